From an optimization exercise on the open Yosys and OpenROAD flow, aimed at small area; shortcuts taken in it are not production practice.
Only simulation tests tie the RTL to the original design; equivalence was not proved.
The runs stand in the order in which they began. Some may have run side by side, so a run need not build on the results above it, and the first need not be the original design.
Some runs may be left out. An edit can pass the tests and still lose a function that they never use.

## design/flow/design.v

```verilog
module fma_mul (
  input  logic [53:0] x,
  input  logic [53:0] y,
  output logic [54:0] p
);
  wire one0 = y[0] ^ 1'b0;
  wire two0 = (y[1] & ~y[0] & ~1'b0) | (~y[1] & y[0] & 1'b0);
  wire neg0 = y[1];
  wire v0_0 = (one0 & x[0]) ^ neg0;
  wire v0_1 = ((one0 & x[1]) | (two0 & x[0])) ^ neg0;
  wire v0_2 = ((one0 & x[2]) | (two0 & x[1])) ^ neg0;
  wire v0_3 = ((one0 & x[3]) | (two0 & x[2])) ^ neg0;
  wire v0_4 = ((one0 & x[4]) | (two0 & x[3])) ^ neg0;
  wire v0_5 = ((one0 & x[5]) | (two0 & x[4])) ^ neg0;
  wire v0_6 = ((one0 & x[6]) | (two0 & x[5])) ^ neg0;
  wire v0_7 = ((one0 & x[7]) | (two0 & x[6])) ^ neg0;
  wire v0_8 = ((one0 & x[8]) | (two0 & x[7])) ^ neg0;
  wire v0_9 = ((one0 & x[9]) | (two0 & x[8])) ^ neg0;
  wire v0_10 = ((one0 & x[10]) | (two0 & x[9])) ^ neg0;
  wire v0_11 = ((one0 & x[11]) | (two0 & x[10])) ^ neg0;
  wire v0_12 = ((one0 & x[12]) | (two0 & x[11])) ^ neg0;
  wire v0_13 = ((one0 & x[13]) | (two0 & x[12])) ^ neg0;
  wire v0_14 = ((one0 & x[14]) | (two0 & x[13])) ^ neg0;
  wire v0_15 = ((one0 & x[15]) | (two0 & x[14])) ^ neg0;
  wire v0_16 = ((one0 & x[16]) | (two0 & x[15])) ^ neg0;
  wire v0_17 = ((one0 & x[17]) | (two0 & x[16])) ^ neg0;
  wire v0_18 = ((one0 & x[18]) | (two0 & x[17])) ^ neg0;
  wire v0_19 = ((one0 & x[19]) | (two0 & x[18])) ^ neg0;
  wire v0_20 = ((one0 & x[20]) | (two0 & x[19])) ^ neg0;
  wire v0_21 = ((one0 & x[21]) | (two0 & x[20])) ^ neg0;
  wire v0_22 = ((one0 & x[22]) | (two0 & x[21])) ^ neg0;
  wire v0_23 = ((one0 & x[23]) | (two0 & x[22])) ^ neg0;
  wire v0_24 = ((one0 & x[24]) | (two0 & x[23])) ^ neg0;
  wire v0_25 = ((one0 & x[25]) | (two0 & x[24])) ^ neg0;
  wire v0_26 = ((one0 & x[26]) | (two0 & x[25])) ^ neg0;
  wire v0_27 = ((one0 & x[27]) | (two0 & x[26])) ^ neg0;
  wire v0_28 = ((one0 & x[28]) | (two0 & x[27])) ^ neg0;
  wire v0_29 = ((one0 & x[29]) | (two0 & x[28])) ^ neg0;
  wire v0_30 = ((one0 & x[30]) | (two0 & x[29])) ^ neg0;
  wire v0_31 = ((one0 & x[31]) | (two0 & x[30])) ^ neg0;
  wire v0_32 = ((one0 & x[32]) | (two0 & x[31])) ^ neg0;
  wire v0_33 = ((one0 & x[33]) | (two0 & x[32])) ^ neg0;
  wire v0_34 = ((one0 & x[34]) | (two0 & x[33])) ^ neg0;
  wire v0_35 = ((one0 & x[35]) | (two0 & x[34])) ^ neg0;
  wire v0_36 = ((one0 & x[36]) | (two0 & x[35])) ^ neg0;
  wire v0_37 = ((one0 & x[37]) | (two0 & x[36])) ^ neg0;
  wire v0_38 = ((one0 & x[38]) | (two0 & x[37])) ^ neg0;
  wire v0_39 = ((one0 & x[39]) | (two0 & x[38])) ^ neg0;
  wire v0_40 = ((one0 & x[40]) | (two0 & x[39])) ^ neg0;
  wire v0_41 = ((one0 & x[41]) | (two0 & x[40])) ^ neg0;
  wire v0_42 = ((one0 & x[42]) | (two0 & x[41])) ^ neg0;
  wire v0_43 = ((one0 & x[43]) | (two0 & x[42])) ^ neg0;
  wire v0_44 = ((one0 & x[44]) | (two0 & x[43])) ^ neg0;
  wire v0_45 = ((one0 & x[45]) | (two0 & x[44])) ^ neg0;
  wire v0_46 = ((one0 & x[46]) | (two0 & x[45])) ^ neg0;
  wire v0_47 = ((one0 & x[47]) | (two0 & x[46])) ^ neg0;
  wire v0_48 = ((one0 & x[48]) | (two0 & x[47])) ^ neg0;
  wire v0_49 = ((one0 & x[49]) | (two0 & x[48])) ^ neg0;
  wire v0_50 = ((one0 & x[50]) | (two0 & x[49])) ^ neg0;
  wire v0_51 = ((one0 & x[51]) | (two0 & x[50])) ^ neg0;
  wire v0_52 = ((one0 & x[52]) | (two0 & x[51])) ^ neg0;
  wire v0_53 = ((one0 & x[53]) | (two0 & x[52])) ^ neg0;
  wire v0_54 = ((one0 & x[53]) | (two0 & x[53])) ^ neg0;
  wire sx1 = v0_54;
  wire sx2 = v0_54;
  wire sx3 = ~v0_54;
  wire one1 = y[2] ^ y[1];
  wire two1 = (y[3] & ~y[2] & ~y[1]) | (~y[3] & y[2] & y[1]);
  wire neg1 = y[3];
  wire v1_0 = (one1 & x[0]) ^ neg1;
  wire v1_1 = ((one1 & x[1]) | (two1 & x[0])) ^ neg1;
  wire v1_2 = ((one1 & x[2]) | (two1 & x[1])) ^ neg1;
  wire v1_3 = ((one1 & x[3]) | (two1 & x[2])) ^ neg1;
  wire v1_4 = ((one1 & x[4]) | (two1 & x[3])) ^ neg1;
  wire v1_5 = ((one1 & x[5]) | (two1 & x[4])) ^ neg1;
  wire v1_6 = ((one1 & x[6]) | (two1 & x[5])) ^ neg1;
  wire v1_7 = ((one1 & x[7]) | (two1 & x[6])) ^ neg1;
  wire v1_8 = ((one1 & x[8]) | (two1 & x[7])) ^ neg1;
  wire v1_9 = ((one1 & x[9]) | (two1 & x[8])) ^ neg1;
  wire v1_10 = ((one1 & x[10]) | (two1 & x[9])) ^ neg1;
  wire v1_11 = ((one1 & x[11]) | (two1 & x[10])) ^ neg1;
  wire v1_12 = ((one1 & x[12]) | (two1 & x[11])) ^ neg1;
  wire v1_13 = ((one1 & x[13]) | (two1 & x[12])) ^ neg1;
  wire v1_14 = ((one1 & x[14]) | (two1 & x[13])) ^ neg1;
  wire v1_15 = ((one1 & x[15]) | (two1 & x[14])) ^ neg1;
  wire v1_16 = ((one1 & x[16]) | (two1 & x[15])) ^ neg1;
  wire v1_17 = ((one1 & x[17]) | (two1 & x[16])) ^ neg1;
  wire v1_18 = ((one1 & x[18]) | (two1 & x[17])) ^ neg1;
  wire v1_19 = ((one1 & x[19]) | (two1 & x[18])) ^ neg1;
  wire v1_20 = ((one1 & x[20]) | (two1 & x[19])) ^ neg1;
  wire v1_21 = ((one1 & x[21]) | (two1 & x[20])) ^ neg1;
  wire v1_22 = ((one1 & x[22]) | (two1 & x[21])) ^ neg1;
  wire v1_23 = ((one1 & x[23]) | (two1 & x[22])) ^ neg1;
  wire v1_24 = ((one1 & x[24]) | (two1 & x[23])) ^ neg1;
  wire v1_25 = ((one1 & x[25]) | (two1 & x[24])) ^ neg1;
  wire v1_26 = ((one1 & x[26]) | (two1 & x[25])) ^ neg1;
  wire v1_27 = ((one1 & x[27]) | (two1 & x[26])) ^ neg1;
  wire v1_28 = ((one1 & x[28]) | (two1 & x[27])) ^ neg1;
  wire v1_29 = ((one1 & x[29]) | (two1 & x[28])) ^ neg1;
  wire v1_30 = ((one1 & x[30]) | (two1 & x[29])) ^ neg1;
  wire v1_31 = ((one1 & x[31]) | (two1 & x[30])) ^ neg1;
  wire v1_32 = ((one1 & x[32]) | (two1 & x[31])) ^ neg1;
  wire v1_33 = ((one1 & x[33]) | (two1 & x[32])) ^ neg1;
  wire v1_34 = ((one1 & x[34]) | (two1 & x[33])) ^ neg1;
  wire v1_35 = ((one1 & x[35]) | (two1 & x[34])) ^ neg1;
  wire v1_36 = ((one1 & x[36]) | (two1 & x[35])) ^ neg1;
  wire v1_37 = ((one1 & x[37]) | (two1 & x[36])) ^ neg1;
  wire v1_38 = ((one1 & x[38]) | (two1 & x[37])) ^ neg1;
  wire v1_39 = ((one1 & x[39]) | (two1 & x[38])) ^ neg1;
  wire v1_40 = ((one1 & x[40]) | (two1 & x[39])) ^ neg1;
  wire v1_41 = ((one1 & x[41]) | (two1 & x[40])) ^ neg1;
  wire v1_42 = ((one1 & x[42]) | (two1 & x[41])) ^ neg1;
  wire v1_43 = ((one1 & x[43]) | (two1 & x[42])) ^ neg1;
  wire v1_44 = ((one1 & x[44]) | (two1 & x[43])) ^ neg1;
  wire v1_45 = ((one1 & x[45]) | (two1 & x[44])) ^ neg1;
  wire v1_46 = ((one1 & x[46]) | (two1 & x[45])) ^ neg1;
  wire v1_47 = ((one1 & x[47]) | (two1 & x[46])) ^ neg1;
  wire v1_48 = ((one1 & x[48]) | (two1 & x[47])) ^ neg1;
  wire v1_49 = ((one1 & x[49]) | (two1 & x[48])) ^ neg1;
  wire v1_50 = ((one1 & x[50]) | (two1 & x[49])) ^ neg1;
  wire v1_51 = ((one1 & x[51]) | (two1 & x[50])) ^ neg1;
  wire v1_52 = ((one1 & x[52]) | (two1 & x[51])) ^ neg1;
  wire v1_53 = ((one1 & x[53]) | (two1 & x[52])) ^ neg1;
  wire v1_54 = ((one1 & x[53]) | (two1 & x[53])) ^ neg1;
  wire sx4 = ~v1_54;
  wire one2 = y[4] ^ y[3];
  wire two2 = (y[5] & ~y[4] & ~y[3]) | (~y[5] & y[4] & y[3]);
  wire neg2 = y[5];
  wire v2_0 = (one2 & x[0]) ^ neg2;
  wire v2_1 = ((one2 & x[1]) | (two2 & x[0])) ^ neg2;
  wire v2_2 = ((one2 & x[2]) | (two2 & x[1])) ^ neg2;
  wire v2_3 = ((one2 & x[3]) | (two2 & x[2])) ^ neg2;
  wire v2_4 = ((one2 & x[4]) | (two2 & x[3])) ^ neg2;
  wire v2_5 = ((one2 & x[5]) | (two2 & x[4])) ^ neg2;
  wire v2_6 = ((one2 & x[6]) | (two2 & x[5])) ^ neg2;
  wire v2_7 = ((one2 & x[7]) | (two2 & x[6])) ^ neg2;
  wire v2_8 = ((one2 & x[8]) | (two2 & x[7])) ^ neg2;
  wire v2_9 = ((one2 & x[9]) | (two2 & x[8])) ^ neg2;
  wire v2_10 = ((one2 & x[10]) | (two2 & x[9])) ^ neg2;
  wire v2_11 = ((one2 & x[11]) | (two2 & x[10])) ^ neg2;
  wire v2_12 = ((one2 & x[12]) | (two2 & x[11])) ^ neg2;
  wire v2_13 = ((one2 & x[13]) | (two2 & x[12])) ^ neg2;
  wire v2_14 = ((one2 & x[14]) | (two2 & x[13])) ^ neg2;
  wire v2_15 = ((one2 & x[15]) | (two2 & x[14])) ^ neg2;
  wire v2_16 = ((one2 & x[16]) | (two2 & x[15])) ^ neg2;
  wire v2_17 = ((one2 & x[17]) | (two2 & x[16])) ^ neg2;
  wire v2_18 = ((one2 & x[18]) | (two2 & x[17])) ^ neg2;
  wire v2_19 = ((one2 & x[19]) | (two2 & x[18])) ^ neg2;
  wire v2_20 = ((one2 & x[20]) | (two2 & x[19])) ^ neg2;
  wire v2_21 = ((one2 & x[21]) | (two2 & x[20])) ^ neg2;
  wire v2_22 = ((one2 & x[22]) | (two2 & x[21])) ^ neg2;
  wire v2_23 = ((one2 & x[23]) | (two2 & x[22])) ^ neg2;
  wire v2_24 = ((one2 & x[24]) | (two2 & x[23])) ^ neg2;
  wire v2_25 = ((one2 & x[25]) | (two2 & x[24])) ^ neg2;
  wire v2_26 = ((one2 & x[26]) | (two2 & x[25])) ^ neg2;
  wire v2_27 = ((one2 & x[27]) | (two2 & x[26])) ^ neg2;
  wire v2_28 = ((one2 & x[28]) | (two2 & x[27])) ^ neg2;
  wire v2_29 = ((one2 & x[29]) | (two2 & x[28])) ^ neg2;
  wire v2_30 = ((one2 & x[30]) | (two2 & x[29])) ^ neg2;
  wire v2_31 = ((one2 & x[31]) | (two2 & x[30])) ^ neg2;
  wire v2_32 = ((one2 & x[32]) | (two2 & x[31])) ^ neg2;
  wire v2_33 = ((one2 & x[33]) | (two2 & x[32])) ^ neg2;
  wire v2_34 = ((one2 & x[34]) | (two2 & x[33])) ^ neg2;
  wire v2_35 = ((one2 & x[35]) | (two2 & x[34])) ^ neg2;
  wire v2_36 = ((one2 & x[36]) | (two2 & x[35])) ^ neg2;
  wire v2_37 = ((one2 & x[37]) | (two2 & x[36])) ^ neg2;
  wire v2_38 = ((one2 & x[38]) | (two2 & x[37])) ^ neg2;
  wire v2_39 = ((one2 & x[39]) | (two2 & x[38])) ^ neg2;
  wire v2_40 = ((one2 & x[40]) | (two2 & x[39])) ^ neg2;
  wire v2_41 = ((one2 & x[41]) | (two2 & x[40])) ^ neg2;
  wire v2_42 = ((one2 & x[42]) | (two2 & x[41])) ^ neg2;
  wire v2_43 = ((one2 & x[43]) | (two2 & x[42])) ^ neg2;
  wire v2_44 = ((one2 & x[44]) | (two2 & x[43])) ^ neg2;
  wire v2_45 = ((one2 & x[45]) | (two2 & x[44])) ^ neg2;
  wire v2_46 = ((one2 & x[46]) | (two2 & x[45])) ^ neg2;
  wire v2_47 = ((one2 & x[47]) | (two2 & x[46])) ^ neg2;
  wire v2_48 = ((one2 & x[48]) | (two2 & x[47])) ^ neg2;
  wire v2_49 = ((one2 & x[49]) | (two2 & x[48])) ^ neg2;
  wire v2_50 = ((one2 & x[50]) | (two2 & x[49])) ^ neg2;
  wire v2_51 = ((one2 & x[51]) | (two2 & x[50])) ^ neg2;
  wire v2_52 = ((one2 & x[52]) | (two2 & x[51])) ^ neg2;
  wire v2_53 = ((one2 & x[53]) | (two2 & x[52])) ^ neg2;
  wire v2_54 = ((one2 & x[53]) | (two2 & x[53])) ^ neg2;
  wire sx5 = ~v2_54;
  wire one3 = y[6] ^ y[5];
  wire two3 = (y[7] & ~y[6] & ~y[5]) | (~y[7] & y[6] & y[5]);
  wire neg3 = y[7];
  wire v3_0 = (one3 & x[0]) ^ neg3;
  wire v3_1 = ((one3 & x[1]) | (two3 & x[0])) ^ neg3;
  wire v3_2 = ((one3 & x[2]) | (two3 & x[1])) ^ neg3;
  wire v3_3 = ((one3 & x[3]) | (two3 & x[2])) ^ neg3;
  wire v3_4 = ((one3 & x[4]) | (two3 & x[3])) ^ neg3;
  wire v3_5 = ((one3 & x[5]) | (two3 & x[4])) ^ neg3;
  wire v3_6 = ((one3 & x[6]) | (two3 & x[5])) ^ neg3;
  wire v3_7 = ((one3 & x[7]) | (two3 & x[6])) ^ neg3;
  wire v3_8 = ((one3 & x[8]) | (two3 & x[7])) ^ neg3;
  wire v3_9 = ((one3 & x[9]) | (two3 & x[8])) ^ neg3;
  wire v3_10 = ((one3 & x[10]) | (two3 & x[9])) ^ neg3;
  wire v3_11 = ((one3 & x[11]) | (two3 & x[10])) ^ neg3;
  wire v3_12 = ((one3 & x[12]) | (two3 & x[11])) ^ neg3;
  wire v3_13 = ((one3 & x[13]) | (two3 & x[12])) ^ neg3;
  wire v3_14 = ((one3 & x[14]) | (two3 & x[13])) ^ neg3;
  wire v3_15 = ((one3 & x[15]) | (two3 & x[14])) ^ neg3;
  wire v3_16 = ((one3 & x[16]) | (two3 & x[15])) ^ neg3;
  wire v3_17 = ((one3 & x[17]) | (two3 & x[16])) ^ neg3;
  wire v3_18 = ((one3 & x[18]) | (two3 & x[17])) ^ neg3;
  wire v3_19 = ((one3 & x[19]) | (two3 & x[18])) ^ neg3;
  wire v3_20 = ((one3 & x[20]) | (two3 & x[19])) ^ neg3;
  wire v3_21 = ((one3 & x[21]) | (two3 & x[20])) ^ neg3;
  wire v3_22 = ((one3 & x[22]) | (two3 & x[21])) ^ neg3;
  wire v3_23 = ((one3 & x[23]) | (two3 & x[22])) ^ neg3;
  wire v3_24 = ((one3 & x[24]) | (two3 & x[23])) ^ neg3;
  wire v3_25 = ((one3 & x[25]) | (two3 & x[24])) ^ neg3;
  wire v3_26 = ((one3 & x[26]) | (two3 & x[25])) ^ neg3;
  wire v3_27 = ((one3 & x[27]) | (two3 & x[26])) ^ neg3;
  wire v3_28 = ((one3 & x[28]) | (two3 & x[27])) ^ neg3;
  wire v3_29 = ((one3 & x[29]) | (two3 & x[28])) ^ neg3;
  wire v3_30 = ((one3 & x[30]) | (two3 & x[29])) ^ neg3;
  wire v3_31 = ((one3 & x[31]) | (two3 & x[30])) ^ neg3;
  wire v3_32 = ((one3 & x[32]) | (two3 & x[31])) ^ neg3;
  wire v3_33 = ((one3 & x[33]) | (two3 & x[32])) ^ neg3;
  wire v3_34 = ((one3 & x[34]) | (two3 & x[33])) ^ neg3;
  wire v3_35 = ((one3 & x[35]) | (two3 & x[34])) ^ neg3;
  wire v3_36 = ((one3 & x[36]) | (two3 & x[35])) ^ neg3;
  wire v3_37 = ((one3 & x[37]) | (two3 & x[36])) ^ neg3;
  wire v3_38 = ((one3 & x[38]) | (two3 & x[37])) ^ neg3;
  wire v3_39 = ((one3 & x[39]) | (two3 & x[38])) ^ neg3;
  wire v3_40 = ((one3 & x[40]) | (two3 & x[39])) ^ neg3;
  wire v3_41 = ((one3 & x[41]) | (two3 & x[40])) ^ neg3;
  wire v3_42 = ((one3 & x[42]) | (two3 & x[41])) ^ neg3;
  wire v3_43 = ((one3 & x[43]) | (two3 & x[42])) ^ neg3;
  wire v3_44 = ((one3 & x[44]) | (two3 & x[43])) ^ neg3;
  wire v3_45 = ((one3 & x[45]) | (two3 & x[44])) ^ neg3;
  wire v3_46 = ((one3 & x[46]) | (two3 & x[45])) ^ neg3;
  wire v3_47 = ((one3 & x[47]) | (two3 & x[46])) ^ neg3;
  wire v3_48 = ((one3 & x[48]) | (two3 & x[47])) ^ neg3;
  wire v3_49 = ((one3 & x[49]) | (two3 & x[48])) ^ neg3;
  wire v3_50 = ((one3 & x[50]) | (two3 & x[49])) ^ neg3;
  wire v3_51 = ((one3 & x[51]) | (two3 & x[50])) ^ neg3;
  wire v3_52 = ((one3 & x[52]) | (two3 & x[51])) ^ neg3;
  wire v3_53 = ((one3 & x[53]) | (two3 & x[52])) ^ neg3;
  wire v3_54 = ((one3 & x[53]) | (two3 & x[53])) ^ neg3;
  wire sx6 = ~v3_54;
  wire one4 = y[8] ^ y[7];
  wire two4 = (y[9] & ~y[8] & ~y[7]) | (~y[9] & y[8] & y[7]);
  wire neg4 = y[9];
  wire v4_0 = (one4 & x[0]) ^ neg4;
  wire v4_1 = ((one4 & x[1]) | (two4 & x[0])) ^ neg4;
  wire v4_2 = ((one4 & x[2]) | (two4 & x[1])) ^ neg4;
  wire v4_3 = ((one4 & x[3]) | (two4 & x[2])) ^ neg4;
  wire v4_4 = ((one4 & x[4]) | (two4 & x[3])) ^ neg4;
  wire v4_5 = ((one4 & x[5]) | (two4 & x[4])) ^ neg4;
  wire v4_6 = ((one4 & x[6]) | (two4 & x[5])) ^ neg4;
  wire v4_7 = ((one4 & x[7]) | (two4 & x[6])) ^ neg4;
  wire v4_8 = ((one4 & x[8]) | (two4 & x[7])) ^ neg4;
  wire v4_9 = ((one4 & x[9]) | (two4 & x[8])) ^ neg4;
  wire v4_10 = ((one4 & x[10]) | (two4 & x[9])) ^ neg4;
  wire v4_11 = ((one4 & x[11]) | (two4 & x[10])) ^ neg4;
  wire v4_12 = ((one4 & x[12]) | (two4 & x[11])) ^ neg4;
  wire v4_13 = ((one4 & x[13]) | (two4 & x[12])) ^ neg4;
  wire v4_14 = ((one4 & x[14]) | (two4 & x[13])) ^ neg4;
  wire v4_15 = ((one4 & x[15]) | (two4 & x[14])) ^ neg4;
  wire v4_16 = ((one4 & x[16]) | (two4 & x[15])) ^ neg4;
  wire v4_17 = ((one4 & x[17]) | (two4 & x[16])) ^ neg4;
  wire v4_18 = ((one4 & x[18]) | (two4 & x[17])) ^ neg4;
  wire v4_19 = ((one4 & x[19]) | (two4 & x[18])) ^ neg4;
  wire v4_20 = ((one4 & x[20]) | (two4 & x[19])) ^ neg4;
  wire v4_21 = ((one4 & x[21]) | (two4 & x[20])) ^ neg4;
  wire v4_22 = ((one4 & x[22]) | (two4 & x[21])) ^ neg4;
  wire v4_23 = ((one4 & x[23]) | (two4 & x[22])) ^ neg4;
  wire v4_24 = ((one4 & x[24]) | (two4 & x[23])) ^ neg4;
  wire v4_25 = ((one4 & x[25]) | (two4 & x[24])) ^ neg4;
  wire v4_26 = ((one4 & x[26]) | (two4 & x[25])) ^ neg4;
  wire v4_27 = ((one4 & x[27]) | (two4 & x[26])) ^ neg4;
  wire v4_28 = ((one4 & x[28]) | (two4 & x[27])) ^ neg4;
  wire v4_29 = ((one4 & x[29]) | (two4 & x[28])) ^ neg4;
  wire v4_30 = ((one4 & x[30]) | (two4 & x[29])) ^ neg4;
  wire v4_31 = ((one4 & x[31]) | (two4 & x[30])) ^ neg4;
  wire v4_32 = ((one4 & x[32]) | (two4 & x[31])) ^ neg4;
  wire v4_33 = ((one4 & x[33]) | (two4 & x[32])) ^ neg4;
  wire v4_34 = ((one4 & x[34]) | (two4 & x[33])) ^ neg4;
  wire v4_35 = ((one4 & x[35]) | (two4 & x[34])) ^ neg4;
  wire v4_36 = ((one4 & x[36]) | (two4 & x[35])) ^ neg4;
  wire v4_37 = ((one4 & x[37]) | (two4 & x[36])) ^ neg4;
  wire v4_38 = ((one4 & x[38]) | (two4 & x[37])) ^ neg4;
  wire v4_39 = ((one4 & x[39]) | (two4 & x[38])) ^ neg4;
  wire v4_40 = ((one4 & x[40]) | (two4 & x[39])) ^ neg4;
  wire v4_41 = ((one4 & x[41]) | (two4 & x[40])) ^ neg4;
  wire v4_42 = ((one4 & x[42]) | (two4 & x[41])) ^ neg4;
  wire v4_43 = ((one4 & x[43]) | (two4 & x[42])) ^ neg4;
  wire v4_44 = ((one4 & x[44]) | (two4 & x[43])) ^ neg4;
  wire v4_45 = ((one4 & x[45]) | (two4 & x[44])) ^ neg4;
  wire v4_46 = ((one4 & x[46]) | (two4 & x[45])) ^ neg4;
  wire v4_47 = ((one4 & x[47]) | (two4 & x[46])) ^ neg4;
  wire v4_48 = ((one4 & x[48]) | (two4 & x[47])) ^ neg4;
  wire v4_49 = ((one4 & x[49]) | (two4 & x[48])) ^ neg4;
  wire v4_50 = ((one4 & x[50]) | (two4 & x[49])) ^ neg4;
  wire v4_51 = ((one4 & x[51]) | (two4 & x[50])) ^ neg4;
  wire v4_52 = ((one4 & x[52]) | (two4 & x[51])) ^ neg4;
  wire v4_53 = ((one4 & x[53]) | (two4 & x[52])) ^ neg4;
  wire v4_54 = ((one4 & x[53]) | (two4 & x[53])) ^ neg4;
  wire sx7 = ~v4_54;
  wire one5 = y[10] ^ y[9];
  wire two5 = (y[11] & ~y[10] & ~y[9]) | (~y[11] & y[10] & y[9]);
  wire neg5 = y[11];
  wire v5_0 = (one5 & x[0]) ^ neg5;
  wire v5_1 = ((one5 & x[1]) | (two5 & x[0])) ^ neg5;
  wire v5_2 = ((one5 & x[2]) | (two5 & x[1])) ^ neg5;
  wire v5_3 = ((one5 & x[3]) | (two5 & x[2])) ^ neg5;
  wire v5_4 = ((one5 & x[4]) | (two5 & x[3])) ^ neg5;
  wire v5_5 = ((one5 & x[5]) | (two5 & x[4])) ^ neg5;
  wire v5_6 = ((one5 & x[6]) | (two5 & x[5])) ^ neg5;
  wire v5_7 = ((one5 & x[7]) | (two5 & x[6])) ^ neg5;
  wire v5_8 = ((one5 & x[8]) | (two5 & x[7])) ^ neg5;
  wire v5_9 = ((one5 & x[9]) | (two5 & x[8])) ^ neg5;
  wire v5_10 = ((one5 & x[10]) | (two5 & x[9])) ^ neg5;
  wire v5_11 = ((one5 & x[11]) | (two5 & x[10])) ^ neg5;
  wire v5_12 = ((one5 & x[12]) | (two5 & x[11])) ^ neg5;
  wire v5_13 = ((one5 & x[13]) | (two5 & x[12])) ^ neg5;
  wire v5_14 = ((one5 & x[14]) | (two5 & x[13])) ^ neg5;
  wire v5_15 = ((one5 & x[15]) | (two5 & x[14])) ^ neg5;
  wire v5_16 = ((one5 & x[16]) | (two5 & x[15])) ^ neg5;
  wire v5_17 = ((one5 & x[17]) | (two5 & x[16])) ^ neg5;
  wire v5_18 = ((one5 & x[18]) | (two5 & x[17])) ^ neg5;
  wire v5_19 = ((one5 & x[19]) | (two5 & x[18])) ^ neg5;
  wire v5_20 = ((one5 & x[20]) | (two5 & x[19])) ^ neg5;
  wire v5_21 = ((one5 & x[21]) | (two5 & x[20])) ^ neg5;
  wire v5_22 = ((one5 & x[22]) | (two5 & x[21])) ^ neg5;
  wire v5_23 = ((one5 & x[23]) | (two5 & x[22])) ^ neg5;
  wire v5_24 = ((one5 & x[24]) | (two5 & x[23])) ^ neg5;
  wire v5_25 = ((one5 & x[25]) | (two5 & x[24])) ^ neg5;
  wire v5_26 = ((one5 & x[26]) | (two5 & x[25])) ^ neg5;
  wire v5_27 = ((one5 & x[27]) | (two5 & x[26])) ^ neg5;
  wire v5_28 = ((one5 & x[28]) | (two5 & x[27])) ^ neg5;
  wire v5_29 = ((one5 & x[29]) | (two5 & x[28])) ^ neg5;
  wire v5_30 = ((one5 & x[30]) | (two5 & x[29])) ^ neg5;
  wire v5_31 = ((one5 & x[31]) | (two5 & x[30])) ^ neg5;
  wire v5_32 = ((one5 & x[32]) | (two5 & x[31])) ^ neg5;
  wire v5_33 = ((one5 & x[33]) | (two5 & x[32])) ^ neg5;
  wire v5_34 = ((one5 & x[34]) | (two5 & x[33])) ^ neg5;
  wire v5_35 = ((one5 & x[35]) | (two5 & x[34])) ^ neg5;
  wire v5_36 = ((one5 & x[36]) | (two5 & x[35])) ^ neg5;
  wire v5_37 = ((one5 & x[37]) | (two5 & x[36])) ^ neg5;
  wire v5_38 = ((one5 & x[38]) | (two5 & x[37])) ^ neg5;
  wire v5_39 = ((one5 & x[39]) | (two5 & x[38])) ^ neg5;
  wire v5_40 = ((one5 & x[40]) | (two5 & x[39])) ^ neg5;
  wire v5_41 = ((one5 & x[41]) | (two5 & x[40])) ^ neg5;
  wire v5_42 = ((one5 & x[42]) | (two5 & x[41])) ^ neg5;
  wire v5_43 = ((one5 & x[43]) | (two5 & x[42])) ^ neg5;
  wire v5_44 = ((one5 & x[44]) | (two5 & x[43])) ^ neg5;
  wire v5_45 = ((one5 & x[45]) | (two5 & x[44])) ^ neg5;
  wire v5_46 = ((one5 & x[46]) | (two5 & x[45])) ^ neg5;
  wire v5_47 = ((one5 & x[47]) | (two5 & x[46])) ^ neg5;
  wire v5_48 = ((one5 & x[48]) | (two5 & x[47])) ^ neg5;
  wire v5_49 = ((one5 & x[49]) | (two5 & x[48])) ^ neg5;
  wire v5_50 = ((one5 & x[50]) | (two5 & x[49])) ^ neg5;
  wire v5_51 = ((one5 & x[51]) | (two5 & x[50])) ^ neg5;
  wire v5_52 = ((one5 & x[52]) | (two5 & x[51])) ^ neg5;
  wire v5_53 = ((one5 & x[53]) | (two5 & x[52])) ^ neg5;
  wire v5_54 = ((one5 & x[53]) | (two5 & x[53])) ^ neg5;
  wire sx8 = ~v5_54;
  wire one6 = y[12] ^ y[11];
  wire two6 = (y[13] & ~y[12] & ~y[11]) | (~y[13] & y[12] & y[11]);
  wire neg6 = y[13];
  wire v6_0 = (one6 & x[0]) ^ neg6;
  wire v6_1 = ((one6 & x[1]) | (two6 & x[0])) ^ neg6;
  wire v6_2 = ((one6 & x[2]) | (two6 & x[1])) ^ neg6;
  wire v6_3 = ((one6 & x[3]) | (two6 & x[2])) ^ neg6;
  wire v6_4 = ((one6 & x[4]) | (two6 & x[3])) ^ neg6;
  wire v6_5 = ((one6 & x[5]) | (two6 & x[4])) ^ neg6;
  wire v6_6 = ((one6 & x[6]) | (two6 & x[5])) ^ neg6;
  wire v6_7 = ((one6 & x[7]) | (two6 & x[6])) ^ neg6;
  wire v6_8 = ((one6 & x[8]) | (two6 & x[7])) ^ neg6;
  wire v6_9 = ((one6 & x[9]) | (two6 & x[8])) ^ neg6;
  wire v6_10 = ((one6 & x[10]) | (two6 & x[9])) ^ neg6;
  wire v6_11 = ((one6 & x[11]) | (two6 & x[10])) ^ neg6;
  wire v6_12 = ((one6 & x[12]) | (two6 & x[11])) ^ neg6;
  wire v6_13 = ((one6 & x[13]) | (two6 & x[12])) ^ neg6;
  wire v6_14 = ((one6 & x[14]) | (two6 & x[13])) ^ neg6;
  wire v6_15 = ((one6 & x[15]) | (two6 & x[14])) ^ neg6;
  wire v6_16 = ((one6 & x[16]) | (two6 & x[15])) ^ neg6;
  wire v6_17 = ((one6 & x[17]) | (two6 & x[16])) ^ neg6;
  wire v6_18 = ((one6 & x[18]) | (two6 & x[17])) ^ neg6;
  wire v6_19 = ((one6 & x[19]) | (two6 & x[18])) ^ neg6;
  wire v6_20 = ((one6 & x[20]) | (two6 & x[19])) ^ neg6;
  wire v6_21 = ((one6 & x[21]) | (two6 & x[20])) ^ neg6;
  wire v6_22 = ((one6 & x[22]) | (two6 & x[21])) ^ neg6;
  wire v6_23 = ((one6 & x[23]) | (two6 & x[22])) ^ neg6;
  wire v6_24 = ((one6 & x[24]) | (two6 & x[23])) ^ neg6;
  wire v6_25 = ((one6 & x[25]) | (two6 & x[24])) ^ neg6;
  wire v6_26 = ((one6 & x[26]) | (two6 & x[25])) ^ neg6;
  wire v6_27 = ((one6 & x[27]) | (two6 & x[26])) ^ neg6;
  wire v6_28 = ((one6 & x[28]) | (two6 & x[27])) ^ neg6;
  wire v6_29 = ((one6 & x[29]) | (two6 & x[28])) ^ neg6;
  wire v6_30 = ((one6 & x[30]) | (two6 & x[29])) ^ neg6;
  wire v6_31 = ((one6 & x[31]) | (two6 & x[30])) ^ neg6;
  wire v6_32 = ((one6 & x[32]) | (two6 & x[31])) ^ neg6;
  wire v6_33 = ((one6 & x[33]) | (two6 & x[32])) ^ neg6;
  wire v6_34 = ((one6 & x[34]) | (two6 & x[33])) ^ neg6;
  wire v6_35 = ((one6 & x[35]) | (two6 & x[34])) ^ neg6;
  wire v6_36 = ((one6 & x[36]) | (two6 & x[35])) ^ neg6;
  wire v6_37 = ((one6 & x[37]) | (two6 & x[36])) ^ neg6;
  wire v6_38 = ((one6 & x[38]) | (two6 & x[37])) ^ neg6;
  wire v6_39 = ((one6 & x[39]) | (two6 & x[38])) ^ neg6;
  wire v6_40 = ((one6 & x[40]) | (two6 & x[39])) ^ neg6;
  wire v6_41 = ((one6 & x[41]) | (two6 & x[40])) ^ neg6;
  wire v6_42 = ((one6 & x[42]) | (two6 & x[41])) ^ neg6;
  wire v6_43 = ((one6 & x[43]) | (two6 & x[42])) ^ neg6;
  wire v6_44 = ((one6 & x[44]) | (two6 & x[43])) ^ neg6;
  wire v6_45 = ((one6 & x[45]) | (two6 & x[44])) ^ neg6;
  wire v6_46 = ((one6 & x[46]) | (two6 & x[45])) ^ neg6;
  wire v6_47 = ((one6 & x[47]) | (two6 & x[46])) ^ neg6;
  wire v6_48 = ((one6 & x[48]) | (two6 & x[47])) ^ neg6;
  wire v6_49 = ((one6 & x[49]) | (two6 & x[48])) ^ neg6;
  wire v6_50 = ((one6 & x[50]) | (two6 & x[49])) ^ neg6;
  wire v6_51 = ((one6 & x[51]) | (two6 & x[50])) ^ neg6;
  wire v6_52 = ((one6 & x[52]) | (two6 & x[51])) ^ neg6;
  wire v6_53 = ((one6 & x[53]) | (two6 & x[52])) ^ neg6;
  wire v6_54 = ((one6 & x[53]) | (two6 & x[53])) ^ neg6;
  wire sx9 = ~v6_54;
  wire one7 = y[14] ^ y[13];
  wire two7 = (y[15] & ~y[14] & ~y[13]) | (~y[15] & y[14] & y[13]);
  wire neg7 = y[15];
  wire v7_0 = (one7 & x[0]) ^ neg7;
  wire v7_1 = ((one7 & x[1]) | (two7 & x[0])) ^ neg7;
  wire v7_2 = ((one7 & x[2]) | (two7 & x[1])) ^ neg7;
  wire v7_3 = ((one7 & x[3]) | (two7 & x[2])) ^ neg7;
  wire v7_4 = ((one7 & x[4]) | (two7 & x[3])) ^ neg7;
  wire v7_5 = ((one7 & x[5]) | (two7 & x[4])) ^ neg7;
  wire v7_6 = ((one7 & x[6]) | (two7 & x[5])) ^ neg7;
  wire v7_7 = ((one7 & x[7]) | (two7 & x[6])) ^ neg7;
  wire v7_8 = ((one7 & x[8]) | (two7 & x[7])) ^ neg7;
  wire v7_9 = ((one7 & x[9]) | (two7 & x[8])) ^ neg7;
  wire v7_10 = ((one7 & x[10]) | (two7 & x[9])) ^ neg7;
  wire v7_11 = ((one7 & x[11]) | (two7 & x[10])) ^ neg7;
  wire v7_12 = ((one7 & x[12]) | (two7 & x[11])) ^ neg7;
  wire v7_13 = ((one7 & x[13]) | (two7 & x[12])) ^ neg7;
  wire v7_14 = ((one7 & x[14]) | (two7 & x[13])) ^ neg7;
  wire v7_15 = ((one7 & x[15]) | (two7 & x[14])) ^ neg7;
  wire v7_16 = ((one7 & x[16]) | (two7 & x[15])) ^ neg7;
  wire v7_17 = ((one7 & x[17]) | (two7 & x[16])) ^ neg7;
  wire v7_18 = ((one7 & x[18]) | (two7 & x[17])) ^ neg7;
  wire v7_19 = ((one7 & x[19]) | (two7 & x[18])) ^ neg7;
  wire v7_20 = ((one7 & x[20]) | (two7 & x[19])) ^ neg7;
  wire v7_21 = ((one7 & x[21]) | (two7 & x[20])) ^ neg7;
  wire v7_22 = ((one7 & x[22]) | (two7 & x[21])) ^ neg7;
  wire v7_23 = ((one7 & x[23]) | (two7 & x[22])) ^ neg7;
  wire v7_24 = ((one7 & x[24]) | (two7 & x[23])) ^ neg7;
  wire v7_25 = ((one7 & x[25]) | (two7 & x[24])) ^ neg7;
  wire v7_26 = ((one7 & x[26]) | (two7 & x[25])) ^ neg7;
  wire v7_27 = ((one7 & x[27]) | (two7 & x[26])) ^ neg7;
  wire v7_28 = ((one7 & x[28]) | (two7 & x[27])) ^ neg7;
  wire v7_29 = ((one7 & x[29]) | (two7 & x[28])) ^ neg7;
  wire v7_30 = ((one7 & x[30]) | (two7 & x[29])) ^ neg7;
  wire v7_31 = ((one7 & x[31]) | (two7 & x[30])) ^ neg7;
  wire v7_32 = ((one7 & x[32]) | (two7 & x[31])) ^ neg7;
  wire v7_33 = ((one7 & x[33]) | (two7 & x[32])) ^ neg7;
  wire v7_34 = ((one7 & x[34]) | (two7 & x[33])) ^ neg7;
  wire v7_35 = ((one7 & x[35]) | (two7 & x[34])) ^ neg7;
  wire v7_36 = ((one7 & x[36]) | (two7 & x[35])) ^ neg7;
  wire v7_37 = ((one7 & x[37]) | (two7 & x[36])) ^ neg7;
  wire v7_38 = ((one7 & x[38]) | (two7 & x[37])) ^ neg7;
  wire v7_39 = ((one7 & x[39]) | (two7 & x[38])) ^ neg7;
  wire v7_40 = ((one7 & x[40]) | (two7 & x[39])) ^ neg7;
  wire v7_41 = ((one7 & x[41]) | (two7 & x[40])) ^ neg7;
  wire v7_42 = ((one7 & x[42]) | (two7 & x[41])) ^ neg7;
  wire v7_43 = ((one7 & x[43]) | (two7 & x[42])) ^ neg7;
  wire v7_44 = ((one7 & x[44]) | (two7 & x[43])) ^ neg7;
  wire v7_45 = ((one7 & x[45]) | (two7 & x[44])) ^ neg7;
  wire v7_46 = ((one7 & x[46]) | (two7 & x[45])) ^ neg7;
  wire v7_47 = ((one7 & x[47]) | (two7 & x[46])) ^ neg7;
  wire v7_48 = ((one7 & x[48]) | (two7 & x[47])) ^ neg7;
  wire v7_49 = ((one7 & x[49]) | (two7 & x[48])) ^ neg7;
  wire v7_50 = ((one7 & x[50]) | (two7 & x[49])) ^ neg7;
  wire v7_51 = ((one7 & x[51]) | (two7 & x[50])) ^ neg7;
  wire v7_52 = ((one7 & x[52]) | (two7 & x[51])) ^ neg7;
  wire v7_53 = ((one7 & x[53]) | (two7 & x[52])) ^ neg7;
  wire v7_54 = ((one7 & x[53]) | (two7 & x[53])) ^ neg7;
  wire sx10 = ~v7_54;
  wire one8 = y[16] ^ y[15];
  wire two8 = (y[17] & ~y[16] & ~y[15]) | (~y[17] & y[16] & y[15]);
  wire neg8 = y[17];
  wire v8_0 = (one8 & x[0]) ^ neg8;
  wire v8_1 = ((one8 & x[1]) | (two8 & x[0])) ^ neg8;
  wire v8_2 = ((one8 & x[2]) | (two8 & x[1])) ^ neg8;
  wire v8_3 = ((one8 & x[3]) | (two8 & x[2])) ^ neg8;
  wire v8_4 = ((one8 & x[4]) | (two8 & x[3])) ^ neg8;
  wire v8_5 = ((one8 & x[5]) | (two8 & x[4])) ^ neg8;
  wire v8_6 = ((one8 & x[6]) | (two8 & x[5])) ^ neg8;
  wire v8_7 = ((one8 & x[7]) | (two8 & x[6])) ^ neg8;
  wire v8_8 = ((one8 & x[8]) | (two8 & x[7])) ^ neg8;
  wire v8_9 = ((one8 & x[9]) | (two8 & x[8])) ^ neg8;
  wire v8_10 = ((one8 & x[10]) | (two8 & x[9])) ^ neg8;
  wire v8_11 = ((one8 & x[11]) | (two8 & x[10])) ^ neg8;
  wire v8_12 = ((one8 & x[12]) | (two8 & x[11])) ^ neg8;
  wire v8_13 = ((one8 & x[13]) | (two8 & x[12])) ^ neg8;
  wire v8_14 = ((one8 & x[14]) | (two8 & x[13])) ^ neg8;
  wire v8_15 = ((one8 & x[15]) | (two8 & x[14])) ^ neg8;
  wire v8_16 = ((one8 & x[16]) | (two8 & x[15])) ^ neg8;
  wire v8_17 = ((one8 & x[17]) | (two8 & x[16])) ^ neg8;
  wire v8_18 = ((one8 & x[18]) | (two8 & x[17])) ^ neg8;
  wire v8_19 = ((one8 & x[19]) | (two8 & x[18])) ^ neg8;
  wire v8_20 = ((one8 & x[20]) | (two8 & x[19])) ^ neg8;
  wire v8_21 = ((one8 & x[21]) | (two8 & x[20])) ^ neg8;
  wire v8_22 = ((one8 & x[22]) | (two8 & x[21])) ^ neg8;
  wire v8_23 = ((one8 & x[23]) | (two8 & x[22])) ^ neg8;
  wire v8_24 = ((one8 & x[24]) | (two8 & x[23])) ^ neg8;
  wire v8_25 = ((one8 & x[25]) | (two8 & x[24])) ^ neg8;
  wire v8_26 = ((one8 & x[26]) | (two8 & x[25])) ^ neg8;
  wire v8_27 = ((one8 & x[27]) | (two8 & x[26])) ^ neg8;
  wire v8_28 = ((one8 & x[28]) | (two8 & x[27])) ^ neg8;
  wire v8_29 = ((one8 & x[29]) | (two8 & x[28])) ^ neg8;
  wire v8_30 = ((one8 & x[30]) | (two8 & x[29])) ^ neg8;
  wire v8_31 = ((one8 & x[31]) | (two8 & x[30])) ^ neg8;
  wire v8_32 = ((one8 & x[32]) | (two8 & x[31])) ^ neg8;
  wire v8_33 = ((one8 & x[33]) | (two8 & x[32])) ^ neg8;
  wire v8_34 = ((one8 & x[34]) | (two8 & x[33])) ^ neg8;
  wire v8_35 = ((one8 & x[35]) | (two8 & x[34])) ^ neg8;
  wire v8_36 = ((one8 & x[36]) | (two8 & x[35])) ^ neg8;
  wire v8_37 = ((one8 & x[37]) | (two8 & x[36])) ^ neg8;
  wire v8_38 = ((one8 & x[38]) | (two8 & x[37])) ^ neg8;
  wire v8_39 = ((one8 & x[39]) | (two8 & x[38])) ^ neg8;
  wire v8_40 = ((one8 & x[40]) | (two8 & x[39])) ^ neg8;
  wire v8_41 = ((one8 & x[41]) | (two8 & x[40])) ^ neg8;
  wire v8_42 = ((one8 & x[42]) | (two8 & x[41])) ^ neg8;
  wire v8_43 = ((one8 & x[43]) | (two8 & x[42])) ^ neg8;
  wire v8_44 = ((one8 & x[44]) | (two8 & x[43])) ^ neg8;
  wire v8_45 = ((one8 & x[45]) | (two8 & x[44])) ^ neg8;
  wire v8_46 = ((one8 & x[46]) | (two8 & x[45])) ^ neg8;
  wire v8_47 = ((one8 & x[47]) | (two8 & x[46])) ^ neg8;
  wire v8_48 = ((one8 & x[48]) | (two8 & x[47])) ^ neg8;
  wire v8_49 = ((one8 & x[49]) | (two8 & x[48])) ^ neg8;
  wire v8_50 = ((one8 & x[50]) | (two8 & x[49])) ^ neg8;
  wire v8_51 = ((one8 & x[51]) | (two8 & x[50])) ^ neg8;
  wire v8_52 = ((one8 & x[52]) | (two8 & x[51])) ^ neg8;
  wire v8_53 = ((one8 & x[53]) | (two8 & x[52])) ^ neg8;
  wire v8_54 = ((one8 & x[53]) | (two8 & x[53])) ^ neg8;
  wire sx11 = ~v8_54;
  wire one9 = y[18] ^ y[17];
  wire two9 = (y[19] & ~y[18] & ~y[17]) | (~y[19] & y[18] & y[17]);
  wire neg9 = y[19];
  wire v9_0 = (one9 & x[0]) ^ neg9;
  wire v9_1 = ((one9 & x[1]) | (two9 & x[0])) ^ neg9;
  wire v9_2 = ((one9 & x[2]) | (two9 & x[1])) ^ neg9;
  wire v9_3 = ((one9 & x[3]) | (two9 & x[2])) ^ neg9;
  wire v9_4 = ((one9 & x[4]) | (two9 & x[3])) ^ neg9;
  wire v9_5 = ((one9 & x[5]) | (two9 & x[4])) ^ neg9;
  wire v9_6 = ((one9 & x[6]) | (two9 & x[5])) ^ neg9;
  wire v9_7 = ((one9 & x[7]) | (two9 & x[6])) ^ neg9;
  wire v9_8 = ((one9 & x[8]) | (two9 & x[7])) ^ neg9;
  wire v9_9 = ((one9 & x[9]) | (two9 & x[8])) ^ neg9;
  wire v9_10 = ((one9 & x[10]) | (two9 & x[9])) ^ neg9;
  wire v9_11 = ((one9 & x[11]) | (two9 & x[10])) ^ neg9;
  wire v9_12 = ((one9 & x[12]) | (two9 & x[11])) ^ neg9;
  wire v9_13 = ((one9 & x[13]) | (two9 & x[12])) ^ neg9;
  wire v9_14 = ((one9 & x[14]) | (two9 & x[13])) ^ neg9;
  wire v9_15 = ((one9 & x[15]) | (two9 & x[14])) ^ neg9;
  wire v9_16 = ((one9 & x[16]) | (two9 & x[15])) ^ neg9;
  wire v9_17 = ((one9 & x[17]) | (two9 & x[16])) ^ neg9;
  wire v9_18 = ((one9 & x[18]) | (two9 & x[17])) ^ neg9;
  wire v9_19 = ((one9 & x[19]) | (two9 & x[18])) ^ neg9;
  wire v9_20 = ((one9 & x[20]) | (two9 & x[19])) ^ neg9;
  wire v9_21 = ((one9 & x[21]) | (two9 & x[20])) ^ neg9;
  wire v9_22 = ((one9 & x[22]) | (two9 & x[21])) ^ neg9;
  wire v9_23 = ((one9 & x[23]) | (two9 & x[22])) ^ neg9;
  wire v9_24 = ((one9 & x[24]) | (two9 & x[23])) ^ neg9;
  wire v9_25 = ((one9 & x[25]) | (two9 & x[24])) ^ neg9;
  wire v9_26 = ((one9 & x[26]) | (two9 & x[25])) ^ neg9;
  wire v9_27 = ((one9 & x[27]) | (two9 & x[26])) ^ neg9;
  wire v9_28 = ((one9 & x[28]) | (two9 & x[27])) ^ neg9;
  wire v9_29 = ((one9 & x[29]) | (two9 & x[28])) ^ neg9;
  wire v9_30 = ((one9 & x[30]) | (two9 & x[29])) ^ neg9;
  wire v9_31 = ((one9 & x[31]) | (two9 & x[30])) ^ neg9;
  wire v9_32 = ((one9 & x[32]) | (two9 & x[31])) ^ neg9;
  wire v9_33 = ((one9 & x[33]) | (two9 & x[32])) ^ neg9;
  wire v9_34 = ((one9 & x[34]) | (two9 & x[33])) ^ neg9;
  wire v9_35 = ((one9 & x[35]) | (two9 & x[34])) ^ neg9;
  wire v9_36 = ((one9 & x[36]) | (two9 & x[35])) ^ neg9;
  wire v9_37 = ((one9 & x[37]) | (two9 & x[36])) ^ neg9;
  wire v9_38 = ((one9 & x[38]) | (two9 & x[37])) ^ neg9;
  wire v9_39 = ((one9 & x[39]) | (two9 & x[38])) ^ neg9;
  wire v9_40 = ((one9 & x[40]) | (two9 & x[39])) ^ neg9;
  wire v9_41 = ((one9 & x[41]) | (two9 & x[40])) ^ neg9;
  wire v9_42 = ((one9 & x[42]) | (two9 & x[41])) ^ neg9;
  wire v9_43 = ((one9 & x[43]) | (two9 & x[42])) ^ neg9;
  wire v9_44 = ((one9 & x[44]) | (two9 & x[43])) ^ neg9;
  wire v9_45 = ((one9 & x[45]) | (two9 & x[44])) ^ neg9;
  wire v9_46 = ((one9 & x[46]) | (two9 & x[45])) ^ neg9;
  wire v9_47 = ((one9 & x[47]) | (two9 & x[46])) ^ neg9;
  wire v9_48 = ((one9 & x[48]) | (two9 & x[47])) ^ neg9;
  wire v9_49 = ((one9 & x[49]) | (two9 & x[48])) ^ neg9;
  wire v9_50 = ((one9 & x[50]) | (two9 & x[49])) ^ neg9;
  wire v9_51 = ((one9 & x[51]) | (two9 & x[50])) ^ neg9;
  wire v9_52 = ((one9 & x[52]) | (two9 & x[51])) ^ neg9;
  wire v9_53 = ((one9 & x[53]) | (two9 & x[52])) ^ neg9;
  wire v9_54 = ((one9 & x[53]) | (two9 & x[53])) ^ neg9;
  wire sx12 = ~v9_54;
  wire one10 = y[20] ^ y[19];
  wire two10 = (y[21] & ~y[20] & ~y[19]) | (~y[21] & y[20] & y[19]);
  wire neg10 = y[21];
  wire v10_0 = (one10 & x[0]) ^ neg10;
  wire v10_1 = ((one10 & x[1]) | (two10 & x[0])) ^ neg10;
  wire v10_2 = ((one10 & x[2]) | (two10 & x[1])) ^ neg10;
  wire v10_3 = ((one10 & x[3]) | (two10 & x[2])) ^ neg10;
  wire v10_4 = ((one10 & x[4]) | (two10 & x[3])) ^ neg10;
  wire v10_5 = ((one10 & x[5]) | (two10 & x[4])) ^ neg10;
  wire v10_6 = ((one10 & x[6]) | (two10 & x[5])) ^ neg10;
  wire v10_7 = ((one10 & x[7]) | (two10 & x[6])) ^ neg10;
  wire v10_8 = ((one10 & x[8]) | (two10 & x[7])) ^ neg10;
  wire v10_9 = ((one10 & x[9]) | (two10 & x[8])) ^ neg10;
  wire v10_10 = ((one10 & x[10]) | (two10 & x[9])) ^ neg10;
  wire v10_11 = ((one10 & x[11]) | (two10 & x[10])) ^ neg10;
  wire v10_12 = ((one10 & x[12]) | (two10 & x[11])) ^ neg10;
  wire v10_13 = ((one10 & x[13]) | (two10 & x[12])) ^ neg10;
  wire v10_14 = ((one10 & x[14]) | (two10 & x[13])) ^ neg10;
  wire v10_15 = ((one10 & x[15]) | (two10 & x[14])) ^ neg10;
  wire v10_16 = ((one10 & x[16]) | (two10 & x[15])) ^ neg10;
  wire v10_17 = ((one10 & x[17]) | (two10 & x[16])) ^ neg10;
  wire v10_18 = ((one10 & x[18]) | (two10 & x[17])) ^ neg10;
  wire v10_19 = ((one10 & x[19]) | (two10 & x[18])) ^ neg10;
  wire v10_20 = ((one10 & x[20]) | (two10 & x[19])) ^ neg10;
  wire v10_21 = ((one10 & x[21]) | (two10 & x[20])) ^ neg10;
  wire v10_22 = ((one10 & x[22]) | (two10 & x[21])) ^ neg10;
  wire v10_23 = ((one10 & x[23]) | (two10 & x[22])) ^ neg10;
  wire v10_24 = ((one10 & x[24]) | (two10 & x[23])) ^ neg10;
  wire v10_25 = ((one10 & x[25]) | (two10 & x[24])) ^ neg10;
  wire v10_26 = ((one10 & x[26]) | (two10 & x[25])) ^ neg10;
  wire v10_27 = ((one10 & x[27]) | (two10 & x[26])) ^ neg10;
  wire v10_28 = ((one10 & x[28]) | (two10 & x[27])) ^ neg10;
  wire v10_29 = ((one10 & x[29]) | (two10 & x[28])) ^ neg10;
  wire v10_30 = ((one10 & x[30]) | (two10 & x[29])) ^ neg10;
  wire v10_31 = ((one10 & x[31]) | (two10 & x[30])) ^ neg10;
  wire v10_32 = ((one10 & x[32]) | (two10 & x[31])) ^ neg10;
  wire v10_33 = ((one10 & x[33]) | (two10 & x[32])) ^ neg10;
  wire v10_34 = ((one10 & x[34]) | (two10 & x[33])) ^ neg10;
  wire v10_35 = ((one10 & x[35]) | (two10 & x[34])) ^ neg10;
  wire v10_36 = ((one10 & x[36]) | (two10 & x[35])) ^ neg10;
  wire v10_37 = ((one10 & x[37]) | (two10 & x[36])) ^ neg10;
  wire v10_38 = ((one10 & x[38]) | (two10 & x[37])) ^ neg10;
  wire v10_39 = ((one10 & x[39]) | (two10 & x[38])) ^ neg10;
  wire v10_40 = ((one10 & x[40]) | (two10 & x[39])) ^ neg10;
  wire v10_41 = ((one10 & x[41]) | (two10 & x[40])) ^ neg10;
  wire v10_42 = ((one10 & x[42]) | (two10 & x[41])) ^ neg10;
  wire v10_43 = ((one10 & x[43]) | (two10 & x[42])) ^ neg10;
  wire v10_44 = ((one10 & x[44]) | (two10 & x[43])) ^ neg10;
  wire v10_45 = ((one10 & x[45]) | (two10 & x[44])) ^ neg10;
  wire v10_46 = ((one10 & x[46]) | (two10 & x[45])) ^ neg10;
  wire v10_47 = ((one10 & x[47]) | (two10 & x[46])) ^ neg10;
  wire v10_48 = ((one10 & x[48]) | (two10 & x[47])) ^ neg10;
  wire v10_49 = ((one10 & x[49]) | (two10 & x[48])) ^ neg10;
  wire v10_50 = ((one10 & x[50]) | (two10 & x[49])) ^ neg10;
  wire v10_51 = ((one10 & x[51]) | (two10 & x[50])) ^ neg10;
  wire v10_52 = ((one10 & x[52]) | (two10 & x[51])) ^ neg10;
  wire v10_53 = ((one10 & x[53]) | (two10 & x[52])) ^ neg10;
  wire v10_54 = ((one10 & x[53]) | (two10 & x[53])) ^ neg10;
  wire sx13 = ~v10_54;
  wire one11 = y[22] ^ y[21];
  wire two11 = (y[23] & ~y[22] & ~y[21]) | (~y[23] & y[22] & y[21]);
  wire neg11 = y[23];
  wire v11_0 = (one11 & x[0]) ^ neg11;
  wire v11_1 = ((one11 & x[1]) | (two11 & x[0])) ^ neg11;
  wire v11_2 = ((one11 & x[2]) | (two11 & x[1])) ^ neg11;
  wire v11_3 = ((one11 & x[3]) | (two11 & x[2])) ^ neg11;
  wire v11_4 = ((one11 & x[4]) | (two11 & x[3])) ^ neg11;
  wire v11_5 = ((one11 & x[5]) | (two11 & x[4])) ^ neg11;
  wire v11_6 = ((one11 & x[6]) | (two11 & x[5])) ^ neg11;
  wire v11_7 = ((one11 & x[7]) | (two11 & x[6])) ^ neg11;
  wire v11_8 = ((one11 & x[8]) | (two11 & x[7])) ^ neg11;
  wire v11_9 = ((one11 & x[9]) | (two11 & x[8])) ^ neg11;
  wire v11_10 = ((one11 & x[10]) | (two11 & x[9])) ^ neg11;
  wire v11_11 = ((one11 & x[11]) | (two11 & x[10])) ^ neg11;
  wire v11_12 = ((one11 & x[12]) | (two11 & x[11])) ^ neg11;
  wire v11_13 = ((one11 & x[13]) | (two11 & x[12])) ^ neg11;
  wire v11_14 = ((one11 & x[14]) | (two11 & x[13])) ^ neg11;
  wire v11_15 = ((one11 & x[15]) | (two11 & x[14])) ^ neg11;
  wire v11_16 = ((one11 & x[16]) | (two11 & x[15])) ^ neg11;
  wire v11_17 = ((one11 & x[17]) | (two11 & x[16])) ^ neg11;
  wire v11_18 = ((one11 & x[18]) | (two11 & x[17])) ^ neg11;
  wire v11_19 = ((one11 & x[19]) | (two11 & x[18])) ^ neg11;
  wire v11_20 = ((one11 & x[20]) | (two11 & x[19])) ^ neg11;
  wire v11_21 = ((one11 & x[21]) | (two11 & x[20])) ^ neg11;
  wire v11_22 = ((one11 & x[22]) | (two11 & x[21])) ^ neg11;
  wire v11_23 = ((one11 & x[23]) | (two11 & x[22])) ^ neg11;
  wire v11_24 = ((one11 & x[24]) | (two11 & x[23])) ^ neg11;
  wire v11_25 = ((one11 & x[25]) | (two11 & x[24])) ^ neg11;
  wire v11_26 = ((one11 & x[26]) | (two11 & x[25])) ^ neg11;
  wire v11_27 = ((one11 & x[27]) | (two11 & x[26])) ^ neg11;
  wire v11_28 = ((one11 & x[28]) | (two11 & x[27])) ^ neg11;
  wire v11_29 = ((one11 & x[29]) | (two11 & x[28])) ^ neg11;
  wire v11_30 = ((one11 & x[30]) | (two11 & x[29])) ^ neg11;
  wire v11_31 = ((one11 & x[31]) | (two11 & x[30])) ^ neg11;
  wire v11_32 = ((one11 & x[32]) | (two11 & x[31])) ^ neg11;
  wire v11_33 = ((one11 & x[33]) | (two11 & x[32])) ^ neg11;
  wire v11_34 = ((one11 & x[34]) | (two11 & x[33])) ^ neg11;
  wire v11_35 = ((one11 & x[35]) | (two11 & x[34])) ^ neg11;
  wire v11_36 = ((one11 & x[36]) | (two11 & x[35])) ^ neg11;
  wire v11_37 = ((one11 & x[37]) | (two11 & x[36])) ^ neg11;
  wire v11_38 = ((one11 & x[38]) | (two11 & x[37])) ^ neg11;
  wire v11_39 = ((one11 & x[39]) | (two11 & x[38])) ^ neg11;
  wire v11_40 = ((one11 & x[40]) | (two11 & x[39])) ^ neg11;
  wire v11_41 = ((one11 & x[41]) | (two11 & x[40])) ^ neg11;
  wire v11_42 = ((one11 & x[42]) | (two11 & x[41])) ^ neg11;
  wire v11_43 = ((one11 & x[43]) | (two11 & x[42])) ^ neg11;
  wire v11_44 = ((one11 & x[44]) | (two11 & x[43])) ^ neg11;
  wire v11_45 = ((one11 & x[45]) | (two11 & x[44])) ^ neg11;
  wire v11_46 = ((one11 & x[46]) | (two11 & x[45])) ^ neg11;
  wire v11_47 = ((one11 & x[47]) | (two11 & x[46])) ^ neg11;
  wire v11_48 = ((one11 & x[48]) | (two11 & x[47])) ^ neg11;
  wire v11_49 = ((one11 & x[49]) | (two11 & x[48])) ^ neg11;
  wire v11_50 = ((one11 & x[50]) | (two11 & x[49])) ^ neg11;
  wire v11_51 = ((one11 & x[51]) | (two11 & x[50])) ^ neg11;
  wire v11_52 = ((one11 & x[52]) | (two11 & x[51])) ^ neg11;
  wire v11_53 = ((one11 & x[53]) | (two11 & x[52])) ^ neg11;
  wire v11_54 = ((one11 & x[53]) | (two11 & x[53])) ^ neg11;
  wire sx14 = ~v11_54;
  wire one12 = y[24] ^ y[23];
  wire two12 = (y[25] & ~y[24] & ~y[23]) | (~y[25] & y[24] & y[23]);
  wire neg12 = y[25];
  wire v12_0 = (one12 & x[0]) ^ neg12;
  wire v12_1 = ((one12 & x[1]) | (two12 & x[0])) ^ neg12;
  wire v12_2 = ((one12 & x[2]) | (two12 & x[1])) ^ neg12;
  wire v12_3 = ((one12 & x[3]) | (two12 & x[2])) ^ neg12;
  wire v12_4 = ((one12 & x[4]) | (two12 & x[3])) ^ neg12;
  wire v12_5 = ((one12 & x[5]) | (two12 & x[4])) ^ neg12;
  wire v12_6 = ((one12 & x[6]) | (two12 & x[5])) ^ neg12;
  wire v12_7 = ((one12 & x[7]) | (two12 & x[6])) ^ neg12;
  wire v12_8 = ((one12 & x[8]) | (two12 & x[7])) ^ neg12;
  wire v12_9 = ((one12 & x[9]) | (two12 & x[8])) ^ neg12;
  wire v12_10 = ((one12 & x[10]) | (two12 & x[9])) ^ neg12;
  wire v12_11 = ((one12 & x[11]) | (two12 & x[10])) ^ neg12;
  wire v12_12 = ((one12 & x[12]) | (two12 & x[11])) ^ neg12;
  wire v12_13 = ((one12 & x[13]) | (two12 & x[12])) ^ neg12;
  wire v12_14 = ((one12 & x[14]) | (two12 & x[13])) ^ neg12;
  wire v12_15 = ((one12 & x[15]) | (two12 & x[14])) ^ neg12;
  wire v12_16 = ((one12 & x[16]) | (two12 & x[15])) ^ neg12;
  wire v12_17 = ((one12 & x[17]) | (two12 & x[16])) ^ neg12;
  wire v12_18 = ((one12 & x[18]) | (two12 & x[17])) ^ neg12;
  wire v12_19 = ((one12 & x[19]) | (two12 & x[18])) ^ neg12;
  wire v12_20 = ((one12 & x[20]) | (two12 & x[19])) ^ neg12;
  wire v12_21 = ((one12 & x[21]) | (two12 & x[20])) ^ neg12;
  wire v12_22 = ((one12 & x[22]) | (two12 & x[21])) ^ neg12;
  wire v12_23 = ((one12 & x[23]) | (two12 & x[22])) ^ neg12;
  wire v12_24 = ((one12 & x[24]) | (two12 & x[23])) ^ neg12;
  wire v12_25 = ((one12 & x[25]) | (two12 & x[24])) ^ neg12;
  wire v12_26 = ((one12 & x[26]) | (two12 & x[25])) ^ neg12;
  wire v12_27 = ((one12 & x[27]) | (two12 & x[26])) ^ neg12;
  wire v12_28 = ((one12 & x[28]) | (two12 & x[27])) ^ neg12;
  wire v12_29 = ((one12 & x[29]) | (two12 & x[28])) ^ neg12;
  wire v12_30 = ((one12 & x[30]) | (two12 & x[29])) ^ neg12;
  wire v12_31 = ((one12 & x[31]) | (two12 & x[30])) ^ neg12;
  wire v12_32 = ((one12 & x[32]) | (two12 & x[31])) ^ neg12;
  wire v12_33 = ((one12 & x[33]) | (two12 & x[32])) ^ neg12;
  wire v12_34 = ((one12 & x[34]) | (two12 & x[33])) ^ neg12;
  wire v12_35 = ((one12 & x[35]) | (two12 & x[34])) ^ neg12;
  wire v12_36 = ((one12 & x[36]) | (two12 & x[35])) ^ neg12;
  wire v12_37 = ((one12 & x[37]) | (two12 & x[36])) ^ neg12;
  wire v12_38 = ((one12 & x[38]) | (two12 & x[37])) ^ neg12;
  wire v12_39 = ((one12 & x[39]) | (two12 & x[38])) ^ neg12;
  wire v12_40 = ((one12 & x[40]) | (two12 & x[39])) ^ neg12;
  wire v12_41 = ((one12 & x[41]) | (two12 & x[40])) ^ neg12;
  wire v12_42 = ((one12 & x[42]) | (two12 & x[41])) ^ neg12;
  wire v12_43 = ((one12 & x[43]) | (two12 & x[42])) ^ neg12;
  wire v12_44 = ((one12 & x[44]) | (two12 & x[43])) ^ neg12;
  wire v12_45 = ((one12 & x[45]) | (two12 & x[44])) ^ neg12;
  wire v12_46 = ((one12 & x[46]) | (two12 & x[45])) ^ neg12;
  wire v12_47 = ((one12 & x[47]) | (two12 & x[46])) ^ neg12;
  wire v12_48 = ((one12 & x[48]) | (two12 & x[47])) ^ neg12;
  wire v12_49 = ((one12 & x[49]) | (two12 & x[48])) ^ neg12;
  wire v12_50 = ((one12 & x[50]) | (two12 & x[49])) ^ neg12;
  wire v12_51 = ((one12 & x[51]) | (two12 & x[50])) ^ neg12;
  wire v12_52 = ((one12 & x[52]) | (two12 & x[51])) ^ neg12;
  wire v12_53 = ((one12 & x[53]) | (two12 & x[52])) ^ neg12;
  wire v12_54 = ((one12 & x[53]) | (two12 & x[53])) ^ neg12;
  wire sx15 = ~v12_54;
  wire one13 = y[26] ^ y[25];
  wire two13 = (y[27] & ~y[26] & ~y[25]) | (~y[27] & y[26] & y[25]);
  wire neg13 = y[27];
  wire v13_0 = (one13 & x[0]) ^ neg13;
  wire v13_1 = ((one13 & x[1]) | (two13 & x[0])) ^ neg13;
  wire v13_2 = ((one13 & x[2]) | (two13 & x[1])) ^ neg13;
  wire v13_3 = ((one13 & x[3]) | (two13 & x[2])) ^ neg13;
  wire v13_4 = ((one13 & x[4]) | (two13 & x[3])) ^ neg13;
  wire v13_5 = ((one13 & x[5]) | (two13 & x[4])) ^ neg13;
  wire v13_6 = ((one13 & x[6]) | (two13 & x[5])) ^ neg13;
  wire v13_7 = ((one13 & x[7]) | (two13 & x[6])) ^ neg13;
  wire v13_8 = ((one13 & x[8]) | (two13 & x[7])) ^ neg13;
  wire v13_9 = ((one13 & x[9]) | (two13 & x[8])) ^ neg13;
  wire v13_10 = ((one13 & x[10]) | (two13 & x[9])) ^ neg13;
  wire v13_11 = ((one13 & x[11]) | (two13 & x[10])) ^ neg13;
  wire v13_12 = ((one13 & x[12]) | (two13 & x[11])) ^ neg13;
  wire v13_13 = ((one13 & x[13]) | (two13 & x[12])) ^ neg13;
  wire v13_14 = ((one13 & x[14]) | (two13 & x[13])) ^ neg13;
  wire v13_15 = ((one13 & x[15]) | (two13 & x[14])) ^ neg13;
  wire v13_16 = ((one13 & x[16]) | (two13 & x[15])) ^ neg13;
  wire v13_17 = ((one13 & x[17]) | (two13 & x[16])) ^ neg13;
  wire v13_18 = ((one13 & x[18]) | (two13 & x[17])) ^ neg13;
  wire v13_19 = ((one13 & x[19]) | (two13 & x[18])) ^ neg13;
  wire v13_20 = ((one13 & x[20]) | (two13 & x[19])) ^ neg13;
  wire v13_21 = ((one13 & x[21]) | (two13 & x[20])) ^ neg13;
  wire v13_22 = ((one13 & x[22]) | (two13 & x[21])) ^ neg13;
  wire v13_23 = ((one13 & x[23]) | (two13 & x[22])) ^ neg13;
  wire v13_24 = ((one13 & x[24]) | (two13 & x[23])) ^ neg13;
  wire v13_25 = ((one13 & x[25]) | (two13 & x[24])) ^ neg13;
  wire v13_26 = ((one13 & x[26]) | (two13 & x[25])) ^ neg13;
  wire v13_27 = ((one13 & x[27]) | (two13 & x[26])) ^ neg13;
  wire v13_28 = ((one13 & x[28]) | (two13 & x[27])) ^ neg13;
  wire v13_29 = ((one13 & x[29]) | (two13 & x[28])) ^ neg13;
  wire v13_30 = ((one13 & x[30]) | (two13 & x[29])) ^ neg13;
  wire v13_31 = ((one13 & x[31]) | (two13 & x[30])) ^ neg13;
  wire v13_32 = ((one13 & x[32]) | (two13 & x[31])) ^ neg13;
  wire v13_33 = ((one13 & x[33]) | (two13 & x[32])) ^ neg13;
  wire v13_34 = ((one13 & x[34]) | (two13 & x[33])) ^ neg13;
  wire v13_35 = ((one13 & x[35]) | (two13 & x[34])) ^ neg13;
  wire v13_36 = ((one13 & x[36]) | (two13 & x[35])) ^ neg13;
  wire v13_37 = ((one13 & x[37]) | (two13 & x[36])) ^ neg13;
  wire v13_38 = ((one13 & x[38]) | (two13 & x[37])) ^ neg13;
  wire v13_39 = ((one13 & x[39]) | (two13 & x[38])) ^ neg13;
  wire v13_40 = ((one13 & x[40]) | (two13 & x[39])) ^ neg13;
  wire v13_41 = ((one13 & x[41]) | (two13 & x[40])) ^ neg13;
  wire v13_42 = ((one13 & x[42]) | (two13 & x[41])) ^ neg13;
  wire v13_43 = ((one13 & x[43]) | (two13 & x[42])) ^ neg13;
  wire v13_44 = ((one13 & x[44]) | (two13 & x[43])) ^ neg13;
  wire v13_45 = ((one13 & x[45]) | (two13 & x[44])) ^ neg13;
  wire v13_46 = ((one13 & x[46]) | (two13 & x[45])) ^ neg13;
  wire v13_47 = ((one13 & x[47]) | (two13 & x[46])) ^ neg13;
  wire v13_48 = ((one13 & x[48]) | (two13 & x[47])) ^ neg13;
  wire v13_49 = ((one13 & x[49]) | (two13 & x[48])) ^ neg13;
  wire v13_50 = ((one13 & x[50]) | (two13 & x[49])) ^ neg13;
  wire v13_51 = ((one13 & x[51]) | (two13 & x[50])) ^ neg13;
  wire v13_52 = ((one13 & x[52]) | (two13 & x[51])) ^ neg13;
  wire v13_53 = ((one13 & x[53]) | (two13 & x[52])) ^ neg13;
  wire v13_54 = ((one13 & x[53]) | (two13 & x[53])) ^ neg13;
  wire sx16 = ~v13_54;
  wire one14 = y[28] ^ y[27];
  wire two14 = (y[29] & ~y[28] & ~y[27]) | (~y[29] & y[28] & y[27]);
  wire neg14 = y[29];
  wire v14_0 = (one14 & x[0]) ^ neg14;
  wire v14_1 = ((one14 & x[1]) | (two14 & x[0])) ^ neg14;
  wire v14_2 = ((one14 & x[2]) | (two14 & x[1])) ^ neg14;
  wire v14_3 = ((one14 & x[3]) | (two14 & x[2])) ^ neg14;
  wire v14_4 = ((one14 & x[4]) | (two14 & x[3])) ^ neg14;
  wire v14_5 = ((one14 & x[5]) | (two14 & x[4])) ^ neg14;
  wire v14_6 = ((one14 & x[6]) | (two14 & x[5])) ^ neg14;
  wire v14_7 = ((one14 & x[7]) | (two14 & x[6])) ^ neg14;
  wire v14_8 = ((one14 & x[8]) | (two14 & x[7])) ^ neg14;
  wire v14_9 = ((one14 & x[9]) | (two14 & x[8])) ^ neg14;
  wire v14_10 = ((one14 & x[10]) | (two14 & x[9])) ^ neg14;
  wire v14_11 = ((one14 & x[11]) | (two14 & x[10])) ^ neg14;
  wire v14_12 = ((one14 & x[12]) | (two14 & x[11])) ^ neg14;
  wire v14_13 = ((one14 & x[13]) | (two14 & x[12])) ^ neg14;
  wire v14_14 = ((one14 & x[14]) | (two14 & x[13])) ^ neg14;
  wire v14_15 = ((one14 & x[15]) | (two14 & x[14])) ^ neg14;
  wire v14_16 = ((one14 & x[16]) | (two14 & x[15])) ^ neg14;
  wire v14_17 = ((one14 & x[17]) | (two14 & x[16])) ^ neg14;
  wire v14_18 = ((one14 & x[18]) | (two14 & x[17])) ^ neg14;
  wire v14_19 = ((one14 & x[19]) | (two14 & x[18])) ^ neg14;
  wire v14_20 = ((one14 & x[20]) | (two14 & x[19])) ^ neg14;
  wire v14_21 = ((one14 & x[21]) | (two14 & x[20])) ^ neg14;
  wire v14_22 = ((one14 & x[22]) | (two14 & x[21])) ^ neg14;
  wire v14_23 = ((one14 & x[23]) | (two14 & x[22])) ^ neg14;
  wire v14_24 = ((one14 & x[24]) | (two14 & x[23])) ^ neg14;
  wire v14_25 = ((one14 & x[25]) | (two14 & x[24])) ^ neg14;
  wire v14_26 = ((one14 & x[26]) | (two14 & x[25])) ^ neg14;
  wire v14_27 = ((one14 & x[27]) | (two14 & x[26])) ^ neg14;
  wire v14_28 = ((one14 & x[28]) | (two14 & x[27])) ^ neg14;
  wire v14_29 = ((one14 & x[29]) | (two14 & x[28])) ^ neg14;
  wire v14_30 = ((one14 & x[30]) | (two14 & x[29])) ^ neg14;
  wire v14_31 = ((one14 & x[31]) | (two14 & x[30])) ^ neg14;
  wire v14_32 = ((one14 & x[32]) | (two14 & x[31])) ^ neg14;
  wire v14_33 = ((one14 & x[33]) | (two14 & x[32])) ^ neg14;
  wire v14_34 = ((one14 & x[34]) | (two14 & x[33])) ^ neg14;
  wire v14_35 = ((one14 & x[35]) | (two14 & x[34])) ^ neg14;
  wire v14_36 = ((one14 & x[36]) | (two14 & x[35])) ^ neg14;
  wire v14_37 = ((one14 & x[37]) | (two14 & x[36])) ^ neg14;
  wire v14_38 = ((one14 & x[38]) | (two14 & x[37])) ^ neg14;
  wire v14_39 = ((one14 & x[39]) | (two14 & x[38])) ^ neg14;
  wire v14_40 = ((one14 & x[40]) | (two14 & x[39])) ^ neg14;
  wire v14_41 = ((one14 & x[41]) | (two14 & x[40])) ^ neg14;
  wire v14_42 = ((one14 & x[42]) | (two14 & x[41])) ^ neg14;
  wire v14_43 = ((one14 & x[43]) | (two14 & x[42])) ^ neg14;
  wire v14_44 = ((one14 & x[44]) | (two14 & x[43])) ^ neg14;
  wire v14_45 = ((one14 & x[45]) | (two14 & x[44])) ^ neg14;
  wire v14_46 = ((one14 & x[46]) | (two14 & x[45])) ^ neg14;
  wire v14_47 = ((one14 & x[47]) | (two14 & x[46])) ^ neg14;
  wire v14_48 = ((one14 & x[48]) | (two14 & x[47])) ^ neg14;
  wire v14_49 = ((one14 & x[49]) | (two14 & x[48])) ^ neg14;
  wire v14_50 = ((one14 & x[50]) | (two14 & x[49])) ^ neg14;
  wire v14_51 = ((one14 & x[51]) | (two14 & x[50])) ^ neg14;
  wire v14_52 = ((one14 & x[52]) | (two14 & x[51])) ^ neg14;
  wire v14_53 = ((one14 & x[53]) | (two14 & x[52])) ^ neg14;
  wire v14_54 = ((one14 & x[53]) | (two14 & x[53])) ^ neg14;
  wire sx17 = ~v14_54;
  wire one15 = y[30] ^ y[29];
  wire two15 = (y[31] & ~y[30] & ~y[29]) | (~y[31] & y[30] & y[29]);
  wire neg15 = y[31];
  wire v15_0 = (one15 & x[0]) ^ neg15;
  wire v15_1 = ((one15 & x[1]) | (two15 & x[0])) ^ neg15;
  wire v15_2 = ((one15 & x[2]) | (two15 & x[1])) ^ neg15;
  wire v15_3 = ((one15 & x[3]) | (two15 & x[2])) ^ neg15;
  wire v15_4 = ((one15 & x[4]) | (two15 & x[3])) ^ neg15;
  wire v15_5 = ((one15 & x[5]) | (two15 & x[4])) ^ neg15;
  wire v15_6 = ((one15 & x[6]) | (two15 & x[5])) ^ neg15;
  wire v15_7 = ((one15 & x[7]) | (two15 & x[6])) ^ neg15;
  wire v15_8 = ((one15 & x[8]) | (two15 & x[7])) ^ neg15;
  wire v15_9 = ((one15 & x[9]) | (two15 & x[8])) ^ neg15;
  wire v15_10 = ((one15 & x[10]) | (two15 & x[9])) ^ neg15;
  wire v15_11 = ((one15 & x[11]) | (two15 & x[10])) ^ neg15;
  wire v15_12 = ((one15 & x[12]) | (two15 & x[11])) ^ neg15;
  wire v15_13 = ((one15 & x[13]) | (two15 & x[12])) ^ neg15;
  wire v15_14 = ((one15 & x[14]) | (two15 & x[13])) ^ neg15;
  wire v15_15 = ((one15 & x[15]) | (two15 & x[14])) ^ neg15;
  wire v15_16 = ((one15 & x[16]) | (two15 & x[15])) ^ neg15;
  wire v15_17 = ((one15 & x[17]) | (two15 & x[16])) ^ neg15;
  wire v15_18 = ((one15 & x[18]) | (two15 & x[17])) ^ neg15;
  wire v15_19 = ((one15 & x[19]) | (two15 & x[18])) ^ neg15;
  wire v15_20 = ((one15 & x[20]) | (two15 & x[19])) ^ neg15;
  wire v15_21 = ((one15 & x[21]) | (two15 & x[20])) ^ neg15;
  wire v15_22 = ((one15 & x[22]) | (two15 & x[21])) ^ neg15;
  wire v15_23 = ((one15 & x[23]) | (two15 & x[22])) ^ neg15;
  wire v15_24 = ((one15 & x[24]) | (two15 & x[23])) ^ neg15;
  wire v15_25 = ((one15 & x[25]) | (two15 & x[24])) ^ neg15;
  wire v15_26 = ((one15 & x[26]) | (two15 & x[25])) ^ neg15;
  wire v15_27 = ((one15 & x[27]) | (two15 & x[26])) ^ neg15;
  wire v15_28 = ((one15 & x[28]) | (two15 & x[27])) ^ neg15;
  wire v15_29 = ((one15 & x[29]) | (two15 & x[28])) ^ neg15;
  wire v15_30 = ((one15 & x[30]) | (two15 & x[29])) ^ neg15;
  wire v15_31 = ((one15 & x[31]) | (two15 & x[30])) ^ neg15;
  wire v15_32 = ((one15 & x[32]) | (two15 & x[31])) ^ neg15;
  wire v15_33 = ((one15 & x[33]) | (two15 & x[32])) ^ neg15;
  wire v15_34 = ((one15 & x[34]) | (two15 & x[33])) ^ neg15;
  wire v15_35 = ((one15 & x[35]) | (two15 & x[34])) ^ neg15;
  wire v15_36 = ((one15 & x[36]) | (two15 & x[35])) ^ neg15;
  wire v15_37 = ((one15 & x[37]) | (two15 & x[36])) ^ neg15;
  wire v15_38 = ((one15 & x[38]) | (two15 & x[37])) ^ neg15;
  wire v15_39 = ((one15 & x[39]) | (two15 & x[38])) ^ neg15;
  wire v15_40 = ((one15 & x[40]) | (two15 & x[39])) ^ neg15;
  wire v15_41 = ((one15 & x[41]) | (two15 & x[40])) ^ neg15;
  wire v15_42 = ((one15 & x[42]) | (two15 & x[41])) ^ neg15;
  wire v15_43 = ((one15 & x[43]) | (two15 & x[42])) ^ neg15;
  wire v15_44 = ((one15 & x[44]) | (two15 & x[43])) ^ neg15;
  wire v15_45 = ((one15 & x[45]) | (two15 & x[44])) ^ neg15;
  wire v15_46 = ((one15 & x[46]) | (two15 & x[45])) ^ neg15;
  wire v15_47 = ((one15 & x[47]) | (two15 & x[46])) ^ neg15;
  wire v15_48 = ((one15 & x[48]) | (two15 & x[47])) ^ neg15;
  wire v15_49 = ((one15 & x[49]) | (two15 & x[48])) ^ neg15;
  wire v15_50 = ((one15 & x[50]) | (two15 & x[49])) ^ neg15;
  wire v15_51 = ((one15 & x[51]) | (two15 & x[50])) ^ neg15;
  wire v15_52 = ((one15 & x[52]) | (two15 & x[51])) ^ neg15;
  wire v15_53 = ((one15 & x[53]) | (two15 & x[52])) ^ neg15;
  wire v15_54 = ((one15 & x[53]) | (two15 & x[53])) ^ neg15;
  wire sx18 = ~v15_54;
  wire one16 = y[32] ^ y[31];
  wire two16 = (y[33] & ~y[32] & ~y[31]) | (~y[33] & y[32] & y[31]);
  wire neg16 = y[33];
  wire v16_0 = (one16 & x[0]) ^ neg16;
  wire v16_1 = ((one16 & x[1]) | (two16 & x[0])) ^ neg16;
  wire v16_2 = ((one16 & x[2]) | (two16 & x[1])) ^ neg16;
  wire v16_3 = ((one16 & x[3]) | (two16 & x[2])) ^ neg16;
  wire v16_4 = ((one16 & x[4]) | (two16 & x[3])) ^ neg16;
  wire v16_5 = ((one16 & x[5]) | (two16 & x[4])) ^ neg16;
  wire v16_6 = ((one16 & x[6]) | (two16 & x[5])) ^ neg16;
  wire v16_7 = ((one16 & x[7]) | (two16 & x[6])) ^ neg16;
  wire v16_8 = ((one16 & x[8]) | (two16 & x[7])) ^ neg16;
  wire v16_9 = ((one16 & x[9]) | (two16 & x[8])) ^ neg16;
  wire v16_10 = ((one16 & x[10]) | (two16 & x[9])) ^ neg16;
  wire v16_11 = ((one16 & x[11]) | (two16 & x[10])) ^ neg16;
  wire v16_12 = ((one16 & x[12]) | (two16 & x[11])) ^ neg16;
  wire v16_13 = ((one16 & x[13]) | (two16 & x[12])) ^ neg16;
  wire v16_14 = ((one16 & x[14]) | (two16 & x[13])) ^ neg16;
  wire v16_15 = ((one16 & x[15]) | (two16 & x[14])) ^ neg16;
  wire v16_16 = ((one16 & x[16]) | (two16 & x[15])) ^ neg16;
  wire v16_17 = ((one16 & x[17]) | (two16 & x[16])) ^ neg16;
  wire v16_18 = ((one16 & x[18]) | (two16 & x[17])) ^ neg16;
  wire v16_19 = ((one16 & x[19]) | (two16 & x[18])) ^ neg16;
  wire v16_20 = ((one16 & x[20]) | (two16 & x[19])) ^ neg16;
  wire v16_21 = ((one16 & x[21]) | (two16 & x[20])) ^ neg16;
  wire v16_22 = ((one16 & x[22]) | (two16 & x[21])) ^ neg16;
  wire v16_23 = ((one16 & x[23]) | (two16 & x[22])) ^ neg16;
  wire v16_24 = ((one16 & x[24]) | (two16 & x[23])) ^ neg16;
  wire v16_25 = ((one16 & x[25]) | (two16 & x[24])) ^ neg16;
  wire v16_26 = ((one16 & x[26]) | (two16 & x[25])) ^ neg16;
  wire v16_27 = ((one16 & x[27]) | (two16 & x[26])) ^ neg16;
  wire v16_28 = ((one16 & x[28]) | (two16 & x[27])) ^ neg16;
  wire v16_29 = ((one16 & x[29]) | (two16 & x[28])) ^ neg16;
  wire v16_30 = ((one16 & x[30]) | (two16 & x[29])) ^ neg16;
  wire v16_31 = ((one16 & x[31]) | (two16 & x[30])) ^ neg16;
  wire v16_32 = ((one16 & x[32]) | (two16 & x[31])) ^ neg16;
  wire v16_33 = ((one16 & x[33]) | (two16 & x[32])) ^ neg16;
  wire v16_34 = ((one16 & x[34]) | (two16 & x[33])) ^ neg16;
  wire v16_35 = ((one16 & x[35]) | (two16 & x[34])) ^ neg16;
  wire v16_36 = ((one16 & x[36]) | (two16 & x[35])) ^ neg16;
  wire v16_37 = ((one16 & x[37]) | (two16 & x[36])) ^ neg16;
  wire v16_38 = ((one16 & x[38]) | (two16 & x[37])) ^ neg16;
  wire v16_39 = ((one16 & x[39]) | (two16 & x[38])) ^ neg16;
  wire v16_40 = ((one16 & x[40]) | (two16 & x[39])) ^ neg16;
  wire v16_41 = ((one16 & x[41]) | (two16 & x[40])) ^ neg16;
  wire v16_42 = ((one16 & x[42]) | (two16 & x[41])) ^ neg16;
  wire v16_43 = ((one16 & x[43]) | (two16 & x[42])) ^ neg16;
  wire v16_44 = ((one16 & x[44]) | (two16 & x[43])) ^ neg16;
  wire v16_45 = ((one16 & x[45]) | (two16 & x[44])) ^ neg16;
  wire v16_46 = ((one16 & x[46]) | (two16 & x[45])) ^ neg16;
  wire v16_47 = ((one16 & x[47]) | (two16 & x[46])) ^ neg16;
  wire v16_48 = ((one16 & x[48]) | (two16 & x[47])) ^ neg16;
  wire v16_49 = ((one16 & x[49]) | (two16 & x[48])) ^ neg16;
  wire v16_50 = ((one16 & x[50]) | (two16 & x[49])) ^ neg16;
  wire v16_51 = ((one16 & x[51]) | (two16 & x[50])) ^ neg16;
  wire v16_52 = ((one16 & x[52]) | (two16 & x[51])) ^ neg16;
  wire v16_53 = ((one16 & x[53]) | (two16 & x[52])) ^ neg16;
  wire v16_54 = ((one16 & x[53]) | (two16 & x[53])) ^ neg16;
  wire sx19 = ~v16_54;
  wire one17 = y[34] ^ y[33];
  wire two17 = (y[35] & ~y[34] & ~y[33]) | (~y[35] & y[34] & y[33]);
  wire neg17 = y[35];
  wire v17_0 = (one17 & x[0]) ^ neg17;
  wire v17_1 = ((one17 & x[1]) | (two17 & x[0])) ^ neg17;
  wire v17_2 = ((one17 & x[2]) | (two17 & x[1])) ^ neg17;
  wire v17_3 = ((one17 & x[3]) | (two17 & x[2])) ^ neg17;
  wire v17_4 = ((one17 & x[4]) | (two17 & x[3])) ^ neg17;
  wire v17_5 = ((one17 & x[5]) | (two17 & x[4])) ^ neg17;
  wire v17_6 = ((one17 & x[6]) | (two17 & x[5])) ^ neg17;
  wire v17_7 = ((one17 & x[7]) | (two17 & x[6])) ^ neg17;
  wire v17_8 = ((one17 & x[8]) | (two17 & x[7])) ^ neg17;
  wire v17_9 = ((one17 & x[9]) | (two17 & x[8])) ^ neg17;
  wire v17_10 = ((one17 & x[10]) | (two17 & x[9])) ^ neg17;
  wire v17_11 = ((one17 & x[11]) | (two17 & x[10])) ^ neg17;
  wire v17_12 = ((one17 & x[12]) | (two17 & x[11])) ^ neg17;
  wire v17_13 = ((one17 & x[13]) | (two17 & x[12])) ^ neg17;
  wire v17_14 = ((one17 & x[14]) | (two17 & x[13])) ^ neg17;
  wire v17_15 = ((one17 & x[15]) | (two17 & x[14])) ^ neg17;
  wire v17_16 = ((one17 & x[16]) | (two17 & x[15])) ^ neg17;
  wire v17_17 = ((one17 & x[17]) | (two17 & x[16])) ^ neg17;
  wire v17_18 = ((one17 & x[18]) | (two17 & x[17])) ^ neg17;
  wire v17_19 = ((one17 & x[19]) | (two17 & x[18])) ^ neg17;
  wire v17_20 = ((one17 & x[20]) | (two17 & x[19])) ^ neg17;
  wire v17_21 = ((one17 & x[21]) | (two17 & x[20])) ^ neg17;
  wire v17_22 = ((one17 & x[22]) | (two17 & x[21])) ^ neg17;
  wire v17_23 = ((one17 & x[23]) | (two17 & x[22])) ^ neg17;
  wire v17_24 = ((one17 & x[24]) | (two17 & x[23])) ^ neg17;
  wire v17_25 = ((one17 & x[25]) | (two17 & x[24])) ^ neg17;
  wire v17_26 = ((one17 & x[26]) | (two17 & x[25])) ^ neg17;
  wire v17_27 = ((one17 & x[27]) | (two17 & x[26])) ^ neg17;
  wire v17_28 = ((one17 & x[28]) | (two17 & x[27])) ^ neg17;
  wire v17_29 = ((one17 & x[29]) | (two17 & x[28])) ^ neg17;
  wire v17_30 = ((one17 & x[30]) | (two17 & x[29])) ^ neg17;
  wire v17_31 = ((one17 & x[31]) | (two17 & x[30])) ^ neg17;
  wire v17_32 = ((one17 & x[32]) | (two17 & x[31])) ^ neg17;
  wire v17_33 = ((one17 & x[33]) | (two17 & x[32])) ^ neg17;
  wire v17_34 = ((one17 & x[34]) | (two17 & x[33])) ^ neg17;
  wire v17_35 = ((one17 & x[35]) | (two17 & x[34])) ^ neg17;
  wire v17_36 = ((one17 & x[36]) | (two17 & x[35])) ^ neg17;
  wire v17_37 = ((one17 & x[37]) | (two17 & x[36])) ^ neg17;
  wire v17_38 = ((one17 & x[38]) | (two17 & x[37])) ^ neg17;
  wire v17_39 = ((one17 & x[39]) | (two17 & x[38])) ^ neg17;
  wire v17_40 = ((one17 & x[40]) | (two17 & x[39])) ^ neg17;
  wire v17_41 = ((one17 & x[41]) | (two17 & x[40])) ^ neg17;
  wire v17_42 = ((one17 & x[42]) | (two17 & x[41])) ^ neg17;
  wire v17_43 = ((one17 & x[43]) | (two17 & x[42])) ^ neg17;
  wire v17_44 = ((one17 & x[44]) | (two17 & x[43])) ^ neg17;
  wire v17_45 = ((one17 & x[45]) | (two17 & x[44])) ^ neg17;
  wire v17_46 = ((one17 & x[46]) | (two17 & x[45])) ^ neg17;
  wire v17_47 = ((one17 & x[47]) | (two17 & x[46])) ^ neg17;
  wire v17_48 = ((one17 & x[48]) | (two17 & x[47])) ^ neg17;
  wire v17_49 = ((one17 & x[49]) | (two17 & x[48])) ^ neg17;
  wire v17_50 = ((one17 & x[50]) | (two17 & x[49])) ^ neg17;
  wire v17_51 = ((one17 & x[51]) | (two17 & x[50])) ^ neg17;
  wire v17_52 = ((one17 & x[52]) | (two17 & x[51])) ^ neg17;
  wire v17_53 = ((one17 & x[53]) | (two17 & x[52])) ^ neg17;
  wire v17_54 = ((one17 & x[53]) | (two17 & x[53])) ^ neg17;
  wire sx20 = ~v17_54;
  wire one18 = y[36] ^ y[35];
  wire two18 = (y[37] & ~y[36] & ~y[35]) | (~y[37] & y[36] & y[35]);
  wire neg18 = y[37];
  wire v18_0 = (one18 & x[0]) ^ neg18;
  wire v18_1 = ((one18 & x[1]) | (two18 & x[0])) ^ neg18;
  wire v18_2 = ((one18 & x[2]) | (two18 & x[1])) ^ neg18;
  wire v18_3 = ((one18 & x[3]) | (two18 & x[2])) ^ neg18;
  wire v18_4 = ((one18 & x[4]) | (two18 & x[3])) ^ neg18;
  wire v18_5 = ((one18 & x[5]) | (two18 & x[4])) ^ neg18;
  wire v18_6 = ((one18 & x[6]) | (two18 & x[5])) ^ neg18;
  wire v18_7 = ((one18 & x[7]) | (two18 & x[6])) ^ neg18;
  wire v18_8 = ((one18 & x[8]) | (two18 & x[7])) ^ neg18;
  wire v18_9 = ((one18 & x[9]) | (two18 & x[8])) ^ neg18;
  wire v18_10 = ((one18 & x[10]) | (two18 & x[9])) ^ neg18;
  wire v18_11 = ((one18 & x[11]) | (two18 & x[10])) ^ neg18;
  wire v18_12 = ((one18 & x[12]) | (two18 & x[11])) ^ neg18;
  wire v18_13 = ((one18 & x[13]) | (two18 & x[12])) ^ neg18;
  wire v18_14 = ((one18 & x[14]) | (two18 & x[13])) ^ neg18;
  wire v18_15 = ((one18 & x[15]) | (two18 & x[14])) ^ neg18;
  wire v18_16 = ((one18 & x[16]) | (two18 & x[15])) ^ neg18;
  wire v18_17 = ((one18 & x[17]) | (two18 & x[16])) ^ neg18;
  wire v18_18 = ((one18 & x[18]) | (two18 & x[17])) ^ neg18;
  wire v18_19 = ((one18 & x[19]) | (two18 & x[18])) ^ neg18;
  wire v18_20 = ((one18 & x[20]) | (two18 & x[19])) ^ neg18;
  wire v18_21 = ((one18 & x[21]) | (two18 & x[20])) ^ neg18;
  wire v18_22 = ((one18 & x[22]) | (two18 & x[21])) ^ neg18;
  wire v18_23 = ((one18 & x[23]) | (two18 & x[22])) ^ neg18;
  wire v18_24 = ((one18 & x[24]) | (two18 & x[23])) ^ neg18;
  wire v18_25 = ((one18 & x[25]) | (two18 & x[24])) ^ neg18;
  wire v18_26 = ((one18 & x[26]) | (two18 & x[25])) ^ neg18;
  wire v18_27 = ((one18 & x[27]) | (two18 & x[26])) ^ neg18;
  wire v18_28 = ((one18 & x[28]) | (two18 & x[27])) ^ neg18;
  wire v18_29 = ((one18 & x[29]) | (two18 & x[28])) ^ neg18;
  wire v18_30 = ((one18 & x[30]) | (two18 & x[29])) ^ neg18;
  wire v18_31 = ((one18 & x[31]) | (two18 & x[30])) ^ neg18;
  wire v18_32 = ((one18 & x[32]) | (two18 & x[31])) ^ neg18;
  wire v18_33 = ((one18 & x[33]) | (two18 & x[32])) ^ neg18;
  wire v18_34 = ((one18 & x[34]) | (two18 & x[33])) ^ neg18;
  wire v18_35 = ((one18 & x[35]) | (two18 & x[34])) ^ neg18;
  wire v18_36 = ((one18 & x[36]) | (two18 & x[35])) ^ neg18;
  wire v18_37 = ((one18 & x[37]) | (two18 & x[36])) ^ neg18;
  wire v18_38 = ((one18 & x[38]) | (two18 & x[37])) ^ neg18;
  wire v18_39 = ((one18 & x[39]) | (two18 & x[38])) ^ neg18;
  wire v18_40 = ((one18 & x[40]) | (two18 & x[39])) ^ neg18;
  wire v18_41 = ((one18 & x[41]) | (two18 & x[40])) ^ neg18;
  wire v18_42 = ((one18 & x[42]) | (two18 & x[41])) ^ neg18;
  wire v18_43 = ((one18 & x[43]) | (two18 & x[42])) ^ neg18;
  wire v18_44 = ((one18 & x[44]) | (two18 & x[43])) ^ neg18;
  wire v18_45 = ((one18 & x[45]) | (two18 & x[44])) ^ neg18;
  wire v18_46 = ((one18 & x[46]) | (two18 & x[45])) ^ neg18;
  wire v18_47 = ((one18 & x[47]) | (two18 & x[46])) ^ neg18;
  wire v18_48 = ((one18 & x[48]) | (two18 & x[47])) ^ neg18;
  wire v18_49 = ((one18 & x[49]) | (two18 & x[48])) ^ neg18;
  wire v18_50 = ((one18 & x[50]) | (two18 & x[49])) ^ neg18;
  wire v18_51 = ((one18 & x[51]) | (two18 & x[50])) ^ neg18;
  wire v18_52 = ((one18 & x[52]) | (two18 & x[51])) ^ neg18;
  wire v18_53 = ((one18 & x[53]) | (two18 & x[52])) ^ neg18;
  wire v18_54 = ((one18 & x[53]) | (two18 & x[53])) ^ neg18;
  wire sx21 = ~v18_54;
  wire one19 = y[38] ^ y[37];
  wire two19 = (y[39] & ~y[38] & ~y[37]) | (~y[39] & y[38] & y[37]);
  wire neg19 = y[39];
  wire v19_0 = (one19 & x[0]) ^ neg19;
  wire v19_1 = ((one19 & x[1]) | (two19 & x[0])) ^ neg19;
  wire v19_2 = ((one19 & x[2]) | (two19 & x[1])) ^ neg19;
  wire v19_3 = ((one19 & x[3]) | (two19 & x[2])) ^ neg19;
  wire v19_4 = ((one19 & x[4]) | (two19 & x[3])) ^ neg19;
  wire v19_5 = ((one19 & x[5]) | (two19 & x[4])) ^ neg19;
  wire v19_6 = ((one19 & x[6]) | (two19 & x[5])) ^ neg19;
  wire v19_7 = ((one19 & x[7]) | (two19 & x[6])) ^ neg19;
  wire v19_8 = ((one19 & x[8]) | (two19 & x[7])) ^ neg19;
  wire v19_9 = ((one19 & x[9]) | (two19 & x[8])) ^ neg19;
  wire v19_10 = ((one19 & x[10]) | (two19 & x[9])) ^ neg19;
  wire v19_11 = ((one19 & x[11]) | (two19 & x[10])) ^ neg19;
  wire v19_12 = ((one19 & x[12]) | (two19 & x[11])) ^ neg19;
  wire v19_13 = ((one19 & x[13]) | (two19 & x[12])) ^ neg19;
  wire v19_14 = ((one19 & x[14]) | (two19 & x[13])) ^ neg19;
  wire v19_15 = ((one19 & x[15]) | (two19 & x[14])) ^ neg19;
  wire v19_16 = ((one19 & x[16]) | (two19 & x[15])) ^ neg19;
  wire v19_17 = ((one19 & x[17]) | (two19 & x[16])) ^ neg19;
  wire v19_18 = ((one19 & x[18]) | (two19 & x[17])) ^ neg19;
  wire v19_19 = ((one19 & x[19]) | (two19 & x[18])) ^ neg19;
  wire v19_20 = ((one19 & x[20]) | (two19 & x[19])) ^ neg19;
  wire v19_21 = ((one19 & x[21]) | (two19 & x[20])) ^ neg19;
  wire v19_22 = ((one19 & x[22]) | (two19 & x[21])) ^ neg19;
  wire v19_23 = ((one19 & x[23]) | (two19 & x[22])) ^ neg19;
  wire v19_24 = ((one19 & x[24]) | (two19 & x[23])) ^ neg19;
  wire v19_25 = ((one19 & x[25]) | (two19 & x[24])) ^ neg19;
  wire v19_26 = ((one19 & x[26]) | (two19 & x[25])) ^ neg19;
  wire v19_27 = ((one19 & x[27]) | (two19 & x[26])) ^ neg19;
  wire v19_28 = ((one19 & x[28]) | (two19 & x[27])) ^ neg19;
  wire v19_29 = ((one19 & x[29]) | (two19 & x[28])) ^ neg19;
  wire v19_30 = ((one19 & x[30]) | (two19 & x[29])) ^ neg19;
  wire v19_31 = ((one19 & x[31]) | (two19 & x[30])) ^ neg19;
  wire v19_32 = ((one19 & x[32]) | (two19 & x[31])) ^ neg19;
  wire v19_33 = ((one19 & x[33]) | (two19 & x[32])) ^ neg19;
  wire v19_34 = ((one19 & x[34]) | (two19 & x[33])) ^ neg19;
  wire v19_35 = ((one19 & x[35]) | (two19 & x[34])) ^ neg19;
  wire v19_36 = ((one19 & x[36]) | (two19 & x[35])) ^ neg19;
  wire v19_37 = ((one19 & x[37]) | (two19 & x[36])) ^ neg19;
  wire v19_38 = ((one19 & x[38]) | (two19 & x[37])) ^ neg19;
  wire v19_39 = ((one19 & x[39]) | (two19 & x[38])) ^ neg19;
  wire v19_40 = ((one19 & x[40]) | (two19 & x[39])) ^ neg19;
  wire v19_41 = ((one19 & x[41]) | (two19 & x[40])) ^ neg19;
  wire v19_42 = ((one19 & x[42]) | (two19 & x[41])) ^ neg19;
  wire v19_43 = ((one19 & x[43]) | (two19 & x[42])) ^ neg19;
  wire v19_44 = ((one19 & x[44]) | (two19 & x[43])) ^ neg19;
  wire v19_45 = ((one19 & x[45]) | (two19 & x[44])) ^ neg19;
  wire v19_46 = ((one19 & x[46]) | (two19 & x[45])) ^ neg19;
  wire v19_47 = ((one19 & x[47]) | (two19 & x[46])) ^ neg19;
  wire v19_48 = ((one19 & x[48]) | (two19 & x[47])) ^ neg19;
  wire v19_49 = ((one19 & x[49]) | (two19 & x[48])) ^ neg19;
  wire v19_50 = ((one19 & x[50]) | (two19 & x[49])) ^ neg19;
  wire v19_51 = ((one19 & x[51]) | (two19 & x[50])) ^ neg19;
  wire v19_52 = ((one19 & x[52]) | (two19 & x[51])) ^ neg19;
  wire v19_53 = ((one19 & x[53]) | (two19 & x[52])) ^ neg19;
  wire v19_54 = ((one19 & x[53]) | (two19 & x[53])) ^ neg19;
  wire sx22 = ~v19_54;
  wire one20 = y[40] ^ y[39];
  wire two20 = (y[41] & ~y[40] & ~y[39]) | (~y[41] & y[40] & y[39]);
  wire neg20 = y[41];
  wire v20_0 = (one20 & x[0]) ^ neg20;
  wire v20_1 = ((one20 & x[1]) | (two20 & x[0])) ^ neg20;
  wire v20_2 = ((one20 & x[2]) | (two20 & x[1])) ^ neg20;
  wire v20_3 = ((one20 & x[3]) | (two20 & x[2])) ^ neg20;
  wire v20_4 = ((one20 & x[4]) | (two20 & x[3])) ^ neg20;
  wire v20_5 = ((one20 & x[5]) | (two20 & x[4])) ^ neg20;
  wire v20_6 = ((one20 & x[6]) | (two20 & x[5])) ^ neg20;
  wire v20_7 = ((one20 & x[7]) | (two20 & x[6])) ^ neg20;
  wire v20_8 = ((one20 & x[8]) | (two20 & x[7])) ^ neg20;
  wire v20_9 = ((one20 & x[9]) | (two20 & x[8])) ^ neg20;
  wire v20_10 = ((one20 & x[10]) | (two20 & x[9])) ^ neg20;
  wire v20_11 = ((one20 & x[11]) | (two20 & x[10])) ^ neg20;
  wire v20_12 = ((one20 & x[12]) | (two20 & x[11])) ^ neg20;
  wire v20_13 = ((one20 & x[13]) | (two20 & x[12])) ^ neg20;
  wire v20_14 = ((one20 & x[14]) | (two20 & x[13])) ^ neg20;
  wire v20_15 = ((one20 & x[15]) | (two20 & x[14])) ^ neg20;
  wire v20_16 = ((one20 & x[16]) | (two20 & x[15])) ^ neg20;
  wire v20_17 = ((one20 & x[17]) | (two20 & x[16])) ^ neg20;
  wire v20_18 = ((one20 & x[18]) | (two20 & x[17])) ^ neg20;
  wire v20_19 = ((one20 & x[19]) | (two20 & x[18])) ^ neg20;
  wire v20_20 = ((one20 & x[20]) | (two20 & x[19])) ^ neg20;
  wire v20_21 = ((one20 & x[21]) | (two20 & x[20])) ^ neg20;
  wire v20_22 = ((one20 & x[22]) | (two20 & x[21])) ^ neg20;
  wire v20_23 = ((one20 & x[23]) | (two20 & x[22])) ^ neg20;
  wire v20_24 = ((one20 & x[24]) | (two20 & x[23])) ^ neg20;
  wire v20_25 = ((one20 & x[25]) | (two20 & x[24])) ^ neg20;
  wire v20_26 = ((one20 & x[26]) | (two20 & x[25])) ^ neg20;
  wire v20_27 = ((one20 & x[27]) | (two20 & x[26])) ^ neg20;
  wire v20_28 = ((one20 & x[28]) | (two20 & x[27])) ^ neg20;
  wire v20_29 = ((one20 & x[29]) | (two20 & x[28])) ^ neg20;
  wire v20_30 = ((one20 & x[30]) | (two20 & x[29])) ^ neg20;
  wire v20_31 = ((one20 & x[31]) | (two20 & x[30])) ^ neg20;
  wire v20_32 = ((one20 & x[32]) | (two20 & x[31])) ^ neg20;
  wire v20_33 = ((one20 & x[33]) | (two20 & x[32])) ^ neg20;
  wire v20_34 = ((one20 & x[34]) | (two20 & x[33])) ^ neg20;
  wire v20_35 = ((one20 & x[35]) | (two20 & x[34])) ^ neg20;
  wire v20_36 = ((one20 & x[36]) | (two20 & x[35])) ^ neg20;
  wire v20_37 = ((one20 & x[37]) | (two20 & x[36])) ^ neg20;
  wire v20_38 = ((one20 & x[38]) | (two20 & x[37])) ^ neg20;
  wire v20_39 = ((one20 & x[39]) | (two20 & x[38])) ^ neg20;
  wire v20_40 = ((one20 & x[40]) | (two20 & x[39])) ^ neg20;
  wire v20_41 = ((one20 & x[41]) | (two20 & x[40])) ^ neg20;
  wire v20_42 = ((one20 & x[42]) | (two20 & x[41])) ^ neg20;
  wire v20_43 = ((one20 & x[43]) | (two20 & x[42])) ^ neg20;
  wire v20_44 = ((one20 & x[44]) | (two20 & x[43])) ^ neg20;
  wire v20_45 = ((one20 & x[45]) | (two20 & x[44])) ^ neg20;
  wire v20_46 = ((one20 & x[46]) | (two20 & x[45])) ^ neg20;
  wire v20_47 = ((one20 & x[47]) | (two20 & x[46])) ^ neg20;
  wire v20_48 = ((one20 & x[48]) | (two20 & x[47])) ^ neg20;
  wire v20_49 = ((one20 & x[49]) | (two20 & x[48])) ^ neg20;
  wire v20_50 = ((one20 & x[50]) | (two20 & x[49])) ^ neg20;
  wire v20_51 = ((one20 & x[51]) | (two20 & x[50])) ^ neg20;
  wire v20_52 = ((one20 & x[52]) | (two20 & x[51])) ^ neg20;
  wire v20_53 = ((one20 & x[53]) | (two20 & x[52])) ^ neg20;
  wire v20_54 = ((one20 & x[53]) | (two20 & x[53])) ^ neg20;
  wire sx23 = ~v20_54;
  wire one21 = y[42] ^ y[41];
  wire two21 = (y[43] & ~y[42] & ~y[41]) | (~y[43] & y[42] & y[41]);
  wire neg21 = y[43];
  wire v21_0 = (one21 & x[0]) ^ neg21;
  wire v21_1 = ((one21 & x[1]) | (two21 & x[0])) ^ neg21;
  wire v21_2 = ((one21 & x[2]) | (two21 & x[1])) ^ neg21;
  wire v21_3 = ((one21 & x[3]) | (two21 & x[2])) ^ neg21;
  wire v21_4 = ((one21 & x[4]) | (two21 & x[3])) ^ neg21;
  wire v21_5 = ((one21 & x[5]) | (two21 & x[4])) ^ neg21;
  wire v21_6 = ((one21 & x[6]) | (two21 & x[5])) ^ neg21;
  wire v21_7 = ((one21 & x[7]) | (two21 & x[6])) ^ neg21;
  wire v21_8 = ((one21 & x[8]) | (two21 & x[7])) ^ neg21;
  wire v21_9 = ((one21 & x[9]) | (two21 & x[8])) ^ neg21;
  wire v21_10 = ((one21 & x[10]) | (two21 & x[9])) ^ neg21;
  wire v21_11 = ((one21 & x[11]) | (two21 & x[10])) ^ neg21;
  wire v21_12 = ((one21 & x[12]) | (two21 & x[11])) ^ neg21;
  wire v21_13 = ((one21 & x[13]) | (two21 & x[12])) ^ neg21;
  wire v21_14 = ((one21 & x[14]) | (two21 & x[13])) ^ neg21;
  wire v21_15 = ((one21 & x[15]) | (two21 & x[14])) ^ neg21;
  wire v21_16 = ((one21 & x[16]) | (two21 & x[15])) ^ neg21;
  wire v21_17 = ((one21 & x[17]) | (two21 & x[16])) ^ neg21;
  wire v21_18 = ((one21 & x[18]) | (two21 & x[17])) ^ neg21;
  wire v21_19 = ((one21 & x[19]) | (two21 & x[18])) ^ neg21;
  wire v21_20 = ((one21 & x[20]) | (two21 & x[19])) ^ neg21;
  wire v21_21 = ((one21 & x[21]) | (two21 & x[20])) ^ neg21;
  wire v21_22 = ((one21 & x[22]) | (two21 & x[21])) ^ neg21;
  wire v21_23 = ((one21 & x[23]) | (two21 & x[22])) ^ neg21;
  wire v21_24 = ((one21 & x[24]) | (two21 & x[23])) ^ neg21;
  wire v21_25 = ((one21 & x[25]) | (two21 & x[24])) ^ neg21;
  wire v21_26 = ((one21 & x[26]) | (two21 & x[25])) ^ neg21;
  wire v21_27 = ((one21 & x[27]) | (two21 & x[26])) ^ neg21;
  wire v21_28 = ((one21 & x[28]) | (two21 & x[27])) ^ neg21;
  wire v21_29 = ((one21 & x[29]) | (two21 & x[28])) ^ neg21;
  wire v21_30 = ((one21 & x[30]) | (two21 & x[29])) ^ neg21;
  wire v21_31 = ((one21 & x[31]) | (two21 & x[30])) ^ neg21;
  wire v21_32 = ((one21 & x[32]) | (two21 & x[31])) ^ neg21;
  wire v21_33 = ((one21 & x[33]) | (two21 & x[32])) ^ neg21;
  wire v21_34 = ((one21 & x[34]) | (two21 & x[33])) ^ neg21;
  wire v21_35 = ((one21 & x[35]) | (two21 & x[34])) ^ neg21;
  wire v21_36 = ((one21 & x[36]) | (two21 & x[35])) ^ neg21;
  wire v21_37 = ((one21 & x[37]) | (two21 & x[36])) ^ neg21;
  wire v21_38 = ((one21 & x[38]) | (two21 & x[37])) ^ neg21;
  wire v21_39 = ((one21 & x[39]) | (two21 & x[38])) ^ neg21;
  wire v21_40 = ((one21 & x[40]) | (two21 & x[39])) ^ neg21;
  wire v21_41 = ((one21 & x[41]) | (two21 & x[40])) ^ neg21;
  wire v21_42 = ((one21 & x[42]) | (two21 & x[41])) ^ neg21;
  wire v21_43 = ((one21 & x[43]) | (two21 & x[42])) ^ neg21;
  wire v21_44 = ((one21 & x[44]) | (two21 & x[43])) ^ neg21;
  wire v21_45 = ((one21 & x[45]) | (two21 & x[44])) ^ neg21;
  wire v21_46 = ((one21 & x[46]) | (two21 & x[45])) ^ neg21;
  wire v21_47 = ((one21 & x[47]) | (two21 & x[46])) ^ neg21;
  wire v21_48 = ((one21 & x[48]) | (two21 & x[47])) ^ neg21;
  wire v21_49 = ((one21 & x[49]) | (two21 & x[48])) ^ neg21;
  wire v21_50 = ((one21 & x[50]) | (two21 & x[49])) ^ neg21;
  wire v21_51 = ((one21 & x[51]) | (two21 & x[50])) ^ neg21;
  wire v21_52 = ((one21 & x[52]) | (two21 & x[51])) ^ neg21;
  wire v21_53 = ((one21 & x[53]) | (two21 & x[52])) ^ neg21;
  wire v21_54 = ((one21 & x[53]) | (two21 & x[53])) ^ neg21;
  wire sx24 = ~v21_54;
  wire one22 = y[44] ^ y[43];
  wire two22 = (y[45] & ~y[44] & ~y[43]) | (~y[45] & y[44] & y[43]);
  wire neg22 = y[45];
  wire v22_0 = (one22 & x[0]) ^ neg22;
  wire v22_1 = ((one22 & x[1]) | (two22 & x[0])) ^ neg22;
  wire v22_2 = ((one22 & x[2]) | (two22 & x[1])) ^ neg22;
  wire v22_3 = ((one22 & x[3]) | (two22 & x[2])) ^ neg22;
  wire v22_4 = ((one22 & x[4]) | (two22 & x[3])) ^ neg22;
  wire v22_5 = ((one22 & x[5]) | (two22 & x[4])) ^ neg22;
  wire v22_6 = ((one22 & x[6]) | (two22 & x[5])) ^ neg22;
  wire v22_7 = ((one22 & x[7]) | (two22 & x[6])) ^ neg22;
  wire v22_8 = ((one22 & x[8]) | (two22 & x[7])) ^ neg22;
  wire v22_9 = ((one22 & x[9]) | (two22 & x[8])) ^ neg22;
  wire v22_10 = ((one22 & x[10]) | (two22 & x[9])) ^ neg22;
  wire v22_11 = ((one22 & x[11]) | (two22 & x[10])) ^ neg22;
  wire v22_12 = ((one22 & x[12]) | (two22 & x[11])) ^ neg22;
  wire v22_13 = ((one22 & x[13]) | (two22 & x[12])) ^ neg22;
  wire v22_14 = ((one22 & x[14]) | (two22 & x[13])) ^ neg22;
  wire v22_15 = ((one22 & x[15]) | (two22 & x[14])) ^ neg22;
  wire v22_16 = ((one22 & x[16]) | (two22 & x[15])) ^ neg22;
  wire v22_17 = ((one22 & x[17]) | (two22 & x[16])) ^ neg22;
  wire v22_18 = ((one22 & x[18]) | (two22 & x[17])) ^ neg22;
  wire v22_19 = ((one22 & x[19]) | (two22 & x[18])) ^ neg22;
  wire v22_20 = ((one22 & x[20]) | (two22 & x[19])) ^ neg22;
  wire v22_21 = ((one22 & x[21]) | (two22 & x[20])) ^ neg22;
  wire v22_22 = ((one22 & x[22]) | (two22 & x[21])) ^ neg22;
  wire v22_23 = ((one22 & x[23]) | (two22 & x[22])) ^ neg22;
  wire v22_24 = ((one22 & x[24]) | (two22 & x[23])) ^ neg22;
  wire v22_25 = ((one22 & x[25]) | (two22 & x[24])) ^ neg22;
  wire v22_26 = ((one22 & x[26]) | (two22 & x[25])) ^ neg22;
  wire v22_27 = ((one22 & x[27]) | (two22 & x[26])) ^ neg22;
  wire v22_28 = ((one22 & x[28]) | (two22 & x[27])) ^ neg22;
  wire v22_29 = ((one22 & x[29]) | (two22 & x[28])) ^ neg22;
  wire v22_30 = ((one22 & x[30]) | (two22 & x[29])) ^ neg22;
  wire v22_31 = ((one22 & x[31]) | (two22 & x[30])) ^ neg22;
  wire v22_32 = ((one22 & x[32]) | (two22 & x[31])) ^ neg22;
  wire v22_33 = ((one22 & x[33]) | (two22 & x[32])) ^ neg22;
  wire v22_34 = ((one22 & x[34]) | (two22 & x[33])) ^ neg22;
  wire v22_35 = ((one22 & x[35]) | (two22 & x[34])) ^ neg22;
  wire v22_36 = ((one22 & x[36]) | (two22 & x[35])) ^ neg22;
  wire v22_37 = ((one22 & x[37]) | (two22 & x[36])) ^ neg22;
  wire v22_38 = ((one22 & x[38]) | (two22 & x[37])) ^ neg22;
  wire v22_39 = ((one22 & x[39]) | (two22 & x[38])) ^ neg22;
  wire v22_40 = ((one22 & x[40]) | (two22 & x[39])) ^ neg22;
  wire v22_41 = ((one22 & x[41]) | (two22 & x[40])) ^ neg22;
  wire v22_42 = ((one22 & x[42]) | (two22 & x[41])) ^ neg22;
  wire v22_43 = ((one22 & x[43]) | (two22 & x[42])) ^ neg22;
  wire v22_44 = ((one22 & x[44]) | (two22 & x[43])) ^ neg22;
  wire v22_45 = ((one22 & x[45]) | (two22 & x[44])) ^ neg22;
  wire v22_46 = ((one22 & x[46]) | (two22 & x[45])) ^ neg22;
  wire v22_47 = ((one22 & x[47]) | (two22 & x[46])) ^ neg22;
  wire v22_48 = ((one22 & x[48]) | (two22 & x[47])) ^ neg22;
  wire v22_49 = ((one22 & x[49]) | (two22 & x[48])) ^ neg22;
  wire v22_50 = ((one22 & x[50]) | (two22 & x[49])) ^ neg22;
  wire v22_51 = ((one22 & x[51]) | (two22 & x[50])) ^ neg22;
  wire v22_52 = ((one22 & x[52]) | (two22 & x[51])) ^ neg22;
  wire v22_53 = ((one22 & x[53]) | (two22 & x[52])) ^ neg22;
  wire v22_54 = ((one22 & x[53]) | (two22 & x[53])) ^ neg22;
  wire sx25 = ~v22_54;
  wire one23 = y[46] ^ y[45];
  wire two23 = (y[47] & ~y[46] & ~y[45]) | (~y[47] & y[46] & y[45]);
  wire neg23 = y[47];
  wire v23_0 = (one23 & x[0]) ^ neg23;
  wire v23_1 = ((one23 & x[1]) | (two23 & x[0])) ^ neg23;
  wire v23_2 = ((one23 & x[2]) | (two23 & x[1])) ^ neg23;
  wire v23_3 = ((one23 & x[3]) | (two23 & x[2])) ^ neg23;
  wire v23_4 = ((one23 & x[4]) | (two23 & x[3])) ^ neg23;
  wire v23_5 = ((one23 & x[5]) | (two23 & x[4])) ^ neg23;
  wire v23_6 = ((one23 & x[6]) | (two23 & x[5])) ^ neg23;
  wire v23_7 = ((one23 & x[7]) | (two23 & x[6])) ^ neg23;
  wire v23_8 = ((one23 & x[8]) | (two23 & x[7])) ^ neg23;
  wire v23_9 = ((one23 & x[9]) | (two23 & x[8])) ^ neg23;
  wire v23_10 = ((one23 & x[10]) | (two23 & x[9])) ^ neg23;
  wire v23_11 = ((one23 & x[11]) | (two23 & x[10])) ^ neg23;
  wire v23_12 = ((one23 & x[12]) | (two23 & x[11])) ^ neg23;
  wire v23_13 = ((one23 & x[13]) | (two23 & x[12])) ^ neg23;
  wire v23_14 = ((one23 & x[14]) | (two23 & x[13])) ^ neg23;
  wire v23_15 = ((one23 & x[15]) | (two23 & x[14])) ^ neg23;
  wire v23_16 = ((one23 & x[16]) | (two23 & x[15])) ^ neg23;
  wire v23_17 = ((one23 & x[17]) | (two23 & x[16])) ^ neg23;
  wire v23_18 = ((one23 & x[18]) | (two23 & x[17])) ^ neg23;
  wire v23_19 = ((one23 & x[19]) | (two23 & x[18])) ^ neg23;
  wire v23_20 = ((one23 & x[20]) | (two23 & x[19])) ^ neg23;
  wire v23_21 = ((one23 & x[21]) | (two23 & x[20])) ^ neg23;
  wire v23_22 = ((one23 & x[22]) | (two23 & x[21])) ^ neg23;
  wire v23_23 = ((one23 & x[23]) | (two23 & x[22])) ^ neg23;
  wire v23_24 = ((one23 & x[24]) | (two23 & x[23])) ^ neg23;
  wire v23_25 = ((one23 & x[25]) | (two23 & x[24])) ^ neg23;
  wire v23_26 = ((one23 & x[26]) | (two23 & x[25])) ^ neg23;
  wire v23_27 = ((one23 & x[27]) | (two23 & x[26])) ^ neg23;
  wire v23_28 = ((one23 & x[28]) | (two23 & x[27])) ^ neg23;
  wire v23_29 = ((one23 & x[29]) | (two23 & x[28])) ^ neg23;
  wire v23_30 = ((one23 & x[30]) | (two23 & x[29])) ^ neg23;
  wire v23_31 = ((one23 & x[31]) | (two23 & x[30])) ^ neg23;
  wire v23_32 = ((one23 & x[32]) | (two23 & x[31])) ^ neg23;
  wire v23_33 = ((one23 & x[33]) | (two23 & x[32])) ^ neg23;
  wire v23_34 = ((one23 & x[34]) | (two23 & x[33])) ^ neg23;
  wire v23_35 = ((one23 & x[35]) | (two23 & x[34])) ^ neg23;
  wire v23_36 = ((one23 & x[36]) | (two23 & x[35])) ^ neg23;
  wire v23_37 = ((one23 & x[37]) | (two23 & x[36])) ^ neg23;
  wire v23_38 = ((one23 & x[38]) | (two23 & x[37])) ^ neg23;
  wire v23_39 = ((one23 & x[39]) | (two23 & x[38])) ^ neg23;
  wire v23_40 = ((one23 & x[40]) | (two23 & x[39])) ^ neg23;
  wire v23_41 = ((one23 & x[41]) | (two23 & x[40])) ^ neg23;
  wire v23_42 = ((one23 & x[42]) | (two23 & x[41])) ^ neg23;
  wire v23_43 = ((one23 & x[43]) | (two23 & x[42])) ^ neg23;
  wire v23_44 = ((one23 & x[44]) | (two23 & x[43])) ^ neg23;
  wire v23_45 = ((one23 & x[45]) | (two23 & x[44])) ^ neg23;
  wire v23_46 = ((one23 & x[46]) | (two23 & x[45])) ^ neg23;
  wire v23_47 = ((one23 & x[47]) | (two23 & x[46])) ^ neg23;
  wire v23_48 = ((one23 & x[48]) | (two23 & x[47])) ^ neg23;
  wire v23_49 = ((one23 & x[49]) | (two23 & x[48])) ^ neg23;
  wire v23_50 = ((one23 & x[50]) | (two23 & x[49])) ^ neg23;
  wire v23_51 = ((one23 & x[51]) | (two23 & x[50])) ^ neg23;
  wire v23_52 = ((one23 & x[52]) | (two23 & x[51])) ^ neg23;
  wire v23_53 = ((one23 & x[53]) | (two23 & x[52])) ^ neg23;
  wire v23_54 = ((one23 & x[53]) | (two23 & x[53])) ^ neg23;
  wire sx26 = ~v23_54;
  wire one24 = y[48] ^ y[47];
  wire two24 = (y[49] & ~y[48] & ~y[47]) | (~y[49] & y[48] & y[47]);
  wire neg24 = y[49];
  wire v24_0 = (one24 & x[0]) ^ neg24;
  wire v24_1 = ((one24 & x[1]) | (two24 & x[0])) ^ neg24;
  wire v24_2 = ((one24 & x[2]) | (two24 & x[1])) ^ neg24;
  wire v24_3 = ((one24 & x[3]) | (two24 & x[2])) ^ neg24;
  wire v24_4 = ((one24 & x[4]) | (two24 & x[3])) ^ neg24;
  wire v24_5 = ((one24 & x[5]) | (two24 & x[4])) ^ neg24;
  wire v24_6 = ((one24 & x[6]) | (two24 & x[5])) ^ neg24;
  wire v24_7 = ((one24 & x[7]) | (two24 & x[6])) ^ neg24;
  wire v24_8 = ((one24 & x[8]) | (two24 & x[7])) ^ neg24;
  wire v24_9 = ((one24 & x[9]) | (two24 & x[8])) ^ neg24;
  wire v24_10 = ((one24 & x[10]) | (two24 & x[9])) ^ neg24;
  wire v24_11 = ((one24 & x[11]) | (two24 & x[10])) ^ neg24;
  wire v24_12 = ((one24 & x[12]) | (two24 & x[11])) ^ neg24;
  wire v24_13 = ((one24 & x[13]) | (two24 & x[12])) ^ neg24;
  wire v24_14 = ((one24 & x[14]) | (two24 & x[13])) ^ neg24;
  wire v24_15 = ((one24 & x[15]) | (two24 & x[14])) ^ neg24;
  wire v24_16 = ((one24 & x[16]) | (two24 & x[15])) ^ neg24;
  wire v24_17 = ((one24 & x[17]) | (two24 & x[16])) ^ neg24;
  wire v24_18 = ((one24 & x[18]) | (two24 & x[17])) ^ neg24;
  wire v24_19 = ((one24 & x[19]) | (two24 & x[18])) ^ neg24;
  wire v24_20 = ((one24 & x[20]) | (two24 & x[19])) ^ neg24;
  wire v24_21 = ((one24 & x[21]) | (two24 & x[20])) ^ neg24;
  wire v24_22 = ((one24 & x[22]) | (two24 & x[21])) ^ neg24;
  wire v24_23 = ((one24 & x[23]) | (two24 & x[22])) ^ neg24;
  wire v24_24 = ((one24 & x[24]) | (two24 & x[23])) ^ neg24;
  wire v24_25 = ((one24 & x[25]) | (two24 & x[24])) ^ neg24;
  wire v24_26 = ((one24 & x[26]) | (two24 & x[25])) ^ neg24;
  wire v24_27 = ((one24 & x[27]) | (two24 & x[26])) ^ neg24;
  wire v24_28 = ((one24 & x[28]) | (two24 & x[27])) ^ neg24;
  wire v24_29 = ((one24 & x[29]) | (two24 & x[28])) ^ neg24;
  wire v24_30 = ((one24 & x[30]) | (two24 & x[29])) ^ neg24;
  wire v24_31 = ((one24 & x[31]) | (two24 & x[30])) ^ neg24;
  wire v24_32 = ((one24 & x[32]) | (two24 & x[31])) ^ neg24;
  wire v24_33 = ((one24 & x[33]) | (two24 & x[32])) ^ neg24;
  wire v24_34 = ((one24 & x[34]) | (two24 & x[33])) ^ neg24;
  wire v24_35 = ((one24 & x[35]) | (two24 & x[34])) ^ neg24;
  wire v24_36 = ((one24 & x[36]) | (two24 & x[35])) ^ neg24;
  wire v24_37 = ((one24 & x[37]) | (two24 & x[36])) ^ neg24;
  wire v24_38 = ((one24 & x[38]) | (two24 & x[37])) ^ neg24;
  wire v24_39 = ((one24 & x[39]) | (two24 & x[38])) ^ neg24;
  wire v24_40 = ((one24 & x[40]) | (two24 & x[39])) ^ neg24;
  wire v24_41 = ((one24 & x[41]) | (two24 & x[40])) ^ neg24;
  wire v24_42 = ((one24 & x[42]) | (two24 & x[41])) ^ neg24;
  wire v24_43 = ((one24 & x[43]) | (two24 & x[42])) ^ neg24;
  wire v24_44 = ((one24 & x[44]) | (two24 & x[43])) ^ neg24;
  wire v24_45 = ((one24 & x[45]) | (two24 & x[44])) ^ neg24;
  wire v24_46 = ((one24 & x[46]) | (two24 & x[45])) ^ neg24;
  wire v24_47 = ((one24 & x[47]) | (two24 & x[46])) ^ neg24;
  wire v24_48 = ((one24 & x[48]) | (two24 & x[47])) ^ neg24;
  wire v24_49 = ((one24 & x[49]) | (two24 & x[48])) ^ neg24;
  wire v24_50 = ((one24 & x[50]) | (two24 & x[49])) ^ neg24;
  wire v24_51 = ((one24 & x[51]) | (two24 & x[50])) ^ neg24;
  wire v24_52 = ((one24 & x[52]) | (two24 & x[51])) ^ neg24;
  wire v24_53 = ((one24 & x[53]) | (two24 & x[52])) ^ neg24;
  wire v24_54 = ((one24 & x[53]) | (two24 & x[53])) ^ neg24;
  wire sx27 = ~v24_54;
  wire one25 = y[50] ^ y[49];
  wire two25 = (y[51] & ~y[50] & ~y[49]) | (~y[51] & y[50] & y[49]);
  wire neg25 = y[51];
  wire v25_0 = (one25 & x[0]) ^ neg25;
  wire v25_1 = ((one25 & x[1]) | (two25 & x[0])) ^ neg25;
  wire v25_2 = ((one25 & x[2]) | (two25 & x[1])) ^ neg25;
  wire v25_3 = ((one25 & x[3]) | (two25 & x[2])) ^ neg25;
  wire v25_4 = ((one25 & x[4]) | (two25 & x[3])) ^ neg25;
  wire v25_5 = ((one25 & x[5]) | (two25 & x[4])) ^ neg25;
  wire v25_6 = ((one25 & x[6]) | (two25 & x[5])) ^ neg25;
  wire v25_7 = ((one25 & x[7]) | (two25 & x[6])) ^ neg25;
  wire v25_8 = ((one25 & x[8]) | (two25 & x[7])) ^ neg25;
  wire v25_9 = ((one25 & x[9]) | (two25 & x[8])) ^ neg25;
  wire v25_10 = ((one25 & x[10]) | (two25 & x[9])) ^ neg25;
  wire v25_11 = ((one25 & x[11]) | (two25 & x[10])) ^ neg25;
  wire v25_12 = ((one25 & x[12]) | (two25 & x[11])) ^ neg25;
  wire v25_13 = ((one25 & x[13]) | (two25 & x[12])) ^ neg25;
  wire v25_14 = ((one25 & x[14]) | (two25 & x[13])) ^ neg25;
  wire v25_15 = ((one25 & x[15]) | (two25 & x[14])) ^ neg25;
  wire v25_16 = ((one25 & x[16]) | (two25 & x[15])) ^ neg25;
  wire v25_17 = ((one25 & x[17]) | (two25 & x[16])) ^ neg25;
  wire v25_18 = ((one25 & x[18]) | (two25 & x[17])) ^ neg25;
  wire v25_19 = ((one25 & x[19]) | (two25 & x[18])) ^ neg25;
  wire v25_20 = ((one25 & x[20]) | (two25 & x[19])) ^ neg25;
  wire v25_21 = ((one25 & x[21]) | (two25 & x[20])) ^ neg25;
  wire v25_22 = ((one25 & x[22]) | (two25 & x[21])) ^ neg25;
  wire v25_23 = ((one25 & x[23]) | (two25 & x[22])) ^ neg25;
  wire v25_24 = ((one25 & x[24]) | (two25 & x[23])) ^ neg25;
  wire v25_25 = ((one25 & x[25]) | (two25 & x[24])) ^ neg25;
  wire v25_26 = ((one25 & x[26]) | (two25 & x[25])) ^ neg25;
  wire v25_27 = ((one25 & x[27]) | (two25 & x[26])) ^ neg25;
  wire v25_28 = ((one25 & x[28]) | (two25 & x[27])) ^ neg25;
  wire v25_29 = ((one25 & x[29]) | (two25 & x[28])) ^ neg25;
  wire v25_30 = ((one25 & x[30]) | (two25 & x[29])) ^ neg25;
  wire v25_31 = ((one25 & x[31]) | (two25 & x[30])) ^ neg25;
  wire v25_32 = ((one25 & x[32]) | (two25 & x[31])) ^ neg25;
  wire v25_33 = ((one25 & x[33]) | (two25 & x[32])) ^ neg25;
  wire v25_34 = ((one25 & x[34]) | (two25 & x[33])) ^ neg25;
  wire v25_35 = ((one25 & x[35]) | (two25 & x[34])) ^ neg25;
  wire v25_36 = ((one25 & x[36]) | (two25 & x[35])) ^ neg25;
  wire v25_37 = ((one25 & x[37]) | (two25 & x[36])) ^ neg25;
  wire v25_38 = ((one25 & x[38]) | (two25 & x[37])) ^ neg25;
  wire v25_39 = ((one25 & x[39]) | (two25 & x[38])) ^ neg25;
  wire v25_40 = ((one25 & x[40]) | (two25 & x[39])) ^ neg25;
  wire v25_41 = ((one25 & x[41]) | (two25 & x[40])) ^ neg25;
  wire v25_42 = ((one25 & x[42]) | (two25 & x[41])) ^ neg25;
  wire v25_43 = ((one25 & x[43]) | (two25 & x[42])) ^ neg25;
  wire v25_44 = ((one25 & x[44]) | (two25 & x[43])) ^ neg25;
  wire v25_45 = ((one25 & x[45]) | (two25 & x[44])) ^ neg25;
  wire v25_46 = ((one25 & x[46]) | (two25 & x[45])) ^ neg25;
  wire v25_47 = ((one25 & x[47]) | (two25 & x[46])) ^ neg25;
  wire v25_48 = ((one25 & x[48]) | (two25 & x[47])) ^ neg25;
  wire v25_49 = ((one25 & x[49]) | (two25 & x[48])) ^ neg25;
  wire v25_50 = ((one25 & x[50]) | (two25 & x[49])) ^ neg25;
  wire v25_51 = ((one25 & x[51]) | (two25 & x[50])) ^ neg25;
  wire v25_52 = ((one25 & x[52]) | (two25 & x[51])) ^ neg25;
  wire v25_53 = ((one25 & x[53]) | (two25 & x[52])) ^ neg25;
  wire v25_54 = ((one25 & x[53]) | (two25 & x[53])) ^ neg25;
  wire sx28 = ~v25_54;
  wire one26 = y[52] ^ y[51];
  wire two26 = (y[53] & ~y[52] & ~y[51]) | (~y[53] & y[52] & y[51]);
  wire neg26 = y[53];
  wire v26_0 = (one26 & x[0]) ^ neg26;
  wire v26_1 = ((one26 & x[1]) | (two26 & x[0])) ^ neg26;
  wire v26_2 = ((one26 & x[2]) | (two26 & x[1])) ^ neg26;
  wire v26_3 = ((one26 & x[3]) | (two26 & x[2])) ^ neg26;
  wire v26_4 = ((one26 & x[4]) | (two26 & x[3])) ^ neg26;
  wire v26_5 = ((one26 & x[5]) | (two26 & x[4])) ^ neg26;
  wire v26_6 = ((one26 & x[6]) | (two26 & x[5])) ^ neg26;
  wire v26_7 = ((one26 & x[7]) | (two26 & x[6])) ^ neg26;
  wire v26_8 = ((one26 & x[8]) | (two26 & x[7])) ^ neg26;
  wire v26_9 = ((one26 & x[9]) | (two26 & x[8])) ^ neg26;
  wire v26_10 = ((one26 & x[10]) | (two26 & x[9])) ^ neg26;
  wire v26_11 = ((one26 & x[11]) | (two26 & x[10])) ^ neg26;
  wire v26_12 = ((one26 & x[12]) | (two26 & x[11])) ^ neg26;
  wire v26_13 = ((one26 & x[13]) | (two26 & x[12])) ^ neg26;
  wire v26_14 = ((one26 & x[14]) | (two26 & x[13])) ^ neg26;
  wire v26_15 = ((one26 & x[15]) | (two26 & x[14])) ^ neg26;
  wire v26_16 = ((one26 & x[16]) | (two26 & x[15])) ^ neg26;
  wire v26_17 = ((one26 & x[17]) | (two26 & x[16])) ^ neg26;
  wire v26_18 = ((one26 & x[18]) | (two26 & x[17])) ^ neg26;
  wire v26_19 = ((one26 & x[19]) | (two26 & x[18])) ^ neg26;
  wire v26_20 = ((one26 & x[20]) | (two26 & x[19])) ^ neg26;
  wire v26_21 = ((one26 & x[21]) | (two26 & x[20])) ^ neg26;
  wire v26_22 = ((one26 & x[22]) | (two26 & x[21])) ^ neg26;
  wire v26_23 = ((one26 & x[23]) | (two26 & x[22])) ^ neg26;
  wire v26_24 = ((one26 & x[24]) | (two26 & x[23])) ^ neg26;
  wire v26_25 = ((one26 & x[25]) | (two26 & x[24])) ^ neg26;
  wire v26_26 = ((one26 & x[26]) | (two26 & x[25])) ^ neg26;
  wire v26_27 = ((one26 & x[27]) | (two26 & x[26])) ^ neg26;
  wire v26_28 = ((one26 & x[28]) | (two26 & x[27])) ^ neg26;
  wire v26_29 = ((one26 & x[29]) | (two26 & x[28])) ^ neg26;
  wire v26_30 = ((one26 & x[30]) | (two26 & x[29])) ^ neg26;
  wire v26_31 = ((one26 & x[31]) | (two26 & x[30])) ^ neg26;
  wire v26_32 = ((one26 & x[32]) | (two26 & x[31])) ^ neg26;
  wire v26_33 = ((one26 & x[33]) | (two26 & x[32])) ^ neg26;
  wire v26_34 = ((one26 & x[34]) | (two26 & x[33])) ^ neg26;
  wire v26_35 = ((one26 & x[35]) | (two26 & x[34])) ^ neg26;
  wire v26_36 = ((one26 & x[36]) | (two26 & x[35])) ^ neg26;
  wire v26_37 = ((one26 & x[37]) | (two26 & x[36])) ^ neg26;
  wire v26_38 = ((one26 & x[38]) | (two26 & x[37])) ^ neg26;
  wire v26_39 = ((one26 & x[39]) | (two26 & x[38])) ^ neg26;
  wire v26_40 = ((one26 & x[40]) | (two26 & x[39])) ^ neg26;
  wire v26_41 = ((one26 & x[41]) | (two26 & x[40])) ^ neg26;
  wire v26_42 = ((one26 & x[42]) | (two26 & x[41])) ^ neg26;
  wire v26_43 = ((one26 & x[43]) | (two26 & x[42])) ^ neg26;
  wire v26_44 = ((one26 & x[44]) | (two26 & x[43])) ^ neg26;
  wire v26_45 = ((one26 & x[45]) | (two26 & x[44])) ^ neg26;
  wire v26_46 = ((one26 & x[46]) | (two26 & x[45])) ^ neg26;
  wire v26_47 = ((one26 & x[47]) | (two26 & x[46])) ^ neg26;
  wire v26_48 = ((one26 & x[48]) | (two26 & x[47])) ^ neg26;
  wire v26_49 = ((one26 & x[49]) | (two26 & x[48])) ^ neg26;
  wire v26_50 = ((one26 & x[50]) | (two26 & x[49])) ^ neg26;
  wire v26_51 = ((one26 & x[51]) | (two26 & x[50])) ^ neg26;
  wire v26_52 = ((one26 & x[52]) | (two26 & x[51])) ^ neg26;
  wire v26_53 = ((one26 & x[53]) | (two26 & x[52])) ^ neg26;
  wire v26_54 = ((one26 & x[53]) | (two26 & x[53])) ^ neg26;
  wire sx29 = ~v26_54;
  wire hs30, hc31;
  fma_ha u_hs30 (.a(v0_36), .b(v1_34), .s(hs30), .co(hc31));
  wire hs32, hc33;
  fma_ha u_hs32 (.a(v0_37), .b(v1_35), .s(hs32), .co(hc33));
  wire fs34, fc35;
  fma_fa u_fs34 (.a(v0_38), .b(v1_36), .c(v2_34), .s(fs34), .co(fc35));
  wire hs36, hc37;
  fma_ha u_hs36 (.a(v3_32), .b(v4_30), .s(hs36), .co(hc37));
  wire fs38, fc39;
  fma_fa u_fs38 (.a(v0_39), .b(v1_37), .c(v2_35), .s(fs38), .co(fc39));
  wire hs40, hc41;
  fma_ha u_hs40 (.a(v3_33), .b(v4_31), .s(hs40), .co(hc41));
  wire fs42, fc43;
  fma_fa u_fs42 (.a(v0_40), .b(v1_38), .c(v2_36), .s(fs42), .co(fc43));
  wire fs44, fc45;
  fma_fa u_fs44 (.a(v3_34), .b(v4_32), .c(v5_30), .s(fs44), .co(fc45));
  wire hs46, hc47;
  fma_ha u_hs46 (.a(v6_28), .b(v7_26), .s(hs46), .co(hc47));
  wire fs48, fc49;
  fma_fa u_fs48 (.a(v0_41), .b(v1_39), .c(v2_37), .s(fs48), .co(fc49));
  wire fs50, fc51;
  fma_fa u_fs50 (.a(v3_35), .b(v4_33), .c(v5_31), .s(fs50), .co(fc51));
  wire hs52, hc53;
  fma_ha u_hs52 (.a(v6_29), .b(v7_27), .s(hs52), .co(hc53));
  wire fs54, fc55;
  fma_fa u_fs54 (.a(v0_42), .b(v1_40), .c(v2_38), .s(fs54), .co(fc55));
  wire fs56, fc57;
  fma_fa u_fs56 (.a(v3_36), .b(v4_34), .c(v5_32), .s(fs56), .co(fc57));
  wire fs58, fc59;
  fma_fa u_fs58 (.a(v6_30), .b(v7_28), .c(v8_26), .s(fs58), .co(fc59));
  wire hs60, hc61;
  fma_ha u_hs60 (.a(v9_24), .b(v10_22), .s(hs60), .co(hc61));
  wire fs62, fc63;
  fma_fa u_fs62 (.a(v0_43), .b(v1_41), .c(v2_39), .s(fs62), .co(fc63));
  wire fs64, fc65;
  fma_fa u_fs64 (.a(v3_37), .b(v4_35), .c(v5_33), .s(fs64), .co(fc65));
  wire fs66, fc67;
  fma_fa u_fs66 (.a(v6_31), .b(v7_29), .c(v8_27), .s(fs66), .co(fc67));
  wire hs68, hc69;
  fma_ha u_hs68 (.a(v9_25), .b(v10_23), .s(hs68), .co(hc69));
  wire fs70, fc71;
  fma_fa u_fs70 (.a(v0_44), .b(v1_42), .c(v2_40), .s(fs70), .co(fc71));
  wire fs72, fc73;
  fma_fa u_fs72 (.a(v3_38), .b(v4_36), .c(v5_34), .s(fs72), .co(fc73));
  wire fs74, fc75;
  fma_fa u_fs74 (.a(v6_32), .b(v7_30), .c(v8_28), .s(fs74), .co(fc75));
  wire fs76, fc77;
  fma_fa u_fs76 (.a(v9_26), .b(v10_24), .c(v11_22), .s(fs76), .co(fc77));
  wire hs78, hc79;
  fma_ha u_hs78 (.a(v12_20), .b(v13_18), .s(hs78), .co(hc79));
  wire fs80, fc81;
  fma_fa u_fs80 (.a(v0_45), .b(v1_43), .c(v2_41), .s(fs80), .co(fc81));
  wire fs82, fc83;
  fma_fa u_fs82 (.a(v3_39), .b(v4_37), .c(v5_35), .s(fs82), .co(fc83));
  wire fs84, fc85;
  fma_fa u_fs84 (.a(v6_33), .b(v7_31), .c(v8_29), .s(fs84), .co(fc85));
  wire fs86, fc87;
  fma_fa u_fs86 (.a(v9_27), .b(v10_25), .c(v11_23), .s(fs86), .co(fc87));
  wire hs88, hc89;
  fma_ha u_hs88 (.a(v12_21), .b(v13_19), .s(hs88), .co(hc89));
  wire fs90, fc91;
  fma_fa u_fs90 (.a(v0_46), .b(v1_44), .c(v2_42), .s(fs90), .co(fc91));
  wire fs92, fc93;
  fma_fa u_fs92 (.a(v3_40), .b(v4_38), .c(v5_36), .s(fs92), .co(fc93));
  wire fs94, fc95;
  fma_fa u_fs94 (.a(v6_34), .b(v7_32), .c(v8_30), .s(fs94), .co(fc95));
  wire fs96, fc97;
  fma_fa u_fs96 (.a(v9_28), .b(v10_26), .c(v11_24), .s(fs96), .co(fc97));
  wire fs98, fc99;
  fma_fa u_fs98 (.a(v12_22), .b(v13_20), .c(v14_18), .s(fs98), .co(fc99));
  wire hs100, hc101;
  fma_ha u_hs100 (.a(v15_16), .b(v16_14), .s(hs100), .co(hc101));
  wire fs102, fc103;
  fma_fa u_fs102 (.a(v0_47), .b(v1_45), .c(v2_43), .s(fs102), .co(fc103));
  wire fs104, fc105;
  fma_fa u_fs104 (.a(v3_41), .b(v4_39), .c(v5_37), .s(fs104), .co(fc105));
  wire fs106, fc107;
  fma_fa u_fs106 (.a(v6_35), .b(v7_33), .c(v8_31), .s(fs106), .co(fc107));
  wire fs108, fc109;
  fma_fa u_fs108 (.a(v9_29), .b(v10_27), .c(v11_25), .s(fs108), .co(fc109));
  wire fs110, fc111;
  fma_fa u_fs110 (.a(v12_23), .b(v13_21), .c(v14_19), .s(fs110), .co(fc111));
  wire hs112, hc113;
  fma_ha u_hs112 (.a(v15_17), .b(v16_15), .s(hs112), .co(hc113));
  wire fs114, fc115;
  fma_fa u_fs114 (.a(v0_48), .b(v1_46), .c(v2_44), .s(fs114), .co(fc115));
  wire fs116, fc117;
  fma_fa u_fs116 (.a(v3_42), .b(v4_40), .c(v5_38), .s(fs116), .co(fc117));
  wire fs118, fc119;
  fma_fa u_fs118 (.a(v6_36), .b(v7_34), .c(v8_32), .s(fs118), .co(fc119));
  wire fs120, fc121;
  fma_fa u_fs120 (.a(v9_30), .b(v10_28), .c(v11_26), .s(fs120), .co(fc121));
  wire fs122, fc123;
  fma_fa u_fs122 (.a(v12_24), .b(v13_22), .c(v14_20), .s(fs122), .co(fc123));
  wire fs124, fc125;
  fma_fa u_fs124 (.a(v15_18), .b(v16_16), .c(v17_14), .s(fs124), .co(fc125));
  wire hs126, hc127;
  fma_ha u_hs126 (.a(v18_12), .b(v19_10), .s(hs126), .co(hc127));
  wire fs128, fc129;
  fma_fa u_fs128 (.a(v0_49), .b(v1_47), .c(v2_45), .s(fs128), .co(fc129));
  wire fs130, fc131;
  fma_fa u_fs130 (.a(v3_43), .b(v4_41), .c(v5_39), .s(fs130), .co(fc131));
  wire fs132, fc133;
  fma_fa u_fs132 (.a(v6_37), .b(v7_35), .c(v8_33), .s(fs132), .co(fc133));
  wire fs134, fc135;
  fma_fa u_fs134 (.a(v9_31), .b(v10_29), .c(v11_27), .s(fs134), .co(fc135));
  wire fs136, fc137;
  fma_fa u_fs136 (.a(v12_25), .b(v13_23), .c(v14_21), .s(fs136), .co(fc137));
  wire fs138, fc139;
  fma_fa u_fs138 (.a(v15_19), .b(v16_17), .c(v17_15), .s(fs138), .co(fc139));
  wire hs140, hc141;
  fma_ha u_hs140 (.a(v18_13), .b(v19_11), .s(hs140), .co(hc141));
  wire fs142, fc143;
  fma_fa u_fs142 (.a(v0_50), .b(v1_48), .c(v2_46), .s(fs142), .co(fc143));
  wire fs144, fc145;
  fma_fa u_fs144 (.a(v3_44), .b(v4_42), .c(v5_40), .s(fs144), .co(fc145));
  wire fs146, fc147;
  fma_fa u_fs146 (.a(v6_38), .b(v7_36), .c(v8_34), .s(fs146), .co(fc147));
  wire fs148, fc149;
  fma_fa u_fs148 (.a(v9_32), .b(v10_30), .c(v11_28), .s(fs148), .co(fc149));
  wire fs150, fc151;
  fma_fa u_fs150 (.a(v12_26), .b(v13_24), .c(v14_22), .s(fs150), .co(fc151));
  wire fs152, fc153;
  fma_fa u_fs152 (.a(v15_20), .b(v16_18), .c(v17_16), .s(fs152), .co(fc153));
  wire fs154, fc155;
  fma_fa u_fs154 (.a(v18_14), .b(v19_12), .c(v20_10), .s(fs154), .co(fc155));
  wire hs156, hc157;
  fma_ha u_hs156 (.a(v21_8), .b(v22_6), .s(hs156), .co(hc157));
  wire fs158, fc159;
  fma_fa u_fs158 (.a(v0_51), .b(v1_49), .c(v2_47), .s(fs158), .co(fc159));
  wire fs160, fc161;
  fma_fa u_fs160 (.a(v3_45), .b(v4_43), .c(v5_41), .s(fs160), .co(fc161));
  wire fs162, fc163;
  fma_fa u_fs162 (.a(v6_39), .b(v7_37), .c(v8_35), .s(fs162), .co(fc163));
  wire fs164, fc165;
  fma_fa u_fs164 (.a(v9_33), .b(v10_31), .c(v11_29), .s(fs164), .co(fc165));
  wire fs166, fc167;
  fma_fa u_fs166 (.a(v12_27), .b(v13_25), .c(v14_23), .s(fs166), .co(fc167));
  wire fs168, fc169;
  fma_fa u_fs168 (.a(v15_21), .b(v16_19), .c(v17_17), .s(fs168), .co(fc169));
  wire fs170, fc171;
  fma_fa u_fs170 (.a(v18_15), .b(v19_13), .c(v20_11), .s(fs170), .co(fc171));
  wire hs172, hc173;
  fma_ha u_hs172 (.a(v21_9), .b(v22_7), .s(hs172), .co(hc173));
  wire fs174, fc175;
  fma_fa u_fs174 (.a(v0_52), .b(v1_50), .c(v2_48), .s(fs174), .co(fc175));
  wire fs176, fc177;
  fma_fa u_fs176 (.a(v3_46), .b(v4_44), .c(v5_42), .s(fs176), .co(fc177));
  wire fs178, fc179;
  fma_fa u_fs178 (.a(v6_40), .b(v7_38), .c(v8_36), .s(fs178), .co(fc179));
  wire fs180, fc181;
  fma_fa u_fs180 (.a(v9_34), .b(v10_32), .c(v11_30), .s(fs180), .co(fc181));
  wire fs182, fc183;
  fma_fa u_fs182 (.a(v12_28), .b(v13_26), .c(v14_24), .s(fs182), .co(fc183));
  wire fs184, fc185;
  fma_fa u_fs184 (.a(v15_22), .b(v16_20), .c(v17_18), .s(fs184), .co(fc185));
  wire fs186, fc187;
  fma_fa u_fs186 (.a(v18_16), .b(v19_14), .c(v20_12), .s(fs186), .co(fc187));
  wire fs188, fc189;
  fma_fa u_fs188 (.a(v21_10), .b(v22_8), .c(v23_6), .s(fs188), .co(fc189));
  wire hs190, hc191;
  fma_ha u_hs190 (.a(v24_4), .b(v25_2), .s(hs190), .co(hc191));
  wire fs192, fc193;
  fma_fa u_fs192 (.a(v0_53), .b(v1_51), .c(v2_49), .s(fs192), .co(fc193));
  wire fs194, fc195;
  fma_fa u_fs194 (.a(v3_47), .b(v4_45), .c(v5_43), .s(fs194), .co(fc195));
  wire fs196, fc197;
  fma_fa u_fs196 (.a(v6_41), .b(v7_39), .c(v8_37), .s(fs196), .co(fc197));
  wire fs198, fc199;
  fma_fa u_fs198 (.a(v9_35), .b(v10_33), .c(v11_31), .s(fs198), .co(fc199));
  wire fs200, fc201;
  fma_fa u_fs200 (.a(v12_29), .b(v13_27), .c(v14_25), .s(fs200), .co(fc201));
  wire fs202, fc203;
  fma_fa u_fs202 (.a(v15_23), .b(v16_21), .c(v17_19), .s(fs202), .co(fc203));
  wire fs204, fc205;
  fma_fa u_fs204 (.a(v18_17), .b(v19_15), .c(v20_13), .s(fs204), .co(fc205));
  wire fs206, fc207;
  fma_fa u_fs206 (.a(v21_11), .b(v22_9), .c(v23_7), .s(fs206), .co(fc207));
  wire hs208, hc209;
  fma_ha u_hs208 (.a(v24_5), .b(v25_3), .s(hs208), .co(hc209));
  wire fs210, fc211;
  fma_fa u_fs210 (.a(sx1), .b(v1_52), .c(v2_50), .s(fs210), .co(fc211));
  wire fs212, fc213;
  fma_fa u_fs212 (.a(v3_48), .b(v4_46), .c(v5_44), .s(fs212), .co(fc213));
  wire fs214, fc215;
  fma_fa u_fs214 (.a(v6_42), .b(v7_40), .c(v8_38), .s(fs214), .co(fc215));
  wire fs216, fc217;
  fma_fa u_fs216 (.a(v9_36), .b(v10_34), .c(v11_32), .s(fs216), .co(fc217));
  wire fs218, fc219;
  fma_fa u_fs218 (.a(v12_30), .b(v13_28), .c(v14_26), .s(fs218), .co(fc219));
  wire fs220, fc221;
  fma_fa u_fs220 (.a(v15_24), .b(v16_22), .c(v17_20), .s(fs220), .co(fc221));
  wire fs222, fc223;
  fma_fa u_fs222 (.a(v18_18), .b(v19_16), .c(v20_14), .s(fs222), .co(fc223));
  wire fs224, fc225;
  fma_fa u_fs224 (.a(v21_12), .b(v22_10), .c(v23_8), .s(fs224), .co(fc225));
  wire hs226, hc227;
  fma_ha u_hs226 (.a(v24_6), .b(v25_4), .s(hs226), .co(hc227));
  wire fs228, fc229;
  fma_fa u_fs228 (.a(sx2), .b(v1_53), .c(v2_51), .s(fs228), .co(fc229));
  wire fs230, fc231;
  fma_fa u_fs230 (.a(v3_49), .b(v4_47), .c(v5_45), .s(fs230), .co(fc231));
  wire fs232, fc233;
  fma_fa u_fs232 (.a(v6_43), .b(v7_41), .c(v8_39), .s(fs232), .co(fc233));
  wire fs234, fc235;
  fma_fa u_fs234 (.a(v9_37), .b(v10_35), .c(v11_33), .s(fs234), .co(fc235));
  wire fs236, fc237;
  fma_fa u_fs236 (.a(v12_31), .b(v13_29), .c(v14_27), .s(fs236), .co(fc237));
  wire fs238, fc239;
  fma_fa u_fs238 (.a(v15_25), .b(v16_23), .c(v17_21), .s(fs238), .co(fc239));
  wire fs240, fc241;
  fma_fa u_fs240 (.a(v18_19), .b(v19_17), .c(v20_15), .s(fs240), .co(fc241));
  wire fs242, fc243;
  fma_fa u_fs242 (.a(v21_13), .b(v22_11), .c(v23_9), .s(fs242), .co(fc243));
  wire hs244, hc245;
  fma_ha u_hs244 (.a(v24_7), .b(v25_5), .s(hs244), .co(hc245));
  wire fs246, fc247;
  fma_fa u_fs246 (.a(sx3), .b(sx4), .c(v2_52), .s(fs246), .co(fc247));
  wire fs248, fc249;
  fma_fa u_fs248 (.a(v3_50), .b(v4_48), .c(v5_46), .s(fs248), .co(fc249));
  wire fs250, fc251;
  fma_fa u_fs250 (.a(v6_44), .b(v7_42), .c(v8_40), .s(fs250), .co(fc251));
  wire fs252, fc253;
  fma_fa u_fs252 (.a(v9_38), .b(v10_36), .c(v11_34), .s(fs252), .co(fc253));
  wire fs254, fc255;
  fma_fa u_fs254 (.a(v12_32), .b(v13_30), .c(v14_28), .s(fs254), .co(fc255));
  wire fs256, fc257;
  fma_fa u_fs256 (.a(v15_26), .b(v16_24), .c(v17_22), .s(fs256), .co(fc257));
  wire fs258, fc259;
  fma_fa u_fs258 (.a(v18_20), .b(v19_18), .c(v20_16), .s(fs258), .co(fc259));
  wire fs260, fc261;
  fma_fa u_fs260 (.a(v21_14), .b(v22_12), .c(v23_10), .s(fs260), .co(fc261));
  wire hs262, hc263;
  fma_ha u_hs262 (.a(v24_8), .b(v25_6), .s(hs262), .co(hc263));
  wire fs264, fc265;
  fma_fa u_fs264 (.a(1'b1), .b(v2_53), .c(v3_51), .s(fs264), .co(fc265));
  wire fs266, fc267;
  fma_fa u_fs266 (.a(v4_49), .b(v5_47), .c(v6_45), .s(fs266), .co(fc267));
  wire fs268, fc269;
  fma_fa u_fs268 (.a(v7_43), .b(v8_41), .c(v9_39), .s(fs268), .co(fc269));
  wire fs270, fc271;
  fma_fa u_fs270 (.a(v10_37), .b(v11_35), .c(v12_33), .s(fs270), .co(fc271));
  wire fs272, fc273;
  fma_fa u_fs272 (.a(v13_31), .b(v14_29), .c(v15_27), .s(fs272), .co(fc273));
  wire fs274, fc275;
  fma_fa u_fs274 (.a(v16_25), .b(v17_23), .c(v18_21), .s(fs274), .co(fc275));
  wire fs276, fc277;
  fma_fa u_fs276 (.a(v19_19), .b(v20_17), .c(v21_15), .s(fs276), .co(fc277));
  wire fs278, fc279;
  fma_fa u_fs278 (.a(v22_13), .b(v23_11), .c(v24_9), .s(fs278), .co(fc279));
  wire fs280, fc281;
  fma_fa u_fs280 (.a(sx5), .b(v3_52), .c(v4_50), .s(fs280), .co(fc281));
  wire fs282, fc283;
  fma_fa u_fs282 (.a(v5_48), .b(v6_46), .c(v7_44), .s(fs282), .co(fc283));
  wire fs284, fc285;
  fma_fa u_fs284 (.a(v8_42), .b(v9_40), .c(v10_38), .s(fs284), .co(fc285));
  wire fs286, fc287;
  fma_fa u_fs286 (.a(v11_36), .b(v12_34), .c(v13_32), .s(fs286), .co(fc287));
  wire fs288, fc289;
  fma_fa u_fs288 (.a(v14_30), .b(v15_28), .c(v16_26), .s(fs288), .co(fc289));
  wire fs290, fc291;
  fma_fa u_fs290 (.a(v17_24), .b(v18_22), .c(v19_20), .s(fs290), .co(fc291));
  wire fs292, fc293;
  fma_fa u_fs292 (.a(v20_18), .b(v21_16), .c(v22_14), .s(fs292), .co(fc293));
  wire fs294, fc295;
  fma_fa u_fs294 (.a(1'b1), .b(v3_53), .c(v4_51), .s(fs294), .co(fc295));
  wire fs296, fc297;
  fma_fa u_fs296 (.a(v5_49), .b(v6_47), .c(v7_45), .s(fs296), .co(fc297));
  wire fs298, fc299;
  fma_fa u_fs298 (.a(v8_43), .b(v9_41), .c(v10_39), .s(fs298), .co(fc299));
  wire fs300, fc301;
  fma_fa u_fs300 (.a(v11_37), .b(v12_35), .c(v13_33), .s(fs300), .co(fc301));
  wire fs302, fc303;
  fma_fa u_fs302 (.a(v14_31), .b(v15_29), .c(v16_27), .s(fs302), .co(fc303));
  wire fs304, fc305;
  fma_fa u_fs304 (.a(v17_25), .b(v18_23), .c(v19_21), .s(fs304), .co(fc305));
  wire hs306, hc307;
  fma_ha u_hs306 (.a(v20_19), .b(v21_17), .s(hs306), .co(hc307));
  wire fs308, fc309;
  fma_fa u_fs308 (.a(sx6), .b(v4_52), .c(v5_50), .s(fs308), .co(fc309));
  wire fs310, fc311;
  fma_fa u_fs310 (.a(v6_48), .b(v7_46), .c(v8_44), .s(fs310), .co(fc311));
  wire fs312, fc313;
  fma_fa u_fs312 (.a(v9_42), .b(v10_40), .c(v11_38), .s(fs312), .co(fc313));
  wire fs314, fc315;
  fma_fa u_fs314 (.a(v12_36), .b(v13_34), .c(v14_32), .s(fs314), .co(fc315));
  wire fs316, fc317;
  fma_fa u_fs316 (.a(v15_30), .b(v16_28), .c(v17_26), .s(fs316), .co(fc317));
  wire fs318, fc319;
  fma_fa u_fs318 (.a(v18_24), .b(v19_22), .c(v20_20), .s(fs318), .co(fc319));
  wire fs320, fc321;
  fma_fa u_fs320 (.a(1'b1), .b(v4_53), .c(v5_51), .s(fs320), .co(fc321));
  wire fs322, fc323;
  fma_fa u_fs322 (.a(v6_49), .b(v7_47), .c(v8_45), .s(fs322), .co(fc323));
  wire fs324, fc325;
  fma_fa u_fs324 (.a(v9_43), .b(v10_41), .c(v11_39), .s(fs324), .co(fc325));
  wire fs326, fc327;
  fma_fa u_fs326 (.a(v12_37), .b(v13_35), .c(v14_33), .s(fs326), .co(fc327));
  wire fs328, fc329;
  fma_fa u_fs328 (.a(v15_31), .b(v16_29), .c(v17_27), .s(fs328), .co(fc329));
  wire hs330, hc331;
  fma_ha u_hs330 (.a(v18_25), .b(v19_23), .s(hs330), .co(hc331));
  wire fs332, fc333;
  fma_fa u_fs332 (.a(sx7), .b(v5_52), .c(v6_50), .s(fs332), .co(fc333));
  wire fs334, fc335;
  fma_fa u_fs334 (.a(v7_48), .b(v8_46), .c(v9_44), .s(fs334), .co(fc335));
  wire fs336, fc337;
  fma_fa u_fs336 (.a(v10_42), .b(v11_40), .c(v12_38), .s(fs336), .co(fc337));
  wire fs338, fc339;
  fma_fa u_fs338 (.a(v13_36), .b(v14_34), .c(v15_32), .s(fs338), .co(fc339));
  wire fs340, fc341;
  fma_fa u_fs340 (.a(v16_30), .b(v17_28), .c(v18_26), .s(fs340), .co(fc341));
  wire fs342, fc343;
  fma_fa u_fs342 (.a(1'b1), .b(v5_53), .c(v6_51), .s(fs342), .co(fc343));
  wire fs344, fc345;
  fma_fa u_fs344 (.a(v7_49), .b(v8_47), .c(v9_45), .s(fs344), .co(fc345));
  wire fs346, fc347;
  fma_fa u_fs346 (.a(v10_43), .b(v11_41), .c(v12_39), .s(fs346), .co(fc347));
  wire fs348, fc349;
  fma_fa u_fs348 (.a(v13_37), .b(v14_35), .c(v15_33), .s(fs348), .co(fc349));
  wire hs350, hc351;
  fma_ha u_hs350 (.a(v16_31), .b(v17_29), .s(hs350), .co(hc351));
  wire fs352, fc353;
  fma_fa u_fs352 (.a(sx8), .b(v6_52), .c(v7_50), .s(fs352), .co(fc353));
  wire fs354, fc355;
  fma_fa u_fs354 (.a(v8_48), .b(v9_46), .c(v10_44), .s(fs354), .co(fc355));
  wire fs356, fc357;
  fma_fa u_fs356 (.a(v11_42), .b(v12_40), .c(v13_38), .s(fs356), .co(fc357));
  wire fs358, fc359;
  fma_fa u_fs358 (.a(v14_36), .b(v15_34), .c(v16_32), .s(fs358), .co(fc359));
  wire fs360, fc361;
  fma_fa u_fs360 (.a(1'b1), .b(v6_53), .c(v7_51), .s(fs360), .co(fc361));
  wire fs362, fc363;
  fma_fa u_fs362 (.a(v8_49), .b(v9_47), .c(v10_45), .s(fs362), .co(fc363));
  wire fs364, fc365;
  fma_fa u_fs364 (.a(v11_43), .b(v12_41), .c(v13_39), .s(fs364), .co(fc365));
  wire hs366, hc367;
  fma_ha u_hs366 (.a(v14_37), .b(v15_35), .s(hs366), .co(hc367));
  wire fs368, fc369;
  fma_fa u_fs368 (.a(sx9), .b(v7_52), .c(v8_50), .s(fs368), .co(fc369));
  wire fs370, fc371;
  fma_fa u_fs370 (.a(v9_48), .b(v10_46), .c(v11_44), .s(fs370), .co(fc371));
  wire fs372, fc373;
  fma_fa u_fs372 (.a(v12_42), .b(v13_40), .c(v14_38), .s(fs372), .co(fc373));
  wire fs374, fc375;
  fma_fa u_fs374 (.a(1'b1), .b(v7_53), .c(v8_51), .s(fs374), .co(fc375));
  wire fs376, fc377;
  fma_fa u_fs376 (.a(v9_49), .b(v10_47), .c(v11_45), .s(fs376), .co(fc377));
  wire hs378, hc379;
  fma_ha u_hs378 (.a(v12_43), .b(v13_41), .s(hs378), .co(hc379));
  wire fs380, fc381;
  fma_fa u_fs380 (.a(sx10), .b(v8_52), .c(v9_50), .s(fs380), .co(fc381));
  wire fs382, fc383;
  fma_fa u_fs382 (.a(v10_48), .b(v11_46), .c(v12_44), .s(fs382), .co(fc383));
  wire fs384, fc385;
  fma_fa u_fs384 (.a(1'b1), .b(v8_53), .c(v9_51), .s(fs384), .co(fc385));
  wire hs386, hc387;
  fma_ha u_hs386 (.a(v10_49), .b(v11_47), .s(hs386), .co(hc387));
  wire fs388, fc389;
  fma_fa u_fs388 (.a(sx11), .b(v9_52), .c(v10_50), .s(fs388), .co(fc389));
  wire hs390, hc391;
  fma_ha u_hs390 (.a(1'b1), .b(v9_53), .s(hs390), .co(hc391));
  wire hs392, hc393;
  fma_ha u_hs392 (.a(v0_24), .b(v1_22), .s(hs392), .co(hc393));
  wire hs394, hc395;
  fma_ha u_hs394 (.a(v0_25), .b(v1_23), .s(hs394), .co(hc395));
  wire fs396, fc397;
  fma_fa u_fs396 (.a(v0_26), .b(v1_24), .c(v2_22), .s(fs396), .co(fc397));
  wire hs398, hc399;
  fma_ha u_hs398 (.a(v3_20), .b(v4_18), .s(hs398), .co(hc399));
  wire fs400, fc401;
  fma_fa u_fs400 (.a(v0_27), .b(v1_25), .c(v2_23), .s(fs400), .co(fc401));
  wire hs402, hc403;
  fma_ha u_hs402 (.a(v3_21), .b(v4_19), .s(hs402), .co(hc403));
  wire fs404, fc405;
  fma_fa u_fs404 (.a(v0_28), .b(v1_26), .c(v2_24), .s(fs404), .co(fc405));
  wire fs406, fc407;
  fma_fa u_fs406 (.a(v3_22), .b(v4_20), .c(v5_18), .s(fs406), .co(fc407));
  wire hs408, hc409;
  fma_ha u_hs408 (.a(v6_16), .b(v7_14), .s(hs408), .co(hc409));
  wire fs410, fc411;
  fma_fa u_fs410 (.a(v0_29), .b(v1_27), .c(v2_25), .s(fs410), .co(fc411));
  wire fs412, fc413;
  fma_fa u_fs412 (.a(v3_23), .b(v4_21), .c(v5_19), .s(fs412), .co(fc413));
  wire hs414, hc415;
  fma_ha u_hs414 (.a(v6_17), .b(v7_15), .s(hs414), .co(hc415));
  wire fs416, fc417;
  fma_fa u_fs416 (.a(v0_30), .b(v1_28), .c(v2_26), .s(fs416), .co(fc417));
  wire fs418, fc419;
  fma_fa u_fs418 (.a(v3_24), .b(v4_22), .c(v5_20), .s(fs418), .co(fc419));
  wire fs420, fc421;
  fma_fa u_fs420 (.a(v6_18), .b(v7_16), .c(v8_14), .s(fs420), .co(fc421));
  wire hs422, hc423;
  fma_ha u_hs422 (.a(v9_12), .b(v10_10), .s(hs422), .co(hc423));
  wire fs424, fc425;
  fma_fa u_fs424 (.a(v0_31), .b(v1_29), .c(v2_27), .s(fs424), .co(fc425));
  wire fs426, fc427;
  fma_fa u_fs426 (.a(v3_25), .b(v4_23), .c(v5_21), .s(fs426), .co(fc427));
  wire fs428, fc429;
  fma_fa u_fs428 (.a(v6_19), .b(v7_17), .c(v8_15), .s(fs428), .co(fc429));
  wire hs430, hc431;
  fma_ha u_hs430 (.a(v9_13), .b(v10_11), .s(hs430), .co(hc431));
  wire fs432, fc433;
  fma_fa u_fs432 (.a(v0_32), .b(v1_30), .c(v2_28), .s(fs432), .co(fc433));
  wire fs434, fc435;
  fma_fa u_fs434 (.a(v3_26), .b(v4_24), .c(v5_22), .s(fs434), .co(fc435));
  wire fs436, fc437;
  fma_fa u_fs436 (.a(v6_20), .b(v7_18), .c(v8_16), .s(fs436), .co(fc437));
  wire fs438, fc439;
  fma_fa u_fs438 (.a(v9_14), .b(v10_12), .c(v11_10), .s(fs438), .co(fc439));
  wire hs440, hc441;
  fma_ha u_hs440 (.a(v12_8), .b(v13_6), .s(hs440), .co(hc441));
  wire fs442, fc443;
  fma_fa u_fs442 (.a(v0_33), .b(v1_31), .c(v2_29), .s(fs442), .co(fc443));
  wire fs444, fc445;
  fma_fa u_fs444 (.a(v3_27), .b(v4_25), .c(v5_23), .s(fs444), .co(fc445));
  wire fs446, fc447;
  fma_fa u_fs446 (.a(v6_21), .b(v7_19), .c(v8_17), .s(fs446), .co(fc447));
  wire fs448, fc449;
  fma_fa u_fs448 (.a(v9_15), .b(v10_13), .c(v11_11), .s(fs448), .co(fc449));
  wire hs450, hc451;
  fma_ha u_hs450 (.a(v12_9), .b(v13_7), .s(hs450), .co(hc451));
  wire fs452, fc453;
  fma_fa u_fs452 (.a(v0_34), .b(v1_32), .c(v2_30), .s(fs452), .co(fc453));
  wire fs454, fc455;
  fma_fa u_fs454 (.a(v3_28), .b(v4_26), .c(v5_24), .s(fs454), .co(fc455));
  wire fs456, fc457;
  fma_fa u_fs456 (.a(v6_22), .b(v7_20), .c(v8_18), .s(fs456), .co(fc457));
  wire fs458, fc459;
  fma_fa u_fs458 (.a(v9_16), .b(v10_14), .c(v11_12), .s(fs458), .co(fc459));
  wire fs460, fc461;
  fma_fa u_fs460 (.a(v12_10), .b(v13_8), .c(v14_6), .s(fs460), .co(fc461));
  wire hs462, hc463;
  fma_ha u_hs462 (.a(v15_4), .b(v16_2), .s(hs462), .co(hc463));
  wire fs464, fc465;
  fma_fa u_fs464 (.a(v0_35), .b(v1_33), .c(v2_31), .s(fs464), .co(fc465));
  wire fs466, fc467;
  fma_fa u_fs466 (.a(v3_29), .b(v4_27), .c(v5_25), .s(fs466), .co(fc467));
  wire fs468, fc469;
  fma_fa u_fs468 (.a(v6_23), .b(v7_21), .c(v8_19), .s(fs468), .co(fc469));
  wire fs470, fc471;
  fma_fa u_fs470 (.a(v9_17), .b(v10_15), .c(v11_13), .s(fs470), .co(fc471));
  wire fs472, fc473;
  fma_fa u_fs472 (.a(v12_11), .b(v13_9), .c(v14_7), .s(fs472), .co(fc473));
  wire hs474, hc475;
  fma_ha u_hs474 (.a(v15_5), .b(v16_3), .s(hs474), .co(hc475));
  wire fs476, fc477;
  fma_fa u_fs476 (.a(hs30), .b(v2_32), .c(v3_30), .s(fs476), .co(fc477));
  wire fs478, fc479;
  fma_fa u_fs478 (.a(v4_28), .b(v5_26), .c(v6_24), .s(fs478), .co(fc479));
  wire fs480, fc481;
  fma_fa u_fs480 (.a(v7_22), .b(v8_20), .c(v9_18), .s(fs480), .co(fc481));
  wire fs482, fc483;
  fma_fa u_fs482 (.a(v10_16), .b(v11_14), .c(v12_12), .s(fs482), .co(fc483));
  wire fs484, fc485;
  fma_fa u_fs484 (.a(v13_10), .b(v14_8), .c(v15_6), .s(fs484), .co(fc485));
  wire fs486, fc487;
  fma_fa u_fs486 (.a(v16_4), .b(v17_2), .c(v18_0), .s(fs486), .co(fc487));
  wire fs488, fc489;
  fma_fa u_fs488 (.a(hc31), .b(hs32), .c(v2_33), .s(fs488), .co(fc489));
  wire fs490, fc491;
  fma_fa u_fs490 (.a(v3_31), .b(v4_29), .c(v5_27), .s(fs490), .co(fc491));
  wire fs492, fc493;
  fma_fa u_fs492 (.a(v6_25), .b(v7_23), .c(v8_21), .s(fs492), .co(fc493));
  wire fs494, fc495;
  fma_fa u_fs494 (.a(v9_19), .b(v10_17), .c(v11_15), .s(fs494), .co(fc495));
  wire fs496, fc497;
  fma_fa u_fs496 (.a(v12_13), .b(v13_11), .c(v14_9), .s(fs496), .co(fc497));
  wire fs498, fc499;
  fma_fa u_fs498 (.a(v15_7), .b(v16_5), .c(v17_3), .s(fs498), .co(fc499));
  wire fs500, fc501;
  fma_fa u_fs500 (.a(hc33), .b(fs34), .c(hs36), .s(fs500), .co(fc501));
  wire fs502, fc503;
  fma_fa u_fs502 (.a(v5_28), .b(v6_26), .c(v7_24), .s(fs502), .co(fc503));
  wire fs504, fc505;
  fma_fa u_fs504 (.a(v8_22), .b(v9_20), .c(v10_18), .s(fs504), .co(fc505));
  wire fs506, fc507;
  fma_fa u_fs506 (.a(v11_16), .b(v12_14), .c(v13_12), .s(fs506), .co(fc507));
  wire fs508, fc509;
  fma_fa u_fs508 (.a(v14_10), .b(v15_8), .c(v16_6), .s(fs508), .co(fc509));
  wire fs510, fc511;
  fma_fa u_fs510 (.a(v17_4), .b(v18_2), .c(v19_0), .s(fs510), .co(fc511));
  wire fs512, fc513;
  fma_fa u_fs512 (.a(fc35), .b(hc37), .c(fs38), .s(fs512), .co(fc513));
  wire fs514, fc515;
  fma_fa u_fs514 (.a(hs40), .b(v5_29), .c(v6_27), .s(fs514), .co(fc515));
  wire fs516, fc517;
  fma_fa u_fs516 (.a(v7_25), .b(v8_23), .c(v9_21), .s(fs516), .co(fc517));
  wire fs518, fc519;
  fma_fa u_fs518 (.a(v10_19), .b(v11_17), .c(v12_15), .s(fs518), .co(fc519));
  wire fs520, fc521;
  fma_fa u_fs520 (.a(v13_13), .b(v14_11), .c(v15_9), .s(fs520), .co(fc521));
  wire fs522, fc523;
  fma_fa u_fs522 (.a(v16_7), .b(v17_5), .c(v18_3), .s(fs522), .co(fc523));
  wire fs524, fc525;
  fma_fa u_fs524 (.a(fc39), .b(hc41), .c(fs42), .s(fs524), .co(fc525));
  wire fs526, fc527;
  fma_fa u_fs526 (.a(fs44), .b(hs46), .c(v8_24), .s(fs526), .co(fc527));
  wire fs528, fc529;
  fma_fa u_fs528 (.a(v9_22), .b(v10_20), .c(v11_18), .s(fs528), .co(fc529));
  wire fs530, fc531;
  fma_fa u_fs530 (.a(v12_16), .b(v13_14), .c(v14_12), .s(fs530), .co(fc531));
  wire fs532, fc533;
  fma_fa u_fs532 (.a(v15_10), .b(v16_8), .c(v17_6), .s(fs532), .co(fc533));
  wire fs534, fc535;
  fma_fa u_fs534 (.a(v18_4), .b(v19_2), .c(v20_0), .s(fs534), .co(fc535));
  wire fs536, fc537;
  fma_fa u_fs536 (.a(fc43), .b(fc45), .c(hc47), .s(fs536), .co(fc537));
  wire fs538, fc539;
  fma_fa u_fs538 (.a(fs48), .b(fs50), .c(hs52), .s(fs538), .co(fc539));
  wire fs540, fc541;
  fma_fa u_fs540 (.a(v8_25), .b(v9_23), .c(v10_21), .s(fs540), .co(fc541));
  wire fs542, fc543;
  fma_fa u_fs542 (.a(v11_19), .b(v12_17), .c(v13_15), .s(fs542), .co(fc543));
  wire fs544, fc545;
  fma_fa u_fs544 (.a(v14_13), .b(v15_11), .c(v16_9), .s(fs544), .co(fc545));
  wire fs546, fc547;
  fma_fa u_fs546 (.a(v17_7), .b(v18_5), .c(v19_3), .s(fs546), .co(fc547));
  wire fs548, fc549;
  fma_fa u_fs548 (.a(fc49), .b(fc51), .c(hc53), .s(fs548), .co(fc549));
  wire fs550, fc551;
  fma_fa u_fs550 (.a(fs54), .b(fs56), .c(fs58), .s(fs550), .co(fc551));
  wire fs552, fc553;
  fma_fa u_fs552 (.a(hs60), .b(v11_20), .c(v12_18), .s(fs552), .co(fc553));
  wire fs554, fc555;
  fma_fa u_fs554 (.a(v13_16), .b(v14_14), .c(v15_12), .s(fs554), .co(fc555));
  wire fs556, fc557;
  fma_fa u_fs556 (.a(v16_10), .b(v17_8), .c(v18_6), .s(fs556), .co(fc557));
  wire fs558, fc559;
  fma_fa u_fs558 (.a(v19_4), .b(v20_2), .c(v21_0), .s(fs558), .co(fc559));
  wire fs560, fc561;
  fma_fa u_fs560 (.a(fc55), .b(fc57), .c(fc59), .s(fs560), .co(fc561));
  wire fs562, fc563;
  fma_fa u_fs562 (.a(hc61), .b(fs62), .c(fs64), .s(fs562), .co(fc563));
  wire fs564, fc565;
  fma_fa u_fs564 (.a(fs66), .b(hs68), .c(v11_21), .s(fs564), .co(fc565));
  wire fs566, fc567;
  fma_fa u_fs566 (.a(v12_19), .b(v13_17), .c(v14_15), .s(fs566), .co(fc567));
  wire fs568, fc569;
  fma_fa u_fs568 (.a(v15_13), .b(v16_11), .c(v17_9), .s(fs568), .co(fc569));
  wire fs570, fc571;
  fma_fa u_fs570 (.a(v18_7), .b(v19_5), .c(v20_3), .s(fs570), .co(fc571));
  wire fs572, fc573;
  fma_fa u_fs572 (.a(fc63), .b(fc65), .c(fc67), .s(fs572), .co(fc573));
  wire fs574, fc575;
  fma_fa u_fs574 (.a(hc69), .b(fs70), .c(fs72), .s(fs574), .co(fc575));
  wire fs576, fc577;
  fma_fa u_fs576 (.a(fs74), .b(fs76), .c(hs78), .s(fs576), .co(fc577));
  wire fs578, fc579;
  fma_fa u_fs578 (.a(v14_16), .b(v15_14), .c(v16_12), .s(fs578), .co(fc579));
  wire fs580, fc581;
  fma_fa u_fs580 (.a(v17_10), .b(v18_8), .c(v19_6), .s(fs580), .co(fc581));
  wire fs582, fc583;
  fma_fa u_fs582 (.a(v20_4), .b(v21_2), .c(v22_0), .s(fs582), .co(fc583));
  wire fs584, fc585;
  fma_fa u_fs584 (.a(fc71), .b(fc73), .c(fc75), .s(fs584), .co(fc585));
  wire fs586, fc587;
  fma_fa u_fs586 (.a(fc77), .b(hc79), .c(fs80), .s(fs586), .co(fc587));
  wire fs588, fc589;
  fma_fa u_fs588 (.a(fs82), .b(fs84), .c(fs86), .s(fs588), .co(fc589));
  wire fs590, fc591;
  fma_fa u_fs590 (.a(hs88), .b(v14_17), .c(v15_15), .s(fs590), .co(fc591));
  wire fs592, fc593;
  fma_fa u_fs592 (.a(v16_13), .b(v17_11), .c(v18_9), .s(fs592), .co(fc593));
  wire fs594, fc595;
  fma_fa u_fs594 (.a(v19_7), .b(v20_5), .c(v21_3), .s(fs594), .co(fc595));
  wire fs596, fc597;
  fma_fa u_fs596 (.a(fc81), .b(fc83), .c(fc85), .s(fs596), .co(fc597));
  wire fs598, fc599;
  fma_fa u_fs598 (.a(fc87), .b(hc89), .c(fs90), .s(fs598), .co(fc599));
  wire fs600, fc601;
  fma_fa u_fs600 (.a(fs92), .b(fs94), .c(fs96), .s(fs600), .co(fc601));
  wire fs602, fc603;
  fma_fa u_fs602 (.a(fs98), .b(hs100), .c(v17_12), .s(fs602), .co(fc603));
  wire fs604, fc605;
  fma_fa u_fs604 (.a(v18_10), .b(v19_8), .c(v20_6), .s(fs604), .co(fc605));
  wire fs606, fc607;
  fma_fa u_fs606 (.a(v21_4), .b(v22_2), .c(v23_0), .s(fs606), .co(fc607));
  wire fs608, fc609;
  fma_fa u_fs608 (.a(fc91), .b(fc93), .c(fc95), .s(fs608), .co(fc609));
  wire fs610, fc611;
  fma_fa u_fs610 (.a(fc97), .b(fc99), .c(hc101), .s(fs610), .co(fc611));
  wire fs612, fc613;
  fma_fa u_fs612 (.a(fs102), .b(fs104), .c(fs106), .s(fs612), .co(fc613));
  wire fs614, fc615;
  fma_fa u_fs614 (.a(fs108), .b(fs110), .c(hs112), .s(fs614), .co(fc615));
  wire fs616, fc617;
  fma_fa u_fs616 (.a(v17_13), .b(v18_11), .c(v19_9), .s(fs616), .co(fc617));
  wire fs618, fc619;
  fma_fa u_fs618 (.a(v20_7), .b(v21_5), .c(v22_3), .s(fs618), .co(fc619));
  wire fs620, fc621;
  fma_fa u_fs620 (.a(fc103), .b(fc105), .c(fc107), .s(fs620), .co(fc621));
  wire fs622, fc623;
  fma_fa u_fs622 (.a(fc109), .b(fc111), .c(hc113), .s(fs622), .co(fc623));
  wire fs624, fc625;
  fma_fa u_fs624 (.a(fs114), .b(fs116), .c(fs118), .s(fs624), .co(fc625));
  wire fs626, fc627;
  fma_fa u_fs626 (.a(fs120), .b(fs122), .c(fs124), .s(fs626), .co(fc627));
  wire fs628, fc629;
  fma_fa u_fs628 (.a(hs126), .b(v20_8), .c(v21_6), .s(fs628), .co(fc629));
  wire fs630, fc631;
  fma_fa u_fs630 (.a(v22_4), .b(v23_2), .c(v24_0), .s(fs630), .co(fc631));
  wire fs632, fc633;
  fma_fa u_fs632 (.a(fc115), .b(fc117), .c(fc119), .s(fs632), .co(fc633));
  wire fs634, fc635;
  fma_fa u_fs634 (.a(fc121), .b(fc123), .c(fc125), .s(fs634), .co(fc635));
  wire fs636, fc637;
  fma_fa u_fs636 (.a(hc127), .b(fs128), .c(fs130), .s(fs636), .co(fc637));
  wire fs638, fc639;
  fma_fa u_fs638 (.a(fs132), .b(fs134), .c(fs136), .s(fs638), .co(fc639));
  wire fs640, fc641;
  fma_fa u_fs640 (.a(fs138), .b(hs140), .c(v20_9), .s(fs640), .co(fc641));
  wire fs642, fc643;
  fma_fa u_fs642 (.a(v21_7), .b(v22_5), .c(v23_3), .s(fs642), .co(fc643));
  wire fs644, fc645;
  fma_fa u_fs644 (.a(fc129), .b(fc131), .c(fc133), .s(fs644), .co(fc645));
  wire fs646, fc647;
  fma_fa u_fs646 (.a(fc135), .b(fc137), .c(fc139), .s(fs646), .co(fc647));
  wire fs648, fc649;
  fma_fa u_fs648 (.a(hc141), .b(fs142), .c(fs144), .s(fs648), .co(fc649));
  wire fs650, fc651;
  fma_fa u_fs650 (.a(fs146), .b(fs148), .c(fs150), .s(fs650), .co(fc651));
  wire fs652, fc653;
  fma_fa u_fs652 (.a(fs152), .b(fs154), .c(hs156), .s(fs652), .co(fc653));
  wire fs654, fc655;
  fma_fa u_fs654 (.a(v23_4), .b(v24_2), .c(v25_0), .s(fs654), .co(fc655));
  wire fs656, fc657;
  fma_fa u_fs656 (.a(fc143), .b(fc145), .c(fc147), .s(fs656), .co(fc657));
  wire fs658, fc659;
  fma_fa u_fs658 (.a(fc149), .b(fc151), .c(fc153), .s(fs658), .co(fc659));
  wire fs660, fc661;
  fma_fa u_fs660 (.a(fc155), .b(hc157), .c(fs158), .s(fs660), .co(fc661));
  wire fs662, fc663;
  fma_fa u_fs662 (.a(fs160), .b(fs162), .c(fs164), .s(fs662), .co(fc663));
  wire fs664, fc665;
  fma_fa u_fs664 (.a(fs166), .b(fs168), .c(fs170), .s(fs664), .co(fc665));
  wire fs666, fc667;
  fma_fa u_fs666 (.a(hs172), .b(v23_5), .c(v24_3), .s(fs666), .co(fc667));
  wire fs668, fc669;
  fma_fa u_fs668 (.a(fc159), .b(fc161), .c(fc163), .s(fs668), .co(fc669));
  wire fs670, fc671;
  fma_fa u_fs670 (.a(fc165), .b(fc167), .c(fc169), .s(fs670), .co(fc671));
  wire fs672, fc673;
  fma_fa u_fs672 (.a(fc171), .b(hc173), .c(fs174), .s(fs672), .co(fc673));
  wire fs674, fc675;
  fma_fa u_fs674 (.a(fs176), .b(fs178), .c(fs180), .s(fs674), .co(fc675));
  wire fs676, fc677;
  fma_fa u_fs676 (.a(fs182), .b(fs184), .c(fs186), .s(fs676), .co(fc677));
  wire fs678, fc679;
  fma_fa u_fs678 (.a(fs188), .b(hs190), .c(v26_0), .s(fs678), .co(fc679));
  wire fs680, fc681;
  fma_fa u_fs680 (.a(fc175), .b(fc177), .c(fc179), .s(fs680), .co(fc681));
  wire fs682, fc683;
  fma_fa u_fs682 (.a(fc181), .b(fc183), .c(fc185), .s(fs682), .co(fc683));
  wire fs684, fc685;
  fma_fa u_fs684 (.a(fc187), .b(fc189), .c(hc191), .s(fs684), .co(fc685));
  wire fs686, fc687;
  fma_fa u_fs686 (.a(fs192), .b(fs194), .c(fs196), .s(fs686), .co(fc687));
  wire fs688, fc689;
  fma_fa u_fs688 (.a(fs198), .b(fs200), .c(fs202), .s(fs688), .co(fc689));
  wire fs690, fc691;
  fma_fa u_fs690 (.a(fs204), .b(fs206), .c(hs208), .s(fs690), .co(fc691));
  wire fs692, fc693;
  fma_fa u_fs692 (.a(fc193), .b(fc195), .c(fc197), .s(fs692), .co(fc693));
  wire fs694, fc695;
  fma_fa u_fs694 (.a(fc199), .b(fc201), .c(fc203), .s(fs694), .co(fc695));
  wire fs696, fc697;
  fma_fa u_fs696 (.a(fc205), .b(fc207), .c(hc209), .s(fs696), .co(fc697));
  wire fs698, fc699;
  fma_fa u_fs698 (.a(fs210), .b(fs212), .c(fs214), .s(fs698), .co(fc699));
  wire fs700, fc701;
  fma_fa u_fs700 (.a(fs216), .b(fs218), .c(fs220), .s(fs700), .co(fc701));
  wire fs702, fc703;
  fma_fa u_fs702 (.a(fs222), .b(fs224), .c(hs226), .s(fs702), .co(fc703));
  wire fs704, fc705;
  fma_fa u_fs704 (.a(fc211), .b(fc213), .c(fc215), .s(fs704), .co(fc705));
  wire fs706, fc707;
  fma_fa u_fs706 (.a(fc217), .b(fc219), .c(fc221), .s(fs706), .co(fc707));
  wire fs708, fc709;
  fma_fa u_fs708 (.a(fc223), .b(fc225), .c(hc227), .s(fs708), .co(fc709));
  wire fs710, fc711;
  fma_fa u_fs710 (.a(fs228), .b(fs230), .c(fs232), .s(fs710), .co(fc711));
  wire fs712, fc713;
  fma_fa u_fs712 (.a(fs234), .b(fs236), .c(fs238), .s(fs712), .co(fc713));
  wire fs714, fc715;
  fma_fa u_fs714 (.a(fs240), .b(fs242), .c(hs244), .s(fs714), .co(fc715));
  wire fs716, fc717;
  fma_fa u_fs716 (.a(fc229), .b(fc231), .c(fc233), .s(fs716), .co(fc717));
  wire fs718, fc719;
  fma_fa u_fs718 (.a(fc235), .b(fc237), .c(fc239), .s(fs718), .co(fc719));
  wire fs720, fc721;
  fma_fa u_fs720 (.a(fc241), .b(fc243), .c(hc245), .s(fs720), .co(fc721));
  wire fs722, fc723;
  fma_fa u_fs722 (.a(fs246), .b(fs248), .c(fs250), .s(fs722), .co(fc723));
  wire fs724, fc725;
  fma_fa u_fs724 (.a(fs252), .b(fs254), .c(fs256), .s(fs724), .co(fc725));
  wire fs726, fc727;
  fma_fa u_fs726 (.a(fs258), .b(fs260), .c(hs262), .s(fs726), .co(fc727));
  wire fs728, fc729;
  fma_fa u_fs728 (.a(fc247), .b(fc249), .c(fc251), .s(fs728), .co(fc729));
  wire fs730, fc731;
  fma_fa u_fs730 (.a(fc253), .b(fc255), .c(fc257), .s(fs730), .co(fc731));
  wire fs732, fc733;
  fma_fa u_fs732 (.a(fc259), .b(fc261), .c(hc263), .s(fs732), .co(fc733));
  wire fs734, fc735;
  fma_fa u_fs734 (.a(fs264), .b(fs266), .c(fs268), .s(fs734), .co(fc735));
  wire fs736, fc737;
  fma_fa u_fs736 (.a(fs270), .b(fs272), .c(fs274), .s(fs736), .co(fc737));
  wire fs738, fc739;
  fma_fa u_fs738 (.a(fs276), .b(fs278), .c(v25_7), .s(fs738), .co(fc739));
  wire fs740, fc741;
  fma_fa u_fs740 (.a(fc265), .b(fc267), .c(fc269), .s(fs740), .co(fc741));
  wire fs742, fc743;
  fma_fa u_fs742 (.a(fc271), .b(fc273), .c(fc275), .s(fs742), .co(fc743));
  wire fs744, fc745;
  fma_fa u_fs744 (.a(fc277), .b(fc279), .c(fs280), .s(fs744), .co(fc745));
  wire fs746, fc747;
  fma_fa u_fs746 (.a(fs282), .b(fs284), .c(fs286), .s(fs746), .co(fc747));
  wire fs748, fc749;
  fma_fa u_fs748 (.a(fs288), .b(fs290), .c(fs292), .s(fs748), .co(fc749));
  wire fs750, fc751;
  fma_fa u_fs750 (.a(v23_12), .b(v24_10), .c(v25_8), .s(fs750), .co(fc751));
  wire fs752, fc753;
  fma_fa u_fs752 (.a(fc281), .b(fc283), .c(fc285), .s(fs752), .co(fc753));
  wire fs754, fc755;
  fma_fa u_fs754 (.a(fc287), .b(fc289), .c(fc291), .s(fs754), .co(fc755));
  wire fs756, fc757;
  fma_fa u_fs756 (.a(fc293), .b(fs294), .c(fs296), .s(fs756), .co(fc757));
  wire fs758, fc759;
  fma_fa u_fs758 (.a(fs298), .b(fs300), .c(fs302), .s(fs758), .co(fc759));
  wire fs760, fc761;
  fma_fa u_fs760 (.a(fs304), .b(hs306), .c(v22_15), .s(fs760), .co(fc761));
  wire fs762, fc763;
  fma_fa u_fs762 (.a(v23_13), .b(v24_11), .c(v25_9), .s(fs762), .co(fc763));
  wire fs764, fc765;
  fma_fa u_fs764 (.a(fc295), .b(fc297), .c(fc299), .s(fs764), .co(fc765));
  wire fs766, fc767;
  fma_fa u_fs766 (.a(fc301), .b(fc303), .c(fc305), .s(fs766), .co(fc767));
  wire fs768, fc769;
  fma_fa u_fs768 (.a(hc307), .b(fs308), .c(fs310), .s(fs768), .co(fc769));
  wire fs770, fc771;
  fma_fa u_fs770 (.a(fs312), .b(fs314), .c(fs316), .s(fs770), .co(fc771));
  wire fs772, fc773;
  fma_fa u_fs772 (.a(fs318), .b(v21_18), .c(v22_16), .s(fs772), .co(fc773));
  wire fs774, fc775;
  fma_fa u_fs774 (.a(v23_14), .b(v24_12), .c(v25_10), .s(fs774), .co(fc775));
  wire fs776, fc777;
  fma_fa u_fs776 (.a(fc309), .b(fc311), .c(fc313), .s(fs776), .co(fc777));
  wire fs778, fc779;
  fma_fa u_fs778 (.a(fc315), .b(fc317), .c(fc319), .s(fs778), .co(fc779));
  wire fs780, fc781;
  fma_fa u_fs780 (.a(fs320), .b(fs322), .c(fs324), .s(fs780), .co(fc781));
  wire fs782, fc783;
  fma_fa u_fs782 (.a(fs326), .b(fs328), .c(hs330), .s(fs782), .co(fc783));
  wire fs784, fc785;
  fma_fa u_fs784 (.a(v20_21), .b(v21_19), .c(v22_17), .s(fs784), .co(fc785));
  wire fs786, fc787;
  fma_fa u_fs786 (.a(v23_15), .b(v24_13), .c(v25_11), .s(fs786), .co(fc787));
  wire fs788, fc789;
  fma_fa u_fs788 (.a(fc321), .b(fc323), .c(fc325), .s(fs788), .co(fc789));
  wire fs790, fc791;
  fma_fa u_fs790 (.a(fc327), .b(fc329), .c(hc331), .s(fs790), .co(fc791));
  wire fs792, fc793;
  fma_fa u_fs792 (.a(fs332), .b(fs334), .c(fs336), .s(fs792), .co(fc793));
  wire fs794, fc795;
  fma_fa u_fs794 (.a(fs338), .b(fs340), .c(v19_24), .s(fs794), .co(fc795));
  wire fs796, fc797;
  fma_fa u_fs796 (.a(v20_22), .b(v21_20), .c(v22_18), .s(fs796), .co(fc797));
  wire fs798, fc799;
  fma_fa u_fs798 (.a(v23_16), .b(v24_14), .c(v25_12), .s(fs798), .co(fc799));
  wire fs800, fc801;
  fma_fa u_fs800 (.a(fc333), .b(fc335), .c(fc337), .s(fs800), .co(fc801));
  wire fs802, fc803;
  fma_fa u_fs802 (.a(fc339), .b(fc341), .c(fs342), .s(fs802), .co(fc803));
  wire fs804, fc805;
  fma_fa u_fs804 (.a(fs344), .b(fs346), .c(fs348), .s(fs804), .co(fc805));
  wire fs806, fc807;
  fma_fa u_fs806 (.a(hs350), .b(v18_27), .c(v19_25), .s(fs806), .co(fc807));
  wire fs808, fc809;
  fma_fa u_fs808 (.a(v20_23), .b(v21_21), .c(v22_19), .s(fs808), .co(fc809));
  wire fs810, fc811;
  fma_fa u_fs810 (.a(v23_17), .b(v24_15), .c(v25_13), .s(fs810), .co(fc811));
  wire fs812, fc813;
  fma_fa u_fs812 (.a(fc343), .b(fc345), .c(fc347), .s(fs812), .co(fc813));
  wire fs814, fc815;
  fma_fa u_fs814 (.a(fc349), .b(hc351), .c(fs352), .s(fs814), .co(fc815));
  wire fs816, fc817;
  fma_fa u_fs816 (.a(fs354), .b(fs356), .c(fs358), .s(fs816), .co(fc817));
  wire fs818, fc819;
  fma_fa u_fs818 (.a(v17_30), .b(v18_28), .c(v19_26), .s(fs818), .co(fc819));
  wire fs820, fc821;
  fma_fa u_fs820 (.a(v20_24), .b(v21_22), .c(v22_20), .s(fs820), .co(fc821));
  wire fs822, fc823;
  fma_fa u_fs822 (.a(v23_18), .b(v24_16), .c(v25_14), .s(fs822), .co(fc823));
  wire fs824, fc825;
  fma_fa u_fs824 (.a(fc353), .b(fc355), .c(fc357), .s(fs824), .co(fc825));
  wire fs826, fc827;
  fma_fa u_fs826 (.a(fc359), .b(fs360), .c(fs362), .s(fs826), .co(fc827));
  wire fs828, fc829;
  fma_fa u_fs828 (.a(fs364), .b(hs366), .c(v16_33), .s(fs828), .co(fc829));
  wire fs830, fc831;
  fma_fa u_fs830 (.a(v17_31), .b(v18_29), .c(v19_27), .s(fs830), .co(fc831));
  wire fs832, fc833;
  fma_fa u_fs832 (.a(v20_25), .b(v21_23), .c(v22_21), .s(fs832), .co(fc833));
  wire fs834, fc835;
  fma_fa u_fs834 (.a(v23_19), .b(v24_17), .c(v25_15), .s(fs834), .co(fc835));
  wire fs836, fc837;
  fma_fa u_fs836 (.a(fc361), .b(fc363), .c(fc365), .s(fs836), .co(fc837));
  wire fs838, fc839;
  fma_fa u_fs838 (.a(hc367), .b(fs368), .c(fs370), .s(fs838), .co(fc839));
  wire fs840, fc841;
  fma_fa u_fs840 (.a(fs372), .b(v15_36), .c(v16_34), .s(fs840), .co(fc841));
  wire fs842, fc843;
  fma_fa u_fs842 (.a(v17_32), .b(v18_30), .c(v19_28), .s(fs842), .co(fc843));
  wire fs844, fc845;
  fma_fa u_fs844 (.a(v20_26), .b(v21_24), .c(v22_22), .s(fs844), .co(fc845));
  wire fs846, fc847;
  fma_fa u_fs846 (.a(v23_20), .b(v24_18), .c(v25_16), .s(fs846), .co(fc847));
  wire fs848, fc849;
  fma_fa u_fs848 (.a(fc369), .b(fc371), .c(fc373), .s(fs848), .co(fc849));
  wire fs850, fc851;
  fma_fa u_fs850 (.a(fs374), .b(fs376), .c(hs378), .s(fs850), .co(fc851));
  wire fs852, fc853;
  fma_fa u_fs852 (.a(v14_39), .b(v15_37), .c(v16_35), .s(fs852), .co(fc853));
  wire fs854, fc855;
  fma_fa u_fs854 (.a(v17_33), .b(v18_31), .c(v19_29), .s(fs854), .co(fc855));
  wire fs856, fc857;
  fma_fa u_fs856 (.a(v20_27), .b(v21_25), .c(v22_23), .s(fs856), .co(fc857));
  wire fs858, fc859;
  fma_fa u_fs858 (.a(v23_21), .b(v24_19), .c(v25_17), .s(fs858), .co(fc859));
  wire fs860, fc861;
  fma_fa u_fs860 (.a(fc375), .b(fc377), .c(hc379), .s(fs860), .co(fc861));
  wire fs862, fc863;
  fma_fa u_fs862 (.a(fs380), .b(fs382), .c(v13_42), .s(fs862), .co(fc863));
  wire fs864, fc865;
  fma_fa u_fs864 (.a(v14_40), .b(v15_38), .c(v16_36), .s(fs864), .co(fc865));
  wire fs866, fc867;
  fma_fa u_fs866 (.a(v17_34), .b(v18_32), .c(v19_30), .s(fs866), .co(fc867));
  wire fs868, fc869;
  fma_fa u_fs868 (.a(v20_28), .b(v21_26), .c(v22_24), .s(fs868), .co(fc869));
  wire fs870, fc871;
  fma_fa u_fs870 (.a(v23_22), .b(v24_20), .c(v25_18), .s(fs870), .co(fc871));
  wire fs872, fc873;
  fma_fa u_fs872 (.a(fc381), .b(fc383), .c(fs384), .s(fs872), .co(fc873));
  wire fs874, fc875;
  fma_fa u_fs874 (.a(hs386), .b(v12_45), .c(v13_43), .s(fs874), .co(fc875));
  wire fs876, fc877;
  fma_fa u_fs876 (.a(v14_41), .b(v15_39), .c(v16_37), .s(fs876), .co(fc877));
  wire fs878, fc879;
  fma_fa u_fs878 (.a(v17_35), .b(v18_33), .c(v19_31), .s(fs878), .co(fc879));
  wire fs880, fc881;
  fma_fa u_fs880 (.a(v20_29), .b(v21_27), .c(v22_25), .s(fs880), .co(fc881));
  wire fs882, fc883;
  fma_fa u_fs882 (.a(v23_23), .b(v24_21), .c(v25_19), .s(fs882), .co(fc883));
  wire fs884, fc885;
  fma_fa u_fs884 (.a(fc385), .b(hc387), .c(fs388), .s(fs884), .co(fc885));
  wire fs886, fc887;
  fma_fa u_fs886 (.a(v11_48), .b(v12_46), .c(v13_44), .s(fs886), .co(fc887));
  wire fs888, fc889;
  fma_fa u_fs888 (.a(v14_42), .b(v15_40), .c(v16_38), .s(fs888), .co(fc889));
  wire fs890, fc891;
  fma_fa u_fs890 (.a(v17_36), .b(v18_34), .c(v19_32), .s(fs890), .co(fc891));
  wire fs892, fc893;
  fma_fa u_fs892 (.a(v20_30), .b(v21_28), .c(v22_26), .s(fs892), .co(fc893));
  wire fs894, fc895;
  fma_fa u_fs894 (.a(v23_24), .b(v24_22), .c(v25_20), .s(fs894), .co(fc895));
  wire fs896, fc897;
  fma_fa u_fs896 (.a(fc389), .b(hs390), .c(v10_51), .s(fs896), .co(fc897));
  wire fs898, fc899;
  fma_fa u_fs898 (.a(v11_49), .b(v12_47), .c(v13_45), .s(fs898), .co(fc899));
  wire fs900, fc901;
  fma_fa u_fs900 (.a(v14_43), .b(v15_41), .c(v16_39), .s(fs900), .co(fc901));
  wire fs902, fc903;
  fma_fa u_fs902 (.a(v17_37), .b(v18_35), .c(v19_33), .s(fs902), .co(fc903));
  wire fs904, fc905;
  fma_fa u_fs904 (.a(v20_31), .b(v21_29), .c(v22_27), .s(fs904), .co(fc905));
  wire fs906, fc907;
  fma_fa u_fs906 (.a(v23_25), .b(v24_23), .c(v25_21), .s(fs906), .co(fc907));
  wire fs908, fc909;
  fma_fa u_fs908 (.a(hc391), .b(sx12), .c(v10_52), .s(fs908), .co(fc909));
  wire fs910, fc911;
  fma_fa u_fs910 (.a(v11_50), .b(v12_48), .c(v13_46), .s(fs910), .co(fc911));
  wire fs912, fc913;
  fma_fa u_fs912 (.a(v14_44), .b(v15_42), .c(v16_40), .s(fs912), .co(fc913));
  wire fs914, fc915;
  fma_fa u_fs914 (.a(v17_38), .b(v18_36), .c(v19_34), .s(fs914), .co(fc915));
  wire fs916, fc917;
  fma_fa u_fs916 (.a(v20_32), .b(v21_30), .c(v22_28), .s(fs916), .co(fc917));
  wire fs918, fc919;
  fma_fa u_fs918 (.a(v23_26), .b(v24_24), .c(v25_22), .s(fs918), .co(fc919));
  wire fs920, fc921;
  fma_fa u_fs920 (.a(1'b1), .b(v10_53), .c(v11_51), .s(fs920), .co(fc921));
  wire fs922, fc923;
  fma_fa u_fs922 (.a(v12_49), .b(v13_47), .c(v14_45), .s(fs922), .co(fc923));
  wire fs924, fc925;
  fma_fa u_fs924 (.a(v15_43), .b(v16_41), .c(v17_39), .s(fs924), .co(fc925));
  wire fs926, fc927;
  fma_fa u_fs926 (.a(v18_37), .b(v19_35), .c(v20_33), .s(fs926), .co(fc927));
  wire fs928, fc929;
  fma_fa u_fs928 (.a(v21_31), .b(v22_29), .c(v23_27), .s(fs928), .co(fc929));
  wire hs930, hc931;
  fma_ha u_hs930 (.a(v24_25), .b(v25_23), .s(hs930), .co(hc931));
  wire fs932, fc933;
  fma_fa u_fs932 (.a(sx13), .b(v11_52), .c(v12_50), .s(fs932), .co(fc933));
  wire fs934, fc935;
  fma_fa u_fs934 (.a(v13_48), .b(v14_46), .c(v15_44), .s(fs934), .co(fc935));
  wire fs936, fc937;
  fma_fa u_fs936 (.a(v16_42), .b(v17_40), .c(v18_38), .s(fs936), .co(fc937));
  wire fs938, fc939;
  fma_fa u_fs938 (.a(v19_36), .b(v20_34), .c(v21_32), .s(fs938), .co(fc939));
  wire fs940, fc941;
  fma_fa u_fs940 (.a(v22_30), .b(v23_28), .c(v24_26), .s(fs940), .co(fc941));
  wire fs942, fc943;
  fma_fa u_fs942 (.a(1'b1), .b(v11_53), .c(v12_51), .s(fs942), .co(fc943));
  wire fs944, fc945;
  fma_fa u_fs944 (.a(v13_49), .b(v14_47), .c(v15_45), .s(fs944), .co(fc945));
  wire fs946, fc947;
  fma_fa u_fs946 (.a(v16_43), .b(v17_41), .c(v18_39), .s(fs946), .co(fc947));
  wire fs948, fc949;
  fma_fa u_fs948 (.a(v19_37), .b(v20_35), .c(v21_33), .s(fs948), .co(fc949));
  wire hs950, hc951;
  fma_ha u_hs950 (.a(v22_31), .b(v23_29), .s(hs950), .co(hc951));
  wire fs952, fc953;
  fma_fa u_fs952 (.a(sx14), .b(v12_52), .c(v13_50), .s(fs952), .co(fc953));
  wire fs954, fc955;
  fma_fa u_fs954 (.a(v14_48), .b(v15_46), .c(v16_44), .s(fs954), .co(fc955));
  wire fs956, fc957;
  fma_fa u_fs956 (.a(v17_42), .b(v18_40), .c(v19_38), .s(fs956), .co(fc957));
  wire fs958, fc959;
  fma_fa u_fs958 (.a(v20_36), .b(v21_34), .c(v22_32), .s(fs958), .co(fc959));
  wire fs960, fc961;
  fma_fa u_fs960 (.a(1'b1), .b(v12_53), .c(v13_51), .s(fs960), .co(fc961));
  wire fs962, fc963;
  fma_fa u_fs962 (.a(v14_49), .b(v15_47), .c(v16_45), .s(fs962), .co(fc963));
  wire fs964, fc965;
  fma_fa u_fs964 (.a(v17_43), .b(v18_41), .c(v19_39), .s(fs964), .co(fc965));
  wire hs966, hc967;
  fma_ha u_hs966 (.a(v20_37), .b(v21_35), .s(hs966), .co(hc967));
  wire fs968, fc969;
  fma_fa u_fs968 (.a(sx15), .b(v13_52), .c(v14_50), .s(fs968), .co(fc969));
  wire fs970, fc971;
  fma_fa u_fs970 (.a(v15_48), .b(v16_46), .c(v17_44), .s(fs970), .co(fc971));
  wire fs972, fc973;
  fma_fa u_fs972 (.a(v18_42), .b(v19_40), .c(v20_38), .s(fs972), .co(fc973));
  wire fs974, fc975;
  fma_fa u_fs974 (.a(1'b1), .b(v13_53), .c(v14_51), .s(fs974), .co(fc975));
  wire fs976, fc977;
  fma_fa u_fs976 (.a(v15_49), .b(v16_47), .c(v17_45), .s(fs976), .co(fc977));
  wire hs978, hc979;
  fma_ha u_hs978 (.a(v18_43), .b(v19_41), .s(hs978), .co(hc979));
  wire fs980, fc981;
  fma_fa u_fs980 (.a(sx16), .b(v14_52), .c(v15_50), .s(fs980), .co(fc981));
  wire fs982, fc983;
  fma_fa u_fs982 (.a(v16_48), .b(v17_46), .c(v18_44), .s(fs982), .co(fc983));
  wire fs984, fc985;
  fma_fa u_fs984 (.a(1'b1), .b(v14_53), .c(v15_51), .s(fs984), .co(fc985));
  wire hs986, hc987;
  fma_ha u_hs986 (.a(v16_49), .b(v17_47), .s(hs986), .co(hc987));
  wire fs988, fc989;
  fma_fa u_fs988 (.a(sx17), .b(v15_52), .c(v16_50), .s(fs988), .co(fc989));
  wire hs990, hc991;
  fma_ha u_hs990 (.a(1'b1), .b(v15_53), .s(hs990), .co(hc991));
  wire hs992, hc993;
  fma_ha u_hs992 (.a(v0_16), .b(v1_14), .s(hs992), .co(hc993));
  wire hs994, hc995;
  fma_ha u_hs994 (.a(v0_17), .b(v1_15), .s(hs994), .co(hc995));
  wire fs996, fc997;
  fma_fa u_fs996 (.a(v0_18), .b(v1_16), .c(v2_14), .s(fs996), .co(fc997));
  wire hs998, hc999;
  fma_ha u_hs998 (.a(v3_12), .b(v4_10), .s(hs998), .co(hc999));
  wire fs1000, fc1001;
  fma_fa u_fs1000 (.a(v0_19), .b(v1_17), .c(v2_15), .s(fs1000), .co(fc1001));
  wire hs1002, hc1003;
  fma_ha u_hs1002 (.a(v3_13), .b(v4_11), .s(hs1002), .co(hc1003));
  wire fs1004, fc1005;
  fma_fa u_fs1004 (.a(v0_20), .b(v1_18), .c(v2_16), .s(fs1004), .co(fc1005));
  wire fs1006, fc1007;
  fma_fa u_fs1006 (.a(v3_14), .b(v4_12), .c(v5_10), .s(fs1006), .co(fc1007));
  wire hs1008, hc1009;
  fma_ha u_hs1008 (.a(v6_8), .b(v7_6), .s(hs1008), .co(hc1009));
  wire fs1010, fc1011;
  fma_fa u_fs1010 (.a(v0_21), .b(v1_19), .c(v2_17), .s(fs1010), .co(fc1011));
  wire fs1012, fc1013;
  fma_fa u_fs1012 (.a(v3_15), .b(v4_13), .c(v5_11), .s(fs1012), .co(fc1013));
  wire hs1014, hc1015;
  fma_ha u_hs1014 (.a(v6_9), .b(v7_7), .s(hs1014), .co(hc1015));
  wire fs1016, fc1017;
  fma_fa u_fs1016 (.a(v0_22), .b(v1_20), .c(v2_18), .s(fs1016), .co(fc1017));
  wire fs1018, fc1019;
  fma_fa u_fs1018 (.a(v3_16), .b(v4_14), .c(v5_12), .s(fs1018), .co(fc1019));
  wire fs1020, fc1021;
  fma_fa u_fs1020 (.a(v6_10), .b(v7_8), .c(v8_6), .s(fs1020), .co(fc1021));
  wire hs1022, hc1023;
  fma_ha u_hs1022 (.a(v9_4), .b(v10_2), .s(hs1022), .co(hc1023));
  wire fs1024, fc1025;
  fma_fa u_fs1024 (.a(v0_23), .b(v1_21), .c(v2_19), .s(fs1024), .co(fc1025));
  wire fs1026, fc1027;
  fma_fa u_fs1026 (.a(v3_17), .b(v4_15), .c(v5_13), .s(fs1026), .co(fc1027));
  wire fs1028, fc1029;
  fma_fa u_fs1028 (.a(v6_11), .b(v7_9), .c(v8_7), .s(fs1028), .co(fc1029));
  wire hs1030, hc1031;
  fma_ha u_hs1030 (.a(v9_5), .b(v10_3), .s(hs1030), .co(hc1031));
  wire fs1032, fc1033;
  fma_fa u_fs1032 (.a(hs392), .b(v2_20), .c(v3_18), .s(fs1032), .co(fc1033));
  wire fs1034, fc1035;
  fma_fa u_fs1034 (.a(v4_16), .b(v5_14), .c(v6_12), .s(fs1034), .co(fc1035));
  wire fs1036, fc1037;
  fma_fa u_fs1036 (.a(v7_10), .b(v8_8), .c(v9_6), .s(fs1036), .co(fc1037));
  wire fs1038, fc1039;
  fma_fa u_fs1038 (.a(v10_4), .b(v11_2), .c(v12_0), .s(fs1038), .co(fc1039));
  wire fs1040, fc1041;
  fma_fa u_fs1040 (.a(hc393), .b(hs394), .c(v2_21), .s(fs1040), .co(fc1041));
  wire fs1042, fc1043;
  fma_fa u_fs1042 (.a(v3_19), .b(v4_17), .c(v5_15), .s(fs1042), .co(fc1043));
  wire fs1044, fc1045;
  fma_fa u_fs1044 (.a(v6_13), .b(v7_11), .c(v8_9), .s(fs1044), .co(fc1045));
  wire fs1046, fc1047;
  fma_fa u_fs1046 (.a(v9_7), .b(v10_5), .c(v11_3), .s(fs1046), .co(fc1047));
  wire fs1048, fc1049;
  fma_fa u_fs1048 (.a(hc395), .b(fs396), .c(hs398), .s(fs1048), .co(fc1049));
  wire fs1050, fc1051;
  fma_fa u_fs1050 (.a(v5_16), .b(v6_14), .c(v7_12), .s(fs1050), .co(fc1051));
  wire fs1052, fc1053;
  fma_fa u_fs1052 (.a(v8_10), .b(v9_8), .c(v10_6), .s(fs1052), .co(fc1053));
  wire fs1054, fc1055;
  fma_fa u_fs1054 (.a(v11_4), .b(v12_2), .c(v13_0), .s(fs1054), .co(fc1055));
  wire fs1056, fc1057;
  fma_fa u_fs1056 (.a(fc397), .b(hc399), .c(fs400), .s(fs1056), .co(fc1057));
  wire fs1058, fc1059;
  fma_fa u_fs1058 (.a(hs402), .b(v5_17), .c(v6_15), .s(fs1058), .co(fc1059));
  wire fs1060, fc1061;
  fma_fa u_fs1060 (.a(v7_13), .b(v8_11), .c(v9_9), .s(fs1060), .co(fc1061));
  wire fs1062, fc1063;
  fma_fa u_fs1062 (.a(v10_7), .b(v11_5), .c(v12_3), .s(fs1062), .co(fc1063));
  wire fs1064, fc1065;
  fma_fa u_fs1064 (.a(fc401), .b(hc403), .c(fs404), .s(fs1064), .co(fc1065));
  wire fs1066, fc1067;
  fma_fa u_fs1066 (.a(fs406), .b(hs408), .c(v8_12), .s(fs1066), .co(fc1067));
  wire fs1068, fc1069;
  fma_fa u_fs1068 (.a(v9_10), .b(v10_8), .c(v11_6), .s(fs1068), .co(fc1069));
  wire fs1070, fc1071;
  fma_fa u_fs1070 (.a(v12_4), .b(v13_2), .c(v14_0), .s(fs1070), .co(fc1071));
  wire fs1072, fc1073;
  fma_fa u_fs1072 (.a(fc405), .b(fc407), .c(hc409), .s(fs1072), .co(fc1073));
  wire fs1074, fc1075;
  fma_fa u_fs1074 (.a(fs410), .b(fs412), .c(hs414), .s(fs1074), .co(fc1075));
  wire fs1076, fc1077;
  fma_fa u_fs1076 (.a(v8_13), .b(v9_11), .c(v10_9), .s(fs1076), .co(fc1077));
  wire fs1078, fc1079;
  fma_fa u_fs1078 (.a(v11_7), .b(v12_5), .c(v13_3), .s(fs1078), .co(fc1079));
  wire fs1080, fc1081;
  fma_fa u_fs1080 (.a(fc411), .b(fc413), .c(hc415), .s(fs1080), .co(fc1081));
  wire fs1082, fc1083;
  fma_fa u_fs1082 (.a(fs416), .b(fs418), .c(fs420), .s(fs1082), .co(fc1083));
  wire fs1084, fc1085;
  fma_fa u_fs1084 (.a(hs422), .b(v11_8), .c(v12_6), .s(fs1084), .co(fc1085));
  wire fs1086, fc1087;
  fma_fa u_fs1086 (.a(v13_4), .b(v14_2), .c(v15_0), .s(fs1086), .co(fc1087));
  wire fs1088, fc1089;
  fma_fa u_fs1088 (.a(fc417), .b(fc419), .c(fc421), .s(fs1088), .co(fc1089));
  wire fs1090, fc1091;
  fma_fa u_fs1090 (.a(hc423), .b(fs424), .c(fs426), .s(fs1090), .co(fc1091));
  wire fs1092, fc1093;
  fma_fa u_fs1092 (.a(fs428), .b(hs430), .c(v11_9), .s(fs1092), .co(fc1093));
  wire fs1094, fc1095;
  fma_fa u_fs1094 (.a(v12_7), .b(v13_5), .c(v14_3), .s(fs1094), .co(fc1095));
  wire fs1096, fc1097;
  fma_fa u_fs1096 (.a(fc425), .b(fc427), .c(fc429), .s(fs1096), .co(fc1097));
  wire fs1098, fc1099;
  fma_fa u_fs1098 (.a(hc431), .b(fs432), .c(fs434), .s(fs1098), .co(fc1099));
  wire fs1100, fc1101;
  fma_fa u_fs1100 (.a(fs436), .b(fs438), .c(hs440), .s(fs1100), .co(fc1101));
  wire fs1102, fc1103;
  fma_fa u_fs1102 (.a(v14_4), .b(v15_2), .c(v16_0), .s(fs1102), .co(fc1103));
  wire fs1104, fc1105;
  fma_fa u_fs1104 (.a(fc433), .b(fc435), .c(fc437), .s(fs1104), .co(fc1105));
  wire fs1106, fc1107;
  fma_fa u_fs1106 (.a(fc439), .b(hc441), .c(fs442), .s(fs1106), .co(fc1107));
  wire fs1108, fc1109;
  fma_fa u_fs1108 (.a(fs444), .b(fs446), .c(fs448), .s(fs1108), .co(fc1109));
  wire fs1110, fc1111;
  fma_fa u_fs1110 (.a(hs450), .b(v14_5), .c(v15_3), .s(fs1110), .co(fc1111));
  wire fs1112, fc1113;
  fma_fa u_fs1112 (.a(fc443), .b(fc445), .c(fc447), .s(fs1112), .co(fc1113));
  wire fs1114, fc1115;
  fma_fa u_fs1114 (.a(fc449), .b(hc451), .c(fs452), .s(fs1114), .co(fc1115));
  wire fs1116, fc1117;
  fma_fa u_fs1116 (.a(fs454), .b(fs456), .c(fs458), .s(fs1116), .co(fc1117));
  wire fs1118, fc1119;
  fma_fa u_fs1118 (.a(fs460), .b(hs462), .c(v17_0), .s(fs1118), .co(fc1119));
  wire fs1120, fc1121;
  fma_fa u_fs1120 (.a(fc453), .b(fc455), .c(fc457), .s(fs1120), .co(fc1121));
  wire fs1122, fc1123;
  fma_fa u_fs1122 (.a(fc459), .b(fc461), .c(hc463), .s(fs1122), .co(fc1123));
  wire fs1124, fc1125;
  fma_fa u_fs1124 (.a(fs464), .b(fs466), .c(fs468), .s(fs1124), .co(fc1125));
  wire fs1126, fc1127;
  fma_fa u_fs1126 (.a(fs470), .b(fs472), .c(hs474), .s(fs1126), .co(fc1127));
  wire fs1128, fc1129;
  fma_fa u_fs1128 (.a(fc465), .b(fc467), .c(fc469), .s(fs1128), .co(fc1129));
  wire fs1130, fc1131;
  fma_fa u_fs1130 (.a(fc471), .b(fc473), .c(hc475), .s(fs1130), .co(fc1131));
  wire fs1132, fc1133;
  fma_fa u_fs1132 (.a(fs476), .b(fs478), .c(fs480), .s(fs1132), .co(fc1133));
  wire fs1134, fc1135;
  fma_fa u_fs1134 (.a(fs482), .b(fs484), .c(fs486), .s(fs1134), .co(fc1135));
  wire fs1136, fc1137;
  fma_fa u_fs1136 (.a(fc477), .b(fc479), .c(fc481), .s(fs1136), .co(fc1137));
  wire fs1138, fc1139;
  fma_fa u_fs1138 (.a(fc483), .b(fc485), .c(fc487), .s(fs1138), .co(fc1139));
  wire fs1140, fc1141;
  fma_fa u_fs1140 (.a(fs488), .b(fs490), .c(fs492), .s(fs1140), .co(fc1141));
  wire fs1142, fc1143;
  fma_fa u_fs1142 (.a(fs494), .b(fs496), .c(fs498), .s(fs1142), .co(fc1143));
  wire fs1144, fc1145;
  fma_fa u_fs1144 (.a(fc489), .b(fc491), .c(fc493), .s(fs1144), .co(fc1145));
  wire fs1146, fc1147;
  fma_fa u_fs1146 (.a(fc495), .b(fc497), .c(fc499), .s(fs1146), .co(fc1147));
  wire fs1148, fc1149;
  fma_fa u_fs1148 (.a(fs500), .b(fs502), .c(fs504), .s(fs1148), .co(fc1149));
  wire fs1150, fc1151;
  fma_fa u_fs1150 (.a(fs506), .b(fs508), .c(fs510), .s(fs1150), .co(fc1151));
  wire fs1152, fc1153;
  fma_fa u_fs1152 (.a(fc501), .b(fc503), .c(fc505), .s(fs1152), .co(fc1153));
  wire fs1154, fc1155;
  fma_fa u_fs1154 (.a(fc507), .b(fc509), .c(fc511), .s(fs1154), .co(fc1155));
  wire fs1156, fc1157;
  fma_fa u_fs1156 (.a(fs512), .b(fs514), .c(fs516), .s(fs1156), .co(fc1157));
  wire fs1158, fc1159;
  fma_fa u_fs1158 (.a(fs518), .b(fs520), .c(fs522), .s(fs1158), .co(fc1159));
  wire fs1160, fc1161;
  fma_fa u_fs1160 (.a(fc513), .b(fc515), .c(fc517), .s(fs1160), .co(fc1161));
  wire fs1162, fc1163;
  fma_fa u_fs1162 (.a(fc519), .b(fc521), .c(fc523), .s(fs1162), .co(fc1163));
  wire fs1164, fc1165;
  fma_fa u_fs1164 (.a(fs524), .b(fs526), .c(fs528), .s(fs1164), .co(fc1165));
  wire fs1166, fc1167;
  fma_fa u_fs1166 (.a(fs530), .b(fs532), .c(fs534), .s(fs1166), .co(fc1167));
  wire fs1168, fc1169;
  fma_fa u_fs1168 (.a(fc525), .b(fc527), .c(fc529), .s(fs1168), .co(fc1169));
  wire fs1170, fc1171;
  fma_fa u_fs1170 (.a(fc531), .b(fc533), .c(fc535), .s(fs1170), .co(fc1171));
  wire fs1172, fc1173;
  fma_fa u_fs1172 (.a(fs536), .b(fs538), .c(fs540), .s(fs1172), .co(fc1173));
  wire fs1174, fc1175;
  fma_fa u_fs1174 (.a(fs542), .b(fs544), .c(fs546), .s(fs1174), .co(fc1175));
  wire fs1176, fc1177;
  fma_fa u_fs1176 (.a(fc537), .b(fc539), .c(fc541), .s(fs1176), .co(fc1177));
  wire fs1178, fc1179;
  fma_fa u_fs1178 (.a(fc543), .b(fc545), .c(fc547), .s(fs1178), .co(fc1179));
  wire fs1180, fc1181;
  fma_fa u_fs1180 (.a(fs548), .b(fs550), .c(fs552), .s(fs1180), .co(fc1181));
  wire fs1182, fc1183;
  fma_fa u_fs1182 (.a(fs554), .b(fs556), .c(fs558), .s(fs1182), .co(fc1183));
  wire fs1184, fc1185;
  fma_fa u_fs1184 (.a(fc549), .b(fc551), .c(fc553), .s(fs1184), .co(fc1185));
  wire fs1186, fc1187;
  fma_fa u_fs1186 (.a(fc555), .b(fc557), .c(fc559), .s(fs1186), .co(fc1187));
  wire fs1188, fc1189;
  fma_fa u_fs1188 (.a(fs560), .b(fs562), .c(fs564), .s(fs1188), .co(fc1189));
  wire fs1190, fc1191;
  fma_fa u_fs1190 (.a(fs566), .b(fs568), .c(fs570), .s(fs1190), .co(fc1191));
  wire fs1192, fc1193;
  fma_fa u_fs1192 (.a(fc561), .b(fc563), .c(fc565), .s(fs1192), .co(fc1193));
  wire fs1194, fc1195;
  fma_fa u_fs1194 (.a(fc567), .b(fc569), .c(fc571), .s(fs1194), .co(fc1195));
  wire fs1196, fc1197;
  fma_fa u_fs1196 (.a(fs572), .b(fs574), .c(fs576), .s(fs1196), .co(fc1197));
  wire fs1198, fc1199;
  fma_fa u_fs1198 (.a(fs578), .b(fs580), .c(fs582), .s(fs1198), .co(fc1199));
  wire fs1200, fc1201;
  fma_fa u_fs1200 (.a(fc573), .b(fc575), .c(fc577), .s(fs1200), .co(fc1201));
  wire fs1202, fc1203;
  fma_fa u_fs1202 (.a(fc579), .b(fc581), .c(fc583), .s(fs1202), .co(fc1203));
  wire fs1204, fc1205;
  fma_fa u_fs1204 (.a(fs584), .b(fs586), .c(fs588), .s(fs1204), .co(fc1205));
  wire fs1206, fc1207;
  fma_fa u_fs1206 (.a(fs590), .b(fs592), .c(fs594), .s(fs1206), .co(fc1207));
  wire fs1208, fc1209;
  fma_fa u_fs1208 (.a(fc585), .b(fc587), .c(fc589), .s(fs1208), .co(fc1209));
  wire fs1210, fc1211;
  fma_fa u_fs1210 (.a(fc591), .b(fc593), .c(fc595), .s(fs1210), .co(fc1211));
  wire fs1212, fc1213;
  fma_fa u_fs1212 (.a(fs596), .b(fs598), .c(fs600), .s(fs1212), .co(fc1213));
  wire fs1214, fc1215;
  fma_fa u_fs1214 (.a(fs602), .b(fs604), .c(fs606), .s(fs1214), .co(fc1215));
  wire fs1216, fc1217;
  fma_fa u_fs1216 (.a(fc597), .b(fc599), .c(fc601), .s(fs1216), .co(fc1217));
  wire fs1218, fc1219;
  fma_fa u_fs1218 (.a(fc603), .b(fc605), .c(fc607), .s(fs1218), .co(fc1219));
  wire fs1220, fc1221;
  fma_fa u_fs1220 (.a(fs608), .b(fs610), .c(fs612), .s(fs1220), .co(fc1221));
  wire fs1222, fc1223;
  fma_fa u_fs1222 (.a(fs614), .b(fs616), .c(fs618), .s(fs1222), .co(fc1223));
  wire fs1224, fc1225;
  fma_fa u_fs1224 (.a(fc609), .b(fc611), .c(fc613), .s(fs1224), .co(fc1225));
  wire fs1226, fc1227;
  fma_fa u_fs1226 (.a(fc615), .b(fc617), .c(fc619), .s(fs1226), .co(fc1227));
  wire fs1228, fc1229;
  fma_fa u_fs1228 (.a(fs620), .b(fs622), .c(fs624), .s(fs1228), .co(fc1229));
  wire fs1230, fc1231;
  fma_fa u_fs1230 (.a(fs626), .b(fs628), .c(fs630), .s(fs1230), .co(fc1231));
  wire fs1232, fc1233;
  fma_fa u_fs1232 (.a(fc621), .b(fc623), .c(fc625), .s(fs1232), .co(fc1233));
  wire fs1234, fc1235;
  fma_fa u_fs1234 (.a(fc627), .b(fc629), .c(fc631), .s(fs1234), .co(fc1235));
  wire fs1236, fc1237;
  fma_fa u_fs1236 (.a(fs632), .b(fs634), .c(fs636), .s(fs1236), .co(fc1237));
  wire fs1238, fc1239;
  fma_fa u_fs1238 (.a(fs638), .b(fs640), .c(fs642), .s(fs1238), .co(fc1239));
  wire fs1240, fc1241;
  fma_fa u_fs1240 (.a(fc633), .b(fc635), .c(fc637), .s(fs1240), .co(fc1241));
  wire fs1242, fc1243;
  fma_fa u_fs1242 (.a(fc639), .b(fc641), .c(fc643), .s(fs1242), .co(fc1243));
  wire fs1244, fc1245;
  fma_fa u_fs1244 (.a(fs644), .b(fs646), .c(fs648), .s(fs1244), .co(fc1245));
  wire fs1246, fc1247;
  fma_fa u_fs1246 (.a(fs650), .b(fs652), .c(fs654), .s(fs1246), .co(fc1247));
  wire fs1248, fc1249;
  fma_fa u_fs1248 (.a(fc645), .b(fc647), .c(fc649), .s(fs1248), .co(fc1249));
  wire fs1250, fc1251;
  fma_fa u_fs1250 (.a(fc651), .b(fc653), .c(fc655), .s(fs1250), .co(fc1251));
  wire fs1252, fc1253;
  fma_fa u_fs1252 (.a(fs656), .b(fs658), .c(fs660), .s(fs1252), .co(fc1253));
  wire fs1254, fc1255;
  fma_fa u_fs1254 (.a(fs662), .b(fs664), .c(fs666), .s(fs1254), .co(fc1255));
  wire fs1256, fc1257;
  fma_fa u_fs1256 (.a(fc657), .b(fc659), .c(fc661), .s(fs1256), .co(fc1257));
  wire fs1258, fc1259;
  fma_fa u_fs1258 (.a(fc663), .b(fc665), .c(fc667), .s(fs1258), .co(fc1259));
  wire fs1260, fc1261;
  fma_fa u_fs1260 (.a(fs668), .b(fs670), .c(fs672), .s(fs1260), .co(fc1261));
  wire fs1262, fc1263;
  fma_fa u_fs1262 (.a(fs674), .b(fs676), .c(fs678), .s(fs1262), .co(fc1263));
  wire fs1264, fc1265;
  fma_fa u_fs1264 (.a(fc669), .b(fc671), .c(fc673), .s(fs1264), .co(fc1265));
  wire fs1266, fc1267;
  fma_fa u_fs1266 (.a(fc675), .b(fc677), .c(fc679), .s(fs1266), .co(fc1267));
  wire fs1268, fc1269;
  fma_fa u_fs1268 (.a(fs680), .b(fs682), .c(fs684), .s(fs1268), .co(fc1269));
  wire fs1270, fc1271;
  fma_fa u_fs1270 (.a(fs686), .b(fs688), .c(fs690), .s(fs1270), .co(fc1271));
  wire fs1272, fc1273;
  fma_fa u_fs1272 (.a(fc681), .b(fc683), .c(fc685), .s(fs1272), .co(fc1273));
  wire fs1274, fc1275;
  fma_fa u_fs1274 (.a(fc687), .b(fc689), .c(fc691), .s(fs1274), .co(fc1275));
  wire fs1276, fc1277;
  fma_fa u_fs1276 (.a(fs692), .b(fs694), .c(fs696), .s(fs1276), .co(fc1277));
  wire fs1278, fc1279;
  fma_fa u_fs1278 (.a(fs698), .b(fs700), .c(fs702), .s(fs1278), .co(fc1279));
  wire fs1280, fc1281;
  fma_fa u_fs1280 (.a(fc693), .b(fc695), .c(fc697), .s(fs1280), .co(fc1281));
  wire fs1282, fc1283;
  fma_fa u_fs1282 (.a(fc699), .b(fc701), .c(fc703), .s(fs1282), .co(fc1283));
  wire fs1284, fc1285;
  fma_fa u_fs1284 (.a(fs704), .b(fs706), .c(fs708), .s(fs1284), .co(fc1285));
  wire fs1286, fc1287;
  fma_fa u_fs1286 (.a(fs710), .b(fs712), .c(fs714), .s(fs1286), .co(fc1287));
  wire fs1288, fc1289;
  fma_fa u_fs1288 (.a(fc705), .b(fc707), .c(fc709), .s(fs1288), .co(fc1289));
  wire fs1290, fc1291;
  fma_fa u_fs1290 (.a(fc711), .b(fc713), .c(fc715), .s(fs1290), .co(fc1291));
  wire fs1292, fc1293;
  fma_fa u_fs1292 (.a(fs716), .b(fs718), .c(fs720), .s(fs1292), .co(fc1293));
  wire fs1294, fc1295;
  fma_fa u_fs1294 (.a(fs722), .b(fs724), .c(fs726), .s(fs1294), .co(fc1295));
  wire fs1296, fc1297;
  fma_fa u_fs1296 (.a(fc717), .b(fc719), .c(fc721), .s(fs1296), .co(fc1297));
  wire fs1298, fc1299;
  fma_fa u_fs1298 (.a(fc723), .b(fc725), .c(fc727), .s(fs1298), .co(fc1299));
  wire fs1300, fc1301;
  fma_fa u_fs1300 (.a(fs728), .b(fs730), .c(fs732), .s(fs1300), .co(fc1301));
  wire fs1302, fc1303;
  fma_fa u_fs1302 (.a(fs734), .b(fs736), .c(fs738), .s(fs1302), .co(fc1303));
  wire fs1304, fc1305;
  fma_fa u_fs1304 (.a(fc729), .b(fc731), .c(fc733), .s(fs1304), .co(fc1305));
  wire fs1306, fc1307;
  fma_fa u_fs1306 (.a(fc735), .b(fc737), .c(fc739), .s(fs1306), .co(fc1307));
  wire fs1308, fc1309;
  fma_fa u_fs1308 (.a(fs740), .b(fs742), .c(fs744), .s(fs1308), .co(fc1309));
  wire fs1310, fc1311;
  fma_fa u_fs1310 (.a(fs746), .b(fs748), .c(fs750), .s(fs1310), .co(fc1311));
  wire fs1312, fc1313;
  fma_fa u_fs1312 (.a(fc741), .b(fc743), .c(fc745), .s(fs1312), .co(fc1313));
  wire fs1314, fc1315;
  fma_fa u_fs1314 (.a(fc747), .b(fc749), .c(fc751), .s(fs1314), .co(fc1315));
  wire fs1316, fc1317;
  fma_fa u_fs1316 (.a(fs752), .b(fs754), .c(fs756), .s(fs1316), .co(fc1317));
  wire fs1318, fc1319;
  fma_fa u_fs1318 (.a(fs758), .b(fs760), .c(fs762), .s(fs1318), .co(fc1319));
  wire fs1320, fc1321;
  fma_fa u_fs1320 (.a(fc753), .b(fc755), .c(fc757), .s(fs1320), .co(fc1321));
  wire fs1322, fc1323;
  fma_fa u_fs1322 (.a(fc759), .b(fc761), .c(fc763), .s(fs1322), .co(fc1323));
  wire fs1324, fc1325;
  fma_fa u_fs1324 (.a(fs764), .b(fs766), .c(fs768), .s(fs1324), .co(fc1325));
  wire fs1326, fc1327;
  fma_fa u_fs1326 (.a(fs770), .b(fs772), .c(fs774), .s(fs1326), .co(fc1327));
  wire fs1328, fc1329;
  fma_fa u_fs1328 (.a(fc765), .b(fc767), .c(fc769), .s(fs1328), .co(fc1329));
  wire fs1330, fc1331;
  fma_fa u_fs1330 (.a(fc771), .b(fc773), .c(fc775), .s(fs1330), .co(fc1331));
  wire fs1332, fc1333;
  fma_fa u_fs1332 (.a(fs776), .b(fs778), .c(fs780), .s(fs1332), .co(fc1333));
  wire fs1334, fc1335;
  fma_fa u_fs1334 (.a(fs782), .b(fs784), .c(fs786), .s(fs1334), .co(fc1335));
  wire fs1336, fc1337;
  fma_fa u_fs1336 (.a(fc777), .b(fc779), .c(fc781), .s(fs1336), .co(fc1337));
  wire fs1338, fc1339;
  fma_fa u_fs1338 (.a(fc783), .b(fc785), .c(fc787), .s(fs1338), .co(fc1339));
  wire fs1340, fc1341;
  fma_fa u_fs1340 (.a(fs788), .b(fs790), .c(fs792), .s(fs1340), .co(fc1341));
  wire fs1342, fc1343;
  fma_fa u_fs1342 (.a(fs794), .b(fs796), .c(fs798), .s(fs1342), .co(fc1343));
  wire fs1344, fc1345;
  fma_fa u_fs1344 (.a(fc789), .b(fc791), .c(fc793), .s(fs1344), .co(fc1345));
  wire fs1346, fc1347;
  fma_fa u_fs1346 (.a(fc795), .b(fc797), .c(fc799), .s(fs1346), .co(fc1347));
  wire fs1348, fc1349;
  fma_fa u_fs1348 (.a(fs800), .b(fs802), .c(fs804), .s(fs1348), .co(fc1349));
  wire fs1350, fc1351;
  fma_fa u_fs1350 (.a(fs806), .b(fs808), .c(fs810), .s(fs1350), .co(fc1351));
  wire fs1352, fc1353;
  fma_fa u_fs1352 (.a(fc801), .b(fc803), .c(fc805), .s(fs1352), .co(fc1353));
  wire fs1354, fc1355;
  fma_fa u_fs1354 (.a(fc807), .b(fc809), .c(fc811), .s(fs1354), .co(fc1355));
  wire fs1356, fc1357;
  fma_fa u_fs1356 (.a(fs812), .b(fs814), .c(fs816), .s(fs1356), .co(fc1357));
  wire fs1358, fc1359;
  fma_fa u_fs1358 (.a(fs818), .b(fs820), .c(fs822), .s(fs1358), .co(fc1359));
  wire fs1360, fc1361;
  fma_fa u_fs1360 (.a(fc813), .b(fc815), .c(fc817), .s(fs1360), .co(fc1361));
  wire fs1362, fc1363;
  fma_fa u_fs1362 (.a(fc819), .b(fc821), .c(fc823), .s(fs1362), .co(fc1363));
  wire fs1364, fc1365;
  fma_fa u_fs1364 (.a(fs824), .b(fs826), .c(fs828), .s(fs1364), .co(fc1365));
  wire fs1366, fc1367;
  fma_fa u_fs1366 (.a(fs830), .b(fs832), .c(fs834), .s(fs1366), .co(fc1367));
  wire fs1368, fc1369;
  fma_fa u_fs1368 (.a(fc825), .b(fc827), .c(fc829), .s(fs1368), .co(fc1369));
  wire fs1370, fc1371;
  fma_fa u_fs1370 (.a(fc831), .b(fc833), .c(fc835), .s(fs1370), .co(fc1371));
  wire fs1372, fc1373;
  fma_fa u_fs1372 (.a(fs836), .b(fs838), .c(fs840), .s(fs1372), .co(fc1373));
  wire fs1374, fc1375;
  fma_fa u_fs1374 (.a(fs842), .b(fs844), .c(fs846), .s(fs1374), .co(fc1375));
  wire fs1376, fc1377;
  fma_fa u_fs1376 (.a(fc837), .b(fc839), .c(fc841), .s(fs1376), .co(fc1377));
  wire fs1378, fc1379;
  fma_fa u_fs1378 (.a(fc843), .b(fc845), .c(fc847), .s(fs1378), .co(fc1379));
  wire fs1380, fc1381;
  fma_fa u_fs1380 (.a(fs848), .b(fs850), .c(fs852), .s(fs1380), .co(fc1381));
  wire fs1382, fc1383;
  fma_fa u_fs1382 (.a(fs854), .b(fs856), .c(fs858), .s(fs1382), .co(fc1383));
  wire fs1384, fc1385;
  fma_fa u_fs1384 (.a(fc849), .b(fc851), .c(fc853), .s(fs1384), .co(fc1385));
  wire fs1386, fc1387;
  fma_fa u_fs1386 (.a(fc855), .b(fc857), .c(fc859), .s(fs1386), .co(fc1387));
  wire fs1388, fc1389;
  fma_fa u_fs1388 (.a(fs860), .b(fs862), .c(fs864), .s(fs1388), .co(fc1389));
  wire fs1390, fc1391;
  fma_fa u_fs1390 (.a(fs866), .b(fs868), .c(fs870), .s(fs1390), .co(fc1391));
  wire fs1392, fc1393;
  fma_fa u_fs1392 (.a(fc861), .b(fc863), .c(fc865), .s(fs1392), .co(fc1393));
  wire fs1394, fc1395;
  fma_fa u_fs1394 (.a(fc867), .b(fc869), .c(fc871), .s(fs1394), .co(fc1395));
  wire fs1396, fc1397;
  fma_fa u_fs1396 (.a(fs872), .b(fs874), .c(fs876), .s(fs1396), .co(fc1397));
  wire fs1398, fc1399;
  fma_fa u_fs1398 (.a(fs878), .b(fs880), .c(fs882), .s(fs1398), .co(fc1399));
  wire fs1400, fc1401;
  fma_fa u_fs1400 (.a(fc873), .b(fc875), .c(fc877), .s(fs1400), .co(fc1401));
  wire fs1402, fc1403;
  fma_fa u_fs1402 (.a(fc879), .b(fc881), .c(fc883), .s(fs1402), .co(fc1403));
  wire fs1404, fc1405;
  fma_fa u_fs1404 (.a(fs884), .b(fs886), .c(fs888), .s(fs1404), .co(fc1405));
  wire fs1406, fc1407;
  fma_fa u_fs1406 (.a(fs890), .b(fs892), .c(fs894), .s(fs1406), .co(fc1407));
  wire fs1408, fc1409;
  fma_fa u_fs1408 (.a(fc885), .b(fc887), .c(fc889), .s(fs1408), .co(fc1409));
  wire fs1410, fc1411;
  fma_fa u_fs1410 (.a(fc891), .b(fc893), .c(fc895), .s(fs1410), .co(fc1411));
  wire fs1412, fc1413;
  fma_fa u_fs1412 (.a(fs896), .b(fs898), .c(fs900), .s(fs1412), .co(fc1413));
  wire fs1414, fc1415;
  fma_fa u_fs1414 (.a(fs902), .b(fs904), .c(fs906), .s(fs1414), .co(fc1415));
  wire fs1416, fc1417;
  fma_fa u_fs1416 (.a(fc897), .b(fc899), .c(fc901), .s(fs1416), .co(fc1417));
  wire fs1418, fc1419;
  fma_fa u_fs1418 (.a(fc903), .b(fc905), .c(fc907), .s(fs1418), .co(fc1419));
  wire fs1420, fc1421;
  fma_fa u_fs1420 (.a(fs908), .b(fs910), .c(fs912), .s(fs1420), .co(fc1421));
  wire fs1422, fc1423;
  fma_fa u_fs1422 (.a(fs914), .b(fs916), .c(fs918), .s(fs1422), .co(fc1423));
  wire fs1424, fc1425;
  fma_fa u_fs1424 (.a(fc909), .b(fc911), .c(fc913), .s(fs1424), .co(fc1425));
  wire fs1426, fc1427;
  fma_fa u_fs1426 (.a(fc915), .b(fc917), .c(fc919), .s(fs1426), .co(fc1427));
  wire fs1428, fc1429;
  fma_fa u_fs1428 (.a(fs920), .b(fs922), .c(fs924), .s(fs1428), .co(fc1429));
  wire fs1430, fc1431;
  fma_fa u_fs1430 (.a(fs926), .b(fs928), .c(hs930), .s(fs1430), .co(fc1431));
  wire fs1432, fc1433;
  fma_fa u_fs1432 (.a(fc921), .b(fc923), .c(fc925), .s(fs1432), .co(fc1433));
  wire fs1434, fc1435;
  fma_fa u_fs1434 (.a(fc927), .b(fc929), .c(hc931), .s(fs1434), .co(fc1435));
  wire fs1436, fc1437;
  fma_fa u_fs1436 (.a(fs932), .b(fs934), .c(fs936), .s(fs1436), .co(fc1437));
  wire fs1438, fc1439;
  fma_fa u_fs1438 (.a(fs938), .b(fs940), .c(v25_24), .s(fs1438), .co(fc1439));
  wire fs1440, fc1441;
  fma_fa u_fs1440 (.a(fc933), .b(fc935), .c(fc937), .s(fs1440), .co(fc1441));
  wire fs1442, fc1443;
  fma_fa u_fs1442 (.a(fc939), .b(fc941), .c(fs942), .s(fs1442), .co(fc1443));
  wire fs1444, fc1445;
  fma_fa u_fs1444 (.a(fs944), .b(fs946), .c(fs948), .s(fs1444), .co(fc1445));
  wire fs1446, fc1447;
  fma_fa u_fs1446 (.a(hs950), .b(v24_27), .c(v25_25), .s(fs1446), .co(fc1447));
  wire fs1448, fc1449;
  fma_fa u_fs1448 (.a(fc943), .b(fc945), .c(fc947), .s(fs1448), .co(fc1449));
  wire fs1450, fc1451;
  fma_fa u_fs1450 (.a(fc949), .b(hc951), .c(fs952), .s(fs1450), .co(fc1451));
  wire fs1452, fc1453;
  fma_fa u_fs1452 (.a(fs954), .b(fs956), .c(fs958), .s(fs1452), .co(fc1453));
  wire fs1454, fc1455;
  fma_fa u_fs1454 (.a(v23_30), .b(v24_28), .c(v25_26), .s(fs1454), .co(fc1455));
  wire fs1456, fc1457;
  fma_fa u_fs1456 (.a(fc953), .b(fc955), .c(fc957), .s(fs1456), .co(fc1457));
  wire fs1458, fc1459;
  fma_fa u_fs1458 (.a(fc959), .b(fs960), .c(fs962), .s(fs1458), .co(fc1459));
  wire fs1460, fc1461;
  fma_fa u_fs1460 (.a(fs964), .b(hs966), .c(v22_33), .s(fs1460), .co(fc1461));
  wire fs1462, fc1463;
  fma_fa u_fs1462 (.a(v23_31), .b(v24_29), .c(v25_27), .s(fs1462), .co(fc1463));
  wire fs1464, fc1465;
  fma_fa u_fs1464 (.a(fc961), .b(fc963), .c(fc965), .s(fs1464), .co(fc1465));
  wire fs1466, fc1467;
  fma_fa u_fs1466 (.a(hc967), .b(fs968), .c(fs970), .s(fs1466), .co(fc1467));
  wire fs1468, fc1469;
  fma_fa u_fs1468 (.a(fs972), .b(v21_36), .c(v22_34), .s(fs1468), .co(fc1469));
  wire fs1470, fc1471;
  fma_fa u_fs1470 (.a(v23_32), .b(v24_30), .c(v25_28), .s(fs1470), .co(fc1471));
  wire fs1472, fc1473;
  fma_fa u_fs1472 (.a(fc969), .b(fc971), .c(fc973), .s(fs1472), .co(fc1473));
  wire fs1474, fc1475;
  fma_fa u_fs1474 (.a(fs974), .b(fs976), .c(hs978), .s(fs1474), .co(fc1475));
  wire fs1476, fc1477;
  fma_fa u_fs1476 (.a(v20_39), .b(v21_37), .c(v22_35), .s(fs1476), .co(fc1477));
  wire fs1478, fc1479;
  fma_fa u_fs1478 (.a(v23_33), .b(v24_31), .c(v25_29), .s(fs1478), .co(fc1479));
  wire fs1480, fc1481;
  fma_fa u_fs1480 (.a(fc975), .b(fc977), .c(hc979), .s(fs1480), .co(fc1481));
  wire fs1482, fc1483;
  fma_fa u_fs1482 (.a(fs980), .b(fs982), .c(v19_42), .s(fs1482), .co(fc1483));
  wire fs1484, fc1485;
  fma_fa u_fs1484 (.a(v20_40), .b(v21_38), .c(v22_36), .s(fs1484), .co(fc1485));
  wire fs1486, fc1487;
  fma_fa u_fs1486 (.a(v23_34), .b(v24_32), .c(v25_30), .s(fs1486), .co(fc1487));
  wire fs1488, fc1489;
  fma_fa u_fs1488 (.a(fc981), .b(fc983), .c(fs984), .s(fs1488), .co(fc1489));
  wire fs1490, fc1491;
  fma_fa u_fs1490 (.a(hs986), .b(v18_45), .c(v19_43), .s(fs1490), .co(fc1491));
  wire fs1492, fc1493;
  fma_fa u_fs1492 (.a(v20_41), .b(v21_39), .c(v22_37), .s(fs1492), .co(fc1493));
  wire fs1494, fc1495;
  fma_fa u_fs1494 (.a(v23_35), .b(v24_33), .c(v25_31), .s(fs1494), .co(fc1495));
  wire fs1496, fc1497;
  fma_fa u_fs1496 (.a(fc985), .b(hc987), .c(fs988), .s(fs1496), .co(fc1497));
  wire fs1498, fc1499;
  fma_fa u_fs1498 (.a(v17_48), .b(v18_46), .c(v19_44), .s(fs1498), .co(fc1499));
  wire fs1500, fc1501;
  fma_fa u_fs1500 (.a(v20_42), .b(v21_40), .c(v22_38), .s(fs1500), .co(fc1501));
  wire fs1502, fc1503;
  fma_fa u_fs1502 (.a(v23_36), .b(v24_34), .c(v25_32), .s(fs1502), .co(fc1503));
  wire fs1504, fc1505;
  fma_fa u_fs1504 (.a(fc989), .b(hs990), .c(v16_51), .s(fs1504), .co(fc1505));
  wire fs1506, fc1507;
  fma_fa u_fs1506 (.a(v17_49), .b(v18_47), .c(v19_45), .s(fs1506), .co(fc1507));
  wire fs1508, fc1509;
  fma_fa u_fs1508 (.a(v20_43), .b(v21_41), .c(v22_39), .s(fs1508), .co(fc1509));
  wire fs1510, fc1511;
  fma_fa u_fs1510 (.a(v23_37), .b(v24_35), .c(v25_33), .s(fs1510), .co(fc1511));
  wire fs1512, fc1513;
  fma_fa u_fs1512 (.a(hc991), .b(sx18), .c(v16_52), .s(fs1512), .co(fc1513));
  wire fs1514, fc1515;
  fma_fa u_fs1514 (.a(v17_50), .b(v18_48), .c(v19_46), .s(fs1514), .co(fc1515));
  wire fs1516, fc1517;
  fma_fa u_fs1516 (.a(v20_44), .b(v21_42), .c(v22_40), .s(fs1516), .co(fc1517));
  wire fs1518, fc1519;
  fma_fa u_fs1518 (.a(v23_38), .b(v24_36), .c(v25_34), .s(fs1518), .co(fc1519));
  wire fs1520, fc1521;
  fma_fa u_fs1520 (.a(1'b1), .b(v16_53), .c(v17_51), .s(fs1520), .co(fc1521));
  wire fs1522, fc1523;
  fma_fa u_fs1522 (.a(v18_49), .b(v19_47), .c(v20_45), .s(fs1522), .co(fc1523));
  wire fs1524, fc1525;
  fma_fa u_fs1524 (.a(v21_43), .b(v22_41), .c(v23_39), .s(fs1524), .co(fc1525));
  wire hs1526, hc1527;
  fma_ha u_hs1526 (.a(v24_37), .b(v25_35), .s(hs1526), .co(hc1527));
  wire fs1528, fc1529;
  fma_fa u_fs1528 (.a(sx19), .b(v17_52), .c(v18_50), .s(fs1528), .co(fc1529));
  wire fs1530, fc1531;
  fma_fa u_fs1530 (.a(v19_48), .b(v20_46), .c(v21_44), .s(fs1530), .co(fc1531));
  wire fs1532, fc1533;
  fma_fa u_fs1532 (.a(v22_42), .b(v23_40), .c(v24_38), .s(fs1532), .co(fc1533));
  wire fs1534, fc1535;
  fma_fa u_fs1534 (.a(1'b1), .b(v17_53), .c(v18_51), .s(fs1534), .co(fc1535));
  wire fs1536, fc1537;
  fma_fa u_fs1536 (.a(v19_49), .b(v20_47), .c(v21_45), .s(fs1536), .co(fc1537));
  wire hs1538, hc1539;
  fma_ha u_hs1538 (.a(v22_43), .b(v23_41), .s(hs1538), .co(hc1539));
  wire fs1540, fc1541;
  fma_fa u_fs1540 (.a(sx20), .b(v18_52), .c(v19_50), .s(fs1540), .co(fc1541));
  wire fs1542, fc1543;
  fma_fa u_fs1542 (.a(v20_48), .b(v21_46), .c(v22_44), .s(fs1542), .co(fc1543));
  wire fs1544, fc1545;
  fma_fa u_fs1544 (.a(1'b1), .b(v18_53), .c(v19_51), .s(fs1544), .co(fc1545));
  wire hs1546, hc1547;
  fma_ha u_hs1546 (.a(v20_49), .b(v21_47), .s(hs1546), .co(hc1547));
  wire fs1548, fc1549;
  fma_fa u_fs1548 (.a(sx21), .b(v19_52), .c(v20_50), .s(fs1548), .co(fc1549));
  wire hs1550, hc1551;
  fma_ha u_hs1550 (.a(1'b1), .b(v19_53), .s(hs1550), .co(hc1551));
  wire hs1552, hc1553;
  fma_ha u_hs1552 (.a(v0_10), .b(v1_8), .s(hs1552), .co(hc1553));
  wire hs1554, hc1555;
  fma_ha u_hs1554 (.a(v0_11), .b(v1_9), .s(hs1554), .co(hc1555));
  wire fs1556, fc1557;
  fma_fa u_fs1556 (.a(v0_12), .b(v1_10), .c(v2_8), .s(fs1556), .co(fc1557));
  wire hs1558, hc1559;
  fma_ha u_hs1558 (.a(v3_6), .b(v4_4), .s(hs1558), .co(hc1559));
  wire fs1560, fc1561;
  fma_fa u_fs1560 (.a(v0_13), .b(v1_11), .c(v2_9), .s(fs1560), .co(fc1561));
  wire hs1562, hc1563;
  fma_ha u_hs1562 (.a(v3_7), .b(v4_5), .s(hs1562), .co(hc1563));
  wire fs1564, fc1565;
  fma_fa u_fs1564 (.a(v0_14), .b(v1_12), .c(v2_10), .s(fs1564), .co(fc1565));
  wire fs1566, fc1567;
  fma_fa u_fs1566 (.a(v3_8), .b(v4_6), .c(v5_4), .s(fs1566), .co(fc1567));
  wire hs1568, hc1569;
  fma_ha u_hs1568 (.a(v6_2), .b(v7_0), .s(hs1568), .co(hc1569));
  wire fs1570, fc1571;
  fma_fa u_fs1570 (.a(v0_15), .b(v1_13), .c(v2_11), .s(fs1570), .co(fc1571));
  wire fs1572, fc1573;
  fma_fa u_fs1572 (.a(v3_9), .b(v4_7), .c(v5_5), .s(fs1572), .co(fc1573));
  wire hs1574, hc1575;
  fma_ha u_hs1574 (.a(v6_3), .b(v7_1), .s(hs1574), .co(hc1575));
  wire fs1576, fc1577;
  fma_fa u_fs1576 (.a(hs992), .b(v2_12), .c(v3_10), .s(fs1576), .co(fc1577));
  wire fs1578, fc1579;
  fma_fa u_fs1578 (.a(v4_8), .b(v5_6), .c(v6_4), .s(fs1578), .co(fc1579));
  wire fs1580, fc1581;
  fma_fa u_fs1580 (.a(v7_2), .b(v8_0), .c(neg8), .s(fs1580), .co(fc1581));
  wire fs1582, fc1583;
  fma_fa u_fs1582 (.a(hc993), .b(hs994), .c(v2_13), .s(fs1582), .co(fc1583));
  wire fs1584, fc1585;
  fma_fa u_fs1584 (.a(v3_11), .b(v4_9), .c(v5_7), .s(fs1584), .co(fc1585));
  wire fs1586, fc1587;
  fma_fa u_fs1586 (.a(v6_5), .b(v7_3), .c(v8_1), .s(fs1586), .co(fc1587));
  wire fs1588, fc1589;
  fma_fa u_fs1588 (.a(hc995), .b(fs996), .c(hs998), .s(fs1588), .co(fc1589));
  wire fs1590, fc1591;
  fma_fa u_fs1590 (.a(v5_8), .b(v6_6), .c(v7_4), .s(fs1590), .co(fc1591));
  wire fs1592, fc1593;
  fma_fa u_fs1592 (.a(v8_2), .b(v9_0), .c(neg9), .s(fs1592), .co(fc1593));
  wire fs1594, fc1595;
  fma_fa u_fs1594 (.a(fc997), .b(hc999), .c(fs1000), .s(fs1594), .co(fc1595));
  wire fs1596, fc1597;
  fma_fa u_fs1596 (.a(hs1002), .b(v5_9), .c(v6_7), .s(fs1596), .co(fc1597));
  wire fs1598, fc1599;
  fma_fa u_fs1598 (.a(v7_5), .b(v8_3), .c(v9_1), .s(fs1598), .co(fc1599));
  wire fs1600, fc1601;
  fma_fa u_fs1600 (.a(fc1001), .b(hc1003), .c(fs1004), .s(fs1600), .co(fc1601));
  wire fs1602, fc1603;
  fma_fa u_fs1602 (.a(fs1006), .b(hs1008), .c(v8_4), .s(fs1602), .co(fc1603));
  wire fs1604, fc1605;
  fma_fa u_fs1604 (.a(v9_2), .b(v10_0), .c(neg10), .s(fs1604), .co(fc1605));
  wire fs1606, fc1607;
  fma_fa u_fs1606 (.a(fc1005), .b(fc1007), .c(hc1009), .s(fs1606), .co(fc1607));
  wire fs1608, fc1609;
  fma_fa u_fs1608 (.a(fs1010), .b(fs1012), .c(hs1014), .s(fs1608), .co(fc1609));
  wire fs1610, fc1611;
  fma_fa u_fs1610 (.a(v8_5), .b(v9_3), .c(v10_1), .s(fs1610), .co(fc1611));
  wire fs1612, fc1613;
  fma_fa u_fs1612 (.a(fc1011), .b(fc1013), .c(hc1015), .s(fs1612), .co(fc1613));
  wire fs1614, fc1615;
  fma_fa u_fs1614 (.a(fs1016), .b(fs1018), .c(fs1020), .s(fs1614), .co(fc1615));
  wire fs1616, fc1617;
  fma_fa u_fs1616 (.a(hs1022), .b(v11_0), .c(neg11), .s(fs1616), .co(fc1617));
  wire fs1618, fc1619;
  fma_fa u_fs1618 (.a(fc1017), .b(fc1019), .c(fc1021), .s(fs1618), .co(fc1619));
  wire fs1620, fc1621;
  fma_fa u_fs1620 (.a(hc1023), .b(fs1024), .c(fs1026), .s(fs1620), .co(fc1621));
  wire fs1622, fc1623;
  fma_fa u_fs1622 (.a(fs1028), .b(hs1030), .c(v11_1), .s(fs1622), .co(fc1623));
  wire fs1624, fc1625;
  fma_fa u_fs1624 (.a(fc1025), .b(fc1027), .c(fc1029), .s(fs1624), .co(fc1625));
  wire fs1626, fc1627;
  fma_fa u_fs1626 (.a(hc1031), .b(fs1032), .c(fs1034), .s(fs1626), .co(fc1627));
  wire fs1628, fc1629;
  fma_fa u_fs1628 (.a(fs1036), .b(fs1038), .c(neg12), .s(fs1628), .co(fc1629));
  wire fs1630, fc1631;
  fma_fa u_fs1630 (.a(fc1033), .b(fc1035), .c(fc1037), .s(fs1630), .co(fc1631));
  wire fs1632, fc1633;
  fma_fa u_fs1632 (.a(fc1039), .b(fs1040), .c(fs1042), .s(fs1632), .co(fc1633));
  wire fs1634, fc1635;
  fma_fa u_fs1634 (.a(fs1044), .b(fs1046), .c(v12_1), .s(fs1634), .co(fc1635));
  wire fs1636, fc1637;
  fma_fa u_fs1636 (.a(fc1041), .b(fc1043), .c(fc1045), .s(fs1636), .co(fc1637));
  wire fs1638, fc1639;
  fma_fa u_fs1638 (.a(fc1047), .b(fs1048), .c(fs1050), .s(fs1638), .co(fc1639));
  wire fs1640, fc1641;
  fma_fa u_fs1640 (.a(fs1052), .b(fs1054), .c(neg13), .s(fs1640), .co(fc1641));
  wire fs1642, fc1643;
  fma_fa u_fs1642 (.a(fc1049), .b(fc1051), .c(fc1053), .s(fs1642), .co(fc1643));
  wire fs1644, fc1645;
  fma_fa u_fs1644 (.a(fc1055), .b(fs1056), .c(fs1058), .s(fs1644), .co(fc1645));
  wire fs1646, fc1647;
  fma_fa u_fs1646 (.a(fs1060), .b(fs1062), .c(v13_1), .s(fs1646), .co(fc1647));
  wire fs1648, fc1649;
  fma_fa u_fs1648 (.a(fc1057), .b(fc1059), .c(fc1061), .s(fs1648), .co(fc1649));
  wire fs1650, fc1651;
  fma_fa u_fs1650 (.a(fc1063), .b(fs1064), .c(fs1066), .s(fs1650), .co(fc1651));
  wire fs1652, fc1653;
  fma_fa u_fs1652 (.a(fs1068), .b(fs1070), .c(neg14), .s(fs1652), .co(fc1653));
  wire fs1654, fc1655;
  fma_fa u_fs1654 (.a(fc1065), .b(fc1067), .c(fc1069), .s(fs1654), .co(fc1655));
  wire fs1656, fc1657;
  fma_fa u_fs1656 (.a(fc1071), .b(fs1072), .c(fs1074), .s(fs1656), .co(fc1657));
  wire fs1658, fc1659;
  fma_fa u_fs1658 (.a(fs1076), .b(fs1078), .c(v14_1), .s(fs1658), .co(fc1659));
  wire fs1660, fc1661;
  fma_fa u_fs1660 (.a(fc1073), .b(fc1075), .c(fc1077), .s(fs1660), .co(fc1661));
  wire fs1662, fc1663;
  fma_fa u_fs1662 (.a(fc1079), .b(fs1080), .c(fs1082), .s(fs1662), .co(fc1663));
  wire fs1664, fc1665;
  fma_fa u_fs1664 (.a(fs1084), .b(fs1086), .c(neg15), .s(fs1664), .co(fc1665));
  wire fs1666, fc1667;
  fma_fa u_fs1666 (.a(fc1081), .b(fc1083), .c(fc1085), .s(fs1666), .co(fc1667));
  wire fs1668, fc1669;
  fma_fa u_fs1668 (.a(fc1087), .b(fs1088), .c(fs1090), .s(fs1668), .co(fc1669));
  wire fs1670, fc1671;
  fma_fa u_fs1670 (.a(fs1092), .b(fs1094), .c(v15_1), .s(fs1670), .co(fc1671));
  wire fs1672, fc1673;
  fma_fa u_fs1672 (.a(fc1089), .b(fc1091), .c(fc1093), .s(fs1672), .co(fc1673));
  wire fs1674, fc1675;
  fma_fa u_fs1674 (.a(fc1095), .b(fs1096), .c(fs1098), .s(fs1674), .co(fc1675));
  wire fs1676, fc1677;
  fma_fa u_fs1676 (.a(fs1100), .b(fs1102), .c(neg16), .s(fs1676), .co(fc1677));
  wire fs1678, fc1679;
  fma_fa u_fs1678 (.a(fc1097), .b(fc1099), .c(fc1101), .s(fs1678), .co(fc1679));
  wire fs1680, fc1681;
  fma_fa u_fs1680 (.a(fc1103), .b(fs1104), .c(fs1106), .s(fs1680), .co(fc1681));
  wire fs1682, fc1683;
  fma_fa u_fs1682 (.a(fs1108), .b(fs1110), .c(v16_1), .s(fs1682), .co(fc1683));
  wire fs1684, fc1685;
  fma_fa u_fs1684 (.a(fc1105), .b(fc1107), .c(fc1109), .s(fs1684), .co(fc1685));
  wire fs1686, fc1687;
  fma_fa u_fs1686 (.a(fc1111), .b(fs1112), .c(fs1114), .s(fs1686), .co(fc1687));
  wire fs1688, fc1689;
  fma_fa u_fs1688 (.a(fs1116), .b(fs1118), .c(neg17), .s(fs1688), .co(fc1689));
  wire fs1690, fc1691;
  fma_fa u_fs1690 (.a(fc1113), .b(fc1115), .c(fc1117), .s(fs1690), .co(fc1691));
  wire fs1692, fc1693;
  fma_fa u_fs1692 (.a(fc1119), .b(fs1120), .c(fs1122), .s(fs1692), .co(fc1693));
  wire fs1694, fc1695;
  fma_fa u_fs1694 (.a(fs1124), .b(fs1126), .c(v17_1), .s(fs1694), .co(fc1695));
  wire fs1696, fc1697;
  fma_fa u_fs1696 (.a(fc1121), .b(fc1123), .c(fc1125), .s(fs1696), .co(fc1697));
  wire fs1698, fc1699;
  fma_fa u_fs1698 (.a(fc1127), .b(fs1128), .c(fs1130), .s(fs1698), .co(fc1699));
  wire fs1700, fc1701;
  fma_fa u_fs1700 (.a(fs1132), .b(fs1134), .c(neg18), .s(fs1700), .co(fc1701));
  wire fs1702, fc1703;
  fma_fa u_fs1702 (.a(fc1129), .b(fc1131), .c(fc1133), .s(fs1702), .co(fc1703));
  wire fs1704, fc1705;
  fma_fa u_fs1704 (.a(fc1135), .b(fs1136), .c(fs1138), .s(fs1704), .co(fc1705));
  wire fs1706, fc1707;
  fma_fa u_fs1706 (.a(fs1140), .b(fs1142), .c(v18_1), .s(fs1706), .co(fc1707));
  wire fs1708, fc1709;
  fma_fa u_fs1708 (.a(fc1137), .b(fc1139), .c(fc1141), .s(fs1708), .co(fc1709));
  wire fs1710, fc1711;
  fma_fa u_fs1710 (.a(fc1143), .b(fs1144), .c(fs1146), .s(fs1710), .co(fc1711));
  wire fs1712, fc1713;
  fma_fa u_fs1712 (.a(fs1148), .b(fs1150), .c(neg19), .s(fs1712), .co(fc1713));
  wire fs1714, fc1715;
  fma_fa u_fs1714 (.a(fc1145), .b(fc1147), .c(fc1149), .s(fs1714), .co(fc1715));
  wire fs1716, fc1717;
  fma_fa u_fs1716 (.a(fc1151), .b(fs1152), .c(fs1154), .s(fs1716), .co(fc1717));
  wire fs1718, fc1719;
  fma_fa u_fs1718 (.a(fs1156), .b(fs1158), .c(v19_1), .s(fs1718), .co(fc1719));
  wire fs1720, fc1721;
  fma_fa u_fs1720 (.a(fc1153), .b(fc1155), .c(fc1157), .s(fs1720), .co(fc1721));
  wire fs1722, fc1723;
  fma_fa u_fs1722 (.a(fc1159), .b(fs1160), .c(fs1162), .s(fs1722), .co(fc1723));
  wire fs1724, fc1725;
  fma_fa u_fs1724 (.a(fs1164), .b(fs1166), .c(neg20), .s(fs1724), .co(fc1725));
  wire fs1726, fc1727;
  fma_fa u_fs1726 (.a(fc1161), .b(fc1163), .c(fc1165), .s(fs1726), .co(fc1727));
  wire fs1728, fc1729;
  fma_fa u_fs1728 (.a(fc1167), .b(fs1168), .c(fs1170), .s(fs1728), .co(fc1729));
  wire fs1730, fc1731;
  fma_fa u_fs1730 (.a(fs1172), .b(fs1174), .c(v20_1), .s(fs1730), .co(fc1731));
  wire fs1732, fc1733;
  fma_fa u_fs1732 (.a(fc1169), .b(fc1171), .c(fc1173), .s(fs1732), .co(fc1733));
  wire fs1734, fc1735;
  fma_fa u_fs1734 (.a(fc1175), .b(fs1176), .c(fs1178), .s(fs1734), .co(fc1735));
  wire fs1736, fc1737;
  fma_fa u_fs1736 (.a(fs1180), .b(fs1182), .c(neg21), .s(fs1736), .co(fc1737));
  wire fs1738, fc1739;
  fma_fa u_fs1738 (.a(fc1177), .b(fc1179), .c(fc1181), .s(fs1738), .co(fc1739));
  wire fs1740, fc1741;
  fma_fa u_fs1740 (.a(fc1183), .b(fs1184), .c(fs1186), .s(fs1740), .co(fc1741));
  wire fs1742, fc1743;
  fma_fa u_fs1742 (.a(fs1188), .b(fs1190), .c(v21_1), .s(fs1742), .co(fc1743));
  wire fs1744, fc1745;
  fma_fa u_fs1744 (.a(fc1185), .b(fc1187), .c(fc1189), .s(fs1744), .co(fc1745));
  wire fs1746, fc1747;
  fma_fa u_fs1746 (.a(fc1191), .b(fs1192), .c(fs1194), .s(fs1746), .co(fc1747));
  wire fs1748, fc1749;
  fma_fa u_fs1748 (.a(fs1196), .b(fs1198), .c(neg22), .s(fs1748), .co(fc1749));
  wire fs1750, fc1751;
  fma_fa u_fs1750 (.a(fc1193), .b(fc1195), .c(fc1197), .s(fs1750), .co(fc1751));
  wire fs1752, fc1753;
  fma_fa u_fs1752 (.a(fc1199), .b(fs1200), .c(fs1202), .s(fs1752), .co(fc1753));
  wire fs1754, fc1755;
  fma_fa u_fs1754 (.a(fs1204), .b(fs1206), .c(v22_1), .s(fs1754), .co(fc1755));
  wire fs1756, fc1757;
  fma_fa u_fs1756 (.a(fc1201), .b(fc1203), .c(fc1205), .s(fs1756), .co(fc1757));
  wire fs1758, fc1759;
  fma_fa u_fs1758 (.a(fc1207), .b(fs1208), .c(fs1210), .s(fs1758), .co(fc1759));
  wire fs1760, fc1761;
  fma_fa u_fs1760 (.a(fs1212), .b(fs1214), .c(neg23), .s(fs1760), .co(fc1761));
  wire fs1762, fc1763;
  fma_fa u_fs1762 (.a(fc1209), .b(fc1211), .c(fc1213), .s(fs1762), .co(fc1763));
  wire fs1764, fc1765;
  fma_fa u_fs1764 (.a(fc1215), .b(fs1216), .c(fs1218), .s(fs1764), .co(fc1765));
  wire fs1766, fc1767;
  fma_fa u_fs1766 (.a(fs1220), .b(fs1222), .c(v23_1), .s(fs1766), .co(fc1767));
  wire fs1768, fc1769;
  fma_fa u_fs1768 (.a(fc1217), .b(fc1219), .c(fc1221), .s(fs1768), .co(fc1769));
  wire fs1770, fc1771;
  fma_fa u_fs1770 (.a(fc1223), .b(fs1224), .c(fs1226), .s(fs1770), .co(fc1771));
  wire fs1772, fc1773;
  fma_fa u_fs1772 (.a(fs1228), .b(fs1230), .c(neg24), .s(fs1772), .co(fc1773));
  wire fs1774, fc1775;
  fma_fa u_fs1774 (.a(fc1225), .b(fc1227), .c(fc1229), .s(fs1774), .co(fc1775));
  wire fs1776, fc1777;
  fma_fa u_fs1776 (.a(fc1231), .b(fs1232), .c(fs1234), .s(fs1776), .co(fc1777));
  wire fs1778, fc1779;
  fma_fa u_fs1778 (.a(fs1236), .b(fs1238), .c(v24_1), .s(fs1778), .co(fc1779));
  wire fs1780, fc1781;
  fma_fa u_fs1780 (.a(fc1233), .b(fc1235), .c(fc1237), .s(fs1780), .co(fc1781));
  wire fs1782, fc1783;
  fma_fa u_fs1782 (.a(fc1239), .b(fs1240), .c(fs1242), .s(fs1782), .co(fc1783));
  wire fs1784, fc1785;
  fma_fa u_fs1784 (.a(fs1244), .b(fs1246), .c(neg25), .s(fs1784), .co(fc1785));
  wire fs1786, fc1787;
  fma_fa u_fs1786 (.a(fc1241), .b(fc1243), .c(fc1245), .s(fs1786), .co(fc1787));
  wire fs1788, fc1789;
  fma_fa u_fs1788 (.a(fc1247), .b(fs1248), .c(fs1250), .s(fs1788), .co(fc1789));
  wire fs1790, fc1791;
  fma_fa u_fs1790 (.a(fs1252), .b(fs1254), .c(v25_1), .s(fs1790), .co(fc1791));
  wire fs1792, fc1793;
  fma_fa u_fs1792 (.a(fc1249), .b(fc1251), .c(fc1253), .s(fs1792), .co(fc1793));
  wire fs1794, fc1795;
  fma_fa u_fs1794 (.a(fc1255), .b(fs1256), .c(fs1258), .s(fs1794), .co(fc1795));
  wire fs1796, fc1797;
  fma_fa u_fs1796 (.a(fs1260), .b(fs1262), .c(neg26), .s(fs1796), .co(fc1797));
  wire fs1798, fc1799;
  fma_fa u_fs1798 (.a(fc1257), .b(fc1259), .c(fc1261), .s(fs1798), .co(fc1799));
  wire fs1800, fc1801;
  fma_fa u_fs1800 (.a(fc1263), .b(fs1264), .c(fs1266), .s(fs1800), .co(fc1801));
  wire fs1802, fc1803;
  fma_fa u_fs1802 (.a(fs1268), .b(fs1270), .c(v26_1), .s(fs1802), .co(fc1803));
  wire fs1804, fc1805;
  fma_fa u_fs1804 (.a(fc1265), .b(fc1267), .c(fc1269), .s(fs1804), .co(fc1805));
  wire fs1806, fc1807;
  fma_fa u_fs1806 (.a(fc1271), .b(fs1272), .c(fs1274), .s(fs1806), .co(fc1807));
  wire fs1808, fc1809;
  fma_fa u_fs1808 (.a(fs1276), .b(fs1278), .c(v26_2), .s(fs1808), .co(fc1809));
  wire fs1810, fc1811;
  fma_fa u_fs1810 (.a(fc1273), .b(fc1275), .c(fc1277), .s(fs1810), .co(fc1811));
  wire fs1812, fc1813;
  fma_fa u_fs1812 (.a(fc1279), .b(fs1280), .c(fs1282), .s(fs1812), .co(fc1813));
  wire fs1814, fc1815;
  fma_fa u_fs1814 (.a(fs1284), .b(fs1286), .c(v26_3), .s(fs1814), .co(fc1815));
  wire fs1816, fc1817;
  fma_fa u_fs1816 (.a(fc1281), .b(fc1283), .c(fc1285), .s(fs1816), .co(fc1817));
  wire fs1818, fc1819;
  fma_fa u_fs1818 (.a(fc1287), .b(fs1288), .c(fs1290), .s(fs1818), .co(fc1819));
  wire fs1820, fc1821;
  fma_fa u_fs1820 (.a(fs1292), .b(fs1294), .c(v26_4), .s(fs1820), .co(fc1821));
  wire fs1822, fc1823;
  fma_fa u_fs1822 (.a(fc1289), .b(fc1291), .c(fc1293), .s(fs1822), .co(fc1823));
  wire fs1824, fc1825;
  fma_fa u_fs1824 (.a(fc1295), .b(fs1296), .c(fs1298), .s(fs1824), .co(fc1825));
  wire fs1826, fc1827;
  fma_fa u_fs1826 (.a(fs1300), .b(fs1302), .c(v26_5), .s(fs1826), .co(fc1827));
  wire fs1828, fc1829;
  fma_fa u_fs1828 (.a(fc1297), .b(fc1299), .c(fc1301), .s(fs1828), .co(fc1829));
  wire fs1830, fc1831;
  fma_fa u_fs1830 (.a(fc1303), .b(fs1304), .c(fs1306), .s(fs1830), .co(fc1831));
  wire fs1832, fc1833;
  fma_fa u_fs1832 (.a(fs1308), .b(fs1310), .c(v26_6), .s(fs1832), .co(fc1833));
  wire fs1834, fc1835;
  fma_fa u_fs1834 (.a(fc1305), .b(fc1307), .c(fc1309), .s(fs1834), .co(fc1835));
  wire fs1836, fc1837;
  fma_fa u_fs1836 (.a(fc1311), .b(fs1312), .c(fs1314), .s(fs1836), .co(fc1837));
  wire fs1838, fc1839;
  fma_fa u_fs1838 (.a(fs1316), .b(fs1318), .c(v26_7), .s(fs1838), .co(fc1839));
  wire fs1840, fc1841;
  fma_fa u_fs1840 (.a(fc1313), .b(fc1315), .c(fc1317), .s(fs1840), .co(fc1841));
  wire fs1842, fc1843;
  fma_fa u_fs1842 (.a(fc1319), .b(fs1320), .c(fs1322), .s(fs1842), .co(fc1843));
  wire fs1844, fc1845;
  fma_fa u_fs1844 (.a(fs1324), .b(fs1326), .c(v26_8), .s(fs1844), .co(fc1845));
  wire fs1846, fc1847;
  fma_fa u_fs1846 (.a(fc1321), .b(fc1323), .c(fc1325), .s(fs1846), .co(fc1847));
  wire fs1848, fc1849;
  fma_fa u_fs1848 (.a(fc1327), .b(fs1328), .c(fs1330), .s(fs1848), .co(fc1849));
  wire fs1850, fc1851;
  fma_fa u_fs1850 (.a(fs1332), .b(fs1334), .c(v26_9), .s(fs1850), .co(fc1851));
  wire fs1852, fc1853;
  fma_fa u_fs1852 (.a(fc1329), .b(fc1331), .c(fc1333), .s(fs1852), .co(fc1853));
  wire fs1854, fc1855;
  fma_fa u_fs1854 (.a(fc1335), .b(fs1336), .c(fs1338), .s(fs1854), .co(fc1855));
  wire fs1856, fc1857;
  fma_fa u_fs1856 (.a(fs1340), .b(fs1342), .c(v26_10), .s(fs1856), .co(fc1857));
  wire fs1858, fc1859;
  fma_fa u_fs1858 (.a(fc1337), .b(fc1339), .c(fc1341), .s(fs1858), .co(fc1859));
  wire fs1860, fc1861;
  fma_fa u_fs1860 (.a(fc1343), .b(fs1344), .c(fs1346), .s(fs1860), .co(fc1861));
  wire fs1862, fc1863;
  fma_fa u_fs1862 (.a(fs1348), .b(fs1350), .c(v26_11), .s(fs1862), .co(fc1863));
  wire fs1864, fc1865;
  fma_fa u_fs1864 (.a(fc1345), .b(fc1347), .c(fc1349), .s(fs1864), .co(fc1865));
  wire fs1866, fc1867;
  fma_fa u_fs1866 (.a(fc1351), .b(fs1352), .c(fs1354), .s(fs1866), .co(fc1867));
  wire fs1868, fc1869;
  fma_fa u_fs1868 (.a(fs1356), .b(fs1358), .c(v26_12), .s(fs1868), .co(fc1869));
  wire fs1870, fc1871;
  fma_fa u_fs1870 (.a(fc1353), .b(fc1355), .c(fc1357), .s(fs1870), .co(fc1871));
  wire fs1872, fc1873;
  fma_fa u_fs1872 (.a(fc1359), .b(fs1360), .c(fs1362), .s(fs1872), .co(fc1873));
  wire fs1874, fc1875;
  fma_fa u_fs1874 (.a(fs1364), .b(fs1366), .c(v26_13), .s(fs1874), .co(fc1875));
  wire fs1876, fc1877;
  fma_fa u_fs1876 (.a(fc1361), .b(fc1363), .c(fc1365), .s(fs1876), .co(fc1877));
  wire fs1878, fc1879;
  fma_fa u_fs1878 (.a(fc1367), .b(fs1368), .c(fs1370), .s(fs1878), .co(fc1879));
  wire fs1880, fc1881;
  fma_fa u_fs1880 (.a(fs1372), .b(fs1374), .c(v26_14), .s(fs1880), .co(fc1881));
  wire fs1882, fc1883;
  fma_fa u_fs1882 (.a(fc1369), .b(fc1371), .c(fc1373), .s(fs1882), .co(fc1883));
  wire fs1884, fc1885;
  fma_fa u_fs1884 (.a(fc1375), .b(fs1376), .c(fs1378), .s(fs1884), .co(fc1885));
  wire fs1886, fc1887;
  fma_fa u_fs1886 (.a(fs1380), .b(fs1382), .c(v26_15), .s(fs1886), .co(fc1887));
  wire fs1888, fc1889;
  fma_fa u_fs1888 (.a(fc1377), .b(fc1379), .c(fc1381), .s(fs1888), .co(fc1889));
  wire fs1890, fc1891;
  fma_fa u_fs1890 (.a(fc1383), .b(fs1384), .c(fs1386), .s(fs1890), .co(fc1891));
  wire fs1892, fc1893;
  fma_fa u_fs1892 (.a(fs1388), .b(fs1390), .c(v26_16), .s(fs1892), .co(fc1893));
  wire fs1894, fc1895;
  fma_fa u_fs1894 (.a(fc1385), .b(fc1387), .c(fc1389), .s(fs1894), .co(fc1895));
  wire fs1896, fc1897;
  fma_fa u_fs1896 (.a(fc1391), .b(fs1392), .c(fs1394), .s(fs1896), .co(fc1897));
  wire fs1898, fc1899;
  fma_fa u_fs1898 (.a(fs1396), .b(fs1398), .c(v26_17), .s(fs1898), .co(fc1899));
  wire fs1900, fc1901;
  fma_fa u_fs1900 (.a(fc1393), .b(fc1395), .c(fc1397), .s(fs1900), .co(fc1901));
  wire fs1902, fc1903;
  fma_fa u_fs1902 (.a(fc1399), .b(fs1400), .c(fs1402), .s(fs1902), .co(fc1903));
  wire fs1904, fc1905;
  fma_fa u_fs1904 (.a(fs1404), .b(fs1406), .c(v26_18), .s(fs1904), .co(fc1905));
  wire fs1906, fc1907;
  fma_fa u_fs1906 (.a(fc1401), .b(fc1403), .c(fc1405), .s(fs1906), .co(fc1907));
  wire fs1908, fc1909;
  fma_fa u_fs1908 (.a(fc1407), .b(fs1408), .c(fs1410), .s(fs1908), .co(fc1909));
  wire fs1910, fc1911;
  fma_fa u_fs1910 (.a(fs1412), .b(fs1414), .c(v26_19), .s(fs1910), .co(fc1911));
  wire fs1912, fc1913;
  fma_fa u_fs1912 (.a(fc1409), .b(fc1411), .c(fc1413), .s(fs1912), .co(fc1913));
  wire fs1914, fc1915;
  fma_fa u_fs1914 (.a(fc1415), .b(fs1416), .c(fs1418), .s(fs1914), .co(fc1915));
  wire fs1916, fc1917;
  fma_fa u_fs1916 (.a(fs1420), .b(fs1422), .c(v26_20), .s(fs1916), .co(fc1917));
  wire fs1918, fc1919;
  fma_fa u_fs1918 (.a(fc1417), .b(fc1419), .c(fc1421), .s(fs1918), .co(fc1919));
  wire fs1920, fc1921;
  fma_fa u_fs1920 (.a(fc1423), .b(fs1424), .c(fs1426), .s(fs1920), .co(fc1921));
  wire fs1922, fc1923;
  fma_fa u_fs1922 (.a(fs1428), .b(fs1430), .c(v26_21), .s(fs1922), .co(fc1923));
  wire fs1924, fc1925;
  fma_fa u_fs1924 (.a(fc1425), .b(fc1427), .c(fc1429), .s(fs1924), .co(fc1925));
  wire fs1926, fc1927;
  fma_fa u_fs1926 (.a(fc1431), .b(fs1432), .c(fs1434), .s(fs1926), .co(fc1927));
  wire fs1928, fc1929;
  fma_fa u_fs1928 (.a(fs1436), .b(fs1438), .c(v26_22), .s(fs1928), .co(fc1929));
  wire fs1930, fc1931;
  fma_fa u_fs1930 (.a(fc1433), .b(fc1435), .c(fc1437), .s(fs1930), .co(fc1931));
  wire fs1932, fc1933;
  fma_fa u_fs1932 (.a(fc1439), .b(fs1440), .c(fs1442), .s(fs1932), .co(fc1933));
  wire fs1934, fc1935;
  fma_fa u_fs1934 (.a(fs1444), .b(fs1446), .c(v26_23), .s(fs1934), .co(fc1935));
  wire fs1936, fc1937;
  fma_fa u_fs1936 (.a(fc1441), .b(fc1443), .c(fc1445), .s(fs1936), .co(fc1937));
  wire fs1938, fc1939;
  fma_fa u_fs1938 (.a(fc1447), .b(fs1448), .c(fs1450), .s(fs1938), .co(fc1939));
  wire fs1940, fc1941;
  fma_fa u_fs1940 (.a(fs1452), .b(fs1454), .c(v26_24), .s(fs1940), .co(fc1941));
  wire fs1942, fc1943;
  fma_fa u_fs1942 (.a(fc1449), .b(fc1451), .c(fc1453), .s(fs1942), .co(fc1943));
  wire fs1944, fc1945;
  fma_fa u_fs1944 (.a(fc1455), .b(fs1456), .c(fs1458), .s(fs1944), .co(fc1945));
  wire fs1946, fc1947;
  fma_fa u_fs1946 (.a(fs1460), .b(fs1462), .c(v26_25), .s(fs1946), .co(fc1947));
  wire fs1948, fc1949;
  fma_fa u_fs1948 (.a(fc1457), .b(fc1459), .c(fc1461), .s(fs1948), .co(fc1949));
  wire fs1950, fc1951;
  fma_fa u_fs1950 (.a(fc1463), .b(fs1464), .c(fs1466), .s(fs1950), .co(fc1951));
  wire fs1952, fc1953;
  fma_fa u_fs1952 (.a(fs1468), .b(fs1470), .c(v26_26), .s(fs1952), .co(fc1953));
  wire fs1954, fc1955;
  fma_fa u_fs1954 (.a(fc1465), .b(fc1467), .c(fc1469), .s(fs1954), .co(fc1955));
  wire fs1956, fc1957;
  fma_fa u_fs1956 (.a(fc1471), .b(fs1472), .c(fs1474), .s(fs1956), .co(fc1957));
  wire fs1958, fc1959;
  fma_fa u_fs1958 (.a(fs1476), .b(fs1478), .c(v26_27), .s(fs1958), .co(fc1959));
  wire fs1960, fc1961;
  fma_fa u_fs1960 (.a(fc1473), .b(fc1475), .c(fc1477), .s(fs1960), .co(fc1961));
  wire fs1962, fc1963;
  fma_fa u_fs1962 (.a(fc1479), .b(fs1480), .c(fs1482), .s(fs1962), .co(fc1963));
  wire fs1964, fc1965;
  fma_fa u_fs1964 (.a(fs1484), .b(fs1486), .c(v26_28), .s(fs1964), .co(fc1965));
  wire fs1966, fc1967;
  fma_fa u_fs1966 (.a(fc1481), .b(fc1483), .c(fc1485), .s(fs1966), .co(fc1967));
  wire fs1968, fc1969;
  fma_fa u_fs1968 (.a(fc1487), .b(fs1488), .c(fs1490), .s(fs1968), .co(fc1969));
  wire fs1970, fc1971;
  fma_fa u_fs1970 (.a(fs1492), .b(fs1494), .c(v26_29), .s(fs1970), .co(fc1971));
  wire fs1972, fc1973;
  fma_fa u_fs1972 (.a(fc1489), .b(fc1491), .c(fc1493), .s(fs1972), .co(fc1973));
  wire fs1974, fc1975;
  fma_fa u_fs1974 (.a(fc1495), .b(fs1496), .c(fs1498), .s(fs1974), .co(fc1975));
  wire fs1976, fc1977;
  fma_fa u_fs1976 (.a(fs1500), .b(fs1502), .c(v26_30), .s(fs1976), .co(fc1977));
  wire fs1978, fc1979;
  fma_fa u_fs1978 (.a(fc1497), .b(fc1499), .c(fc1501), .s(fs1978), .co(fc1979));
  wire fs1980, fc1981;
  fma_fa u_fs1980 (.a(fc1503), .b(fs1504), .c(fs1506), .s(fs1980), .co(fc1981));
  wire fs1982, fc1983;
  fma_fa u_fs1982 (.a(fs1508), .b(fs1510), .c(v26_31), .s(fs1982), .co(fc1983));
  wire fs1984, fc1985;
  fma_fa u_fs1984 (.a(fc1505), .b(fc1507), .c(fc1509), .s(fs1984), .co(fc1985));
  wire fs1986, fc1987;
  fma_fa u_fs1986 (.a(fc1511), .b(fs1512), .c(fs1514), .s(fs1986), .co(fc1987));
  wire fs1988, fc1989;
  fma_fa u_fs1988 (.a(fs1516), .b(fs1518), .c(v26_32), .s(fs1988), .co(fc1989));
  wire fs1990, fc1991;
  fma_fa u_fs1990 (.a(fc1513), .b(fc1515), .c(fc1517), .s(fs1990), .co(fc1991));
  wire fs1992, fc1993;
  fma_fa u_fs1992 (.a(fc1519), .b(fs1520), .c(fs1522), .s(fs1992), .co(fc1993));
  wire fs1994, fc1995;
  fma_fa u_fs1994 (.a(fs1524), .b(hs1526), .c(v26_33), .s(fs1994), .co(fc1995));
  wire fs1996, fc1997;
  fma_fa u_fs1996 (.a(fc1521), .b(fc1523), .c(fc1525), .s(fs1996), .co(fc1997));
  wire fs1998, fc1999;
  fma_fa u_fs1998 (.a(hc1527), .b(fs1528), .c(fs1530), .s(fs1998), .co(fc1999));
  wire fs2000, fc2001;
  fma_fa u_fs2000 (.a(fs1532), .b(v25_36), .c(v26_34), .s(fs2000), .co(fc2001));
  wire fs2002, fc2003;
  fma_fa u_fs2002 (.a(fc1529), .b(fc1531), .c(fc1533), .s(fs2002), .co(fc2003));
  wire fs2004, fc2005;
  fma_fa u_fs2004 (.a(fs1534), .b(fs1536), .c(hs1538), .s(fs2004), .co(fc2005));
  wire fs2006, fc2007;
  fma_fa u_fs2006 (.a(v24_39), .b(v25_37), .c(v26_35), .s(fs2006), .co(fc2007));
  wire fs2008, fc2009;
  fma_fa u_fs2008 (.a(fc1535), .b(fc1537), .c(hc1539), .s(fs2008), .co(fc2009));
  wire fs2010, fc2011;
  fma_fa u_fs2010 (.a(fs1540), .b(fs1542), .c(v23_42), .s(fs2010), .co(fc2011));
  wire fs2012, fc2013;
  fma_fa u_fs2012 (.a(v24_40), .b(v25_38), .c(v26_36), .s(fs2012), .co(fc2013));
  wire fs2014, fc2015;
  fma_fa u_fs2014 (.a(fc1541), .b(fc1543), .c(fs1544), .s(fs2014), .co(fc2015));
  wire fs2016, fc2017;
  fma_fa u_fs2016 (.a(hs1546), .b(v22_45), .c(v23_43), .s(fs2016), .co(fc2017));
  wire fs2018, fc2019;
  fma_fa u_fs2018 (.a(v24_41), .b(v25_39), .c(v26_37), .s(fs2018), .co(fc2019));
  wire fs2020, fc2021;
  fma_fa u_fs2020 (.a(fc1545), .b(hc1547), .c(fs1548), .s(fs2020), .co(fc2021));
  wire fs2022, fc2023;
  fma_fa u_fs2022 (.a(v21_48), .b(v22_46), .c(v23_44), .s(fs2022), .co(fc2023));
  wire fs2024, fc2025;
  fma_fa u_fs2024 (.a(v24_42), .b(v25_40), .c(v26_38), .s(fs2024), .co(fc2025));
  wire fs2026, fc2027;
  fma_fa u_fs2026 (.a(fc1549), .b(hs1550), .c(v20_51), .s(fs2026), .co(fc2027));
  wire fs2028, fc2029;
  fma_fa u_fs2028 (.a(v21_49), .b(v22_47), .c(v23_45), .s(fs2028), .co(fc2029));
  wire fs2030, fc2031;
  fma_fa u_fs2030 (.a(v24_43), .b(v25_41), .c(v26_39), .s(fs2030), .co(fc2031));
  wire fs2032, fc2033;
  fma_fa u_fs2032 (.a(hc1551), .b(sx22), .c(v20_52), .s(fs2032), .co(fc2033));
  wire fs2034, fc2035;
  fma_fa u_fs2034 (.a(v21_50), .b(v22_48), .c(v23_46), .s(fs2034), .co(fc2035));
  wire fs2036, fc2037;
  fma_fa u_fs2036 (.a(v24_44), .b(v25_42), .c(v26_40), .s(fs2036), .co(fc2037));
  wire fs2038, fc2039;
  fma_fa u_fs2038 (.a(1'b1), .b(v20_53), .c(v21_51), .s(fs2038), .co(fc2039));
  wire fs2040, fc2041;
  fma_fa u_fs2040 (.a(v22_49), .b(v23_47), .c(v24_45), .s(fs2040), .co(fc2041));
  wire hs2042, hc2043;
  fma_ha u_hs2042 (.a(v25_43), .b(v26_41), .s(hs2042), .co(hc2043));
  wire fs2044, fc2045;
  fma_fa u_fs2044 (.a(sx23), .b(v21_52), .c(v22_50), .s(fs2044), .co(fc2045));
  wire fs2046, fc2047;
  fma_fa u_fs2046 (.a(v23_48), .b(v24_46), .c(v25_44), .s(fs2046), .co(fc2047));
  wire fs2048, fc2049;
  fma_fa u_fs2048 (.a(1'b1), .b(v21_53), .c(v22_51), .s(fs2048), .co(fc2049));
  wire hs2050, hc2051;
  fma_ha u_hs2050 (.a(v23_49), .b(v24_47), .s(hs2050), .co(hc2051));
  wire fs2052, fc2053;
  fma_fa u_fs2052 (.a(sx24), .b(v22_52), .c(v23_50), .s(fs2052), .co(fc2053));
  wire hs2054, hc2055;
  fma_ha u_hs2054 (.a(1'b1), .b(v22_53), .s(hs2054), .co(hc2055));
  wire hs2056, hc2057;
  fma_ha u_hs2056 (.a(v0_6), .b(v1_4), .s(hs2056), .co(hc2057));
  wire hs2058, hc2059;
  fma_ha u_hs2058 (.a(v0_7), .b(v1_5), .s(hs2058), .co(hc2059));
  wire fs2060, fc2061;
  fma_fa u_fs2060 (.a(v0_8), .b(v1_6), .c(v2_4), .s(fs2060), .co(fc2061));
  wire hs2062, hc2063;
  fma_ha u_hs2062 (.a(v3_2), .b(v4_0), .s(hs2062), .co(hc2063));
  wire fs2064, fc2065;
  fma_fa u_fs2064 (.a(v0_9), .b(v1_7), .c(v2_5), .s(fs2064), .co(fc2065));
  wire hs2066, hc2067;
  fma_ha u_hs2066 (.a(v3_3), .b(v4_1), .s(hs2066), .co(hc2067));
  wire fs2068, fc2069;
  fma_fa u_fs2068 (.a(hs1552), .b(v2_6), .c(v3_4), .s(fs2068), .co(fc2069));
  wire fs2070, fc2071;
  fma_fa u_fs2070 (.a(v4_2), .b(v5_0), .c(neg5), .s(fs2070), .co(fc2071));
  wire fs2072, fc2073;
  fma_fa u_fs2072 (.a(hc1553), .b(hs1554), .c(v2_7), .s(fs2072), .co(fc2073));
  wire fs2074, fc2075;
  fma_fa u_fs2074 (.a(v3_5), .b(v4_3), .c(v5_1), .s(fs2074), .co(fc2075));
  wire fs2076, fc2077;
  fma_fa u_fs2076 (.a(hc1555), .b(fs1556), .c(hs1558), .s(fs2076), .co(fc2077));
  wire fs2078, fc2079;
  fma_fa u_fs2078 (.a(v5_2), .b(v6_0), .c(neg6), .s(fs2078), .co(fc2079));
  wire fs2080, fc2081;
  fma_fa u_fs2080 (.a(fc1557), .b(hc1559), .c(fs1560), .s(fs2080), .co(fc2081));
  wire fs2082, fc2083;
  fma_fa u_fs2082 (.a(hs1562), .b(v5_3), .c(v6_1), .s(fs2082), .co(fc2083));
  wire fs2084, fc2085;
  fma_fa u_fs2084 (.a(fc1561), .b(hc1563), .c(fs1564), .s(fs2084), .co(fc2085));
  wire fs2086, fc2087;
  fma_fa u_fs2086 (.a(fs1566), .b(hs1568), .c(neg7), .s(fs2086), .co(fc2087));
  wire fs2088, fc2089;
  fma_fa u_fs2088 (.a(fc1565), .b(fc1567), .c(hc1569), .s(fs2088), .co(fc2089));
  wire fs2090, fc2091;
  fma_fa u_fs2090 (.a(fs1570), .b(fs1572), .c(hs1574), .s(fs2090), .co(fc2091));
  wire fs2092, fc2093;
  fma_fa u_fs2092 (.a(fc1571), .b(fc1573), .c(hc1575), .s(fs2092), .co(fc2093));
  wire fs2094, fc2095;
  fma_fa u_fs2094 (.a(fs1576), .b(fs1578), .c(fs1580), .s(fs2094), .co(fc2095));
  wire fs2096, fc2097;
  fma_fa u_fs2096 (.a(fc1577), .b(fc1579), .c(fc1581), .s(fs2096), .co(fc2097));
  wire fs2098, fc2099;
  fma_fa u_fs2098 (.a(fs1582), .b(fs1584), .c(fs1586), .s(fs2098), .co(fc2099));
  wire fs2100, fc2101;
  fma_fa u_fs2100 (.a(fc1583), .b(fc1585), .c(fc1587), .s(fs2100), .co(fc2101));
  wire fs2102, fc2103;
  fma_fa u_fs2102 (.a(fs1588), .b(fs1590), .c(fs1592), .s(fs2102), .co(fc2103));
  wire fs2104, fc2105;
  fma_fa u_fs2104 (.a(fc1589), .b(fc1591), .c(fc1593), .s(fs2104), .co(fc2105));
  wire fs2106, fc2107;
  fma_fa u_fs2106 (.a(fs1594), .b(fs1596), .c(fs1598), .s(fs2106), .co(fc2107));
  wire fs2108, fc2109;
  fma_fa u_fs2108 (.a(fc1595), .b(fc1597), .c(fc1599), .s(fs2108), .co(fc2109));
  wire fs2110, fc2111;
  fma_fa u_fs2110 (.a(fs1600), .b(fs1602), .c(fs1604), .s(fs2110), .co(fc2111));
  wire fs2112, fc2113;
  fma_fa u_fs2112 (.a(fc1601), .b(fc1603), .c(fc1605), .s(fs2112), .co(fc2113));
  wire fs2114, fc2115;
  fma_fa u_fs2114 (.a(fs1606), .b(fs1608), .c(fs1610), .s(fs2114), .co(fc2115));
  wire fs2116, fc2117;
  fma_fa u_fs2116 (.a(fc1607), .b(fc1609), .c(fc1611), .s(fs2116), .co(fc2117));
  wire fs2118, fc2119;
  fma_fa u_fs2118 (.a(fs1612), .b(fs1614), .c(fs1616), .s(fs2118), .co(fc2119));
  wire fs2120, fc2121;
  fma_fa u_fs2120 (.a(fc1613), .b(fc1615), .c(fc1617), .s(fs2120), .co(fc2121));
  wire fs2122, fc2123;
  fma_fa u_fs2122 (.a(fs1618), .b(fs1620), .c(fs1622), .s(fs2122), .co(fc2123));
  wire fs2124, fc2125;
  fma_fa u_fs2124 (.a(fc1619), .b(fc1621), .c(fc1623), .s(fs2124), .co(fc2125));
  wire fs2126, fc2127;
  fma_fa u_fs2126 (.a(fs1624), .b(fs1626), .c(fs1628), .s(fs2126), .co(fc2127));
  wire fs2128, fc2129;
  fma_fa u_fs2128 (.a(fc1625), .b(fc1627), .c(fc1629), .s(fs2128), .co(fc2129));
  wire fs2130, fc2131;
  fma_fa u_fs2130 (.a(fs1630), .b(fs1632), .c(fs1634), .s(fs2130), .co(fc2131));
  wire fs2132, fc2133;
  fma_fa u_fs2132 (.a(fc1631), .b(fc1633), .c(fc1635), .s(fs2132), .co(fc2133));
  wire fs2134, fc2135;
  fma_fa u_fs2134 (.a(fs1636), .b(fs1638), .c(fs1640), .s(fs2134), .co(fc2135));
  wire fs2136, fc2137;
  fma_fa u_fs2136 (.a(fc1637), .b(fc1639), .c(fc1641), .s(fs2136), .co(fc2137));
  wire fs2138, fc2139;
  fma_fa u_fs2138 (.a(fs1642), .b(fs1644), .c(fs1646), .s(fs2138), .co(fc2139));
  wire fs2140, fc2141;
  fma_fa u_fs2140 (.a(fc1643), .b(fc1645), .c(fc1647), .s(fs2140), .co(fc2141));
  wire fs2142, fc2143;
  fma_fa u_fs2142 (.a(fs1648), .b(fs1650), .c(fs1652), .s(fs2142), .co(fc2143));
  wire fs2144, fc2145;
  fma_fa u_fs2144 (.a(fc1649), .b(fc1651), .c(fc1653), .s(fs2144), .co(fc2145));
  wire fs2146, fc2147;
  fma_fa u_fs2146 (.a(fs1654), .b(fs1656), .c(fs1658), .s(fs2146), .co(fc2147));
  wire fs2148, fc2149;
  fma_fa u_fs2148 (.a(fc1655), .b(fc1657), .c(fc1659), .s(fs2148), .co(fc2149));
  wire fs2150, fc2151;
  fma_fa u_fs2150 (.a(fs1660), .b(fs1662), .c(fs1664), .s(fs2150), .co(fc2151));
  wire fs2152, fc2153;
  fma_fa u_fs2152 (.a(fc1661), .b(fc1663), .c(fc1665), .s(fs2152), .co(fc2153));
  wire fs2154, fc2155;
  fma_fa u_fs2154 (.a(fs1666), .b(fs1668), .c(fs1670), .s(fs2154), .co(fc2155));
  wire fs2156, fc2157;
  fma_fa u_fs2156 (.a(fc1667), .b(fc1669), .c(fc1671), .s(fs2156), .co(fc2157));
  wire fs2158, fc2159;
  fma_fa u_fs2158 (.a(fs1672), .b(fs1674), .c(fs1676), .s(fs2158), .co(fc2159));
  wire fs2160, fc2161;
  fma_fa u_fs2160 (.a(fc1673), .b(fc1675), .c(fc1677), .s(fs2160), .co(fc2161));
  wire fs2162, fc2163;
  fma_fa u_fs2162 (.a(fs1678), .b(fs1680), .c(fs1682), .s(fs2162), .co(fc2163));
  wire fs2164, fc2165;
  fma_fa u_fs2164 (.a(fc1679), .b(fc1681), .c(fc1683), .s(fs2164), .co(fc2165));
  wire fs2166, fc2167;
  fma_fa u_fs2166 (.a(fs1684), .b(fs1686), .c(fs1688), .s(fs2166), .co(fc2167));
  wire fs2168, fc2169;
  fma_fa u_fs2168 (.a(fc1685), .b(fc1687), .c(fc1689), .s(fs2168), .co(fc2169));
  wire fs2170, fc2171;
  fma_fa u_fs2170 (.a(fs1690), .b(fs1692), .c(fs1694), .s(fs2170), .co(fc2171));
  wire fs2172, fc2173;
  fma_fa u_fs2172 (.a(fc1691), .b(fc1693), .c(fc1695), .s(fs2172), .co(fc2173));
  wire fs2174, fc2175;
  fma_fa u_fs2174 (.a(fs1696), .b(fs1698), .c(fs1700), .s(fs2174), .co(fc2175));
  wire fs2176, fc2177;
  fma_fa u_fs2176 (.a(fc1697), .b(fc1699), .c(fc1701), .s(fs2176), .co(fc2177));
  wire fs2178, fc2179;
  fma_fa u_fs2178 (.a(fs1702), .b(fs1704), .c(fs1706), .s(fs2178), .co(fc2179));
  wire fs2180, fc2181;
  fma_fa u_fs2180 (.a(fc1703), .b(fc1705), .c(fc1707), .s(fs2180), .co(fc2181));
  wire fs2182, fc2183;
  fma_fa u_fs2182 (.a(fs1708), .b(fs1710), .c(fs1712), .s(fs2182), .co(fc2183));
  wire fs2184, fc2185;
  fma_fa u_fs2184 (.a(fc1709), .b(fc1711), .c(fc1713), .s(fs2184), .co(fc2185));
  wire fs2186, fc2187;
  fma_fa u_fs2186 (.a(fs1714), .b(fs1716), .c(fs1718), .s(fs2186), .co(fc2187));
  wire fs2188, fc2189;
  fma_fa u_fs2188 (.a(fc1715), .b(fc1717), .c(fc1719), .s(fs2188), .co(fc2189));
  wire fs2190, fc2191;
  fma_fa u_fs2190 (.a(fs1720), .b(fs1722), .c(fs1724), .s(fs2190), .co(fc2191));
  wire fs2192, fc2193;
  fma_fa u_fs2192 (.a(fc1721), .b(fc1723), .c(fc1725), .s(fs2192), .co(fc2193));
  wire fs2194, fc2195;
  fma_fa u_fs2194 (.a(fs1726), .b(fs1728), .c(fs1730), .s(fs2194), .co(fc2195));
  wire fs2196, fc2197;
  fma_fa u_fs2196 (.a(fc1727), .b(fc1729), .c(fc1731), .s(fs2196), .co(fc2197));
  wire fs2198, fc2199;
  fma_fa u_fs2198 (.a(fs1732), .b(fs1734), .c(fs1736), .s(fs2198), .co(fc2199));
  wire fs2200, fc2201;
  fma_fa u_fs2200 (.a(fc1733), .b(fc1735), .c(fc1737), .s(fs2200), .co(fc2201));
  wire fs2202, fc2203;
  fma_fa u_fs2202 (.a(fs1738), .b(fs1740), .c(fs1742), .s(fs2202), .co(fc2203));
  wire fs2204, fc2205;
  fma_fa u_fs2204 (.a(fc1739), .b(fc1741), .c(fc1743), .s(fs2204), .co(fc2205));
  wire fs2206, fc2207;
  fma_fa u_fs2206 (.a(fs1744), .b(fs1746), .c(fs1748), .s(fs2206), .co(fc2207));
  wire fs2208, fc2209;
  fma_fa u_fs2208 (.a(fc1745), .b(fc1747), .c(fc1749), .s(fs2208), .co(fc2209));
  wire fs2210, fc2211;
  fma_fa u_fs2210 (.a(fs1750), .b(fs1752), .c(fs1754), .s(fs2210), .co(fc2211));
  wire fs2212, fc2213;
  fma_fa u_fs2212 (.a(fc1751), .b(fc1753), .c(fc1755), .s(fs2212), .co(fc2213));
  wire fs2214, fc2215;
  fma_fa u_fs2214 (.a(fs1756), .b(fs1758), .c(fs1760), .s(fs2214), .co(fc2215));
  wire fs2216, fc2217;
  fma_fa u_fs2216 (.a(fc1757), .b(fc1759), .c(fc1761), .s(fs2216), .co(fc2217));
  wire fs2218, fc2219;
  fma_fa u_fs2218 (.a(fs1762), .b(fs1764), .c(fs1766), .s(fs2218), .co(fc2219));
  wire fs2220, fc2221;
  fma_fa u_fs2220 (.a(fc1763), .b(fc1765), .c(fc1767), .s(fs2220), .co(fc2221));
  wire fs2222, fc2223;
  fma_fa u_fs2222 (.a(fs1768), .b(fs1770), .c(fs1772), .s(fs2222), .co(fc2223));
  wire fs2224, fc2225;
  fma_fa u_fs2224 (.a(fc1769), .b(fc1771), .c(fc1773), .s(fs2224), .co(fc2225));
  wire fs2226, fc2227;
  fma_fa u_fs2226 (.a(fs1774), .b(fs1776), .c(fs1778), .s(fs2226), .co(fc2227));
  wire fs2228, fc2229;
  fma_fa u_fs2228 (.a(fc1775), .b(fc1777), .c(fc1779), .s(fs2228), .co(fc2229));
  wire fs2230, fc2231;
  fma_fa u_fs2230 (.a(fs1780), .b(fs1782), .c(fs1784), .s(fs2230), .co(fc2231));
  wire fs2232, fc2233;
  fma_fa u_fs2232 (.a(fc1781), .b(fc1783), .c(fc1785), .s(fs2232), .co(fc2233));
  wire fs2234, fc2235;
  fma_fa u_fs2234 (.a(fs1786), .b(fs1788), .c(fs1790), .s(fs2234), .co(fc2235));
  wire fs2236, fc2237;
  fma_fa u_fs2236 (.a(fc1787), .b(fc1789), .c(fc1791), .s(fs2236), .co(fc2237));
  wire fs2238, fc2239;
  fma_fa u_fs2238 (.a(fs1792), .b(fs1794), .c(fs1796), .s(fs2238), .co(fc2239));
  wire fs2240, fc2241;
  fma_fa u_fs2240 (.a(fc1793), .b(fc1795), .c(fc1797), .s(fs2240), .co(fc2241));
  wire fs2242, fc2243;
  fma_fa u_fs2242 (.a(fs1798), .b(fs1800), .c(fs1802), .s(fs2242), .co(fc2243));
  wire fs2244, fc2245;
  fma_fa u_fs2244 (.a(fc1799), .b(fc1801), .c(fc1803), .s(fs2244), .co(fc2245));
  wire fs2246, fc2247;
  fma_fa u_fs2246 (.a(fs1804), .b(fs1806), .c(fs1808), .s(fs2246), .co(fc2247));
  wire fs2248, fc2249;
  fma_fa u_fs2248 (.a(fc1805), .b(fc1807), .c(fc1809), .s(fs2248), .co(fc2249));
  wire fs2250, fc2251;
  fma_fa u_fs2250 (.a(fs1810), .b(fs1812), .c(fs1814), .s(fs2250), .co(fc2251));
  wire fs2252, fc2253;
  fma_fa u_fs2252 (.a(fc1811), .b(fc1813), .c(fc1815), .s(fs2252), .co(fc2253));
  wire fs2254, fc2255;
  fma_fa u_fs2254 (.a(fs1816), .b(fs1818), .c(fs1820), .s(fs2254), .co(fc2255));
  wire fs2256, fc2257;
  fma_fa u_fs2256 (.a(fc1817), .b(fc1819), .c(fc1821), .s(fs2256), .co(fc2257));
  wire fs2258, fc2259;
  fma_fa u_fs2258 (.a(fs1822), .b(fs1824), .c(fs1826), .s(fs2258), .co(fc2259));
  wire fs2260, fc2261;
  fma_fa u_fs2260 (.a(fc1823), .b(fc1825), .c(fc1827), .s(fs2260), .co(fc2261));
  wire fs2262, fc2263;
  fma_fa u_fs2262 (.a(fs1828), .b(fs1830), .c(fs1832), .s(fs2262), .co(fc2263));
  wire fs2264, fc2265;
  fma_fa u_fs2264 (.a(fc1829), .b(fc1831), .c(fc1833), .s(fs2264), .co(fc2265));
  wire fs2266, fc2267;
  fma_fa u_fs2266 (.a(fs1834), .b(fs1836), .c(fs1838), .s(fs2266), .co(fc2267));
  wire fs2268, fc2269;
  fma_fa u_fs2268 (.a(fc1835), .b(fc1837), .c(fc1839), .s(fs2268), .co(fc2269));
  wire fs2270, fc2271;
  fma_fa u_fs2270 (.a(fs1840), .b(fs1842), .c(fs1844), .s(fs2270), .co(fc2271));
  wire fs2272, fc2273;
  fma_fa u_fs2272 (.a(fc1841), .b(fc1843), .c(fc1845), .s(fs2272), .co(fc2273));
  wire fs2274, fc2275;
  fma_fa u_fs2274 (.a(fs1846), .b(fs1848), .c(fs1850), .s(fs2274), .co(fc2275));
  wire fs2276, fc2277;
  fma_fa u_fs2276 (.a(fc1847), .b(fc1849), .c(fc1851), .s(fs2276), .co(fc2277));
  wire fs2278, fc2279;
  fma_fa u_fs2278 (.a(fs1852), .b(fs1854), .c(fs1856), .s(fs2278), .co(fc2279));
  wire fs2280, fc2281;
  fma_fa u_fs2280 (.a(fc1853), .b(fc1855), .c(fc1857), .s(fs2280), .co(fc2281));
  wire fs2282, fc2283;
  fma_fa u_fs2282 (.a(fs1858), .b(fs1860), .c(fs1862), .s(fs2282), .co(fc2283));
  wire fs2284, fc2285;
  fma_fa u_fs2284 (.a(fc1859), .b(fc1861), .c(fc1863), .s(fs2284), .co(fc2285));
  wire fs2286, fc2287;
  fma_fa u_fs2286 (.a(fs1864), .b(fs1866), .c(fs1868), .s(fs2286), .co(fc2287));
  wire fs2288, fc2289;
  fma_fa u_fs2288 (.a(fc1865), .b(fc1867), .c(fc1869), .s(fs2288), .co(fc2289));
  wire fs2290, fc2291;
  fma_fa u_fs2290 (.a(fs1870), .b(fs1872), .c(fs1874), .s(fs2290), .co(fc2291));
  wire fs2292, fc2293;
  fma_fa u_fs2292 (.a(fc1871), .b(fc1873), .c(fc1875), .s(fs2292), .co(fc2293));
  wire fs2294, fc2295;
  fma_fa u_fs2294 (.a(fs1876), .b(fs1878), .c(fs1880), .s(fs2294), .co(fc2295));
  wire fs2296, fc2297;
  fma_fa u_fs2296 (.a(fc1877), .b(fc1879), .c(fc1881), .s(fs2296), .co(fc2297));
  wire fs2298, fc2299;
  fma_fa u_fs2298 (.a(fs1882), .b(fs1884), .c(fs1886), .s(fs2298), .co(fc2299));
  wire fs2300, fc2301;
  fma_fa u_fs2300 (.a(fc1883), .b(fc1885), .c(fc1887), .s(fs2300), .co(fc2301));
  wire fs2302, fc2303;
  fma_fa u_fs2302 (.a(fs1888), .b(fs1890), .c(fs1892), .s(fs2302), .co(fc2303));
  wire fs2304, fc2305;
  fma_fa u_fs2304 (.a(fc1889), .b(fc1891), .c(fc1893), .s(fs2304), .co(fc2305));
  wire fs2306, fc2307;
  fma_fa u_fs2306 (.a(fs1894), .b(fs1896), .c(fs1898), .s(fs2306), .co(fc2307));
  wire fs2308, fc2309;
  fma_fa u_fs2308 (.a(fc1895), .b(fc1897), .c(fc1899), .s(fs2308), .co(fc2309));
  wire fs2310, fc2311;
  fma_fa u_fs2310 (.a(fs1900), .b(fs1902), .c(fs1904), .s(fs2310), .co(fc2311));
  wire fs2312, fc2313;
  fma_fa u_fs2312 (.a(fc1901), .b(fc1903), .c(fc1905), .s(fs2312), .co(fc2313));
  wire fs2314, fc2315;
  fma_fa u_fs2314 (.a(fs1906), .b(fs1908), .c(fs1910), .s(fs2314), .co(fc2315));
  wire fs2316, fc2317;
  fma_fa u_fs2316 (.a(fc1907), .b(fc1909), .c(fc1911), .s(fs2316), .co(fc2317));
  wire fs2318, fc2319;
  fma_fa u_fs2318 (.a(fs1912), .b(fs1914), .c(fs1916), .s(fs2318), .co(fc2319));
  wire fs2320, fc2321;
  fma_fa u_fs2320 (.a(fc1913), .b(fc1915), .c(fc1917), .s(fs2320), .co(fc2321));
  wire fs2322, fc2323;
  fma_fa u_fs2322 (.a(fs1918), .b(fs1920), .c(fs1922), .s(fs2322), .co(fc2323));
  wire fs2324, fc2325;
  fma_fa u_fs2324 (.a(fc1919), .b(fc1921), .c(fc1923), .s(fs2324), .co(fc2325));
  wire fs2326, fc2327;
  fma_fa u_fs2326 (.a(fs1924), .b(fs1926), .c(fs1928), .s(fs2326), .co(fc2327));
  wire fs2328, fc2329;
  fma_fa u_fs2328 (.a(fc1925), .b(fc1927), .c(fc1929), .s(fs2328), .co(fc2329));
  wire fs2330, fc2331;
  fma_fa u_fs2330 (.a(fs1930), .b(fs1932), .c(fs1934), .s(fs2330), .co(fc2331));
  wire fs2332, fc2333;
  fma_fa u_fs2332 (.a(fc1931), .b(fc1933), .c(fc1935), .s(fs2332), .co(fc2333));
  wire fs2334, fc2335;
  fma_fa u_fs2334 (.a(fs1936), .b(fs1938), .c(fs1940), .s(fs2334), .co(fc2335));
  wire fs2336, fc2337;
  fma_fa u_fs2336 (.a(fc1937), .b(fc1939), .c(fc1941), .s(fs2336), .co(fc2337));
  wire fs2338, fc2339;
  fma_fa u_fs2338 (.a(fs1942), .b(fs1944), .c(fs1946), .s(fs2338), .co(fc2339));
  wire fs2340, fc2341;
  fma_fa u_fs2340 (.a(fc1943), .b(fc1945), .c(fc1947), .s(fs2340), .co(fc2341));
  wire fs2342, fc2343;
  fma_fa u_fs2342 (.a(fs1948), .b(fs1950), .c(fs1952), .s(fs2342), .co(fc2343));
  wire fs2344, fc2345;
  fma_fa u_fs2344 (.a(fc1949), .b(fc1951), .c(fc1953), .s(fs2344), .co(fc2345));
  wire fs2346, fc2347;
  fma_fa u_fs2346 (.a(fs1954), .b(fs1956), .c(fs1958), .s(fs2346), .co(fc2347));
  wire fs2348, fc2349;
  fma_fa u_fs2348 (.a(fc1955), .b(fc1957), .c(fc1959), .s(fs2348), .co(fc2349));
  wire fs2350, fc2351;
  fma_fa u_fs2350 (.a(fs1960), .b(fs1962), .c(fs1964), .s(fs2350), .co(fc2351));
  wire fs2352, fc2353;
  fma_fa u_fs2352 (.a(fc1961), .b(fc1963), .c(fc1965), .s(fs2352), .co(fc2353));
  wire fs2354, fc2355;
  fma_fa u_fs2354 (.a(fs1966), .b(fs1968), .c(fs1970), .s(fs2354), .co(fc2355));
  wire fs2356, fc2357;
  fma_fa u_fs2356 (.a(fc1967), .b(fc1969), .c(fc1971), .s(fs2356), .co(fc2357));
  wire fs2358, fc2359;
  fma_fa u_fs2358 (.a(fs1972), .b(fs1974), .c(fs1976), .s(fs2358), .co(fc2359));
  wire fs2360, fc2361;
  fma_fa u_fs2360 (.a(fc1973), .b(fc1975), .c(fc1977), .s(fs2360), .co(fc2361));
  wire fs2362, fc2363;
  fma_fa u_fs2362 (.a(fs1978), .b(fs1980), .c(fs1982), .s(fs2362), .co(fc2363));
  wire fs2364, fc2365;
  fma_fa u_fs2364 (.a(fc1979), .b(fc1981), .c(fc1983), .s(fs2364), .co(fc2365));
  wire fs2366, fc2367;
  fma_fa u_fs2366 (.a(fs1984), .b(fs1986), .c(fs1988), .s(fs2366), .co(fc2367));
  wire fs2368, fc2369;
  fma_fa u_fs2368 (.a(fc1985), .b(fc1987), .c(fc1989), .s(fs2368), .co(fc2369));
  wire fs2370, fc2371;
  fma_fa u_fs2370 (.a(fs1990), .b(fs1992), .c(fs1994), .s(fs2370), .co(fc2371));
  wire fs2372, fc2373;
  fma_fa u_fs2372 (.a(fc1991), .b(fc1993), .c(fc1995), .s(fs2372), .co(fc2373));
  wire fs2374, fc2375;
  fma_fa u_fs2374 (.a(fs1996), .b(fs1998), .c(fs2000), .s(fs2374), .co(fc2375));
  wire fs2376, fc2377;
  fma_fa u_fs2376 (.a(fc1997), .b(fc1999), .c(fc2001), .s(fs2376), .co(fc2377));
  wire fs2378, fc2379;
  fma_fa u_fs2378 (.a(fs2002), .b(fs2004), .c(fs2006), .s(fs2378), .co(fc2379));
  wire fs2380, fc2381;
  fma_fa u_fs2380 (.a(fc2003), .b(fc2005), .c(fc2007), .s(fs2380), .co(fc2381));
  wire fs2382, fc2383;
  fma_fa u_fs2382 (.a(fs2008), .b(fs2010), .c(fs2012), .s(fs2382), .co(fc2383));
  wire fs2384, fc2385;
  fma_fa u_fs2384 (.a(fc2009), .b(fc2011), .c(fc2013), .s(fs2384), .co(fc2385));
  wire fs2386, fc2387;
  fma_fa u_fs2386 (.a(fs2014), .b(fs2016), .c(fs2018), .s(fs2386), .co(fc2387));
  wire fs2388, fc2389;
  fma_fa u_fs2388 (.a(fc2015), .b(fc2017), .c(fc2019), .s(fs2388), .co(fc2389));
  wire fs2390, fc2391;
  fma_fa u_fs2390 (.a(fs2020), .b(fs2022), .c(fs2024), .s(fs2390), .co(fc2391));
  wire fs2392, fc2393;
  fma_fa u_fs2392 (.a(fc2021), .b(fc2023), .c(fc2025), .s(fs2392), .co(fc2393));
  wire fs2394, fc2395;
  fma_fa u_fs2394 (.a(fs2026), .b(fs2028), .c(fs2030), .s(fs2394), .co(fc2395));
  wire fs2396, fc2397;
  fma_fa u_fs2396 (.a(fc2027), .b(fc2029), .c(fc2031), .s(fs2396), .co(fc2397));
  wire fs2398, fc2399;
  fma_fa u_fs2398 (.a(fs2032), .b(fs2034), .c(fs2036), .s(fs2398), .co(fc2399));
  wire fs2400, fc2401;
  fma_fa u_fs2400 (.a(fc2033), .b(fc2035), .c(fc2037), .s(fs2400), .co(fc2401));
  wire fs2402, fc2403;
  fma_fa u_fs2402 (.a(fs2038), .b(fs2040), .c(hs2042), .s(fs2402), .co(fc2403));
  wire fs2404, fc2405;
  fma_fa u_fs2404 (.a(fc2039), .b(fc2041), .c(hc2043), .s(fs2404), .co(fc2405));
  wire fs2406, fc2407;
  fma_fa u_fs2406 (.a(fs2044), .b(fs2046), .c(v26_42), .s(fs2406), .co(fc2407));
  wire fs2408, fc2409;
  fma_fa u_fs2408 (.a(fc2045), .b(fc2047), .c(fs2048), .s(fs2408), .co(fc2409));
  wire fs2410, fc2411;
  fma_fa u_fs2410 (.a(hs2050), .b(v25_45), .c(v26_43), .s(fs2410), .co(fc2411));
  wire fs2412, fc2413;
  fma_fa u_fs2412 (.a(fc2049), .b(hc2051), .c(fs2052), .s(fs2412), .co(fc2413));
  wire fs2414, fc2415;
  fma_fa u_fs2414 (.a(v24_48), .b(v25_46), .c(v26_44), .s(fs2414), .co(fc2415));
  wire fs2416, fc2417;
  fma_fa u_fs2416 (.a(fc2053), .b(hs2054), .c(v23_51), .s(fs2416), .co(fc2417));
  wire fs2418, fc2419;
  fma_fa u_fs2418 (.a(v24_49), .b(v25_47), .c(v26_45), .s(fs2418), .co(fc2419));
  wire fs2420, fc2421;
  fma_fa u_fs2420 (.a(hc2055), .b(sx25), .c(v23_52), .s(fs2420), .co(fc2421));
  wire fs2422, fc2423;
  fma_fa u_fs2422 (.a(v24_50), .b(v25_48), .c(v26_46), .s(fs2422), .co(fc2423));
  wire fs2424, fc2425;
  fma_fa u_fs2424 (.a(1'b1), .b(v23_53), .c(v24_51), .s(fs2424), .co(fc2425));
  wire hs2426, hc2427;
  fma_ha u_hs2426 (.a(v25_49), .b(v26_47), .s(hs2426), .co(hc2427));
  wire fs2428, fc2429;
  fma_fa u_fs2428 (.a(sx26), .b(v24_52), .c(v25_50), .s(fs2428), .co(fc2429));
  wire hs2430, hc2431;
  fma_ha u_hs2430 (.a(1'b1), .b(v24_53), .s(hs2430), .co(hc2431));
  wire hs2432, hc2433;
  fma_ha u_hs2432 (.a(v0_4), .b(v1_2), .s(hs2432), .co(hc2433));
  wire hs2434, hc2435;
  fma_ha u_hs2434 (.a(v0_5), .b(v1_3), .s(hs2434), .co(hc2435));
  wire fs2436, fc2437;
  fma_fa u_fs2436 (.a(hs2056), .b(v2_2), .c(v3_0), .s(fs2436), .co(fc2437));
  wire fs2438, fc2439;
  fma_fa u_fs2438 (.a(hc2057), .b(hs2058), .c(v2_3), .s(fs2438), .co(fc2439));
  wire fs2440, fc2441;
  fma_fa u_fs2440 (.a(hc2059), .b(fs2060), .c(hs2062), .s(fs2440), .co(fc2441));
  wire fs2442, fc2443;
  fma_fa u_fs2442 (.a(fc2061), .b(hc2063), .c(fs2064), .s(fs2442), .co(fc2443));
  wire fs2444, fc2445;
  fma_fa u_fs2444 (.a(fc2065), .b(hc2067), .c(fs2068), .s(fs2444), .co(fc2445));
  wire fs2446, fc2447;
  fma_fa u_fs2446 (.a(fc2069), .b(fc2071), .c(fs2072), .s(fs2446), .co(fc2447));
  wire fs2448, fc2449;
  fma_fa u_fs2448 (.a(fc2073), .b(fc2075), .c(fs2076), .s(fs2448), .co(fc2449));
  wire fs2450, fc2451;
  fma_fa u_fs2450 (.a(fc2077), .b(fc2079), .c(fs2080), .s(fs2450), .co(fc2451));
  wire fs2452, fc2453;
  fma_fa u_fs2452 (.a(fc2081), .b(fc2083), .c(fs2084), .s(fs2452), .co(fc2453));
  wire fs2454, fc2455;
  fma_fa u_fs2454 (.a(fc2085), .b(fc2087), .c(fs2088), .s(fs2454), .co(fc2455));
  wire fs2456, fc2457;
  fma_fa u_fs2456 (.a(fc2089), .b(fc2091), .c(fs2092), .s(fs2456), .co(fc2457));
  wire fs2458, fc2459;
  fma_fa u_fs2458 (.a(fc2093), .b(fc2095), .c(fs2096), .s(fs2458), .co(fc2459));
  wire fs2460, fc2461;
  fma_fa u_fs2460 (.a(fc2097), .b(fc2099), .c(fs2100), .s(fs2460), .co(fc2461));
  wire fs2462, fc2463;
  fma_fa u_fs2462 (.a(fc2101), .b(fc2103), .c(fs2104), .s(fs2462), .co(fc2463));
  wire fs2464, fc2465;
  fma_fa u_fs2464 (.a(fc2105), .b(fc2107), .c(fs2108), .s(fs2464), .co(fc2465));
  wire fs2466, fc2467;
  fma_fa u_fs2466 (.a(fc2109), .b(fc2111), .c(fs2112), .s(fs2466), .co(fc2467));
  wire fs2468, fc2469;
  fma_fa u_fs2468 (.a(fc2113), .b(fc2115), .c(fs2116), .s(fs2468), .co(fc2469));
  wire fs2470, fc2471;
  fma_fa u_fs2470 (.a(fc2117), .b(fc2119), .c(fs2120), .s(fs2470), .co(fc2471));
  wire fs2472, fc2473;
  fma_fa u_fs2472 (.a(fc2121), .b(fc2123), .c(fs2124), .s(fs2472), .co(fc2473));
  wire fs2474, fc2475;
  fma_fa u_fs2474 (.a(fc2125), .b(fc2127), .c(fs2128), .s(fs2474), .co(fc2475));
  wire fs2476, fc2477;
  fma_fa u_fs2476 (.a(fc2129), .b(fc2131), .c(fs2132), .s(fs2476), .co(fc2477));
  wire fs2478, fc2479;
  fma_fa u_fs2478 (.a(fc2133), .b(fc2135), .c(fs2136), .s(fs2478), .co(fc2479));
  wire fs2480, fc2481;
  fma_fa u_fs2480 (.a(fc2137), .b(fc2139), .c(fs2140), .s(fs2480), .co(fc2481));
  wire fs2482, fc2483;
  fma_fa u_fs2482 (.a(fc2141), .b(fc2143), .c(fs2144), .s(fs2482), .co(fc2483));
  wire fs2484, fc2485;
  fma_fa u_fs2484 (.a(fc2145), .b(fc2147), .c(fs2148), .s(fs2484), .co(fc2485));
  wire fs2486, fc2487;
  fma_fa u_fs2486 (.a(fc2149), .b(fc2151), .c(fs2152), .s(fs2486), .co(fc2487));
  wire fs2488, fc2489;
  fma_fa u_fs2488 (.a(fc2153), .b(fc2155), .c(fs2156), .s(fs2488), .co(fc2489));
  wire fs2490, fc2491;
  fma_fa u_fs2490 (.a(fc2157), .b(fc2159), .c(fs2160), .s(fs2490), .co(fc2491));
  wire fs2492, fc2493;
  fma_fa u_fs2492 (.a(fc2161), .b(fc2163), .c(fs2164), .s(fs2492), .co(fc2493));
  wire fs2494, fc2495;
  fma_fa u_fs2494 (.a(fc2165), .b(fc2167), .c(fs2168), .s(fs2494), .co(fc2495));
  wire fs2496, fc2497;
  fma_fa u_fs2496 (.a(fc2169), .b(fc2171), .c(fs2172), .s(fs2496), .co(fc2497));
  wire fs2498, fc2499;
  fma_fa u_fs2498 (.a(fc2173), .b(fc2175), .c(fs2176), .s(fs2498), .co(fc2499));
  wire fs2500, fc2501;
  fma_fa u_fs2500 (.a(fc2177), .b(fc2179), .c(fs2180), .s(fs2500), .co(fc2501));
  wire fs2502, fc2503;
  fma_fa u_fs2502 (.a(fc2181), .b(fc2183), .c(fs2184), .s(fs2502), .co(fc2503));
  wire fs2504, fc2505;
  fma_fa u_fs2504 (.a(fc2185), .b(fc2187), .c(fs2188), .s(fs2504), .co(fc2505));
  wire fs2506, fc2507;
  fma_fa u_fs2506 (.a(fc2189), .b(fc2191), .c(fs2192), .s(fs2506), .co(fc2507));
  wire fs2508, fc2509;
  fma_fa u_fs2508 (.a(fc2193), .b(fc2195), .c(fs2196), .s(fs2508), .co(fc2509));
  wire fs2510, fc2511;
  fma_fa u_fs2510 (.a(fc2197), .b(fc2199), .c(fs2200), .s(fs2510), .co(fc2511));
  wire fs2512, fc2513;
  fma_fa u_fs2512 (.a(fc2201), .b(fc2203), .c(fs2204), .s(fs2512), .co(fc2513));
  wire fs2514, fc2515;
  fma_fa u_fs2514 (.a(fc2205), .b(fc2207), .c(fs2208), .s(fs2514), .co(fc2515));
  wire fs2516, fc2517;
  fma_fa u_fs2516 (.a(fc2209), .b(fc2211), .c(fs2212), .s(fs2516), .co(fc2517));
  wire fs2518, fc2519;
  fma_fa u_fs2518 (.a(fc2213), .b(fc2215), .c(fs2216), .s(fs2518), .co(fc2519));
  wire fs2520, fc2521;
  fma_fa u_fs2520 (.a(fc2217), .b(fc2219), .c(fs2220), .s(fs2520), .co(fc2521));
  wire fs2522, fc2523;
  fma_fa u_fs2522 (.a(fc2221), .b(fc2223), .c(fs2224), .s(fs2522), .co(fc2523));
  wire fs2524, fc2525;
  fma_fa u_fs2524 (.a(fc2225), .b(fc2227), .c(fs2228), .s(fs2524), .co(fc2525));
  wire fs2526, fc2527;
  fma_fa u_fs2526 (.a(fc2229), .b(fc2231), .c(fs2232), .s(fs2526), .co(fc2527));
  wire fs2528, fc2529;
  fma_fa u_fs2528 (.a(fc2233), .b(fc2235), .c(fs2236), .s(fs2528), .co(fc2529));
  wire fs2530, fc2531;
  fma_fa u_fs2530 (.a(fc2237), .b(fc2239), .c(fs2240), .s(fs2530), .co(fc2531));
  wire fs2532, fc2533;
  fma_fa u_fs2532 (.a(fc2241), .b(fc2243), .c(fs2244), .s(fs2532), .co(fc2533));
  wire fs2534, fc2535;
  fma_fa u_fs2534 (.a(fc2245), .b(fc2247), .c(fs2248), .s(fs2534), .co(fc2535));
  wire fs2536, fc2537;
  fma_fa u_fs2536 (.a(fc2249), .b(fc2251), .c(fs2252), .s(fs2536), .co(fc2537));
  wire fs2538, fc2539;
  fma_fa u_fs2538 (.a(fc2253), .b(fc2255), .c(fs2256), .s(fs2538), .co(fc2539));
  wire fs2540, fc2541;
  fma_fa u_fs2540 (.a(fc2257), .b(fc2259), .c(fs2260), .s(fs2540), .co(fc2541));
  wire fs2542, fc2543;
  fma_fa u_fs2542 (.a(fc2261), .b(fc2263), .c(fs2264), .s(fs2542), .co(fc2543));
  wire fs2544, fc2545;
  fma_fa u_fs2544 (.a(fc2265), .b(fc2267), .c(fs2268), .s(fs2544), .co(fc2545));
  wire fs2546, fc2547;
  fma_fa u_fs2546 (.a(fc2269), .b(fc2271), .c(fs2272), .s(fs2546), .co(fc2547));
  wire fs2548, fc2549;
  fma_fa u_fs2548 (.a(fc2273), .b(fc2275), .c(fs2276), .s(fs2548), .co(fc2549));
  wire fs2550, fc2551;
  fma_fa u_fs2550 (.a(fc2277), .b(fc2279), .c(fs2280), .s(fs2550), .co(fc2551));
  wire fs2552, fc2553;
  fma_fa u_fs2552 (.a(fc2281), .b(fc2283), .c(fs2284), .s(fs2552), .co(fc2553));
  wire fs2554, fc2555;
  fma_fa u_fs2554 (.a(fc2285), .b(fc2287), .c(fs2288), .s(fs2554), .co(fc2555));
  wire fs2556, fc2557;
  fma_fa u_fs2556 (.a(fc2289), .b(fc2291), .c(fs2292), .s(fs2556), .co(fc2557));
  wire fs2558, fc2559;
  fma_fa u_fs2558 (.a(fc2293), .b(fc2295), .c(fs2296), .s(fs2558), .co(fc2559));
  wire fs2560, fc2561;
  fma_fa u_fs2560 (.a(fc2297), .b(fc2299), .c(fs2300), .s(fs2560), .co(fc2561));
  wire fs2562, fc2563;
  fma_fa u_fs2562 (.a(fc2301), .b(fc2303), .c(fs2304), .s(fs2562), .co(fc2563));
  wire fs2564, fc2565;
  fma_fa u_fs2564 (.a(fc2305), .b(fc2307), .c(fs2308), .s(fs2564), .co(fc2565));
  wire fs2566, fc2567;
  fma_fa u_fs2566 (.a(fc2309), .b(fc2311), .c(fs2312), .s(fs2566), .co(fc2567));
  wire fs2568, fc2569;
  fma_fa u_fs2568 (.a(fc2313), .b(fc2315), .c(fs2316), .s(fs2568), .co(fc2569));
  wire fs2570, fc2571;
  fma_fa u_fs2570 (.a(fc2317), .b(fc2319), .c(fs2320), .s(fs2570), .co(fc2571));
  wire fs2572, fc2573;
  fma_fa u_fs2572 (.a(fc2321), .b(fc2323), .c(fs2324), .s(fs2572), .co(fc2573));
  wire fs2574, fc2575;
  fma_fa u_fs2574 (.a(fc2325), .b(fc2327), .c(fs2328), .s(fs2574), .co(fc2575));
  wire fs2576, fc2577;
  fma_fa u_fs2576 (.a(fc2329), .b(fc2331), .c(fs2332), .s(fs2576), .co(fc2577));
  wire fs2578, fc2579;
  fma_fa u_fs2578 (.a(fc2333), .b(fc2335), .c(fs2336), .s(fs2578), .co(fc2579));
  wire fs2580, fc2581;
  fma_fa u_fs2580 (.a(fc2337), .b(fc2339), .c(fs2340), .s(fs2580), .co(fc2581));
  wire fs2582, fc2583;
  fma_fa u_fs2582 (.a(fc2341), .b(fc2343), .c(fs2344), .s(fs2582), .co(fc2583));
  wire fs2584, fc2585;
  fma_fa u_fs2584 (.a(fc2345), .b(fc2347), .c(fs2348), .s(fs2584), .co(fc2585));
  wire fs2586, fc2587;
  fma_fa u_fs2586 (.a(fc2349), .b(fc2351), .c(fs2352), .s(fs2586), .co(fc2587));
  wire fs2588, fc2589;
  fma_fa u_fs2588 (.a(fc2353), .b(fc2355), .c(fs2356), .s(fs2588), .co(fc2589));
  wire fs2590, fc2591;
  fma_fa u_fs2590 (.a(fc2357), .b(fc2359), .c(fs2360), .s(fs2590), .co(fc2591));
  wire fs2592, fc2593;
  fma_fa u_fs2592 (.a(fc2361), .b(fc2363), .c(fs2364), .s(fs2592), .co(fc2593));
  wire fs2594, fc2595;
  fma_fa u_fs2594 (.a(fc2365), .b(fc2367), .c(fs2368), .s(fs2594), .co(fc2595));
  wire fs2596, fc2597;
  fma_fa u_fs2596 (.a(fc2369), .b(fc2371), .c(fs2372), .s(fs2596), .co(fc2597));
  wire fs2598, fc2599;
  fma_fa u_fs2598 (.a(fc2373), .b(fc2375), .c(fs2376), .s(fs2598), .co(fc2599));
  wire fs2600, fc2601;
  fma_fa u_fs2600 (.a(fc2377), .b(fc2379), .c(fs2380), .s(fs2600), .co(fc2601));
  wire fs2602, fc2603;
  fma_fa u_fs2602 (.a(fc2381), .b(fc2383), .c(fs2384), .s(fs2602), .co(fc2603));
  wire fs2604, fc2605;
  fma_fa u_fs2604 (.a(fc2385), .b(fc2387), .c(fs2388), .s(fs2604), .co(fc2605));
  wire fs2606, fc2607;
  fma_fa u_fs2606 (.a(fc2389), .b(fc2391), .c(fs2392), .s(fs2606), .co(fc2607));
  wire fs2608, fc2609;
  fma_fa u_fs2608 (.a(fc2393), .b(fc2395), .c(fs2396), .s(fs2608), .co(fc2609));
  wire fs2610, fc2611;
  fma_fa u_fs2610 (.a(fc2397), .b(fc2399), .c(fs2400), .s(fs2610), .co(fc2611));
  wire fs2612, fc2613;
  fma_fa u_fs2612 (.a(fc2401), .b(fc2403), .c(fs2404), .s(fs2612), .co(fc2613));
  wire fs2614, fc2615;
  fma_fa u_fs2614 (.a(fc2405), .b(fc2407), .c(fs2408), .s(fs2614), .co(fc2615));
  wire fs2616, fc2617;
  fma_fa u_fs2616 (.a(fc2409), .b(fc2411), .c(fs2412), .s(fs2616), .co(fc2617));
  wire fs2618, fc2619;
  fma_fa u_fs2618 (.a(fc2413), .b(fc2415), .c(fs2416), .s(fs2618), .co(fc2619));
  wire fs2620, fc2621;
  fma_fa u_fs2620 (.a(fc2417), .b(fc2419), .c(fs2420), .s(fs2620), .co(fc2621));
  wire fs2622, fc2623;
  fma_fa u_fs2622 (.a(fc2421), .b(fc2423), .c(fs2424), .s(fs2622), .co(fc2623));
  wire fs2624, fc2625;
  fma_fa u_fs2624 (.a(fc2425), .b(hc2427), .c(fs2428), .s(fs2624), .co(fc2625));
  wire fs2626, fc2627;
  fma_fa u_fs2626 (.a(fc2429), .b(hs2430), .c(v25_51), .s(fs2626), .co(fc2627));
  wire fs2628, fc2629;
  fma_fa u_fs2628 (.a(hc2431), .b(sx27), .c(v25_52), .s(fs2628), .co(fc2629));
  wire hs2630, hc2631;
  fma_ha u_hs2630 (.a(1'b1), .b(v25_53), .s(hs2630), .co(hc2631));
  wire hs2632, hc2633;
  fma_ha u_hs2632 (.a(v0_2), .b(v1_0), .s(hs2632), .co(hc2633));
  wire hs2634, hc2635;
  fma_ha u_hs2634 (.a(v0_3), .b(v1_1), .s(hs2634), .co(hc2635));
  wire fs2636, fc2637;
  fma_fa u_fs2636 (.a(hs2432), .b(v2_0), .c(neg2), .s(fs2636), .co(fc2637));
  wire fs2638, fc2639;
  fma_fa u_fs2638 (.a(hc2433), .b(hs2434), .c(v2_1), .s(fs2638), .co(fc2639));
  wire fs2640, fc2641;
  fma_fa u_fs2640 (.a(hc2435), .b(fs2436), .c(neg3), .s(fs2640), .co(fc2641));
  wire fs2642, fc2643;
  fma_fa u_fs2642 (.a(fc2437), .b(fs2438), .c(v3_1), .s(fs2642), .co(fc2643));
  wire fs2644, fc2645;
  fma_fa u_fs2644 (.a(fc2439), .b(fs2440), .c(neg4), .s(fs2644), .co(fc2645));
  wire fs2646, fc2647;
  fma_fa u_fs2646 (.a(fc2441), .b(fs2442), .c(hs2066), .s(fs2646), .co(fc2647));
  wire fs2648, fc2649;
  fma_fa u_fs2648 (.a(fc2443), .b(fs2444), .c(fs2070), .s(fs2648), .co(fc2649));
  wire fs2650, fc2651;
  fma_fa u_fs2650 (.a(fc2445), .b(fs2446), .c(fs2074), .s(fs2650), .co(fc2651));
  wire fs2652, fc2653;
  fma_fa u_fs2652 (.a(fc2447), .b(fs2448), .c(fs2078), .s(fs2652), .co(fc2653));
  wire fs2654, fc2655;
  fma_fa u_fs2654 (.a(fc2449), .b(fs2450), .c(fs2082), .s(fs2654), .co(fc2655));
  wire fs2656, fc2657;
  fma_fa u_fs2656 (.a(fc2451), .b(fs2452), .c(fs2086), .s(fs2656), .co(fc2657));
  wire fs2658, fc2659;
  fma_fa u_fs2658 (.a(fc2453), .b(fs2454), .c(fs2090), .s(fs2658), .co(fc2659));
  wire fs2660, fc2661;
  fma_fa u_fs2660 (.a(fc2455), .b(fs2456), .c(fs2094), .s(fs2660), .co(fc2661));
  wire fs2662, fc2663;
  fma_fa u_fs2662 (.a(fc2457), .b(fs2458), .c(fs2098), .s(fs2662), .co(fc2663));
  wire fs2664, fc2665;
  fma_fa u_fs2664 (.a(fc2459), .b(fs2460), .c(fs2102), .s(fs2664), .co(fc2665));
  wire fs2666, fc2667;
  fma_fa u_fs2666 (.a(fc2461), .b(fs2462), .c(fs2106), .s(fs2666), .co(fc2667));
  wire fs2668, fc2669;
  fma_fa u_fs2668 (.a(fc2463), .b(fs2464), .c(fs2110), .s(fs2668), .co(fc2669));
  wire fs2670, fc2671;
  fma_fa u_fs2670 (.a(fc2465), .b(fs2466), .c(fs2114), .s(fs2670), .co(fc2671));
  wire fs2672, fc2673;
  fma_fa u_fs2672 (.a(fc2467), .b(fs2468), .c(fs2118), .s(fs2672), .co(fc2673));
  wire fs2674, fc2675;
  fma_fa u_fs2674 (.a(fc2469), .b(fs2470), .c(fs2122), .s(fs2674), .co(fc2675));
  wire fs2676, fc2677;
  fma_fa u_fs2676 (.a(fc2471), .b(fs2472), .c(fs2126), .s(fs2676), .co(fc2677));
  wire fs2678, fc2679;
  fma_fa u_fs2678 (.a(fc2473), .b(fs2474), .c(fs2130), .s(fs2678), .co(fc2679));
  wire fs2680, fc2681;
  fma_fa u_fs2680 (.a(fc2475), .b(fs2476), .c(fs2134), .s(fs2680), .co(fc2681));
  wire fs2682, fc2683;
  fma_fa u_fs2682 (.a(fc2477), .b(fs2478), .c(fs2138), .s(fs2682), .co(fc2683));
  wire fs2684, fc2685;
  fma_fa u_fs2684 (.a(fc2479), .b(fs2480), .c(fs2142), .s(fs2684), .co(fc2685));
  wire fs2686, fc2687;
  fma_fa u_fs2686 (.a(fc2481), .b(fs2482), .c(fs2146), .s(fs2686), .co(fc2687));
  wire fs2688, fc2689;
  fma_fa u_fs2688 (.a(fc2483), .b(fs2484), .c(fs2150), .s(fs2688), .co(fc2689));
  wire fs2690, fc2691;
  fma_fa u_fs2690 (.a(fc2485), .b(fs2486), .c(fs2154), .s(fs2690), .co(fc2691));
  wire fs2692, fc2693;
  fma_fa u_fs2692 (.a(fc2487), .b(fs2488), .c(fs2158), .s(fs2692), .co(fc2693));
  wire fs2694, fc2695;
  fma_fa u_fs2694 (.a(fc2489), .b(fs2490), .c(fs2162), .s(fs2694), .co(fc2695));
  wire fs2696, fc2697;
  fma_fa u_fs2696 (.a(fc2491), .b(fs2492), .c(fs2166), .s(fs2696), .co(fc2697));
  wire fs2698, fc2699;
  fma_fa u_fs2698 (.a(fc2493), .b(fs2494), .c(fs2170), .s(fs2698), .co(fc2699));
  wire fs2700, fc2701;
  fma_fa u_fs2700 (.a(fc2495), .b(fs2496), .c(fs2174), .s(fs2700), .co(fc2701));
  wire fs2702, fc2703;
  fma_fa u_fs2702 (.a(fc2497), .b(fs2498), .c(fs2178), .s(fs2702), .co(fc2703));
  wire fs2704, fc2705;
  fma_fa u_fs2704 (.a(fc2499), .b(fs2500), .c(fs2182), .s(fs2704), .co(fc2705));
  wire fs2706, fc2707;
  fma_fa u_fs2706 (.a(fc2501), .b(fs2502), .c(fs2186), .s(fs2706), .co(fc2707));
  wire fs2708, fc2709;
  fma_fa u_fs2708 (.a(fc2503), .b(fs2504), .c(fs2190), .s(fs2708), .co(fc2709));
  wire fs2710, fc2711;
  fma_fa u_fs2710 (.a(fc2505), .b(fs2506), .c(fs2194), .s(fs2710), .co(fc2711));
  wire fs2712, fc2713;
  fma_fa u_fs2712 (.a(fc2507), .b(fs2508), .c(fs2198), .s(fs2712), .co(fc2713));
  wire fs2714, fc2715;
  fma_fa u_fs2714 (.a(fc2509), .b(fs2510), .c(fs2202), .s(fs2714), .co(fc2715));
  wire fs2716, fc2717;
  fma_fa u_fs2716 (.a(fc2511), .b(fs2512), .c(fs2206), .s(fs2716), .co(fc2717));
  wire fs2718, fc2719;
  fma_fa u_fs2718 (.a(fc2513), .b(fs2514), .c(fs2210), .s(fs2718), .co(fc2719));
  wire fs2720, fc2721;
  fma_fa u_fs2720 (.a(fc2515), .b(fs2516), .c(fs2214), .s(fs2720), .co(fc2721));
  wire fs2722, fc2723;
  fma_fa u_fs2722 (.a(fc2517), .b(fs2518), .c(fs2218), .s(fs2722), .co(fc2723));
  wire fs2724, fc2725;
  fma_fa u_fs2724 (.a(fc2519), .b(fs2520), .c(fs2222), .s(fs2724), .co(fc2725));
  wire fs2726, fc2727;
  fma_fa u_fs2726 (.a(fc2521), .b(fs2522), .c(fs2226), .s(fs2726), .co(fc2727));
  wire fs2728, fc2729;
  fma_fa u_fs2728 (.a(fc2523), .b(fs2524), .c(fs2230), .s(fs2728), .co(fc2729));
  wire fs2730, fc2731;
  fma_fa u_fs2730 (.a(fc2525), .b(fs2526), .c(fs2234), .s(fs2730), .co(fc2731));
  wire fs2732, fc2733;
  fma_fa u_fs2732 (.a(fc2527), .b(fs2528), .c(fs2238), .s(fs2732), .co(fc2733));
  wire fs2734, fc2735;
  fma_fa u_fs2734 (.a(fc2529), .b(fs2530), .c(fs2242), .s(fs2734), .co(fc2735));
  wire fs2736, fc2737;
  fma_fa u_fs2736 (.a(fc2531), .b(fs2532), .c(fs2246), .s(fs2736), .co(fc2737));
  wire fs2738, fc2739;
  fma_fa u_fs2738 (.a(fc2533), .b(fs2534), .c(fs2250), .s(fs2738), .co(fc2739));
  wire fs2740, fc2741;
  fma_fa u_fs2740 (.a(fc2535), .b(fs2536), .c(fs2254), .s(fs2740), .co(fc2741));
  wire fs2742, fc2743;
  fma_fa u_fs2742 (.a(fc2537), .b(fs2538), .c(fs2258), .s(fs2742), .co(fc2743));
  wire fs2744, fc2745;
  fma_fa u_fs2744 (.a(fc2539), .b(fs2540), .c(fs2262), .s(fs2744), .co(fc2745));
  wire fs2746, fc2747;
  fma_fa u_fs2746 (.a(fc2541), .b(fs2542), .c(fs2266), .s(fs2746), .co(fc2747));
  wire fs2748, fc2749;
  fma_fa u_fs2748 (.a(fc2543), .b(fs2544), .c(fs2270), .s(fs2748), .co(fc2749));
  wire fs2750, fc2751;
  fma_fa u_fs2750 (.a(fc2545), .b(fs2546), .c(fs2274), .s(fs2750), .co(fc2751));
  wire fs2752, fc2753;
  fma_fa u_fs2752 (.a(fc2547), .b(fs2548), .c(fs2278), .s(fs2752), .co(fc2753));
  wire fs2754, fc2755;
  fma_fa u_fs2754 (.a(fc2549), .b(fs2550), .c(fs2282), .s(fs2754), .co(fc2755));
  wire fs2756, fc2757;
  fma_fa u_fs2756 (.a(fc2551), .b(fs2552), .c(fs2286), .s(fs2756), .co(fc2757));
  wire fs2758, fc2759;
  fma_fa u_fs2758 (.a(fc2553), .b(fs2554), .c(fs2290), .s(fs2758), .co(fc2759));
  wire fs2760, fc2761;
  fma_fa u_fs2760 (.a(fc2555), .b(fs2556), .c(fs2294), .s(fs2760), .co(fc2761));
  wire fs2762, fc2763;
  fma_fa u_fs2762 (.a(fc2557), .b(fs2558), .c(fs2298), .s(fs2762), .co(fc2763));
  wire fs2764, fc2765;
  fma_fa u_fs2764 (.a(fc2559), .b(fs2560), .c(fs2302), .s(fs2764), .co(fc2765));
  wire fs2766, fc2767;
  fma_fa u_fs2766 (.a(fc2561), .b(fs2562), .c(fs2306), .s(fs2766), .co(fc2767));
  wire fs2768, fc2769;
  fma_fa u_fs2768 (.a(fc2563), .b(fs2564), .c(fs2310), .s(fs2768), .co(fc2769));
  wire fs2770, fc2771;
  fma_fa u_fs2770 (.a(fc2565), .b(fs2566), .c(fs2314), .s(fs2770), .co(fc2771));
  wire fs2772, fc2773;
  fma_fa u_fs2772 (.a(fc2567), .b(fs2568), .c(fs2318), .s(fs2772), .co(fc2773));
  wire fs2774, fc2775;
  fma_fa u_fs2774 (.a(fc2569), .b(fs2570), .c(fs2322), .s(fs2774), .co(fc2775));
  wire fs2776, fc2777;
  fma_fa u_fs2776 (.a(fc2571), .b(fs2572), .c(fs2326), .s(fs2776), .co(fc2777));
  wire fs2778, fc2779;
  fma_fa u_fs2778 (.a(fc2573), .b(fs2574), .c(fs2330), .s(fs2778), .co(fc2779));
  wire fs2780, fc2781;
  fma_fa u_fs2780 (.a(fc2575), .b(fs2576), .c(fs2334), .s(fs2780), .co(fc2781));
  wire fs2782, fc2783;
  fma_fa u_fs2782 (.a(fc2577), .b(fs2578), .c(fs2338), .s(fs2782), .co(fc2783));
  wire fs2784, fc2785;
  fma_fa u_fs2784 (.a(fc2579), .b(fs2580), .c(fs2342), .s(fs2784), .co(fc2785));
  wire fs2786, fc2787;
  fma_fa u_fs2786 (.a(fc2581), .b(fs2582), .c(fs2346), .s(fs2786), .co(fc2787));
  wire fs2788, fc2789;
  fma_fa u_fs2788 (.a(fc2583), .b(fs2584), .c(fs2350), .s(fs2788), .co(fc2789));
  wire fs2790, fc2791;
  fma_fa u_fs2790 (.a(fc2585), .b(fs2586), .c(fs2354), .s(fs2790), .co(fc2791));
  wire fs2792, fc2793;
  fma_fa u_fs2792 (.a(fc2587), .b(fs2588), .c(fs2358), .s(fs2792), .co(fc2793));
  wire fs2794, fc2795;
  fma_fa u_fs2794 (.a(fc2589), .b(fs2590), .c(fs2362), .s(fs2794), .co(fc2795));
  wire fs2796, fc2797;
  fma_fa u_fs2796 (.a(fc2591), .b(fs2592), .c(fs2366), .s(fs2796), .co(fc2797));
  wire fs2798, fc2799;
  fma_fa u_fs2798 (.a(fc2593), .b(fs2594), .c(fs2370), .s(fs2798), .co(fc2799));
  wire fs2800, fc2801;
  fma_fa u_fs2800 (.a(fc2595), .b(fs2596), .c(fs2374), .s(fs2800), .co(fc2801));
  wire fs2802, fc2803;
  fma_fa u_fs2802 (.a(fc2597), .b(fs2598), .c(fs2378), .s(fs2802), .co(fc2803));
  wire fs2804, fc2805;
  fma_fa u_fs2804 (.a(fc2599), .b(fs2600), .c(fs2382), .s(fs2804), .co(fc2805));
  wire fs2806, fc2807;
  fma_fa u_fs2806 (.a(fc2601), .b(fs2602), .c(fs2386), .s(fs2806), .co(fc2807));
  wire fs2808, fc2809;
  fma_fa u_fs2808 (.a(fc2603), .b(fs2604), .c(fs2390), .s(fs2808), .co(fc2809));
  wire fs2810, fc2811;
  fma_fa u_fs2810 (.a(fc2605), .b(fs2606), .c(fs2394), .s(fs2810), .co(fc2811));
  wire fs2812, fc2813;
  fma_fa u_fs2812 (.a(fc2607), .b(fs2608), .c(fs2398), .s(fs2812), .co(fc2813));
  wire fs2814, fc2815;
  fma_fa u_fs2814 (.a(fc2609), .b(fs2610), .c(fs2402), .s(fs2814), .co(fc2815));
  wire fs2816, fc2817;
  fma_fa u_fs2816 (.a(fc2611), .b(fs2612), .c(fs2406), .s(fs2816), .co(fc2817));
  wire fs2818, fc2819;
  fma_fa u_fs2818 (.a(fc2613), .b(fs2614), .c(fs2410), .s(fs2818), .co(fc2819));
  wire fs2820, fc2821;
  fma_fa u_fs2820 (.a(fc2615), .b(fs2616), .c(fs2414), .s(fs2820), .co(fc2821));
  wire fs2822, fc2823;
  fma_fa u_fs2822 (.a(fc2617), .b(fs2618), .c(fs2418), .s(fs2822), .co(fc2823));
  wire fs2824, fc2825;
  fma_fa u_fs2824 (.a(fc2619), .b(fs2620), .c(fs2422), .s(fs2824), .co(fc2825));
  wire fs2826, fc2827;
  fma_fa u_fs2826 (.a(fc2621), .b(fs2622), .c(hs2426), .s(fs2826), .co(fc2827));
  wire fs2828, fc2829;
  fma_fa u_fs2828 (.a(fc2623), .b(fs2624), .c(v26_48), .s(fs2828), .co(fc2829));
  wire fs2830, fc2831;
  fma_fa u_fs2830 (.a(fc2625), .b(fs2626), .c(v26_49), .s(fs2830), .co(fc2831));
  wire fs2832, fc2833;
  fma_fa u_fs2832 (.a(fc2627), .b(fs2628), .c(v26_50), .s(fs2832), .co(fc2833));
  wire fs2834, fc2835;
  fma_fa u_fs2834 (.a(fc2629), .b(hs2630), .c(v26_51), .s(fs2834), .co(fc2835));
  wire fs2836, fc2837;
  fma_fa u_fs2836 (.a(hc2631), .b(sx28), .c(v26_52), .s(fs2836), .co(fc2837));
  wire hs2838, hc2839;
  fma_ha u_hs2838 (.a(1'b1), .b(v26_53), .s(hs2838), .co(hc2839));
  wire ax2840 = v0_0 ^ neg0;
  wire ag2841 = v0_0 & neg0;
  wire ax2842 = v0_1 ^ 1'b0;
  wire ag2843 = v0_1 & 1'b0;
  wire ax2844 = hs2632 ^ neg1;
  wire ag2845 = hs2632 & neg1;
  wire ax2846 = hc2633 ^ hs2634;
  wire ag2847 = hc2633 & hs2634;
  wire ax2848 = hc2635 ^ fs2636;
  wire ag2849 = hc2635 & fs2636;
  wire ax2850 = fc2637 ^ fs2638;
  wire ag2851 = fc2637 & fs2638;
  wire ax2852 = fc2639 ^ fs2640;
  wire ag2853 = fc2639 & fs2640;
  wire ax2854 = fc2641 ^ fs2642;
  wire ag2855 = fc2641 & fs2642;
  wire ax2856 = fc2643 ^ fs2644;
  wire ag2857 = fc2643 & fs2644;
  wire ax2858 = fc2645 ^ fs2646;
  wire ag2859 = fc2645 & fs2646;
  wire ax2860 = fc2647 ^ fs2648;
  wire ag2861 = fc2647 & fs2648;
  wire ax2862 = fc2649 ^ fs2650;
  wire ag2863 = fc2649 & fs2650;
  wire ax2864 = fc2651 ^ fs2652;
  wire ag2865 = fc2651 & fs2652;
  wire ax2866 = fc2653 ^ fs2654;
  wire ag2867 = fc2653 & fs2654;
  wire ax2868 = fc2655 ^ fs2656;
  wire ag2869 = fc2655 & fs2656;
  wire ax2870 = fc2657 ^ fs2658;
  wire ag2871 = fc2657 & fs2658;
  wire ax2872 = fc2659 ^ fs2660;
  wire ag2873 = fc2659 & fs2660;
  wire ax2874 = fc2661 ^ fs2662;
  wire ag2875 = fc2661 & fs2662;
  wire ax2876 = fc2663 ^ fs2664;
  wire ag2877 = fc2663 & fs2664;
  wire ax2878 = fc2665 ^ fs2666;
  wire ag2879 = fc2665 & fs2666;
  wire ax2880 = fc2667 ^ fs2668;
  wire ag2881 = fc2667 & fs2668;
  wire ax2882 = fc2669 ^ fs2670;
  wire ag2883 = fc2669 & fs2670;
  wire ax2884 = fc2671 ^ fs2672;
  wire ag2885 = fc2671 & fs2672;
  wire ax2886 = fc2673 ^ fs2674;
  wire ag2887 = fc2673 & fs2674;
  wire ax2888 = fc2675 ^ fs2676;
  wire ag2889 = fc2675 & fs2676;
  wire ax2890 = fc2677 ^ fs2678;
  wire ag2891 = fc2677 & fs2678;
  wire ax2892 = fc2679 ^ fs2680;
  wire ag2893 = fc2679 & fs2680;
  wire ax2894 = fc2681 ^ fs2682;
  wire ag2895 = fc2681 & fs2682;
  wire ax2896 = fc2683 ^ fs2684;
  wire ag2897 = fc2683 & fs2684;
  wire ax2898 = fc2685 ^ fs2686;
  wire ag2899 = fc2685 & fs2686;
  wire ax2900 = fc2687 ^ fs2688;
  wire ag2901 = fc2687 & fs2688;
  wire ax2902 = fc2689 ^ fs2690;
  wire ag2903 = fc2689 & fs2690;
  wire ax2904 = fc2691 ^ fs2692;
  wire ag2905 = fc2691 & fs2692;
  wire ax2906 = fc2693 ^ fs2694;
  wire ag2907 = fc2693 & fs2694;
  wire ax2908 = fc2695 ^ fs2696;
  wire ag2909 = fc2695 & fs2696;
  wire ax2910 = fc2697 ^ fs2698;
  wire ag2911 = fc2697 & fs2698;
  wire ax2912 = fc2699 ^ fs2700;
  wire ag2913 = fc2699 & fs2700;
  wire ax2914 = fc2701 ^ fs2702;
  wire ag2915 = fc2701 & fs2702;
  wire ax2916 = fc2703 ^ fs2704;
  wire ag2917 = fc2703 & fs2704;
  wire ax2918 = fc2705 ^ fs2706;
  wire ag2919 = fc2705 & fs2706;
  wire ax2920 = fc2707 ^ fs2708;
  wire ag2921 = fc2707 & fs2708;
  wire ax2922 = fc2709 ^ fs2710;
  wire ag2923 = fc2709 & fs2710;
  wire ax2924 = fc2711 ^ fs2712;
  wire ag2925 = fc2711 & fs2712;
  wire ax2926 = fc2713 ^ fs2714;
  wire ag2927 = fc2713 & fs2714;
  wire ax2928 = fc2715 ^ fs2716;
  wire ag2929 = fc2715 & fs2716;
  wire ax2930 = fc2717 ^ fs2718;
  wire ag2931 = fc2717 & fs2718;
  wire ax2932 = fc2719 ^ fs2720;
  wire ag2933 = fc2719 & fs2720;
  wire ax2934 = fc2721 ^ fs2722;
  wire ag2935 = fc2721 & fs2722;
  wire ax2936 = fc2723 ^ fs2724;
  wire ag2937 = fc2723 & fs2724;
  wire ax2938 = fc2725 ^ fs2726;
  wire ag2939 = fc2725 & fs2726;
  wire ax2940 = fc2727 ^ fs2728;
  wire ag2941 = fc2727 & fs2728;
  wire ax2942 = fc2729 ^ fs2730;
  wire ag2943 = fc2729 & fs2730;
  wire ax2944 = fc2731 ^ fs2732;
  wire ag2945 = fc2731 & fs2732;
  wire pg2946 = ag2843 | (ax2842 & ag2841);
  wire pg2947 = ag2847 | (ax2846 & ag2845);
  wire pp2948 = ax2846 & ax2844;
  wire pg2949 = ag2851 | (ax2850 & ag2849);
  wire pp2950 = ax2850 & ax2848;
  wire pg2951 = ag2855 | (ax2854 & ag2853);
  wire pp2952 = ax2854 & ax2852;
  wire pg2953 = ag2859 | (ax2858 & ag2857);
  wire pp2954 = ax2858 & ax2856;
  wire pg2955 = ag2863 | (ax2862 & ag2861);
  wire pp2956 = ax2862 & ax2860;
  wire pg2957 = ag2867 | (ax2866 & ag2865);
  wire pp2958 = ax2866 & ax2864;
  wire pg2959 = ag2871 | (ax2870 & ag2869);
  wire pp2960 = ax2870 & ax2868;
  wire pg2961 = ag2875 | (ax2874 & ag2873);
  wire pp2962 = ax2874 & ax2872;
  wire pg2963 = ag2879 | (ax2878 & ag2877);
  wire pp2964 = ax2878 & ax2876;
  wire pg2965 = ag2883 | (ax2882 & ag2881);
  wire pp2966 = ax2882 & ax2880;
  wire pg2967 = ag2887 | (ax2886 & ag2885);
  wire pp2968 = ax2886 & ax2884;
  wire pg2969 = ag2891 | (ax2890 & ag2889);
  wire pp2970 = ax2890 & ax2888;
  wire pg2971 = ag2895 | (ax2894 & ag2893);
  wire pp2972 = ax2894 & ax2892;
  wire pg2973 = ag2899 | (ax2898 & ag2897);
  wire pp2974 = ax2898 & ax2896;
  wire pg2975 = ag2903 | (ax2902 & ag2901);
  wire pp2976 = ax2902 & ax2900;
  wire pg2977 = ag2907 | (ax2906 & ag2905);
  wire pp2978 = ax2906 & ax2904;
  wire pg2979 = ag2911 | (ax2910 & ag2909);
  wire pp2980 = ax2910 & ax2908;
  wire pg2981 = ag2915 | (ax2914 & ag2913);
  wire pp2982 = ax2914 & ax2912;
  wire pg2983 = ag2919 | (ax2918 & ag2917);
  wire pp2984 = ax2918 & ax2916;
  wire pg2985 = ag2923 | (ax2922 & ag2921);
  wire pp2986 = ax2922 & ax2920;
  wire pg2987 = ag2927 | (ax2926 & ag2925);
  wire pp2988 = ax2926 & ax2924;
  wire pg2989 = ag2931 | (ax2930 & ag2929);
  wire pp2990 = ax2930 & ax2928;
  wire pg2991 = ag2935 | (ax2934 & ag2933);
  wire pp2992 = ax2934 & ax2932;
  wire pg2993 = ag2939 | (ax2938 & ag2937);
  wire pp2994 = ax2938 & ax2936;
  wire pg2995 = ag2943 | (ax2942 & ag2941);
  wire pp2996 = ax2942 & ax2940;
  wire pg2997 = pg2947 | (pp2948 & pg2946);
  wire pg2998 = pg2951 | (pp2952 & pg2949);
  wire pp2999 = pp2952 & pp2950;
  wire pg3000 = pg2955 | (pp2956 & pg2953);
  wire pp3001 = pp2956 & pp2954;
  wire pg3002 = pg2959 | (pp2960 & pg2957);
  wire pp3003 = pp2960 & pp2958;
  wire pg3004 = pg2963 | (pp2964 & pg2961);
  wire pp3005 = pp2964 & pp2962;
  wire pg3006 = pg2967 | (pp2968 & pg2965);
  wire pp3007 = pp2968 & pp2966;
  wire pg3008 = pg2971 | (pp2972 & pg2969);
  wire pp3009 = pp2972 & pp2970;
  wire pg3010 = pg2975 | (pp2976 & pg2973);
  wire pp3011 = pp2976 & pp2974;
  wire pg3012 = pg2979 | (pp2980 & pg2977);
  wire pp3013 = pp2980 & pp2978;
  wire pg3014 = pg2983 | (pp2984 & pg2981);
  wire pp3015 = pp2984 & pp2982;
  wire pg3016 = pg2987 | (pp2988 & pg2985);
  wire pp3017 = pp2988 & pp2986;
  wire pg3018 = pg2991 | (pp2992 & pg2989);
  wire pp3019 = pp2992 & pp2990;
  wire pg3020 = pg2995 | (pp2996 & pg2993);
  wire pp3021 = pp2996 & pp2994;
  wire pg3022 = pg2998 | (pp2999 & pg2997);
  wire pg3023 = pg3002 | (pp3003 & pg3000);
  wire pp3024 = pp3003 & pp3001;
  wire pg3025 = pg3006 | (pp3007 & pg3004);
  wire pp3026 = pp3007 & pp3005;
  wire pg3027 = pg3010 | (pp3011 & pg3008);
  wire pp3028 = pp3011 & pp3009;
  wire pg3029 = pg3014 | (pp3015 & pg3012);
  wire pp3030 = pp3015 & pp3013;
  wire pg3031 = pg3018 | (pp3019 & pg3016);
  wire pp3032 = pp3019 & pp3017;
  wire pg3033 = pg3023 | (pp3024 & pg3022);
  wire pg3034 = pg3027 | (pp3028 & pg3025);
  wire pp3035 = pp3028 & pp3026;
  wire pg3036 = pg3031 | (pp3032 & pg3029);
  wire pp3037 = pp3032 & pp3030;
  wire pg3038 = pg3034 | (pp3035 & pg3033);
  wire pg3039 = pg3036 | (pp3037 & pg3038);
  wire pg3040 = pg3025 | (pp3026 & pg3033);
  wire pg3041 = pg3029 | (pp3030 & pg3038);
  wire pg3042 = pg3000 | (pp3001 & pg3022);
  wire pg3043 = pg3004 | (pp3005 & pg3033);
  wire pg3044 = pg3008 | (pp3009 & pg3040);
  wire pg3045 = pg3012 | (pp3013 & pg3038);
  wire pg3046 = pg3016 | (pp3017 & pg3041);
  wire pg3047 = pg3020 | (pp3021 & pg3039);
  wire pg3048 = pg2949 | (pp2950 & pg2997);
  wire pg3049 = pg2953 | (pp2954 & pg3022);
  wire pg3050 = pg2957 | (pp2958 & pg3042);
  wire pg3051 = pg2961 | (pp2962 & pg3033);
  wire pg3052 = pg2965 | (pp2966 & pg3043);
  wire pg3053 = pg2969 | (pp2970 & pg3040);
  wire pg3054 = pg2973 | (pp2974 & pg3044);
  wire pg3055 = pg2977 | (pp2978 & pg3038);
  wire pg3056 = pg2981 | (pp2982 & pg3045);
  wire pg3057 = pg2985 | (pp2986 & pg3041);
  wire pg3058 = pg2989 | (pp2990 & pg3046);
  wire pg3059 = pg2993 | (pp2994 & pg3039);
  wire pg3060 = ag2845 | (ax2844 & pg2946);
  wire pg3061 = ag2849 | (ax2848 & pg2997);
  wire pg3062 = ag2853 | (ax2852 & pg3048);
  wire pg3063 = ag2857 | (ax2856 & pg3022);
  wire pg3064 = ag2861 | (ax2860 & pg3049);
  wire pg3065 = ag2865 | (ax2864 & pg3042);
  wire pg3066 = ag2869 | (ax2868 & pg3050);
  wire pg3067 = ag2873 | (ax2872 & pg3033);
  wire pg3068 = ag2877 | (ax2876 & pg3051);
  wire pg3069 = ag2881 | (ax2880 & pg3043);
  wire pg3070 = ag2885 | (ax2884 & pg3052);
  wire pg3071 = ag2889 | (ax2888 & pg3040);
  wire pg3072 = ag2893 | (ax2892 & pg3053);
  wire pg3073 = ag2897 | (ax2896 & pg3044);
  wire pg3074 = ag2901 | (ax2900 & pg3054);
  wire pg3075 = ag2905 | (ax2904 & pg3038);
  wire pg3076 = ag2909 | (ax2908 & pg3055);
  wire pg3077 = ag2913 | (ax2912 & pg3045);
  wire pg3078 = ag2917 | (ax2916 & pg3056);
  wire pg3079 = ag2921 | (ax2920 & pg3041);
  wire pg3080 = ag2925 | (ax2924 & pg3057);
  wire pg3081 = ag2929 | (ax2928 & pg3046);
  wire pg3082 = ag2933 | (ax2932 & pg3058);
  wire pg3083 = ag2937 | (ax2936 & pg3039);
  wire pg3084 = ag2941 | (ax2940 & pg3059);
  wire pg3085 = ag2945 | (ax2944 & pg3047);
  wire ax3086 = fc2733 ^ fs2734;
  wire ag3087 = fc2733 & fs2734;
  wire ax3088 = fc2735 ^ fs2736;
  wire ag3089 = fc2735 & fs2736;
  wire ax3090 = fc2737 ^ fs2738;
  wire ag3091 = fc2737 & fs2738;
  wire ax3092 = fc2739 ^ fs2740;
  wire ag3093 = fc2739 & fs2740;
  wire ax3094 = fc2741 ^ fs2742;
  wire ag3095 = fc2741 & fs2742;
  wire ax3096 = fc2743 ^ fs2744;
  wire ag3097 = fc2743 & fs2744;
  wire ax3098 = fc2745 ^ fs2746;
  wire ag3099 = fc2745 & fs2746;
  wire ax3100 = fc2747 ^ fs2748;
  wire ag3101 = fc2747 & fs2748;
  wire ax3102 = fc2749 ^ fs2750;
  wire ag3103 = fc2749 & fs2750;
  wire ax3104 = fc2751 ^ fs2752;
  wire ag3105 = fc2751 & fs2752;
  wire ax3106 = fc2753 ^ fs2754;
  wire ag3107 = fc2753 & fs2754;
  wire ax3108 = fc2755 ^ fs2756;
  wire ag3109 = fc2755 & fs2756;
  wire ax3110 = fc2757 ^ fs2758;
  wire ag3111 = fc2757 & fs2758;
  wire ax3112 = fc2759 ^ fs2760;
  wire ag3113 = fc2759 & fs2760;
  wire ax3114 = fc2761 ^ fs2762;
  wire ag3115 = fc2761 & fs2762;
  wire ax3116 = fc2763 ^ fs2764;
  wire ag3117 = fc2763 & fs2764;
  wire ax3118 = fc2765 ^ fs2766;
  wire ag3119 = fc2765 & fs2766;
  wire ax3120 = fc2767 ^ fs2768;
  wire ag3121 = fc2767 & fs2768;
  wire ax3122 = fc2769 ^ fs2770;
  wire ag3123 = fc2769 & fs2770;
  wire ax3124 = fc2771 ^ fs2772;
  wire ag3125 = fc2771 & fs2772;
  wire ax3126 = fc2773 ^ fs2774;
  wire ag3127 = fc2773 & fs2774;
  wire ax3128 = fc2775 ^ fs2776;
  wire ag3129 = fc2775 & fs2776;
  wire ax3130 = fc2777 ^ fs2778;
  wire ag3131 = fc2777 & fs2778;
  wire ax3132 = fc2779 ^ fs2780;
  wire ag3133 = fc2779 & fs2780;
  wire ax3134 = fc2781 ^ fs2782;
  wire ag3135 = fc2781 & fs2782;
  wire ax3136 = fc2783 ^ fs2784;
  wire ag3137 = fc2783 & fs2784;
  wire ax3138 = fc2785 ^ fs2786;
  wire ag3139 = fc2785 & fs2786;
  wire ax3140 = fc2787 ^ fs2788;
  wire ag3141 = fc2787 & fs2788;
  wire ax3142 = fc2789 ^ fs2790;
  wire ag3143 = fc2789 & fs2790;
  wire ax3144 = fc2791 ^ fs2792;
  wire ag3145 = fc2791 & fs2792;
  wire ax3146 = fc2793 ^ fs2794;
  wire ag3147 = fc2793 & fs2794;
  wire ax3148 = fc2795 ^ fs2796;
  wire ag3149 = fc2795 & fs2796;
  wire ax3150 = fc2797 ^ fs2798;
  wire ag3151 = fc2797 & fs2798;
  wire ax3152 = fc2799 ^ fs2800;
  wire ag3153 = fc2799 & fs2800;
  wire ax3154 = fc2801 ^ fs2802;
  wire ag3155 = fc2801 & fs2802;
  wire ax3156 = fc2803 ^ fs2804;
  wire ag3157 = fc2803 & fs2804;
  wire ax3158 = fc2805 ^ fs2806;
  wire ag3159 = fc2805 & fs2806;
  wire ax3160 = fc2807 ^ fs2808;
  wire ag3161 = fc2807 & fs2808;
  wire ax3162 = fc2809 ^ fs2810;
  wire ag3163 = fc2809 & fs2810;
  wire ax3164 = fc2811 ^ fs2812;
  wire ag3165 = fc2811 & fs2812;
  wire ax3166 = fc2813 ^ fs2814;
  wire ag3167 = fc2813 & fs2814;
  wire ax3168 = fc2815 ^ fs2816;
  wire ag3169 = fc2815 & fs2816;
  wire ax3170 = fc2817 ^ fs2818;
  wire ag3171 = fc2817 & fs2818;
  wire ax3172 = fc2819 ^ fs2820;
  wire ag3173 = fc2819 & fs2820;
  wire ax3174 = fc2821 ^ fs2822;
  wire ag3175 = fc2821 & fs2822;
  wire ax3176 = fc2823 ^ fs2824;
  wire ag3177 = fc2823 & fs2824;
  wire ax3178 = fc2825 ^ fs2826;
  wire ag3179 = fc2825 & fs2826;
  wire ax3180 = fc2827 ^ fs2828;
  wire ag3181 = fc2827 & fs2828;
  wire ax3182 = fc2829 ^ fs2830;
  wire ag3183 = fc2829 & fs2830;
  wire ax3184 = fc2831 ^ fs2832;
  wire ag3185 = fc2831 & fs2832;
  wire ax3186 = fc2833 ^ fs2834;
  wire ag3187 = fc2833 & fs2834;
  wire ax3188 = fc2835 ^ fs2836;
  wire ag3189 = fc2835 & fs2836;
  wire ax3190 = fc2837 ^ hs2838;
  wire ag3191 = fc2837 & hs2838;
  wire ax3192 = hc2839 ^ sx29;
  wire ag3193 = hc2839 & sx29;
  wire ax3194 = 1'b1 ^ 1'b0;
  wire ag3195 = 1'b1 & 1'b0;
  wire pg3196 = ag3089 | (ax3088 & ag3087);
  wire pp3197 = ax3088 & ax3086;
  wire pg3198 = ag3093 | (ax3092 & ag3091);
  wire pp3199 = ax3092 & ax3090;
  wire pg3200 = ag3097 | (ax3096 & ag3095);
  wire pp3201 = ax3096 & ax3094;
  wire pg3202 = ag3101 | (ax3100 & ag3099);
  wire pp3203 = ax3100 & ax3098;
  wire pg3204 = ag3105 | (ax3104 & ag3103);
  wire pp3205 = ax3104 & ax3102;
  wire pg3206 = ag3109 | (ax3108 & ag3107);
  wire pp3207 = ax3108 & ax3106;
  wire pg3208 = ag3113 | (ax3112 & ag3111);
  wire pp3209 = ax3112 & ax3110;
  wire pg3210 = ag3117 | (ax3116 & ag3115);
  wire pp3211 = ax3116 & ax3114;
  wire pg3212 = ag3121 | (ax3120 & ag3119);
  wire pp3213 = ax3120 & ax3118;
  wire pg3214 = ag3125 | (ax3124 & ag3123);
  wire pp3215 = ax3124 & ax3122;
  wire pg3216 = ag3129 | (ax3128 & ag3127);
  wire pp3217 = ax3128 & ax3126;
  wire pg3218 = ag3133 | (ax3132 & ag3131);
  wire pp3219 = ax3132 & ax3130;
  wire pg3220 = ag3137 | (ax3136 & ag3135);
  wire pp3221 = ax3136 & ax3134;
  wire pg3222 = ag3141 | (ax3140 & ag3139);
  wire pp3223 = ax3140 & ax3138;
  wire pg3224 = ag3145 | (ax3144 & ag3143);
  wire pp3225 = ax3144 & ax3142;
  wire pg3226 = ag3149 | (ax3148 & ag3147);
  wire pp3227 = ax3148 & ax3146;
  wire pg3228 = ag3153 | (ax3152 & ag3151);
  wire pp3229 = ax3152 & ax3150;
  wire pg3230 = ag3157 | (ax3156 & ag3155);
  wire pp3231 = ax3156 & ax3154;
  wire pg3232 = ag3161 | (ax3160 & ag3159);
  wire pp3233 = ax3160 & ax3158;
  wire pg3234 = ag3165 | (ax3164 & ag3163);
  wire pp3235 = ax3164 & ax3162;
  wire pg3236 = ag3169 | (ax3168 & ag3167);
  wire pp3237 = ax3168 & ax3166;
  wire pg3238 = ag3173 | (ax3172 & ag3171);
  wire pp3239 = ax3172 & ax3170;
  wire pg3240 = ag3177 | (ax3176 & ag3175);
  wire pp3241 = ax3176 & ax3174;
  wire pg3242 = ag3181 | (ax3180 & ag3179);
  wire pp3243 = ax3180 & ax3178;
  wire pg3244 = ag3185 | (ax3184 & ag3183);
  wire pp3245 = ax3184 & ax3182;
  wire pg3246 = ag3189 | (ax3188 & ag3187);
  wire pp3247 = ax3188 & ax3186;
  wire pg3248 = ag3193 | (ax3192 & ag3191);
  wire pp3249 = ax3192 & ax3190;
  wire pg3250 = pg3198 | (pp3199 & pg3196);
  wire pp3251 = pp3199 & pp3197;
  wire pg3252 = pg3202 | (pp3203 & pg3200);
  wire pp3253 = pp3203 & pp3201;
  wire pg3254 = pg3206 | (pp3207 & pg3204);
  wire pp3255 = pp3207 & pp3205;
  wire pg3256 = pg3210 | (pp3211 & pg3208);
  wire pp3257 = pp3211 & pp3209;
  wire pg3258 = pg3214 | (pp3215 & pg3212);
  wire pp3259 = pp3215 & pp3213;
  wire pg3260 = pg3218 | (pp3219 & pg3216);
  wire pp3261 = pp3219 & pp3217;
  wire pg3262 = pg3222 | (pp3223 & pg3220);
  wire pp3263 = pp3223 & pp3221;
  wire pg3264 = pg3226 | (pp3227 & pg3224);
  wire pp3265 = pp3227 & pp3225;
  wire pg3266 = pg3230 | (pp3231 & pg3228);
  wire pp3267 = pp3231 & pp3229;
  wire pg3268 = pg3234 | (pp3235 & pg3232);
  wire pp3269 = pp3235 & pp3233;
  wire pg3270 = pg3238 | (pp3239 & pg3236);
  wire pp3271 = pp3239 & pp3237;
  wire pg3272 = pg3242 | (pp3243 & pg3240);
  wire pp3273 = pp3243 & pp3241;
  wire pg3274 = pg3246 | (pp3247 & pg3244);
  wire pp3275 = pp3247 & pp3245;
  wire pg3276 = pg3252 | (pp3253 & pg3250);
  wire pp3277 = pp3253 & pp3251;
  wire pg3278 = pg3256 | (pp3257 & pg3254);
  wire pp3279 = pp3257 & pp3255;
  wire pg3280 = pg3260 | (pp3261 & pg3258);
  wire pp3281 = pp3261 & pp3259;
  wire pg3282 = pg3264 | (pp3265 & pg3262);
  wire pp3283 = pp3265 & pp3263;
  wire pg3284 = pg3268 | (pp3269 & pg3266);
  wire pp3285 = pp3269 & pp3267;
  wire pg3286 = pg3272 | (pp3273 & pg3270);
  wire pp3287 = pp3273 & pp3271;
  wire pg3288 = pg3278 | (pp3279 & pg3276);
  wire pp3289 = pp3279 & pp3277;
  wire pg3290 = pg3282 | (pp3283 & pg3280);
  wire pp3291 = pp3283 & pp3281;
  wire pg3292 = pg3286 | (pp3287 & pg3284);
  wire pp3293 = pp3287 & pp3285;
  wire pg3294 = pg3290 | (pp3291 & pg3288);
  wire pp3295 = pp3291 & pp3289;
  wire pg3296 = pg3292 | (pp3293 & pg3294);
  wire pp3297 = pp3293 & pp3295;
  wire pg3298 = pg3280 | (pp3281 & pg3288);
  wire pp3299 = pp3281 & pp3289;
  wire pg3300 = pg3284 | (pp3285 & pg3294);
  wire pp3301 = pp3285 & pp3295;
  wire pg3302 = pg3254 | (pp3255 & pg3276);
  wire pp3303 = pp3255 & pp3277;
  wire pg3304 = pg3258 | (pp3259 & pg3288);
  wire pp3305 = pp3259 & pp3289;
  wire pg3306 = pg3262 | (pp3263 & pg3298);
  wire pp3307 = pp3263 & pp3299;
  wire pg3308 = pg3266 | (pp3267 & pg3294);
  wire pp3309 = pp3267 & pp3295;
  wire pg3310 = pg3270 | (pp3271 & pg3300);
  wire pp3311 = pp3271 & pp3301;
  wire pg3312 = pg3274 | (pp3275 & pg3296);
  wire pp3313 = pp3275 & pp3297;
  wire pg3314 = pg3200 | (pp3201 & pg3250);
  wire pp3315 = pp3201 & pp3251;
  wire pg3316 = pg3204 | (pp3205 & pg3276);
  wire pp3317 = pp3205 & pp3277;
  wire pg3318 = pg3208 | (pp3209 & pg3302);
  wire pp3319 = pp3209 & pp3303;
  wire pg3320 = pg3212 | (pp3213 & pg3288);
  wire pp3321 = pp3213 & pp3289;
  wire pg3322 = pg3216 | (pp3217 & pg3304);
  wire pp3323 = pp3217 & pp3305;
  wire pg3324 = pg3220 | (pp3221 & pg3298);
  wire pp3325 = pp3221 & pp3299;
  wire pg3326 = pg3224 | (pp3225 & pg3306);
  wire pp3327 = pp3225 & pp3307;
  wire pg3328 = pg3228 | (pp3229 & pg3294);
  wire pp3329 = pp3229 & pp3295;
  wire pg3330 = pg3232 | (pp3233 & pg3308);
  wire pp3331 = pp3233 & pp3309;
  wire pg3332 = pg3236 | (pp3237 & pg3300);
  wire pp3333 = pp3237 & pp3301;
  wire pg3334 = pg3240 | (pp3241 & pg3310);
  wire pp3335 = pp3241 & pp3311;
  wire pg3336 = pg3244 | (pp3245 & pg3296);
  wire pp3337 = pp3245 & pp3297;
  wire pg3338 = pg3248 | (pp3249 & pg3312);
  wire pp3339 = pp3249 & pp3313;
  wire pg3340 = ag3091 | (ax3090 & pg3196);
  wire pp3341 = ax3090 & pp3197;
  wire pg3342 = ag3095 | (ax3094 & pg3250);
  wire pp3343 = ax3094 & pp3251;
  wire pg3344 = ag3099 | (ax3098 & pg3314);
  wire pp3345 = ax3098 & pp3315;
  wire pg3346 = ag3103 | (ax3102 & pg3276);
  wire pp3347 = ax3102 & pp3277;
  wire pg3348 = ag3107 | (ax3106 & pg3316);
  wire pp3349 = ax3106 & pp3317;
  wire pg3350 = ag3111 | (ax3110 & pg3302);
  wire pp3351 = ax3110 & pp3303;
  wire pg3352 = ag3115 | (ax3114 & pg3318);
  wire pp3353 = ax3114 & pp3319;
  wire pg3354 = ag3119 | (ax3118 & pg3288);
  wire pp3355 = ax3118 & pp3289;
  wire pg3356 = ag3123 | (ax3122 & pg3320);
  wire pp3357 = ax3122 & pp3321;
  wire pg3358 = ag3127 | (ax3126 & pg3304);
  wire pp3359 = ax3126 & pp3305;
  wire pg3360 = ag3131 | (ax3130 & pg3322);
  wire pp3361 = ax3130 & pp3323;
  wire pg3362 = ag3135 | (ax3134 & pg3298);
  wire pp3363 = ax3134 & pp3299;
  wire pg3364 = ag3139 | (ax3138 & pg3324);
  wire pp3365 = ax3138 & pp3325;
  wire pg3366 = ag3143 | (ax3142 & pg3306);
  wire pp3367 = ax3142 & pp3307;
  wire pg3368 = ag3147 | (ax3146 & pg3326);
  wire pp3369 = ax3146 & pp3327;
  wire pg3370 = ag3151 | (ax3150 & pg3294);
  wire pp3371 = ax3150 & pp3295;
  wire pg3372 = ag3155 | (ax3154 & pg3328);
  wire pp3373 = ax3154 & pp3329;
  wire pg3374 = ag3159 | (ax3158 & pg3308);
  wire pp3375 = ax3158 & pp3309;
  wire pg3376 = ag3163 | (ax3162 & pg3330);
  wire pp3377 = ax3162 & pp3331;
  wire pg3378 = ag3167 | (ax3166 & pg3300);
  wire pp3379 = ax3166 & pp3301;
  wire pg3380 = ag3171 | (ax3170 & pg3332);
  wire pp3381 = ax3170 & pp3333;
  wire pg3382 = ag3175 | (ax3174 & pg3310);
  wire pp3383 = ax3174 & pp3311;
  wire pg3384 = ag3179 | (ax3178 & pg3334);
  wire pp3385 = ax3178 & pp3335;
  wire pg3386 = ag3183 | (ax3182 & pg3296);
  wire pp3387 = ax3182 & pp3297;
  wire pg3388 = ag3187 | (ax3186 & pg3336);
  wire pp3389 = ax3186 & pp3337;
  wire pg3390 = ag3191 | (ax3190 & pg3312);
  wire pp3391 = ax3190 & pp3313;
  wire pg3392 = ag3195 | (ax3194 & pg3338);
  wire pp3393 = ax3194 & pp3339;
  wire lc3394 = ag3087 | (ax3086 & pg3085);
  wire lc3395 = pg3196 | (pp3197 & pg3085);
  wire lc3396 = pg3340 | (pp3341 & pg3085);
  wire lc3397 = pg3250 | (pp3251 & pg3085);
  wire lc3398 = pg3342 | (pp3343 & pg3085);
  wire lc3399 = pg3314 | (pp3315 & pg3085);
  wire lc3400 = pg3344 | (pp3345 & pg3085);
  wire lc3401 = pg3276 | (pp3277 & pg3085);
  wire lc3402 = pg3346 | (pp3347 & pg3085);
  wire lc3403 = pg3316 | (pp3317 & pg3085);
  wire lc3404 = pg3348 | (pp3349 & pg3085);
  wire lc3405 = pg3302 | (pp3303 & pg3085);
  wire lc3406 = pg3350 | (pp3351 & pg3085);
  wire lc3407 = pg3318 | (pp3319 & pg3085);
  wire lc3408 = pg3352 | (pp3353 & pg3085);
  wire lc3409 = pg3288 | (pp3289 & pg3085);
  wire lc3410 = pg3354 | (pp3355 & pg3085);
  wire lc3411 = pg3320 | (pp3321 & pg3085);
  wire lc3412 = pg3356 | (pp3357 & pg3085);
  wire lc3413 = pg3304 | (pp3305 & pg3085);
  wire lc3414 = pg3358 | (pp3359 & pg3085);
  wire lc3415 = pg3322 | (pp3323 & pg3085);
  wire lc3416 = pg3360 | (pp3361 & pg3085);
  wire lc3417 = pg3298 | (pp3299 & pg3085);
  wire lc3418 = pg3362 | (pp3363 & pg3085);
  wire lc3419 = pg3324 | (pp3325 & pg3085);
  wire lc3420 = pg3364 | (pp3365 & pg3085);
  wire lc3421 = pg3306 | (pp3307 & pg3085);
  wire lc3422 = pg3366 | (pp3367 & pg3085);
  wire lc3423 = pg3326 | (pp3327 & pg3085);
  wire lc3424 = pg3368 | (pp3369 & pg3085);
  wire lc3425 = pg3294 | (pp3295 & pg3085);
  wire lc3426 = pg3370 | (pp3371 & pg3085);
  wire lc3427 = pg3328 | (pp3329 & pg3085);
  wire lc3428 = pg3372 | (pp3373 & pg3085);
  wire lc3429 = pg3308 | (pp3309 & pg3085);
  wire lc3430 = pg3374 | (pp3375 & pg3085);
  wire lc3431 = pg3330 | (pp3331 & pg3085);
  wire lc3432 = pg3376 | (pp3377 & pg3085);
  wire lc3433 = pg3300 | (pp3301 & pg3085);
  wire lc3434 = pg3378 | (pp3379 & pg3085);
  wire lc3435 = pg3332 | (pp3333 & pg3085);
  wire lc3436 = pg3380 | (pp3381 & pg3085);
  wire lc3437 = pg3310 | (pp3311 & pg3085);
  wire lc3438 = pg3382 | (pp3383 & pg3085);
  wire lc3439 = pg3334 | (pp3335 & pg3085);
  wire lc3440 = pg3384 | (pp3385 & pg3085);
  wire lc3441 = pg3296 | (pp3297 & pg3085);
  wire lc3442 = pg3386 | (pp3387 & pg3085);
  wire lc3443 = pg3336 | (pp3337 & pg3085);
  wire lc3444 = pg3388 | (pp3389 & pg3085);
  wire lc3445 = pg3312 | (pp3313 & pg3085);
  wire lc3446 = pg3390 | (pp3391 & pg3085);
  wire lc3447 = pg3338 | (pp3339 & pg3085);
  wire lc3448 = pg3392 | (pp3393 & pg3085);
  wire as3449 = ax3086 ^ pg3085;
  wire as3450 = ax3088 ^ lc3394;
  wire as3451 = ax3090 ^ lc3395;
  wire as3452 = ax3092 ^ lc3396;
  wire as3453 = ax3094 ^ lc3397;
  wire as3454 = ax3096 ^ lc3398;
  wire as3455 = ax3098 ^ lc3399;
  wire as3456 = ax3100 ^ lc3400;
  wire as3457 = ax3102 ^ lc3401;
  wire as3458 = ax3104 ^ lc3402;
  wire as3459 = ax3106 ^ lc3403;
  wire as3460 = ax3108 ^ lc3404;
  wire as3461 = ax3110 ^ lc3405;
  wire as3462 = ax3112 ^ lc3406;
  wire as3463 = ax3114 ^ lc3407;
  wire as3464 = ax3116 ^ lc3408;
  wire as3465 = ax3118 ^ lc3409;
  wire as3466 = ax3120 ^ lc3410;
  wire as3467 = ax3122 ^ lc3411;
  wire as3468 = ax3124 ^ lc3412;
  wire as3469 = ax3126 ^ lc3413;
  wire as3470 = ax3128 ^ lc3414;
  wire as3471 = ax3130 ^ lc3415;
  wire as3472 = ax3132 ^ lc3416;
  wire as3473 = ax3134 ^ lc3417;
  wire as3474 = ax3136 ^ lc3418;
  wire as3475 = ax3138 ^ lc3419;
  wire as3476 = ax3140 ^ lc3420;
  wire as3477 = ax3142 ^ lc3421;
  wire as3478 = ax3144 ^ lc3422;
  wire as3479 = ax3146 ^ lc3423;
  wire as3480 = ax3148 ^ lc3424;
  wire as3481 = ax3150 ^ lc3425;
  wire as3482 = ax3152 ^ lc3426;
  wire as3483 = ax3154 ^ lc3427;
  wire as3484 = ax3156 ^ lc3428;
  wire as3485 = ax3158 ^ lc3429;
  wire as3486 = ax3160 ^ lc3430;
  wire as3487 = ax3162 ^ lc3431;
  wire as3488 = ax3164 ^ lc3432;
  wire as3489 = ax3166 ^ lc3433;
  wire as3490 = ax3168 ^ lc3434;
  wire as3491 = ax3170 ^ lc3435;
  wire as3492 = ax3172 ^ lc3436;
  wire as3493 = ax3174 ^ lc3437;
  wire as3494 = ax3176 ^ lc3438;
  wire as3495 = ax3178 ^ lc3439;
  wire as3496 = ax3180 ^ lc3440;
  wire as3497 = ax3182 ^ lc3441;
  wire as3498 = ax3184 ^ lc3442;
  wire as3499 = ax3186 ^ lc3443;
  wire as3500 = ax3188 ^ lc3444;
  wire as3501 = ax3190 ^ lc3445;
  wire as3502 = ax3192 ^ lc3446;
  wire as3503 = ax3194 ^ lc3447;
  assign p = {as3503, as3502, as3501, as3500, as3499, as3498, as3497, as3496, as3495, as3494, as3493, as3492, as3491, as3490, as3489, as3488, as3487, as3486, as3485, as3484, as3483, as3482, as3481, as3480, as3479, as3478, as3477, as3476, as3475, as3474, as3473, as3472, as3471, as3470, as3469, as3468, as3467, as3466, as3465, as3464, as3463, as3462, as3461, as3460, as3459, as3458, as3457, as3456, as3455, as3454, as3453, as3452, as3451, as3450, as3449};
endmodule
module fma_fa (input logic a, input logic b, input logic c, output logic s, output logic co);
  assign s = a ^ b ^ c;
  assign co = (a & b) | (a & c) | (b & c);
endmodule
module fma_ha (input logic a, input logic b, output logic s, output logic co);
  assign s = a ^ b;
  assign co = a & b;
endmodule
module FMA (
		input  logic        clk,
		input  logic [64:0] mult1,
		input  logic [64:0] mult2,
		input  logic [64:0] acc,
		output logic [64:0] out
		);
	logic [10:0] e1, e2, ea;
	assign e1 = mult1[64:54];
	assign e2 = mult2[64:54];
	assign ea = acc[64:54];
	logic [54:0] prod;
	fma_mul mul (.x(mult1[53:0]), .y(mult2[53:0]), .p(prod));
	logic [12:0] expMul, d, nd;
	assign expMul = {2'b00, e1} + {2'b00, e2} - 13'd1023;
	assign d  = expMul - {2'b00, ea};
	assign nd = {2'b00, ea} - expMul;
	logic dpos;           
	assign dpos = ~d[12] & (|d[11:0]);
	logic [5:0] k;
	always_comb begin
		if (dpos)
			k = (|d[11:6]) ? 6'h3f : (d[5:0] == 6'h3f) ? 6'h3f : d[5:0] + 6'd1;
		else
			k = (expMul[12] | (|nd[11:6])) ? 6'h3f : nd[5:0];
	end
	logic [10:0] expOut;
	assign expOut = dpos ? expMul[10:0] : ea;
	logic isInf;
	assign isInf = (~expMul[12] & (expMul[11:0] >= 12'd2047)) | (&e1) | (&e2) | (&ea);
	logic [54:0] prod_r1;
	logic [53:0] accm_r1;
	logic [5:0]  k_r1;
	logic        shp_r1;      
	logic [10:0] expOut_r1;
	logic        isInf_r1;
	always_ff @(posedge clk) begin
		prod_r1   <= prod;
		accm_r1   <= acc[53:0];
		k_r1      <= k;
		shp_r1    <= ~dpos;
		expOut_r1 <= expOut;
		isInf_r1  <= isInf;
	end
	logic [54:0] sin;
	assign sin = shp_r1 ? prod_r1 : {accm_r1[53], accm_r1};
	logic [55:0] z;
	assign z = $signed({sin, 1'b0}) >>> k_r1;
	logic [55:0] op1, op2, mant;
	assign op1 = {z[55:1], z[0] & ~shp_r1};
	assign op2 = shp_r1 ? {{2{accm_r1[53]}}, accm_r1} : {prod_r1, 1'b0};
  wire ax1 = op1[0] ^ op2[0];
  wire ag2 = op1[0] & op2[0];
  wire ax3 = op1[1] ^ op2[1];
  wire ag4 = op1[1] & op2[1];
  wire ax5 = op1[2] ^ op2[2];
  wire ag6 = op1[2] & op2[2];
  wire ax7 = op1[3] ^ op2[3];
  wire ag8 = op1[3] & op2[3];
  wire ax9 = op1[4] ^ op2[4];
  wire ag10 = op1[4] & op2[4];
  wire ax11 = op1[5] ^ op2[5];
  wire ag12 = op1[5] & op2[5];
  wire ax13 = op1[6] ^ op2[6];
  wire ag14 = op1[6] & op2[6];
  wire ax15 = op1[7] ^ op2[7];
  wire ag16 = op1[7] & op2[7];
  wire ax17 = op1[8] ^ op2[8];
  wire ag18 = op1[8] & op2[8];
  wire ax19 = op1[9] ^ op2[9];
  wire ag20 = op1[9] & op2[9];
  wire ax21 = op1[10] ^ op2[10];
  wire ag22 = op1[10] & op2[10];
  wire ax23 = op1[11] ^ op2[11];
  wire ag24 = op1[11] & op2[11];
  wire ax25 = op1[12] ^ op2[12];
  wire ag26 = op1[12] & op2[12];
  wire ax27 = op1[13] ^ op2[13];
  wire ag28 = op1[13] & op2[13];
  wire ax29 = op1[14] ^ op2[14];
  wire ag30 = op1[14] & op2[14];
  wire ax31 = op1[15] ^ op2[15];
  wire ag32 = op1[15] & op2[15];
  wire ax33 = op1[16] ^ op2[16];
  wire ag34 = op1[16] & op2[16];
  wire ax35 = op1[17] ^ op2[17];
  wire ag36 = op1[17] & op2[17];
  wire ax37 = op1[18] ^ op2[18];
  wire ag38 = op1[18] & op2[18];
  wire ax39 = op1[19] ^ op2[19];
  wire ag40 = op1[19] & op2[19];
  wire ax41 = op1[20] ^ op2[20];
  wire ag42 = op1[20] & op2[20];
  wire ax43 = op1[21] ^ op2[21];
  wire ag44 = op1[21] & op2[21];
  wire ax45 = op1[22] ^ op2[22];
  wire ag46 = op1[22] & op2[22];
  wire ax47 = op1[23] ^ op2[23];
  wire ag48 = op1[23] & op2[23];
  wire ax49 = op1[24] ^ op2[24];
  wire ag50 = op1[24] & op2[24];
  wire ax51 = op1[25] ^ op2[25];
  wire ag52 = op1[25] & op2[25];
  wire ax53 = op1[26] ^ op2[26];
  wire ag54 = op1[26] & op2[26];
  wire ax55 = op1[27] ^ op2[27];
  wire ag56 = op1[27] & op2[27];
  wire ax57 = op1[28] ^ op2[28];
  wire ag58 = op1[28] & op2[28];
  wire ax59 = op1[29] ^ op2[29];
  wire ag60 = op1[29] & op2[29];
  wire ax61 = op1[30] ^ op2[30];
  wire ag62 = op1[30] & op2[30];
  wire ax63 = op1[31] ^ op2[31];
  wire ag64 = op1[31] & op2[31];
  wire ax65 = op1[32] ^ op2[32];
  wire ag66 = op1[32] & op2[32];
  wire ax67 = op1[33] ^ op2[33];
  wire ag68 = op1[33] & op2[33];
  wire ax69 = op1[34] ^ op2[34];
  wire ag70 = op1[34] & op2[34];
  wire ax71 = op1[35] ^ op2[35];
  wire ag72 = op1[35] & op2[35];
  wire ax73 = op1[36] ^ op2[36];
  wire ag74 = op1[36] & op2[36];
  wire ax75 = op1[37] ^ op2[37];
  wire ag76 = op1[37] & op2[37];
  wire ax77 = op1[38] ^ op2[38];
  wire ag78 = op1[38] & op2[38];
  wire ax79 = op1[39] ^ op2[39];
  wire ag80 = op1[39] & op2[39];
  wire ax81 = op1[40] ^ op2[40];
  wire ag82 = op1[40] & op2[40];
  wire ax83 = op1[41] ^ op2[41];
  wire ag84 = op1[41] & op2[41];
  wire ax85 = op1[42] ^ op2[42];
  wire ag86 = op1[42] & op2[42];
  wire ax87 = op1[43] ^ op2[43];
  wire ag88 = op1[43] & op2[43];
  wire ax89 = op1[44] ^ op2[44];
  wire ag90 = op1[44] & op2[44];
  wire ax91 = op1[45] ^ op2[45];
  wire ag92 = op1[45] & op2[45];
  wire ax93 = op1[46] ^ op2[46];
  wire ag94 = op1[46] & op2[46];
  wire ax95 = op1[47] ^ op2[47];
  wire ag96 = op1[47] & op2[47];
  wire ax97 = op1[48] ^ op2[48];
  wire ag98 = op1[48] & op2[48];
  wire ax99 = op1[49] ^ op2[49];
  wire ag100 = op1[49] & op2[49];
  wire ax101 = op1[50] ^ op2[50];
  wire ag102 = op1[50] & op2[50];
  wire ax103 = op1[51] ^ op2[51];
  wire ag104 = op1[51] & op2[51];
  wire ax105 = op1[52] ^ op2[52];
  wire ag106 = op1[52] & op2[52];
  wire ax107 = op1[53] ^ op2[53];
  wire ag108 = op1[53] & op2[53];
  wire ax109 = op1[54] ^ op2[54];
  wire ag110 = op1[54] & op2[54];
  wire ax111 = op1[55] ^ op2[55];
  wire ag112 = op1[55] & op2[55];
  wire pg113 = ag4 | (ax3 & ag2);
  wire pg114 = ag8 | (ax7 & ag6);
  wire pp115 = ax7 & ax5;
  wire pg116 = ag12 | (ax11 & ag10);
  wire pp117 = ax11 & ax9;
  wire pg118 = ag16 | (ax15 & ag14);
  wire pp119 = ax15 & ax13;
  wire pg120 = ag20 | (ax19 & ag18);
  wire pp121 = ax19 & ax17;
  wire pg122 = ag24 | (ax23 & ag22);
  wire pp123 = ax23 & ax21;
  wire pg124 = ag28 | (ax27 & ag26);
  wire pp125 = ax27 & ax25;
  wire pg126 = ag32 | (ax31 & ag30);
  wire pp127 = ax31 & ax29;
  wire pg128 = ag36 | (ax35 & ag34);
  wire pp129 = ax35 & ax33;
  wire pg130 = ag40 | (ax39 & ag38);
  wire pp131 = ax39 & ax37;
  wire pg132 = ag44 | (ax43 & ag42);
  wire pp133 = ax43 & ax41;
  wire pg134 = ag48 | (ax47 & ag46);
  wire pp135 = ax47 & ax45;
  wire pg136 = ag52 | (ax51 & ag50);
  wire pp137 = ax51 & ax49;
  wire pg138 = ag56 | (ax55 & ag54);
  wire pp139 = ax55 & ax53;
  wire pg140 = ag60 | (ax59 & ag58);
  wire pp141 = ax59 & ax57;
  wire pg142 = ag64 | (ax63 & ag62);
  wire pp143 = ax63 & ax61;
  wire pg144 = ag68 | (ax67 & ag66);
  wire pp145 = ax67 & ax65;
  wire pg146 = ag72 | (ax71 & ag70);
  wire pp147 = ax71 & ax69;
  wire pg148 = ag76 | (ax75 & ag74);
  wire pp149 = ax75 & ax73;
  wire pg150 = ag80 | (ax79 & ag78);
  wire pp151 = ax79 & ax77;
  wire pg152 = ag84 | (ax83 & ag82);
  wire pp153 = ax83 & ax81;
  wire pg154 = ag88 | (ax87 & ag86);
  wire pp155 = ax87 & ax85;
  wire pg156 = ag92 | (ax91 & ag90);
  wire pp157 = ax91 & ax89;
  wire pg158 = ag96 | (ax95 & ag94);
  wire pp159 = ax95 & ax93;
  wire pg160 = ag100 | (ax99 & ag98);
  wire pp161 = ax99 & ax97;
  wire pg162 = ag104 | (ax103 & ag102);
  wire pp163 = ax103 & ax101;
  wire pg164 = ag108 | (ax107 & ag106);
  wire pp165 = ax107 & ax105;
  wire pg166 = ag112 | (ax111 & ag110);
  wire pp167 = ax111 & ax109;
  wire pg168 = pg114 | (pp115 & pg113);
  wire pg169 = pg118 | (pp119 & pg116);
  wire pp170 = pp119 & pp117;
  wire pg171 = pg122 | (pp123 & pg120);
  wire pp172 = pp123 & pp121;
  wire pg173 = pg126 | (pp127 & pg124);
  wire pp174 = pp127 & pp125;
  wire pg175 = pg130 | (pp131 & pg128);
  wire pp176 = pp131 & pp129;
  wire pg177 = pg134 | (pp135 & pg132);
  wire pp178 = pp135 & pp133;
  wire pg179 = pg138 | (pp139 & pg136);
  wire pp180 = pp139 & pp137;
  wire pg181 = pg142 | (pp143 & pg140);
  wire pp182 = pp143 & pp141;
  wire pg183 = pg146 | (pp147 & pg144);
  wire pp184 = pp147 & pp145;
  wire pg185 = pg150 | (pp151 & pg148);
  wire pp186 = pp151 & pp149;
  wire pg187 = pg154 | (pp155 & pg152);
  wire pp188 = pp155 & pp153;
  wire pg189 = pg158 | (pp159 & pg156);
  wire pp190 = pp159 & pp157;
  wire pg191 = pg162 | (pp163 & pg160);
  wire pp192 = pp163 & pp161;
  wire pg193 = pg166 | (pp167 & pg164);
  wire pp194 = pp167 & pp165;
  wire pg195 = pg169 | (pp170 & pg168);
  wire pg196 = pg173 | (pp174 & pg171);
  wire pp197 = pp174 & pp172;
  wire pg198 = pg177 | (pp178 & pg175);
  wire pp199 = pp178 & pp176;
  wire pg200 = pg181 | (pp182 & pg179);
  wire pp201 = pp182 & pp180;
  wire pg202 = pg185 | (pp186 & pg183);
  wire pp203 = pp186 & pp184;
  wire pg204 = pg189 | (pp190 & pg187);
  wire pp205 = pp190 & pp188;
  wire pg206 = pg193 | (pp194 & pg191);
  wire pp207 = pp194 & pp192;
  wire pg208 = pg196 | (pp197 & pg195);
  wire pg209 = pg200 | (pp201 & pg198);
  wire pp210 = pp201 & pp199;
  wire pg211 = pg204 | (pp205 & pg202);
  wire pp212 = pp205 & pp203;
  wire pg213 = pg209 | (pp210 & pg208);
  wire pg214 = pg211 | (pp212 & pg213);
  wire pg215 = pg198 | (pp199 & pg208);
  wire pg216 = pg202 | (pp203 & pg213);
  wire pg217 = pg206 | (pp207 & pg214);
  wire pg218 = pg171 | (pp172 & pg195);
  wire pg219 = pg175 | (pp176 & pg208);
  wire pg220 = pg179 | (pp180 & pg215);
  wire pg221 = pg183 | (pp184 & pg213);
  wire pg222 = pg187 | (pp188 & pg216);
  wire pg223 = pg191 | (pp192 & pg214);
  wire pg224 = pg116 | (pp117 & pg168);
  wire pg225 = pg120 | (pp121 & pg195);
  wire pg226 = pg124 | (pp125 & pg218);
  wire pg227 = pg128 | (pp129 & pg208);
  wire pg228 = pg132 | (pp133 & pg219);
  wire pg229 = pg136 | (pp137 & pg215);
  wire pg230 = pg140 | (pp141 & pg220);
  wire pg231 = pg144 | (pp145 & pg213);
  wire pg232 = pg148 | (pp149 & pg221);
  wire pg233 = pg152 | (pp153 & pg216);
  wire pg234 = pg156 | (pp157 & pg222);
  wire pg235 = pg160 | (pp161 & pg214);
  wire pg236 = pg164 | (pp165 & pg223);
  wire pg237 = ag6 | (ax5 & pg113);
  wire pg238 = ag10 | (ax9 & pg168);
  wire pg239 = ag14 | (ax13 & pg224);
  wire pg240 = ag18 | (ax17 & pg195);
  wire pg241 = ag22 | (ax21 & pg225);
  wire pg242 = ag26 | (ax25 & pg218);
  wire pg243 = ag30 | (ax29 & pg226);
  wire pg244 = ag34 | (ax33 & pg208);
  wire pg245 = ag38 | (ax37 & pg227);
  wire pg246 = ag42 | (ax41 & pg219);
  wire pg247 = ag46 | (ax45 & pg228);
  wire pg248 = ag50 | (ax49 & pg215);
  wire pg249 = ag54 | (ax53 & pg229);
  wire pg250 = ag58 | (ax57 & pg220);
  wire pg251 = ag62 | (ax61 & pg230);
  wire pg252 = ag66 | (ax65 & pg213);
  wire pg253 = ag70 | (ax69 & pg231);
  wire pg254 = ag74 | (ax73 & pg221);
  wire pg255 = ag78 | (ax77 & pg232);
  wire pg256 = ag82 | (ax81 & pg216);
  wire pg257 = ag86 | (ax85 & pg233);
  wire pg258 = ag90 | (ax89 & pg222);
  wire pg259 = ag94 | (ax93 & pg234);
  wire pg260 = ag98 | (ax97 & pg214);
  wire pg261 = ag102 | (ax101 & pg235);
  wire pg262 = ag106 | (ax105 & pg223);
  wire pg263 = ag110 | (ax109 & pg236);
  wire as264 = ax1;
  wire as265 = ax3 ^ ag2;
  wire as266 = ax5 ^ pg113;
  wire as267 = ax7 ^ pg237;
  wire as268 = ax9 ^ pg168;
  wire as269 = ax11 ^ pg238;
  wire as270 = ax13 ^ pg224;
  wire as271 = ax15 ^ pg239;
  wire as272 = ax17 ^ pg195;
  wire as273 = ax19 ^ pg240;
  wire as274 = ax21 ^ pg225;
  wire as275 = ax23 ^ pg241;
  wire as276 = ax25 ^ pg218;
  wire as277 = ax27 ^ pg242;
  wire as278 = ax29 ^ pg226;
  wire as279 = ax31 ^ pg243;
  wire as280 = ax33 ^ pg208;
  wire as281 = ax35 ^ pg244;
  wire as282 = ax37 ^ pg227;
  wire as283 = ax39 ^ pg245;
  wire as284 = ax41 ^ pg219;
  wire as285 = ax43 ^ pg246;
  wire as286 = ax45 ^ pg228;
  wire as287 = ax47 ^ pg247;
  wire as288 = ax49 ^ pg215;
  wire as289 = ax51 ^ pg248;
  wire as290 = ax53 ^ pg229;
  wire as291 = ax55 ^ pg249;
  wire as292 = ax57 ^ pg220;
  wire as293 = ax59 ^ pg250;
  wire as294 = ax61 ^ pg230;
  wire as295 = ax63 ^ pg251;
  wire as296 = ax65 ^ pg213;
  wire as297 = ax67 ^ pg252;
  wire as298 = ax69 ^ pg231;
  wire as299 = ax71 ^ pg253;
  wire as300 = ax73 ^ pg221;
  wire as301 = ax75 ^ pg254;
  wire as302 = ax77 ^ pg232;
  wire as303 = ax79 ^ pg255;
  wire as304 = ax81 ^ pg216;
  wire as305 = ax83 ^ pg256;
  wire as306 = ax85 ^ pg233;
  wire as307 = ax87 ^ pg257;
  wire as308 = ax89 ^ pg222;
  wire as309 = ax91 ^ pg258;
  wire as310 = ax93 ^ pg234;
  wire as311 = ax95 ^ pg259;
  wire as312 = ax97 ^ pg214;
  wire as313 = ax99 ^ pg260;
  wire as314 = ax101 ^ pg235;
  wire as315 = ax103 ^ pg261;
  wire as316 = ax105 ^ pg223;
  wire as317 = ax107 ^ pg262;
  wire as318 = ax109 ^ pg236;
  wire as319 = ax111 ^ pg263;
  assign mant = {as319, as318, as317, as316, as315, as314, as313, as312, as311, as310, as309, as308, as307, as306, as305, as304, as303, as302, as301, as300, as299, as298, as297, as296, as295, as294, as293, as292, as291, as290, as289, as288, as287, as286, as285, as284, as283, as282, as281, as280, as279, as278, as277, as276, as275, as274, as273, as272, as271, as270, as269, as268, as267, as266, as265, as264};
	logic [55:0] mant_r2;
	logic [10:0] expOut_r2;
	logic        isInf_r2;
	always_ff @(posedge clk) begin
		mant_r2   <= mant;
		expOut_r2 <= expOut_r1;
		isInf_r2  <= isInf_r1;
	end
	logic mneg;
	logic [54:0] mx;
	assign mneg = mant_r2[55];
	assign mx = mant_r2[54:0] ^ {55{mneg}};
	logic p10;            
	assign p10 = ~|(~mant_r2[54:1] & mant_r2[53:0]);
	logic [63:0] lzin;
	assign lzin = {mx, 1'b1, 8'b0};
	logic [31:0] v1; logic [31:0]      c1;
	logic [15:0] v2; logic [15:0][1:0] c2;
	logic [7:0]  v3; logic [7:0][2:0]  c3;
	logic [3:0]  v4; logic [3:0][3:0]  c4;
	logic [1:0]  v5; logic [1:0][4:0]  c5;
	logic [5:0]  tx, t;
	always_comb begin
		for (int i = 0; i < 32; i++) begin
			v1[i] = lzin[2*i+1] | lzin[2*i];
			c1[i] = ~lzin[2*i+1];
		end
		for (int i = 0; i < 16; i++) begin
			v2[i] = v1[2*i+1] | v1[2*i];
			c2[i] = v1[2*i+1] ? {1'b0, c1[2*i+1]} : {1'b1, c1[2*i]};
		end
		for (int i = 0; i < 8; i++) begin
			v3[i] = v2[2*i+1] | v2[2*i];
			c3[i] = v2[2*i+1] ? {1'b0, c2[2*i+1]} : {1'b1, c2[2*i]};
		end
		for (int i = 0; i < 4; i++) begin
			v4[i] = v3[2*i+1] | v3[2*i];
			c4[i] = v3[2*i+1] ? {1'b0, c3[2*i+1]} : {1'b1, c3[2*i]};
		end
		for (int i = 0; i < 2; i++) begin
			v5[i] = v4[2*i+1] | v4[2*i];
			c5[i] = v4[2*i+1] ? {1'b0, c4[2*i+1]} : {1'b1, c4[2*i]};
		end
		tx = v5[1] ? {1'b0, c5[1]} : {1'b1, c5[0]};
	end
	always_comb begin
		if (mneg & p10 & ~mant_r2[54])
			t = 6'd55;
		else if (mneg & p10)
			t = tx - 6'd1;
		else
			t = tx;
	end
	logic [55:0] mshift;
	assign mshift = mant_r2 << t;
	logic [12:0] rse;
	assign rse = {2'b00, expOut_r2} + 13'd2 - {7'd0, t};
	logic isZero, infOut;
	assign isZero = rse[12] | (t == 6'd55);
	assign infOut = isInf_r2 | (~rse[12] & (rse[11:0] >= 12'd2047));
	logic [64:0] norm;
	always_comb begin
		if (infOut)
			norm = {11'h7ff, 54'd0};
		else if (isZero)
			norm = 65'd0;
		else
			norm = {rse[10:0], mshift[55:2]};
	end
	logic [64:0] out_r3, out_r4, out_r5;
	always_ff @(posedge clk) begin
		out_r3 <= norm;
		out_r4 <= out_r3;
		out_r5 <= out_r4;
	end
	assign out = out_r5;
endmodule
module fma64 (
		input  logic        clk,
		input  logic [64:0] mult1,
		input  logic [64:0] mult2,
		input  logic [64:0] acc,
		output logic [64:0] out
		);
	FMA fma (
			.clk(clk),
			.mult1(mult1),
			.mult2(mult2),
			.acc(acc),
			.out(out));
endmodule
```

## design/flow/run.sh

```bash
#!/bin/bash
# synth_recipe.tcl (not shown) runs the flow's synth.tcl, then flattens the netlist and writes it again
# the make line also repeats each setting of config.mk as NAME=value (left out here)
make -C /OpenROAD-flow-scripts/flow DESIGN_CONFIG=/design/flow/config.mk WORK_HOME=/design/flow/orfs CLKGATE_MAP_FILE= SYNTH_SCRIPT=/design/flow/synth_recipe.tcl finish
```

## design/flow/config.mk

```make
export PLATFORM = sky130hd
export DESIGN_NAME = fma64
export DESIGN_NICKNAME = fma64
export VERILOG_FILES = /design/flow/design.v
export SDC_FILE = /design/flow/constraint.sdc
export NUM_CORES = 4
export LEC_CHECK = 0
export ABC_AREA = 1
export CAP_MARGIN = 10
export CORE_MARGIN = 2
export CORE_UTILIZATION = 55
export SETUP_SLACK_MARGIN = 0.1
export SLEW_MARGIN = 10
export SYNTH_HIERARCHICAL = 1
export SYNTH_MINIMUM_KEEP_SIZE = 0
```

## design/flow/constraint.sdc

```tcl
create_clock -name core_clock -period 12.5 [get_ports {clk}]
set_input_delay 2.5000 -clock core_clock [delete_from_list [all_inputs] [get_ports {clk}]]
set_output_delay 2.5000 -clock core_clock [all_outputs]
set_load 0.01 [all_outputs]
```

==> summary.txt, run 1 <==
CTS tree done; # IOs 261; setup repair bufs after CTS 0; total track usage 0.4383; DIE HEIGHT 389.0 microns; Worst Setup End Kind flop; Tightest Pin Transition 1.336 ns; largest net degree at the start of global routing 93; yosys warns 7; Setup Skew 0.03627 ns; Starting Density 0.5529; Final Hold Fails 0; number of max-cap violations 0; die width 389.0 microns; H-tree Lvls 2; R2R setup slack 4.33 ns; Setup CP Type in2reg; Reg-to-Reg End fma.out_r3[20]; Clock Latency Late Sink 0.62 ns; RSZ-0062 raised after global routing false; core area 147500 sq um; Post-DP HPWL 246700 microns; met2 GRT Util 0.6685; hold_buf cts 0; Synth cell types 61; total clock buffers created by CTS 40; worst rel slew slack 0.1084; status finished clean; Routed Antenna Nets 0; Startpoint Class primary input; CTS Sinks 391; Period minus WS final 10.73 ns; Finish-stage setup viols 0; Worst Hold End fma.expOut_r2[4]; Root Driver clkbuf_16; initial antenna violation count 6; Routed WL 337500 microns; hold path depth 0; vias in the first global route 76730; post-synthesis cell area 81540 sq um; gpl congestion 1.027; Worst EP arrival 11.22 ns; first-pass detailed-route iteration total 6; Iter 0 DRT Violations 10160; setup_tns 0 ns; Worst Path Max Fanout 32; R2R Path Start fma.mant_r2[55]; max-slew violations 0; residual DRC count 0; clk buf depth 3; Yosys reg bits 391; via count 75810; Post-CTS Resized 0; Primary FF master, synth dfxtp_1; met3 usage 0.1395; part of the cycle the worst path needs 0.8586; Critical Path RT 12.98 ns; met1 Use GR 0.5478; vias per cell 6.743; Avg WL per Cell 30.02 microns; Seq/Total Area, Yosys 0.09600; Fmax 0.09317 GHz; total gr overflow 0; synthesized area per cell 8.423 sq um; Total Die Area 151400 sq um; Rows 141; Synth async-reset ratio 0; post-synthesis instance total 9681; Reg2Reg Depth 33; fill count 13460; Hold Path Origin fma.expOut_r1[4]; EDFF count, synth 0; area delta synth->final 5.564%; global route hottest layer met2; I/O Buffers 260; worst min path class reg2reg; Final Net Count 11140; first-pass GRT wire length 496900 microns; layout cell share with drive strength beyond 1 0.05854; clock slew at reported path FFs 0.06 ns
==> worst max path at each step <==
stage          startpoint              end  depth (start not counted)
3_3_place_gp     mult2[3]  fma.prod_r1[53]                         25
4_1_cts          mult2[4]  fma.prod_r1[51]                         26
3_5_place_dp     mult2[4]  fma.prod_r1[51]                         26
6_report         mult2[4]  fma.prod_r1[51]                         26
5_1_grt          mult2[4]  fma.prod_r1[46]                         26
2_1_floorplan    mult2[5]   fma.prod_r1[1]                         30
==> through the flow <==
| stage | utilization | cells | worst slack [ns] | area (sq um) | hold WS, ns |
|---|---|---|---|---|---|
| floorplan | - | 9705 | 3.411 | 81630 | 0.3096 |
| global placement | 0.5746 | 11170 | 1.334 | 84740 | 0.3101 |
| detailed placement | 0.5746 | 11170 | 1.318 | 84740 | 0.3121 |
| CTS | 0.5836 | 11240 | 1.909 | 86070 | 0.3252 |
| global route | 0.5836 | 11240 | 1.622 | 86070 | 0.3290 |
| finish | 0.5836 | 11240 | 1.767 | 86080 | 0.3210 |
==> flip-flops by register name, summed over array words and instances (netlist names) <==
name / flops
fma.out_r5: 65
fma.out_r4: 65
fma.mant_r2: 56
fma.expOut_r2: 11
fma.k_r1: 6
fma.accm_r1: 54
fma.shp_r1: 1
fma.isInf_r2: 1
fma.isInf_r1: 1
fma.prod_r1: 55
fma.out_r3: 65
fma.expOut_r1: 11
==> critical path: stages <==
cell,delay [ns]
clkdlybuf4s50_1,0.55
nand2_1,0.20
nor2_1,0.09
a21oi_4,0.88
o22ai_1,0.18
xor2_1,0.21
fa_1,0.60
fa_1,0.47
fa_1,0.55
fa_1,0.51
fa_1,0.41
fa_1,0.49
fa_1,0.52
ha_1,0.35
nand4_1,0.27
o21ai_0,0.49
a21oi_1,0.13
nand2_1,0.19
nand2_1,0.08
nand2_1,0.07
nand2_1,0.06
nand2_2,0.66
buf_4,0.37
nand3_1,0.12
nand3_1,0.09
nand2_1,0.05
==> cells in the final DEF, fill, tap and decap left out, drive strengths merged, types with 7 or more instances in the layout <==
cell type	instances
nand2	1521
o22ai	1383
nor4	7
clkdlybuf4s50	232
clkinv	11
mux2i	40
nand3	517
o211ai	27
a31oi	14
conb	26
fa	1359
nor2	355
buf	267
a211oi	30
ha	301
dfxtp	391
clkbuf	46
a21oi	276
inv	473
o21ai	384
o21bai	10
xor2	1460
o21a	16
xnor2	22
a21o	7
nand4	54
nor3	28
or2	11
==> logic make-up after synthesis <==
| kind of cell | Yosys count | share of synthesized area |
|---|---|---|
| and+or+nand+nor | 2501 | 0.1297 |
| buffers and inverters | 1432 | 0.07126 |
| other | 2 | 0.00009210 |
| adders and majority gates | 1660 | 0.3798 |
| xor gates and xnor gates | 1482 | 0.1592 |
| AOI/OAI and AO/OA | 2173 | 0.1591 |
| DFF | 391 | 0.09600 |
| muxes | 40 | 0.004910 |
==> Yosys stat by module, one instance, submodules excluded, a selection <==
| module | flops+latches | cells |
|---|---|---|
| fma_fa | 0 | 1 |
| fma_mul | 0 | 4869 |
| fma_ha | 0 | 1 |
| FMA | 391 | 3407 |
==> cell usage after synthesis (10+ instances only) <==
| cell | n | area [sq um] |
|---|---|---|
| xor2_1 | 1460 | 12790 |
| nand2_2 | 24 | 150.1 |
| o211ai_1 | 27 | 202.7 |
| dfxtp_1 | 391 | 7828 |
| buf_6 | 10 | 112.6 |
| o21ai_1 | 30 | 150.1 |
| nand4_1 | 54 | 337.8 |
| xnor2_1 | 22 | 192.7 |
| a211oi_1 | 30 | 225.2 |
| nand3_1 | 507 | 2537 |
| ha_1 | 301 | 3766 |
| nand2_1 | 1487 | 5582 |
| buf_4 | 71 | 533.0 |
| nor2_2 | 10 | 62.56 |
| o22ai_1 | 1383 | 8652 |
| o21bai_1 | 10 | 75.07 |
| inv_2 | 70 | 262.8 |
| nor3_1 | 26 | 130.1 |
| clkbuf_1 | 680 | 2552 |
| inv_1 | 391 | 1468 |
| nand2_4 | 10 | 112.6 |
| buf_2 | 73 | 365.4 |
| mux2i_1 | 40 | 400.4 |
| buf_1 | 131 | 491.7 |
| a31oi_1 | 14 | 87.58 |
| fa_1 | 1359 | 27210 |
| o21a_1 | 16 | 120.1 |
| o21ai_0 | 352 | 1762 |
| nor2_1 | 339 | 1272 |
| a21oi_1 | 271 | 1356 |
==> routing by layer <==
metal | vias to the layer above | share of wire
li1 | 31690 | -
met1 | 36830 | 0.36
met2 | 5856 | 0.44
met3 | 1424 | 0.13
met4 | 2 | 0.068
met5 | - | 0.000041
==> layout make-up <==
type | count | area (sq um) | share of cell area
sequential | 391 | 7835 | 0.09102
clock inverter | 25 | 272.8 | 0.003169
tap | 1930 | 2415 | 0.02805
inverter | 467 | 1757 | 0.02041
multi-input combinational | 7882 | 68350 | 0.7941
antenna | 3 | 7.507 | 0.00008721
timing repair buffer | 499 | 4387 | 0.05096
clock buffer | 46 | 1054 | 0.01224
Power of run 1 is not shown: default switching activity piles up to over one toggle a cycle in this logic, so the estimate is an artifact.
==> run 2: too many edits to list; what changed since run 1 <==
design/flow/design.v: 5546 -> 5808 lines; modules unchanged: 3
  fma_mul2: new, 4912 lines, shown in part
  FMA: edited, 448 -> 874 lines
  removed: fma_mul
==> module fma_mul2 as of run 2, first 65 of 4912 lines <==
module fma_mul2 (
  input  logic [53:0] x,
  input  logic [53:0] y,
  output logic [54:0] ha,
  output logic [54:0] hb,
  output logic lc
);
  wire ax1 = x[1] ^ x[0];
  wire ag2 = x[1] & x[0];
  wire ax3 = x[2] ^ x[1];
  wire ag4 = x[2] & x[1];
  wire ax5 = x[3] ^ x[2];
  wire ag6 = x[3] & x[2];
  wire ax7 = x[4] ^ x[3];
  wire ag8 = x[4] & x[3];
  wire ax9 = x[5] ^ x[4];
  wire ag10 = x[5] & x[4];
  wire ax11 = x[6] ^ x[5];
  wire ag12 = x[6] & x[5];
  wire ax13 = x[7] ^ x[6];
  wire ag14 = x[7] & x[6];
  wire ax15 = x[8] ^ x[7];
  wire ag16 = x[8] & x[7];
  wire ax17 = x[9] ^ x[8];
  wire ag18 = x[9] & x[8];
  wire ax19 = x[10] ^ x[9];
  wire ag20 = x[10] & x[9];
  wire ax21 = x[11] ^ x[10];
  wire ag22 = x[11] & x[10];
  wire ax23 = x[12] ^ x[11];
  wire ag24 = x[12] & x[11];
  wire ax25 = x[13] ^ x[12];
  wire ag26 = x[13] & x[12];
  wire ax27 = x[14] ^ x[13];
  wire ag28 = x[14] & x[13];
  wire ax29 = x[15] ^ x[14];
  wire ag30 = x[15] & x[14];
  wire ax31 = x[16] ^ x[15];
  wire ag32 = x[16] & x[15];
  wire ax33 = x[17] ^ x[16];
  wire ag34 = x[17] & x[16];
  wire ax35 = x[18] ^ x[17];
  wire ag36 = x[18] & x[17];
  wire ax37 = x[19] ^ x[18];
  wire ag38 = x[19] & x[18];
  wire ax39 = x[20] ^ x[19];
  wire ag40 = x[20] & x[19];
  wire ax41 = x[21] ^ x[20];
  wire ag42 = x[21] & x[20];
  wire ax43 = x[22] ^ x[21];
  wire ag44 = x[22] & x[21];
  wire ax45 = x[23] ^ x[22];
  wire ag46 = x[23] & x[22];
  wire ax47 = x[24] ^ x[23];
  wire ag48 = x[24] & x[23];
  wire ax49 = x[25] ^ x[24];
  wire ag50 = x[25] & x[24];
  wire ax51 = x[26] ^ x[25];
  wire ag52 = x[26] & x[25];
  wire ax53 = x[27] ^ x[26];
  wire ag54 = x[27] & x[26];
  wire ax55 = x[28] ^ x[27];
  wire ag56 = x[28] & x[27];
  wire ax57 = x[29] ^ x[28];
  wire ag58 = x[29] & x[28];
==> module FMA, changes in run 2 <==
@@ -9,8 +9,9 @@
 	assign e1 = mult1[64:54];
 	assign e2 = mult2[64:54];
 	assign ea = acc[64:54];
-	logic [54:0] prod;
-	fma_mul mul (.x(mult1[53:0]), .y(mult2[53:0]), .p(prod));
+	logic [54:0] pha, phb;     
+	logic        plc;          
+	fma_mul2 mul (.x(mult1[53:0]), .y(mult2[53:0]), .ha(pha), .hb(phb), .lc(plc));
 	logic [12:0] expMul, d, nd;
 	assign expMul = {2'b00, e1} + {2'b00, e2} - 13'd1023;
 	assign d  = expMul - {2'b00, ea};
@@ -28,20 +29,445 @@
 	assign expOut = dpos ? expMul[10:0] : ea;
 	logic isInf;
 	assign isInf = (~expMul[12] & (expMul[11:0] >= 12'd2047)) | (&e1) | (&e2) | (&ea);
-	logic [54:0] prod_r1;
+	logic [54:0] pha_r1, phb_r1;
+	logic        plc_r1;
 	logic [53:0] accm_r1;
 	logic [5:0]  k_r1;
 	logic        shp_r1;      
 	logic [10:0] expOut_r1;
 	logic        isInf_r1;
 	always_ff @(posedge clk) begin
-		prod_r1   <= prod;
+		pha_r1    <= pha;
+		phb_r1    <= phb;
+		plc_r1    <= plc;
 		accm_r1   <= acc[53:0];
 		k_r1      <= k;
 		shp_r1    <= ~dpos;
 		expOut_r1 <= expOut;
 		isInf_r1  <= isInf;
 	end
+	logic [54:0] prod_r1, pa, pb;
+	assign pa = ~pha_r1;
+	assign pb = ~phb_r1;
+  wire ax200001 = pa[0] ^ pb[0];
+  wire ag200002 = pa[0] & pb[0];
+  wire ax200003 = pa[1] ^ pb[1];
+  wire ag200004 = pa[1] & pb[1];
+  wire ax200005 = pa[2] ^ pb[2];
+  wire ag200006 = pa[2] & pb[2];
+  wire ax200007 = pa[3] ^ pb[3];
+  wire ag200008 = pa[3] & pb[3];
+  wire ax200009 = pa[4] ^ pb[4];
+  wire ag200010 = pa[4] & pb[4];
+  wire ax200011 = pa[5] ^ pb[5];
+  wire ag200012 = pa[5] & pb[5];
+  wire ax200013 = pa[6] ^ pb[6];
+  wire ag200014 = pa[6] & pb[6];
+  wire ax200015 = pa[7] ^ pb[7];
+  wire ag200016 = pa[7] & pb[7];
+  wire ax200017 = pa[8] ^ pb[8];
+  wire ag200018 = pa[8] & pb[8];
+  wire ax200019 = pa[9] ^ pb[9];
+  wire ag200020 = pa[9] & pb[9];
+  wire ax200021 = pa[10] ^ pb[10];
+  wire ag200022 = pa[10] & pb[10];
+  wire ax200023 = pa[11] ^ pb[11];
+  wire ag200024 = pa[11] & pb[11];
+  wire ax200025 = pa[12] ^ pb[12];
+  wire ag200026 = pa[12] & pb[12];
+  wire ax200027 = pa[13] ^ pb[13];
+  wire ag200028 = pa[13] & pb[13];
+  wire ax200029 = pa[14] ^ pb[14];
+  wire ag200030 = pa[14] & pb[14];
+  wire ax200031 = pa[15] ^ pb[15];
+  wire ag200032 = pa[15] & pb[15];
+  wire ax200033 = pa[16] ^ pb[16];
+  wire ag200034 = pa[16] & pb[16];
+  wire ax200035 = pa[17] ^ pb[17];
+  wire ag200036 = pa[17] & pb[17];
+  wire ax200037 = pa[18] ^ pb[18];
+  wire ag200038 = pa[18] & pb[18];
+  wire ax200039 = pa[19] ^ pb[19];
+  wire ag200040 = pa[19] & pb[19];
+  wire ax200041 = pa[20] ^ pb[20];
+  wire ag200042 = pa[20] & pb[20];
+  wire ax200043 = pa[21] ^ pb[21];
+  wire ag200044 = pa[21] & pb[21];
+  wire ax200045 = pa[22] ^ pb[22];
+  wire ag200046 = pa[22] & pb[22];
+  wire ax200047 = pa[23] ^ pb[23];
+  wire ag200048 = pa[23] & pb[23];
+  wire ax200049 = pa[24] ^ pb[24];
+  wire ag200050 = pa[24] & pb[24];
+  wire ax200051 = pa[25] ^ pb[25];
+  wire ag200052 = pa[25] & pb[25];
+  wire ax200053 = pa[26] ^ pb[26];
+  wire ag200054 = pa[26] & pb[26];
+  wire ax200055 = pa[27] ^ pb[27];
+  wire ag200056 = pa[27] & pb[27];
+  wire ax200057 = pa[28] ^ pb[28];
+  wire ag200058 = pa[28] & pb[28];
+  wire ax200059 = pa[29] ^ pb[29];
+  wire ag200060 = pa[29] & pb[29];
+  wire ax200061 = pa[30] ^ pb[30];
+  wire ag200062 = pa[30] & pb[30];
+  wire ax200063 = pa[31] ^ pb[31];
+  wire ag200064 = pa[31] & pb[31];
+  wire ax200065 = pa[32] ^ pb[32];
+  wire ag200066 = pa[32] & pb[32];
+  wire ax200067 = pa[33] ^ pb[33];
+  wire ag200068 = pa[33] & pb[33];
+  wire ax200069 = pa[34] ^ pb[34];
+  wire ag200070 = pa[34] & pb[34];
+  wire ax200071 = pa[35] ^ pb[35];
+  wire ag200072 = pa[35] & pb[35];
+  wire ax200073 = pa[36] ^ pb[36];
+  wire ag200074 = pa[36] & pb[36];
+  wire ax200075 = pa[37] ^ pb[37];
+  wire ag200076 = pa[37] & pb[37];
+  wire ax200077 = pa[38] ^ pb[38];
+  wire ag200078 = pa[38] & pb[38];
+  wire ax200079 = pa[39] ^ pb[39];
+  wire ag200080 = pa[39] & pb[39];
+  wire ax200081 = pa[40] ^ pb[40];
+  wire ag200082 = pa[40] & pb[40];
+  wire ax200083 = pa[41] ^ pb[41];
+  wire ag200084 = pa[41] & pb[41];
+  wire ax200085 = pa[42] ^ pb[42];
+  wire ag200086 = pa[42] & pb[42];
+  wire ax200087 = pa[43] ^ pb[43];
+  wire ag200088 = pa[43] & pb[43];
+  wire ax200089 = pa[44] ^ pb[44];
+  wire ag200090 = pa[44] & pb[44];
+  wire ax200091 = pa[45] ^ pb[45];
+  wire ag200092 = pa[45] & pb[45];
+  wire ax200093 = pa[46] ^ pb[46];
+  wire ag200094 = pa[46] & pb[46];
+  wire ax200095 = pa[47] ^ pb[47];
+  wire ag200096 = pa[47] & pb[47];
+  wire ax200097 = pa[48] ^ pb[48];
+  wire ag200098 = pa[48] & pb[48];
+  wire ax200099 = pa[49] ^ pb[49];
+  wire ag200100 = pa[49] & pb[49];
+  wire ax200101 = pa[50] ^ pb[50];
+  wire ag200102 = pa[50] & pb[50];
+  wire ax200103 = pa[51] ^ pb[51];
+  wire ag200104 = pa[51] & pb[51];
+  wire ax200105 = pa[52] ^ pb[52];
+  wire ag200106 = pa[52] & pb[52];
+  wire ax200107 = pa[53] ^ pb[53];
+  wire ag200108 = pa[53] & pb[53];
+  wire ax200109 = pa[54] ^ pb[54];
+  wire ag200110 = pa[54] & pb[54];
+  wire pg200111 = ag200004 | (ax200003 & ag200002);
+  wire pp200112 = ax200003 & ax200001;
+  wire pg200113 = ag200008 | (ax200007 & ag200006);
+  wire pp200114 = ax200007 & ax200005;
+  wire pg200115 = ag200012 | (ax200011 & ag200010);
+  wire pp200116 = ax200011 & ax200009;
+  wire pg200117 = ag200016 | (ax200015 & ag200014);
+  wire pp200118 = ax200015 & ax200013;
+  wire pg200119 = ag200020 | (ax200019 & ag200018);
+  wire pp200120 = ax200019 & ax200017;
+  wire pg200121 = ag200024 | (ax200023 & ag200022);
+  wire pp200122 = ax200023 & ax200021;
+  wire pg200123 = ag200028 | (ax200027 & ag200026);
+  wire pp200124 = ax200027 & ax200025;
+  wire pg200125 = ag200032 | (ax200031 & ag200030);
+  wire pp200126 = ax200031 & ax200029;
+  wire pg200127 = ag200036 | (ax200035 & ag200034);
+  wire pp200128 = ax200035 & ax200033;
+  wire pg200129 = ag200040 | (ax200039 & ag200038);
+  wire pp200130 = ax200039 & ax200037;
+  wire pg200131 = ag200044 | (ax200043 & ag200042);
+  wire pp200132 = ax200043 & ax200041;
+  wire pg200133 = ag200048 | (ax200047 & ag200046);
+  wire pp200134 = ax200047 & ax200045;
+  wire pg200135 = ag200052 | (ax200051 & ag200050);
+  wire pp200136 = ax200051 & ax200049;
+  wire pg200137 = ag200056 | (ax200055 & ag200054);
+  wire pp200138 = ax200055 & ax200053;
+  wire pg200139 = ag200060 | (ax200059 & ag200058);
+  wire pp200140 = ax200059 & ax200057;
+  wire pg200141 = ag200064 | (ax200063 & ag200062);
+  wire pp200142 = ax200063 & ax200061;
+  wire pg200143 = ag200068 | (ax200067 & ag200066);
+  wire pp200144 = ax200067 & ax200065;
+  wire pg200145 = ag200072 | (ax200071 & ag200070);
+  wire pp200146 = ax200071 & ax200069;
+  wire pg200147 = ag200076 | (ax200075 & ag200074);
+  wire pp200148 = ax200075 & ax200073;
+  wire pg200149 = ag200080 | (ax200079 & ag200078);
+  wire pp200150 = ax200079 & ax200077;
+  wire pg200151 = ag200084 | (ax200083 & ag200082);
+  wire pp200152 = ax200083 & ax200081;
+  wire pg200153 = ag200088 | (ax200087 & ag200086);
+  wire pp200154 = ax200087 & ax200085;
+  wire pg200155 = ag200092 | (ax200091 & ag200090);
+  wire pp200156 = ax200091 & ax200089;
+  wire pg200157 = ag200096 | (ax200095 & ag200094);
+  wire pp200158 = ax200095 & ax200093;
+  wire pg200159 = ag200100 | (ax200099 & ag200098);
+  wire pp200160 = ax200099 & ax200097;
+  wire pg200161 = ag200104 | (ax200103 & ag200102);
+  wire pp200162 = ax200103 & ax200101;
+  wire pg200163 = ag200108 | (ax200107 & ag200106);
+  wire pp200164 = ax200107 & ax200105;
+  wire pg200165 = pg200113 | (pp200114 & pg200111);
+  wire pp200166 = pp200114 & pp200112;
+  wire pg200167 = pg200117 | (pp200118 & pg200115);
+  wire pp200168 = pp200118 & pp200116;
+  wire pg200169 = pg200121 | (pp200122 & pg200119);
+  wire pp200170 = pp200122 & pp200120;
+  wire pg200171 = pg200125 | (pp200126 & pg200123);
+  wire pp200172 = pp200126 & pp200124;
+  wire pg200173 = pg200129 | (pp200130 & pg200127);
+  wire pp200174 = pp200130 & pp200128;
+  wire pg200175 = pg200133 | (pp200134 & pg200131);
+  wire pp200176 = pp200134 & pp200132;
+  wire pg200177 = pg200137 | (pp200138 & pg200135);
+  wire pp200178 = pp200138 & pp200136;
+  wire pg200179 = pg200141 | (pp200142 & pg200139);
+  wire pp200180 = pp200142 & pp200140;
+  wire pg200181 = pg200145 | (pp200146 & pg200143);
+  wire pp200182 = pp200146 & pp200144;
+  wire pg200183 = pg200149 | (pp200150 & pg200147);
+  wire pp200184 = pp200150 & pp200148;
+  wire pg200185 = pg200153 | (pp200154 & pg200151);
+  wire pp200186 = pp200154 & pp200152;
+  wire pg200187 = pg200157 | (pp200158 & pg200155);
+  wire pp200188 = pp200158 & pp200156;
+  wire pg200189 = pg200161 | (pp200162 & pg200159);
+  wire pp200190 = pp200162 & pp200160;
+  wire pg200191 = pg200167 | (pp200168 & pg200165);
+  wire pp200192 = pp200168 & pp200166;
+  wire pg200193 = pg200171 | (pp200172 & pg200169);
+  wire pp200194 = pp200172 & pp200170;
+  wire pg200195 = pg200175 | (pp200176 & pg200173);
+  wire pp200196 = pp200176 & pp200174;
+  wire pg200197 = pg200179 | (pp200180 & pg200177);
+  wire pp200198 = pp200180 & pp200178;
+  wire pg200199 = pg200183 | (pp200184 & pg200181);
+  wire pp200200 = pp200184 & pp200182;
+  wire pg200201 = pg200187 | (pp200188 & pg200185);
+  wire pp200202 = pp200188 & pp200186;
+  wire pg200203 = pg200193 | (pp200194 & pg200191);
+  wire pp200204 = pp200194 & pp200192;
+  wire pg200205 = pg200197 | (pp200198 & pg200195);
+  wire pp200206 = pp200198 & pp200196;
+  wire pg200207 = pg200201 | (pp200202 & pg200199);
+  wire pp200208 = pp200202 & pp200200;
+  wire pg200209 = pg200205 | (pp200206 & pg200203);
+  wire pp200210 = pp200206 & pp200204;
+  wire pg200211 = pg200207 | (pp200208 & pg200209);
+  wire pp200212 = pp200208 & pp200210;
+  wire pg200213 = pg200195 | (pp200196 & pg200203);
+  wire pp200214 = pp200196 & pp200204;
+  wire pg200215 = pg200199 | (pp200200 & pg200209);
+  wire pp200216 = pp200200 & pp200210;
+  wire pg200217 = pg200169 | (pp200170 & pg200191);
+  wire pp200218 = pp200170 & pp200192;
+  wire pg200219 = pg200173 | (pp200174 & pg200203);
+  wire pp200220 = pp200174 & pp200204;
+  wire pg200221 = pg200177 | (pp200178 & pg200213);
+  wire pp200222 = pp200178 & pp200214;
+  wire pg200223 = pg200181 | (pp200182 & pg200209);
+  wire pp200224 = pp200182 & pp200210;
+  wire pg200225 = pg200185 | (pp200186 & pg200215);
+  wire pp200226 = pp200186 & pp200216;
+  wire pg200227 = pg200189 | (pp200190 & pg200211);
+  wire pp200228 = pp200190 & pp200212;
+  wire pg200229 = pg200115 | (pp200116 & pg200165);
+  wire pp200230 = pp200116 & pp200166;
+  wire pg200231 = pg200119 | (pp200120 & pg200191);
+  wire pp200232 = pp200120 & pp200192;
+  wire pg200233 = pg200123 | (pp200124 & pg200217);
+  wire pp200234 = pp200124 & pp200218;
+  wire pg200235 = pg200127 | (pp200128 & pg200203);
+  wire pp200236 = pp200128 & pp200204;
+  wire pg200237 = pg200131 | (pp200132 & pg200219);
+  wire pp200238 = pp200132 & pp200220;
+  wire pg200239 = pg200135 | (pp200136 & pg200213);
+  wire pp200240 = pp200136 & pp200214;
+  wire pg200241 = pg200139 | (pp200140 & pg200221);
+  wire pp200242 = pp200140 & pp200222;
+  wire pg200243 = pg200143 | (pp200144 & pg200209);
+  wire pp200244 = pp200144 & pp200210;
+  wire pg200245 = pg200147 | (pp200148 & pg200223);
+  wire pp200246 = pp200148 & pp200224;
+  wire pg200247 = pg200151 | (pp200152 & pg200215);
+  wire pp200248 = pp200152 & pp200216;
+  wire pg200249 = pg200155 | (pp200156 & pg200225);
+  wire pp200250 = pp200156 & pp200226;
+  wire pg200251 = pg200159 | (pp200160 & pg200211);
+  wire pp200252 = pp200160 & pp200212;
+  wire pg200253 = pg200163 | (pp200164 & pg200227);
+  wire pp200254 = pp200164 & pp200228;
+  wire pg200255 = ag200006 | (ax200005 & pg200111);
+  wire pp200256 = ax200005 & pp200112;
+  wire pg200257 = ag200010 | (ax200009 & pg200165);
+  wire pp200258 = ax200009 & pp200166;
+  wire pg200259 = ag200014 | (ax200013 & pg200229);
+  wire pp200260 = ax200013 & pp200230;
+  wire pg200261 = ag200018 | (ax200017 & pg200191);
+  wire pp200262 = ax200017 & pp200192;
+  wire pg200263 = ag200022 | (ax200021 & pg200231);
+  wire pp200264 = ax200021 & pp200232;
+  wire pg200265 = ag200026 | (ax200025 & pg200217);
+  wire pp200266 = ax200025 & pp200218;
+  wire pg200267 = ag200030 | (ax200029 & pg200233);
+  wire pp200268 = ax200029 & pp200234;
+  wire pg200269 = ag200034 | (ax200033 & pg200203);
+  wire pp200270 = ax200033 & pp200204;
+  wire pg200271 = ag200038 | (ax200037 & pg200235);
+  wire pp200272 = ax200037 & pp200236;
+  wire pg200273 = ag200042 | (ax200041 & pg200219);
+  wire pp200274 = ax200041 & pp200220;
+  wire pg200275 = ag200046 | (ax200045 & pg200237);
+  wire pp200276 = ax200045 & pp200238;
+  wire pg200277 = ag200050 | (ax200049 & pg200213);
+  wire pp200278 = ax200049 & pp200214;
+  wire pg200279 = ag200054 | (ax200053 & pg200239);
+  wire pp200280 = ax200053 & pp200240;
+  wire pg200281 = ag200058 | (ax200057 & pg200221);
+  wire pp200282 = ax200057 & pp200222;
+  wire pg200283 = ag200062 | (ax200061 & pg200241);
+  wire pp200284 = ax200061 & pp200242;
+  wire pg200285 = ag200066 | (ax200065 & pg200209);
+  wire pp200286 = ax200065 & pp200210;
+  wire pg200287 = ag200070 | (ax200069 & pg200243);
+  wire pp200288 = ax200069 & pp200244;
+  wire pg200289 = ag200074 | (ax200073 & pg200223);
+  wire pp200290 = ax200073 & pp200224;
+  wire pg200291 = ag200078 | (ax200077 & pg200245);
+  wire pp200292 = ax200077 & pp200246;
+  wire pg200293 = ag200082 | (ax200081 & pg200215);
+  wire pp200294 = ax200081 & pp200216;
+  wire pg200295 = ag200086 | (ax200085 & pg200247);
+  wire pp200296 = ax200085 & pp200248;
+  wire pg200297 = ag200090 | (ax200089 & pg200225);
+  wire pp200298 = ax200089 & pp200226;
+  wire pg200299 = ag200094 | (ax200093 & pg200249);
+  wire pp200300 = ax200093 & pp200250;
+  wire pg200301 = ag200098 | (ax200097 & pg200211);
+  wire pp200302 = ax200097 & pp200212;
+  wire pg200303 = ag200102 | (ax200101 & pg200251);
+  wire pp200304 = ax200101 & pp200252;
+  wire pg200305 = ag200106 | (ax200105 & pg200227);
+  wire pp200306 = ax200105 & pp200228;
+  wire pg200307 = ag200110 | (ax200109 & pg200253);
+  wire pp200308 = ax200109 & pp200254;
+  wire lc200309 = ag200002 | (ax200001 & plc_r1);
+  wire lc200310 = pg200111 | (pp200112 & plc_r1);
+  wire lc200311 = pg200255 | (pp200256 & plc_r1);
+  wire lc200312 = pg200165 | (pp200166 & plc_r1);
+  wire lc200313 = pg200257 | (pp200258 & plc_r1);
+  wire lc200314 = pg200229 | (pp200230 & plc_r1);
+  wire lc200315 = pg200259 | (pp200260 & plc_r1);
+  wire lc200316 = pg200191 | (pp200192 & plc_r1);
+  wire lc200317 = pg200261 | (pp200262 & plc_r1);
+  wire lc200318 = pg200231 | (pp200232 & plc_r1);
+  wire lc200319 = pg200263 | (pp200264 & plc_r1);
+  wire lc200320 = pg200217 | (pp200218 & plc_r1);
+  wire lc200321 = pg200265 | (pp200266 & plc_r1);
+  wire lc200322 = pg200233 | (pp200234 & plc_r1);
+  wire lc200323 = pg200267 | (pp200268 & plc_r1);
+  wire lc200324 = pg200203 | (pp200204 & plc_r1);
+  wire lc200325 = pg200269 | (pp200270 & plc_r1);
+  wire lc200326 = pg200235 | (pp200236 & plc_r1);
+  wire lc200327 = pg200271 | (pp200272 & plc_r1);
+  wire lc200328 = pg200219 | (pp200220 & plc_r1);
+  wire lc200329 = pg200273 | (pp200274 & plc_r1);
+  wire lc200330 = pg200237 | (pp200238 & plc_r1);
+  wire lc200331 = pg200275 | (pp200276 & plc_r1);
+  wire lc200332 = pg200213 | (pp200214 & plc_r1);
+  wire lc200333 = pg200277 | (pp200278 & plc_r1);
+  wire lc200334 = pg200239 | (pp200240 & plc_r1);
+  wire lc200335 = pg200279 | (pp200280 & plc_r1);
+  wire lc200336 = pg200221 | (pp200222 & plc_r1);
+  wire lc200337 = pg200281 | (pp200282 & plc_r1);
+  wire lc200338 = pg200241 | (pp200242 & plc_r1);
+  wire lc200339 = pg200283 | (pp200284 & plc_r1);
+  wire lc200340 = pg200209 | (pp200210 & plc_r1);
+  wire lc200341 = pg200285 | (pp200286 & plc_r1);
+  wire lc200342 = pg200243 | (pp200244 & plc_r1);
+  wire lc200343 = pg200287 | (pp200288 & plc_r1);
+  wire lc200344 = pg200223 | (pp200224 & plc_r1);
+  wire lc200345 = pg200289 | (pp200290 & plc_r1);
+  wire lc200346 = pg200245 | (pp200246 & plc_r1);
+  wire lc200347 = pg200291 | (pp200292 & plc_r1);
+  wire lc200348 = pg200215 | (pp200216 & plc_r1);
+  wire lc200349 = pg200293 | (pp200294 & plc_r1);
+  wire lc200350 = pg200247 | (pp200248 & plc_r1);
+  wire lc200351 = pg200295 | (pp200296 & plc_r1);
+  wire lc200352 = pg200225 | (pp200226 & plc_r1);
+  wire lc200353 = pg200297 | (pp200298 & plc_r1);
+  wire lc200354 = pg200249 | (pp200250 & plc_r1);
+  wire lc200355 = pg200299 | (pp200300 & plc_r1);
+  wire lc200356 = pg200211 | (pp200212 & plc_r1);
+  wire lc200357 = pg200301 | (pp200302 & plc_r1);
+  wire lc200358 = pg200251 | (pp200252 & plc_r1);
+  wire lc200359 = pg200303 | (pp200304 & plc_r1);
+  wire lc200360 = pg200227 | (pp200228 & plc_r1);
+  wire lc200361 = pg200305 | (pp200306 & plc_r1);
+  wire lc200362 = pg200253 | (pp200254 & plc_r1);
+  wire lc200363 = pg200307 | (pp200308 & plc_r1);
+  wire as200364 = ax200001 ^ plc_r1;
+  wire as200365 = ax200003 ^ lc200309;
+  wire as200366 = ax200005 ^ lc200310;
+  wire as200367 = ax200007 ^ lc200311;
+  wire as200368 = ax200009 ^ lc200312;
+  wire as200369 = ax200011 ^ lc200313;
+  wire as200370 = ax200013 ^ lc200314;
+  wire as200371 = ax200015 ^ lc200315;
+  wire as200372 = ax200017 ^ lc200316;
+  wire as200373 = ax200019 ^ lc200317;
+  wire as200374 = ax200021 ^ lc200318;
+  wire as200375 = ax200023 ^ lc200319;
+  wire as200376 = ax200025 ^ lc200320;
+  wire as200377 = ax200027 ^ lc200321;
+  wire as200378 = ax200029 ^ lc200322;
+  wire as200379 = ax200031 ^ lc200323;
+  wire as200380 = ax200033 ^ lc200324;
+  wire as200381 = ax200035 ^ lc200325;
+  wire as200382 = ax200037 ^ lc200326;
+  wire as200383 = ax200039 ^ lc200327;
+  wire as200384 = ax200041 ^ lc200328;
+  wire as200385 = ax200043 ^ lc200329;
+  wire as200386 = ax200045 ^ lc200330;
+  wire as200387 = ax200047 ^ lc200331;
+  wire as200388 = ax200049 ^ lc200332;
+  wire as200389 = ax200051 ^ lc200333;
+  wire as200390 = ax200053 ^ lc200334;
+  wire as200391 = ax200055 ^ lc200335;
+  wire as200392 = ax200057 ^ lc200336;
+  wire as200393 = ax200059 ^ lc200337;
+  wire as200394 = ax200061 ^ lc200338;
+  wire as200395 = ax200063 ^ lc200339;
+  wire as200396 = ax200065 ^ lc200340;
+  wire as200397 = ax200067 ^ lc200341;
+  wire as200398 = ax200069 ^ lc200342;
+  wire as200399 = ax200071 ^ lc200343;
+  wire as200400 = ax200073 ^ lc200344;
+  wire as200401 = ax200075 ^ lc200345;
+  wire as200402 = ax200077 ^ lc200346;
+  wire as200403 = ax200079 ^ lc200347;
+  wire as200404 = ax200081 ^ lc200348;
+  wire as200405 = ax200083 ^ lc200349;
+  wire as200406 = ax200085 ^ lc200350;
+  wire as200407 = ax200087 ^ lc200351;
+  wire as200408 = ax200089 ^ lc200352;
+  wire as200409 = ax200091 ^ lc200353;
+  wire as200410 = ax200093 ^ lc200354;
+  wire as200411 = ax200095 ^ lc200355;
+  wire as200412 = ax200097 ^ lc200356;
+  wire as200413 = ax200099 ^ lc200357;
+  wire as200414 = ax200101 ^ lc200358;
+  wire as200415 = ax200103 ^ lc200359;
+  wire as200416 = ax200105 ^ lc200360;
+  wire as200417 = ax200107 ^ lc200361;
+  wire as200418 = ax200109 ^ lc200362;
+  assign prod_r1 = {as200418, as200417, as200416, as200415, as200414, as200413, as200412, as200411, as200410, as200409, as200408, as200407, as200406, as200405, as200404, as200403, as200402, as200401, as200400, as200399, as200398, as200397, as200396, as200395, as200394, as200393, as200392, as200391, as200390, as200389, as200388, as200387, as200386, as200385, as200384, as200383, as200382, as200381, as200380, as200379, as200378, as200377, as200376, as200375, as200374, as200373, as200372, as200371, as200370, as200369, as200368, as200367, as200366, as200365, as200364};
 	logic [54:0] sin;
 	assign sin = shp_r1 ? prod_r1 : {accm_r1[53], accm_r1};
 	logic [55:0] z;
--- a/design/flow/config.mk
+++ b/design/flow/config.mk
@@ -6,10 +6,10 @@
 export NUM_CORES = 4
 export LEC_CHECK = 0
 export ABC_AREA = 1
-export CAP_MARGIN = 10
+export CAP_MARGIN = 0
 export CORE_MARGIN = 2
-export CORE_UTILIZATION = 55
+export CORE_UTILIZATION = 65
 export SETUP_SLACK_MARGIN = 0.1
-export SLEW_MARGIN = 10
+export SLEW_MARGIN = 0
 export SYNTH_HIERARCHICAL = 1
 export SYNTH_MINIMUM_KEEP_SIZE = 0
==> run 2 against run 1 <==
Effect of this change:
- the flow now stops in 5_1_grt
- area after synthesis shrank 1.7%
- synthesized cell count grew 5.6%
==> summary.txt, run 2 <==
status aborted with a tool error (was finished clean); Halt Stage 5_1_grt; Halt Reason [ERROR GRT-0116] Global routing finished with congestion. Check the congestion regions in the DRC Viewer.; EDFF count, synth 0 (unchanged); I/O Buffers 260 (unchanged); post-synthesis cell area 80130 sq um (was 81540 sq um); H-tree Lvls 2 (unchanged); CTS Sinks 447 (was 391); die width 355.1 microns (was 389.0 microns); largest net degree at the start of global routing 93; share of the synthesized area in the top cell type 0.3403 (was 0.3337); Rows 128 (was 141); synthesized area per cell 7.838 sq um (was 8.423 sq um); yosys warns 7 (unchanged); most instantiated library cell after synthesis a21oi_1 (was nand2_1); Synth area leaders fa_1 (34%), dfxtp_1 (11%), o22ai_1 (10%) (was fa_1 (33%), xor2_1 (16%), o22ai_1 (11%)); Post-CTS Resized 0 (unchanged); cell taking the most area after synthesis fa_1 (unchanged); hold_buf cts 0 (unchanged); Seq/Total Area, Yosys 0.1117 (was 0.09600); Primary FF master, synth dfxtp_1 (unchanged); Yosys reg bits 447 (was 391); Starting Density 0.6566 (was 0.5529); post-synthesis instance total 10220 (was 9681); total clock buffers created by CTS 48 (was 40); Synth cell types 62 (was 61); Synth async-reset ratio 0 (unchanged); DIE HEIGHT 355.1 microns (was 389.0 microns); Root Driver clkbuf_16 (unchanged); Placed Instances 11410 (was 11170); # IOs 261 (unchanged); gpl congestion 1.248 (was 1.027); Post-synth top cells a21oi_1 (1527), nand2_1 (1448), fa_1 (1362) (was nand2_1 (1487), xor2_1 (1460), o22ai_1 (1383)); Post-DP HPWL 321000 microns (was 246700 microns); clk buf depth 3 (unchanged); setup repair bufs after CTS 0 (unchanged)
-- run 2: cells by family after synthesis --
| kind of cell | count (synthesis) | share of synthesized area |
|---|---|---|
| XOR/XNOR | 162 | 0.01771 |
| multiplexers | 2 | 0.0002498 |
| flip-flops | 447 | 0.1117 |
| AND/OR/NAND/NOR | 2594 | 0.1396 |
| AO/OA/AOI/OAI | 3350 | 0.2376 |
| buffers and inverters | 1963 | 0.09923 |
| adder cells (fa/ha/maj) | 1706 | 0.3940 |
-- run 2: metrics by stage --
| step | utilization | cell area, sq um | setup WS, ns |
|---|---|---|---|
| after floorplan | - | 80130 | 2.262 |
| after global placement | 0.6815 | 83160 | 0.6159 |
| after detailed placement | 0.6816 | 83180 | 0.5294 |
| after CTS | 0.6954 | 84860 | 1.163 |
-- run 2: modules after synthesis (local to each module, per instance), a selection --
module    flops+latches  times used  cell area [sq um]  cells
fma_fa                0        1302              20.02      1
fma_ha                0          24              12.51      1
fma_mul2              0           1              26620   4854
FMA                 447           1              27150   4044
-- run 2: how the worst max path moves through the flow --
stage | from | end | slack (ns) | cells past startpoint
after floorplan | mult1[1] | fma.plc_r1 | 2.26 | 39
after global placement | mult1[1] | fma.plc_r1 | 0.62 | 36
after detailed placement | mult1[16] | fma.plc_r1 | 0.53 | 32
after CTS | mult1[16] | fma.plc_r1 | 1.16 | 32
==> inputs of run 3 (changes only) <==
==> design/flow/design.v: back to that of run 1 <==
==> design/flow/flow/run.sh (new file) <==
#!/bin/bash
# The standard layout flow, with plain buffers (buf_1) on the ports instead of
# the flow's default port buffer cell. Everything else is standard.sh.
set -e
export BUFFER_PORTS_ARGS="-buffer_cell sky130_fd_sc_hd__buf_1"
bash standard.sh > standard.log 2>&1
==> design/flow/standard.sh (new file) <==
#!/bin/bash
# synth_recipe.tcl (not shown) runs the flow's synth.tcl, then flattens the netlist and writes it again
# the make line also repeats each setting of config.mk as NAME=value (left out here)
make -C /OpenROAD-flow-scripts/flow DESIGN_CONFIG=/design/flow/config.mk WORK_HOME=/design/flow/orfs CLKGATE_MAP_FILE= SYNTH_SCRIPT=/design/flow/synth_recipe.tcl "${@:-finish}"
--- a/design/flow/config.mk
+++ b/design/flow/config.mk
@@ -6,10 +6,10 @@
 export NUM_CORES = 4
 export LEC_CHECK = 0
 export ABC_AREA = 1
-export CAP_MARGIN = 0
+export CAP_MARGIN = 10
 export CORE_MARGIN = 2
-export CORE_UTILIZATION = 65
+export CORE_UTILIZATION = 55
 export SETUP_SLACK_MARGIN = 0.1
-export SLEW_MARGIN = 0
+export SLEW_MARGIN = 10
 export SYNTH_HIERARCHICAL = 1
 export SYNTH_MINIMUM_KEEP_SIZE = 0
removed: design/flow/run.sh
==> run 3 against run 2 <==
Effect of this change:
- the run now finishes clean
- area after synthesis increased by 1.8%
- synthesized cell count shrank 5.3%
==> summary.txt, run 3 <==
Starting Density 0.5529 (was 0.6566); Routed Antenna Nets 0; setup_tns 0 ns; Avg WL per Cell 30.40 microns; most instantiated library cell after synthesis nand2_1 (was a21oi_1); CTS tree done; most frequent cells in the layout nand2_1 (1461), xor2_1 (1460), o22ai_1 (1383); layout cell share with drive strength beyond 1 0.05895; total clock buffers created by CTS 40 (was 48); CTS Sinks 391 (was 447); DIE HEIGHT 389.0 microns (was 355.1 microns); most common cell after layout, fill and taps aside nand2_1; synthesized area per cell 8.423 sq um (was 7.838 sq um); initial antenna violation count 10; number of max-cap violations 0; share of the synthesized area in the top cell type 0.3337 (was 0.3403); Post-DP HPWL 247600 microns (was 321000 microns); Period minus WS final 10.56 ns; Rows 141 (was 128); Routed WL 342000 microns; clk buf depth 3 (unchanged); hold_buf cts 0 (unchanged); Startpoint Class primary input; Final Hold Fails 0; post-synthesis cell area 81540 sq um (was 80130 sq um); setup repair bufs after CTS 0 (unchanged); Worst Setup End Kind flop; first-pass GRT wire length 501300 microns; register area 7835 sq um; yosys warns 7 (unchanged); residual DRC count 0; Synth area leaders fa_1 (33%), xor2_1 (16%), o22ai_1 (11%) (was fa_1 (34%), dfxtp_1 (11%), o22ai_1 (10%)); # IOs 261 (unchanged); CP max stage delay 0.69 ns; vias in the first global route 77760; total track usage 0.4435; Seq/Total Area, Yosys 0.09600 (was 0.1117); post-synthesis instance total 9681 (was 10220); Setup Skew 0.04202 ns; Worst Path Max Fanout 35; EDFF count, synth 0 (unchanged); worst min path class reg2reg; Final Net Count 11140; cell taking the most area after synthesis fa_1 (unchanged); Setup CP Type in2reg; Primary FF master, synth dfxtp_1 (unchanged); via count 76640; Synth async-reset ratio 0 (unchanged); Post-CTS Resized 0 (unchanged); Clock Latency Late Sink 0.60 ns; Iter 0 DRT Violations 9383; Synth cell types 61 (was 62); die width 389.0 microns (was 355.1 microns); status finished clean (was aborted with a tool error); I/O Buffers 260 (unchanged); CP max-delay cell nand2_2; clock slew at reported path FFs 0.07 ns; Post-synth top cells nand2_1 (1487), xor2_1 (1460), o22ai_1 (1383) (was a21oi_1 (1527), nand2_1 (1448), fa_1 (1362)); part of the cycle the worst path needs 0.8451; biggest regs fma.out_r3: 65 flops, fma.out_r4: 65 flops, fma.out_r5: 65 flops; Tightest Pin Transition 1.367 ns; core area 147500 sq um; vias per cell 6.813; Root Driver clkbuf_16 (unchanged); RSZ-0062 raised after global routing false; Fmax 0.09466 GHz; fill count 13650; worst rel slew slack 0.08668; total gr overflow 0; Worst EP arrival 11.03 ns; largest net degree at the start of global routing 80; H-tree Lvls 2 (unchanged); gpl congestion 1.006 (was 1.248); Multi-input gate area 68360 sq um; first-pass detailed-route iteration total 9; area delta synth->final 3.881%; Total Die Area 151400 sq um; Finish-stage setup viols 0; max-slew violations 0; Critical Path RT 12.97 ns; Yosys reg bits 391 (was 447)
[run 3: changes by cell type after synthesis, sizes merged, moves of 43 or more]
cell    delta
clkbuf    -89
o21ai     +52
dfxtp     -56
clkinv    -50
nand3    -209
o22ai     +95
xor2    +1330
o221ai    -90
nand2     +59
nor2     +103
a21oi   -1255
ha        -43
inv      -366
[run 3: per-module statistics from Yosys (local to each module, per instance), a selection]
module / copies in the design / cells inside
fma_fa: 1326 / 1
FMA: 1 / 3407
fma_mul: 1 / 4869
fma_ha: 79 / 1
[run 3: layer usage]
| layer | GRT usage | wire length (microns) | vias to the layer above |
|---|---|---|---|
| met5 | 0 | 66 | - |
| met3 | 0.1351 | 44500 | 1703 |
| met4 | 0.2743 | 26020 | 10 |
| li1 | - | - | 31700 |
| met1 | 0.5471 | 122500 | 37290 |
| met2 | 0.6808 | 148900 | 5938 |
[run 3: worst paths after layout]
kind                   start               to  slack (ns)  cells after the start
max                mult2[25]  fma.prod_r1[43]        1.94                     28
min           fma.out_r4[36]   fma.out_r5[36]        0.31                      0
max reg2reg  fma.mant_r2[55]   fma.out_r3[14]        4.40                     33
min reg2reg   fma.out_r4[36]   fma.out_r5[36]        0.31                      0
[run 3: cell type report]
| class | instances | share of cell area |
|---|---|---|
| clock inverter | 23 | 0.002895 |
| timing repair buffer | 501 | 0.03498 |
| tap | 1930 | 0.02851 |
| inverter | 467 | 0.02075 |
| antenna | 7 | 0.0002068 |
| sequential | 391 | 0.09250 |
| multi-input combinational | 7882 | 0.8070 |
| clock buffer | 49 | 0.01318 |
[run 3: critical path: cells and delay by family]
kind            cells  cell delay, ns
buf+inv             3            0.96
compound gates      1            0.50
fa+ha+maj           8            3.75
simple gates       15            2.91
xor+xnor            1            0.23
[run 3: kinds of logic (layout without fill, tap and decap cells)]
logic type,after synthesis,after routing,synth area share
adder cells (fa/ha/maj),1660,1660,0.3798
AO/OA/AOI/OAI,2173,2173,0.1591
AND/OR/NAND/NOR,2501,2501,0.1297
other,2,33,0.00009210
XOR/XNOR,1482,1482,0.1592
buffers and inverters,1432,1040,0.07126
multiplexers,40,40,0.004910
flip-flops,391,391,0.09600
[run 3: through the flow]
stage	area [sq um]	hold WS [ns]	utilization	setup slack, ns	std cells
finish	84710	0.3094	0.5743	1.936	11250
global route	84700	0.3248	0.5743	1.520	11250
CTS	84690	0.2949	0.5742	2.099	11240
detailed placement	83330	0.3121	0.5650	1.488	11170
global placement	83320	0.3106	0.5649	1.553	11170
floorplan	81630	0.3096	-	3.411	9705
Power of run 3 is left out for the same reason.
==> inputs of run 4 (changes only) <==
==> design/flow/flow/run.sh (replaced) <==
#!/bin/bash
# The standard layout flow, with plain buffers (buf_1) on the ports instead of
# the flow's default port buffer cell, and clock tree synthesis without dummy
# loads. Everything else is standard.sh.
set -e
export BUFFER_PORTS_ARGS="-buffer_cell sky130_fd_sc_hd__buf_1"
export CTS_ARGS="-sink_clustering_enable -repair_clock_nets -dont_use_dummy_load"
bash standard.sh > standard.log 2>&1
--- a/design/flow/config.mk
+++ b/design/flow/config.mk
@@ -8,7 +8,8 @@
 export ABC_AREA = 1
 export CAP_MARGIN = 10
 export CORE_MARGIN = 2
-export CORE_UTILIZATION = 55
+export CORE_UTILIZATION = 60
+export PLACE_DENSITY = 0.7
 export SETUP_SLACK_MARGIN = 0.1
 export SLEW_MARGIN = 10
 export SYNTH_HIERARCHICAL = 1
==> run 4 against run 3 <==
Effect of this change:
- sequential cell count did not move
- clock skew fell by 0.0038 ns
- via count rose by 1.0%
- largest cell class unchanged
==> summary.txt, run 4 <==
Startpoint Class primary input (unchanged); Total Die Area 138900 sq um (was 151400 sq um); Placed Instances 11000 (was 11170); first-pass GRT wire length 494300 microns (was 501300 microns); synthesized area per cell 8.423 sq um (unchanged); CTS Sinks 391 (unchanged); H-tree Lvls 2 (unchanged); Worst Setup End Kind flop (unchanged); layout cell share with drive strength beyond 1 0.05286 (was 0.05895); gpl congestion 1.030 (was 1.006); RSZ-0062 raised after global routing false (unchanged); R2R setup slack 4.24 ns (was 4.40 ns); Synth area leaders fa_1 (33%), xor2_1 (16%), o22ai_1 (11%) (unchanged); Avg WL per Cell 30.36 microns (was 30.40 microns); setup repair bufs after CTS 0 (unchanged); area delta synth->final 2.797% (was 3.881%); worst min path class reg2reg (unchanged); pre-CTS setup slack 1.583 ns (was 1.488 ns); Root Driver clkbuf_16 (unchanged); clk buf depth 3 (unchanged); status finished clean (unchanged); total gr overflow 0 (unchanged); post-synthesis instance total 9681 (unchanged); Post-CTS Resized 0 (unchanged); Fmax 0.09286 GHz (was 0.09466 GHz); most frequent cells in the layout nand2_1 (1461), xor2_1 (1460), o22ai_1 (1383) (unchanged); first-pass detailed-route iteration total 9 (unchanged); max-slew violations 0 (unchanged); Seq/Total Area, Yosys 0.09600 (unchanged); core area 135100 sq um (was 147500 sq um); Final Hold Fails 0 (unchanged); cell taking the most area after synthesis fa_1 (unchanged); Clock Latency Late Sink 0.57 ns (was 0.60 ns); worst rel slew slack 0.07329 (was 0.08668); largest net degree at the start of global routing 80 (unchanged); Finish-stage setup viols 0 (unchanged); clock slew at reported path FFs 0.06 ns (was 0.07 ns); hold_buf cts 0 (unchanged); biggest regs fma.out_r3: 65 flops, fma.out_r4: 65 flops, fma.out_r5: 65 flops (unchanged); vias in the first global route 77550 (was 77760); initial antenna violation count 10 (unchanged); Iter 0 DRT Violations 11470 (was 9383); Post-synth top cells nand2_1 (1487), xor2_1 (1460), o22ai_1 (1383) (unchanged); Period minus WS final 10.77 ns (was 10.56 ns); Routed Antenna Nets 0 (unchanged); die width 372.6 microns (was 389.0 microns); most instantiated library cell after synthesis nand2_1 (unchanged); Tightest Pin Transition 1.387 ns (was 1.367 ns); CP max stage delay 1.07 ns (was 0.69 ns); Final Non-Filler Cells 11050 (was 11250); # IOs 261 (unchanged); total track usage 0.4724 (was 0.4435); Rows 135 (was 141); fill count 11970 (was 13650); Routed WL 335400 microns (was 342000 microns); Setup CP Type in2reg (unchanged); part of the cycle the worst path needs 0.8616 (was 0.8451); Yosys reg bits 391 (unchanged); DIE HEIGHT 372.6 microns (was 389.0 microns); I/O Buffers 260 (unchanged); Post-DP HPWL 242400 microns (was 247600 microns); Worst EP arrival 11.21 ns (was 11.03 ns); Synth async-reset ratio 0 (unchanged); worst hold margin 0.2904 ns (was 0.3094 ns); Critical Path RT 12.94 ns (was 12.97 ns); Final WS setup 1.731 ns (was 1.936 ns); Worst Path Max Fanout 32 (was 35); via count 77430 (was 76640); Final Net Count 11110 (was 11140); post-synthesis cell area 81540 sq um (unchanged); share of the synthesized area in the top cell type 0.3337 (unchanged); Synth cell types 61 (unchanged); CP max-delay cell a21oi_4 (was nand2_2); CTS tree done (unchanged); number of max-cap violations 0 (unchanged); residual DRC count 0 (unchanged); vias per cell 7.010 (was 6.813); setup_tns 0 ns (unchanged); EDFF count, synth 0 (unchanged); Primary FF master, synth dfxtp_1 (unchanged); yosys warns 7 (unchanged); Setup Skew 0.03825 ns (was 0.04202 ns); total clock buffers created by CTS 36 (was 40); most common cell after layout, fill and taps aside nand2_1 (unchanged); Starting Density 0.6034 (was 0.5529)
[run 4: cell families (layout without fill, tap and decap cells)]
family	after synthesis	in the layout	synth area share
buffers and inverters	1432	978	0.07126
other	2	39	0.00009210
AOI/OAI and AO/OA	2173	2173	0.1591
and+or+nand+nor	2501	2501	0.1297
muxes	40	40	0.004910
DFF	391	391	0.09600
xor gates and xnor gates	1482	1482	0.1592
adders and majority gates	1660	1660	0.3798
[run 4: cell type report]
class / instances / area (sq um) / share of cell area
inverters: 467 / 1759 / 0.02099
clock buffers: 36 / 900.9 / 0.01075
repair buffers: 475 / 2705 / 0.03227
multi-input cells: 7882 / 68360 / 0.8155
diodes: 13 / 32.53 / 0.0003881
flip-flops and latches: 391 / 7835 / 0.09347
well taps: 1781 / 2228 / 0.02658
[run 4: layer usage]
metal	share of wire	vias up	GRT usage	wire (microns)
met5	0.00025	-	0	84
met4	0.083	10	0.3095	27910
met3	0.15	1908	0.1805	49880
met2	0.42	6692	0.6869	139300
met1	0.35	37210	0.5852	118200
li1	-	31610	-	-
[run 4: through the flow]
| step | utilization | instance area [sq um] |
|---|---|---|
| 2_1_floorplan | - | 81630 |
| 3_3_place_gp | 0.6134 | 82890 |
| 3_5_place_dp | 0.6134 | 82890 |
| 4_1_cts | 0.6201 | 83790 |
| 5_1_grt | 0.6201 | 83790 |
| 6_report | 0.6203 | 83820 |
[run 4: per-module statistics from Yosys, one instance, submodules excluded, excerpt]
module / copies in the design / flip-flops and latches
FMA: 1 / 391
fma_fa: 1326 / 0
fma_ha: 79 / 0
fma_mul: 1 / 0
[run 4: path summary, 6_finish.rpt]
path | start | end | cells after the start
max | mult2[23] | fma.prod_r1[33] | 27
min reg2reg | fma.out_r4[62] | fma.out_r5[62] | 0
max reg2reg | fma.mant_r2[55] | fma.out_r3[1] | 34
min | fma.out_r4[62] | fma.out_r5[62] | 0
[run 4: worst max-delay path: cells and delay by family]
family	cells	cell delay (ns)
xor+xnor	1	0.22
fa+ha+maj	8	3.77
buf+inv	2	0.99
simple gates	14	2.33
compound gates	2	1.25
Power of run 4 is left out for the same reason.
==> inputs of run 5 (changes only) <==
==> design/flow/flow/run.sh (replaced) <==
#!/bin/bash
# The standard layout flow, with plain buffers (buf_1) on the ports instead of
# the flow's default port buffer cell, and clock tree synthesis without dummy
# loads and with larger sink clusters. Everything else is standard.sh.
set -e
export BUFFER_PORTS_ARGS="-buffer_cell sky130_fd_sc_hd__buf_1"
export CTS_ARGS="-sink_clustering_enable -repair_clock_nets -dont_use_dummy_load -sink_clustering_size 30 -sink_clustering_max_diameter 150"
bash standard.sh > standard.log 2>&1
==> run 5 against run 4 <==
Effect of this change:
- sequential share of layout area increased by 0.055 points
- critical path depth unchanged
- via count decreased by 0.53%
- critical path type unchanged
- highest routed layer unchanged
==> summary.txt, run 5 <==
layout cell share with drive strength beyond 1 0.05091 (was 0.05286); Clock Latency Late Sink 0.56 ns (was 0.57 ns); most instantiated library cell after synthesis nand2_1 (unchanged); max-slew violations 0 (unchanged); DP Area 82890 sq um (unchanged); area delta synth->final 2.196% (was 2.797%); Final Net Count 11090 (was 11110); post-synthesis mux area share 0.004910 (unchanged); RSZ-0062 raised after global routing false (unchanged); Post-CTS Resized 0 (unchanged); Worst EP arrival 11.18 ns (was 11.21 ns); Routed Antenna Nets 0 (unchanged); Synth cell types 61 (unchanged); Seq/Total Area, Yosys 0.09600 (unchanged); post-synthesis cell area 81540 sq um (unchanged); I/O Buffers 260 (unchanged); vias in the first global route 77330 (was 77550); clock slew at reported path FFs 0.10 ns (was 0.06 ns); Hold Path Origin fma.out_r4[60] (was fma.out_r4[62]); Fmax 0.09270 GHz (was 0.09286 GHz); Tightest Pin Transition 1.347 ns (was 1.387 ns); H-tree Lvls 1 (was 2); setup repair bufs after CTS 0 (unchanged); Worst Path Max Fanout 32 (unchanged); Synth Area in XOR/XNOR 0.1592 (unchanged); setup_tns 0 ns (unchanged); Final Hold Fails 0 (unchanged); residual DRC count 0 (unchanged); Yosys reg bits 391 (unchanged); largest family of logic cells by synthesized area adder cells (unchanged); worst min path class reg2reg (unchanged); Startpoint Class primary input (unchanged); first-pass GRT wire length 493000 microns (was 494300 microns); Routed WL 334800 microns (was 335400 microns); Period minus WS final 10.79 ns (was 10.77 ns); post-synthesis instance total 9681 (unchanged); status finished clean (unchanged); CTS Sinks 391 (unchanged); Starting Density 0.6034 (unchanged); Avg WL per Cell 30.38 microns (was 30.36 microns); first-pass detailed-route iteration total 10 (was 9); DIE HEIGHT 372.6 microns (unchanged); gpl congestion 1.030 (unchanged); Compound-Gate Fraction of Synth Area 0.1591 (unchanged); total track usage 0.4708 (was 0.4724); biggest regs fma.out_r3: 65 flops, fma.out_r4: 65 flops, fma.out_r5: 65 flops (unchanged); worst hold margin 0.3324 ns (was 0.2904 ns); post-synthesis adder-cell area fraction 0.3798 (unchanged); Synth area leaders fa_1 (33%), xor2_1 (16%), o22ai_1 (11%) (unchanged); worst rel slew slack 0.1002 (was 0.07329); CTS tree done (unchanged); Rows 135 (unchanged); number of max-cap violations 0 (unchanged); Total Die Area 138900 sq um (unchanged); Setup CP Type in2reg (unchanged); yosys warns 7 (unchanged); # IOs 261 (unchanged); cell taking the most area after synthesis fa_1 (unchanged); most frequent cells in the layout nand2_1 (1461), xor2_1 (1460), o22ai_1 (1383) (unchanged); total clock buffers created by CTS 17 (was 36); share of the synthesized area in the top cell type 0.3337 (unchanged); core area 135100 sq um (unchanged); CP max-delay cell a21oi_4 (unchanged); design area 83330 sq um (was 83820 sq um); Iter 0 DRT Violations 11500 (was 11470); initial antenna violation count 10 (unchanged); fill count 12020 (was 11970); CP max stage delay 1.04 ns (was 1.07 ns); EDFF count, synth 0 (unchanged); CP startpoint mult2[23] (unchanged); Post-DP HPWL 242400 microns (unchanged); Synth async-reset ratio 0 (unchanged); Critical Path RT 12.89 ns (was 12.94 ns); die width 372.6 microns (unchanged); total gr overflow 0 (unchanged); hold_buf cts 0 (unchanged); part of the cycle the worst path needs 0.8630 (was 0.8616); via count 77020 (was 77430); most common cell after layout, fill and taps aside nand2_1 (unchanged); largest net degree at the start of global routing 80 (unchanged); Primary FF master, synth dfxtp_1 (unchanged); Root Driver clkbuf_16 (unchanged); Finish-stage setup viols 0 (unchanged); synthesized area per cell 8.423 sq um (unchanged); clk buf depth 3 (unchanged); vias per cell 6.989 (was 7.010); Worst Setup End Kind flop (unchanged); R2R Path Start fma.mant_r2[55] (unchanged); simple logic cell fraction of the synthesized area 0.1297 (unchanged); Setup Skew 0.05951 ns (was 0.03825 ns); Post-synth top cells nand2_1 (1487), xor2_1 (1460), o22ai_1 (1383) (unchanged)
run 5: changes by cell type in the layout (fill, tap and decap cells not counted):
cell       previous run  this run
clkbuf_16            36        17
diode_2              13         7
run 5: kinds of logic after synthesis:
| kind of cell | Yosys count |
|---|---|
| compound gates | 2173 |
| other cells | 2 |
| buf+inv | 1432 |
| flops | 391 |
| mux | 40 |
| fa+ha+maj | 1660 |
| simple gates | 2501 |
| xor+xnor | 1482 |
run 5: stage by stage:
step | setup WS (ns) | std cells | utilization
after floorplan | 3.411 | 9705 | -
after global placement | 1.615 | 11000 | 0.6134
after detailed placement | 1.583 | 11000 | 0.6134
after CTS | 2.116 | 11010 | 0.6165
after global routing | 1.528 | 11020 | 0.6166
final | 1.712 | 11020 | 0.6167
run 5: worst paths after layout:
| kind | endpoint | slack [ns] | depth (start not counted) |
|---|---|---|---|
| worst max-delay path | fma.prod_r1[39] | 1.71 | 27 |
| worst min-delay path | fma.out_r5[60] | 0.33 | 0 |
| worst max register to register | fma.out_r3[1] | 4.24 | 36 |
| worst min register to register | fma.out_r5[60] | 0.33 | 0 |
run 5: modules after synthesis, one instance, submodules excluded, a selection:
module	cells	cell area [sq um]	flops+latches	times used
fma_fa	1	20.02	0	1326
fma_mul	4869	30720	0	1
FMA	3407	23280	391	1
fma_ha	1	12.51	0	79
run 5: critical path, delay by kind of cell:
kind / cells / cell delay [ns]
AOI/OAI and AO/OA: 2 / 1.22
xor gates and xnor gates: 1 / 0.22
and+or+nand+nor: 14 / 2.30
adders and majority gates: 8 / 3.78
buffers and inverters: 2 / 1.01
run 5: area by class of cell:
class                           instances  area [sq um]  share of cell area
Multi-Input combinational cell       7882         68360              0.8203
Sequential cell                       391          7835             0.09402
Timing Repair Buffer                  475          2705             0.03246
Tap cell                             1781          2228             0.02674
Inverter                              467          1759             0.02111
Clock buffer                           17         425.4            0.005105
Antenna cell                            7         17.52           0.0002102
run 5: layer usage:
layer	track usage	share of wire
met1	0.5843	0.35
met2	0.6886	0.42
met3	0.1776	0.15
met4	0.3007	0.082
met5	0	0.00011
Power of run 5 is left out for the same reason.

==> what the ideal ports hide <==
The results above use ideal ports. As a check the final layouts listed here were re-extracted and re-timed, cells and wires unchanged. Step 1, drivers: a clkbuf_16 drives clk and a buf_2 each remaining input, both assumed. Step 2, shift: input delay + t, output delay - t, t = (earliest + latest rising clock arrival at the registers) / 2. This alone moves slack from input paths to output paths. a / b / c = no drivers / after step 1 / after step 2; a / b = the first two.
run | t, ns | setup WS [ns] | worst hold slack (ns) | worst data-port slew with drivers (ns)
run 1 | 0.662 | 1.767 / 1.808 / 1.146 | 0.321 / 0.321 / 0.321 | 0.24
run 3 | 0.639 | 1.936 / 1.951 / 1.312 | 0.309 / 0.309 / 0.309 | 0.20
run 4 | 0.621 | 1.731 / 1.755 / 1.135 | 0.290 / 0.290 / 0.290 | 0.21
run 5 | 0.603 | 1.712 / 1.739 / 1.136 | 0.332 / 0.332 / 0.332 | 0.20
After both steps setup and hold are still met in every run listed. The setup slack of run 3, which loses most, moves by +0.015 ns with the drivers and by -0.624 ns with both steps.
